Source: an optimization exercise on an open RTL-to-GDS flow (aim: small area, a short achievable clock period and few clock cycles per item). Production flows keep margins and buffers that such runs may drop. RTL that was checked went through simulation tests only; none was proved equivalent to the original. Runs are listed by start time; runs that overlapped did not see each other's results, and the first one shown may already differ from the original design. The series may have gaps, and a smaller design here may also do less where the tests do not look. For runs 3 to 5, 12, 16 to 21 and 41, only the layout was checked, not whether the RTL still works. Power and IR drop assume default switching activity.

[flow/config.mk]
export PLATFORM = sky130hd
export DESIGN_NAME = SME
export DESIGN_NICKNAME = SME
export VERILOG_FILES = /design/flow/design.v
export SDC_FILE = /design/flow/constraint.sdc
export NUM_CORES = 4
export LEC_CHECK = 0
export CAP_MARGIN = 20
export CORE_MARGIN = 2
export CORE_UTILIZATION = 40
export SLEW_MARGIN = 20
[flow/run.sh]
#!/bin/bash
# synth_recipe.tcl (not shown) runs the flow's synth.tcl, then flattens the netlist and writes it again
# the make line also repeats each setting of config.mk as NAME=value (left out here)
make -C /OpenROAD-flow-scripts/flow DESIGN_CONFIG=/design/flow/config.mk WORK_HOME=/design/flow/orfs CLKGATE_MAP_FILE= SYNTH_SCRIPT=/design/flow/synth_recipe.tcl finish
[flow/constraint.sdc]
create_clock -name core_clock -period 7.0 [get_ports {clk}]
set_input_delay 1.4000 -clock core_clock [delete_from_list [all_inputs] [get_ports {clk}]]
set_output_delay 1.4000 -clock core_clock [all_outputs]
set_load 0.01 [all_outputs]
[flow/design.v]
module SME(clk,reset,chardata,isstring,ispattern,valid,match,match_index);
input clk;
input reset;
input [7:0] chardata;
input isstring;
input ispattern;
output reg match;
output [4:0] match_index;
output reg valid;
parameter IDEL_MA = 3'd0, anchor_MA = 3'd1, matching_MA = 3'd2, dollar_MA = 3'd3;
reg isstring_R, ispattern_R;
reg [7:0] r_string [31:0];    
reg [7:0] r_pattern [7:0];    
integer i;
reg [5:0] maxString;          
reg [3:0] maxPattern;         
reg [5:0] r_String_cnt;       
reg [3:0] r_Pattern_cnt;      
reg [5:0] r_cand;             
reg [2:0] r_SM_matching_MA;
reg [4:0] match_index_R;
assign match_index = match_index_R;
wire       lambd     = (r_pattern[maxPattern[2:0]] == 8'd94);    
wire       dollar    = (r_pattern[7] == 8'd36);                  
wire [3:0] coreFirst = maxPattern + {3'd0, lambd};               
wire [3:0] coreLast  = dollar ? 4'd6 : 4'd7;                     
wire [6:0] candLast  = {1'b0, r_cand} + {3'd0, coreLast - coreFirst};  
wire [7:0] patChar   = r_pattern[r_Pattern_cnt[2:0]];
wire [7:0] strChar   = r_string[r_String_cnt[4:0]];
wire [4:0] candPrev  = r_cand[4:0] - 5'd1;
always@(posedge clk)
begin
if(reset)begin
	isstring_R <= 0;
	ispattern_R <= 0;
	maxString <= 0;
	maxPattern <= 0;
	r_String_cnt <= 0;
	r_Pattern_cnt <= 0;
	r_cand <= 0;
	r_SM_matching_MA <= IDEL_MA;
	match_index_R <= 0;
	match <= 0;
	valid <= 0;
end
else begin
	isstring_R <= isstring;
	ispattern_R <= ispattern;
	if(isstring) begin
		r_string[31] <= chardata;
		for (i=31; i>=1; i=i-1) begin
			r_string[i-1] <= r_string[i];
		end
		if(!isstring_R)
			maxString <= 0;
		else
			maxString <= maxString + 1;
	end
	if(isstring_R && !isstring)
		maxString <= 6'd31 - maxString;
	if(ispattern) begin
		r_pattern[7] <= chardata;
		for (i=7; i>=1; i=i-1) begin
			r_pattern[i-1] <= r_pattern[i];
		end
		if(!ispattern_R)
			maxPattern <= 0;
		else
			maxPattern <= maxPattern + 1;
	end
	match <= 0;
	valid <= 0;
	case (r_SM_matching_MA)
		IDEL_MA :
			begin
				if(ispattern_R && !ispattern) begin
					maxPattern <= 4'd7 - maxPattern;
					r_cand <= maxString;
					r_SM_matching_MA <= anchor_MA;
				end
			end
		anchor_MA :
			begin
				if(candLast > 7'd31) begin             
					valid <= 1;
					r_SM_matching_MA <= IDEL_MA;
				end
				else if(lambd && r_cand != maxString && r_string[candPrev] != 8'd32) begin
					r_cand <= r_cand + 1;              
				end
				else begin
					r_String_cnt <= r_cand;
					r_Pattern_cnt <= coreFirst;
					r_SM_matching_MA <= matching_MA;
				end
			end
		matching_MA :
			begin
				if(patChar == strChar || patChar == 8'd46) begin    
					if(r_Pattern_cnt == coreLast) begin
						if(dollar) begin
							r_String_cnt <= r_String_cnt + 1;
							r_SM_matching_MA <= dollar_MA;
						end
						else begin
							valid <= 1;
							match <= 1;
							match_index_R <= r_cand[4:0] - maxString[4:0];
							r_SM_matching_MA <= IDEL_MA;
						end
					end
					else begin
						r_Pattern_cnt <= r_Pattern_cnt + 1;
						r_String_cnt <= r_String_cnt + 1;
					end
				end
				else begin
					r_cand <= r_cand + 1;
					r_SM_matching_MA <= anchor_MA;
				end
			end
		dollar_MA :
			begin
				if(r_String_cnt[5] || strChar == 8'd32) begin     
					valid <= 1;
					match <= 1;
					match_index_R <= r_cand[4:0] - maxString[4:0];
					r_SM_matching_MA <= IDEL_MA;
				end
				else begin
					r_cand <= r_cand + 1;
					r_SM_matching_MA <= anchor_MA;
				end
			end
		default :
			r_SM_matching_MA <= IDEL_MA;
	endcase
end
end
endmodule
==> results_dict.tcl, run 1 <==
set metrics [dict create \
    crit_path_cell_trace "ha_1, a22oi_1, a221o_1, o21ai_0, o21ai_0, o41ai_1, ha_1, ha_1, ha_1, inv_1, ha_1, a21oi_1, nor2b_1, o21ai_0, a21oi_1, a21oi_1, nand2_1, inv_1, a211oi_1, a311oi_1, o211ai_1, a32o_1" \
    outcome "no timing/DRC/antenna violations" \
    timing.critical_path.fanout_max 16 \
    tns_ns 0 \
    slowest_stage "dfxtp_1" \
    cts_max_level 2 \
    synth.yosys.seq_area_share 0.567 \
    drv_slew 0 \
    most_instantiated_flip_flop_cell_in_the_synthesis_netlist "edfxtp_1" \
    grt_pass1_vias 13700 \
    place.port_buffers 18 \
    clockRootBuffer "clkbuf_16" \
    layout_setup_ws_ns 1.17 \
    tightest_slew_ns 1.21 \
    areaGrowthSynthToFinish_pct 11.0 \
    vias 14800 \
    largest_net_degree_at_the_start_of_global_routing 179 \
    timing.critical_path.required_ns 7.46 \
    p_leak_uw 0.00656 \
    critical_path.top_delay_family "compound AO/OA/AOI/OAI gates" \
    maxClockFrequency_mhz 171 \
    relSlewSlack 0.191 \
    mappedNetlistArea_um2 18300 \
    critical_path.endpoint_type "flop" \
    yosysWarningCount 3 \
    final_design_area_no_fill_um2 20300 \
    cts_tree "done" \
    synth_enable_flop_cells 320 \
    numCtsBuffers 40 \
    detail_route.drc_violations 0 \
    power_frac_clock 0.424 \
    post_cts_resized 0 \
    ys_types 94 \
    detail_route.iter0.violations 2328 \
    antenna_left 0 \
    clk_latency_ns 0.58 \
    track_usage 0.301 \
    place_congestion 1.01 \
    grt.overflow.total 0 \
    drt-total-wl_um 72100 \
    max-vdd-ir-drop_v 0.000188 \
    cts_buffer_depth 3 \
    synth.avg_cell_area_um2 12.0 \
    grt_antenna_before_repair 5 \
    routedWlPerCell_um 33.7 \
    post-cts-setup-buffers 0 \
    pwr-share-seq 0.506 \
    maxCapViolations 0 \
    synth_area_leaders "edfxtp_1 53%, mux2i_1 4.6%, dfxtp_1 4.1%" \
    ioPinCount 19 \
    crit_path_max_incr_delay_ns 0.71 \
    p_per_area_nw_per_um2 246 \
    switching_share_of_total_power 0.244 \
    hold_viol 0 \
    power_frac_comb 0.070 \
    post_drt_via_cell_ratio 6.94 \
    cts.clk_slew.worst_paths_ns 0.06 \
    num_rows 78 \
    multi_input_gate_area_in_the_final_layout_um2 7260 \
    die-area_um2 47400 \
    worstPathArrival_ns 6.29 \
    layout-drive-gt1-share 0.0938 \
    area_taken_by_flip_flops_and_latches_um2 10400 \
    placed_cell_area_um2 19000 \
    post_cts_hold_buffers 0 \
    finalNetCount 1558 \
    num-fill-cells 4092 \
    period_share 0.833 \
    total_internal_power_uw 3760 \
    synth_top_cell_by_area "edfxtp_1" \
    post_synth_inst_count 1522 \
    post-dp-hpwl_um 52000 \
    clock_sinks 357 \
    dr.pass1.iters 6 \
    synth_async_sr_flop_share 0 \
    worst_hold_path_type "reg2reg" \
    die_w_um 218 \
    critical_path_class "reg2reg" \
    floorplan.initialDensity 0.404 \
    finalSetupViolCount 0 \
    timing.critical_path.buf_inv 2 \
    synth-seq-cells 357 \
    startpoint_type "flop" \
    core_um2 45200 \
    pre_cts_slack_ns 1.28 \
    rsz0062_at_grt "no" \
    total_switching_power_uw 1220 \
    fin_worst_skew_ns 0.0242 \
    die_y_um 218 \
    netlist.area_leader.share 0.526 \
    path_common_cell "ha_1" \
    period_needed_ns 5.83 \
    first_pass_grt_wire_length_um 102000 \
    post-route-util 0.449 \
]
==> registers in the layout, indices dropped and copies added (netlist names), 2 cells and up <==
register,cells
match_index_R,5
r_string,256
r_String_cnt,6
r_cand,6
r_SM_matching_MA,2
maxPattern,4
r_pattern,64
r_Pattern_cnt,4
maxString,6
==> power by group through the flow <==
stage,Sequential [uW],Clock (uW),Combinational (uW)
4_1_cts,2510,2150,341
3_5_place_dp,2560,0,339
2_1_floorplan,2500,0,231
5_1_grt,2520,2230,371
3_3_place_gp,2560,0,339
6_report,2520,2110,351
==> path summary, 6_finish.rpt <==
path | cells past startpoint | slack, ns | start | to
worst max-delay path | 22 | 1.17 | maxPattern[2] | r_cand[2]
worst min-delay path | 0 | 0.46 | r_string[6][3] | r_string[5][3]
worst max register to register | 22 | 1.17 | maxPattern[2] | r_cand[2]
worst min register to register | 0 | 0.46 | r_string[6][3] | r_string[5][3]
==> cell usage in the layout (no fill, tap or decap), types with 13 or more instances in the layout <==
cell type        instances
nand3_1                 60
nor2_1                  70
dfxtp_1                 34
nor3_1                  39
o21ai_0                 73
a311oi_1                15
buf_4                   28
mux2i_1                 84
inv_1                   41
nor2b_1                 17
mux2_2                  19
clkdlybuf4s50_1         18
nand4_1                 20
or4_1                   16
a22o_1                  15
edfxtp_1               320
o211ai_1                13
a21oi_1                 72
a22oi_1                 27
nor4_1                  16
a32o_1                  13
xnor2_1                 15
o31ai_1                 15
nand3b_1                14
o22ai_1                 27
clkbuf_16               43
ha_1                    37
a222oi_1                13
a31oi_1                 22
nand2_1                 74
a221oi_1                19
==> through the flow <==
stage	total power [uW]	cells	hold slack, ns
after floorplan	2730	1522	0.426
after detailed placement	2900	2065	0.456
after global routing	5120	2135	0.480
after global placement	2900	2065	0.446
final	4980	2137	0.465
after CTS	5010	2135	0.475
==> per-layer routing <==
layer / global-route usage / part of all wire / vias to the layer above
met5: 0 / 0.00017 / -
met3: 0.0763 / 0.11 / 280
met1: 0.409 / 0.40 / 7347
li1: - / - / 6072
met4: 0.155 / 0.060 / 2
met2: 0.446 / 0.43 / 1121
==> cell families after synthesis <==
group,Yosys count,synth area share
buffers and inverters,147,0.0377
AND/OR/NAND/NOR,413,0.125
multiplexers,104,0.0584
flip-flops,357,0.567
AO/OA/AOI/OAI,439,0.173
adder cells (fa/ha/maj),39,0.0276
XOR/XNOR,23,0.0114
==> synth_stat cells, types with 14 or more instances <==
cell type	count
nor2_1	70
o21ai_0	73
ha_1	37
nor3_1	40
mux2i_1	84
xnor2_1	16
or4_1	16
a21oi_1	72
o31ai_1	15
nor4_1	16
nand2_1	74
nand3b_1	14
clkbuf_1	63
dfxtp_1	37
edfxtp_1	320
mux2_2	19
o22ai_1	27
buf_2	21
a22oi_1	27
nand3_1	60
nor2b_1	19
a311oi_1	15
a22o_1	15
inv_1	41
nand4_1	20
a31oi_1	22
a221oi_1	19
==> layout make-up <==
| type | count | share of cell area |
|---|---|---|
| flip-flops and latches | 357 | 0.511 |
| multi-input cells | 1018 | 0.358 |
| clock buffers | 49 | 0.0547 |
| well taps | 600 | 0.0370 |
| repair buffers | 48 | 0.0212 |
| clock inverters | 21 | 0.00994 |
| inverters | 42 | 0.00778 |
| diodes | 2 | 0.000247 |
Testbench counts, summed over its fixed seeds: cycles 56,669, queries 1,536.
==> run 2: changes to the inputs <==
==> flow/design.v (replaced) <==
module SME(clk,reset,chardata,isstring,ispattern,valid,match,match_index);
input clk;
input reset;
input [7:0] chardata;
input isstring;
input ispattern;
output reg match;
output reg [4:0] match_index;
output reg valid;
reg  [6:0]  s [0:31];
reg  [31:0] v;
reg  [31:0] D;
reg  [4:0]  r0;
reg  [4:0]  X;
reg         isstring_R, ispattern_R, pwc;
wire [6:0] c         = chardata[6:0];
wire       newstring = isstring & ~isstring_R;
wire       isdot     = (c == 7'h2E);
wire       isdollar  = (c == 7'h24);
wire       iscaret   = (c == 7'h5E);
wire       init      = ~ispattern_R | pwc;    
wire [31:0] first, sp, M, Dn, geX;
genvar g;
generate
for (g = 0; g < 32; g = g + 1) begin : pos
	localparam integer N = (g + 1) % 32;
	assign first[g] = (r0 == g);
	assign sp[g]    = (s[g] == 7'h20);
	assign M[g]     = v[g] & (isdot | (s[g] == c));
	assign geX[g]   = (g >= X);
	assign Dn[g]    = isdollar ? (D[g] & (~v[N] | sp[N] | first[N]))
	                           : (M[N] & (init ? (~pwc | first[N] | sp[g]) : (D[g] & ~first[N])));
end
endgenerate
wire [31:0] hi = D & geX;
reg  [4:0]  pe_hi, pe_all;
integer i;
always @* begin
	pe_hi = 5'd0;
	pe_all = 5'd0;
	for (i = 31; i >= 0; i = i - 1) begin
		if (hi[i]) pe_hi = i;
		if (D[i])  pe_all = i;
	end
end
wire [4:0] jstar = (|hi) ? pe_hi : pe_all;
always @(posedge clk) begin
	for (i = 0; i < 31; i = i + 1)
		s[i] <= s[i+1];
	s[31] <= isstring ? c : s[0];
	v <= {isstring | v[0], v[31:1] & {31{~newstring}}};
	r0 <= newstring ? 5'd31 : r0 - 5'd1;
	X <= ispattern ? (ispattern_R ? X : r0 - 5'd1 - {4'd0, iscaret}) : X - 5'd1;
	pwc <= ispattern & iscaret;
	isstring_R <= isstring;
	ispattern_R <= ispattern;
	D <= Dn;
	match <= |D;
	match_index <= jstar - X;
	valid <= ~reset & ispattern_R & ~ispattern;
end
endmodule
==> results_dict.tcl, run 2 <==
set metrics [dict create \
    place_congestion 0.892 \
    cts_max_level 2 \
    pwr-share-seq 0.475 \
    ioPinCount 19 \
    multi_input_gate_area_in_the_final_layout_um2 6270 \
    track_usage 0.195 \
    areaGrowthSynthToFinish_pct 11.3 \
    flip_flop_count_of_the_largest_register_after_layout 224 \
    drt-total-wl_um 32700 \
    post-cts-setup-buffers 0 \
    core_um2 31600 \
    synth_enable_flop_cells 5 \
    synth.avg_cell_area_um2 9.67 \
    timing.critical_path.required_ns 7.38 \
    drv_slew 0 \
    critical_path.endpoint_type "flop" \
    area_taken_by_flip_flops_and_latches_um2 6220 \
    antenna-diode-count 0 \
    layout-drive-gt1-share 0.0688 \
    p_per_area_nw_per_um2 301 \
    final_cells 1740 \
    synth_async_sr_flop_share 0 \
    synth_xor_area_frac 0.161 \
    vias 9800 \
    p_leak_uw 0.00512 \
    final_cell_mix "303 x dfxtp_1, 138 x xnor2_1, 123 x nand3_1" \
    detail_route.drc_violations 0 \
    timing.critical_path.buf_inv 2 \
    post_cts_hold_buffers 0 \
    critical_path_class "reg2reg" \
    grt.overflow.total 0 \
    clk_latency_ns 0.50 \
    clockRootBuffer "clkbuf_16" \
    crit_path_cell_trace "inv_1, ha_1, o21bai_2, a21o_1, a211o_1, nand4b_1, nand4b_4, nor3_1, a2bb2oi_1, ha_1, inv_1, fa_1, a21o_1, a21oi_1, xnor2_1, xnor2_1" \
    crit_path_max_incr_delay_ns 0.74 \
    num-fill-cells 2977 \
    total_internal_power_uw 3130 \
    relSlewSlack 0.460 \
    startpoint_type "flop" \
    yosysWarningCount 2 \
    antenna_left 0 \
    synth_top_cell_by_area "dfxtp_1" \
    met3RoutedLength_um 1560 \
    cts_tree "done" \
    finalNetCount 1349 \
    place.port_buffers 17 \
    die_w_um 184 \
    synth-seq-cells 308 \
    die-area_um2 33700 \
    cts.clk_slew.worst_paths_ns 0.06 \
    highest-signal-layer "met4" \
    synth_area_leaders "dfxtp_1 47%, xnor2_1 9.4%, xor2_1 6.7%" \
    max-vdd-ir-drop_v 0.000128 \
    routedWlPerCell_um 18.8 \
    numCtsBuffers 34 \
    grt_antenna_before_repair 0 \
    outcome "no timing/DRC/antenna violations" \
    detail_route.iter0.violations 646 \
    fin_worst_skew_ns 0.00886 \
    post-route-util 0.454 \
    worstPathArrival_ns 4.48 \
    worst_hold_path_type "reg2reg" \
    post_cts_resized 0 \
    synth_simple_gate_area_frac 0.191 \
    first_pass_grt_wire_length_um 52800 \
    synth.yosys.seq_area_share 0.482 \
    slowest_stage "edfxtp_1" \
    die_y_um 184 \
    registers.top_by_ff_count "s" \
    num_rows 65 \
    timing.critical_path.fanout_max 18 \
    rsz0062_at_grt "no" \
    ys_types 74 \
    dr.pass1.iters 5 \
    clock_sinks 308 \
    cts_buffer_depth 3 \
    maxClockFrequency_mhz 244 \
    main_combinational_cell_family_by_area_after_synthesis "simple AND/OR/NAND/NOR gates" \
    wirelength_met1_um 15800 \
    synth_compound_area_frac 0.109 \
    most_instantiated_flip_flop_cell_in_the_synthesis_netlist "dfxtp_1" \
    post_synth_mux_area_share 0.00766 \
    power_frac_comb 0.132 \
    synth.cells.most_frequent "303 x dfxtp_1, 138 x xnor2_1, 123 x nand3_1" \
    post_synth_inst_count 1335 \
    layout_commonest_cell "dfxtp_1" \
    tightest_slew_ns 0.810 \
    period_needed_ns 4.10 \
    total_switching_power_uw 1190 \
    mappedNetlistArea_um2 12900 \
    floorplan.initialDensity 0.408 \
    largest_registers "s x224, D x32, v x32" \
    maxCapViolations 0 \
    post-place-cells 1687 \
    final_design_area_no_fill_um2 14400 \
    post-dp-hpwl_um 21900 \
    largest_net_degree_at_the_start_of_global_routing 37 \
    placed_cell_area_um2 13300 \
    post_drt_via_cell_ratio 5.63 \
    synth_most_common_cell "dfxtp_1" \
    period_share 0.586 \
    yosys.area_share.adder 0.0161 \
    dr_wl_met2_um 14800 \
    power_frac_clock 0.393 \
    tns_ns 0 \
    critical_path.top_delay_family "compound AO/OA/AOI/OAI gates" \
    switching_share_of_total_power 0.276 \
    grt_pass1_vias 9693 \
    finalSetupViolCount 0 \
    total_power_uw 4320 \
    netlist.area_leader.share 0.470 \
    hold_viol 0 \
]
[run 2: changes by cell type after synthesis, moves of 25 or more]
cell	change
nand3_1	+63
o21ai_0	-34
nor4b_1	+28
xor2_1	+93
edfxtp_1	-315
and2_1	+26
nor4_1	+25
dfxtp_1	+266
nor2_1	-40
mux2i_1	-82
o2111ai_1	+31
xnor2_1	+122
[run 2: power groups by stage]
stage	Combinational, uW	Clock (uW)	Sequential, uW
after floorplan	484	0	2010
after global placement	559	0	2090
after detailed placement	564	0	2090
after CTS	569	1730	2060
after global routing	627	1800	2080
final	570	1700	2060
[run 2: worst paths after layout]
path	cells after the start	start	slack (ns)	endpoint
max	16	X[1]	2.90	match_index[4]
min	0	s[17][5]	0.37	s[16][5]
max reg2reg	16	X[1]	2.90	match_index[4]
min reg2reg	0	s[17][5]	0.37	s[16][5]
[run 2: routing by layer]
layer | global-route usage | up-vias
met4 | 0.0531 | 0
met1 | 0.273 | 4778
met3 | 0.0263 | 54
li1 | - | 4712
met5 | 0 | -
met2 | 0.317 | 256
[run 2: final cells by class]
cell class,instances,share of cell area
tap,402,0.0350
sequential,308,0.433
clock buffer,44,0.0676
inverter,21,0.00549
clock inverter,9,0.00601
timing repair buffer,30,0.0162
multi-input combinational,926,0.437
[run 2: kinds of logic after synthesis]
kind of cell,after synthesis
AO/OA/AOI/OAI,215
adder cells (fa/ha/maj),16
multiplexers,9
flip-flops,308
buffers and inverters,101
AND/OR/NAND/NOR,449
XOR/XNOR,237
[run 2: worst reg2reg max path: stages, from the launching register on]
cell and delay [ns]:
edfxtp_1 0.74, inv_1 0.35, ha_1 0.32, o21bai_2 0.30, a21o_1 0.27, a211o_1 0.33
nand4b_1 0.22, nand4b_4 0.21, nor3_1 0.19, a2bb2oi_1 0.09, ha_1 0.20, inv_1 0.08
fa_1 0.21, a21o_1 0.12, a21oi_1 0.07, xnor2_1 0.13, xnor2_1 0.13
[run 2: metrics by stage]
stage | setup slack (ns) | hold slack [ns]
after CTS | 2.87 | 0.373
after global routing | 2.53 | 0.380
after floorplan | 3.33 | 0.358
after global placement | 2.65 | 0.366
after detailed placement | 2.66 | 0.367
final | 2.90 | 0.372
Testbench counts for the RTL of run 2, summed over its fixed seeds: cycles 12,684, queries 1,536.
==> run 3: changes to the inputs <==
==> flow/design.v (replaced) <==
module SME(clk,reset,chardata,isstring,ispattern,valid,match,match_index);
input clk;
input reset;
input [7:0] chardata;
input isstring;
input ispattern;
output reg match;
output reg [4:0] match_index;
output reg valid;
reg  [6:0]  s [0:31];
reg  [31:0] v;
reg  [31:0] D;
reg  [4:0]  q;       
reg  [4:0]  X;
reg  [31:0] G;       
reg         isstring_R, ispattern_R, pwc;
wire [6:0] c         = chardata[6:0];
wire       newstring = isstring & ~isstring_R;
wire       isdot     = (c == 7'h2E);
wire       isdollar  = (c == 7'h24);
wire       iscaret   = (c == 7'h5E);
wire       init      = ~ispattern_R | pwc;    
wire [31:0] first, sp, M, Dn, T1, T2;
wire [4:0]  qm1 = q - 5'd1;
genvar g;
generate
for (g = 0; g < 32; g = g + 1) begin : pos
	localparam integer N = (g + 1) % 32;
	assign first[g] = (q == (g + 31) % 32);
	assign sp[g]    = (s[g] == 7'h20);
	assign M[g]     = v[g] & (isdot | (s[g] == c));
	assign T1[g]    = (g >= q);
	assign T2[g]    = (g >= qm1);
	assign Dn[g]    = isdollar ? (D[g] & (~v[N] | sp[N] | first[N]))
	                           : (M[N] & (init ? (~pwc | first[N] | sp[g]) : (D[g] & ~first[N])));
end
endgenerate
wire [31:0] hi = D & G;
reg  [4:0]  pe_hi, pe_all;
integer i;
always @* begin
	pe_hi = 5'd0;
	pe_all = 5'd0;
	for (i = 31; i >= 0; i = i - 1) begin
		if (hi[i]) pe_hi = i;
		if (D[i])  pe_all = i;
	end
end
wire [4:0] idx_hi  = pe_hi - X;
wire [4:0] idx_all = pe_all - X;
always @(posedge clk) begin
	for (i = 0; i < 31; i = i + 1)
		s[i] <= s[i+1];
	s[31] <= isstring ? c : s[0];
	v <= {isstring | v[0], v[31:1] & {31{~newstring}}};
	q <= newstring ? 5'd30 : q - 5'd1;
	X <= ispattern ? (ispattern_R ? X : q - {4'd0, iscaret}) : X - 5'd1;
	if (ispattern & ~ispattern_R)
		G <= iscaret ? T2 : T1;
	pwc <= ispattern & iscaret;
	isstring_R <= isstring;
	ispattern_R <= ispattern;
	D <= Dn;
	match <= |D;
	match_index <= (|hi) ? idx_hi : idx_all;
	valid <= ~reset & ispattern_R & ~ispattern;
end
endmodule
==> results_dict.tcl, run 3 <==
set metrics [dict create \
    netlist.area_leader.share 0.428 \
    holdPathStages 0 \
    core_um2 34700 \
    finalSetupViolCount 0 \
    drv_slew 0 \
    cts_buffer_depth 3 \
    worstPathArrival_ns 4.01 \
    rsz0062_at_grt "no" \
    die_w_um 192 \
    path_common_cell "buf_4" \
    synth_most_common_cell "dfxtp_1" \
    flip_flop_count_of_the_largest_register_after_layout 224 \
    ys_types 73 \
    layout-drive-gt1-share 0.0767 \
    fin_worst_skew_ns 0.0214 \
    cts_tree "done" \
    place_congestion 0.956 \
    detail_route.drc_violations 0 \
    largest_registers "s x224, D x32, v x32" \
    die-area_um2 36900 \
    track_usage 0.214 \
    post_cts_hold_buffers 0 \
    fin_worst_hold_slack_ns 0.372 \
    layout_commonest_cell "dfxtp_1" \
    dr.pass1.iters 6 \
    largest_net_degree_at_the_start_of_global_routing 43 \
    maxClockFrequency_mhz 268 \
    hold_viol 0 \
    synth.avg_cell_area_um2 9.96 \
    first_pass_grt_wire_length_um 61000 \
    synth_enable_flop_cells 36 \
    grt_pass1_vias 10500 \
    total_power_uw 5090 \
    finalNetCount 1433 \
    detail_route.iter0.violations 919 \
    registers.top_by_ff_count "s" \
    critical_path.endpoint_type "flop" \
    tns_ns 0 \
    drt-total-wl_um 38900 \
    place.port_buffers 17 \
    r2r_cells 8 \
    post_drt_via_cell_ratio 5.61 \
    post-route-util 0.459 \
    cts.clk_slew.worst_paths_ns 0.07 \
    most_instantiated_flip_flop_cell_in_the_synthesis_netlist "dfxtp_1" \
    clock_sinks 339 \
    startpoint_type "primary input" \
    synth_async_sr_flop_share 0 \
    num_rows 68 \
    crit_path_max_incr_delay_ns 0.59 \
    grt_antenna_before_repair 0 \
    crit_path_cell_trace "buf_2, buf_4, nand4b_1, nor3_2, buf_4, nand2_1, nor2_2, o21ai_1, o21a_1" \
    antenna_left 0 \
    vias 10600 \
    yosysWarningCount 2 \
    die_y_um 192 \
    p_per_area_nw_per_um2 319 \
    post-cts-setup-buffers 0 \
    period_needed_ns 3.72 \
    max-vdd-ir-drop_v 0.000241 \
    numCtsBuffers 36 \
    clk_latency_ns 0.53 \
    post_synth_inst_count 1421 \
    post_cts_resized 0 \
    mappedNetlistArea_um2 14200 \
    worst_hold_path_type "reg2reg" \
    period_share 0.532 \
    grt.overflow.total 0 \
    maxCapViolations 0 \
    timing.critical_path.fanout_max 36 \
    relSlewSlack 0.402 \
    timing.critical_path.required_ns 7.28 \
    synth.yosys.seq_area_share 0.505 \
    post-dp-hpwl_um 25700 \
    slowest_stage "buf_4" \
    synth.cells.most_frequent "303 x dfxtp_1, 123 x nand3_1, 123 x xnor2_1" \
    tightest_slew_ns 0.896 \
    areaGrowthSynthToFinish_pct 12.6 \
    p_leak_uw 0.00575 \
    floorplan.initialDensity 0.408 \
    final_cell_mix "303 x dfxtp_1, 123 x nand3_1, 123 x xnor2_1" \
    synth_area_leaders "dfxtp_1 43%, edfxtp_1 7.6%, xnor2_1 7.6%" \
    clockRootBuffer "clkbuf_16" \
    outcome "no timing/DRC/antenna violations" \
    routedWlPerCell_um 20.6 \
    synth-seq-cells 339 \
    critical_path_class "in2reg" \
    synth_top_cell_by_area "dfxtp_1" \
    cts_max_level 2 \
    ioPinCount 19 \
]
run 3: changes by cell type after synthesis, moves of 16 or more:
cell,change
o21ai_0,-26
xor2_1,+17
edfxtp_1,+31
nand2_1,+19
nand4_1,-16
run 3: final timing paths:
path | start | endpoint | slack [ns]
max | chardata[1] | G[24] | 3.28
min | s[13][5] | s[12][5] | 0.37
min reg2reg | s[13][5] | s[12][5] | 0.37
max reg2reg | q[0] | G[24] | 3.31
run 3: stage by stage:
step                worst slack [ns]  area, um2  std cells
global route                    3.10      15900       1889
global placement                2.73      14600       1824
CTS                             3.26      15900       1889
finish                          3.28      15900       1890
detailed placement              2.73      14600       1824
floorplan                       3.64      14200       1421
run 3: power breakdown:
part           internal, uW  switching (uW)  total [uW]
sequential             2130             144        2270
combinational           279             471         750
clock                  1270             789        2060
run 3: final cells by class:
| cell class | instances | area, um2 |
|---|---|---|
| Fill cell | 3282 | 18800 |
| Sequential cell | 339 | 7150 |
| Multi-Input combinational cell | 977 | 6600 |
| Clock buffer | 51 | 1090 |
| Tap cell | 455 | 569 |
| Timing Repair Buffer | 32 | 248 |
| Clock inverter | 14 | 209 |
| Inverter | 21 | 78.8 |
| Antenna cell | 1 | 2.50 |
run 3: worst max-delay path, delay by kind of cell:
family	cells	cell delay, ns
simple gates	4	1.40
buf+inv	3	0.95
compound gates	2	0.25
run 3: routing by layer:
metal | wire (um) | global-route usage | vias to the layer above
met5 | 0 | 0 | -
met4 | 866 | 0.0628 | 0
met3 | 2040 | 0.0358 | 57
met2 | 18400 | 0.357 | 302
met1 | 17600 | 0.283 | 5183
li1 | - | - | 5061
run 3: kinds of logic (layout without fill, tap and decap cells):
family / Yosys count / in the layout / share of synthesized area
muxes: 9 / 9 / 0.00698
other: 0 / 1 / 0
adders and majority gates: 14 / 14 / 0.0129
buffers and inverters: 105 / 118 / 0.0301
DFF: 339 / 339 / 0.505
and+or+nand+nor: 485 / 485 / 0.184
AOI/OAI and AO/OA: 229 / 229 / 0.113
xor gates and xnor gates: 240 / 240 / 0.149
==> run 4: changes to the inputs <==
--- a/flow/config.mk
+++ b/flow/config.mk
@@ -8,4 +8,5 @@
 export CAP_MARGIN = 20
 export CORE_MARGIN = 2
 export CORE_UTILIZATION = 40
+export SETUP_SLACK_MARGIN = 4.2
 export SLEW_MARGIN = 20
==> results_dict.tcl, run 4 <==
set metrics [dict create \
    outcome "no timing/DRC/antenna violations" \
    p_leak_uw 0.00614 \
    grt_pass1_vias 10900 \
    cts_max_level 2 \
    synth.avg_cell_area_um2 9.96 \
    layout_commonest_cell "dfxtp_1" \
    synth_area_leaders "dfxtp_1 43%, edfxtp_1 7.6%, xnor2_1 7.6%" \
    post_synth_inst_count 1421 \
    yosysWarningCount 2 \
    synth_most_common_cell "dfxtp_1" \
    finalNetCount 1492 \
    drt-total-wl_um 43300 \
    routedWlPerCell_um 22.3 \
    met1_usage 0.317 \
    grt_util_met2 0.375 \
    synth_async_sr_flop_share 0 \
    track_usage 0.230 \
    vias 11100 \
    numCtsBuffers 36 \
    tns_ns 0 \
    post-route-util 0.480 \
    worst_setup_path_startpoint "G[24]" \
    floorplan.initialDensity 0.408 \
    cts_buffer_depth 3 \
    grt.busiest_layer "met2" \
    holdPathStages 0 \
    cp-endpoint "match_index[4]" \
    setup.reg_to_reg.worst_slack_ns 3.94 \
    post_drt_via_cell_ratio 5.71 \
    largest_net_degree_at_the_start_of_global_routing 43 \
    maxClockFrequency_mhz 327 \
    synth-seq-cells 339 \
    die-area_um2 36900 \
    first_pass_grt_wire_length_um 64800 \
    max-vdd-ir-drop_v 0.000212 \
    largest_registers "s x224, D x32, v x32" \
    flip_flop_count_of_the_largest_register_after_layout 224 \
    drv_slew 0 \
    registers.top_by_ff_count "s" \
    antenna-diode-count 0 \
    regToRegStartpoint "G[24]" \
    r2r_cells 13 \
    relSlewSlack 0.400 \
    tightest_slew_ns 0.901 \
    worstPathArrival_ns 3.51 \
    antenna_left 0 \
    terminus_of_the_critical_flop_to_flop_path "match_index[4]" \
    area_taken_by_flip_flops_and_latches_um2 7170 \
    dr.pass1.iters 5 \
    grt.overflow.total 0 \
    netlist.area_leader.share 0.428 \
    num-fill-cells 3206 \
    timing.critical_path.required_ns 7.45 \
    layout-drive-gt1-share 0.136 \
    hold_viol 0 \
    worst_hold_path_type "reg2reg" \
    timing.critical_path.fanout_max 4 \
    period_needed_ns 3.06 \
    mappedNetlistArea_um2 14200 \
    most_instantiated_flip_flop_cell_in_the_synthesis_netlist "dfxtp_1" \
    grt_antenna_before_repair 0 \
    place.port_buffers 17 \
    finalSetupViolCount 0 \
    critical_path.endpoint_type "flop" \
    die_w_um 192 \
    post-dp-hpwl_um 24800 \
    cts.clk_slew.worst_paths_ns 0.06 \
    die_y_um 192 \
    core_um2 34700 \
    clockRootBuffer "clkbuf_16" \
    maxCapViolations 0 \
    ys_types 73 \
    synth_top_cell_by_area "dfxtp_1" \
    synth.yosys.seq_area_share 0.505 \
    critical_path_class "reg2reg" \
    p_per_area_nw_per_um2 295 \
    met3_usage 0.0280 \
    detail_route.drc_violations 0 \
    cts_tree "done" \
    rsz0062_at_grt "yes" \
    areaGrowthSynthToFinish_pct 17.8 \
    synth_enable_flop_cells 36 \
    clk_latency_ns 0.54 \
    detail_route.iter0.violations 1060 \
    place_congestion 0.915 \
    multi_input_gate_area_in_the_final_layout_um2 6750 \
    period_share 0.437 \
    ioPinCount 19 \
    synth.cells.most_frequent "303 x dfxtp_1, 123 x nand3_1, 123 x xnor2_1" \
    clock_sinks 339 \
    startpoint_type "flop" \
    num_rows 68 \
    fin_worst_skew_ns 0.0279 \
    final_cell_mix "285 x dfxtp_1, 123 x nand3_1, 121 x xnor2_1" \
    fin_worst_hold_slack_ns 0.363 \
]
[run 4: cell types whose count changed in the layout (fill, tap and decap cells not counted), moves of 5 or more]
cell	change
dfxtp_1	-18
dfxtp_2	+16
clkbuf_1	+5
a22oi_2	+5
buf_4	+36
a22oi_1	-5
buf_12	+10
bufinv_16	-5
[run 4: worst max-delay path, cell delays in order (launching register included)]
cell and delay [ns]:
edfxtp_1 0.41, a22o_1 0.27, nand4bb_1 0.22, or3_4 0.39, or2_4 0.27, and4_4 0.15, a311oi_2 0.22, ha_2 0.24
fa_2 0.20, inv_1 0.04, a21o_1 0.16, a21oi_2 0.12, xnor2_1 0.14, xnor2_1 0.14
[run 4: power breakdown]
part | switching (uW) | leakage, uW | internal, uW
Combinational | 514 | 0.00273 | 324
Sequential | 143 | 0.00287 | 2130
Clock | 766 | 0.000546 | 1050
[run 4: cell type report]
type                    instances  area share
flip-flops and latches        339       0.430
multi-input cells             978       0.405
clock buffers                  52      0.0632
repair buffers                 90      0.0594
well taps                     455      0.0341
inverters                      21     0.00473
clock inverters                 8     0.00338
[run 4: worst min path at each step]
stage              from  endpoint  slack (ns)
2_1_floorplan   s[1][5]   s[0][5]        0.36
3_3_place_gp   s[12][5]  s[11][5]        0.37
3_5_place_dp   s[12][5]  s[11][5]        0.37
4_1_cts        s[11][2]  s[10][2]        0.36
5_1_grt        s[11][4]  s[10][4]        0.38
6_report       s[21][5]  s[20][5]        0.36
[run 4: stage by stage]
stage	setup WS, ns	std cells	instance area [um2]	power (uW)
floorplan	3.95	1421	14300	2810
global placement	2.88	1822	14700	3050
detailed placement	2.87	1822	14700	3060
CTS	3.94	1904	16300	4900
global route	3.82	1943	16700	5110
finish	3.94	1943	16700	4920
[run 4: cells by family (layout without fill, tap and decap cells)]
| kind of cell | Yosys count | after routing | share of synthesized area |
|---|---|---|---|
| simple gates | 485 | 486 | 0.184 |
| flops | 339 | 339 | 0.505 |
| fa+ha+maj | 14 | 14 | 0.0129 |
| xor+xnor | 240 | 240 | 0.149 |
| compound gates | 229 | 229 | 0.113 |
| mux | 9 | 9 | 0.00698 |
| buf+inv | 105 | 171 | 0.0301 |
[run 4: timing repair]
| item | CTS | global route |
|---|---|---|
| resized for setup | 49 | 18 |
| setup endpoints to repair | 70 | 35 |
| buffers inserted | 16 | 34 |
| pin swaps | 8 | 10 |
| gates cloned | 6 | 5 |
| hold buffers | 0 | 0 |
[run 4: routing by layer]
layer | vias up | wire length (um) | share of wire
met5 | - | 0 | 0
met4 | 0 | 1260 | 0.029
met3 | 83 | 2630 | 0.061
met1 | 5420 | 19400 | 0.45
li1 | 5183 | - | -
met2 | 403 | 20000 | 0.46
==> run 5: changes to the inputs <==
--- a/flow/config.mk
+++ b/flow/config.mk
@@ -5,6 +5,7 @@
 export SDC_FILE = /design/flow/constraint.sdc
 export NUM_CORES = 4
 export LEC_CHECK = 0
+export ABC_AREA = 1
 export CAP_MARGIN = 20
 export CORE_MARGIN = 2
 export CORE_UTILIZATION = 40
==> results_dict.tcl, run 5 <==
set metrics [dict create \
    numCtsBuffers 39 \
    post-dp-hpwl_um 28700 \
    cts_tree "done" \
    antenna_left 0 \
    timing.critical_path.fanout_max 2 \
    clock_sinks 339 \
    die-area_um2 37700 \
    core_um2 35600 \
    most_instantiated_flip_flop_cell_in_the_synthesis_netlist "dfxtp_1" \
    place.port_buffers 17 \
    mappedNetlistArea_um2 14500 \
    num-fill-cells 3366 \
    outcome "no timing/DRC/antenna violations" \
    tightest_slew_ns 0.862 \
    maxClockFrequency_mhz 299 \
    finalSetupViolCount 0 \
    synth_top_cell_by_area "dfxtp_1" \
    grt_antenna_before_repair 0 \
    clk_latency_ns 0.54 \
    synth.cells.most_frequent "303 x dfxtp_1, 275 x nand2_1, 143 x inv_1" \
    fin_worst_skew_ns 0.0187 \
    detail_route.drc_violations 0 \
    timing.critical_path.required_ns 7.40 \
    cts.clk_slew.worst_paths_ns 0.06 \
    rsz0062_at_grt "yes" \
    num_rows 69 \
    path_common_cell "nand2_1" \
    layout-drive-gt1-share 0.127 \
    synth_area_leaders "dfxtp_1 42%, edfxtp_1 7.5%, xnor2_1 7.4%" \
    period_needed_ns 3.35 \
    slowest_stage "edfxtp_1" \
    ys_types 56 \
    flip_flop_count_of_the_largest_register_after_layout 224 \
    critical_path_class "reg2reg" \
    worstPathArrival_ns 3.74 \
    largest_registers "s x224, D x32, v x32" \
    routedWlPerCell_um 19.3 \
    p_leak_uw 0.00693 \
    dr.pass1.iters 5 \
    track_usage 0.220 \
    detail_route.iter0.violations 1034 \
    registers.top_by_ff_count "s" \
    critical_path.endpoint_type "flop" \
    clockRootBuffer "clkbuf_16" \
    max-vdd-ir-drop_v 0.000225 \
    setup.reg_to_reg.worst_slack_ns 3.65 \
    fin_worst_hold_slack_ns 0.359 \
    p_per_area_nw_per_um2 304 \
    relSlewSlack 0.420 \
    yosysWarningCount 2 \
    drv_slew 0 \
    post_drt_via_cell_ratio 5.43 \
    synth_async_sr_flop_share 0 \
    cts_buffer_depth 3 \
    die_w_um 194 \
    grt.overflow.total 0 \
    synth.yosys.seq_area_share 0.495 \
    period_share 0.478 \
    netlist.area_leader.share 0.420 \
    crit_path_max_incr_delay_ns 0.38 \
    die_y_um 194 \
    place_congestion 1.03 \
    floorplan.initialDensity 0.406 \
    tns_ns 0 \
    startpoint_type "flop" \
    hold_viol 0 \
    ioPinCount 19 \
    first_pass_grt_wire_length_um 65500 \
    drt-total-wl_um 42400 \
    finalNetCount 1734 \
    grt_pass1_vias 11700 \
    worst_hold_path_type "reg2reg" \
    antenna-diode-count 0 \
    synth-seq-cells 339 \
    largest_net_degree_at_the_start_of_global_routing 47 \
    final_cell_mix "297 x dfxtp_1, 270 x nand2_1, 138 x inv_1" \
    post_synth_inst_count 1664 \
    maxCapViolations 0 \
    synth.avg_cell_area_um2 8.68 \
    synth_most_common_cell "dfxtp_1" \
    synth_enable_flop_cells 36 \
    vias 11900 \
    areaGrowthSynthToFinish_pct 18.5 \
    cts_max_level 2 \
    layout_commonest_cell "dfxtp_1" \
]
-- run 5: changes by cell type after synthesis, sizes merged, moves of 37 or more --
cell	delta
and2	-37
a21oi	-39
nor2	+75
o21ai	+47
nand2	+184
xor2	-48
inv	+142
nand3	-46
-- run 5: per-layer routing --
layer,GRT usage,vias up,routed length [um]
met5,0,-,0
met4,0.0752,0,1180
met3,0.0357,73,2410
met2,0.365,370,19700
met1,0.293,5749,19100
li1,-,5734,-
-- run 5: cells by family (layout without fill, tap and decap cells) --
kind of cell | after synthesis | in the layout | synth area share
AND/OR/NAND/NOR | 684 | 685 | 0.221
flip-flops | 339 | 339 | 0.495
buffers and inverters | 224 | 296 | 0.0590
AO/OA/AOI/OAI | 212 | 212 | 0.0969
XOR/XNOR | 190 | 190 | 0.115
adder cells (fa/ha/maj) | 14 | 14 | 0.0126
multiplexers | 1 | 1 | 0.000693
-- run 5: critical path, delay by kind of cell, from the launching register on --
kind | cells | cell delay (ns)
simple gates | 33 | 1.89
fa+ha+maj | 2 | 0.51
flops | 1 | 0.38
xor+xnor | 2 | 0.25
compound gates | 1 | 0.15
buf+inv | 1 | 0.04
-- run 5: timing repair --
action                     4_1_cts  5_1_grt
gates cloned                     3        1
buffers inserted                18       12
hold buffers                     0        0
pin swaps                       18       19
gates resized for setup         49       53
setup endpoints to repair      109       56
-- run 5: layout make-up --
| type | instances | area (um2) | area share |
|---|---|---|---|
| Sequential cell | 339 | 7160 | 0.418 |
| Multi-Input combinational cell | 1102 | 6770 | 0.395 |
| Clock buffer | 55 | 1150 | 0.0669 |
| Inverter | 165 | 669 | 0.0391 |
| Timing Repair Buffer | 61 | 621 | 0.0362 |
| Tap cell | 461 | 577 | 0.0337 |
| Clock inverter | 15 | 183 | 0.0107 |
-- run 5: path summary, 6_finish.rpt --
path                                from              to  cells past startpoint
worst max-delay path               G[30]  match_index[4]                     39
worst min-delay path            s[14][5]        s[13][5]                      0
worst max register to register     G[30]  match_index[4]                     39
worst min register to register  s[14][5]        s[13][5]                      0
-- run 5: power by group --
group	leakage (uW)	switching, uW	total (uW)	internal, uW
clock network	0.000666	804	2090	1290
registers	0.00288	153	2290	2140
logic	0.00339	537	818	281
total	0.00693	1490	5200	3700
-- run 5: through the flow --
stage / std cells / area, um2 / worst slack [ns] / utilization / power, uW
after floorplan: 1664 / 14600 / 3.90 / - / 2790
after global placement: 2094 / 15100 / 2.86 / 0.424 / 3030
after detailed placement: 2094 / 15100 / 2.84 / 0.424 / 3030
after CTS: 2185 / 16800 / 3.55 / 0.473 / 5160
after global routing: 2198 / 17100 / 3.29 / 0.481 / 5390
final: 2198 / 17100 / 3.65 / 0.481 / 5200
==> run 6: changes to the inputs <==
==> flow/design.v (replaced) <==
module SME(clk,reset,chardata,isstring,ispattern,valid,match,match_index);
input clk;
input reset;
input [7:0] chardata;
input isstring;
input ispattern;
output reg match;
output reg [4:0] match_index;
output reg valid;
reg  [6:0]  s [0:31];
reg  [31:0] v;
reg  [31:0] D;
reg  [4:0]  r0;
reg  [4:0]  X;
reg         isstring_R, ispattern_R, pwc;
wire [6:0] c         = chardata[6:0];
wire       newstring = isstring & ~isstring_R;
wire       isdot     = (c == 7'h2E);
wire       isdollar  = (c == 7'h24);
wire       iscaret   = (c == 7'h5E);
wire       init      = ~ispattern_R | pwc;    
wire [31:0] first, sp, M, Dn, geX;
genvar g;
generate
for (g = 0; g < 32; g = g + 1) begin : pos
	localparam integer N = (g + 1) % 32;
	assign first[g] = (r0 == g);
	assign sp[g]    = (s[g] == 7'h20);
	assign M[g]     = v[g] & (isdot | (s[g] == c));
	assign geX[g]   = (g >= X);
	assign Dn[g]    = isdollar ? (D[g] & (~v[N] | sp[N] | first[N]))
	                           : (M[N] & (init ? (~pwc | first[N] | sp[g]) : (D[g] & ~first[N])));
end
endgenerate
wire [31:0] hi = D & geX;
reg  [4:0]  pe_hi, pe_all;
integer i;
always @* begin
	pe_hi = 5'd0;
	pe_all = 5'd0;
	for (i = 31; i >= 0; i = i - 1) begin
		if (hi[i]) pe_hi = i;
		if (D[i])  pe_all = i;
	end
end
wire [4:0] jstar = (|hi) ? pe_hi : pe_all;
always @(posedge clk) begin
	for (i = 0; i < 31; i = i + 1)
		s[i] <= s[i+1];
	s[31] <= isstring ? c : s[0];
	v <= {isstring | v[0], v[31:1] & {31{~newstring}}};
	r0 <= newstring ? 5'd31 : r0 - 5'd1;
	X <= ispattern ? (ispattern_R ? X : r0 - 5'd1 - {4'd0, iscaret}) : X - 5'd1;
	pwc <= ispattern & iscaret;
	isstring_R <= isstring;
	ispattern_R <= ispattern;
	D <= Dn;
	match <= |D;
	match_index <= jstar - X;
	valid <= ~reset & ispattern_R & ~ispattern;
end
endmodule
--- a/flow/config.mk
+++ b/flow/config.mk
@@ -5,7 +5,6 @@
 export SDC_FILE = /design/flow/constraint.sdc
 export NUM_CORES = 4
 export LEC_CHECK = 0
-export ABC_AREA = 1
 export CAP_MARGIN = 20
 export CORE_MARGIN = 2
 export CORE_UTILIZATION = 40
==> results_dict.tcl, run 6 <==
set metrics [dict create \
    grt.overflow.total 0 \
    synth_area_leaders "dfxtp_1 47%, xnor2_1 9.4%, xor2_1 6.7%" \
    antenna-diode-count 0 \
    finalNetCount 1401 \
    regToRegStartpoint "X[1]" \
    numCtsBuffers 34 \
    rsz0062_at_grt "yes" \
    grt_antenna_before_repair 0 \
    yosysWarningCount 2 \
    largest_registers "s x224, D x32, v x32" \
    worst_hold_path_type "reg2reg" \
    ys_types 74 \
    maxCapViolations 0 \
    timing.critical_path.required_ns 7.38 \
    core_um2 31600 \
    final_design_area_no_fill_um2 15400 \
    layout_commonest_cell "dfxtp_1" \
    period_share 0.470 \
    cts_buffer_depth 3 \
    timing.critical_path.fanout_max 4 \
    dr.pass1.iters 6 \
    relSlewSlack 0.290 \
    drt-total-wl_um 37700 \
    synth.cells.most_frequent "303 x dfxtp_1, 138 x xnor2_1, 123 x nand3_1" \
    post_cts_hold_buffers 0 \
    netlist.area_leader.share 0.470 \
    startpoint_type "flop" \
    maxClockFrequency_mhz 304 \
    num_rows 65 \
    p_leak_uw 0.00551 \
    cts_max_level 2 \
    layout_setup_ws_ns 3.71 \
    power_frac_comb 0.183 \
    vias 10300 \
    worst_setup_path_startpoint "X[1]" \
    clk_latency_ns 0.51 \
    outcome "no timing/DRC/antenna violations" \
    period_needed_ns 3.29 \
    finalSetupViolCount 0 \
    max-vdd-ir-drop_v 0.000161 \
    flip_flop_count_of_the_largest_register_after_layout 224 \
    tightest_slew_ns 1.06 \
    synth_enable_flop_cells 5 \
    die_y_um 184 \
    synth_most_common_cell "dfxtp_1" \
    post_drt_via_cell_ratio 5.72 \
    synth.avg_cell_area_um2 9.67 \
    routedWlPerCell_um 21.0 \
    synth_async_sr_flop_share 0 \
    pwr-share-seq 0.442 \
    total_internal_power_uw 3230 \
    cts.clk_slew.worst_paths_ns 0.06 \
    cts_tree "done" \
    placed_cell_area_um2 13600 \
    synth_top_cell_by_area "dfxtp_1" \
    ioPinCount 19 \
    most_instantiated_flip_flop_cell_in_the_synthesis_netlist "dfxtp_1" \
    die_w_um 184 \
    hold_viol 0 \
    mappedNetlistArea_um2 12900 \
    fin_worst_hold_slack_ns 0.371 \
    floorplan.initialDensity 0.408 \
    critical_path.endpoint_type "flop" \
    p_per_area_nw_per_um2 296 \
    tns_ns 0 \
    clock_sinks 308 \
    die-area_um2 33700 \
    final_cells 1798 \
    place_congestion 0.906 \
    grt_pass1_vias 10100 \
    first_pass_grt_wire_length_um 57900 \
    critical_path_class "reg2reg" \
    track_usage 0.220 \
    power_frac_clock 0.374 \
    post-place-cells 1686 \
    areaGrowthSynthToFinish_pct 19.3 \
    drv_slew 0 \
    pre_cts_slack_ns 2.75 \
    min-delay-start "s[30][6]" \
    registers.top_by_ff_count "s" \
    place.port_buffers 17 \
    switching_share_of_total_power 0.290 \
    detail_route.drc_violations 0 \
    layout-drive-gt1-share 0.153 \
    fin_worst_skew_ns 0.0200 \
    synth-seq-cells 308 \
    final_cell_mix "303 x dfxtp_1, 137 x xnor2_1, 123 x nand3_1" \
    post-dp-hpwl_um 22500 \
    antenna_left 0 \
    synth.yosys.seq_area_share 0.482 \
    largest_net_degree_at_the_start_of_global_routing 37 \
    detail_route.iter0.violations 844 \
    total_switching_power_uw 1320 \
    post_synth_inst_count 1335 \
    clockRootBuffer "clkbuf_16" \
    worstPathArrival_ns 3.68 \
]
==> run 6: final timing paths <==
check                                      end  slack [ns]  cells past startpoint
worst max-delay path            match_index[4]        3.71                     16
worst min-delay path                  s[29][6]        0.37                      0
worst max register to register  match_index[4]        3.71                     16
worst min register to register        s[29][6]        0.37                      0
==> run 6: critical path, stage by stage, from the launching register on <==
cell and delay [ns]:
edfxtp_1 0.45, buf_12 0.17, ha_4 0.16, nand3b_4 0.18
o311a_1 0.37, a211o_1 0.26, nand4b_1 0.20, nand4b_4 0.22
nor3_2 0.15, a2bb2oi_2 0.09, ha_2 0.19, inv_2 0.07
fa_2 0.20, a21o_1 0.14, a21oi_2 0.07, xnor2_2 0.14
xnor2_1 0.12
==> run 6: layout make-up <==
class,count,area (um2)
fill,2871,16200
multi-input combinational,928,6710
sequential,308,6220
clock buffer,48,993
timing repair buffer,80,825
tap,402,503
inverter,21,82.6
clock inverter,11,73.8
==> run 6: timing repair <==
action	in CTS	in global routing
gates resized for setup	39	25
pin swaps	22	15
setup endpoints to repair	41	25
cloned	3	2
setup buffers	28	20
==> run 6: metrics by stage <==
step	util	total power, uW
finish	0.487	4560
global route	0.487	4720
CTS	0.478	4530
detailed placement	0.429	2700
global placement	0.429	2700
floorplan	-	2530
==> run 6: cell families after synthesis <==
logic type,Yosys count,share of synthesized area
mux,9,0.00766
buf+inv,101,0.0332
simple gates,449,0.191
flops,308,0.482
compound gates,215,0.109
fa+ha+maj,16,0.0161
xor+xnor,237,0.161
==> run 6: routing by layer <==
layer  vias up  wire length (um)  track usage
met2       386             16800        0.348
met5         -                 0            0
met3       103              2490       0.0416
met4         0              1330       0.0746
met1      4961             17100        0.302
li1       4831                 -            -
==> run 6: power groups by stage <==
stage	clock network (uW)	logic (uW)	registers (uW)
final	1710	835	2020
after global routing	1790	892	2030
after CTS	1720	789	2010
after detailed placement	0	597	2100
after global placement	0	591	2110
after floorplan	0	517	2010
Testbench counts for the RTL of run 6, summed over its fixed seeds: cycles 12,684, queries 1,536.
==> run 7: changes to the inputs <==
--- a/flow/config.mk
+++ b/flow/config.mk
@@ -7,6 +7,8 @@
 export LEC_CHECK = 0
 export CAP_MARGIN = 20
 export CORE_MARGIN = 2
-export CORE_UTILIZATION = 40
+export CORE_UTILIZATION = 60
+export CTS_CLUSTER_DIAMETER = 60
+export CTS_CLUSTER_SIZE = 30
 export SETUP_SLACK_MARGIN = 4.2
 export SLEW_MARGIN = 20
==> results_dict.tcl, run 7 <==
set metrics [dict create \
    post-dp-hpwl_um 21700 \
    relSlewSlack 0.283 \
    numCtsBuffers 19 \
    synth_simple_gate_area_frac 0.191 \
    critical_path.endpoint_type "flop" \
    synth_async_sr_flop_share 0 \
    areaGrowthSynthToFinish_pct 16.0 \
    cts_tree "done" \
    multi_input_gate_area_in_the_final_layout_um2 6710 \
    synth_top_cell_by_area "dfxtp_1" \
    ys_types 74 \
    synth_most_common_cell "dfxtp_1" \
    mappedNetlistArea_um2 12900 \
    place_congestion 0.881 \
    area_taken_by_flip_flops_and_latches_um2 6220 \
    finalNetCount 1392 \
    maxClockFrequency_mhz 295 \
    maxCapViolations 0 \
    vias 10100 \
    hold_viol 0 \
    die_y_um 151 \
    netlist.area_leader.share 0.470 \
    terminus_of_the_critical_flop_to_flop_path "match_index[4]" \
    main_combinational_cell_family_by_area_after_synthesis "simple AND/OR/NAND/NOR gates" \
    post-route-util 0.710 \
    synth-seq-cells 308 \
    detail_route.iter0.violations 631 \
    yosys.area_share.adder 0.0161 \
    regToRegStartpoint "X[1]" \
    layout-drive-gt1-share 0.146 \
    outcome "no timing/DRC/antenna violations" \
    post_synth_inst_count 1335 \
    final_cell_mix "303 x dfxtp_1, 136 x xnor2_1, 123 x nand3_1" \
    r2r_cells 16 \
    min_to "s[25][2]" \
    fin_worst_skew_ns 0.0359 \
    synth.cells.most_frequent "303 x dfxtp_1, 138 x xnor2_1, 123 x nand3_1" \
    post_cts_hold_buffers 0 \
    min-delay-start "s[26][2]" \
    antenna_left 0 \
    tightest_slew_ns 1.07 \
    dr.pass1.iters 5 \
    worst_hold_path_type "reg2reg" \
    period_share 0.484 \
    timing.critical_path.fanout_max 5 \
    largest_net_degree_at_the_start_of_global_routing 35 \
    clockRootBuffer "clkbuf_16" \
    ioPinCount 19 \
    worstPathArrival_ns 3.81 \
    num_rows 53 \
    die_w_um 151 \
    cts_buffer_depth 3 \
    die-area_um2 22700 \
    p_leak_uw 0.00541 \
    final_cells 1653 \
    rsz0062_at_grt "yes" \
    floorplan.initialDensity 0.612 \
    post_synth_mux_area_share 0.00766 \
    flip_flop_count_of_the_largest_register_after_layout 224 \
    drt-total-wl_um 35900 \
    core_um2 21100 \
    detail_route.drc_violations 0 \
    grt_pass1_vias 9849 \
    place.port_buffers 17 \
    grt_antenna_before_repair 0 \
    cts.clk_slew.worst_paths_ns 0.10 \
    timing.critical_path.required_ns 7.42 \
    clk_latency_ns 0.53 \
    setup.reg_to_reg.worst_slack_ns 3.61 \
    p_per_area_nw_per_um2 278 \
    routedWlPerCell_um 21.7 \
    finalSetupViolCount 0 \
    clock_sinks 308 \
    first_pass_grt_wire_length_um 55900 \
    cts_max_level 1 \
    total_power_uw 4160 \
    synth.yosys.seq_area_share 0.482 \
    critical_path_class "reg2reg" \
    drv_slew 0 \
    holdPathStages 0 \
    track_usage 0.318 \
    registers.top_by_ff_count "s" \
    grt.overflow.total 0 \
    synth_xor_area_frac 0.161 \
    num-fill-cells 1620 \
    yosysWarningCount 2 \
    most_instantiated_flip_flop_cell_in_the_synthesis_netlist "dfxtp_1" \
    post_drt_via_cell_ratio 6.11 \
    period_needed_ns 3.39 \
    synth_compound_area_frac 0.109 \
    layout_commonest_cell "dfxtp_1" \
    post-place-cells 1559 \
    synth.avg_cell_area_um2 9.67 \
    synth_area_leaders "dfxtp_1 47%, xnor2_1 9.4%, xor2_1 6.7%" \
    largest_registers "s x224, D x32, v x32" \
    fin_worst_hold_slack_ns 0.368 \
    synth_enable_flop_cells 5 \
    max-vdd-ir-drop_v 0.000238 \
    startpoint_type "flop" \
    tns_ns 0 \
]
## run 7: metal layers
layer  vias up  track usage  part of all wire
met5         -            0                 0
met4         0       0.0949             0.033
met3        81       0.0594             0.062
met2       325        0.510              0.45
met1      4885        0.438              0.46
li1       4802            -                 -
## run 7: worst max-delay path: stages (launching register included)
cell	delay (ns)
edfxtp_1	0.41
buf_6	0.15
ha_4	0.16
nand3b_4	0.18
o311ai_1	0.47
a31oi_2	0.21
nor2_2	0.26
nand4b_4	0.16
nor3_4	0.15
a2bb2oi_2	0.10
ha_2	0.21
inv_2	0.06
fa_2	0.20
a21o_1	0.14
a21oi_2	0.06
xnor2_1	0.21
xnor2_1	0.16
## run 7: worst max-delay path by stage
| stage | start | slack, ns | end |
|---|---|---|---|
| finish | X[1] | 3.61 | match_index[4] |
| global route | X[1] | 3.49 | match_index[4] |
| CTS | X[1] | 3.70 | match_index[4] |
| detailed placement | X[1] | 2.83 | match_index[4] |
| floorplan | X[1] | 3.86 | match_index[4] |
| global placement | X[1] | 2.84 | match_index[4] |
## run 7: layout make-up
| type | instances | share of cell area |
|---|---|---|
| Antenna cell | 1 | 0.000167 |
| Clock buffer | 19 | 0.0318 |
| Clock inverter | 15 | 0.0161 |
| Inverter | 21 | 0.00552 |
| Multi-Input combinational cell | 926 | 0.449 |
| Sequential cell | 308 | 0.415 |
| Tap cell | 275 | 0.0230 |
| Timing Repair Buffer | 88 | 0.0596 |
## run 7: report_power, final
group	internal (uW)	switching (uW)	total, uW
Clock	628	682	1310
Sequential	1890	125	2010
Combinational	360	475	835
## run 7: repair_timing
action / CTS / global route
gates cloned: 4 / 0
endpoints found under the setup margin: 42 / 15
setup buffers: 42 / 13
pin swaps: 17 / 26
resized for setup: 36 / 28
## run 7: logic make-up (layout without fill, tap and decap cells)
group                      Yosys count  after routing
other                                0              1
muxes                                9              9
buffers and inverters              101            143
AOI/OAI and AO/OA                  215            215
xor gates and xnor gates           237            237
and+or+nand+nor                    449            449
adders and majority gates           16             16
DFF                                308            308
## run 7: per-stage QoR
stage	worst slack, ns	instance area (um2)
after global placement	2.84	13400
final	3.61	15000
after detailed placement	2.83	13400
after CTS	3.70	14700
after global routing	3.49	15000
after floorplan	3.86	13300
==> run 8: changes to the inputs <==
--- a/flow/config.mk
+++ b/flow/config.mk
@@ -7,8 +7,8 @@
 export LEC_CHECK = 0
 export CAP_MARGIN = 20
 export CORE_MARGIN = 2
-export CORE_UTILIZATION = 60
-export CTS_CLUSTER_DIAMETER = 60
-export CTS_CLUSTER_SIZE = 30
+export CORE_UTILIZATION = 40
+export CTS_BUF_LIST = sky130_fd_sc_hd__clkbuf_4 sky130_fd_sc_hd__clkbuf_8
 export SETUP_SLACK_MARGIN = 4.2
 export SLEW_MARGIN = 20
+export TNS_END_PERCENT = 5
==> results_dict.tcl, run 8 <==
set metrics [dict create \
    outcome "no timing/DRC/antenna violations" \
    most_instantiated_flip_flop_cell_in_the_synthesis_netlist "dfxtp_1" \
    power_frac_comb 0.172 \
    grt_pass1_vias 9800 \
    yosysWarningCount 2 \
    met1_usage 0.289 \
    power_frac_clock 0.378 \
    numCtsBuffers 51 \
    synth_top_cell_by_area "dfxtp_1" \
    layout_commonest_cell "dfxtp_1" \
    die_y_um 184 \
    synth_enable_flop_cells 5 \
    rsz0062_at_grt "yes" \
    detail_route.iter0.violations 613 \
    dr.pass1.iters 5 \
    timing.critical_path.required_ns 7.30 \
    startpoint_type "primary input" \
    clock_sinks 308 \
    tns_ns 0 \
    worstPathArrival_ns 3.71 \
    synth_async_sr_flop_share 0 \
    worst_setup_path_startpoint "chardata[4]" \
    floorplan.initialDensity 0.408 \
    grt_antenna_before_repair 0 \
    layout-drive-gt1-share 0.127 \
    slowest_stage "buf_6" \
    hold_viol 0 \
    p_per_area_nw_per_um2 302 \
    netlist.area_leader.share 0.470 \
    tightest_slew_ns 0.808 \
    track_usage 0.204 \
    core_um2 31600 \
    p_leak_uw 0.00534 \
    max-vdd-ir-drop_v 0.000130 \
    maxClockFrequency_mhz 293 \
    post_cts_hold_buffers 0 \
    total_power_uw 4470 \
    critical_path_class "in2reg" \
    area_taken_by_flip_flops_and_latches_um2 6220 \
    drt-total-wl_um 34300 \
    die-area_um2 33700 \
    antenna_left 0 \
    registers.top_by_ff_count "s" \
    synth.cells.most_frequent "303 x dfxtp_1, 138 x xnor2_1, 123 x nand3_1" \
    met3_usage 0.0281 \
    worst_hold_path_type "reg2reg" \
    final_cells 1801 \
    switching_share_of_total_power 0.282 \
    period_share 0.488 \
    final_cell_mix "303 x dfxtp_1, 138 x xnor2_1, 123 x nand3_1" \
    timing.critical_path.fanout_max 35 \
    grt.overflow.total 0 \
    post-place-cells 1688 \
    detail_route.drc_violations 0 \
    critical_path.endpoint_type "flop" \
    synth.yosys.seq_area_share 0.482 \
    post_drt_via_cell_ratio 5.57 \
    holdPathStages 0 \
    crit_path_max_incr_delay_ns 0.42 \
    ys_types 74 \
    flip_flop_count_of_the_largest_register_after_layout 224 \
    drv_slew 0 \
    post_synth_inst_count 1335 \
    clk_latency_ns 0.58 \
    grt_util_met2 0.322 \
    ioPinCount 19 \
    clockRootBuffer "clkbuf_8" \
    place_congestion 0.884 \
    num-fill-cells 3030 \
    regToRegStartpoint "X[1]" \
    antenna-diode-count 0 \
    multi_input_gate_area_in_the_final_layout_um2 6400 \
    num_rows 65 \
    total_internal_power_uw 3200 \
    synth_most_common_cell "dfxtp_1" \
    die_w_um 184 \
    routedWlPerCell_um 19.0 \
    mappedNetlistArea_um2 12900 \
    r2r_cells 17 \
    maxCapViolations 0 \
    cts_max_level 2 \
    cts.clk_slew.worst_paths_ns 0.06 \
    synth.avg_cell_area_um2 9.67 \
    synth_area_leaders "dfxtp_1 47%, xnor2_1 9.4%, xor2_1 6.7%" \
    finalSetupViolCount 0 \
    total_switching_power_uw 1260 \
    largest_net_degree_at_the_start_of_global_routing 37 \
    place.port_buffers 17 \
    crit_path_cell_trace "buf_2, buf_6, nand2_1, nor3_2, ha_2, ha_4, o21ai_0, a21oi_1, a21oi_1, o21ai_1, xnor2_1, a21oi_1" \
    relSlewSlack 0.460 \
    path_common_cell "a21oi_1" \
    vias 10000 \
    fin_worst_hold_slack_ns 0.368 \
    grt.busiest_layer "met2" \
    areaGrowthSynthToFinish_pct 14.6 \
    fin_worst_skew_ns 0.0325 \
    min-delay-start "s[9][3]" \
    first_pass_grt_wire_length_um 54500 \
    pwr-share-seq 0.450 \
    synth-seq-cells 308 \
    period_needed_ns 3.41 \
    finalNetCount 1389 \
    post-dp-hpwl_um 22300 \
    cts_buffer_depth 3 \
    largest_registers "s x224, D x32, v x32" \
    cts_tree "done" \
]
run 8: area by class of cell:
type,instances,area share
Clock inverter,5,0.00381
Sequential cell,308,0.420
Timing Repair Buffer,53,0.0312
Clock buffer,86,0.0720
Multi-Input combinational cell,926,0.433
Tap cell,402,0.0340
Inverter,21,0.00559
run 8: final timing paths:
check / slack [ns] / to
hold reg to reg: 0.37 / s[8][3]
hold / removal: 0.37 / s[8][3]
setup reg to reg: 3.63 / match_index[4]
setup / recovery: 3.59 / X[4]
run 8: what timing repair did:
action,in CTS,in global routing
buffers inserted,21,1
gates resized for setup,15,5
gates cloned,0,0
endpoints found under the setup margin,46,47
pin swaps,3,6
run 8: per-layer routing:
layer  vias up  routed length [um]
li1       4822                   -
met1      4875               16800
met2       270               15300
met3        61                1490
met4         0                 694
met5         -                   0
run 8: cell families after synthesis:
kind of cell | count (synthesis) | synth area share
simple gates | 449 | 0.191
flops | 308 | 0.482
xor+xnor | 237 | 0.161
compound gates | 215 | 0.109
buf+inv | 101 | 0.0332
fa+ha+maj | 16 | 0.0161
mux | 9 | 0.00766
run 8: critical path: cells and delay by family:
family | cells | cell delay (ns)
compound gates | 5 | 0.63
xor+xnor | 1 | 0.24
fa+ha+maj | 2 | 0.45
buf+inv | 2 | 0.50
simple gates | 2 | 0.46
run 8: per-stage QoR:
stage	worst slack [ns]	area, um2	utilization
after floorplan	3.86	13100	-
after detailed placement	2.81	13400	0.423
after global routing	3.44	14800	0.467
final	3.59	14800	0.467
after global placement	2.81	13400	0.423
after CTS	3.69	14700	0.466
run 8: power by group through the flow:
stage / clock network [uW] / logic, uW / registers, uW
floorplan: 0 / 515 / 2010
global placement: 0 / 585 / 2100
detailed placement: 0 / 591 / 2100
CTS: 1720 / 744 / 2010
global route: 1810 / 824 / 2030
finish: 1690 / 768 / 2010
==> run 9: changes to the inputs <==
==> flow/design.v (replaced) <==
module SME(clk,reset,chardata,isstring,ispattern,valid,match,match_index);
input clk;
input reset;
input [7:0] chardata;
input isstring;
input ispattern;
output reg match;
output reg [4:0] match_index;
output reg valid;
reg  [6:0]  s [0:31];
reg  [31:0] v;
reg  [31:0] D;
reg  [4:0]  q;
reg  [4:0]  NX;       
reg  [3:0]  Hgt;      
reg  [3:0]  Heq;      
reg  [7:0]  Lge;      
reg         isstring_R, ispattern_R, pwc;
wire [6:0] c         = chardata[6:0];
wire       newstring = isstring & ~isstring_R;
wire       isdot     = (c == 7'h2E);
wire       isdollar  = (c == 7'h24);
wire       iscaret   = (c == 7'h5E);
wire       init      = ~ispattern_R | pwc;    
wire       pstart    = ispattern & ~ispattern_R;
wire [4:0] xa = q;
wire [4:0] xb = q - 5'd1;
wire [31:0] first, sp, M, Dn, G;
genvar g;
generate
for (g = 0; g < 32; g = g + 1) begin : pos
	localparam integer N = (g + 1) % 32;
	assign first[g] = (q == (g + 31) % 32);
	assign sp[g]    = ~s[g][6] & ~|s[g][4:0];
	assign M[g]     = v[g] & (isdot | (s[g] == c));
	assign G[g]     = Hgt[g / 8] | (Heq[g / 8] & Lge[g % 8]);
	assign Dn[g]    = isdollar ? (D[g] & (~v[N] | sp[N] | first[N]))
	                           : (M[N] & (init ? (~pwc | first[N] | sp[g]) : (D[g] & ~first[N])));
end
endgenerate
wire [31:0] hi = D & G;
reg  [4:0]  pe_hi, pe_all;
integer i;
always @* begin
	pe_hi = 5'd0;
	pe_all = 5'd0;
	for (i = 31; i >= 0; i = i - 1) begin
		if (hi[i]) pe_hi = i;
		if (D[i])  pe_all = i;
	end
end
wire [4:0] idx_hi  = pe_hi + NX;
wire [4:0] idx_all = pe_all + NX;
always @(posedge clk) begin
	for (i = 0; i < 31; i = i + 1)
		s[i] <= s[i+1];
	s[31] <= isstring ? c : s[0];
	v <= {isstring | v[0], v[31:1] & {31{~newstring}}};
	q <= newstring ? 5'd30 : q - 5'd1;
	if (pstart) begin
		NX <= iscaret ? -xb : -xa;
		for (i = 0; i < 4; i = i + 1) begin
			Hgt[i] <= iscaret ? (i > xb[4:3]) : (i > xa[4:3]);
			Heq[i] <= iscaret ? (i == xb[4:3]) : (i == xa[4:3]);
		end
		for (i = 0; i < 8; i = i + 1)
			Lge[i] <= iscaret ? (i >= xb[2:0]) : (i >= xa[2:0]);
	end
	pwc <= ispattern & iscaret;
	isstring_R <= isstring;
	ispattern_R <= ispattern;
	D <= Dn;
	match <= |D;
	match_index <= (|hi) ? idx_hi : idx_all;
	valid <= ~reset & ispattern_R & ~ispattern;
end
endmodule
--- a/flow/config.mk
+++ b/flow/config.mk
@@ -8,7 +8,5 @@
 export CAP_MARGIN = 20
 export CORE_MARGIN = 2
 export CORE_UTILIZATION = 40
-export CTS_BUF_LIST = sky130_fd_sc_hd__clkbuf_4 sky130_fd_sc_hd__clkbuf_8
 export SETUP_SLACK_MARGIN = 4.2
 export SLEW_MARGIN = 20
-export TNS_END_PERCENT = 5
==> results_dict.tcl, run 9 <==
set metrics [dict create \
    final_cell_mix "301 x dfxtp_1, 129 x xnor2_1, 112 x nand3_1" \
    tns_ns 0 \
    placed_cell_area_um2 13800 \
    die-area_um2 34700 \
    synth_enable_flop_cells 18 \
    largest_registers "s x224, D x32, v x32" \
    drv_slew 0 \
    cts.clk_slew.worst_paths_ns 0.06 \
    antenna_left 0 \
    die_y_um 186 \
    clockRootBuffer "clkbuf_16" \
    ioPinCount 19 \
    crit_path_max_incr_delay_ns 0.55 \
    pwr-share-seq 0.472 \
    drt-total-wl_um 34700 \
    routedWlPerCell_um 18.7 \
    detail_route.iter0.violations 752 \
    core_um2 32600 \
    final_cells 1852 \
    timing.critical_path.required_ns 7.40 \
    netlist.area_leader.share 0.457 \
    maxClockFrequency_mhz 308 \
    synth.avg_cell_area_um2 9.87 \
    rsz0062_at_grt "yes" \
    die_w_um 186 \
    registers.top_by_ff_count "s" \
    period_share 0.463 \
    synth.yosys.seq_area_share 0.498 \
    finalSetupViolCount 0 \
    post_synth_inst_count 1344 \
    vias 10200 \
    synth_area_leaders "dfxtp_1 46%, xnor2_1 8.5%, xor2_1 7.0%" \
    grt.overflow.total 0 \
    final_design_area_no_fill_um2 15600 \
    num_rows 66 \
    ys_types 72 \
    num-fill-cells 2992 \
    post-route-util 0.480 \
    critical_path.endpoint_type "flop" \
    synth_async_sr_flop_share 0 \
    synth_most_common_cell "dfxtp_1" \
    layout_commonest_cell "dfxtp_1" \
    outcome "no timing/DRC/antenna violations" \
    antenna-diode-count 0 \
    areaGrowthSynthToFinish_pct 17.9 \
    p_leak_uw 0.00586 \
    worstPathArrival_ns 3.64 \
    dr.pass1.iters 7 \
    critical_path_class "reg2reg" \
    synth.cells.most_frequent "303 x dfxtp_1, 129 x xnor2_1, 112 x nand3_1" \
    floorplan.initialDensity 0.407 \
    grt_pass1_vias 10100 \
    startpoint_type "flop" \
    total_switching_power_uw 1170 \
    most_instantiated_flip_flop_cell_in_the_synthesis_netlist "dfxtp_1" \
    first_pass_grt_wire_length_um 55400 \
    post-place-cells 1739 \
    period_needed_ns 3.24 \
    max-vdd-ir-drop_v 0.000151 \
    total_internal_power_uw 3330 \
    worst_hold_path_type "reg2reg" \
    finalNetCount 1415 \
    power_frac_comb 0.120 \
    timing.critical_path.buf_inv 1 \
    place.port_buffers 17 \
    synth_top_cell_by_area "dfxtp_1" \
    relSlewSlack 0.317 \
    track_usage 0.202 \
    detail_route.drc_violations 0 \
    power_frac_clock 0.409 \
    layout-drive-gt1-share 0.130 \
    post-dp-hpwl_um 22800 \
    place_congestion 0.837 \
    p_per_area_nw_per_um2 287 \
    cts_max_level 2 \
    largest_net_degree_at_the_start_of_global_routing 37 \
    yosysWarningCount 2 \
    timing.critical_path.fanout_max 4 \
    synth-seq-cells 321 \
    flip_flop_count_of_the_largest_register_after_layout 224 \
    numCtsBuffers 34 \
    switching_share_of_total_power 0.260 \
    maxCapViolations 0 \
    hold_viol 0 \
    critical_path.top_delay_family "simple AND/OR/NAND/NOR gates" \
    post_cts_hold_buffers 0 \
    clock_sinks 321 \
    slowest_stage "or4_4" \
    cts_buffer_depth 3 \
    post_drt_via_cell_ratio 5.50 \
    grt_antenna_before_repair 0 \
    cts_tree "done" \
    mappedNetlistArea_um2 13300 \
    clk_latency_ns 0.51 \
    tightest_slew_ns 1.02 \
    fin_worst_skew_ns 0.0162 \
    crit_path_cell_trace "buf_6, a22o_1, nand2_1, nand4_1, or4_4, nand2b_4, o311ai_4, ha_2, fa_2, a21o_1, a21oi_2, xor2_1, xnor2_1" \
]
[run 9: changes by cell type after synthesis, sizes merged, moves of 5 or more]
| cell | delta |
|---|---|
| a21o | +15 |
| nand4 | -6 |
| a22o | +5 |
| nor3 | -24 |
| or4 | +5 |
| nor4b | -31 |
| nand3 | -12 |
| nor2 | +24 |
| xnor2 | -9 |
| nor4 | +26 |
| xor2 | +7 |
| edfxtp | +13 |
[run 9: layout make-up]
type | instances | area (um2) | share of cell area
flip-flops and latches | 321 | 6610 | 0.422
clock inverters | 9 | 85.1 | 0.00544
well taps | 442 | 553 | 0.0354
inverters | 18 | 67.6 | 0.00432
clock buffers | 51 | 1090 | 0.0697
repair buffers | 84 | 776 | 0.0496
multi-input cells | 927 | 6460 | 0.413
[run 9: through the flow]
stage / hold WS, ns / setup WS, ns / total power, uW
after floorplan: 0.349 / 4.10 / 2500
after global placement: 0.353 / 2.92 / 2640
after detailed placement: 0.354 / 2.84 / 2650
after CTS: 0.363 / 3.77 / 4520
after global routing: 0.370 / 3.69 / 4680
final: 0.354 / 3.76 / 4500
[run 9: final timing paths]
| path | from | depth (start not counted) | end | slack [ns] |
|---|---|---|---|---|
| min reg2reg | s[23][5] | 0 | s[22][5] | 0.35 |
| max | Lge[1] | 13 | match_index[4] | 3.76 |
| max reg2reg | Lge[1] | 13 | match_index[4] | 3.76 |
| min | s[23][5] | 0 | s[22][5] | 0.35 |
[run 9: repair_timing]
action	in CTS	in global routing
cloned	1	1
setup endpoints to repair	56	29
setup buffers	48	3
gates resized for setup	24	22
pin swaps	19	12
[run 9: per-layer routing]
| metal | vias to the layer above | part of all wire | global-route usage | wire, um |
|---|---|---|---|---|
| li1 | 4873 | - | - | - |
| met1 | 4962 | 0.47 | 0.279 | 16300 |
| met2 | 289 | 0.45 | 0.324 | 15700 |
| met3 | 67 | 0.048 | 0.0327 | 1660 |
| met4 | 0 | 0.029 | 0.0677 | 1020 |
| met5 | - | 0 | 0 | 0 |
[run 9: cell families (layout without fill, tap and decap cells)]
group | count (synthesis) | in the layout | synth area share
and+or+nand+nor | 434 | 434 | 0.171
DFF | 321 | 321 | 0.498
xor gates and xnor gates | 235 | 235 | 0.155
AOI/OAI and AO/OA | 233 | 233 | 0.119
buffers and inverters | 96 | 162 | 0.0339
adders and majority gates | 17 | 17 | 0.0166
muxes | 8 | 8 | 0.00669
[run 9: power by group through the flow]
stage | clock network (uW) | registers (uW) | logic, uW
6_report | 1840 | 2120 | 537
5_1_grt | 1950 | 2140 | 589
4_1_cts | 1870 | 2120 | 526
3_5_place_dp | 0 | 2160 | 486
3_3_place_gp | 0 | 2160 | 478
2_1_floorplan | 0 | 2100 | 401
Testbench counts for the RTL of run 9, summed over its fixed seeds: cycles 12,684, queries 1,536.
==> run 10: changes to the inputs <==
--- a/flow/config.mk
+++ b/flow/config.mk
@@ -8,5 +8,7 @@
 export CAP_MARGIN = 20
 export CORE_MARGIN = 2
 export CORE_UTILIZATION = 40
+export CTS_BUF_LIST = sky130_fd_sc_hd__clkbuf_4 sky130_fd_sc_hd__clkbuf_8
 export SETUP_SLACK_MARGIN = 4.2
 export SLEW_MARGIN = 20
+export TNS_END_PERCENT = 5
==> results_dict.tcl, run 10 <==
set metrics [dict create \
    highest-signal-layer "met4" \
    place_congestion 0.839 \
    power_frac_clock 0.383 \
    post-place-cells 1740 \
    floorplan.initialDensity 0.407 \
    fin_worst_hold_slack_ns 0.361 \
    die-area_um2 34700 \
    synth.avg_cell_area_um2 9.87 \
    startpoint_type "flop" \
    drv_slew 0 \
    antenna_left 0 \
    clock_sinks 321 \
    hold_viol 0 \
    netlist.area_leader.share 0.457 \
    dr_wl_met2_um 15600 \
    post_drt_via_cell_ratio 5.46 \
    total_internal_power_uw 3130 \
    critical_path_class "reg2reg" \
    synth_async_sr_flop_share 0 \
    final_cells 1869 \
    grt.overflow.total 0 \
    grt_antenna_before_repair 0 \
    maxClockFrequency_mhz 317 \
    pwr-share-seq 0.494 \
    period_share 0.451 \
    mappedNetlistArea_um2 13300 \
    finalNetCount 1423 \
    wirelength_met1_um 16400 \
    fin_worst_skew_ns 0.0245 \
    worstPathArrival_ns 3.66 \
    antenna-diode-count 0 \
    layout_commonest_cell "dfxtp_1" \
    post-dp-hpwl_um 22400 \
    synth_most_common_cell "dfxtp_1" \
    rsz0062_at_grt "yes" \
    core_um2 32600 \
    first_pass_grt_wire_length_um 55300 \
    timing.critical_path.fanout_max 7 \
    place.port_buffers 17 \
    grt_pass1_vias 10100 \
    final_cell_mix "299 x dfxtp_1, 129 x xnor2_1, 112 x nand3_1" \
    largest_registers "s x224, D x32, v x32" \
    p_leak_uw 0.00571 \
    routedWlPerCell_um 18.5 \
    post_synth_inst_count 1344 \
    synth.cells.most_frequent "303 x dfxtp_1, 129 x xnor2_1, 112 x nand3_1" \
    cts.clk_slew.worst_paths_ns 0.07 \
    total_switching_power_uw 1160 \
    registers.top_by_ff_count "s" \
    dr.pass1.iters 5 \
    ys_types 72 \
    clk_latency_ns 0.58 \
    outcome "no timing/DRC/antenna violations" \
    cts_tree "done" \
    synth_enable_flop_cells 18 \
    post-route-util 0.466 \
    finalSetupViolCount 0 \
    detail_route.iter0.violations 832 \
    worst_hold_path_type "reg2reg" \
    synth_area_leaders "dfxtp_1 46%, xnor2_1 8.5%, xor2_1 7.0%" \
    most_instantiated_flip_flop_cell_in_the_synthesis_netlist "dfxtp_1" \
    synth-seq-cells 321 \
    track_usage 0.202 \
    areaGrowthSynthToFinish_pct 14.7 \
    num-fill-cells 3061 \
    cts_buffer_depth 3 \
    synth.yosys.seq_area_share 0.498 \
    cts_max_level 2 \
    numCtsBuffers 52 \
    yosysWarningCount 2 \
    detail_route.drc_violations 0 \
    drt-total-wl_um 34600 \
    synth_top_cell_by_area "dfxtp_1" \
    maxCapViolations 0 \
    critical_path.endpoint_type "flop" \
    tightest_slew_ns 1.02 \
    die_y_um 186 \
    power_frac_comb 0.122 \
    tns_ns 0 \
    largest_net_degree_at_the_start_of_global_routing 37 \
    ioPinCount 19 \
    met3RoutedLength_um 1580 \
    timing.critical_path.required_ns 7.51 \
    max-vdd-ir-drop_v 0.000140 \
    clockRootBuffer "clkbuf_8" \
    setup.reg_to_reg.worst_slack_ns 3.84 \
    vias 10200 \
    switching_share_of_total_power 0.271 \
    p_per_area_nw_per_um2 282 \
    num_rows 66 \
    period_needed_ns 3.16 \
    die_w_um 186 \
    layout-drive-gt1-share 0.134 \
    relSlewSlack 0.318 \
    flip_flop_count_of_the_largest_register_after_layout 224 \
]
[run 10: cell counts after synthesis]
Identical to the previous run, type by type.
[run 10: routing by layer]
metal,vias up,GRT usage
met5,-,0
met4,0,0.0709
met3,72,0.0294
met2,277,0.328
met1,4966,0.276
li1,4896,-
[run 10: area by class of cell]
| class | instances | area, um2 | area share |
|---|---|---|---|
| inverter | 18 | 67.6 | 0.00444 |
| tap | 442 | 553 | 0.0363 |
| timing repair buffer | 74 | 604 | 0.0397 |
| clock buffer | 84 | 1040 | 0.0682 |
| clock inverter | 3 | 27.5 | 0.00181 |
| multi-input combinational | 927 | 6310 | 0.415 |
| sequential | 321 | 6610 | 0.435 |
[run 10: per-stage QoR]
stage | setup WS [ns] | total power, uW | cell area, um2
final | 3.84 | 4290 | 15200
after global routing | 3.71 | 4470 | 15200
after CTS | 3.85 | 4320 | 15100
after detailed placement | 3.37 | 2650 | 13700
after global placement | 3.40 | 2640 | 13700
after floorplan | 4.09 | 2490 | 13400
[run 10: cells by family after synthesis]
logic type	Yosys count	synth area share
fa+ha+maj	17	0.0166
flops	321	0.498
xor+xnor	235	0.155
compound gates	233	0.119
buf+inv	96	0.0339
mux	8	0.00669
simple gates	434	0.171
[run 10: power groups by stage]
stage	clock (uW)	combinational [uW]	sequential, uW
floorplan	0	394	2100
finish	1650	524	2120
global route	1760	571	2140
detailed placement	0	487	2160
CTS	1680	514	2120
global placement	0	476	2170
[run 10: worst max-delay path, stage by stage (launching register included)]
cell      delay [ns]
edfxtp_1        0.54
a22o_1          0.18
nand2_1         0.07
buf_4           0.14
buf_4           0.13
buf_4           0.12
buf_4           0.12
buf_4           0.12
buf_4           0.12
buf_4           0.12
o21ai_0         0.09
a21o_1          0.14
o22ai_1         0.16
fa_2            0.39
a21o_1          0.20
a21oi_2         0.13
xor2_1          0.20
xnor2_1         0.13
[run 10: repair_timing]
action                                  CTS  global route
hold buffers                              0             0
buffers inserted                         39             3
gates resized for setup                   9            19
endpoints found under the setup margin   54            57
pin swaps                                19             3
[run 10: path summary, 6_finish.rpt]
| kind | depth (start not counted) | start | to |
|---|---|---|---|
| max | 17 | Lge[0] | match_index[4] |
| min | 0 | s[12][5] | s[11][5] |
| max reg2reg | 17 | Lge[0] | match_index[4] |
| min reg2reg | 0 | s[12][5] | s[11][5] |
==> run 11: changes to the inputs <==
--- a/flow/config.mk
+++ b/flow/config.mk
@@ -7,8 +7,7 @@
 export LEC_CHECK = 0
 export CAP_MARGIN = 20
 export CORE_MARGIN = 2
-export CORE_UTILIZATION = 40
+export CORE_UTILIZATION = 55
 export CTS_BUF_LIST = sky130_fd_sc_hd__clkbuf_4 sky130_fd_sc_hd__clkbuf_8
-export SETUP_SLACK_MARGIN = 4.2
+export SETUP_SLACK_MARGIN = 4.6
 export SLEW_MARGIN = 20
-export TNS_END_PERCENT = 5
==> results_dict.tcl, run 11 <==
set metrics [dict create \
    drt-total-wl_um 38800 \
    netlist.area_leader.share 0.457 \
    synth.yosys.seq_area_share 0.498 \
    ioPinCount 19 \
    synth_compound_area_frac 0.119 \
    cts_tree "done" \
    core_um2 23600 \
    fin_worst_skew_ns 0.0492 \
    place_congestion 0.875 \
    hold_viol 0 \
    layout-drive-gt1-share 0.214 \
    synth_async_sr_flop_share 0 \
    mappedNetlistArea_um2 13300 \
    post_drt_via_cell_ratio 5.89 \
    grt.overflow.total 0 \
    synth_most_common_cell "dfxtp_1" \
    finalNetCount 1466 \
    period_share 0.452 \
    drv_slew 0 \
    ys_types 72 \
    grt_antenna_before_repair 0 \
    yosys.area_share.adder 0.0166 \
    main_combinational_cell_family_by_area_after_synthesis "simple AND/OR/NAND/NOR gates" \
    post_cts_hold_buffers 0 \
    final_cells 1798 \
    first_pass_grt_wire_length_um 58000 \
    num_rows 56 \
    worstPathArrival_ns 3.60 \
    synth_simple_gate_area_frac 0.171 \
    fin_worst_hold_slack_ns 0.355 \
    maxClockFrequency_mhz 316 \
    largest_net_degree_at_the_start_of_global_routing 37 \
    crit_path_max_incr_delay_ns 0.50 \
    finalSetupViolCount 0 \
    total_internal_power_uw 3280 \
    r2r_cells 13 \
    area_taken_by_flip_flops_and_latches_um2 6610 \
    synth_enable_flop_cells 18 \
    clk_latency_ns 0.60 \
    flip_flop_count_of_the_largest_register_after_layout 224 \
    switching_share_of_total_power 0.274 \
    regToRegStartpoint "Lge[1]" \
    post_synth_mux_area_share 0.00669 \
    synth.avg_cell_area_um2 9.87 \
    met3_usage 0.0518 \
    registers.top_by_ff_count "s" \
    routedWlPerCell_um 21.6 \
    multi_input_gate_area_in_the_final_layout_um2 6850 \
    terminus_of_the_critical_flop_to_flop_path "match_index[4]" \
    tightest_slew_ns 1.01 \
    synth-seq-cells 321 \
    pwr-share-seq 0.471 \
    die-area_um2 25400 \
    yosysWarningCount 2 \
    power_frac_comb 0.136 \
    antenna-diode-count 0 \
    place.port_buffers 17 \
    worst_hold_path_type "reg2reg" \
    cts_buffer_depth 3 \
    die_y_um 159 \
    worst_setup_path_startpoint "Lge[1]" \
    final_cell_mix "297 x dfxtp_1, 129 x xnor2_1, 111 x nand3_1" \
    antenna_left 0 \
    clockRootBuffer "clkbuf_8" \
    setup.reg_to_reg.worst_slack_ns 3.84 \
    p_per_area_nw_per_um2 276 \
    power_frac_clock 0.393 \
    track_usage 0.290 \
    relSlewSlack 0.324 \
    outcome "no timing/DRC/antenna violations" \
    synth_xor_area_frac 0.155 \
    cts.clk_slew.worst_paths_ns 0.06 \
    floorplan.initialDensity 0.562 \
    num-fill-cells 1882 \
    met1_usage 0.414 \
    layout_commonest_cell "dfxtp_1" \
    dr.pass1.iters 5 \
    post-dp-hpwl_um 22700 \
    largest_registers "s x224, D x32, v x32" \
    slowest_stage "edfxtp_1" \
    vias 10600 \
    areaGrowthSynthToFinish_pct 23.4 \
    critical_path.endpoint_type "flop" \
    tns_ns 0 \
    die_w_um 159 \
    clock_sinks 321 \
    period_needed_ns 3.16 \
    post_synth_inst_count 1344 \
    synth.cells.most_frequent "303 x dfxtp_1, 129 x xnor2_1, 112 x nand3_1" \
    p_leak_uw 0.00618 \
    grt.busiest_layer "met2" \
    grt_util_met2 0.442 \
    cp-endpoint "match_index[4]" \
    startpoint_type "flop" \
    grt_pass1_vias 10100 \
    cts_max_level 2 \
    detail_route.iter0.violations 967 \
    detail_route.drc_violations 0 \
    post-place-cells 1615 \
    synth_top_cell_by_area "dfxtp_1" \
    max-vdd-ir-drop_v 0.000241 \
    maxCapViolations 0 \
    numCtsBuffers 51 \
    total_switching_power_uw 1240 \
    timing.critical_path.required_ns 7.44 \
    critical_path_class "reg2reg" \
    rsz0062_at_grt "yes" \
    synth_area_leaders "dfxtp_1 46%, xnor2_1 8.5%, xor2_1 7.0%" \
    timing.critical_path.fanout_max 5 \
    most_instantiated_flip_flop_cell_in_the_synthesis_netlist "dfxtp_1" \
    crit_path_cell_trace "buf_6, a21o_4, a22oi_4, nand2_2, or4_4, nand2b_4, o311ai_4, ha_2, fa_2, a21o_1, a21oi_2, xor2_1, xnor2_1" \
]
-- run 11: cell counts after synthesis --
Identical to the previous run, type by type.
-- run 11: layer usage --
layer / part of all wire / wire length (um) / up-vias
li1: - / - / 4996
met1: 0.46 / 17900 / 5142
met2: 0.44 / 17300 / 361
met3: 0.069 / 2670 / 85
met4: 0.026 / 1010 / 0
met5: 0 / 0 / -
-- run 11: cells by family (layout without fill, tap and decap cells) --
group,after synthesis,after routing
AO/OA/AOI/OAI,233,233
adder cells (fa/ha/maj),17,17
multiplexers,8,8
flip-flops,321,321
XOR/XNOR,235,235
buffers and inverters,96,230
AND/OR/NAND/NOR,434,435
-- run 11: through the flow --
| stage | total power [uW] | instance area (um2) | util | setup slack [ns] |
|---|---|---|---|---|
| finish | 4520 | 16400 | 0.694 | 3.84 |
| global route | 4690 | 16400 | 0.694 | 3.74 |
| CTS | 4470 | 15600 | 0.660 | 3.83 |
| detailed placement | 2670 | 13800 | 0.582 | 2.69 |
| global placement | 2660 | 13700 | 0.582 | 2.41 |
| floorplan | 2520 | 13600 | - | 4.10 |
-- run 11: critical path: cells and delay by family (launching register included) --
family / cells / cell delay, ns
AO/OA/AOI/OAI: 5 / 0.91
AND/OR/NAND/NOR: 3 / 0.69
flip-flops: 1 / 0.50
adder cells (fa/ha/maj): 2 / 0.48
XOR/XNOR: 2 / 0.28
buffers and inverters: 1 / 0.17
-- run 11: layout make-up --
| class | instances | share of cell area |
|---|---|---|
| well taps | 319 | 0.0244 |
| clock inverters | 8 | 0.00634 |
| multi-input cells | 928 | 0.418 |
| repair buffers | 117 | 0.0786 |
| flip-flops and latches | 321 | 0.404 |
| inverters | 18 | 0.00412 |
| clock buffers | 87 | 0.0647 |
-- run 11: worst min path at each step --
stage              from        to  slack (ns)  depth (start not counted)
3_3_place_gp   s[27][5]  s[26][5]        0.35                          0
5_1_grt        s[22][5]  s[21][5]        0.34                          0
4_1_cts        s[22][5]  s[21][5]        0.34                          0
2_1_floorplan  s[11][5]  s[10][5]        0.35                          0
3_5_place_dp   s[27][5]  s[26][5]        0.35                          0
6_report       s[27][5]  s[26][5]        0.36                          0
-- run 11: power by group through the flow --
| stage | clock, uW | combinational [uW] | sequential, uW |
|---|---|---|---|
| 2_1_floorplan | 0 | 416 | 2100 |
| 3_3_place_gp | 0 | 487 | 2170 |
| 3_5_place_dp | 0 | 495 | 2170 |
| 4_1_cts | 1790 | 556 | 2120 |
| 5_1_grt | 1880 | 663 | 2150 |
| 6_report | 1770 | 614 | 2130 |
-- run 11: timing repair --
action / 4_1_cts / 5_1_grt
gates resized for setup: 94 / 56
pin swaps: 50 / 41
setup endpoints to repair: 81 / 57
gates cloned: 6 / 3
setup buffers: 33 / 46
==> run 12: changes to the inputs <==
--- a/flow/design.v
+++ b/flow/design.v
@@ -15,14 +15,12 @@
 reg  [3:0]  Hgt;      
 reg  [3:0]  Heq;      
 reg  [7:0]  Lge;      
-reg         isstring_R, ispattern_R, pwc;
-wire [6:0] c         = chardata[6:0];
+reg         isstring_R, pwc;
+reg  [6:0]  c;
+reg         pat, pat_R, isdot, isdollar, iscaret;
 wire       newstring = isstring & ~isstring_R;
-wire       isdot     = (c == 7'h2E);
-wire       isdollar  = (c == 7'h24);
-wire       iscaret   = (c == 7'h5E);
-wire       init      = ~ispattern_R | pwc;    
-wire       pstart    = ispattern & ~ispattern_R;
+wire       init      = ~pat_R | pwc;    
+wire       pstart    = pat & ~pat_R;
 wire [4:0] xa = q;
 wire [4:0] xb = q - 5'd1;
 wire [31:0] first, sp, M, Dn, G;
@@ -54,7 +52,7 @@
 always @(posedge clk) begin
 	for (i = 0; i < 31; i = i + 1)
 		s[i] <= s[i+1];
-	s[31] <= isstring ? c : s[0];
+	s[31] <= isstring ? chardata[6:0] : s[0];
 	v <= {isstring | v[0], v[31:1] & {31{~newstring}}};
 	q <= newstring ? 5'd30 : q - 5'd1;
 	if (pstart) begin
@@ -66,12 +64,17 @@
 		for (i = 0; i < 8; i = i + 1)
 			Lge[i] <= iscaret ? (i >= xb[2:0]) : (i >= xa[2:0]);
 	end
-	pwc <= ispattern & iscaret;
+	pwc <= pat & iscaret;
 	isstring_R <= isstring;
-	ispattern_R <= ispattern;
+	c <= chardata[6:0];
+	isdot <= (chardata[6:0] == 7'h2E);
+	isdollar <= (chardata[6:0] == 7'h24);
+	iscaret <= (chardata[6:0] == 7'h5E);
+	pat <= ispattern;
+	pat_R <= pat & ~reset;
 	D <= Dn;
 	match <= |D;
 	match_index <= (|hi) ? idx_hi : idx_all;
-	valid <= ~reset & ispattern_R & ~ispattern;
+	valid <= ~reset & pat_R & ~pat;
 end
 endmodule
--- a/flow/config.mk
+++ b/flow/config.mk
@@ -7,7 +7,8 @@
 export LEC_CHECK = 0
 export CAP_MARGIN = 20
 export CORE_MARGIN = 2
-export CORE_UTILIZATION = 55
+export CORE_UTILIZATION = 40
 export CTS_BUF_LIST = sky130_fd_sc_hd__clkbuf_4 sky130_fd_sc_hd__clkbuf_8
 export SETUP_SLACK_MARGIN = 4.6
 export SLEW_MARGIN = 20
+export TNS_END_PERCENT = 5
==> results_dict.tcl, run 12 <==
set metrics [dict create \
    worst_hold_path_type "reg2reg" \
    area_taken_by_flip_flops_and_latches_um2 6850 \
    netlist.area_leader.share 0.466 \
    registers.top_by_ff_count "s" \
    critical_path.top_delay_family "compound AO/OA/AOI/OAI gates" \
    rsz0062_at_grt "yes" \
    place.port_buffers 17 \
    synth_top_cell_by_area "dfxtp_1" \
    fin_worst_skew_ns 0.0307 \
    routedWlPerCell_um 18.4 \
    period_needed_ns 3.02 \
    met3_usage 0.0344 \
    multi_input_gate_area_in_the_final_layout_um2 6290 \
    floorplan.initialDensity 0.405 \
    worstPathArrival_ns 3.52 \
    flip_flop_count_of_the_largest_register_after_layout 224 \
    layout_commonest_cell "dfxtp_1" \
    maxClockFrequency_mhz 331 \
    die_w_um 188 \
    timing.critical_path.required_ns 7.50 \
    path_depth 13 \
    outcome "no timing/DRC/antenna violations" \
    ys_types 72 \
    terminus_of_the_critical_flop_to_flop_path "match_index[4]" \
    critical_path.endpoint_type "flop" \
    finalSetupViolCount 0 \
    grt_util_met2 0.325 \
    crit_path_max_incr_delay_ns 0.46 \
    dr.pass1.iters 5 \
    grt_antenna_before_repair 0 \
    grt.busiest_layer "met2" \
    first_pass_grt_wire_length_um 55300 \
    post-route-util 0.459 \
    clock_sinks 332 \
    grt_pass1_vias 10100 \
    r2r_cells 13 \
    critical_path_class "reg2reg" \
    most_instantiated_flip_flop_cell_in_the_synthesis_netlist "dfxtp_1" \
    post_synth_inst_count 1359 \
    crit_path_cell_trace "buf_12, o21a_1, o22a_1, or2_0, or3_4, nor2_4, a311o_1, ha_2, fa_2, a21o_1, a21oi_2, xnor2_2, xnor2_2" \
    layout-drive-gt1-share 0.123 \
    synth.yosys.seq_area_share 0.506 \
    synth_enable_flop_cells 18 \
    p_per_area_nw_per_um2 297 \
    antenna_left 0 \
    antenna-diode-count 0 \
    synth_area_leaders "dfxtp_1 47%, xor2_1 8.6%, xnor2_1 6.6%" \
    areaGrowthSynthToFinish_pct 13.6 \
    ioPinCount 19 \
    synth_most_common_cell "dfxtp_1" \
    final_cell_mix "305 x dfxtp_1, 145 x nand3_1, 133 x xor2_1" \
    die-area_um2 35200 \
    post_cts_hold_buffers 0 \
    synth.cells.most_frequent "314 x dfxtp_1, 145 x nand3_1, 133 x xor2_1" \
    regToRegStartpoint "Hgt[2]" \
    largest_net_degree_at_the_start_of_global_routing 37 \
    cp-endpoint "match_index[4]" \
    mappedNetlistArea_um2 13500 \
    cts_buffer_depth 3 \
    synth.avg_cell_area_um2 9.93 \
    tightest_slew_ns 0.906 \
    met1_usage 0.255 \
    drv_slew 0 \
    grt.overflow.total 0 \
    track_usage 0.196 \
    core_um2 33400 \
    yosysWarningCount 2 \
    tns_ns 0 \
    cts_max_level 2 \
    max-vdd-ir-drop_v 0.000152 \
    timing.critical_path.buf_inv 1 \
    period_share 0.432 \
    detail_route.drc_violations 0 \
    place_congestion 0.868 \
    largest_registers "s x224, D x32, v x32" \
    worst_setup_path_startpoint "Hgt[2]" \
    post-place-cells 1754 \
    post-dp-hpwl_um 23000 \
    setup.reg_to_reg.worst_slack_ns 3.98 \
    hold_viol 0 \
    path_common_cell "xnor2_2" \
    p_leak_uw 0.00574 \
    startpoint_type "flop" \
    synth-seq-cells 332 \
    die_y_um 188 \
    synth_async_sr_flop_share 0 \
    cts_tree "done" \
    num_rows 67 \
    clk_latency_ns 0.61 \
    clockRootBuffer "clkbuf_8" \
    detail_route.iter0.violations 698 \
    post_drt_via_cell_ratio 5.32 \
    drt-total-wl_um 34400 \
    finalNetCount 1411 \
    num-fill-cells 3175 \
    final_cells 1871 \
    relSlewSlack 0.395 \
    numCtsBuffers 52 \
    slowest_stage "edfxtp_1" \
    maxCapViolations 0 \
    timing.critical_path.fanout_max 11 \
    cts.clk_slew.worst_paths_ns 0.06 \
    vias 9950 \
]
-- run 12: final cells by class --
class,count,share of cell area
sequential,332,0.447
multi-input combinational,928,0.410
clock buffer,84,0.0656
tap,448,0.0366
timing repair buffer,47,0.0264
clock inverter,11,0.00930
inverter,21,0.00514
-- run 12: cells by family after synthesis --
logic type,count (synthesis),share of synthesized area
muxes,8,0.00658
DFF,332,0.506
adders and majority gates,17,0.0163
buffers and inverters,99,0.0334
and+or+nand+nor,450,0.170
AOI/OAI and AO/OA,217,0.115
xor gates and xnor gates,236,0.154
-- run 12: worst min-delay path by stage --
stage	startpoint	to	cells past startpoint
5_1_grt	s[8][5]	s[7][5]	0
3_5_place_dp	s[16][5]	s[15][5]	0
3_3_place_gp	s[15][5]	s[14][5]	0
6_report	s[13][5]	s[12][5]	0
2_1_floorplan	s[13][5]	s[12][5]	0
4_1_cts	s[13][5]	s[12][5]	0
-- run 12: layer usage --
layer,vias up,part of all wire
li1,4853,-
met1,4772,0.46
met2,251,0.47
met3,74,0.049
met4,0,0.029
met5,-,0
-- run 12: repair_timing --
action,4_1_cts,5_1_grt
endpoints found under the hold margin,0,0
setup buffers,20,2
pin swaps,5,6
setup endpoints to repair,16,27
resized for setup,8,7
-- run 12: power by group --
part           switching (uW)  total [uW]  internal (uW)
logic                     318         557            239
clock network             748        1770           1020
registers                 161        2220           2060
total                    1230        4550           3320
-- run 12: stage by stage --
stage | power, uW | cell area (um2) | setup WS (ns) | hold slack (ns)
finish | 4550 | 15300 | 3.98 | 0.355
global route | 4750 | 15300 | 3.86 | 0.351
CTS | 4580 | 15300 | 3.92 | 0.360
detailed placement | 2770 | 13900 | 3.75 | 0.357
global placement | 2760 | 13900 | 3.80 | 0.354
floorplan | 2600 | 13500 | 4.31 | 0.349
-- run 12: worst reg2reg max path, stage by stage, from the launching register on --
cell and delay, ns:
edfxtp_1 0.46, buf_12 0.18, o21a_1 0.16, o22a_1 0.18, or2_0 0.22, or3_4 0.43, nor2_4 0.12, a311o_1 0.26
ha_2 0.22, fa_2 0.21, a21o_1 0.13, a21oi_2 0.07, xnor2_2 0.15, xnor2_2 0.13
==> run 13: changes to the inputs <==
--- a/flow/design.v
+++ b/flow/design.v
@@ -15,12 +15,14 @@
 reg  [3:0]  Hgt;      
 reg  [3:0]  Heq;      
 reg  [7:0]  Lge;      
-reg         isstring_R, pwc;
-reg  [6:0]  c;
-reg         pat, pat_R, isdot, isdollar, iscaret;
+reg         isstring_R, ispattern_R, pwc;
+wire [6:0] c         = chardata[6:0];
 wire       newstring = isstring & ~isstring_R;
-wire       init      = ~pat_R | pwc;    
-wire       pstart    = pat & ~pat_R;
+wire       isdot     = (c == 7'h2E);
+wire       isdollar  = (c == 7'h24);
+wire       iscaret   = (c == 7'h5E);
+wire       init      = ~ispattern_R | pwc;    
+wire       pstart    = ispattern & ~ispattern_R;
 wire [4:0] xa = q;
 wire [4:0] xb = q - 5'd1;
 wire [31:0] first, sp, M, Dn, G;
@@ -52,7 +54,7 @@
 always @(posedge clk) begin
 	for (i = 0; i < 31; i = i + 1)
 		s[i] <= s[i+1];
-	s[31] <= isstring ? chardata[6:0] : s[0];
+	s[31] <= isstring ? c : s[0];
 	v <= {isstring | v[0], v[31:1] & {31{~newstring}}};
 	q <= newstring ? 5'd30 : q - 5'd1;
 	if (pstart) begin
@@ -64,17 +66,12 @@
 		for (i = 0; i < 8; i = i + 1)
 			Lge[i] <= iscaret ? (i >= xb[2:0]) : (i >= xa[2:0]);
 	end
-	pwc <= pat & iscaret;
+	pwc <= ispattern & iscaret;
 	isstring_R <= isstring;
-	c <= chardata[6:0];
-	isdot <= (chardata[6:0] == 7'h2E);
-	isdollar <= (chardata[6:0] == 7'h24);
-	iscaret <= (chardata[6:0] == 7'h5E);
-	pat <= ispattern;
-	pat_R <= pat & ~reset;
+	ispattern_R <= ispattern;
 	D <= Dn;
 	match <= |D;
 	match_index <= (|hi) ? idx_hi : idx_all;
-	valid <= ~reset & pat_R & ~pat;
+	valid <= ~reset & ispattern_R & ~ispattern;
 end
 endmodule
--- a/flow/config.mk
+++ b/flow/config.mk
@@ -5,6 +5,7 @@
 export SDC_FILE = /design/flow/constraint.sdc
 export NUM_CORES = 4
 export LEC_CHECK = 0
+export ABC_CLOCK_PERIOD_IN_PS = 3000
 export CAP_MARGIN = 20
 export CORE_MARGIN = 2
 export CORE_UTILIZATION = 40
==> results_dict.tcl, run 13 <==
set metrics [dict create \
    worst_setup_path_startpoint "Lge[1]" \
    total_switching_power_uw 1210 \
    worst_hold_path_type "reg2reg" \
    synth_compound_area_frac 0.119 \
    cts_tree "done" \
    track_usage 0.212 \
    core_um2 32600 \
    yosys.area_share.adder 0.0166 \
    die_y_um 186 \
    worstPathArrival_ns 3.66 \
    num_rows 66 \
    registers.top_by_ff_count "s" \
    largest_net_degree_at_the_start_of_global_routing 37 \
    detail_route.iter0.violations 883 \
    clock_sinks 321 \
    synth.avg_cell_area_um2 9.87 \
    final_design_area_no_fill_um2 15700 \
    post_drt_via_cell_ratio 5.52 \
    synth-seq-cells 321 \
    synth_async_sr_flop_share 0 \
    synth_simple_gate_area_frac 0.171 \
    timing.critical_path.required_ns 7.49 \
    terminus_of_the_critical_flop_to_flop_path "match_index[4]" \
    main_combinational_cell_family_by_area_after_synthesis "simple AND/OR/NAND/NOR gates" \
    regToRegStartpoint "Lge[1]" \
    tns_ns 0 \
    startpoint_type "flop" \
    synth.yosys.seq_area_share 0.498 \
    drv_slew 0 \
    place_congestion 0.847 \
    num-fill-cells 3008 \
    outcome "no timing/DRC/antenna violations" \
    fin_worst_skew_ns 0.0408 \
    grt.overflow.total 0 \
    ys_types 72 \
    most_instantiated_flip_flop_cell_in_the_synthesis_netlist "dfxtp_1" \
    routedWlPerCell_um 20.3 \
    placed_cell_area_um2 13800 \
    max-vdd-ir-drop_v 0.000131 \
    synth.cells.most_frequent "303 x dfxtp_1, 129 x xnor2_1, 112 x nand3_1" \
    rsz0062_at_grt "yes" \
    synth_top_cell_by_area "dfxtp_1" \
    layout-drive-gt1-share 0.145 \
    die-area_um2 34700 \
    ioPinCount 19 \
    floorplan.initialDensity 0.407 \
    first_pass_grt_wire_length_um 56900 \
    yosysWarningCount 2 \
    post-dp-hpwl_um 22500 \
    synth_xor_area_frac 0.155 \
    maxClockFrequency_mhz 315 \
    post_synth_inst_count 1344 \
    finalSetupViolCount 0 \
    cp-endpoint "match_index[4]" \
    synth_area_leaders "dfxtp_1 46%, xnor2_1 8.5%, xor2_1 7.0%" \
    post-route-util 0.480 \
    setup.reg_to_reg.worst_slack_ns 3.83 \
    tightest_slew_ns 1.10 \
    cts.clk_slew.worst_paths_ns 0.07 \
    synth_enable_flop_cells 18 \
    largest_registers "s x224, D x32, v x32" \
    layout_commonest_cell "dfxtp_1" \
    place.port_buffers 17 \
    antenna_left 0 \
    post_synth_mux_area_share 0.00669 \
    cts_buffer_depth 3 \
    relSlewSlack 0.265 \
    p_per_area_nw_per_um2 279 \
    vias 10400 \
    timing.critical_path.fanout_max 3 \
    total_internal_power_uw 3160 \
    period_share 0.453 \
    flip_flop_count_of_the_largest_register_after_layout 224 \
    period_needed_ns 3.17 \
    hold_viol 0 \
    switching_share_of_total_power 0.277 \
    critical_path.endpoint_type "flop" \
    r2r_cells 13 \
    die_w_um 186 \
    areaGrowthSynthToFinish_pct 18.0 \
    pwr-share-seq 0.487 \
    clk_latency_ns 0.61 \
    detail_route.drc_violations 0 \
    cts_max_level 2 \
    power_frac_clock 0.385 \
    mappedNetlistArea_um2 13300 \
    critical_path_class "reg2reg" \
    clockRootBuffer "clkbuf_8" \
    synth_most_common_cell "dfxtp_1" \
    grt_antenna_before_repair 1 \
    finalNetCount 1436 \
    netlist.area_leader.share 0.457 \
    grt_pass1_vias 10100 \
    numCtsBuffers 52 \
    final_cell_mix "299 x dfxtp_1, 128 x xnor2_1, 112 x nand3_1" \
    p_leak_uw 0.00594 \
    maxCapViolations 0 \
    drt-total-wl_um 38200 \
    dr.pass1.iters 5 \
    power_frac_comb 0.128 \
]
-- run 13: power by group through the flow --
| stage | Combinational [uW] | Clock, uW | Sequential, uW |
|---|---|---|---|
| floorplan | 396 | 0 | 2100 |
| global placement | 476 | 0 | 2170 |
| detailed placement | 485 | 0 | 2160 |
| CTS | 532 | 1710 | 2130 |
| global route | 606 | 1790 | 2140 |
| finish | 558 | 1680 | 2130 |
-- run 13: logic make-up after synthesis --
group                    Yosys count
AND/OR/NAND/NOR                  434
flip-flops                       321
XOR/XNOR                         235
AO/OA/AOI/OAI                    233
buffers and inverters             96
adder cells (fa/ha/maj)           17
multiplexers                       8
-- run 13: worst min-delay path by stage --
stage,from,end,cells past startpoint
final,s[13][5],s[12][5],0
after detailed placement,s[6][5],s[5][5],0
after global placement,s[9][5],s[8][5],0
after global routing,s[13][5],s[12][5],0
after CTS,s[13][5],s[12][5],0
after floorplan,s[11][5],s[10][5],0
-- run 13: what timing repair did --
item | CTS | global route
endpoints found under the setup margin | 63 | 58
hold buffers | 0 | 0
gates cloned | 3 | 5
resized for setup | 27 | 30
pin swaps | 16 | 10
setup buffers | 33 | 15
-- run 13: routing by layer --
layer / share of wire / vias to the layer above / global-route usage / wire [um]
li1: - / 4929 / - / -
met1: 0.44 / 4990 / 0.283 / 17000
met2: 0.46 / 387 / 0.339 / 17400
met3: 0.064 / 92 / 0.0384 / 2430
met4: 0.036 / 2 / 0.0910 / 1380
met5: 0.00045 / - / 0 / 17
-- run 13: stage by stage --
stage	instances	hold WS (ns)	power, uW	setup slack (ns)
detailed placement	1739	0.354	2650	2.98
finish	1885	0.349	4370	3.83
CTS	1864	0.347	4370	3.78
global route	1884	0.364	4540	3.73
floorplan	1344	0.349	2490	4.09
global placement	1739	0.354	2640	2.99
-- run 13: layout make-up --
class                   instances  area [um2]  share of cell area
diodes                          1        2.50            0.000160
clock buffers                  77         941              0.0601
clock inverters                12         141             0.00902
inverters                      18        67.6             0.00431
multi-input cells             927        6350               0.405
flip-flops and latches        321        6610               0.422
well taps                     442         553              0.0353
repair buffers                 87         998              0.0637
-- run 13: worst max-delay path, stage by stage (launching register included) --
cell      delay (ns)
edfxtp_1        0.51
buf_6           0.18
a21o_1          0.16
a22o_1          0.21
a21o_1          0.15
a221o_1         0.33
o21ai_2         0.19
o311ai_4        0.15
ha_2            0.23
fa_2            0.36
a21o_1          0.20
a21oi_2         0.13
xor2_1          0.20
xnor2_1         0.09
Testbench counts for the RTL of run 13, summed over its fixed seeds: cycles 12,684, queries 1,536.
==> run 14: changes to the inputs <==
--- a/flow/config.mk
+++ b/flow/config.mk
@@ -5,7 +5,7 @@
 export SDC_FILE = /design/flow/constraint.sdc
 export NUM_CORES = 4
 export LEC_CHECK = 0
-export ABC_CLOCK_PERIOD_IN_PS = 3000
+export ABC_CLOCK_PERIOD_IN_PS = 1500
 export CAP_MARGIN = 20
 export CORE_MARGIN = 2
 export CORE_UTILIZATION = 40
==> results_dict.tcl, run 14 <==
set metrics [dict create \
    outcome "no timing/DRC/antenna violations" \
    die_w_um 186 \
    grt.overflow.total 0 \
    period_needed_ns 3.17 \
    synth_most_common_cell "dfxtp_1" \
    worstPathArrival_ns 3.66 \
    post_synth_inst_count 1344 \
    p_leak_uw 0.00594 \
    antenna_left 0 \
    path_common_cell "a21o_1" \
    max-vdd-ir-drop_v 0.000131 \
    relSlewSlack 0.265 \
    detail_route.drc_violations 0 \
    detail_route.iter0.violations 883 \
    cts_buffer_depth 3 \
    layout_commonest_cell "dfxtp_1" \
    cts_tree "done" \
    drv_slew 0 \
    grt_antenna_before_repair 1 \
    tns_ns 0 \
    setup.reg_to_reg.worst_slack_ns 3.83 \
    rsz0062_at_grt "yes" \
    synth.avg_cell_area_um2 9.87 \
    largest_registers "s x224, D x32, v x32" \
    cts.clk_slew.worst_paths_ns 0.07 \
    routedWlPerCell_um 20.3 \
    min-delay-start "s[13][5]" \
    clock_sinks 321 \
    layout-drive-gt1-share 0.145 \
    timing.critical_path.fanout_max 3 \
    synth_area_leaders "dfxtp_1 46%, xnor2_1 8.5%, xor2_1 7.0%" \
    total_internal_power_uw 3160 \
    power_frac_comb 0.128 \
    numCtsBuffers 52 \
    pre_cts_slack_ns 2.98 \
    synth_enable_flop_cells 18 \
    most_instantiated_flip_flop_cell_in_the_synthesis_netlist "dfxtp_1" \
    startpoint_type "flop" \
    period_share 0.453 \
    finalSetupViolCount 0 \
    vias 10400 \
    mappedNetlistArea_um2 13300 \
    die-area_um2 34700 \
    maxClockFrequency_mhz 315 \
    flip_flop_count_of_the_largest_register_after_layout 224 \
    core_um2 32600 \
    die_y_um 186 \
    crit_path_max_incr_delay_ns 0.51 \
    clockRootBuffer "clkbuf_8" \
    timing.critical_path.required_ns 7.49 \
    ioPinCount 19 \
    floorplan.initialDensity 0.407 \
    pwr-share-seq 0.487 \
    slowest_stage "edfxtp_1" \
    track_usage 0.212 \
    total_switching_power_uw 1210 \
    synth-seq-cells 321 \
    synth_top_cell_by_area "dfxtp_1" \
    place.port_buffers 17 \
    yosysWarningCount 2 \
    tightest_slew_ns 1.10 \
    num_rows 66 \
    critical_path_class "reg2reg" \
    switching_share_of_total_power 0.277 \
    cts_max_level 2 \
    critical_path.top_delay_family "compound AO/OA/AOI/OAI gates" \
    critical_path.endpoint_type "flop" \
    drt-total-wl_um 38200 \
    grt_pass1_vias 10100 \
    hold_viol 0 \
    ys_types 72 \
    power_frac_clock 0.385 \
    maxCapViolations 0 \
    clk_latency_ns 0.61 \
    layout_setup_ws_ns 3.83 \
    holdPathStages 0 \
    areaGrowthSynthToFinish_pct 18.0 \
    first_pass_grt_wire_length_um 56900 \
    timing.critical_path.buf_inv 1 \
    registers.top_by_ff_count "s" \
    r2r_cells 13 \
    num-fill-cells 3008 \
    netlist.area_leader.share 0.457 \
    post_cts_hold_buffers 0 \
    p_per_area_nw_per_um2 279 \
    crit_path_cell_trace "buf_6, a21o_1, a22o_1, a21o_1, a221o_1, o21ai_2, o311ai_4, ha_2, fa_2, a21o_1, a21oi_2, xor2_1, xnor2_1" \
    synth.cells.most_frequent "303 x dfxtp_1, 129 x xnor2_1, 112 x nand3_1" \
    post_drt_via_cell_ratio 5.52 \
    regToRegStartpoint "Lge[1]" \
    largest_net_degree_at_the_start_of_global_routing 37 \
    min_to "s[12][5]" \
    place_congestion 0.847 \
    fin_worst_skew_ns 0.0408 \
    dr.pass1.iters 5 \
    synth_async_sr_flop_share 0 \
    worst_hold_path_type "reg2reg" \
    synth.yosys.seq_area_share 0.498 \
    terminus_of_the_critical_flop_to_flop_path "match_index[4]" \
    post-dp-hpwl_um 22500 \
    finalNetCount 1436 \
    final_cell_mix "299 x dfxtp_1, 128 x xnor2_1, 112 x nand3_1" \
]
## run 14: cell counts after synthesis
No cell type changed its count.
## run 14: how the worst max path moves through the flow
stage                     start        endpoint  slack [ns]  cells past startpoint
floorplan           chardata[6]           D[10]        4.09                      7
global placement    chardata[1]          Hgt[3]        2.99                      8
detailed placement  chardata[1]          Hgt[3]        2.98                      8
CTS                      Lge[1]  match_index[4]        3.78                     13
global route             Lge[1]  match_index[4]        3.73                     13
finish                   Lge[1]  match_index[4]        3.83                     13
## run 14: repair_timing
| action | in CTS | in global routing |
|---|---|---|
| endpoints found under the setup margin | 63 | 58 |
| cloned | 3 | 5 |
| resized for setup | 27 | 30 |
| buffers inserted | 33 | 15 |
| pin swaps | 16 | 10 |
## run 14: layer usage
metal,up-vias,share of wire,track usage,routed length (um)
li1,4929,-,-,-
met4,2,0.036,0.0910,1380
met5,-,0.00045,0,17
met3,92,0.064,0.0384,2430
met2,387,0.46,0.339,17400
met1,4990,0.44,0.283,17000
## run 14: layout make-up
cell class / instances / area, um2 / share of cell area
antenna: 1 / 2.50 / 0.000160
clock buffer: 77 / 941 / 0.0601
clock inverter: 12 / 141 / 0.00902
inverter: 18 / 67.6 / 0.00431
multi-input combinational: 927 / 6350 / 0.405
sequential: 321 / 6610 / 0.422
tap: 442 / 553 / 0.0353
timing repair buffer: 87 / 998 / 0.0637
## run 14: cells by family after synthesis
| kind of cell | count (synthesis) | share of synthesized area |
|---|---|---|
| AND/OR/NAND/NOR | 434 | 0.171 |
| AO/OA/AOI/OAI | 233 | 0.119 |
| adder cells (fa/ha/maj) | 17 | 0.0166 |
| multiplexers | 8 | 0.00669 |
| XOR/XNOR | 235 | 0.155 |
| buffers and inverters | 96 | 0.0339 |
| flip-flops | 321 | 0.498 |
## run 14: through the flow
step	hold WS, ns	power, uW	instances	cell area [um2]	utilization
final	0.349	4370	1885	15700	0.480
after global routing	0.364	4540	1884	15700	0.480
after CTS	0.347	4370	1864	15300	0.470
after detailed placement	0.354	2650	1739	13800	0.422
after global placement	0.354	2640	1739	13800	0.422
after floorplan	0.349	2490	1344	13400	-
## run 14: power by group through the flow
| stage | clock network [uW] | registers (uW) | logic, uW |
|---|---|---|---|
| 6_report | 1680 | 2130 | 558 |
| 5_1_grt | 1790 | 2140 | 606 |
| 3_5_place_dp | 0 | 2160 | 485 |
| 2_1_floorplan | 0 | 2100 | 396 |
| 4_1_cts | 1710 | 2130 | 532 |
| 3_3_place_gp | 0 | 2170 | 476 |
==> run 15: changes to the inputs <==
--- a/flow/config.mk
+++ b/flow/config.mk
@@ -5,7 +5,6 @@
 export SDC_FILE = /design/flow/constraint.sdc
 export NUM_CORES = 4
 export LEC_CHECK = 0
-export ABC_CLOCK_PERIOD_IN_PS = 1500
 export CAP_MARGIN = 20
 export CORE_MARGIN = 2
 export CORE_UTILIZATION = 40
==> results_dict.tcl, run 15 <==
set metrics [dict create \
    synth_simple_gate_area_frac 0.171 \
    die_w_um 186 \
    synth_xor_area_frac 0.155 \
    floorplan.initialDensity 0.407 \
    grt_pass1_vias 10100 \
    routedWlPerCell_um 20.3 \
    cp-endpoint "match_index[4]" \
    outcome "no timing/DRC/antenna violations" \
    path_depth 13 \
    synth_enable_flop_cells 18 \
    post_synth_inst_count 1344 \
    registers.top_by_ff_count "s" \
    vias 10400 \
    critical_path_class "reg2reg" \
    clk_latency_ns 0.61 \
    cts_max_level 2 \
    cts.clk_slew.worst_paths_ns 0.07 \
    place.port_buffers 17 \
    post-route-util 0.480 \
    critical_path.endpoint_type "flop" \
    mappedNetlistArea_um2 13300 \
    numCtsBuffers 52 \
    layout_setup_ws_ns 3.83 \
    largest_net_degree_at_the_start_of_global_routing 37 \
    placed_cell_area_um2 13800 \
    dr.pass1.iters 5 \
    period_share 0.453 \
    maxClockFrequency_mhz 315 \
    final_design_area_no_fill_um2 15700 \
    period_needed_ns 3.17 \
    timing.critical_path.required_ns 7.49 \
    main_combinational_cell_family_by_area_after_synthesis "simple AND/OR/NAND/NOR gates" \
    r2r_cells 13 \
    terminus_of_the_critical_flop_to_flop_path "match_index[4]" \
    tns_ns 0 \
    detail_route.drc_violations 0 \
    tightest_slew_ns 1.10 \
    synth.cells.most_frequent "303 x dfxtp_1, 129 x xnor2_1, 112 x nand3_1" \
    slowest_stage "edfxtp_1" \
    cts_buffer_depth 3 \
    synth_area_leaders "dfxtp_1 46%, xnor2_1 8.5%, xor2_1 7.0%" \
    finalNetCount 1436 \
    final_cell_mix "299 x dfxtp_1, 128 x xnor2_1, 112 x nand3_1" \
    yosys.area_share.adder 0.0166 \
    ioPinCount 19 \
    max-vdd-ir-drop_v 0.000131 \
    detail_route.iter0.violations 883 \
    worstPathArrival_ns 3.66 \
    synth_most_common_cell "dfxtp_1" \
    synth_compound_area_frac 0.119 \
    synth-seq-cells 321 \
    first_pass_grt_wire_length_um 56900 \
    drt-total-wl_um 38200 \
    post_synth_mux_area_share 0.00669 \
    post_drt_via_cell_ratio 5.52 \
    layout_commonest_cell "dfxtp_1" \
    synth_async_sr_flop_share 0 \
    drv_slew 0 \
    pre_cts_slack_ns 2.98 \
    yosysWarningCount 2 \
    crit_path_cell_trace "buf_6, a21o_1, a22o_1, a21o_1, a221o_1, o21ai_2, o311ai_4, ha_2, fa_2, a21o_1, a21oi_2, xor2_1, xnor2_1" \
    final_cells 1885 \
    num-fill-cells 3008 \
    p_leak_uw 0.00594 \
    path_common_cell "a21o_1" \
    core_um2 32600 \
    netlist.area_leader.share 0.457 \
    cts_tree "done" \
    worst_hold_path_type "reg2reg" \
    worst_setup_path_startpoint "Lge[1]" \
    regToRegStartpoint "Lge[1]" \
    grt.overflow.total 0 \
    relSlewSlack 0.265 \
    antenna_left 0 \
    synth.avg_cell_area_um2 9.87 \
    post-dp-hpwl_um 22500 \
    num_rows 66 \
    maxCapViolations 0 \
    synth_top_cell_by_area "dfxtp_1" \
    synth.yosys.seq_area_share 0.498 \
    die-area_um2 34700 \
    post-place-cells 1739 \
    layout-drive-gt1-share 0.145 \
    most_instantiated_flip_flop_cell_in_the_synthesis_netlist "dfxtp_1" \
    timing.critical_path.buf_inv 1 \
    timing.critical_path.fanout_max 3 \
    finalSetupViolCount 0 \
    clock_sinks 321 \
    track_usage 0.212 \
    areaGrowthSynthToFinish_pct 18.0 \
    die_y_um 186 \
    rsz0062_at_grt "yes" \
    startpoint_type "flop" \
    critical_path.top_delay_family "compound AO/OA/AOI/OAI gates" \
    fin_worst_skew_ns 0.0408 \
    setup.reg_to_reg.worst_slack_ns 3.83 \
    place_congestion 0.847 \
    flip_flop_count_of_the_largest_register_after_layout 224 \
    hold_viol 0 \
    post_cts_hold_buffers 0 \
    area_taken_by_flip_flops_and_latches_um2 6610 \
    crit_path_max_incr_delay_ns 0.51 \
    largest_registers "s x224, D x32, v x32" \
    clockRootBuffer "clkbuf_8" \
    grt_antenna_before_repair 1 \
    p_per_area_nw_per_um2 279 \
    multi_input_gate_area_in_the_final_layout_um2 6350 \
    ys_types 72 \
]
[run 15: cell counts after synthesis]
No cell type changed its count.
[run 15: worst min path at each step]
| stage | from | end | slack [ns] | depth (start not counted) |
|---|---|---|---|---|
| after floorplan | s[11][5] | s[10][5] | 0.35 | 0 |
| after global placement | s[9][5] | s[8][5] | 0.35 | 0 |
| after detailed placement | s[6][5] | s[5][5] | 0.35 | 0 |
| after CTS | s[13][5] | s[12][5] | 0.35 | 0 |
| after global routing | s[13][5] | s[12][5] | 0.36 | 0 |
| final | s[13][5] | s[12][5] | 0.35 | 0 |
[run 15: area by class of cell]
class	instances	share of cell area
clock inverters	12	0.00902
diodes	1	0.000160
flip-flops and latches	321	0.422
clock buffers	77	0.0601
well taps	442	0.0353
multi-input cells	927	0.405
inverters	18	0.00431
repair buffers	87	0.0637
[run 15: metal layers]
metal / vias to the layer above / wire [um] / GRT usage
met5: - / 17 / 0
met2: 387 / 17400 / 0.339
li1: 4929 / - / -
met3: 92 / 2430 / 0.0384
met1: 4990 / 17000 / 0.283
met4: 2 / 1380 / 0.0910
[run 15: kinds of logic after synthesis]
| group | after synthesis |
|---|---|
| xor gates and xnor gates | 235 |
| muxes | 8 |
| AOI/OAI and AO/OA | 233 |
| and+or+nand+nor | 434 |
| adders and majority gates | 17 |
| DFF | 321 |
| buffers and inverters | 96 |
[run 15: power by group]
part	switching, uW	internal (uW)
Combinational	321	238
Clock	746	938
Sequential	145	1980
[run 15: stage by stage]
stage / power, uW / hold slack, ns
floorplan: 2490 / 0.349
CTS: 4370 / 0.347
global route: 4540 / 0.364
global placement: 2640 / 0.354
finish: 4370 / 0.349
detailed placement: 2650 / 0.354
[run 15: repair_timing]
| item | in CTS | in global routing |
|---|---|---|
| setup buffers | 33 | 15 |
| resized for setup | 27 | 30 |
| gates cloned | 3 | 5 |
| endpoints found under the setup margin | 63 | 58 |
| pin swaps | 16 | 10 |
==> run 16: changes to the inputs <==
--- a/flow/design.v
+++ b/flow/design.v
@@ -39,18 +39,38 @@
 end
 endgenerate
 wire [31:0] hi = D & G;
-reg  [4:0]  pe_hi, pe_all;
+function [5:0] pe32;    
+	input [31:0] x;
+	reg [15:0] a1; reg [15:0] i1;           
+	reg [7:0]  a2; reg [15:0] i2;           
+	reg [3:0]  a3; reg [11:0] i3;           
+	reg [1:0]  a4; reg [7:0]  i4;
+	integer k;
+	begin
+		for (k = 0; k < 16; k = k + 1) begin
+			a1[k] = x[2*k] | x[2*k+1];
+			i1[k] = ~x[2*k];
+		end
+		for (k = 0; k < 8; k = k + 1) begin
+			a2[k] = a1[2*k] | a1[2*k+1];
+			i2[2*k +: 2] = a1[2*k] ? {1'b0, i1[2*k]} : {1'b1, i1[2*k+1]};
+		end
+		for (k = 0; k < 4; k = k + 1) begin
+			a3[k] = a2[2*k] | a2[2*k+1];
+			i3[3*k +: 3] = a2[2*k] ? {1'b0, i2[4*k +: 2]} : {1'b1, i2[4*k+2 +: 2]};
+		end
+		for (k = 0; k < 2; k = k + 1) begin
+			a4[k] = a3[2*k] | a3[2*k+1];
+			i4[4*k +: 4] = a3[2*k] ? {1'b0, i3[6*k +: 3]} : {1'b1, i3[6*k+3 +: 3]};
+		end
+		pe32 = {a4[0] | a4[1], a4[0] ? {1'b0, i4[3:0]} : {1'b1, i4[7:4]}};
+	end
+endfunction
+wire [5:0] pH = pe32(hi);
+wire [5:0] pA = pe32(D);
+wire [4:0] idx_hi  = pH[4:0] + NX;
+wire [4:0] idx_all = pA[4:0] + NX;
 integer i;
-always @* begin
-	pe_hi = 5'd0;
-	pe_all = 5'd0;
-	for (i = 31; i >= 0; i = i - 1) begin
-		if (hi[i]) pe_hi = i;
-		if (D[i])  pe_all = i;
-	end
-end
-wire [4:0] idx_hi  = pe_hi + NX;
-wire [4:0] idx_all = pe_all + NX;
 always @(posedge clk) begin
 	for (i = 0; i < 31; i = i + 1)
 		s[i] <= s[i+1];
@@ -70,8 +90,8 @@
 	isstring_R <= isstring;
 	ispattern_R <= ispattern;
 	D <= Dn;
-	match <= |D;
-	match_index <= (|hi) ? idx_hi : idx_all;
+	match <= pA[5];
+	match_index <= pH[5] ? idx_hi : idx_all;
 	valid <= ~reset & ispattern_R & ~ispattern;
 end
 endmodule
==> results_dict.tcl, run 16 <==
set metrics [dict create \
    outcome "no timing/DRC/antenna violations" \
    registers.top_by_ff_count "s" \
    synth.cells.most_frequent "303 x dfxtp_1, 131 x xor2_1, 104 x xnor2_1" \
    final_design_area_no_fill_um2 15100 \
    power_frac_clock 0.389 \
    worstPathArrival_ns 3.91 \
    netlist.area_leader.share 0.466 \
    core_um2 32300 \
    total_internal_power_uw 3180 \
    final_cell_mix "303 x dfxtp_1, 131 x xor2_1, 104 x xnor2_1" \
    layout-drive-gt1-share 0.127 \
    grt_pass1_vias 9795 \
    switching_share_of_total_power 0.275 \
    min_to "s[17][5]" \
    min-delay-start "s[18][5]" \
    power_frac_comb 0.125 \
    die_y_um 184 \
    synth.yosys.seq_area_share 0.508 \
    drt-total-wl_um 35700 \
    layout_setup_ws_ns 3.54 \
    synth_area_leaders "dfxtp_1 47%, xor2_1 8.8%, xnor2_1 7.0%" \
    setup.reg_to_reg.worst_slack_ns 3.54 \
    die-area_um2 34000 \
    holdPathStages 0 \
    placed_cell_area_um2 13500 \
    post_cts_hold_buffers 0 \
    detail_route.drc_violations 0 \
    largest_registers "s x224, D x32, v x32" \
    cts.clk_slew.worst_paths_ns 0.06 \
    synth-seq-cells 321 \
    post-dp-hpwl_um 22200 \
    rsz0062_at_grt "yes" \
    largest_net_degree_at_the_start_of_global_routing 37 \
    drv_slew 0 \
    max-vdd-ir-drop_v 0.000137 \
    first_pass_grt_wire_length_um 56000 \
    areaGrowthSynthToFinish_pct 15.7 \
    antenna-diode-count 0 \
    grt_antenna_before_repair 0 \
    synth.avg_cell_area_um2 9.94 \
    clock_sinks 321 \
    r2r_cells 12 \
    timing.critical_path.fanout_max 6 \
    mappedNetlistArea_um2 13000 \
    place.port_buffers 17 \
    total_switching_power_uw 1200 \
    synth_top_cell_by_area "dfxtp_1" \
    num_rows 66 \
    floorplan.initialDensity 0.403 \
    ioPinCount 19 \
    track_usage 0.212 \
    pwr-share-seq 0.487 \
    tns_ns 0 \
    cts_max_level 2 \
    cts_tree "done" \
    p_per_area_nw_per_um2 291 \
    layout_commonest_cell "dfxtp_1" \
    finalSetupViolCount 0 \
    synth_async_sr_flop_share 0 \
    period_needed_ns 3.46 \
    pre_cts_slack_ns 2.97 \
    yosysWarningCount 2 \
    vias 9897 \
    worst_hold_path_type "reg2reg" \
    timing.critical_path.required_ns 7.45 \
    numCtsBuffers 52 \
    tightest_slew_ns 1.06 \
    cts_buffer_depth 3 \
    finalNetCount 1380 \
    ys_types 63 \
    startpoint_type "flop" \
    post_drt_via_cell_ratio 5.41 \
    period_share 0.495 \
    clockRootBuffer "clkbuf_8" \
    p_leak_uw 0.00560 \
    routedWlPerCell_um 19.5 \
    critical_path_class "reg2reg" \
    place_congestion 0.856 \
    dr.pass1.iters 5 \
    flip_flop_count_of_the_largest_register_after_layout 224 \
    most_instantiated_flip_flop_cell_in_the_synthesis_netlist "dfxtp_1" \
    detail_route.iter0.violations 831 \
    critical_path.endpoint_type "flop" \
    relSlewSlack 0.290 \
    hold_viol 0 \
    antenna_left 0 \
    synth_enable_flop_cells 18 \
    synth_most_common_cell "dfxtp_1" \
    maxClockFrequency_mhz 289 \
    maxCapViolations 0 \
    clk_latency_ns 0.59 \
    fin_worst_hold_slack_ns 0.350 \
    regToRegStartpoint "Lge[4]" \
    die_w_um 184 \
    grt.overflow.total 0 \
    post_synth_inst_count 1310 \
    fin_worst_skew_ns 0.0244 \
    terminus_of_the_critical_flop_to_flop_path "match_index[4]" \
]
run 16: cell count changes in the layout (fill, tap and decap cells not counted), moves of 16 or more:
cell,change
a31oi_1,+17
xor2_1,+25
buf_4,-16
o21ai_1,-16
a41oi_1,+28
nand4_1,-25
xnor2_1,-24
o2111ai_1,-27
run 16: timing repair:
| action | 4_1_cts | 5_1_grt |
|---|---|---|
| setup buffers | 22 | 6 |
| gates cloned | 2 | 0 |
| hold endpoints to repair | 0 | 0 |
| resized for setup | 19 | 10 |
| pin swaps | 6 | 4 |
| endpoints found under the setup margin | 63 | 57 |
run 16: stage by stage:
stage / cells / utilization / total power (uW)
after CTS: 1825 / 0.463 / 4400
after floorplan: 1310 / - / 2500
after detailed placement: 1709 / 0.419 / 2670
after global placement: 1709 / 0.419 / 2660
final: 1831 / 0.467 / 4380
after global routing: 1831 / 0.467 / 4560
run 16: power groups by stage:
stage               logic (uW)  registers (uW)  clock network [uW]
CTS                        533            2130                1740
global route               598            2150                1810
floorplan                  394            2110                   0
finish                     546            2130                1700
global placement           489            2180                   0
detailed placement         496            2170                   0
run 16: worst max path at each step:
stage | start | to | slack (ns)
after floorplan | Lge[5] | match_index[4] | 3.72
after global placement | chardata[4] | Hgt[1] | 3.00
after detailed placement | chardata[4] | Hgt[1] | 2.97
after CTS | Lge[4] | match_index[4] | 3.55
after global routing | Lge[6] | match_index[4] | 3.41
final | Lge[4] | match_index[4] | 3.54
run 16: cell families (layout without fill, tap and decap cells):
| kind of cell | after synthesis | after routing | synth area share |
|---|---|---|---|
| fa+ha+maj | 17 | 17 | 0.0169 |
| compound gates | 229 | 229 | 0.121 |
| simple gates | 412 | 412 | 0.162 |
| mux | 7 | 7 | 0.00606 |
| flops | 321 | 321 | 0.508 |
| xor+xnor | 235 | 235 | 0.158 |
| buf+inv | 89 | 168 | 0.0283 |
run 16: per-layer routing:
metal | routed length (um) | global-route usage | up-vias | part of all wire
met3 | 1750 | 0.0328 | 76 | 0.049
met4 | 1090 | 0.0762 | 0 | 0.030
met2 | 16200 | 0.334 | 282 | 0.45
li1 | - | - | 4753 | -
met5 | 0 | 0 | - | 0
met1 | 16700 | 0.294 | 4786 | 0.47
run 16: worst max-delay path: stages, from the launching register on:
cell and delay (ns):
edfxtp_1 0.52, a22o_1 0.27, a22oi_2 0.17, or4b_4 0.49, or4b_4 0.51, a31oi_1 0.16
nor3_1 0.09, ha_2 0.20, fa_2 0.35, a21o_1 0.18, a21oi_2 0.14, xor2_1 0.18
xnor2_1 0.09
run 16: cell type report:
cell class                 count  area, um2
timing repair buffer          61        569
inverter                      15       56.3
multi-input combinational    900       6160
clock buffer                  79       1010
sequential                   321       6610
fill                        2982      17200
clock inverter                13        106
tap                          442        553
==> run 17: changes to the inputs <==
--- a/flow/design.v
+++ b/flow/design.v
@@ -1,4 +1,5 @@
 module SME(clk,reset,chardata,isstring,ispattern,valid,match,match_index);
+integer i;
 input clk;
 input reset;
 input [7:0] chardata;
@@ -11,7 +12,8 @@
 reg  [31:0] v;
 reg  [31:0] D;
 reg  [4:0]  q;
-reg  [4:0]  NX;       
+reg  [1:0]  Xh;       
+reg  [2:0]  Xl;       
 reg  [3:0]  Hgt;      
 reg  [3:0]  Heq;      
 reg  [7:0]  Lge;      
@@ -25,6 +27,20 @@
 wire       pstart    = ispattern & ~ispattern_R;
 wire [4:0] xa = q;
 wire [4:0] xb = q - 5'd1;
+function [15:0] xtab;    
+	input [4:0] x;
+	integer k;
+	begin
+		for (k = 0; k < 4; k = k + 1) begin
+			xtab[k] = (k > x[4:3]);
+			xtab[4 + k] = (k == x[4:3]);
+		end
+		for (k = 0; k < 8; k = k + 1) begin
+			xtab[8 + k] = (k >= x[2:0]);
+		end
+	end
+endfunction
+wire [15:0] tab_a = xtab(xa), tab_b = xtab(xb);
 wire [31:0] first, sp, M, Dn, G;
 genvar g;
 generate
@@ -68,9 +84,13 @@
 endfunction
 wire [5:0] pH = pe32(hi);
 wire [5:0] pA = pe32(D);
-wire [4:0] idx_hi  = pH[4:0] + NX;
-wire [4:0] idx_all = pA[4:0] + NX;
-integer i;
+wire [4:0] J  = pH[5] ? pH[4:0] : pA[4:0];
+reg  [23:0] LT;       
+always @* for (i = 0; i < 8; i = i + 1) LT[3*i +: 3] = i - Xl;
+wire [2:0] lo = LT[3*J[2:0] +: 3];
+wire       br = ~Lge[J[2:0]];
+wire [1:0] h0 = J[4:3] - Xh;
+wire [1:0] h1 = J[4:3] - Xh - 2'd1;
 always @(posedge clk) begin
 	for (i = 0; i < 31; i = i + 1)
 		s[i] <= s[i+1];
@@ -78,20 +98,16 @@
 	v <= {isstring | v[0], v[31:1] & {31{~newstring}}};
 	q <= newstring ? 5'd30 : q - 5'd1;
 	if (pstart) begin
-		NX <= iscaret ? -xb : -xa;
-		for (i = 0; i < 4; i = i + 1) begin
-			Hgt[i] <= iscaret ? (i > xb[4:3]) : (i > xa[4:3]);
-			Heq[i] <= iscaret ? (i == xb[4:3]) : (i == xa[4:3]);
-		end
-		for (i = 0; i < 8; i = i + 1)
-			Lge[i] <= iscaret ? (i >= xb[2:0]) : (i >= xa[2:0]);
+		Xh <= iscaret ? xb[4:3] : xa[4:3];
+		Xl <= iscaret ? xb[2:0] : xa[2:0];
+		{Lge, Heq, Hgt} <= iscaret ? tab_b : tab_a;
 	end
 	pwc <= ispattern & iscaret;
 	isstring_R <= isstring;
 	ispattern_R <= ispattern;
 	D <= Dn;
 	match <= pA[5];
-	match_index <= pH[5] ? idx_hi : idx_all;
+	match_index <= {br ? h1 : h0, lo};
 	valid <= ~reset & ispattern_R & ~ispattern;
 end
 endmodule
==> results_dict.tcl, run 17 <==
set metrics [dict create \
    post-dp-hpwl_um 22000 \
    setup.reg_to_reg.worst_slack_ns 3.80 \
    antenna-diode-count 0 \
    final_cell_mix "299 x dfxtp_1, 140 x xnor2_1, 119 x nand3_1" \
    cts_tree "done" \
    registers.top_by_ff_count "s" \
    layout_commonest_cell "dfxtp_1" \
    drv_slew 0 \
    synth_most_common_cell "dfxtp_1" \
    layout_setup_ws_ns 3.80 \
    worst_hold_path_type "reg2reg" \
    clk_latency_ns 0.59 \
    dr.pass1.iters 5 \
    largest_registers "s x224, D x32, v x32" \
    period_needed_ns 3.20 \
    timing.critical_path.required_ns 7.49 \
    die-area_um2 34100 \
    clock_sinks 321 \
    period_share 0.458 \
    tns_ns 0 \
    timing.critical_path.fanout_max 2 \
    num_rows 66 \
    die_y_um 185 \
    netlist.area_leader.share 0.465 \
    grt_pass1_vias 10100 \
    drt-total-wl_um 35400 \
    synth.avg_cell_area_um2 9.79 \
    worstPathArrival_ns 3.70 \
    synth_enable_flop_cells 18 \
    num-fill-cells 3007 \
    synth_top_cell_by_area "dfxtp_1" \
    holdPathStages 0 \
    grt.overflow.total 0 \
    cts.clk_slew.worst_paths_ns 0.06 \
    relSlewSlack 0.249 \
    crit_path_max_incr_delay_ns 0.54 \
    ioPinCount 19 \
    crit_path_cell_trace "or4_4, or4_4, or4_4, a211o_1, a211o_2, nand2_4, o2111ai_4, a221oi_2, xnor2_1" \
    synth-seq-cells 321 \
    finalSetupViolCount 0 \
    largest_net_degree_at_the_start_of_global_routing 37 \
    post_drt_via_cell_ratio 5.49 \
    clockRootBuffer "clkbuf_8" \
    max-vdd-ir-drop_v 0.000126 \
    outcome "no timing/DRC/antenna violations" \
    place_congestion 0.870 \
    track_usage 0.211 \
    critical_path_class "reg2reg" \
    floorplan.initialDensity 0.403 \
    routedWlPerCell_um 19.1 \
    rsz0062_at_grt "yes" \
    detail_route.iter0.violations 753 \
    startpoint_type "flop" \
    placed_cell_area_um2 13600 \
    r2r_cells 9 \
    place.port_buffers 17 \
    synth_area_leaders "dfxtp_1 46%, xnor2_1 9.4%, xor2_1 6.6%" \
    min-delay-start "s[24][5]" \
    regToRegStartpoint "D[19]" \
    maxClockFrequency_mhz 312 \
    p_per_area_nw_per_um2 284 \
    pre_cts_slack_ns 3.11 \
    slowest_stage "or4_4" \
    tightest_slew_ns 1.13 \
    path_common_cell "or4_4" \
    maxCapViolations 0 \
    vias 10200 \
    mappedNetlistArea_um2 13100 \
    most_instantiated_flip_flop_cell_in_the_synthesis_netlist "dfxtp_1" \
    areaGrowthSynthToFinish_pct 17.3 \
    synth.cells.most_frequent "303 x dfxtp_1, 140 x xnor2_1, 119 x nand3_1" \
    synth_async_sr_flop_share 0 \
    min_to "s[23][5]" \
    cts_max_level 2 \
    core_um2 32400 \
    final_design_area_no_fill_um2 15300 \
    post-place-cells 1733 \
    ys_types 62 \
    detail_route.drc_violations 0 \
    flip_flop_count_of_the_largest_register_after_layout 224 \
    fin_worst_skew_ns 0.0291 \
    die_w_um 185 \
    total_power_uw 4340 \
    antenna_left 0 \
    yosysWarningCount 2 \
    p_leak_uw 0.00565 \
    final_cells 1853 \
    numCtsBuffers 52 \
    first_pass_grt_wire_length_um 56300 \
    critical_path.endpoint_type "flop" \
    grt_antenna_before_repair 0 \
    synth.yosys.seq_area_share 0.506 \
    terminus_of_the_critical_flop_to_flop_path "match_index[4]" \
    post_synth_inst_count 1334 \
    cts_buffer_depth 3 \
    hold_viol 0 \
    layout-drive-gt1-share 0.132 \
    finalNetCount 1396 \
]
-- run 17: cell types whose count changed after synthesis, moves of 8 or more --
cell       delta
a22oi_1       +8
a41oi_1      -30
nor3_1       -15
o21ai_0      +11
nand3_1      +16
a32o_1       -10
nand4_1      +30
xor2_1       -33
clkbuf_1     +22
buf_2        -19
xnor2_1      +36
a31oi_1      -17
ha_1          -8
o2111ai_1    +29
-- run 17: cell type report --
cell class,instances,area [um2],area share
Clock buffer,83,1020,0.0668
Clock inverter,6,93.8,0.00613
Inverter,16,60.1,0.00392
Multi-Input combinational cell,922,6240,0.407
Sequential cell,321,6620,0.432
Tap cell,442,553,0.0361
Timing Repair Buffer,63,727,0.0475
-- run 17: worst max-delay path by stage --
| stage | from | end | cells after the start |
|---|---|---|---|
| after CTS | D[19] | match_index[4] | 9 |
| final | D[19] | match_index[4] | 9 |
| after floorplan | D[19] | match_index[4] | 9 |
| after global routing | D[19] | match_index[3] | 9 |
| after global placement | chardata[5] | D[8] | 7 |
| after detailed placement | chardata[5] | D[5] | 7 |
-- run 17: critical path: cells and delay by family (launching register included) --
family          cells  cell delay, ns
flops               1            0.36
xor+xnor            1            0.14
compound gates      4            1.14
simple gates        4            1.48
-- run 17: power breakdown --
group          switching (uW)  leakage (uW)  total, uW  internal (uW)
Sequential                150       0.00269       2130           1980
Clock                     720      0.000591       1720            996
Combinational             283       0.00237        499            216
Total                    1150       0.00565       4340           3190
-- run 17: cell families after synthesis --
| group | share of synthesized area |
|---|---|
| buf+inv | 0.0267 |
| fa+ha+maj | 0.00767 |
| simple gates | 0.178 |
| mux | 0.00757 |
| compound gates | 0.115 |
| xor+xnor | 0.160 |
| flops | 0.506 |
-- run 17: per-stage QoR --
step / utilization / hold WS (ns)
after floorplan: - / 0.349
after global placement: 0.420 / 0.353
after detailed placement: 0.420 / 0.354
after CTS: 0.469 / 0.355
after global routing: 0.473 / 0.369
final: 0.473 / 0.361
-- run 17: routing by layer --
layer  share of wire  up-vias  GRT usage
met4           0.016        0     0.0540
li1                -     4844          -
met2            0.45      311      0.338
met5               0        -          0
met3           0.058       50     0.0375
met1            0.47     4960      0.294
-- run 17: timing repair --
| item | CTS | global route |
|---|---|---|
| pin swaps | 12 | 9 |
| endpoints found under the setup margin | 63 | 63 |
| cloned | 5 | 0 |
| hold buffers | 0 | 0 |
| buffers inserted | 20 | 6 |
| resized for setup | 38 | 15 |
==> run 18: changes to the inputs <==
--- a/flow/config.mk
+++ b/flow/config.mk
@@ -11,4 +11,3 @@
 export CTS_BUF_LIST = sky130_fd_sc_hd__clkbuf_4 sky130_fd_sc_hd__clkbuf_8
 export SETUP_SLACK_MARGIN = 4.6
 export SLEW_MARGIN = 20
-export TNS_END_PERCENT = 5
==> results_dict.tcl, run 18 <==
set metrics [dict create \
    tns_ns 0 \
    largest_net_degree_at_the_start_of_global_routing 34 \
    fin_worst_skew_ns 0.0297 \
    synth_area_leaders "dfxtp_1 46%, xnor2_1 9.4%, xor2_1 6.6%" \
    path_common_cell "or4_4" \
    netlist.area_leader.share 0.465 \
    synth_enable_flop_cells 18 \
    layout-drive-gt1-share 0.185 \
    num_rows 66 \
    power_frac_comb 0.126 \
    grt_pass1_vias 10400 \
    period_needed_ns 3.16 \
    post_synth_inst_count 1334 \
    total_switching_power_uw 1240 \
    min-delay-start "s[19][5]" \
    timing.critical_path.buf_inv 0 \
    synth.cells.most_frequent "303 x dfxtp_1, 140 x xnor2_1, 119 x nand3_1" \
    die_y_um 185 \
    power_frac_clock 0.409 \
    synth_most_common_cell "dfxtp_1" \
    synth.avg_cell_area_um2 9.79 \
    relSlewSlack 0.323 \
    num-fill-cells 2997 \
    synth-seq-cells 321 \
    die_w_um 185 \
    critical_path_class "reg2reg" \
    outcome "no timing/DRC/antenna violations" \
    core_um2 32400 \
    drt-total-wl_um 39900 \
    ioPinCount 19 \
    maxCapViolations 0 \
    switching_share_of_total_power 0.271 \
    rsz0062_at_grt "yes" \
    timing.critical_path.required_ns 7.54 \
    max-vdd-ir-drop_v 0.000152 \
    post_cts_hold_buffers 0 \
    areaGrowthSynthToFinish_pct 22.0 \
    startpoint_type "flop" \
    worst_hold_path_type "reg2reg" \
    most_instantiated_flip_flop_cell_in_the_synthesis_netlist "dfxtp_1" \
    cts.clk_slew.worst_paths_ns 0.07 \
    grt.overflow.total 0 \
    clk_latency_ns 0.62 \
    synth.yosys.seq_area_share 0.506 \
    detail_route.drc_violations 0 \
    layout_commonest_cell "dfxtp_1" \
    final_cell_mix "298 x dfxtp_1, 138 x xnor2_1, 119 x nand3_1" \
    critical_path.top_delay_family "simple AND/OR/NAND/NOR gates" \
    floorplan.initialDensity 0.403 \
    cts_tree "done" \
    drv_slew 0 \
    critical_path.endpoint_type "flop" \
    ys_types 62 \
    die-area_um2 34100 \
    crit_path_max_incr_delay_ns 0.53 \
    antenna_left 0 \
    place.port_buffers 17 \
    p_leak_uw 0.00585 \
    maxClockFrequency_mhz 317 \
    yosysWarningCount 2 \
    regToRegStartpoint "D[19]" \
    timing.critical_path.fanout_max 2 \
    dr.pass1.iters 5 \
    numCtsBuffers 52 \
    cts_buffer_depth 3 \
    post-dp-hpwl_um 21600 \
    registers.top_by_ff_count "s" \
    first_pass_grt_wire_length_um 61500 \
    finalNetCount 1404 \
    slowest_stage "or4_4" \
    post_drt_via_cell_ratio 5.62 \
    antenna-diode-count 0 \
    grt_antenna_before_repair 0 \
    mappedNetlistArea_um2 13100 \
    clockRootBuffer "clkbuf_8" \
    place_congestion 0.847 \
    track_usage 0.237 \
    period_share 0.451 \
    clock_sinks 321 \
    crit_path_cell_trace "or4_4, or4_4, or4_4, a211o_1, a211oi_2, nor2_2, o211a_1, a221oi_2, xnor2_1" \
    finalSetupViolCount 0 \
    worst_setup_path_startpoint "D[19]" \
    detail_route.iter0.violations 797 \
    vias 10500 \
    total_internal_power_uw 3330 \
    pwr-share-seq 0.466 \
    post-route-util 0.492 \
    synth_async_sr_flop_share 0 \
    hold_viol 0 \
    tightest_slew_ns 1.01 \
    synth_top_cell_by_area "dfxtp_1" \
    largest_registers "s x224, D x32, v x32" \
    flip_flop_count_of_the_largest_register_after_layout 224 \
    worstPathArrival_ns 3.70 \
    routedWlPerCell_um 21.4 \
    p_per_area_nw_per_um2 286 \
    fin_worst_hold_slack_ns 0.348 \
    cts_max_level 2 \
]
==> run 18: cell families (layout without fill, tap and decap cells) <==
kind of cell / Yosys count / count (layout) / share of synthesized area
buffers and inverters: 91 / 178 / 0.0267
DFF: 321 / 321 / 0.506
AOI/OAI and AO/OA: 221 / 221 / 0.115
and+or+nand+nor: 446 / 449 / 0.178
xor gates and xnor gates: 238 / 238 / 0.160
muxes: 9 / 9 / 0.00757
adders and majority gates: 8 / 8 / 0.00767
==> run 18: timing repair <==
action	CTS	global route
hold endpoints to repair	0	0
setup endpoints to repair	111	55
gates cloned	12	0
gates resized for setup	92	31
pin swaps	21	19
setup buffers	26	5
==> run 18: layer usage <==
layer / GRT usage / routed length (um) / vias to the layer above / share of wire
met3: 0.0391 / 2260 / 86 / 0.057
met5: 0 / 0 / - / 0
met4: 0.0949 / 1420 / 0 / 0.036
met1: 0.315 / 17900 / 5168 / 0.45
met2: 0.384 / 18300 / 361 / 0.46
li1: - / - / 4879 / -
==> run 18: path summary, 6_finish.rpt <==
check	endpoint	slack, ns	depth (start not counted)
worst max-delay path	match_index[4]	3.84	9
worst min-delay path	s[18][5]	0.35	0
worst max register to register	match_index[4]	3.84	9
worst min register to register	s[18][5]	0.35	0
==> run 18: layout make-up <==
class,instances,area (um2),area share
clock buffer,81,1010,0.0637
timing repair buffer,68,920,0.0577
sequential,321,6620,0.415
tap,442,553,0.0347
inverter,16,60.1,0.00377
multi-input combinational,925,6570,0.413
clock inverter,13,195,0.0122
==> run 18: metrics by stage <==
stage / cells / cell area, um2 / total power [uW] / setup WS, ns
after floorplan: 1334 / 13400 / 2490 / 3.93
after global placement: 1729 / 13800 / 2640 / 2.91
after detailed placement: 1729 / 13800 / 2640 / 2.90
after CTS: 1861 / 15800 / 4550 / 3.82
after global routing: 1866 / 15900 / 4730 / 3.74
final: 1866 / 15900 / 4560 / 3.84
==> run 18: power by group through the flow <==
stage | combinational, uW | sequential, uW | clock [uW]
final | 572 | 2130 | 1860
after global routing | 617 | 2140 | 1970
after CTS | 549 | 2120 | 1880
after detailed placement | 489 | 2150 | 0
after global placement | 481 | 2160 | 0
after floorplan | 397 | 2090 | 0
==> run 19: changes to the inputs <==
--- a/flow/config.mk
+++ b/flow/config.mk
@@ -11,3 +11,4 @@
 export CTS_BUF_LIST = sky130_fd_sc_hd__clkbuf_4 sky130_fd_sc_hd__clkbuf_8
 export SETUP_SLACK_MARGIN = 4.6
 export SLEW_MARGIN = 20
+export TNS_END_PERCENT = 30
==> results_dict.tcl, run 19 <==
set metrics [dict create \
    fin_worst_skew_ns 0.0295 \
    outcome "no timing/DRC/antenna violations" \
    critical_path_class "reg2reg" \
    pre_cts_slack_ns 3.02 \
    largest_registers "s x224, D x32, v x32" \
    met3RoutedLength_um 2310 \
    layout-drive-gt1-share 0.180 \
    first_pass_grt_wire_length_um 58100 \
    clk_latency_ns 0.60 \
    clock_sinks 321 \
    worstPathArrival_ns 3.68 \
    areaGrowthSynthToFinish_pct 23.5 \
    synth-seq-cells 321 \
    detail_route.iter0.violations 721 \
    synth_xor_area_frac 0.160 \
    placed_cell_area_um2 13700 \
    timing.critical_path.required_ns 7.47 \
    layout_commonest_cell "dfxtp_1" \
    maxCapViolations 0 \
    core_um2 32400 \
    final_design_area_no_fill_um2 16100 \
    finalSetupViolCount 0 \
    tns_ns 0 \
    clockRootBuffer "clkbuf_8" \
    cts_buffer_depth 3 \
    flip_flop_count_of_the_largest_register_after_layout 224 \
    ys_types 62 \
    yosys.area_share.adder 0.00767 \
    period_needed_ns 3.21 \
    die_w_um 185 \
    highest-signal-layer "met4" \
    drt-total-wl_um 38300 \
    cts.clk_slew.worst_paths_ns 0.06 \
    setup.reg_to_reg.worst_slack_ns 3.79 \
    drv_slew 0 \
    layout_setup_ws_ns 3.79 \
    period_share 0.459 \
    most_instantiated_flip_flop_cell_in_the_synthesis_netlist "dfxtp_1" \
    post_cts_hold_buffers 0 \
    ioPinCount 19 \
    synth_simple_gate_area_frac 0.178 \
    final_cell_mix "299 x dfxtp_1, 139 x xnor2_1, 119 x nand3_1" \
    num-fill-cells 2920 \
    main_combinational_cell_family_by_area_after_synthesis "simple AND/OR/NAND/NOR gates" \
    post_synth_mux_area_share 0.00757 \
    floorplan.initialDensity 0.403 \
    synth_area_leaders "dfxtp_1 46%, xnor2_1 9.4%, xor2_1 6.6%" \
    synth_enable_flop_cells 18 \
    mappedNetlistArea_um2 13100 \
    startpoint_type "flop" \
    tightest_slew_ns 1.13 \
    yosysWarningCount 2 \
    routedWlPerCell_um 20.4 \
    worst_hold_path_type "reg2reg" \
    netlist.area_leader.share 0.465 \
    finalNetCount 1415 \
    synth.yosys.seq_area_share 0.506 \
    synth.cells.most_frequent "303 x dfxtp_1, 140 x xnor2_1, 119 x nand3_1" \
    p_leak_uw 0.00589 \
    critical_path.endpoint_type "flop" \
    timing.critical_path.fanout_max 2 \
    antenna_left 0 \
    grt.overflow.total 0 \
    synth_async_sr_flop_share 0 \
    post-dp-hpwl_um 22000 \
    antenna-diode-count 0 \
    die-area_um2 34100 \
    rsz0062_at_grt "yes" \
    synth_compound_area_frac 0.115 \
    dr.pass1.iters 5 \
    cts_max_level 2 \
    maxClockFrequency_mhz 311 \
    post_drt_via_cell_ratio 5.50 \
    vias 10300 \
    grt_antenna_before_repair 0 \
    place_congestion 0.792 \
    synth_top_cell_by_area "dfxtp_1" \
    registers.top_by_ff_count "s" \
    numCtsBuffers 51 \
    fin_worst_hold_slack_ns 0.354 \
    synth_most_common_cell "dfxtp_1" \
    p_per_area_nw_per_um2 269 \
    place.port_buffers 17 \
    max-vdd-ir-drop_v 0.000146 \
    cts_tree "done" \
    detail_route.drc_violations 0 \
    grt_pass1_vias 10200 \
    hold_viol 0 \
    track_usage 0.221 \
    largest_net_degree_at_the_start_of_global_routing 37 \
    num_rows 66 \
    relSlewSlack 0.246 \
    synth.avg_cell_area_um2 9.79 \
    dr_wl_met2_um 18000 \
    wirelength_met1_um 16900 \
    die_y_um 185 \
    post_synth_inst_count 1334 \
    post-route-util 0.498 \
]
## run 19: worst paths after layout
kind / cells past startpoint / end / startpoint
hold / removal: 0 / s[2][5] / s[3][5]
setup reg to reg: 9 / match_index[4] / D[19]
hold reg to reg: 0 / s[2][5] / s[3][5]
setup / recovery: 9 / match_index[4] / D[19]
## run 19: kinds of logic (layout without fill, tap and decap cells)
kind of cell    count (synthesis)  after routing
buf+inv                        91            187
mux                             9              9
fa+ha+maj                       8              8
flops                         321            321
xor+xnor                      238            238
simple gates                  446            447
compound gates                221            221
## run 19: report_power, final
part / internal (uW) / switching, uW / total [uW]
Clock: 936 / 733 / 1670
Sequential: 1980 / 151 / 2130
Combinational: 234 / 311 / 545
Total: 3150 / 1200 / 4340
## run 19: area by class of cell
type	count	area, um2	area share
multi-input cells	923	6660	0.413
well taps	442	553	0.0343
clock inverters	12	133	0.00823
clock buffers	77	941	0.0584
flip-flops and latches	321	6620	0.410
inverters	16	60.1	0.00372
repair buffers	82	1160	0.0719
## run 19: metal layers
layer  up-vias  global-route usage
li1       4895                   -
met2       295               0.363
met4         0              0.0711
met5         -                   0
met1      5027               0.290
met3        86              0.0445
## run 19: metrics by stage
step | instances | power [uW]
5_1_grt | 1873 | 4510
2_1_floorplan | 1334 | 2480
3_5_place_dp | 1732 | 2630
4_1_cts | 1866 | 4330
6_report | 1873 | 4340
3_3_place_gp | 1732 | 2620
## run 19: critical path, cell delays in order, from the launching register on
cell and delay [ns]:
dfxtp_4 0.36, or4_4 0.54, or4_4 0.43, or4_4 0.44, a211o_4 0.37, a211o_4 0.36, nand2_4 0.09, o2111ai_4 0.12
a221oi_2 0.29, xnor2_1 0.10
## run 19: repair_timing
item                       in CTS  in global routing
cloned                         11                  2
setup buffers                  34                  5
resized for setup              89                 73
setup endpoints to repair      63                 56
pin swaps                      33                 20
==> run 20: changes to the inputs <==
--- a/flow/config.mk
+++ b/flow/config.mk
@@ -7,8 +7,9 @@
 export LEC_CHECK = 0
 export CAP_MARGIN = 20
 export CORE_MARGIN = 2
-export CORE_UTILIZATION = 40
+export CORE_UTILIZATION = 55
 export CTS_BUF_LIST = sky130_fd_sc_hd__clkbuf_4 sky130_fd_sc_hd__clkbuf_8
+export PLACE_DENSITY = 0.75
 export SETUP_SLACK_MARGIN = 4.6
 export SLEW_MARGIN = 20
-export TNS_END_PERCENT = 30
+export TNS_END_PERCENT = 5
==> results_dict.tcl, run 20 <==
set metrics [dict create \
    clk_latency_ns 0.57 \
    numCtsBuffers 50 \
    grt_pass1_vias 9985 \
    tightest_slew_ns 1.04 \
    floorplan.initialDensity 0.558 \
    die_w_um 158 \
    die_y_um 158 \
    drv_slew 0 \
    timing.critical_path.required_ns 7.47 \
    synth_top_cell_by_area "dfxtp_1" \
    path_common_cell "or4_4" \
    rsz0062_at_grt "yes" \
    worst_hold_path_type "reg2reg" \
    core_um2 23400 \
    max-vdd-ir-drop_v 0.000133 \
    post_cts_hold_buffers 0 \
    grt.busiest_layer "met2" \
    vias 10500 \
    finalSetupViolCount 0 \
    synth.cells.most_frequent "303 x dfxtp_1, 140 x xnor2_1, 119 x nand3_1" \
    post_synth_inst_count 1334 \
    timing.critical_path.fanout_max 2 \
    grt_util_met2 0.418 \
    min-delay-start "s[21][5]" \
    regToRegStartpoint "D[19]" \
    largest_registers "s x224, D x32, v x32" \
    num-fill-cells 1843 \
    cts.clk_slew.worst_paths_ns 0.06 \
    timing.critical_path.buf_inv 0 \
    critical_path.top_delay_family "simple AND/OR/NAND/NOR gates" \
    ioPinCount 19 \
    critical_path_class "reg2reg" \
    min_to "s[20][5]" \
    antenna_left 0 \
    routedWlPerCell_um 20.5 \
    areaGrowthSynthToFinish_pct 17.0 \
    critical_path.endpoint_type "flop" \
    synth-seq-cells 321 \
    synth_enable_flop_cells 18 \
    met3_usage 0.0531 \
    grt.overflow.total 0 \
    multi_input_gate_area_in_the_final_layout_um2 6210 \
    cts_max_level 2 \
    cts_buffer_depth 3 \
    grt_antenna_before_repair 1 \
    outcome "no timing/DRC/antenna violations" \
    r2r_cells 9 \
    first_pass_grt_wire_length_um 52200 \
    crit_path_cell_trace "or4_4, or4_4, or4_4, a211o_1, a211oi_2, nor2_2, o211a_1, a221oi_2, xnor2_1" \
    relSlewSlack 0.307 \
    p_per_area_nw_per_um2 288 \
    crit_path_max_incr_delay_ns 0.53 \
    drt-total-wl_um 36000 \
    period_needed_ns 3.22 \
    final_cell_mix "299 x dfxtp_1, 140 x xnor2_1, 119 x nand3_1" \
    synth_most_common_cell "dfxtp_1" \
    flip_flop_count_of_the_largest_register_after_layout 224 \
    most_instantiated_flip_flop_cell_in_the_synthesis_netlist "dfxtp_1" \
    maxClockFrequency_mhz 310 \
    die-area_um2 25000 \
    largest_net_degree_at_the_start_of_global_routing 37 \
    synth.avg_cell_area_um2 9.79 \
    registers.top_by_ff_count "s" \
    layout-drive-gt1-share 0.144 \
    maxCapViolations 0 \
    clock_sinks 321 \
    layout_commonest_cell "dfxtp_1" \
    area_taken_by_flip_flops_and_latches_um2 6620 \
    met1_usage 0.355 \
    p_leak_uw 0.00572 \
    synth_async_sr_flop_share 0 \
    startpoint_type "flop" \
    clockRootBuffer "clkbuf_8" \
    num_rows 56 \
    detail_route.iter0.violations 948 \
    post-route-util 0.653 \
    mappedNetlistArea_um2 13100 \
    fin_worst_skew_ns 0.0143 \
    ys_types 62 \
    terminus_of_the_critical_flop_to_flop_path "match_index[4]" \
    synth.yosys.seq_area_share 0.506 \
    track_usage 0.265 \
    cts_tree "done" \
    dr.pass1.iters 5 \
    yosysWarningCount 2 \
    holdPathStages 0 \
    worstPathArrival_ns 3.69 \
    place_congestion 0.911 \
    netlist.area_leader.share 0.465 \
    detail_route.drc_violations 0 \
    synth_area_leaders "dfxtp_1 46%, xnor2_1 9.4%, xor2_1 6.6%" \
    tns_ns 0 \
    place.port_buffers 17 \
    setup.reg_to_reg.worst_slack_ns 3.78 \
    period_share 0.460 \
    finalNetCount 1416 \
    hold_viol 0 \
    post_drt_via_cell_ratio 6.00 \
    post-dp-hpwl_um 20600 \
    slowest_stage "or4_4" \
]
## run 20: cell counts after synthesis
No cell type changed its count.
## run 20: where the power goes
part	switching, uW	total [uW]	internal, uW
clock network	737	1740	1000
logic	324	551	227
registers	138	2120	1980
total	1200	4410	3210
## run 20: layout make-up
type,count,area share
Timing Repair Buffer,85,0.0564
Antenna cell,1,0.000164
Tap cell,319,0.0261
Sequential cell,321,0.433
Clock buffer,77,0.0640
Clock inverter,15,0.00999
Multi-Input combinational cell,922,0.406
Inverter,16,0.00393
## run 20: layer usage
metal,vias to the layer above,share of wire,wire length [um]
met2,513,0.45,16300
li1,4901,-,-
met4,0,0.033,1190
met1,5035,0.43,15500
met3,91,0.084,3020
met5,-,0,0
## run 20: cells by family after synthesis
family,count (synthesis),synth area share
AND/OR/NAND/NOR,446,0.178
flip-flops,321,0.506
XOR/XNOR,238,0.160
AO/OA/AOI/OAI,221,0.115
buffers and inverters,91,0.0267
multiplexers,9,0.00757
adder cells (fa/ha/maj),8,0.00767
## run 20: worst max path at each step
stage / cells after the start / start / slack (ns) / endpoint
global placement: 6 / chardata[3] / 3.31 / Hgt[3]
global route: 11 / D[19] / 3.74 / match_index[2]
detailed placement: 6 / chardata[3] / 3.24 / Hgt[3]
CTS: 9 / D[19] / 3.80 / match_index[4]
finish: 9 / D[19] / 3.78 / match_index[4]
floorplan: 9 / D[19] / 3.93 / match_index[4]
## run 20: per-stage QoR
stage | hold slack (ns) | power, uW | area, um2 | worst slack [ns] | instances
2_1_floorplan | 0.349 | 2480 | 13200 | 3.93 | 1334
3_3_place_gp | 0.354 | 2620 | 13500 | 3.31 | 1611
3_5_place_dp | 0.354 | 2630 | 13500 | 3.24 | 1611
4_1_cts | 0.362 | 4350 | 14700 | 3.80 | 1709
5_1_grt | 0.365 | 4550 | 15300 | 3.74 | 1755
6_report | 0.362 | 4410 | 15300 | 3.78 | 1756
## run 20: timing repair
item | in CTS | in global routing
setup endpoints to repair | 62 | 63
gates cloned | 0 | 7
buffers inserted | 6 | 39
gates resized for setup | 9 | 43
pin swaps | 11 | 5
==> run 21: changes to the inputs <==
--- a/flow/design.v
+++ b/flow/design.v
@@ -24,9 +24,6 @@
 wire       isdollar  = (c == 7'h24);
 wire       iscaret   = (c == 7'h5E);
 wire       init      = ~ispattern_R | pwc;    
-wire       pstart    = ispattern & ~ispattern_R;
-wire [4:0] xa = q;
-wire [4:0] xb = q - 5'd1;
 function [15:0] xtab;    
 	input [4:0] x;
 	integer k;
@@ -40,7 +37,6 @@
 		end
 	end
 endfunction
-wire [15:0] tab_a = xtab(xa), tab_b = xtab(xb);
 wire [31:0] first, sp, M, Dn, G;
 genvar g;
 generate
@@ -55,6 +51,7 @@
 end
 endgenerate
 wire [31:0] hi = D & G;
+wire [31:0] wr = D & ~G;    
 function [5:0] pe32;    
 	input [31:0] x;
 	reg [15:0] a1; reg [15:0] i1;           
@@ -83,7 +80,7 @@
 	end
 endfunction
 wire [5:0] pH = pe32(hi);
-wire [5:0] pA = pe32(D);
+wire [5:0] pA = pe32(wr);    
 wire [4:0] J  = pH[5] ? pH[4:0] : pA[4:0];
 reg  [23:0] LT;       
 always @* for (i = 0; i < 8; i = i + 1) LT[3*i +: 3] = i - Xl;
@@ -97,16 +94,16 @@
 	s[31] <= isstring ? c : s[0];
 	v <= {isstring | v[0], v[31:1] & {31{~newstring}}};
 	q <= newstring ? 5'd30 : q - 5'd1;
-	if (pstart) begin
-		Xh <= iscaret ? xb[4:3] : xa[4:3];
-		Xl <= iscaret ? xb[2:0] : xa[2:0];
-		{Lge, Heq, Hgt} <= iscaret ? tab_b : tab_a;
+	if (init) begin
+		Xh <= q[4:3];
+		Xl <= q[2:0];
+		{Lge, Heq, Hgt} <= xtab(q);
 	end
 	pwc <= ispattern & iscaret;
 	isstring_R <= isstring;
 	ispattern_R <= ispattern;
 	D <= Dn;
-	match <= pA[5];
+	match <= pH[5] | pA[5];
 	match_index <= {br ? h1 : h0, lo};
 	valid <= ~reset & ispattern_R & ~ispattern;
 end
--- a/flow/config.mk
+++ b/flow/config.mk
@@ -7,9 +7,8 @@
 export LEC_CHECK = 0
 export CAP_MARGIN = 20
 export CORE_MARGIN = 2
-export CORE_UTILIZATION = 55
+export CORE_UTILIZATION = 40
 export CTS_BUF_LIST = sky130_fd_sc_hd__clkbuf_4 sky130_fd_sc_hd__clkbuf_8
-export PLACE_DENSITY = 0.75
 export SETUP_SLACK_MARGIN = 4.6
 export SLEW_MARGIN = 20
 export TNS_END_PERCENT = 5
==> results_dict.tcl, run 21 <==
set metrics [dict create \
    drv_slew 0 \
    main_combinational_cell_family_by_area_after_synthesis "simple AND/OR/NAND/NOR gates" \
    layout-drive-gt1-share 0.170 \
    tns_ns 0 \
    post_synth_mux_area_share 0.00732 \
    synth_async_sr_flop_share 0 \
    place.port_buffers 17 \
    rsz0062_at_grt "yes" \
    synth.avg_cell_area_um2 9.77 \
    outcome "no timing/DRC/antenna violations" \
    period_share 0.429 \
    critical_path.endpoint_type "flop" \
    final_cell_mix "300 x dfxtp_1, 134 x xnor2_1, 117 x nand3_1" \
    timing.critical_path.required_ns 7.51 \
    grt_pass1_vias 10800 \
    tightest_slew_ns 0.921 \
    synth_most_common_cell "dfxtp_1" \
    routedWlPerCell_um 18.1 \
    floorplan.initialDensity 0.404 \
    timing.critical_path.fanout_max 7 \
    maxClockFrequency_mhz 333 \
    post_drt_via_cell_ratio 5.47 \
    areaGrowthSynthToFinish_pct 17.9 \
    most_instantiated_flip_flop_cell_in_the_synthesis_netlist "dfxtp_1" \
    max-vdd-ir-drop_v 0.000197 \
    num_rows 67 \
    clock_sinks 321 \
    p_per_area_nw_per_um2 293 \
    post_synth_inst_count 1381 \
    post-route-util 0.477 \
    startpoint_type "flop" \
    registers.top_by_ff_count "s" \
    synth_compound_area_frac 0.135 \
    grt_antenna_before_repair 0 \
    period_needed_ns 3.00 \
    antenna_left 0 \
    maxCapViolations 0 \
    largest_registers "s x224, D x32, v x32" \
    first_pass_grt_wire_length_um 56600 \
    numCtsBuffers 53 \
    cts_tree "done" \
    synth-seq-cells 321 \
    synth.cells.most_frequent "303 x dfxtp_1, 134 x xnor2_1, 118 x nand3_1" \
    die_w_um 188 \
    relSlewSlack 0.384 \
    antenna-diode-count 0 \
    core_um2 33400 \
    finalNetCount 1461 \
    detail_route.drc_violations 0 \
    detail_route.iter0.violations 754 \
    yosys.area_share.adder 0.00742 \
    synth.yosys.seq_area_share 0.490 \
    synth_xor_area_frac 0.152 \
    cts_max_level 2 \
    worst_hold_path_type "reg2reg" \
    post_cts_hold_buffers 0 \
    yosysWarningCount 2 \
    grt.overflow.total 0 \
    die_y_um 188 \
    cts_buffer_depth 3 \
    ioPinCount 19 \
    synth_area_leaders "dfxtp_1 45%, xnor2_1 8.7%, xor2_1 6.5%" \
    place_congestion 0.865 \
    crit_path_cell_trace "buf_6, a22o_1, a22o_1, or4_4, nor4b_4, o31a_1, a211o_2, a211oi_4, o41ai_2, xnor2_1" \
    synth_top_cell_by_area "dfxtp_1" \
    clk_latency_ns 0.58 \
    worstPathArrival_ns 3.51 \
    regToRegStartpoint "Lge[4]" \
    post-dp-hpwl_um 21600 \
    track_usage 0.197 \
    min_to "s[27][5]" \
    terminus_of_the_critical_flop_to_flop_path "match_index[4]" \
    finalSetupViolCount 0 \
    drt-total-wl_um 35000 \
    crit_path_max_incr_delay_ns 0.47 \
    die-area_um2 35200 \
    p_leak_uw 0.00582 \
    clockRootBuffer "clkbuf_8" \
    dr.pass1.iters 5 \
    critical_path_class "reg2reg" \
    path_common_cell "a22o_1" \
    flip_flop_count_of_the_largest_register_after_layout 224 \
    synth_simple_gate_area_frac 0.177 \
    min-delay-start "s[28][5]" \
    synth_enable_flop_cells 18 \
    hold_viol 0 \
    ys_types 86 \
    slowest_stage "or4_4" \
    mappedNetlistArea_um2 13500 \
    holdPathStages 0 \
    netlist.area_leader.share 0.450 \
    largest_net_degree_at_the_start_of_global_routing 51 \
    fin_worst_skew_ns 0.0134 \
    vias 10600 \
    cts.clk_slew.worst_paths_ns 0.07 \
    r2r_cells 10 \
    setup.reg_to_reg.worst_slack_ns 4.00 \
    layout_commonest_cell "dfxtp_1" \
]
[run 21: cell count changes after synthesis, sizes merged, moves of 5 or more]
cell    previous run  this run
xnor2            140       134
a21o              13         4
inv               16        21
nand2b             7        15
a21bo              2         8
nand2             78        84
o21bai             2         7
a21oi             45        59
a22oi             15         8
o21ai             55        62
o21a               3         8
a32oi              0         7
nor2              59        54
o31ai              7         1
[run 21: logic make-up after synthesis]
kind of cell,count (synthesis)
buffers and inverters,103
DFF,321
xor gates and xnor gates,234
muxes,9
adders and majority gates,8
AOI/OAI and AO/OA,258
and+or+nand+nor,448
[run 21: cell type report]
| class | instances | area (um2) |
|---|---|---|
| multi-input cells | 957 | 6670 |
| well taps | 448 | 561 |
| clock buffers | 82 | 1080 |
| clock inverters | 18 | 225 |
| fillers | 3162 | 17500 |
| flip-flops and latches | 321 | 6620 |
| repair buffers | 87 | 672 |
| inverters | 21 | 78.8 |
[run 21: worst max path at each step]
stage | from | to | slack [ns] | cells after the start
after CTS | Lge[6] | match_index[4] | 4.06 | 10
final | Lge[4] | match_index[4] | 4.00 | 10
after global placement | Hgt[1] | match_index[4] | 3.45 | 9
after detailed placement | Hgt[1] | match_index[4] | 3.35 | 9
after global routing | Lge[4] | match_index[4] | 3.88 | 10
after floorplan | D[0] | match_index[4] | 4.19 | 9
[run 21: worst max-delay path, delay by kind of cell, from the launching register on]
| kind | cells | cell delay, ns |
|---|---|---|
| buffers and inverters | 1 | 0.17 |
| XOR/XNOR | 1 | 0.15 |
| flip-flops | 1 | 0.44 |
| AO/OA/AOI/OAI | 6 | 1.43 |
| AND/OR/NAND/NOR | 2 | 0.72 |
[run 21: report_power, final]
part	total, uW	internal [uW]	leakage (uW)	switching [uW]
registers	2130	1990	0.00269	139
logic	598	256	0.00243	342
clock network	1940	1170	0.000693	768
[run 21: layer usage]
metal	track usage	share of wire	vias up
met5	0	0	-
met4	0.0769	0.030	0
met3	0.0316	0.051	93
met2	0.311	0.44	316
met1	0.270	0.48	5091
li1	-	-	5075
[run 21: metrics by stage]
stage	worst slack [ns]	instances	total power (uW)	instance area (um2)	hold WS, ns
2_1_floorplan	4.19	1381	2510	13500	0.349
3_3_place_gp	3.45	1777	2650	14000	0.352
3_5_place_dp	3.35	1777	2660	14000	0.357
4_1_cts	4.06	1928	4670	15800	0.355
5_1_grt	3.88	1934	4860	15900	0.360
6_report	4.00	1934	4670	15900	0.356
[run 21: what timing repair did]
item                                    4_1_cts  5_1_grt
endpoints found under the setup margin       45       44
resized for setup                            23       21
pin swaps                                    17       12
buffers inserted                             51        6
cloned                                        0        0
==> run 22: changes to the inputs <==
--- a/flow/design.v
+++ b/flow/design.v
@@ -51,7 +51,6 @@
 end
 endgenerate
 wire [31:0] hi = D & G;
-wire [31:0] wr = D & ~G;    
 function [5:0] pe32;    
 	input [31:0] x;
 	reg [15:0] a1; reg [15:0] i1;           
@@ -80,7 +79,7 @@
 	end
 endfunction
 wire [5:0] pH = pe32(hi);
-wire [5:0] pA = pe32(wr);    
+wire [5:0] pA = pe32(D);
 wire [4:0] J  = pH[5] ? pH[4:0] : pA[4:0];
 reg  [23:0] LT;       
 always @* for (i = 0; i < 8; i = i + 1) LT[3*i +: 3] = i - Xl;
@@ -103,7 +102,7 @@
 	isstring_R <= isstring;
 	ispattern_R <= ispattern;
 	D <= Dn;
-	match <= pH[5] | pA[5];
+	match <= pA[5];
 	match_index <= {br ? h1 : h0, lo};
 	valid <= ~reset & ispattern_R & ~ispattern;
 end
==> results_dict.tcl, run 22 <==
set metrics [dict create \
    critical_path.endpoint_type "flop" \
    p_leak_uw 0.00541 \
    synth.avg_cell_area_um2 10.0 \
    crit_path_cell_trace "or4_1, o21ai_0, a31oi_1, o31ai_1, a21oi_1, o311ai_1, a2111oi_4, a211oi_2, xnor2_1" \
    timing.critical_path.required_ns 7.48 \
    period_share 0.439 \
    areaGrowthSynthToFinish_pct 14.7 \
    worst_hold_path_type "reg2reg" \
    largest_registers "s x224, D x32, v x32" \
    post-route-util 0.467 \
    post_cts_hold_buffers 0 \
    place.port_buffers 17 \
    finalNetCount 1344 \
    synth-seq-cells 321 \
    num-fill-cells 2940 \
    period_needed_ns 3.08 \
    flip_flop_count_of_the_largest_register_after_layout 224 \
    largest_net_degree_at_the_start_of_global_routing 51 \
    grt_antenna_before_repair 0 \
    max-vdd-ir-drop_v 0.000143 \
    core_um2 31600 \
    rsz0062_at_grt "yes" \
    layout_commonest_cell "dfxtp_1" \
    antenna_left 0 \
    post-dp-hpwl_um 21000 \
    detail_route.iter0.violations 587 \
    netlist.area_leader.share 0.471 \
    numCtsBuffers 52 \
    registers.top_by_ff_count "s" \
    synth_enable_flop_cells 18 \
    layout-drive-gt1-share 0.136 \
    ys_types 74 \
    mappedNetlistArea_um2 12900 \
    p_per_area_nw_per_um2 300 \
    die_w_um 184 \
    synth_async_sr_flop_share 0 \
    final_cell_mix "303 x dfxtp_1, 137 x xnor2_1, 114 x nand3_1" \
    routedWlPerCell_um 18.6 \
    met1_usage 0.274 \
    critical_path_class "reg2reg" \
    synth_top_cell_by_area "dfxtp_1" \
    finalSetupViolCount 0 \
    dr.pass1.iters 5 \
    drt-total-wl_um 32900 \
    floorplan.initialDensity 0.407 \
    yosysWarningCount 2 \
    grt.overflow.total 0 \
    startpoint_type "flop" \
    place_congestion 0.895 \
    maxClockFrequency_mhz 325 \
    worstPathArrival_ns 3.55 \
    met3_usage 0.0357 \
    clock_sinks 321 \
    cts_tree "done" \
    clk_latency_ns 0.58 \
    detail_route.drc_violations 0 \
    track_usage 0.197 \
    hold_viol 0 \
    maxCapViolations 0 \
    num_rows 65 \
    vias 9690 \
    cts_buffer_depth 3 \
    timing.critical_path.buf_inv 0 \
    most_instantiated_flip_flop_cell_in_the_synthesis_netlist "dfxtp_1" \
    synth.cells.most_frequent "303 x dfxtp_1, 137 x xnor2_1, 114 x nand3_1" \
    post_drt_via_cell_ratio 5.49 \
    clockRootBuffer "clkbuf_8" \
    timing.critical_path.fanout_max 6 \
    grt_util_met2 0.309 \
    antenna-diode-count 0 \
    critical_path.top_delay_family "compound AO/OA/AOI/OAI gates" \
    grt_pass1_vias 9662 \
    fin_worst_hold_slack_ns 0.358 \
    synth.yosys.seq_area_share 0.512 \
    die-area_um2 33700 \
    cts.clk_slew.worst_paths_ns 0.08 \
    outcome "no timing/DRC/antenna violations" \
    drv_slew 0 \
    first_pass_grt_wire_length_um 52800 \
    synth_most_common_cell "dfxtp_1" \
    fin_worst_skew_ns 0.0298 \
    cts_max_level 2 \
    die_y_um 184 \
    crit_path_max_incr_delay_ns 0.77 \
    ioPinCount 19 \
    slowest_stage "o311ai_1" \
    post_synth_inst_count 1283 \
    tightest_slew_ns 0.915 \
    grt.busiest_layer "met2" \
    synth_area_leaders "dfxtp_1 47%, xnor2_1 9.3%, xor2_1 6.6%" \
    tns_ns 0 \
    relSlewSlack 0.380 \
]
[run 22: cell types whose count changed after synthesis, moves of 4 or more]
cell	before	now
clkbuf_1	69	55
a21o_1	3	10
nand2_1	83	64
clkbuf_8	4	0
nand2b_1	15	5
buf_6	1	6
nand3_1	118	114
a21oi_1	58	49
a22o_1	8	3
a21bo_2	8	1
o21bai_1	7	3
o21a_1	8	4
[run 22: what timing repair did]
item | 4_1_cts | 5_1_grt
endpoints found under the hold margin | 0 | 0
setup buffers | 26 | 2
setup endpoints to repair | 44 | 46
resized for setup | 10 | 6
pin swaps | 8 | 5
[run 22: worst reg2reg max path: stages (launching register included)]
cell and delay (ns):
dfxtp_1 0.37, or4_1 0.58, o21ai_0 0.27, a31oi_1 0.15, o31ai_1 0.27, a21oi_1 0.15
o311ai_1 0.77, a2111oi_4 0.06, a211oi_2 0.27, xnor2_1 0.09
[run 22: metal layers]
metal,vias up,share of wire,routed length (um)
li1,4654,-,-
met1,4679,0.48,15900
met2,289,0.44,14500
met3,68,0.051,1690
met4,0,0.027,883
met5,-,0,0
[run 22: kinds of logic (layout without fill, tap and decap cells)]
logic type / Yosys count / in the layout / synth area share
compound gates: 210 / 210 / 0.111
flops: 321 / 321 / 0.512
mux: 9 / 9 / 0.00864
fa+ha+maj: 8 / 8 / 0.00777
simple gates: 410 / 410 / 0.170
xor+xnor: 234 / 234 / 0.159
buf+inv: 91 / 172 / 0.0310
[run 22: path summary, 6_finish.rpt]
check                   end  cells after the start  slack (ns)  startpoint
min reg2reg        s[18][5]                      0        0.36    s[19][5]
max reg2reg  match_index[4]                      9        3.92       D[20]
min                s[18][5]                      0        0.36    s[19][5]
max          match_index[4]                      9        3.92       D[20]
[run 22: metrics by stage]
stage | area [um2] | setup slack (ns) | std cells | total power (uW)
after floorplan | 12900 | 4.11 | 1283 | 2480
after global placement | 13300 | 3.59 | 1644 | 2620
after detailed placement | 13300 | 3.50 | 1644 | 2630
after CTS | 14700 | 3.93 | 1764 | 4450
after global routing | 14800 | 3.80 | 1766 | 4600
final | 14800 | 3.92 | 1766 | 4430
[run 22: final cells by class]
class                           count  area (um2)  share of cell area
Clock buffer                       73         911              0.0616
Clock inverter                     21         239              0.0162
Inverter                           19        71.3             0.00482
Multi-Input combinational cell    871        6000               0.406
Sequential cell                   321        6610               0.447
Tap cell                          402         503              0.0340
Timing Repair Buffer               59         454              0.0307
[run 22: report_power, final]
group,switching (uW),total (uW),internal (uW)
registers,154,2150,1990
logic,284,500,216
clock network,752,1780,1030
Testbench counts for the RTL of run 22, summed over its fixed seeds: cycles 12,684, queries 1,536.
==> run 23: changes to the inputs <==
--- a/flow/design.v
+++ b/flow/design.v
@@ -37,7 +37,7 @@
 		end
 	end
 endfunction
-wire [31:0] first, sp, M, Dn, G;
+wire [31:0] first, sp, M, Dn;
 genvar g;
 generate
 for (g = 0; g < 32; g = g + 1) begin : pos
@@ -45,12 +45,51 @@
 	assign first[g] = (q == (g + 31) % 32);
 	assign sp[g]    = ~s[g][6] & ~|s[g][4:0];
 	assign M[g]     = v[g] & (isdot | (s[g] == c));
-	assign G[g]     = Hgt[g / 8] | (Heq[g / 8] & Lge[g % 8]);
 	assign Dn[g]    = isdollar ? (D[g] & (~v[N] | sp[N] | first[N]))
 	                           : (M[N] & (init ? (~pwc | first[N] | sp[g]) : (D[g] & ~first[N])));
 end
 endgenerate
-wire [31:0] hi = D & G;
+wire       match_n;
+wire [4:0] index_n;
+SME_result result (.D(D), .Hgt(Hgt), .Heq(Heq), .Lge(Lge), .Xh(Xh), .Xl(Xl),
+                   .match(match_n), .index(index_n));
+always @(posedge clk) begin
+	for (i = 0; i < 31; i = i + 1)
+		s[i] <= s[i+1];
+	s[31] <= isstring ? c : s[0];
+	v <= {isstring | v[0], v[31:1] & {31{~newstring}}};
+	q <= newstring ? 5'd30 : q - 5'd1;
+	if (init) begin
+		Xh <= q[4:3];
+		Xl <= q[2:0];
+		{Lge, Heq, Hgt} <= xtab(q);
+	end
+	pwc <= ispattern & iscaret;
+	isstring_R <= isstring;
+	ispattern_R <= ispattern;
+	D <= Dn;
+	match <= match_n;
+	match_index <= index_n;
+	valid <= ~reset & ispattern_R & ~ispattern;
+end
+endmodule
+module SME_result(D, Hgt, Heq, Lge, Xh, Xl, match, index);
+input  [31:0] D;
+input  [3:0]  Hgt;
+input  [3:0]  Heq;
+input  [7:0]  Lge;
+input  [1:0]  Xh;
+input  [2:0]  Xl;
+output        match;
+output [4:0]  index;
+wire [31:0] G, hi;
+genvar g;
+generate
+for (g = 0; g < 32; g = g + 1) begin : pos
+	assign G[g] = Hgt[g / 8] | (Heq[g / 8] & Lge[g % 8]);
+end
+endgenerate
+assign hi = D & G;
 function [5:0] pe32;    
 	input [31:0] x;
 	reg [15:0] a1; reg [15:0] i1;           
@@ -82,28 +121,12 @@
 wire [5:0] pA = pe32(D);
 wire [4:0] J  = pH[5] ? pH[4:0] : pA[4:0];
 reg  [23:0] LT;       
+integer i;
 always @* for (i = 0; i < 8; i = i + 1) LT[3*i +: 3] = i - Xl;
 wire [2:0] lo = LT[3*J[2:0] +: 3];
 wire       br = ~Lge[J[2:0]];
 wire [1:0] h0 = J[4:3] - Xh;
 wire [1:0] h1 = J[4:3] - Xh - 2'd1;
-always @(posedge clk) begin
-	for (i = 0; i < 31; i = i + 1)
-		s[i] <= s[i+1];
-	s[31] <= isstring ? c : s[0];
-	v <= {isstring | v[0], v[31:1] & {31{~newstring}}};
-	q <= newstring ? 5'd30 : q - 5'd1;
-	if (init) begin
-		Xh <= q[4:3];
-		Xl <= q[2:0];
-		{Lge, Heq, Hgt} <= xtab(q);
-	end
-	pwc <= ispattern & iscaret;
-	isstring_R <= isstring;
-	ispattern_R <= ispattern;
-	D <= Dn;
-	match <= pA[5];
-	match_index <= {br ? h1 : h0, lo};
-	valid <= ~reset & ispattern_R & ~ispattern;
-end
+assign match = pA[5];
+assign index = {br ? h1 : h0, lo};
 endmodule
--- a/flow/config.mk
+++ b/flow/config.mk
@@ -11,4 +11,6 @@
 export CTS_BUF_LIST = sky130_fd_sc_hd__clkbuf_4 sky130_fd_sc_hd__clkbuf_8
 export SETUP_SLACK_MARGIN = 4.6
 export SLEW_MARGIN = 20
+export SYNTH_HIERARCHICAL = 1
+export SYNTH_MINIMUM_KEEP_SIZE = 0
 export TNS_END_PERCENT = 5
==> results_dict.tcl, run 23 <==
set metrics [dict create \
    ioPinCount 19 \
    max-vdd-ir-drop_v 0.000229 \
    period_needed_ns 2.96 \
    timing.critical_path.required_ns 7.51 \
    tns_ns 0 \
    finalSetupViolCount 0 \
    p_per_area_nw_per_um2 288 \
    grt.overflow.total 0 \
    fin_worst_skew_ns 0.0312 \
    post_synth_inst_count 1247 \
    die-area_um2 34400 \
    cts_max_level 2 \
    final_cells 1794 \
    yosysWarningCount 9 \
    floorplan.initialDensity 0.405 \
    post-dp-hpwl_um 21000 \
    grt_antenna_before_repair 0 \
    synth.cells.most_frequent "303 x dfxtp_1, 131 x xor2_1, 102 x xnor2_1" \
    slowest_stage "mux4_2" \
    ys_types 74 \
    netlist.area_leader.share 0.461 \
    synth.avg_cell_area_um2 10.6 \
    period_share 0.423 \
    cp-endpoint "match_index[4]" \
    num-fill-cells 2995 \
    worst_hold_path_type "reg2reg" \
    largest_net_degree_at_the_start_of_global_routing 51 \
    tightest_slew_ns 0.900 \
    largest_registers "s x224, D x32, v x32" \
    synth_area_leaders "dfxtp_1 46%, xor2_1 8.7%, xnor2_1 6.8%" \
    clk_latency_ns 0.60 \
    mappedNetlistArea_um2 13200 \
    finalNetCount 1331 \
    layout_commonest_cell "dfxtp_1" \
    crit_path_cell_trace "a21o_1, a22oi_2, nand2_2, or4_4, nor3_2, o31a_1, mux4_2, o22ai_2, xnor2_1" \
    track_usage 0.214 \
    critical_path.top_delay_family "compound AO/OA/AOI/OAI gates" \
    post_cts_hold_buffers 0 \
    clockRootBuffer "clkbuf_8" \
    regToRegStartpoint "Heq[2]" \
    synth_enable_flop_cells 18 \
    post-place-cells 1652 \
    drt-total-wl_um 36400 \
    synth_most_common_cell "dfxtp_1" \
    cts_buffer_depth 3 \
    detail_route.iter0.violations 765 \
    detail_route.drc_violations 0 \
    terminus_of_the_critical_flop_to_flop_path "match_index[4]" \
    worstPathArrival_ns 3.47 \
    antenna-diode-count 0 \
    most_instantiated_flip_flop_cell_in_the_synthesis_netlist "dfxtp_1" \
    core_um2 32500 \
    grt_pass1_vias 10100 \
    maxCapViolations 0 \
    flip_flop_count_of_the_largest_register_after_layout 224 \
    die_y_um 185 \
    synth_top_cell_by_area "dfxtp_1" \
    critical_path.endpoint_type "flop" \
    crit_path_max_incr_delay_ns 0.57 \
    clock_sinks 321 \
    drv_slew 0 \
    critical_path_class "reg2reg" \
    outcome "no timing/DRC/antenna violations" \
    hold_viol 0 \
    synth-seq-cells 321 \
    startpoint_type "flop" \
    place.port_buffers 17 \
    timing.critical_path.fanout_max 8 \
    timing.critical_path.buf_inv 0 \
    post_drt_via_cell_ratio 5.56 \
    synth.yosys.seq_area_share 0.502 \
    registers.top_by_ff_count "s" \
    relSlewSlack 0.400 \
    die_w_um 185 \
    first_pass_grt_wire_length_um 56900 \
    place_congestion 0.857 \
    cts_tree "done" \
    antenna_left 0 \
    path_depth 9 \
    p_leak_uw 0.00584 \
    rsz0062_at_grt "yes" \
    worst_setup_path_startpoint "Heq[2]" \
    cts.clk_slew.worst_paths_ns 0.06 \
    num_rows 66 \
    dr.pass1.iters 5 \
    r2r_cells 9 \
    vias 9973 \
    layout-drive-gt1-share 0.168 \
    numCtsBuffers 53 \
    final_cell_mix "299 x dfxtp_1, 131 x xor2_1, 102 x xnor2_1" \
    routedWlPerCell_um 20.3 \
    maxClockFrequency_mhz 337 \
    areaGrowthSynthToFinish_pct 17.4 \
    synth_async_sr_flop_share 0 \
    setup.reg_to_reg.worst_slack_ns 4.04 \
]
## run 23: cell type report
| type | instances | area [um2] | share of cell area |
|---|---|---|---|
| sequential | 321 | 6610 | 0.428 |
| multi-input combinational | 836 | 6300 | 0.408 |
| clock buffer | 90 | 1090 | 0.0709 |
| timing repair buffer | 74 | 742 | 0.0480 |
| tap | 442 | 553 | 0.0358 |
| inverter | 24 | 90.1 | 0.00583 |
| clock inverter | 7 | 60.1 | 0.00389 |
## run 23: Yosys stat by module (local to each module, per instance)
module	cells inside	flops+latches	copies in the design
SME	1037	321	1
SME_result	210	0	1
## run 23: how the worst min path moves through the flow
stage / start / endpoint / slack (ns) / cells after the start
3_5_place_dp: s[13][5] / s[12][5] / 0.36 / 0
2_1_floorplan: s[1][5] / s[0][5] / 0.35 / 0
6_report: s[4][5] / s[3][5] / 0.36 / 0
3_3_place_gp: s[15][5] / s[14][5] / 0.36 / 0
5_1_grt: s[4][5] / s[3][5] / 0.36 / 0
4_1_cts: s[4][5] / s[3][5] / 0.36 / 0
## run 23: cells by family after synthesis
logic type | synth area share
flip-flops | 0.502
AND/OR/NAND/NOR | 0.139
AO/OA/AOI/OAI | 0.151
XOR/XNOR | 0.155
buffers and inverters | 0.0324
multiplexers | 0.0117
adder cells (fa/ha/maj) | 0.00856
other | 0.000571
## run 23: stage by stage
step | util | power (uW) | setup WS, ns | hold WS, ns | cell area, um2
after global placement | 0.420 | 2670 | 2.88 | 0.355 | 13600
after CTS | 0.474 | 4470 | 4.06 | 0.361 | 15400
after detailed placement | 0.420 | 2680 | 2.84 | 0.357 | 13600
after global routing | 0.476 | 4630 | 3.92 | 0.361 | 15400
final | 0.476 | 4450 | 4.04 | 0.355 | 15400
after floorplan | - | 2500 | 4.07 | 0.350 | 13200
## run 23: worst register-to-register path, stage by stage (launching register included)
cell and delay (ns):
edfxtp_1 0.53, a21o_1 0.24, a22oi_2 0.23, nand2_2 0.10, or4_4 0.53, nor3_2 0.12
o31a_1 0.23, mux4_2 0.57, o22ai_2 0.21, xnor2_1 0.13
## run 23: metal layers
metal | vias up | routed length, um | track usage | part of all wire
met5 | - | 0 | 0 | 0
met3 | 85 | 1720 | 0.0289 | 0.047
met2 | 312 | 16400 | 0.345 | 0.45
met4 | 0 | 1130 | 0.0851 | 0.031
met1 | 4886 | 17100 | 0.289 | 0.47
li1 | 4690 | - | - | -
## run 23: what timing repair did
item                                    CTS  global route
cloned                                    5             0
buffers inserted                         36             4
pin swaps                                25             5
resized for setup                        53            10
endpoints found under the setup margin   44            44
## run 23: report_power, final
group	total [uW]	leakage, uW	internal (uW)	switching (uW)
clock network	1730	0.000617	985	747
registers	2200	0.00269	2000	204
logic	519	0.00254	245	273
total	4450	0.00584	3230	1220
Testbench counts for the RTL of run 23, summed over its fixed seeds: cycles 12,684, queries 1,536.
==> run 24: changes to the inputs <==
==> flow/flow/run.sh (new file) <==
#!/bin/bash
set -euo pipefail
here=$(pwd)
dont_use=$(tr -s ' \n' ' ' < "$here/flow/dont_use.txt")
bash "$here/standard.sh" "DONT_USE_CELLS=$dont_use" finish > "$here/standard.log" 2>&1
==> flow/flow/dont_use.txt (new file) <==
 sky130_fd_sc_hd__probe_p_8 sky130_fd_sc_hd__probec_p_8 sky130_fd_sc_hd__lpflow_bleeder_1 sky130_fd_sc_hd__lpflow_clkbufkapwr_1 sky130_fd_sc_hd__lpflow_clkbufkapwr_16 sky130_fd_sc_hd__lpflow_clkbufkapwr_2 sky130_fd_sc_hd__lpflow_clkbufkapwr_4 sky130_fd_sc_hd__lpflow_clkbufkapwr_8 sky130_fd_sc_hd__lpflow_clkinvkapwr_1 sky130_fd_sc_hd__lpflow_clkinvkapwr_16 sky130_fd_sc_hd__lpflow_clkinvkapwr_2 sky130_fd_sc_hd__lpflow_clkinvkapwr_4 sky130_fd_sc_hd__lpflow_clkinvkapwr_8 sky130_fd_sc_hd__lpflow_decapkapwr_12 sky130_fd_sc_hd__lpflow_decapkapwr_3 sky130_fd_sc_hd__lpflow_decapkapwr_4 sky130_fd_sc_hd__lpflow_decapkapwr_6 sky130_fd_sc_hd__lpflow_decapkapwr_8 sky130_fd_sc_hd__lpflow_inputiso0n_1 sky130_fd_sc_hd__lpflow_inputiso0p_1 sky130_fd_sc_hd__lpflow_inputiso1n_1 sky130_fd_sc_hd__lpflow_inputiso1p_1 sky130_fd_sc_hd__lpflow_inputisolatch_1 sky130_fd_sc_hd__lpflow_isobufsrc_1 sky130_fd_sc_hd__lpflow_isobufsrc_16 sky130_fd_sc_hd__lpflow_isobufsrc_2 sky130_fd_sc_hd__lpflow_isobufsrc_4 sky130_fd_sc_hd__lpflow_isobufsrc_8 sky130_fd_sc_hd__lpflow_isobufsrckapwr_16 sky130_fd_sc_hd__lpflow_lsbuf_lh_hl_isowell_tap_1 sky130_fd_sc_hd__lpflow_lsbuf_lh_hl_isowell_tap_2 sky130_fd_sc_hd__lpflow_lsbuf_lh_hl_isowell_tap_4 sky130_fd_sc_hd__lpflow_lsbuf_lh_isowell_4 sky130_fd_sc_hd__lpflow_lsbuf_lh_isowell_tap_1 sky130_fd_sc_hd__lpflow_lsbuf_lh_isowell_tap_2 sky130_fd_sc_hd__lpflow_lsbuf_lh_isowell_tap_4 # # Define fill cells export FILL_CELLS ?= sky130_fd_sc_hd__fill_1 sky130_fd_sc_hd__fill_2 sky130_fd_sc_hd__fill_4 sky130_fd_sc_hd__fill_8   sky130_fd_sc_hd__or3_1 sky130_fd_sc_hd__or3_2 sky130_fd_sc_hd__or3_4 sky130_fd_sc_hd__or3b_1 sky130_fd_sc_hd__or3b_2 sky130_fd_sc_hd__or3b_4 sky130_fd_sc_hd__or4_1 sky130_fd_sc_hd__or4_2 sky130_fd_sc_hd__or4_4 sky130_fd_sc_hd__or4b_1 sky130_fd_sc_hd__or4b_2 sky130_fd_sc_hd__or4b_4 sky130_fd_sc_hd__or4bb_1 sky130_fd_sc_hd__or4bb_2 sky130_fd_sc_hd__or4bb_4 sky130_fd_sc_hd__mux4_1 sky130_fd_sc_hd__mux4_2 sky130_fd_sc_hd__mux4_4 sky130_fd_sc_hd__clkdlybuf4s15_1 sky130_fd_sc_hd__clkdlybuf4s15_2 sky130_fd_sc_hd__clkdlybuf4s18_1 sky130_fd_sc_hd__clkdlybuf4s18_2 sky130_fd_sc_hd__clkdlybuf4s25_1 sky130_fd_sc_hd__clkdlybuf4s25_2 sky130_fd_sc_hd__clkdlybuf4s50_1 sky130_fd_sc_hd__clkdlybuf4s50_2
==> flow/standard.sh (new file) <==
#!/bin/bash
# synth_recipe.tcl (not shown) runs the flow's synth.tcl, then flattens the netlist and writes it again
# the make line also repeats each setting of config.mk as NAME=value (left out here)
make -C /OpenROAD-flow-scripts/flow DESIGN_CONFIG=/design/flow/config.mk WORK_HOME=/design/flow/orfs CLKGATE_MAP_FILE= SYNTH_SCRIPT=/design/flow/synth_recipe.tcl "${@:-finish}"
removed: flow/run.sh
==> results_dict.tcl, run 24 <==
set metrics [dict create \
    hold_viol 0 \
    place.port_buffers 17 \
    place_congestion 0.841 \
    dr.pass1.iters 6 \
    relSlewSlack 0.382 \
    tns_ns 0 \
    total_switching_power_uw 1220 \
    power_frac_comb 0.121 \
    switching_share_of_total_power 0.272 \
    critical_path_class "in2reg" \
    synth_area_leaders "dfxtp_1 45%, xor2_1 8.5%, xnor2_1 6.8%" \
    timing.critical_path.buf_inv 2 \
    tightest_slew_ns 0.927 \
    cts.clk_slew.worst_paths_ns 0.06 \
    clockRootBuffer "clkbuf_8" \
    layout_commonest_cell "dfxtp_1" \
    fin_worst_skew_ns 0.0156 \
    rsz0062_at_grt "yes" \
    netlist.area_leader.share 0.454 \
    startpoint_type "primary input" \
    most_instantiated_flip_flop_cell_in_the_synthesis_netlist "dfxtp_1" \
    synth_async_sr_flop_share 0 \
    cts_tree "done" \
    yosysWarningCount 9 \
    flip_flop_count_of_the_largest_register_after_layout 224 \
    power_frac_clock 0.396 \
    critical_path.endpoint_type "flop" \
    largest_registers "s x224, D x32, v x32" \
    synth_most_common_cell "dfxtp_1" \
    timing.critical_path.fanout_max 23 \
    synth_compound_area_frac 0.151 \
    detail_route.iter0.violations 638 \
    total_internal_power_uw 3260 \
    antenna-diode-count 0 \
    finalSetupViolCount 0 \
    max-vdd-ir-drop_v 0.000131 \
    antenna_left 0 \
    clock_sinks 321 \
    areaGrowthSynthToFinish_pct 15.0 \
    numCtsBuffers 52 \
    grt.overflow.total 0 \
    grt_pass1_vias 9897 \
    drv_slew 0 \
    routedWlPerCell_um 19.5 \
    layout-drive-gt1-share 0.159 \
    synth_simple_gate_area_frac 0.141 \
    critical_path.top_delay_family "buffers and inverters" \
    crit_path_cell_trace "buf_1, nand2b_2, buf_1, and2_1" \
    synth.yosys.seq_area_share 0.495 \
    synth-seq-cells 321 \
    period_needed_ns 2.62 \
    first_pass_grt_wire_length_um 55600 \
    drt-total-wl_um 35200 \
    floorplan.initialDensity 0.408 \
    period_share 0.374 \
    p_leak_uw 0.00577 \
    registers.top_by_ff_count "s" \
    largest_net_degree_at_the_start_of_global_routing 43 \
    ioPinCount 19 \
    synth_xor_area_frac 0.153 \
    fin_worst_hold_slack_ns 0.361 \
    core_um2 32700 \
    path_common_cell "buf_1" \
    main_combinational_cell_family_by_area_after_synthesis "XOR/XNOR gates" \
    crit_path_max_incr_delay_ns 0.47 \
    cts_buffer_depth 3 \
    outcome "no timing/DRC/antenna violations" \
    mappedNetlistArea_um2 13400 \
    maxClockFrequency_mhz 382 \
    worst_hold_path_type "reg2reg" \
    p_per_area_nw_per_um2 292 \
    synth.cells.most_frequent "303 x dfxtp_1, 130 x xor2_1, 103 x xnor2_1" \
    track_usage 0.198 \
    vias 9792 \
    yosys.area_share.adder 0.00843 \
    num_rows 66 \
    die-area_um2 34900 \
    cts_max_level 2 \
    pwr-share-seq 0.483 \
    die_y_um 187 \
    timing.critical_path.required_ns 7.46 \
    die_w_um 187 \
    maxCapViolations 0 \
    synth_top_cell_by_area "dfxtp_1" \
    synth.avg_cell_area_um2 10.5 \
    post_cts_hold_buffers 0 \
    post-route-util 0.469 \
    post_synth_mux_area_share 0.0136 \
    worstPathArrival_ns 3.08 \
    grt_antenna_before_repair 0 \
    detail_route.drc_violations 0 \
    post-dp-hpwl_um 23000 \
    ys_types 74 \
    post_synth_inst_count 1266 \
    synth_enable_flop_cells 18 \
    post_drt_via_cell_ratio 5.44 \
    slowest_stage "buf_1" \
    finalNetCount 1343 \
    clk_latency_ns 0.58 \
    final_cell_mix "289 x dfxtp_1, 130 x xor2_1, 103 x xnor2_1" \
]
[run 24: cell count changes after synthesis, moves of 14 or more]
| cell | previous run | this run |
|---|---|---|
| nand2_1 | 65 | 80 |
| or4_1 | 31 | 0 |
| nor4_1 | 40 | 69 |
| nor3_1 | 25 | 2 |
| o311ai_0 | 16 | 2 |
| o211ai_1 | 34 | 54 |
| nor3b_1 | 1 | 32 |
| nand3_1 | 26 | 11 |
[run 24: what timing repair did]
action	CTS	global route
pin swaps	9	8
resized for setup	69	20
setup endpoints to repair	82	56
setup buffers	29	8
[run 24: cell families after synthesis]
| group | Yosys count |
|---|---|
| other | 2 |
| adder cells (fa/ha/maj) | 9 |
| AND/OR/NAND/NOR | 315 |
| XOR/XNOR | 233 |
| flip-flops | 321 |
| AO/OA/AOI/OAI | 269 |
| multiplexers | 17 |
| buffers and inverters | 100 |
[run 24: worst register-to-register path, cell delays in order, from the launching register on]
cell and delay (ns):
edfxtp_1 0.53, a22o_1 0.27, a22oi_2 0.19, and2_4 0.18, and4bb_4 0.27, mux2i_4 0.25, o21ai_4 0.10, mux2i_1 0.13
mux2_4 0.29, a22oi_2 0.20, xnor2_1 0.13
[run 24: cell type report]
type                       instances  area, um2
timing repair buffer              69        445
tap                              442        553
inverter                          29        109
sequential                       321       6630
fill                            3105      17400
clock buffer                      77        972
multi-input combinational        849       6470
clock inverter                    14        176
[run 24: through the flow]
stage / setup WS (ns) / cell area (um2) / total power, uW / instances
2_1_floorplan: 4.47 / 13500 / 2540 / 1270
3_3_place_gp: 2.73 / 13700 / 2680 / 1673
3_5_place_dp: 2.68 / 13700 / 2690 / 1673
4_1_cts: 4.36 / 15300 / 4500 / 1793
5_1_grt: 4.27 / 15400 / 4650 / 1801
6_report: 4.38 / 15400 / 4480 / 1801
[run 24: worst paths after layout]
kind            start        endpoint  slack [ns]  cells after the start
max          isstring            v[1]        4.38                      4
min          s[28][5]        s[27][5]        0.36                      0
max reg2reg    Lge[2]  match_index[4]        4.39                     10
min reg2reg  s[28][5]        s[27][5]        0.36                      0
[run 24: metal layers]
layer  share of wire  routed length (um)  GRT usage  up-vias
met1            0.47               16700      0.268     4811
met4           0.032                1140     0.0836        0
li1                -                   -          -     4663
met3           0.048                1710     0.0346       72
met5               0                   0          0        -
met2            0.45               15700      0.313      246
[run 24: power by group through the flow]
stage | Sequential (uW) | Combinational (uW) | Clock (uW)
final | 2160 | 543 | 1770
after global routing | 2180 | 590 | 1880
after CTS | 2160 | 532 | 1800
after detailed placement | 2210 | 476 | 0
after global placement | 2210 | 470 | 0
after floorplan | 2120 | 415 | 0
[run 24: modules after synthesis, one instance, submodules excluded]
module      flip-flops and latches  area (um2)
SME                            321       11900
SME_result                       0        1500
==> run 25: changes to the inputs <==
--- a/flow/config.mk
+++ b/flow/config.mk
@@ -8,7 +8,9 @@
 export CAP_MARGIN = 20
 export CORE_MARGIN = 2
 export CORE_UTILIZATION = 40
-export CTS_BUF_LIST = sky130_fd_sc_hd__clkbuf_4 sky130_fd_sc_hd__clkbuf_8
+export CTS_BUF_LIST = sky130_fd_sc_hd__clkbuf_8 sky130_fd_sc_hd__clkbuf_16
+export CTS_CLUSTER_DIAMETER = 60
+export CTS_CLUSTER_SIZE = 25
 export SETUP_SLACK_MARGIN = 4.6
 export SLEW_MARGIN = 20
 export SYNTH_HIERARCHICAL = 1
==> results_dict.tcl, run 25 <==
set metrics [dict create \
    timing.critical_path.fanout_max 6 \
    mappedNetlistArea_um2 13400 \
    synth_enable_flop_cells 18 \
    antenna_left 0 \
    most_instantiated_flip_flop_cell_in_the_synthesis_netlist "dfxtp_1" \
    crit_path_cell_trace "a21oi_2, a2bb2oi_2, nand2_2, and4bb_4, mux2i_4, o21ai_4, mux2i_1, mux2_4, a22oi_2, xnor2_1" \
    place.port_buffers 17 \
    maxCapViolations 0 \
    vias 9661 \
    track_usage 0.196 \
    dr.pass1.iters 6 \
    detail_route.drc_violations 0 \
    period_share 0.377 \
    worstPathArrival_ns 3.12 \
    period_needed_ns 2.64 \
    r2r_cells 10 \
    synth_top_cell_by_area "dfxtp_1" \
    synth_most_common_cell "dfxtp_1" \
    cts.clk_slew.worst_paths_ns 0.08 \
    relSlewSlack 0.391 \
    wirelength_met1_um 16600 \
    finalNetCount 1317 \
    clock_sinks 321 \
    synth_area_leaders "dfxtp_1 45%, xor2_1 8.5%, xnor2_1 6.8%" \
    synth.yosys.seq_area_share 0.495 \
    placed_cell_area_um2 13700 \
    registers.top_by_ff_count "s" \
    tightest_slew_ns 0.914 \
    maxClockFrequency_mhz 379 \
    synth.cells.most_frequent "303 x dfxtp_1, 130 x xor2_1, 103 x xnor2_1" \
    fin_worst_skew_ns 0.0207 \
    synth.avg_cell_area_um2 10.5 \
    dr_wl_met2_um 15600 \
    clk_latency_ns 0.56 \
    p_leak_uw 0.00562 \
    grt_antenna_before_repair 0 \
    timing.critical_path.required_ns 7.48 \
    die-area_um2 34900 \
    cts_tree "done" \
    area_taken_by_flip_flops_and_latches_um2 6630 \
    timing.critical_path.buf_inv 0 \
    multi_input_gate_area_in_the_final_layout_um2 6480 \
    slowest_stage "edfxtp_1" \
    tns_ns 0 \
    worst_hold_path_type "reg2reg" \
    detail_route.iter0.violations 624 \
    post_drt_via_cell_ratio 5.50 \
    cts_buffer_depth 3 \
    regToRegStartpoint "Lge[6]" \
    die_y_um 187 \
    largest_net_degree_at_the_start_of_global_routing 43 \
    post_synth_inst_count 1266 \
    max-vdd-ir-drop_v 0.000191 \
    ioPinCount 19 \
    setup.reg_to_reg.worst_slack_ns 4.36 \
    numCtsBuffers 26 \
    grt_pass1_vias 9613 \
    layout_setup_ws_ns 4.36 \
    core_um2 32700 \
    synth-seq-cells 321 \
    crit_path_max_incr_delay_ns 0.53 \
    largest_registers "s x224, D x32, v x32" \
    antenna-diode-count 0 \
    grt.overflow.total 0 \
    cp-endpoint "match_index[4]" \
    rsz0062_at_grt "yes" \
    post-dp-hpwl_um 23000 \
    synth_async_sr_flop_share 0 \
    num-fill-cells 3118 \
    cts_max_level 1 \
    place_congestion 0.841 \
    netlist.area_leader.share 0.454 \
    critical_path.top_delay_family "compound AO/OA/AOI/OAI gates" \
    outcome "no timing/DRC/antenna violations" \
    drv_slew 0 \
    routedWlPerCell_um 19.8 \
    terminus_of_the_critical_flop_to_flop_path "match_index[4]" \
    critical_path_class "reg2reg" \
    finalSetupViolCount 0 \
    worst_setup_path_startpoint "Lge[6]" \
    path_depth 10 \
    final_design_area_no_fill_um2 15100 \
    highest-signal-layer "met4" \
    layout-drive-gt1-share 0.131 \
    startpoint_type "flop" \
    critical_path.endpoint_type "flop" \
    final_cell_mix "290 x dfxtp_1, 130 x xor2_1, 103 x xnor2_1" \
    clockRootBuffer "clkbuf_16" \
    num_rows 66 \
    layout_commonest_cell "dfxtp_1" \
    hold_viol 0 \
    flip_flop_count_of_the_largest_register_after_layout 224 \
    areaGrowthSynthToFinish_pct 13.5 \
    drt-total-wl_um 34800 \
    post-route-util 0.463 \
    pre_cts_slack_ns 2.68 \
    first_pass_grt_wire_length_um 55100 \
    ys_types 74 \
    yosysWarningCount 9 \
    die_w_um 187 \
    floorplan.initialDensity 0.408 \
    met3RoutedLength_um 1560 \
    p_per_area_nw_per_um2 282 \
]
run 25: cell types whose count changed in the layout (fill, tap and decap cells not counted), moves of 4 or more:
cell	previous run	this run
inv_6	0	5
clkbuf_8	69	6
clkbuf_16	0	28
clkinv_8	0	4
clkbuf_4	14	1
clkinv_4	0	6
bufinv_16	4	0
clkinv_2	9	0
run 25: metrics by stage:
stage	std cells	hold WS (ns)	total power (uW)
global placement	1673	0.355	2680
CTS	1752	0.361	4280
floorplan	1270	0.350	2540
detailed placement	1673	0.356	2690
finish	1758	0.361	4270
global route	1758	0.370	4440
run 25: layout make-up:
cell class	count	area share
tap	442	0.0365
timing repair buffer	69	0.0297
multi-input combinational	849	0.428
clock buffer	28	0.0463
inverter	29	0.00719
clock inverter	20	0.0153
sequential	321	0.437
run 25: worst min path at each step:
stage | startpoint | endpoint | slack, ns | cells after the start
finish | s[13][5] | s[12][5] | 0.36 | 0
global route | s[3][5] | s[2][5] | 0.37 | 0
CTS | s[3][5] | s[2][5] | 0.36 | 0
detailed placement | s[25][5] | s[24][5] | 0.36 | 0
global placement | s[25][5] | s[24][5] | 0.36 | 0
floorplan | s[1][5] | s[0][5] | 0.35 | 0
run 25: logic make-up (layout without fill, tap and decap cells):
family,count (synthesis),after routing,synth area share
adders and majority gates,9,9,0.00844
other,2,6,0.000563
and+or+nand+nor,315,315,0.141
buffers and inverters,100,146,0.0373
muxes,17,17,0.0136
xor gates and xnor gates,233,233,0.153
AOI/OAI and AO/OA,269,269,0.151
DFF,321,321,0.495
run 25: worst register-to-register path: cells and delay by family, from the launching register on:
| kind | cells | cell delay, ns |
|---|---|---|
| multiplexers | 3 | 0.67 |
| XOR/XNOR | 1 | 0.13 |
| flip-flops | 1 | 0.53 |
| AND/OR/NAND/NOR | 2 | 0.49 |
| AO/OA/AOI/OAI | 4 | 0.74 |
run 25: modules after synthesis, one instance, submodules excluded:
module	flip-flops and latches	cell area [um2]	times used
SME_result	0	1500	1
SME	321	11900	1
run 25: power by group:
group,internal [uW],total [uW],switching [uW]
Clock,781,1570,790
Combinational,230,544,314
Sequential,1990,2160,171
Total,3000,4270,1270
run 25: what timing repair did:
item	in CTS	in global routing
pin swaps	8	9
resized for setup	70	21
hold buffers	0	0
setup endpoints to repair	84	53
buffers inserted	31	6
run 25: metal layers:
layer	vias to the layer above	GRT usage
li1	4622	-
met1	4746	0.271
met2	229	0.312
met3	64	0.0282
met4	0	0.0711
met5	-	0
==> run 26: changes to the inputs <==
--- a/flow/config.mk
+++ b/flow/config.mk
@@ -15,4 +15,4 @@
 export SLEW_MARGIN = 20
 export SYNTH_HIERARCHICAL = 1
 export SYNTH_MINIMUM_KEEP_SIZE = 0
-export TNS_END_PERCENT = 5
+export TNS_END_PERCENT = 15
==> results_dict.tcl, run 26 <==
set metrics [dict create \
    yosysWarningCount 9 \
    flip_flop_count_of_the_largest_register_after_layout 224 \
    die_y_um 187 \
    post_synth_inst_count 1266 \
    cts_max_level 1 \
    largest_net_degree_at_the_start_of_global_routing 43 \
    critical_path_class "reg2reg" \
    synth.avg_cell_area_um2 10.5 \
    synth.cells.most_frequent "303 x dfxtp_1, 130 x xor2_1, 103 x xnor2_1" \
    period_needed_ns 2.71 \
    layout-drive-gt1-share 0.138 \
    netlist.area_leader.share 0.454 \
    final_cell_mix "293 x dfxtp_1, 130 x xor2_1, 103 x xnor2_1" \
    mappedNetlistArea_um2 13400 \
    critical_path.endpoint_type "flop" \
    antenna-diode-count 0 \
    place_congestion 0.866 \
    hold_viol 0 \
    num_rows 66 \
    synth.yosys.seq_area_share 0.495 \
    antenna_left 0 \
    dr.pass1.iters 5 \
    period_share 0.387 \
    core_um2 32700 \
    vias 9658 \
    drv_slew 0 \
    cts.clk_slew.worst_paths_ns 0.09 \
    grt.overflow.total 0 \
    clock_sinks 321 \
    cts_buffer_depth 3 \
    maxClockFrequency_mhz 370 \
    die-area_um2 34900 \
    most_instantiated_flip_flop_cell_in_the_synthesis_netlist "dfxtp_1" \
    synth_async_sr_flop_share 0 \
    cts_tree "done" \
    layout_setup_ws_ns 4.29 \
    tns_ns 0 \
    startpoint_type "flop" \
    timing.critical_path.required_ns 7.47 \
    die_w_um 187 \
    post-dp-hpwl_um 22900 \
    detail_route.iter0.violations 655 \
    grt_antenna_before_repair 0 \
    largest_registers "s x224, D x32, v x32" \
    finalSetupViolCount 0 \
    pre_cts_slack_ns 2.57 \
    synth_enable_flop_cells 18 \
    rsz0062_at_grt "yes" \
    relSlewSlack 0.334 \
    numCtsBuffers 26 \
    num-fill-cells 3052 \
    grt_pass1_vias 9609 \
    place.port_buffers 17 \
    worst_hold_path_type "reg2reg" \
    synth-seq-cells 321 \
    synth_most_common_cell "dfxtp_1" \
    maxCapViolations 0 \
    finalNetCount 1341 \
    first_pass_grt_wire_length_um 55200 \
    p_per_area_nw_per_um2 282 \
    track_usage 0.197 \
    detail_route.drc_violations 0 \
    floorplan.initialDensity 0.408 \
    synth_top_cell_by_area "dfxtp_1" \
    post_cts_hold_buffers 0 \
    clockRootBuffer "clkbuf_16" \
    timing.critical_path.fanout_max 6 \
    areaGrowthSynthToFinish_pct 15.8 \
    routedWlPerCell_um 19.5 \
    post_drt_via_cell_ratio 5.42 \
    drt-total-wl_um 34800 \
    clk_latency_ns 0.55 \
    outcome "no timing/DRC/antenna violations" \
    tightest_slew_ns 0.999 \
    max-vdd-ir-drop_v 0.000233 \
    ys_types 74 \
    synth_area_leaders "dfxtp_1 45%, xor2_1 8.5%, xnor2_1 6.8%" \
    layout_commonest_cell "dfxtp_1" \
    worstPathArrival_ns 3.18 \
    fin_worst_skew_ns 0.0185 \
    ioPinCount 19 \
    registers.top_by_ff_count "s" \
    p_leak_uw 0.00579 \
]
run 26: cell counts after synthesis:
Identical to the previous run, type by type.
run 26: routing by layer:
metal  global-route usage  share of wire  vias to the layer above
met5                    0              0                        -
met2                0.315           0.45                      233
li1                     -              -                     4652
met3               0.0284          0.045                       53
met1                0.275           0.48                     4720
met4               0.0589          0.025                        0
run 26: power by group:
| part | internal [uW] | switching [uW] | leakage [uW] |
|---|---|---|---|
| Combinational | 241 | 312 | 0.00262 |
| Sequential | 1990 | 181 | 0.00270 |
| Clock | 801 | 833 | 0.000473 |
run 26: modules after synthesis (local to each module, per instance):
| module | copies in the design | cells | cell area (um2) | flip-flops and latches |
|---|---|---|---|---|
| SME | 1 | 1053 | 11900 | 321 |
| SME_result | 1 | 213 | 1500 | 0 |
run 26: metrics by stage:
stage	cells	utilization	hold slack [ns]	cell area (um2)	power [uW]
final	1781	0.473	0.353	15500	4360
after global routing	1781	0.473	0.361	15500	4520
after CTS	1763	0.466	0.357	15200	4360
after detailed placement	1673	0.419	0.358	13700	2690
after global placement	1673	0.419	0.355	13700	2680
after floorplan	1270	-	0.350	13500	2540
run 26: cells by family after synthesis:
logic type      count (synthesis)  share of synthesized area
flops                         321                      0.495
simple gates                  315                      0.141
mux                            17                     0.0136
xor+xnor                      233                      0.153
buf+inv                       100                     0.0373
fa+ha+maj                       9                    0.00844
other cells                     2                   0.000563
compound gates                269                      0.151
run 26: critical path, cell delays in order, from the launching register on:
cell       delay, ns
edfxtp_1        0.47
buf_1           0.15
a21oi_2         0.22
a2bb2oi_4       0.20
nand2_2         0.10
and4bb_4        0.39
mux2i_4         0.26
o21ai_4         0.10
mux2i_1         0.13
mux2_4          0.29
a22oi_2         0.18
xnor2_1         0.14
run 26: path summary, 6_finish.rpt:
| path | start | to | slack, ns | depth (start not counted) |
|---|---|---|---|---|
| setup / recovery | Hgt[2] | match_index[4] | 4.29 | 11 |
| hold / removal | s[30][5] | s[29][5] | 0.35 | 0 |
| setup reg to reg | Hgt[2] | match_index[4] | 4.29 | 11 |
| hold reg to reg | s[30][5] | s[29][5] | 0.35 | 0 |
run 26: what timing repair did:
| item | in CTS | in global routing |
|---|---|---|
| endpoints found under the setup margin | 80 | 78 |
| cloned | 0 | 1 |
| setup buffers | 43 | 17 |
| gates resized for setup | 81 | 45 |
| pin swaps | 18 | 20 |
run 26: final cells by class:
| cell class | count | area [um2] | area share |
|---|---|---|---|
| Sequential cell | 321 | 6620 | 0.428 |
| Multi-Input combinational cell | 849 | 6520 | 0.421 |
| Clock buffer | 28 | 689 | 0.0446 |
| Timing Repair Buffer | 93 | 667 | 0.0431 |
| Tap cell | 442 | 553 | 0.0358 |
| Clock inverter | 19 | 308 | 0.0199 |
| Inverter | 29 | 109 | 0.00704 |
==> run 27: changes to the inputs <==
==> flow/flow/dont_use.txt (replaced) <==
 sky130_fd_sc_hd__probe_p_8 sky130_fd_sc_hd__probec_p_8 sky130_fd_sc_hd__lpflow_bleeder_1 sky130_fd_sc_hd__lpflow_clkbufkapwr_1 sky130_fd_sc_hd__lpflow_clkbufkapwr_16 sky130_fd_sc_hd__lpflow_clkbufkapwr_2 sky130_fd_sc_hd__lpflow_clkbufkapwr_4 sky130_fd_sc_hd__lpflow_clkbufkapwr_8 sky130_fd_sc_hd__lpflow_clkinvkapwr_1 sky130_fd_sc_hd__lpflow_clkinvkapwr_16 sky130_fd_sc_hd__lpflow_clkinvkapwr_2 sky130_fd_sc_hd__lpflow_clkinvkapwr_4 sky130_fd_sc_hd__lpflow_clkinvkapwr_8 sky130_fd_sc_hd__lpflow_decapkapwr_12 sky130_fd_sc_hd__lpflow_decapkapwr_3 sky130_fd_sc_hd__lpflow_decapkapwr_4 sky130_fd_sc_hd__lpflow_decapkapwr_6 sky130_fd_sc_hd__lpflow_decapkapwr_8 sky130_fd_sc_hd__lpflow_inputiso0n_1 sky130_fd_sc_hd__lpflow_inputiso0p_1 sky130_fd_sc_hd__lpflow_inputiso1n_1 sky130_fd_sc_hd__lpflow_inputiso1p_1 sky130_fd_sc_hd__lpflow_inputisolatch_1 sky130_fd_sc_hd__lpflow_isobufsrc_1 sky130_fd_sc_hd__lpflow_isobufsrc_16 sky130_fd_sc_hd__lpflow_isobufsrc_2 sky130_fd_sc_hd__lpflow_isobufsrc_4 sky130_fd_sc_hd__lpflow_isobufsrc_8 sky130_fd_sc_hd__lpflow_isobufsrckapwr_16 sky130_fd_sc_hd__lpflow_lsbuf_lh_hl_isowell_tap_1 sky130_fd_sc_hd__lpflow_lsbuf_lh_hl_isowell_tap_2 sky130_fd_sc_hd__lpflow_lsbuf_lh_hl_isowell_tap_4 sky130_fd_sc_hd__lpflow_lsbuf_lh_isowell_4 sky130_fd_sc_hd__lpflow_lsbuf_lh_isowell_tap_1 sky130_fd_sc_hd__lpflow_lsbuf_lh_isowell_tap_2 sky130_fd_sc_hd__lpflow_lsbuf_lh_isowell_tap_4 # # Define fill cells export FILL_CELLS ?= sky130_fd_sc_hd__fill_1 sky130_fd_sc_hd__fill_2 sky130_fd_sc_hd__fill_4 sky130_fd_sc_hd__fill_8   sky130_fd_sc_hd__or3_1 sky130_fd_sc_hd__or3_2 sky130_fd_sc_hd__or3_4 sky130_fd_sc_hd__or3b_1 sky130_fd_sc_hd__or3b_2 sky130_fd_sc_hd__or3b_4 sky130_fd_sc_hd__or4_1 sky130_fd_sc_hd__or4_2 sky130_fd_sc_hd__or4_4 sky130_fd_sc_hd__or4b_1 sky130_fd_sc_hd__or4b_2 sky130_fd_sc_hd__or4b_4 sky130_fd_sc_hd__or4bb_1 sky130_fd_sc_hd__or4bb_2 sky130_fd_sc_hd__or4bb_4 sky130_fd_sc_hd__mux4_1 sky130_fd_sc_hd__mux4_2 sky130_fd_sc_hd__mux4_4 sky130_fd_sc_hd__clkdlybuf4s15_1 sky130_fd_sc_hd__clkdlybuf4s15_2 sky130_fd_sc_hd__clkdlybuf4s18_1 sky130_fd_sc_hd__clkdlybuf4s18_2 sky130_fd_sc_hd__clkdlybuf4s25_1 sky130_fd_sc_hd__clkdlybuf4s25_2 sky130_fd_sc_hd__clkdlybuf4s50_1 sky130_fd_sc_hd__clkdlybuf4s50_2
 sky130_fd_sc_hd__buf_1 sky130_fd_sc_hd__clkbuf_1
--- a/flow/config.mk
+++ b/flow/config.mk
@@ -15,4 +15,4 @@
 export SLEW_MARGIN = 20
 export SYNTH_HIERARCHICAL = 1
 export SYNTH_MINIMUM_KEEP_SIZE = 0
-export TNS_END_PERCENT = 15
+export TNS_END_PERCENT = 5
==> results_dict.tcl, run 27 <==
set metrics [dict create \
    outcome "stopped before the end" \
    failing_step "synthesis" \
    error_that_stopped_the_run "ERROR: TCL interpreter returned an error: ABC_DRIVER_CELL names sky130_fd_sc_hd__buf_1, which is on DONT_USE_CELLS. ABC reads the library without the cells on that lis..." \
    yosysWarningCount 3 \
]
==> run 28: changes to the inputs <==
==> flow/flow/dont_use.txt (replaced) <==
 sky130_fd_sc_hd__probe_p_8 sky130_fd_sc_hd__probec_p_8 sky130_fd_sc_hd__lpflow_bleeder_1 sky130_fd_sc_hd__lpflow_clkbufkapwr_1 sky130_fd_sc_hd__lpflow_clkbufkapwr_16 sky130_fd_sc_hd__lpflow_clkbufkapwr_2 sky130_fd_sc_hd__lpflow_clkbufkapwr_4 sky130_fd_sc_hd__lpflow_clkbufkapwr_8 sky130_fd_sc_hd__lpflow_clkinvkapwr_1 sky130_fd_sc_hd__lpflow_clkinvkapwr_16 sky130_fd_sc_hd__lpflow_clkinvkapwr_2 sky130_fd_sc_hd__lpflow_clkinvkapwr_4 sky130_fd_sc_hd__lpflow_clkinvkapwr_8 sky130_fd_sc_hd__lpflow_decapkapwr_12 sky130_fd_sc_hd__lpflow_decapkapwr_3 sky130_fd_sc_hd__lpflow_decapkapwr_4 sky130_fd_sc_hd__lpflow_decapkapwr_6 sky130_fd_sc_hd__lpflow_decapkapwr_8 sky130_fd_sc_hd__lpflow_inputiso0n_1 sky130_fd_sc_hd__lpflow_inputiso0p_1 sky130_fd_sc_hd__lpflow_inputiso1n_1 sky130_fd_sc_hd__lpflow_inputiso1p_1 sky130_fd_sc_hd__lpflow_inputisolatch_1 sky130_fd_sc_hd__lpflow_isobufsrc_1 sky130_fd_sc_hd__lpflow_isobufsrc_16 sky130_fd_sc_hd__lpflow_isobufsrc_2 sky130_fd_sc_hd__lpflow_isobufsrc_4 sky130_fd_sc_hd__lpflow_isobufsrc_8 sky130_fd_sc_hd__lpflow_isobufsrckapwr_16 sky130_fd_sc_hd__lpflow_lsbuf_lh_hl_isowell_tap_1 sky130_fd_sc_hd__lpflow_lsbuf_lh_hl_isowell_tap_2 sky130_fd_sc_hd__lpflow_lsbuf_lh_hl_isowell_tap_4 sky130_fd_sc_hd__lpflow_lsbuf_lh_isowell_4 sky130_fd_sc_hd__lpflow_lsbuf_lh_isowell_tap_1 sky130_fd_sc_hd__lpflow_lsbuf_lh_isowell_tap_2 sky130_fd_sc_hd__lpflow_lsbuf_lh_isowell_tap_4 # # Define fill cells export FILL_CELLS ?= sky130_fd_sc_hd__fill_1 sky130_fd_sc_hd__fill_2 sky130_fd_sc_hd__fill_4 sky130_fd_sc_hd__fill_8   sky130_fd_sc_hd__or3_1 sky130_fd_sc_hd__or3_2 sky130_fd_sc_hd__or3_4 sky130_fd_sc_hd__or3b_1 sky130_fd_sc_hd__or3b_2 sky130_fd_sc_hd__or3b_4 sky130_fd_sc_hd__or4_1 sky130_fd_sc_hd__or4_2 sky130_fd_sc_hd__or4_4 sky130_fd_sc_hd__or4b_1 sky130_fd_sc_hd__or4b_2 sky130_fd_sc_hd__or4b_4 sky130_fd_sc_hd__or4bb_1 sky130_fd_sc_hd__or4bb_2 sky130_fd_sc_hd__or4bb_4 sky130_fd_sc_hd__mux4_1 sky130_fd_sc_hd__mux4_2 sky130_fd_sc_hd__mux4_4 sky130_fd_sc_hd__clkdlybuf4s15_1 sky130_fd_sc_hd__clkdlybuf4s15_2 sky130_fd_sc_hd__clkdlybuf4s18_1 sky130_fd_sc_hd__clkdlybuf4s18_2 sky130_fd_sc_hd__clkdlybuf4s25_1 sky130_fd_sc_hd__clkdlybuf4s25_2 sky130_fd_sc_hd__clkdlybuf4s50_1 sky130_fd_sc_hd__clkdlybuf4s50_2
--- a/flow/config.mk
+++ b/flow/config.mk
@@ -8,9 +8,9 @@
 export CAP_MARGIN = 20
 export CORE_MARGIN = 2
 export CORE_UTILIZATION = 40
-export CTS_BUF_LIST = sky130_fd_sc_hd__clkbuf_8 sky130_fd_sc_hd__clkbuf_16
-export CTS_CLUSTER_DIAMETER = 60
-export CTS_CLUSTER_SIZE = 25
+export CTS_BUF_LIST = sky130_fd_sc_hd__clkbuf_16
+export CTS_CLUSTER_DIAMETER = 90
+export CTS_CLUSTER_SIZE = 28
 export SETUP_SLACK_MARGIN = 4.6
 export SLEW_MARGIN = 20
 export SYNTH_HIERARCHICAL = 1
==> results_dict.tcl, run 28 <==
set metrics [dict create \
    cp-endpoint "match_index[4]" \
    wirelength_met1_um 16600 \
    most_instantiated_flip_flop_cell_in_the_synthesis_netlist "dfxtp_1" \
    areaGrowthSynthToFinish_pct 9.69 \
    largest_registers "s x224, D x32, v x32" \
    place.port_buffers 17 \
    post_drt_via_cell_ratio 5.50 \
    maxClockFrequency_mhz 376 \
    critical_path.endpoint_type "flop" \
    post-route-util 0.448 \
    core_um2 32700 \
    floorplan.initialDensity 0.408 \
    period_needed_ns 2.66 \
    main_combinational_cell_family_by_area_after_synthesis "XOR/XNOR gates" \
    grt_pass1_vias 9475 \
    met3RoutedLength_um 1420 \
    numCtsBuffers 16 \
    dr.pass1.iters 5 \
    synth.cells.most_frequent "303 x dfxtp_1, 130 x xor2_1, 103 x xnor2_1" \
    timing.critical_path.required_ns 7.44 \
    worst_setup_path_startpoint "Hgt[1]" \
    outcome "no timing/DRC/antenna violations" \
    clockRootBuffer "clkbuf_16" \
    place_congestion 0.841 \
    die_y_um 187 \
    tns_ns 0 \
    synth_compound_area_frac 0.151 \
    cts.clk_slew.worst_paths_ns 0.11 \
    grt.overflow.total 0 \
    final_cell_mix "293 x dfxtp_1, 130 x xor2_1, 103 x xnor2_1" \
    synth_async_sr_flop_share 0 \
    worstPathArrival_ns 3.10 \
    vias 9527 \
    post_synth_inst_count 1266 \
    first_pass_grt_wire_length_um 54000 \
    largest_net_degree_at_the_start_of_global_routing 43 \
    finalSetupViolCount 0 \
    ys_types 74 \
    setup.reg_to_reg.worst_slack_ns 4.34 \
    synth_xor_area_frac 0.153 \
    synth_area_leaders "dfxtp_1 45%, xor2_1 8.5%, xnor2_1 6.8%" \
    yosys.area_share.adder 0.00843 \
    netlist.area_leader.share 0.454 \
    relSlewSlack 0.396 \
    yosysWarningCount 9 \
    p_per_area_nw_per_um2 257 \
    startpoint_type "flop" \
    num_rows 66 \
    routedWlPerCell_um 19.8 \
    r2r_cells 11 \
    drv_slew 0 \
    detail_route.drc_violations 0 \
    flip_flop_count_of_the_largest_register_after_layout 224 \
    max-vdd-ir-drop_v 0.000132 \
    ioPinCount 19 \
    antenna_left 0 \
    finalNetCount 1305 \
    dr_wl_met2_um 15200 \
    synth_top_cell_by_area "dfxtp_1" \
    synth.avg_cell_area_um2 10.5 \
    period_share 0.380 \
    p_leak_uw 0.00540 \
    synth-seq-cells 321 \
    synth_most_common_cell "dfxtp_1" \
    cts_tree "done" \
    worst_hold_path_type "reg2reg" \
    clk_latency_ns 0.51 \
    drt-total-wl_um 34200 \
    critical_path_class "reg2reg" \
    detail_route.iter0.violations 656 \
    regToRegStartpoint "Hgt[1]" \
    registers.top_by_ff_count "s" \
    terminus_of_the_critical_flop_to_flop_path "match_index[4]" \
    track_usage 0.192 \
    rsz0062_at_grt "yes" \
    clock_sinks 321 \
    mappedNetlistArea_um2 13400 \
    cts_max_level 1 \
    synth_simple_gate_area_frac 0.141 \
    die-area_um2 34900 \
    layout-drive-gt1-share 0.108 \
    die_w_um 187 \
    layout_commonest_cell "dfxtp_1" \
    fin_worst_skew_ns 0.0210 \
    maxCapViolations 0 \
    synth_enable_flop_cells 18 \
    holdPathStages 0 \
    synth.yosys.seq_area_share 0.495 \
    post-dp-hpwl_um 23000 \
    hold_viol 0 \
    grt_antenna_before_repair 0 \
    post_cts_hold_buffers 0 \
    timing.critical_path.fanout_max 7 \
    tightest_slew_ns 0.906 \
    highest-signal-layer "met4" \
    post_synth_mux_area_share 0.0136 \
    total_power_uw 3760 \
    cts_buffer_depth 3 \
]
-- run 28: per-module statistics from Yosys (local to each module, per instance) --
module | times used | flops+latches | cell area, um2 | cells
SME | 1 | 321 | 11900 | 1053
SME_result | 1 | 0 | 1500 | 213
-- run 28: logic make-up (layout without fill, tap and decap cells) --
logic type,count (synthesis),count (layout)
AO/OA/AOI/OAI,269,269
XOR/XNOR,233,233
adder cells (fa/ha/maj),9,9
buffers and inverters,100,118
flip-flops,321,321
multiplexers,17,17
other,2,7
AND/OR/NAND/NOR,315,315
-- run 28: per-stage QoR --
step                      hold WS (ns)  worst slack (ns)  cells  area [um2]
final                            0.360              4.34   1731       14600
after global routing             0.363              4.21   1730       14600
after global placement           0.355              2.73   1673       13700
after CTS                        0.366              4.32   1711       14500
after floorplan                  0.350              4.47   1270       13500
after detailed placement         0.356              2.68   1673       13700
-- run 28: worst min-delay path by stage --
stage                        start  endpoint  slack, ns
after CTS                  s[8][5]   s[7][5]       0.37
after floorplan            s[1][5]   s[0][5]       0.35
after detailed placement  s[25][5]  s[24][5]       0.36
after global placement    s[25][5]  s[24][5]       0.36
after global routing       s[8][5]   s[7][5]       0.36
final                      s[8][5]   s[7][5]       0.36
-- run 28: metal layers --
layer  GRT usage  vias to the layer above
met5           0                        -
met3      0.0231                       53
met1       0.267                     4703
li1            -                     4565
met2       0.307                      206
met4      0.0659                        0
-- run 28: critical path, cell delays in order (launching register included) --
cell,delay [ns]
edfxtp_1,0.46
buf_4,0.19
a21o_1,0.17
a22oi_1,0.23
nand3_1,0.17
o21a_1,0.23
o31a_2,0.31
o21ai_4,0.11
mux2i_1,0.10
mux2_2,0.29
a22oi_2,0.18
xnor2_1,0.13
-- run 28: timing repair --
| action | 4_1_cts | 5_1_grt |
|---|---|---|
| setup endpoints to repair | 77 | 55 |
| gates cloned | 0 | 0 |
| setup buffers | 16 | 19 |
| pin swaps | 4 | 8 |
| gates resized for setup | 68 | 14 |
-- run 28: power breakdown --
group | switching (uW) | total [uW] | leakage [uW] | internal [uW]
combinational | 307 | 536 | 0.00246 | 228
sequential | 171 | 2160 | 0.00270 | 1990
clock | 607 | 1060 | 0.000240 | 458
-- run 28: cell type report --
class	count	area (um2)
inverter	29	109
clock buffer	17	425
clock inverter	5	55.1
timing repair buffer	67	433
tap	442	553
fill	3156	18100
multi-input combinational	849	6440
antenna	1	2.50
sequential	321	6620
==> run 29: changes to the inputs <==
==> flow/flow/run.sh (replaced) <==
#!/bin/bash
set -euo pipefail
here=$(pwd)
dont_use=$(tr -s ' \n' ' ' < "$here/flow/dont_use.txt")
bash "$here/standard.sh" "DONT_USE_CELLS=$dont_use" ABC_DRIVER_CELL=sky130_fd_sc_hd__buf_2 finish > "$here/standard.log" 2>&1
==> flow/flow/dont_use.txt (replaced) <==
 sky130_fd_sc_hd__probe_p_8 sky130_fd_sc_hd__probec_p_8 sky130_fd_sc_hd__lpflow_bleeder_1 sky130_fd_sc_hd__lpflow_clkbufkapwr_1 sky130_fd_sc_hd__lpflow_clkbufkapwr_16 sky130_fd_sc_hd__lpflow_clkbufkapwr_2 sky130_fd_sc_hd__lpflow_clkbufkapwr_4 sky130_fd_sc_hd__lpflow_clkbufkapwr_8 sky130_fd_sc_hd__lpflow_clkinvkapwr_1 sky130_fd_sc_hd__lpflow_clkinvkapwr_16 sky130_fd_sc_hd__lpflow_clkinvkapwr_2 sky130_fd_sc_hd__lpflow_clkinvkapwr_4 sky130_fd_sc_hd__lpflow_clkinvkapwr_8 sky130_fd_sc_hd__lpflow_decapkapwr_12 sky130_fd_sc_hd__lpflow_decapkapwr_3 sky130_fd_sc_hd__lpflow_decapkapwr_4 sky130_fd_sc_hd__lpflow_decapkapwr_6 sky130_fd_sc_hd__lpflow_decapkapwr_8 sky130_fd_sc_hd__lpflow_inputiso0n_1 sky130_fd_sc_hd__lpflow_inputiso0p_1 sky130_fd_sc_hd__lpflow_inputiso1n_1 sky130_fd_sc_hd__lpflow_inputiso1p_1 sky130_fd_sc_hd__lpflow_inputisolatch_1 sky130_fd_sc_hd__lpflow_isobufsrc_1 sky130_fd_sc_hd__lpflow_isobufsrc_16 sky130_fd_sc_hd__lpflow_isobufsrc_2 sky130_fd_sc_hd__lpflow_isobufsrc_4 sky130_fd_sc_hd__lpflow_isobufsrc_8 sky130_fd_sc_hd__lpflow_isobufsrckapwr_16 sky130_fd_sc_hd__lpflow_lsbuf_lh_hl_isowell_tap_1 sky130_fd_sc_hd__lpflow_lsbuf_lh_hl_isowell_tap_2 sky130_fd_sc_hd__lpflow_lsbuf_lh_hl_isowell_tap_4 sky130_fd_sc_hd__lpflow_lsbuf_lh_isowell_4 sky130_fd_sc_hd__lpflow_lsbuf_lh_isowell_tap_1 sky130_fd_sc_hd__lpflow_lsbuf_lh_isowell_tap_2 sky130_fd_sc_hd__lpflow_lsbuf_lh_isowell_tap_4 # # Define fill cells export FILL_CELLS ?= sky130_fd_sc_hd__fill_1 sky130_fd_sc_hd__fill_2 sky130_fd_sc_hd__fill_4 sky130_fd_sc_hd__fill_8   sky130_fd_sc_hd__or3_1 sky130_fd_sc_hd__or3_2 sky130_fd_sc_hd__or3_4 sky130_fd_sc_hd__or3b_1 sky130_fd_sc_hd__or3b_2 sky130_fd_sc_hd__or3b_4 sky130_fd_sc_hd__or4_1 sky130_fd_sc_hd__or4_2 sky130_fd_sc_hd__or4_4 sky130_fd_sc_hd__or4b_1 sky130_fd_sc_hd__or4b_2 sky130_fd_sc_hd__or4b_4 sky130_fd_sc_hd__or4bb_1 sky130_fd_sc_hd__or4bb_2 sky130_fd_sc_hd__or4bb_4 sky130_fd_sc_hd__mux4_1 sky130_fd_sc_hd__mux4_2 sky130_fd_sc_hd__mux4_4 sky130_fd_sc_hd__clkdlybuf4s15_1 sky130_fd_sc_hd__clkdlybuf4s15_2 sky130_fd_sc_hd__clkdlybuf4s18_1 sky130_fd_sc_hd__clkdlybuf4s18_2 sky130_fd_sc_hd__clkdlybuf4s25_1 sky130_fd_sc_hd__clkdlybuf4s25_2 sky130_fd_sc_hd__clkdlybuf4s50_1 sky130_fd_sc_hd__clkdlybuf4s50_2
 sky130_fd_sc_hd__buf_1 sky130_fd_sc_hd__clkbuf_1
==> results_dict.tcl, run 29 <==
set metrics [dict create \
    tightest_slew_ns 0.869 \
    floorplan.initialDensity 0.403 \
    first_pass_grt_wire_length_um 54600 \
    antenna_left 0 \
    hold_viol 0 \
    clock_sinks 321 \
    die_y_um 187 \
    synth.cells.most_frequent "303 x dfxtp_1, 130 x xor2_1, 103 x xnor2_1" \
    final_cell_mix "290 x dfxtp_1, 130 x xor2_1, 103 x xnor2_1" \
    fin_worst_hold_slack_ns 0.356 \
    worstPathArrival_ns 3.11 \
    die_w_um 187 \
    grt_antenna_before_repair 0 \
    post_cts_hold_buffers 0 \
    maxCapViolations 0 \
    cts_buffer_depth 3 \
    critical_path.endpoint_type "flop" \
    relSlewSlack 0.421 \
    antenna-diode-count 0 \
    startpoint_type "flop" \
    timing.critical_path.required_ns 7.42 \
    synth.yosys.seq_area_share 0.493 \
    place_congestion 0.863 \
    grt.overflow.total 0 \
    post_synth_inst_count 1271 \
    post-route-util 0.442 \
    synth_enable_flop_cells 18 \
    maxClockFrequency_mhz 371 \
    numCtsBuffers 16 \
    drv_slew 0 \
    ioPinCount 19 \
    clockRootBuffer "clkbuf_16" \
    flip_flop_count_of_the_largest_register_after_layout 224 \
    ys_types 74 \
    routedWlPerCell_um 19.6 \
    worst_hold_path_type "reg2reg" \
    rsz0062_at_grt "yes" \
    finalSetupViolCount 0 \
    synth_async_sr_flop_share 0 \
    largest_net_degree_at_the_start_of_global_routing 46 \
    finalNetCount 1301 \
    detail_route.drc_violations 0 \
    fin_worst_skew_ns 0.0268 \
    die-area_um2 35000 \
    yosysWarningCount 9 \
    registers.top_by_ff_count "s" \
    netlist.area_leader.share 0.452 \
    place.port_buffers 17 \
    outcome "no timing/DRC/antenna violations" \
    post-place-cells 1679 \
    period_needed_ns 2.70 \
    synth_most_common_cell "dfxtp_1" \
    layout_commonest_cell "dfxtp_1" \
    dr.pass1.iters 6 \
    drt-total-wl_um 33900 \
    most_instantiated_flip_flop_cell_in_the_synthesis_netlist "dfxtp_1" \
    critical_path_class "reg2reg" \
    p_leak_uw 0.00544 \
    synth_area_leaders "dfxtp_1 45%, xor2_1 8.5%, xnor2_1 6.7%" \
    layout-drive-gt1-share 0.118 \
    detail_route.iter0.violations 737 \
    synth_top_cell_by_area "dfxtp_1" \
    period_share 0.385 \
    cts_tree "done" \
    p_per_area_nw_per_um2 257 \
    grt_pass1_vias 9557 \
    total_power_uw 3780 \
    mappedNetlistArea_um2 13400 \
    areaGrowthSynthToFinish_pct 9.64 \
    timing.critical_path.fanout_max 7 \
    final_cells 1732 \
    synth-seq-cells 321 \
    track_usage 0.193 \
    num_rows 67 \
    cts.clk_slew.worst_paths_ns 0.10 \
    cts_max_level 1 \
    clk_latency_ns 0.53 \
    max-vdd-ir-drop_v 0.000134 \
    synth.avg_cell_area_um2 10.5 \
    core_um2 33300 \
    largest_registers "s x224, D x32, v x32" \
    tns_ns 0 \
    num-fill-cells 3161 \
    post-dp-hpwl_um 22700 \
    vias 9556 \
    post_drt_via_cell_ratio 5.52 \
]
==> run 29: changes by cell type after synthesis, moves of 2 or more <==
cell / previous run / this run
a22oi_2: 1 / 3
buf_2: 29 / 53
buf_4: 9 / 11
buf_6: 7 / 11
clkbuf_1: 26 / 0
==> run 29: cell families after synthesis <==
| family | share of synthesized area |
|---|---|
| XOR/XNOR | 0.152 |
| other | 0.000560 |
| adder cells (fa/ha/maj) | 0.00840 |
| buffers and inverters | 0.0437 |
| flip-flops | 0.493 |
| AND/OR/NAND/NOR | 0.140 |
| multiplexers | 0.0135 |
| AO/OA/AOI/OAI | 0.149 |
==> run 29: critical path, cell delays in order, from the launching register on <==
cell	delay, ns
dfxtp_1	0.52
a22oi_1	0.14
o21ai_0	0.26
and2b_2	0.28
and4bb_4	0.22
nor3b_2	0.15
a221o_1	0.40
o211ai_4	0.16
mux2i_1	0.22
a21oi_1	0.09
xnor2_1	0.12
==> run 29: path summary, 6_finish.rpt <==
path | end | slack [ns] | cells past startpoint | startpoint
worst min-delay path | s[1][3] | 0.36 | 0 | s[2][3]
worst max register to register | match_index[2] | 4.30 | 10 | D[28]
worst min register to register | s[1][3] | 0.36 | 0 | s[2][3]
worst max-delay path | match_index[2] | 4.30 | 10 | D[28]
==> run 29: report_power, final <==
| group | internal, uW | switching, uW | total [uW] | leakage [uW] |
|---|---|---|---|---|
| clock | 456 | 616 | 1070 | 0.000240 |
| combinational | 239 | 312 | 551 | 0.00251 |
| sequential | 1990 | 163 | 2150 | 0.00270 |
==> run 29: cell type report <==
type | instances | area [um2] | area share
clock buffers | 17 | 425 | 0.0289
clock inverters | 5 | 60.1 | 0.00409
inverters | 29 | 109 | 0.00740
multi-input cells | 849 | 6380 | 0.434
flip-flops and latches | 321 | 6620 | 0.451
well taps | 448 | 561 | 0.0381
repair buffers | 63 | 542 | 0.0369
==> run 29: what timing repair did <==
item	in CTS	in global routing
cloned	0	1
hold endpoints to repair	0	0
setup buffers	19	11
pin swaps	4	6
resized for setup	75	14
endpoints found under the setup margin	102	54
==> run 29: modules after synthesis (local to each module, per instance) <==
module	copies in the design	cells inside
SME_result	1	216
SME	1	1055
==> run 29: per-layer routing <==
| layer | track usage | up-vias | part of all wire |
|---|---|---|---|
| li1 | - | 4543 | - |
| met1 | 0.275 | 4722 | 0.48 |
| met2 | 0.311 | 247 | 0.45 |
| met3 | 0.0231 | 44 | 0.044 |
| met4 | 0.0501 | 0 | 0.019 |
| met5 | 0 | - | 0 |
==> run 29: metrics by stage <==
step	cell area, um2	setup WS [ns]
finish	14700	4.30
detailed placement	13700	3.03
global route	14700	4.18
CTS	14600	4.32
floorplan	13500	4.50
global placement	13700	3.06
==> run 30: changes to the inputs <==
==> flow/design.v: back to that of run 22 <==
==> flow/flow/run.sh (replaced) <==
#!/bin/bash
set -euo pipefail
here=$(pwd)
dont_use=$(tr -s ' \n' ' ' < "$here/flow/dont_use.txt")
bash "$here/standard.sh" "DONT_USE_CELLS=$dont_use" finish > "$here/standard.log" 2>&1
==> flow/flow/dont_use.txt (replaced) <==
 sky130_fd_sc_hd__probe_p_8 sky130_fd_sc_hd__probec_p_8 sky130_fd_sc_hd__lpflow_bleeder_1 sky130_fd_sc_hd__lpflow_clkbufkapwr_1 sky130_fd_sc_hd__lpflow_clkbufkapwr_16 sky130_fd_sc_hd__lpflow_clkbufkapwr_2 sky130_fd_sc_hd__lpflow_clkbufkapwr_4 sky130_fd_sc_hd__lpflow_clkbufkapwr_8 sky130_fd_sc_hd__lpflow_clkinvkapwr_1 sky130_fd_sc_hd__lpflow_clkinvkapwr_16 sky130_fd_sc_hd__lpflow_clkinvkapwr_2 sky130_fd_sc_hd__lpflow_clkinvkapwr_4 sky130_fd_sc_hd__lpflow_clkinvkapwr_8 sky130_fd_sc_hd__lpflow_decapkapwr_12 sky130_fd_sc_hd__lpflow_decapkapwr_3 sky130_fd_sc_hd__lpflow_decapkapwr_4 sky130_fd_sc_hd__lpflow_decapkapwr_6 sky130_fd_sc_hd__lpflow_decapkapwr_8 sky130_fd_sc_hd__lpflow_inputiso0n_1 sky130_fd_sc_hd__lpflow_inputiso0p_1 sky130_fd_sc_hd__lpflow_inputiso1n_1 sky130_fd_sc_hd__lpflow_inputiso1p_1 sky130_fd_sc_hd__lpflow_inputisolatch_1 sky130_fd_sc_hd__lpflow_isobufsrc_1 sky130_fd_sc_hd__lpflow_isobufsrc_16 sky130_fd_sc_hd__lpflow_isobufsrc_2 sky130_fd_sc_hd__lpflow_isobufsrc_4 sky130_fd_sc_hd__lpflow_isobufsrc_8 sky130_fd_sc_hd__lpflow_isobufsrckapwr_16 sky130_fd_sc_hd__lpflow_lsbuf_lh_hl_isowell_tap_1 sky130_fd_sc_hd__lpflow_lsbuf_lh_hl_isowell_tap_2 sky130_fd_sc_hd__lpflow_lsbuf_lh_hl_isowell_tap_4 sky130_fd_sc_hd__lpflow_lsbuf_lh_isowell_4 sky130_fd_sc_hd__lpflow_lsbuf_lh_isowell_tap_1 sky130_fd_sc_hd__lpflow_lsbuf_lh_isowell_tap_2 sky130_fd_sc_hd__lpflow_lsbuf_lh_isowell_tap_4 # # Define fill cells export FILL_CELLS ?= sky130_fd_sc_hd__fill_1 sky130_fd_sc_hd__fill_2 sky130_fd_sc_hd__fill_4 sky130_fd_sc_hd__fill_8   sky130_fd_sc_hd__or3_1 sky130_fd_sc_hd__or3_2 sky130_fd_sc_hd__or3_4 sky130_fd_sc_hd__or3b_1 sky130_fd_sc_hd__or3b_2 sky130_fd_sc_hd__or3b_4 sky130_fd_sc_hd__or4_1 sky130_fd_sc_hd__or4_2 sky130_fd_sc_hd__or4_4 sky130_fd_sc_hd__or4b_1 sky130_fd_sc_hd__or4b_2 sky130_fd_sc_hd__or4b_4 sky130_fd_sc_hd__or4bb_1 sky130_fd_sc_hd__or4bb_2 sky130_fd_sc_hd__or4bb_4 sky130_fd_sc_hd__mux4_1 sky130_fd_sc_hd__mux4_2 sky130_fd_sc_hd__mux4_4 sky130_fd_sc_hd__clkdlybuf4s15_1 sky130_fd_sc_hd__clkdlybuf4s15_2 sky130_fd_sc_hd__clkdlybuf4s18_1 sky130_fd_sc_hd__clkdlybuf4s18_2 sky130_fd_sc_hd__clkdlybuf4s25_1 sky130_fd_sc_hd__clkdlybuf4s25_2 sky130_fd_sc_hd__clkdlybuf4s50_1 sky130_fd_sc_hd__clkdlybuf4s50_2
--- a/flow/config.mk
+++ b/flow/config.mk
@@ -13,6 +13,4 @@
 export CTS_CLUSTER_SIZE = 28
 export SETUP_SLACK_MARGIN = 4.6
 export SLEW_MARGIN = 20
-export SYNTH_HIERARCHICAL = 1
-export SYNTH_MINIMUM_KEEP_SIZE = 0
 export TNS_END_PERCENT = 5
==> results_dict.tcl, run 30 <==
set metrics [dict create \
    total_internal_power_uw 2650 \
    synth_compound_area_frac 0.113 \
    crit_path_max_incr_delay_ns 0.52 \
    synth_xor_area_frac 0.159 \
    flip_flop_count_of_the_largest_register_after_layout 224 \
    synth.yosys.seq_area_share 0.514 \
    drv_slew 0 \
    most_instantiated_flip_flop_cell_in_the_synthesis_netlist "dfxtp_1" \
    timing.critical_path.buf_inv 10 \
    registers.top_by_ff_count "s" \
    ys_types 68 \
    r2r_cells 16 \
    timing.critical_path.required_ns 7.45 \
    critical_path_class "reg2reg" \
    place.port_buffers 17 \
    path_depth 16 \
    clk_latency_ns 0.52 \
    vias 9712 \
    holdPathStages 0 \
    critical_path.top_delay_family "buffers and inverters" \
    pwr-share-seq 0.583 \
    die-area_um2 33600 \
    detail_route.drc_violations 0 \
    path_common_cell "buf_1" \
    yosys.area_share.adder 0.00778 \
    timing.critical_path.fanout_max 5 \
    post_cts_hold_buffers 0 \
    critical_path.endpoint_type "flop" \
    period_needed_ns 3.03 \
    largest_net_degree_at_the_start_of_global_routing 51 \
    hold_viol 0 \
    floorplan.initialDensity 0.406 \
    routedWlPerCell_um 19.1 \
    synth.avg_cell_area_um2 9.93 \
    mappedNetlistArea_um2 12900 \
    cts_max_level 1 \
    finalSetupViolCount 0 \
    total_power_uw 3690 \
    total_switching_power_uw 1040 \
    core_um2 31600 \
    die_w_um 183 \
    drt-total-wl_um 33200 \
    ioPinCount 19 \
    track_usage 0.197 \
    power_frac_clock 0.285 \
    antenna_left 0 \
    period_share 0.433 \
    synth_enable_flop_cells 18 \
    startpoint_type "flop" \
    synth_simple_gate_area_frac 0.170 \
    final_cell_mix "303 x dfxtp_1, 135 x xnor2_1, 115 x nand3_1" \
    synth-seq-cells 321 \
    cts.clk_slew.worst_paths_ns 0.11 \
    layout_commonest_cell "dfxtp_1" \
    post_synth_mux_area_share 0.00691 \
    tightest_slew_ns 1.08 \
    power_frac_comb 0.132 \
    synth_async_sr_flop_share 0 \
    relSlewSlack 0.282 \
    post_drt_via_cell_ratio 5.60 \
    rsz0062_at_grt "yes" \
    cts_tree "done" \
    maxClockFrequency_mhz 330 \
    synth_top_cell_by_area "dfxtp_1" \
    synth.cells.most_frequent "303 x dfxtp_1, 135 x xnor2_1, 116 x nand3_1" \
    first_pass_grt_wire_length_um 52700 \
    netlist.area_leader.share 0.472 \
    num_rows 65 \
    layout-drive-gt1-share 0.0916 \
    grt_antenna_before_repair 0 \
    largest_registers "s x224, D x32, v x32" \
    post_synth_inst_count 1295 \
    yosysWarningCount 2 \
    tns_ns 0 \
    clock_sinks 321 \
    antenna-diode-count 0 \
    slowest_stage "edfxtp_1" \
    post-route-util 0.452 \
    layout_setup_ws_ns 3.97 \
    max-vdd-ir-drop_v 0.000130 \
    finalNetCount 1348 \
    outcome "no timing/DRC/antenna violations" \
    pre_cts_slack_ns 2.72 \
    p_per_area_nw_per_um2 258 \
    die_y_um 183 \
    post-dp-hpwl_um 22800 \
    areaGrowthSynthToFinish_pct 11.1 \
    worst_hold_path_type "reg2reg" \
    detail_route.iter0.violations 882 \
    place_congestion 0.853 \
    clockRootBuffer "clkbuf_16" \
    cts_buffer_depth 3 \
    switching_share_of_total_power 0.282 \
    grt_pass1_vias 9347 \
    grt.overflow.total 0 \
    dr.pass1.iters 5 \
    synth_most_common_cell "dfxtp_1" \
    numCtsBuffers 16 \
    worstPathArrival_ns 3.48 \
    maxCapViolations 0 \
    p_leak_uw 0.00505 \
    crit_path_cell_trace "buf_6, o21ai_4, a41oi_4, a2111oi_4, buf_1, buf_1, buf_1, buf_1, buf_1, buf_1, buf_1, buf_1, buf_1, o21ai_2, xnor2_1, xnor2_1" \
    main_combinational_cell_family_by_area_after_synthesis "simple AND/OR/NAND/NOR gates" \
    synth_area_leaders "dfxtp_1 47%, xnor2_1 9.2%, xor2_1 6.7%" \
    fin_worst_skew_ns 0.0195 \
]
[run 30: cell count changes after synthesis, sizes merged, moves of 33 or more]
cell	before	now
nor2	25	61
nand3	12	116
clkbuf	1	59
o21ai	25	58
o211ai	55	4
buf	75	11
[run 30: cell families after synthesis]
family / after synthesis
DFF: 321
adders and majority gates: 8
xor gates and xnor gates: 234
buffers and inverters: 91
AOI/OAI and AO/OA: 210
and+or+nand+nor: 423
muxes: 8
[run 30: path summary, 6_finish.rpt]
| check | startpoint | slack [ns] | to |
|---|---|---|---|
| worst max-delay path | Lge[4] | 3.97 | match_index[4] |
| worst min-delay path | s[12][5] | 0.36 | s[11][5] |
| worst max register to register | Lge[4] | 3.97 | match_index[4] |
| worst min register to register | s[12][5] | 0.36 | s[11][5] |
[run 30: layout make-up]
type                    count  area (um2)
well taps                 402         503
repair buffers             83         499
fillers                  2970       17300
clock buffers              17         425
clock inverters             5        56.3
multi-input cells         885        6120
flip-flops and latches    321        6610
inverters                  21        78.8
[run 30: per-stage QoR]
stage | area, um2 | cells | hold slack [ns]
floorplan | 13000 | 1295 | 0.349
global placement | 13300 | 1656 | 0.351
detailed placement | 13300 | 1656 | 0.355
CTS | 14100 | 1719 | 0.368
global route | 14300 | 1734 | 0.367
finish | 14300 | 1734 | 0.364
[run 30: power by group through the flow]
stage / combinational, uW / sequential, uW / clock (uW)
2_1_floorplan: 371 / 2120 / 0
3_3_place_gp: 410 / 2210 / 0
3_5_place_dp: 416 / 2210 / 0
4_1_cts: 471 / 2150 / 1070
5_1_grt: 534 / 2170 / 1140
6_report: 485 / 2150 / 1050
[run 30: per-layer routing]
metal | wire (um) | global-route usage
met5 | 0 | 0
met4 | 780 | 0.0506
met1 | 15800 | 0.279
met3 | 1850 | 0.0272
met2 | 14700 | 0.319
[run 30: repair_timing]
| action | in CTS | in global routing |
|---|---|---|
| gates cloned | 2 | 0 |
| pin swaps | 11 | 13 |
| endpoints found under the setup margin | 55 | 79 |
| buffers inserted | 39 | 15 |
| resized for setup | 49 | 23 |
Testbench counts for the RTL of run 30, summed over its fixed seeds: cycles 12,684, queries 1,536.
==> run 31: changes to the inputs <==
==> flow/design.v: back to that of run 23 <==
==> flow/flow/dont_use.txt (replaced) <==
 sky130_fd_sc_hd__probe_p_8 sky130_fd_sc_hd__probec_p_8 sky130_fd_sc_hd__lpflow_bleeder_1 sky130_fd_sc_hd__lpflow_clkbufkapwr_1 sky130_fd_sc_hd__lpflow_clkbufkapwr_16 sky130_fd_sc_hd__lpflow_clkbufkapwr_2 sky130_fd_sc_hd__lpflow_clkbufkapwr_4 sky130_fd_sc_hd__lpflow_clkbufkapwr_8 sky130_fd_sc_hd__lpflow_clkinvkapwr_1 sky130_fd_sc_hd__lpflow_clkinvkapwr_16 sky130_fd_sc_hd__lpflow_clkinvkapwr_2 sky130_fd_sc_hd__lpflow_clkinvkapwr_4 sky130_fd_sc_hd__lpflow_clkinvkapwr_8 sky130_fd_sc_hd__lpflow_decapkapwr_12 sky130_fd_sc_hd__lpflow_decapkapwr_3 sky130_fd_sc_hd__lpflow_decapkapwr_4 sky130_fd_sc_hd__lpflow_decapkapwr_6 sky130_fd_sc_hd__lpflow_decapkapwr_8 sky130_fd_sc_hd__lpflow_inputiso0n_1 sky130_fd_sc_hd__lpflow_inputiso0p_1 sky130_fd_sc_hd__lpflow_inputiso1n_1 sky130_fd_sc_hd__lpflow_inputiso1p_1 sky130_fd_sc_hd__lpflow_inputisolatch_1 sky130_fd_sc_hd__lpflow_isobufsrc_1 sky130_fd_sc_hd__lpflow_isobufsrc_16 sky130_fd_sc_hd__lpflow_isobufsrc_2 sky130_fd_sc_hd__lpflow_isobufsrc_4 sky130_fd_sc_hd__lpflow_isobufsrc_8 sky130_fd_sc_hd__lpflow_isobufsrckapwr_16 sky130_fd_sc_hd__lpflow_lsbuf_lh_hl_isowell_tap_1 sky130_fd_sc_hd__lpflow_lsbuf_lh_hl_isowell_tap_2 sky130_fd_sc_hd__lpflow_lsbuf_lh_hl_isowell_tap_4 sky130_fd_sc_hd__lpflow_lsbuf_lh_isowell_4 sky130_fd_sc_hd__lpflow_lsbuf_lh_isowell_tap_1 sky130_fd_sc_hd__lpflow_lsbuf_lh_isowell_tap_2 sky130_fd_sc_hd__lpflow_lsbuf_lh_isowell_tap_4 # # Define fill cells export FILL_CELLS ?= sky130_fd_sc_hd__fill_1 sky130_fd_sc_hd__fill_2 sky130_fd_sc_hd__fill_4 sky130_fd_sc_hd__fill_8   sky130_fd_sc_hd__or3_1 sky130_fd_sc_hd__or3_2 sky130_fd_sc_hd__or3_4 sky130_fd_sc_hd__or3b_1 sky130_fd_sc_hd__or3b_2 sky130_fd_sc_hd__or3b_4 sky130_fd_sc_hd__or4_1 sky130_fd_sc_hd__or4_2 sky130_fd_sc_hd__or4_4 sky130_fd_sc_hd__or4b_1 sky130_fd_sc_hd__or4b_2 sky130_fd_sc_hd__or4b_4 sky130_fd_sc_hd__or4bb_1 sky130_fd_sc_hd__or4bb_2 sky130_fd_sc_hd__or4bb_4 sky130_fd_sc_hd__mux4_1 sky130_fd_sc_hd__mux4_2 sky130_fd_sc_hd__mux4_4 sky130_fd_sc_hd__clkdlybuf4s15_1 sky130_fd_sc_hd__clkdlybuf4s15_2 sky130_fd_sc_hd__clkdlybuf4s18_1 sky130_fd_sc_hd__clkdlybuf4s18_2 sky130_fd_sc_hd__clkdlybuf4s25_1 sky130_fd_sc_hd__clkdlybuf4s25_2 sky130_fd_sc_hd__clkdlybuf4s50_1 sky130_fd_sc_hd__clkdlybuf4s50_2
 sky130_fd_sc_hd__nor4_1 sky130_fd_sc_hd__nor4_2 sky130_fd_sc_hd__nor4_4 sky130_fd_sc_hd__a2111oi_0 sky130_fd_sc_hd__a2111oi_1 sky130_fd_sc_hd__a2111oi_2 sky130_fd_sc_hd__a2111oi_4 sky130_fd_sc_hd__o2111ai_1 sky130_fd_sc_hd__o2111ai_2 sky130_fd_sc_hd__o2111ai_4 sky130_fd_sc_hd__nor4b_1 sky130_fd_sc_hd__nor4b_2 sky130_fd_sc_hd__nor4b_4 sky130_fd_sc_hd__nor4bb_1 sky130_fd_sc_hd__nor4bb_2 sky130_fd_sc_hd__nor4bb_4
--- a/flow/config.mk
+++ b/flow/config.mk
@@ -13,4 +13,6 @@
 export CTS_CLUSTER_SIZE = 28
 export SETUP_SLACK_MARGIN = 4.6
 export SLEW_MARGIN = 20
+export SYNTH_HIERARCHICAL = 1
+export SYNTH_MINIMUM_KEEP_SIZE = 0
 export TNS_END_PERCENT = 5
==> results_dict.tcl, run 31 <==
set metrics [dict create \
    num-fill-cells 3137 \
    place.port_buffers 17 \
    timing.critical_path.required_ns 7.45 \
    die_w_um 188 \
    ys_types 70 \
    tns_ns 0 \
    hold_viol 0 \
    layout-drive-gt1-share 0.0946 \
    maxClockFrequency_mhz 365 \
    max-vdd-ir-drop_v 0.000136 \
    rsz0062_at_grt "yes" \
    worst_hold_path_type "reg2reg" \
    synth.cells.most_frequent "303 x dfxtp_1, 162 x xor2_1, 158 x nor2_1" \
    cts_max_level 1 \
    critical_path.endpoint_type "flop" \
    crit_path_max_incr_delay_ns 0.52 \
    fin_worst_skew_ns 0.0159 \
    die_y_um 188 \
    post_synth_inst_count 1364 \
    outcome "no timing/DRC/antenna violations" \
    final_cells 1844 \
    synth_most_common_cell "dfxtp_1" \
    synth.yosys.seq_area_share 0.488 \
    final_cell_mix "300 x dfxtp_1, 162 x xor2_1, 156 x nor2_1" \
    grt_pass1_vias 9846 \
    most_instantiated_flip_flop_cell_in_the_synthesis_netlist "dfxtp_1" \
    post_synth_mux_area_share 0.0128 \
    detail_route.iter0.violations 733 \
    total_power_uw 3790 \
    synth_async_sr_flop_share 0 \
    num_rows 67 \
    placed_cell_area_um2 13900 \
    areaGrowthSynthToFinish_pct 10.4 \
    place_congestion 0.860 \
    antenna-diode-count 0 \
    drv_slew 0 \
    ioPinCount 19 \
    crit_path_cell_trace "buf_1, a21o_1, a22oi_4, buf_2, and2_1, nand2_1, and4_4, o311ai_4, buf_6, mux2i_1, mux2_4, mux2i_1, xnor2_1" \
    registers.top_by_ff_count "s" \
    drt-total-wl_um 34800 \
    largest_registers "s x224, D x32, v x32" \
    total_switching_power_uw 1090 \
    pre_cts_slack_ns 2.64 \
    period_share 0.392 \
    critical_path_class "reg2reg" \
    synth.avg_cell_area_um2 9.92 \
    mappedNetlistArea_um2 13500 \
    detail_route.drc_violations 0 \
    cts_buffer_depth 3 \
    numCtsBuffers 16 \
    timing.critical_path.fanout_max 7 \
    startpoint_type "flop" \
    synth_area_leaders "dfxtp_1 45%, xor2_1 10%, xnor2_1 4.6%" \
    final_design_area_no_fill_um2 14900 \
    clockRootBuffer "clkbuf_16" \
    clock_sinks 321 \
    layout_commonest_cell "dfxtp_1" \
    main_combinational_cell_family_by_area_after_synthesis "simple AND/OR/NAND/NOR gates" \
    p_leak_uw 0.00584 \
    layout_setup_ws_ns 4.26 \
    regToRegStartpoint "Heq[2]" \
    first_pass_grt_wire_length_um 55000 \
    pwr-share-seq 0.572 \
    power_frac_comb 0.149 \
    cts.clk_slew.worst_paths_ns 0.11 \
    dr.pass1.iters 5 \
    track_usage 0.195 \
    largest_net_degree_at_the_start_of_global_routing 42 \
    core_um2 33400 \
    post_drt_via_cell_ratio 5.32 \
    synth_enable_flop_cells 18 \
    clk_latency_ns 0.52 \
    period_needed_ns 2.74 \
    routedWlPerCell_um 18.9 \
    synth_xor_area_frac 0.151 \
    synth_simple_gate_area_frac 0.153 \
    antenna_left 0 \
    synth-seq-cells 321 \
    netlist.area_leader.share 0.448 \
    setup.reg_to_reg.worst_slack_ns 4.26 \
    post-place-cells 1776 \
    worst_setup_path_startpoint "Heq[2]" \
    min-delay-start "s[18][5]" \
    flip_flop_count_of_the_largest_register_after_layout 224 \
    path_common_cell "mux2i_1" \
    p_per_area_nw_per_um2 254 \
    switching_share_of_total_power 0.289 \
    total_internal_power_uw 2700 \
    yosys.area_share.adder 0.00832 \
    yosysWarningCount 9 \
    worstPathArrival_ns 3.19 \
    finalSetupViolCount 0 \
    slowest_stage "edfxtp_1" \
    finalNetCount 1413 \
    vias 9817 \
    maxCapViolations 0 \
    tightest_slew_ns 1.04 \
    synth_top_cell_by_area "dfxtp_1" \
    die-area_um2 35300 \
    floorplan.initialDensity 0.405 \
    grt.overflow.total 0 \
    grt_antenna_before_repair 0 \
    power_frac_clock 0.279 \
    cts_tree "done" \
    relSlewSlack 0.307 \
    synth_compound_area_frac 0.148 \
    post-dp-hpwl_um 23100 \
]
==> run 31: cell types whose count changed after synthesis, sizes merged, moves of 33 or more <==
cell,before,now
and3,1,34
clkbuf,59,25
nor4,75,0
o211ai,4,56
nand3,116,16
nor3,3,36
xnor2,135,71
o21ai,58,22
buf,11,48
xor2,99,162
nor2,61,158
==> run 31: worst paths after layout <==
check / cells after the start / end
max: 13 / match_index[3]
min reg2reg: 0 / s[17][5]
min: 0 / s[17][5]
max reg2reg: 13 / match_index[3]
==> run 31: power groups by stage <==
stage / sequential (uW) / combinational [uW] / clock, uW
6_report: 2170 / 564 / 1060
5_1_grt: 2190 / 620 / 1140
3_3_place_gp: 2240 / 454 / 0
2_1_floorplan: 2120 / 428 / 0
3_5_place_dp: 2240 / 460 / 0
4_1_cts: 2160 / 554 / 1090
==> run 31: metal layers <==
layer  track usage  wire, um  vias to the layer above
met5             0         0                        -
met4        0.0539       738                        0
met3        0.0262      1700                       42
met2         0.319     15800                      222
met1         0.271     16600                     4791
li1              -         -                     4762
==> run 31: what timing repair did <==
action | 4_1_cts | 5_1_grt
pin swaps | 14 | 8
resized for setup | 57 | 11
gates cloned | 1 | 0
buffers inserted | 42 | 3
hold buffers | 0 | 0
endpoints found under the setup margin | 71 | 69
==> run 31: critical path: cells and delay by family (launching register included) <==
family / cells / cell delay (ns)
AOI/OAI and AO/OA: 3 / 0.62
xor gates and xnor gates: 1 / 0.13
buffers and inverters: 3 / 0.49
DFF: 1 / 0.52
muxes: 3 / 0.52
and+or+nand+nor: 3 / 0.39
==> run 31: final cells by class <==
class,count,area [um2],area share
multi-input cells,944,6600,0.442
inverters,30,113,0.00754
repair buffers,79,571,0.0382
clock buffers,17,425,0.0285
well taps,448,561,0.0375
flip-flops and latches,321,6610,0.442
clock inverters,5,58.8,0.00394
==> run 31: through the flow <==
step / utilization / hold slack, ns
after floorplan: - / 0.349
after detailed placement: 0.414 / 0.354
after CTS: 0.445 / 0.359
after global placement: 0.414 / 0.355
final: 0.447 / 0.352
after global routing: 0.447 / 0.363
==> run 31: logic make-up (layout without fill, tap and decap cells) <==
logic type               Yosys count  count (layout)
AO/OA/AOI/OAI                    265             265
AND/OR/NAND/NOR                  415             415
XOR/XNOR                         233             233
flip-flops                       321             321
multiplexers                      16              16
buffers and inverters            103             131
other                              2               6
adder cells (fa/ha/maj)            9               9
==> run 31: Yosys stat by module, one instance, submodules excluded <==
module | times used | flops+latches
SME | 1 | 321
SME_result | 1 | 0
Testbench counts for the RTL of run 31, summed over its fixed seeds: cycles 12,684, queries 1,536.
==> run 32: changes to the inputs <==
==> flow/flow/dont_use.txt (replaced) <==
 sky130_fd_sc_hd__probe_p_8 sky130_fd_sc_hd__probec_p_8 sky130_fd_sc_hd__lpflow_bleeder_1 sky130_fd_sc_hd__lpflow_clkbufkapwr_1 sky130_fd_sc_hd__lpflow_clkbufkapwr_16 sky130_fd_sc_hd__lpflow_clkbufkapwr_2 sky130_fd_sc_hd__lpflow_clkbufkapwr_4 sky130_fd_sc_hd__lpflow_clkbufkapwr_8 sky130_fd_sc_hd__lpflow_clkinvkapwr_1 sky130_fd_sc_hd__lpflow_clkinvkapwr_16 sky130_fd_sc_hd__lpflow_clkinvkapwr_2 sky130_fd_sc_hd__lpflow_clkinvkapwr_4 sky130_fd_sc_hd__lpflow_clkinvkapwr_8 sky130_fd_sc_hd__lpflow_decapkapwr_12 sky130_fd_sc_hd__lpflow_decapkapwr_3 sky130_fd_sc_hd__lpflow_decapkapwr_4 sky130_fd_sc_hd__lpflow_decapkapwr_6 sky130_fd_sc_hd__lpflow_decapkapwr_8 sky130_fd_sc_hd__lpflow_inputiso0n_1 sky130_fd_sc_hd__lpflow_inputiso0p_1 sky130_fd_sc_hd__lpflow_inputiso1n_1 sky130_fd_sc_hd__lpflow_inputiso1p_1 sky130_fd_sc_hd__lpflow_inputisolatch_1 sky130_fd_sc_hd__lpflow_isobufsrc_1 sky130_fd_sc_hd__lpflow_isobufsrc_16 sky130_fd_sc_hd__lpflow_isobufsrc_2 sky130_fd_sc_hd__lpflow_isobufsrc_4 sky130_fd_sc_hd__lpflow_isobufsrc_8 sky130_fd_sc_hd__lpflow_isobufsrckapwr_16 sky130_fd_sc_hd__lpflow_lsbuf_lh_hl_isowell_tap_1 sky130_fd_sc_hd__lpflow_lsbuf_lh_hl_isowell_tap_2 sky130_fd_sc_hd__lpflow_lsbuf_lh_hl_isowell_tap_4 sky130_fd_sc_hd__lpflow_lsbuf_lh_isowell_4 sky130_fd_sc_hd__lpflow_lsbuf_lh_isowell_tap_1 sky130_fd_sc_hd__lpflow_lsbuf_lh_isowell_tap_2 sky130_fd_sc_hd__lpflow_lsbuf_lh_isowell_tap_4 # # Define fill cells export FILL_CELLS ?= sky130_fd_sc_hd__fill_1 sky130_fd_sc_hd__fill_2 sky130_fd_sc_hd__fill_4 sky130_fd_sc_hd__fill_8   sky130_fd_sc_hd__or3_1 sky130_fd_sc_hd__or3_2 sky130_fd_sc_hd__or3_4 sky130_fd_sc_hd__or3b_1 sky130_fd_sc_hd__or3b_2 sky130_fd_sc_hd__or3b_4 sky130_fd_sc_hd__or4_1 sky130_fd_sc_hd__or4_2 sky130_fd_sc_hd__or4_4 sky130_fd_sc_hd__or4b_1 sky130_fd_sc_hd__or4b_2 sky130_fd_sc_hd__or4b_4 sky130_fd_sc_hd__or4bb_1 sky130_fd_sc_hd__or4bb_2 sky130_fd_sc_hd__or4bb_4 sky130_fd_sc_hd__mux4_1 sky130_fd_sc_hd__mux4_2 sky130_fd_sc_hd__mux4_4 sky130_fd_sc_hd__clkdlybuf4s15_1 sky130_fd_sc_hd__clkdlybuf4s15_2 sky130_fd_sc_hd__clkdlybuf4s18_1 sky130_fd_sc_hd__clkdlybuf4s18_2 sky130_fd_sc_hd__clkdlybuf4s25_1 sky130_fd_sc_hd__clkdlybuf4s25_2 sky130_fd_sc_hd__clkdlybuf4s50_1 sky130_fd_sc_hd__clkdlybuf4s50_2
--- a/flow/config.mk
+++ b/flow/config.mk
@@ -7,10 +7,11 @@
 export LEC_CHECK = 0
 export CAP_MARGIN = 20
 export CORE_MARGIN = 2
-export CORE_UTILIZATION = 40
+export CORE_UTILIZATION = 55
 export CTS_BUF_LIST = sky130_fd_sc_hd__clkbuf_16
 export CTS_CLUSTER_DIAMETER = 90
 export CTS_CLUSTER_SIZE = 28
+export PLACE_DENSITY = 0.7
 export SETUP_SLACK_MARGIN = 4.6
 export SLEW_MARGIN = 20
 export SYNTH_HIERARCHICAL = 1
==> results_dict.tcl, run 32 <==
set metrics [dict create \
    tns_ns 0 \
    core_um2 24100 \
    layout_commonest_cell "dfxtp_1" \
    drt-total-wl_um 32700 \
    period_share 0.380 \
    grt_pass1_vias 9391 \
    grt.overflow.total 0 \
    worst_hold_path_type "reg2reg" \
    largest_registers "s x224, D x32, v x32" \
    ioPinCount 19 \
    layout_setup_ws_ns 4.34 \
    first_pass_grt_wire_length_um 52200 \
    maxCapViolations 0 \
    synth_most_common_cell "dfxtp_1" \
    critical_path.endpoint_type "flop" \
    min-delay-start "s[2][5]" \
    min_to "s[1][5]" \
    outcome "no timing/DRC/antenna violations" \
    synth.avg_cell_area_um2 10.5 \
    mappedNetlistArea_um2 13400 \
    r2r_cells 13 \
    total_switching_power_uw 1030 \
    synth_top_cell_by_area "dfxtp_1" \
    post-dp-hpwl_um 22100 \
    critical_path_class "reg2reg" \
    floorplan.initialDensity 0.554 \
    power_frac_comb 0.145 \
    dr.pass1.iters 6 \
    timing.critical_path.buf_inv 3 \
    synth.yosys.seq_area_share 0.495 \
    pwr-share-seq 0.594 \
    layout-drive-gt1-share 0.115 \
    critical_path.top_delay_family "compound AO/OA/AOI/OAI gates" \
    areaGrowthSynthToFinish_pct 9.57 \
    post-place-cells 1555 \
    synth.cells.most_frequent "303 x dfxtp_1, 130 x xor2_1, 103 x xnor2_1" \
    largest_net_degree_at_the_start_of_global_routing 43 \
    ys_types 74 \
    grt_antenna_before_repair 0 \
    cts_tree "done" \
    finalSetupViolCount 0 \
    clockRootBuffer "clkbuf_16" \
    cts_buffer_depth 3 \
    die-area_um2 25500 \
    post_cts_hold_buffers 0 \
    power_frac_clock 0.261 \
    antenna-diode-count 0 \
    period_needed_ns 2.66 \
    switching_share_of_total_power 0.282 \
    terminus_of_the_critical_flop_to_flop_path "match_index[4]" \
    flip_flop_count_of_the_largest_register_after_layout 224 \
    detail_route.drc_violations 0 \
    final_cells 1629 \
    tightest_slew_ns 0.930 \
    netlist.area_leader.share 0.454 \
    crit_path_cell_trace "buf_6, buf_2, clkbuf_2, a21oi_2, o22ai_2, and2b_2, nand2_2, o31a_2, o21ai_4, mux2i_1, mux2_4, a22oi_2, xnor2_1" \
    die_y_um 160 \
    crit_path_max_incr_delay_ns 0.42 \
    antenna_left 0 \
    setup.reg_to_reg.worst_slack_ns 4.34 \
    track_usage 0.253 \
    cts_max_level 1 \
    numCtsBuffers 15 \
    maxClockFrequency_mhz 376 \
    hold_viol 0 \
    synth_async_sr_flop_share 0 \
    most_instantiated_flip_flop_cell_in_the_synthesis_netlist "dfxtp_1" \
    startpoint_type "flop" \
    timing.critical_path.fanout_max 5 \
    timing.critical_path.required_ns 7.44 \
    fin_worst_hold_slack_ns 0.361 \
    worstPathArrival_ns 3.10 \
    final_design_area_no_fill_um2 14600 \
    placed_cell_area_um2 13600 \
    detail_route.iter0.violations 783 \
    place_congestion 0.875 \
    routedWlPerCell_um 20.1 \
    p_per_area_nw_per_um2 250 \
    clk_latency_ns 0.50 \
    holdPathStages 0 \
    final_cell_mix "292 x dfxtp_1, 130 x xor2_1, 103 x xnor2_1" \
    drv_slew 0 \
    cts.clk_slew.worst_paths_ns 0.11 \
    post_drt_via_cell_ratio 5.89 \
    total_internal_power_uw 2620 \
    vias 9590 \
    rsz0062_at_grt "yes" \
    yosysWarningCount 9 \
    synth-seq-cells 321 \
    max-vdd-ir-drop_v 0.000182 \
    place.port_buffers 17 \
    clock_sinks 321 \
    pre_cts_slack_ns 2.73 \
    relSlewSlack 0.380 \
    registers.top_by_ff_count "s" \
    regToRegStartpoint "Hgt[1]" \
    finalNetCount 1323 \
    num_rows 57 \
    die_w_um 160 \
    post_synth_inst_count 1266 \
    synth_area_leaders "dfxtp_1 45%, xor2_1 8.5%, xnor2_1 6.8%" \
    p_leak_uw 0.00543 \
    fin_worst_skew_ns 0.0184 \
    slowest_stage "edfxtp_1" \
    synth_enable_flop_cells 18 \
]
==> run 32: cell count changes in the layout (fill, tap and decap cells not counted), moves of 7 or more <==
cell / delta
nor2_1: -132
nor4_1: +65
nor3_1: -35
xnor2_1: +32
xor2_1: -32
nor3b_1: +30
and3_1: -29
buf_1: +13
dfxtp_1: -8
buf_2: -7
==> run 32: worst max path at each step <==
| stage | startpoint | end | slack [ns] | cells past startpoint |
|---|---|---|---|---|
| after detailed placement | chardata[3] | D[4] | 2.73 | 6 |
| final | Hgt[1] | match_index[4] | 4.34 | 13 |
| after global placement | chardata[3] | D[4] | 2.84 | 6 |
| after floorplan | chardata[6] | D[0] | 4.47 | 7 |
| after CTS | Lge[5] | match_index[4] | 4.43 | 10 |
| after global routing | Hgt[1] | match_index[4] | 4.21 | 13 |
==> run 32: power by group through the flow <==
stage | sequential [uW] | clock, uW | combinational, uW
6_report | 2170 | 953 | 530
5_1_grt | 2190 | 1030 | 572
4_1_cts | 2170 | 969 | 509
3_5_place_dp | 2230 | 0 | 448
3_3_place_gp | 2220 | 0 | 438
2_1_floorplan | 2120 | 0 | 415
==> run 32: kinds of logic (layout without fill, tap and decap cells) <==
group	after synthesis	after routing	share of synthesized area
AOI/OAI and AO/OA	269	269	0.151
and+or+nand+nor	315	316	0.141
muxes	17	17	0.0136
buffers and inverters	100	134	0.0373
xor gates and xnor gates	233	233	0.153
other	2	6	0.000563
DFF	321	321	0.495
adders and majority gates	9	9	0.00844
==> run 32: metal layers <==
layer | vias up | routed length, um | GRT usage
li1 | 4588 | - | -
met1 | 4698 | 15500 | 0.359
met2 | 256 | 14900 | 0.411
met3 | 48 | 1660 | 0.0343
met4 | 0 | 587 | 0.0594
met5 | - | 0 | 0
==> run 32: layout make-up <==
type	count	area, um2
timing repair buffer	85	551
sequential	321	6630
fill	2049	9480
clock buffer	15	375
tap	324	405
clock inverter	5	25.0
inverter	29	109
multi-input combinational	850	6540
==> run 32: repair_timing <==
| action | 4_1_cts | 5_1_grt |
|---|---|---|
| pin swaps | 26 | 5 |
| setup buffers | 49 | 4 |
| endpoints found under the setup margin | 56 | 57 |
| resized for setup | 90 | 16 |
| cloned | 1 | 0 |
==> run 32: stage by stage <==
step	utilization	total power (uW)
after detailed placement	0.562	2670
after CTS	0.603	3650
after floorplan	-	2540
after global placement	0.562	2660
after global routing	0.607	3800
final	0.607	3650
==> run 32: modules after synthesis (local to each module, per instance) <==
module / area (um2) / flops+latches
SME: 11900 / 321
SME_result: 1500 / 0
==> run 32: worst register-to-register path: stages (launching register included) <==
cell and delay (ns):
edfxtp_1 0.42, buf_6 0.15, buf_2 0.13, clkbuf_2 0.12, a21oi_2 0.16, o22ai_2 0.10
and2b_2 0.27, nand2_2 0.07, o31a_2 0.36, o21ai_4 0.12, mux2i_1 0.12, mux2_4 0.29
a22oi_2 0.17, xnor2_1 0.13
==> run 33: changes to the inputs <==
--- a/flow/config.mk
+++ b/flow/config.mk
@@ -7,12 +7,11 @@
 export LEC_CHECK = 0
 export CAP_MARGIN = 20
 export CORE_MARGIN = 2
-export CORE_UTILIZATION = 55
+export CORE_UTILIZATION = 40
 export CTS_BUF_LIST = sky130_fd_sc_hd__clkbuf_16
 export CTS_CLUSTER_DIAMETER = 90
 export CTS_CLUSTER_SIZE = 28
-export PLACE_DENSITY = 0.7
-export SETUP_SLACK_MARGIN = 4.6
+export SETUP_SLACK_MARGIN = 4.9
 export SLEW_MARGIN = 20
 export SYNTH_HIERARCHICAL = 1
 export SYNTH_MINIMUM_KEEP_SIZE = 0
==> results_dict.tcl, run 33 <==
set metrics [dict create \
    switching_share_of_total_power 0.293 \
    cts.clk_slew.worst_paths_ns 0.11 \
    rsz0062_at_grt "yes" \
    grt_pass1_vias 9913 \
    p_per_area_nw_per_um2 247 \
    antenna-diode-count 0 \
    pwr-share-seq 0.565 \
    grt.busiest_layer "met2" \
    multi_input_gate_area_in_the_final_layout_um2 6540 \
    layout-drive-gt1-share 0.135 \
    met1_usage 0.289 \
    synth-seq-cells 321 \
    grt_util_met2 0.347 \
    place.port_buffers 17 \
    tns_ns 0 \
    antenna_left 0 \
    clock_sinks 321 \
    dr.pass1.iters 5 \
    timing.critical_path.required_ns 7.43 \
    period_needed_ns 2.70 \
    finalSetupViolCount 0 \
    total_internal_power_uw 2710 \
    synth_area_leaders "dfxtp_1 45%, xor2_1 8.5%, xnor2_1 6.8%" \
    post_synth_inst_count 1266 \
    power_frac_clock 0.281 \
    flip_flop_count_of_the_largest_register_after_layout 224 \
    timing.critical_path.fanout_max 6 \
    max-vdd-ir-drop_v 0.000184 \
    fin_worst_skew_ns 0.0373 \
    tightest_slew_ns 0.890 \
    netlist.area_leader.share 0.454 \
    critical_path_class "reg2reg" \
    die-area_um2 34900 \
    final_cell_mix "292 x dfxtp_1, 129 x xor2_1, 103 x xnor2_1" \
    total_switching_power_uw 1120 \
    post-place-cells 1673 \
    startpoint_type "flop" \
    outcome "no timing/DRC/antenna violations" \
    core_um2 32700 \
    post_drt_via_cell_ratio 5.54 \
    hold_viol 0 \
    total_power_uw 3830 \
    cts_buffer_depth 3 \
    floorplan.initialDensity 0.408 \
    largest_net_degree_at_the_start_of_global_routing 43 \
    mappedNetlistArea_um2 13400 \
    place_congestion 0.871 \
    setup.reg_to_reg.worst_slack_ns 4.30 \
    synth_async_sr_flop_share 0 \
    clockRootBuffer "clkbuf_16" \
    ioPinCount 19 \
    maxClockFrequency_mhz 371 \
    num_rows 66 \
    worstPathArrival_ns 3.13 \
    registers.top_by_ff_count "s" \
    die_y_um 187 \
    synth.cells.most_frequent "303 x dfxtp_1, 130 x xor2_1, 103 x xnor2_1" \
    detail_route.drc_violations 0 \
    relSlewSlack 0.407 \
    numCtsBuffers 16 \
    die_w_um 187 \
    num-fill-cells 3086 \
    maxCapViolations 0 \
    drt-total-wl_um 38000 \
    power_frac_comb 0.154 \
    post_cts_hold_buffers 0 \
    worst_hold_path_type "reg2reg" \
    post-route-util 0.473 \
    most_instantiated_flip_flop_cell_in_the_synthesis_netlist "dfxtp_1" \
    synth_top_cell_by_area "dfxtp_1" \
    final_cells 1790 \
    critical_path.endpoint_type "flop" \
    p_leak_uw 0.00573 \
    finalNetCount 1363 \
    synth.avg_cell_area_um2 10.5 \
    drv_slew 0 \
    routedWlPerCell_um 21.3 \
    fin_worst_hold_slack_ns 0.360 \
    grt_antenna_before_repair 0 \
    first_pass_grt_wire_length_um 58900 \
    largest_registers "s x224, D x32, v x32" \
    area_taken_by_flip_flops_and_latches_um2 6630 \
    yosysWarningCount 9 \
    detail_route.iter0.violations 797 \
    synth_enable_flop_cells 18 \
    met3_usage 0.0327 \
    post-dp-hpwl_um 23200 \
    track_usage 0.215 \
    period_share 0.386 \
    synth_most_common_cell "dfxtp_1" \
    vias 9919 \
    synth.yosys.seq_area_share 0.495 \
    ys_types 74 \
    layout_commonest_cell "dfxtp_1" \
    grt.overflow.total 0 \
    cts_max_level 1 \
    areaGrowthSynthToFinish_pct 15.9 \
    clk_latency_ns 0.53 \
    cts_tree "done" \
]
-- run 33: per-layer routing --
metal	vias to the layer above	part of all wire	wire (um)
li1	4687	-	-
met1	4892	0.46	17700
met2	261	0.45	17100
met3	79	0.046	1760
met4	0	0.039	1470
met5	-	0	0
-- run 33: worst max-delay path, cell delays in order (launching register included) --
cell,delay [ns]
dfxtp_1,0.58
nor2b_1,0.18
o21ai_0,0.10
a221oi_1,0.53
o32ai_4,0.19
mux2i_4,0.20
o21ai_4,0.11
mux2i_1,0.13
mux2_4,0.29
a22oi_2,0.17
xnor2_1,0.13
-- run 33: power groups by stage --
| stage | clock network [uW] | logic, uW | registers [uW] |
|---|---|---|---|
| 6_report | 1080 | 589 | 2160 |
| 5_1_grt | 1150 | 632 | 2180 |
| 4_1_cts | 1090 | 565 | 2160 |
| 3_5_place_dp | 0 | 475 | 2210 |
| 3_3_place_gp | 0 | 467 | 2210 |
| 2_1_floorplan | 0 | 415 | 2120 |
-- run 33: area by class of cell --
type | instances | area share
tap | 442 | 0.0357
sequential | 321 | 0.429
timing repair buffer | 125 | 0.0743
clock buffer | 17 | 0.0275
clock inverter | 7 | 0.00437
inverter | 29 | 0.00703
multi-input combinational | 849 | 0.423
-- run 33: Yosys stat by module, one instance, submodules excluded --
module / cells inside / area (um2) / flops+latches / copies in the design
SME: 1053 / 11900 / 321 / 1
SME_result: 213 / 1500 / 0 / 1
-- run 33: logic make-up (layout without fill, tap and decap cells) --
| logic type | count (synthesis) | after routing | share of synthesized area |
|---|---|---|---|
| compound gates | 269 | 269 | 0.151 |
| buf+inv | 100 | 178 | 0.0373 |
| xor+xnor | 233 | 233 | 0.153 |
| fa+ha+maj | 9 | 9 | 0.00844 |
| simple gates | 315 | 315 | 0.141 |
| flops | 321 | 321 | 0.495 |
| mux | 17 | 17 | 0.0136 |
| other cells | 2 | 6 | 0.000563 |
-- run 33: stage by stage --
| step | area, um2 | setup slack [ns] |
|---|---|---|
| after global routing | 15500 | 4.23 |
| after detailed placement | 13700 | 2.55 |
| after CTS | 15300 | 4.36 |
| final | 15500 | 4.30 |
| after global placement | 13700 | 2.60 |
| after floorplan | 13500 | 4.47 |
-- run 33: final timing paths --
kind	from	end	cells after the start
hold reg to reg	s[24][5]	s[23][5]	0
hold / removal	s[24][5]	s[23][5]	0
setup reg to reg	D[7]	match_index[4]	10
setup / recovery	D[7]	match_index[4]	10
-- run 33: what timing repair did --
action,4_1_cts,5_1_grt
pin swaps,27,12
gates resized for setup,127,20
buffers inserted,66,17
gates cloned,10,0
setup endpoints to repair,100,94
==> run 34: changes to the inputs <==
--- a/flow/config.mk
+++ b/flow/config.mk
@@ -11,7 +11,7 @@
 export CTS_BUF_LIST = sky130_fd_sc_hd__clkbuf_16
 export CTS_CLUSTER_DIAMETER = 90
 export CTS_CLUSTER_SIZE = 28
-export SETUP_SLACK_MARGIN = 4.9
+export SETUP_SLACK_MARGIN = 4.3
 export SLEW_MARGIN = 20
 export SYNTH_HIERARCHICAL = 1
 export SYNTH_MINIMUM_KEEP_SIZE = 0
==> results_dict.tcl, run 34 <==
set metrics [dict create \
    outcome "no timing/DRC/antenna violations" \
    synth.avg_cell_area_um2 10.5 \
    post_cts_hold_buffers 0 \
    maxCapViolations 0 \
    synth.cells.most_frequent "303 x dfxtp_1, 130 x xor2_1, 103 x xnor2_1" \
    total_switching_power_uw 1100 \
    period_needed_ns 2.81 \
    place.port_buffers 17 \
    tns_ns 0 \
    pre_cts_slack_ns 2.64 \
    floorplan.initialDensity 0.408 \
    routedWlPerCell_um 19.5 \
    largest_registers "s x224, D x32, v x32" \
    r2r_cells 6 \
    post_drt_via_cell_ratio 5.52 \
    post_synth_mux_area_share 0.0136 \
    post_synth_inst_count 1266 \
    worst_setup_path_startpoint "chardata[3]" \
    first_pass_grt_wire_length_um 53400 \
    total_power_uw 3790 \
    clk_latency_ns 0.52 \
    hold_viol 0 \
    most_instantiated_flip_flop_cell_in_the_synthesis_netlist "dfxtp_1" \
    power_frac_clock 0.279 \
    holdPathStages 0 \
    p_per_area_nw_per_um2 255 \
    rsz0062_at_grt "yes" \
    ioPinCount 19 \
    cts.clk_slew.worst_paths_ns 0.11 \
    final_cell_mix "294 x dfxtp_1, 130 x xor2_1, 103 x xnor2_1" \
    max-vdd-ir-drop_v 0.000222 \
    track_usage 0.190 \
    setup.reg_to_reg.worst_slack_ns 4.25 \
    post-dp-hpwl_um 23000 \
    core_um2 32700 \
    finalSetupViolCount 0 \
    synth.yosys.seq_area_share 0.495 \
    cts_tree "done" \
    layout-drive-gt1-share 0.127 \
    synth-seq-cells 321 \
    cts_max_level 1 \
    critical_path.endpoint_type "flop" \
    antenna-diode-count 0 \
    cts_buffer_depth 3 \
    vias 9678 \
    antenna_left 0 \
    synth_most_common_cell "dfxtp_1" \
    grt_antenna_before_repair 0 \
    post-place-cells 1673 \
    place_congestion 0.852 \
    layout_commonest_cell "dfxtp_1" \
    p_leak_uw 0.00547 \
    netlist.area_leader.share 0.454 \
    yosys.area_share.adder 0.00843 \
    mappedNetlistArea_um2 13400 \
    synth_top_cell_by_area "dfxtp_1" \
    synth_xor_area_frac 0.153 \
    period_share 0.401 \
    yosysWarningCount 9 \
    detail_route.drc_violations 0 \
    die-area_um2 34900 \
    num_rows 66 \
    synth_enable_flop_cells 18 \
    terminus_of_the_critical_flop_to_flop_path "D[3]" \
    startpoint_type "primary input" \
    relSlewSlack 0.298 \
    synth_simple_gate_area_frac 0.141 \
    synth_compound_area_frac 0.151 \
    grt_pass1_vias 9382 \
    die_y_um 187 \
    pwr-share-seq 0.572 \
    timing.critical_path.fanout_max 18 \
    clock_sinks 321 \
    cp-endpoint "D[4]" \
    dr.pass1.iters 6 \
    drt-total-wl_um 34200 \
    critical_path_class "in2reg" \
    total_internal_power_uw 2690 \
    numCtsBuffers 16 \
    flip_flop_count_of_the_largest_register_after_layout 224 \
    synth_async_sr_flop_share 0 \
    ys_types 74 \
    power_frac_comb 0.148 \
    die_w_um 187 \
    drv_slew 0 \
    worstPathArrival_ns 3.23 \
    switching_share_of_total_power 0.291 \
    main_combinational_cell_family_by_area_after_synthesis "XOR/XNOR gates" \
    num-fill-cells 3121 \
    areaGrowthSynthToFinish_pct 11.2 \
    synth_area_leaders "dfxtp_1 45%, xor2_1 8.5%, xnor2_1 6.8%" \
    grt.overflow.total 0 \
    timing.critical_path.required_ns 7.43 \
    clockRootBuffer "clkbuf_16" \
    maxClockFrequency_mhz 356 \
    worst_hold_path_type "reg2reg" \
    regToRegStartpoint "q[3]" \
    layout_setup_ws_ns 4.19 \
    registers.top_by_ff_count "s" \
    finalNetCount 1328 \
    detail_route.iter0.violations 880 \
    final_cells 1752 \
    tightest_slew_ns 1.05 \
    largest_net_degree_at_the_start_of_global_routing 43 \
    fin_worst_skew_ns 0.0295 \
]
==> run 34: worst max-delay path, cell delays in order <==
cell      delay [ns]
clkbuf_4        0.36
buf_4           0.46
xor2_1          0.12
nor4_1          0.35
a41oi_1         0.21
o41ai_2         0.32
==> run 34: how the worst min path moves through the flow <==
stage	start	to	slack (ns)
4_1_cts	s[20][5]	s[19][5]	0.37
5_1_grt	s[20][5]	s[19][5]	0.37
6_report	s[3][5]	s[2][5]	0.36
2_1_floorplan	s[1][5]	s[0][5]	0.35
3_5_place_dp	s[23][5]	s[22][5]	0.36
3_3_place_gp	s[23][5]	s[22][5]	0.35
==> run 34: Yosys stat by module, one instance, submodules excluded <==
module | area, um2 | copies in the design
SME_result | 1500 | 1
SME | 11900 | 1
==> run 34: kinds of logic after synthesis <==
group	Yosys count
flops	321
simple gates	315
compound gates	269
xor+xnor	233
buf+inv	100
mux	17
fa+ha+maj	9
other cells	2
==> run 34: power by group through the flow <==
| stage | Combinational (uW) | Clock, uW | Sequential (uW) |
|---|---|---|---|
| 2_1_floorplan | 406 | 0 | 2120 |
| 5_1_grt | 607 | 1140 | 2190 |
| 4_1_cts | 483 | 1080 | 2180 |
| 6_report | 563 | 1060 | 2170 |
| 3_5_place_dp | 462 | 0 | 2230 |
| 3_3_place_gp | 452 | 0 | 2230 |
==> run 34: layout make-up <==
class                      instances  area (um2)  area share
clock inverter                     4        50.0     0.00337
inverter                          29         109     0.00733
clock buffer                      17         425      0.0287
timing repair buffer              90         505      0.0340
sequential                       321        6630       0.446
multi-input combinational        849        6580       0.443
tap                              442         553      0.0373
==> run 34: per-layer routing <==
metal	vias up	routed length, um	track usage
met5	-	0	0
met4	0	505	0.0305
met3	35	1820	0.0205
met2	262	15400	0.304
met1	4761	16500	0.280
li1	4620	-	-
==> run 34: per-stage QoR <==
step	hold slack [ns]	instance area, um2	utilization
final	0.365	14800	0.454
after global routing	0.372	14800	0.454
after CTS	0.367	14300	0.437
after detailed placement	0.357	13700	0.418
after global placement	0.355	13700	0.418
after floorplan	0.350	13400	-
==> run 34: timing repair <==
item	CTS	global route
buffers inserted	13	45
cloned	0	0
setup endpoints to repair	52	73
pin swaps	1	26
gates resized for setup	30	74
==> run 35: changes to the inputs <==
--- a/flow/config.mk
+++ b/flow/config.mk
@@ -11,8 +11,8 @@
 export CTS_BUF_LIST = sky130_fd_sc_hd__clkbuf_16
 export CTS_CLUSTER_DIAMETER = 90
 export CTS_CLUSTER_SIZE = 28
-export SETUP_SLACK_MARGIN = 4.3
+export SETUP_SLACK_MARGIN = 4.6
 export SLEW_MARGIN = 20
 export SYNTH_HIERARCHICAL = 1
 export SYNTH_MINIMUM_KEEP_SIZE = 0
-export TNS_END_PERCENT = 5
+export TNS_END_PERCENT = 1
==> results_dict.tcl, run 35 <==
set metrics [dict create \
    synth_most_common_cell "dfxtp_1" \
    areaGrowthSynthToFinish_pct 9.48 \
    grt.overflow.total 0 \
    power_frac_clock 0.283 \
    die-area_um2 34900 \
    die_w_um 187 \
    routedWlPerCell_um 19.7 \
    clk_latency_ns 0.51 \
    timing.critical_path.buf_inv 1 \
    dr.pass1.iters 5 \
    max-vdd-ir-drop_v 0.000130 \
    clockRootBuffer "clkbuf_16" \
    layout_commonest_cell "dfxtp_1" \
    synth.avg_cell_area_um2 10.5 \
    yosysWarningCount 9 \
    place.port_buffers 17 \
    total_power_uw 3760 \
    cts_buffer_depth 3 \
    cts.clk_slew.worst_paths_ns 0.11 \
    power_frac_comb 0.143 \
    multi_input_gate_area_in_the_final_layout_um2 6440 \
    synth-seq-cells 321 \
    mappedNetlistArea_um2 13400 \
    largest_registers "s x224, D x32, v x32" \
    finalSetupViolCount 0 \
    clock_sinks 321 \
    final_design_area_no_fill_um2 14600 \
    netlist.area_leader.share 0.454 \
    grt_pass1_vias 9453 \
    largest_net_degree_at_the_start_of_global_routing 43 \
    floorplan.initialDensity 0.408 \
    synth_top_cell_by_area "dfxtp_1" \
    place_congestion 0.841 \
    synth.cells.most_frequent "303 x dfxtp_1, 130 x xor2_1, 103 x xnor2_1" \
    cts_max_level 1 \
    critical_path_class "reg2reg" \
    maxClockFrequency_mhz 375 \
    fin_worst_skew_ns 0.0197 \
    timing.critical_path.required_ns 7.44 \
    crit_path_max_incr_delay_ns 0.46 \
    slowest_stage "edfxtp_1" \
    registers.top_by_ff_count "s" \
    flip_flop_count_of_the_largest_register_after_layout 224 \
    worstPathArrival_ns 3.11 \
    period_share 0.381 \
    period_needed_ns 2.67 \
    synth_enable_flop_cells 18 \
    drv_slew 0 \
    timing.critical_path.fanout_max 7 \
    synth_async_sr_flop_share 0 \
    post-dp-hpwl_um 23000 \
    layout-drive-gt1-share 0.106 \
    ioPinCount 19 \
    total_switching_power_uw 1090 \
    worst_hold_path_type "reg2reg" \
    detail_route.iter0.violations 624 \
    most_instantiated_flip_flop_cell_in_the_synthesis_netlist "dfxtp_1" \
    p_leak_uw 0.00537 \
    fin_worst_hold_slack_ns 0.359 \
    crit_path_cell_trace "buf_4, a21o_1, a22oi_1, nand3_1, o21a_1, o31a_2, o21ai_4, mux2i_1, mux2_2, a22oi_2, xnor2_1" \
    vias 9561 \
    drt-total-wl_um 34200 \
    antenna-diode-count 0 \
    detail_route.drc_violations 0 \
    tightest_slew_ns 0.967 \
    post_synth_inst_count 1266 \
    outcome "no timing/DRC/antenna violations" \
    critical_path.top_delay_family "compound AO/OA/AOI/OAI gates" \
    post-route-util 0.447 \
    switching_share_of_total_power 0.289 \
    maxCapViolations 0 \
    grt_antenna_before_repair 0 \
    tns_ns 0 \
    cts_tree "done" \
    ys_types 74 \
    post_cts_hold_buffers 0 \
    numCtsBuffers 16 \
    synth.yosys.seq_area_share 0.495 \
    num_rows 66 \
    post_drt_via_cell_ratio 5.52 \
    hold_viol 0 \
    die_y_um 187 \
    first_pass_grt_wire_length_um 54000 \
    area_taken_by_flip_flops_and_latches_um2 6620 \
    core_um2 32700 \
    p_per_area_nw_per_um2 257 \
    startpoint_type "flop" \
    finalNetCount 1306 \
    total_internal_power_uw 2680 \
    synth_area_leaders "dfxtp_1 45%, xor2_1 8.5%, xnor2_1 6.8%" \
    num-fill-cells 3165 \
    placed_cell_area_um2 13700 \
    pwr-share-seq 0.575 \
    rsz0062_at_grt "yes" \
    relSlewSlack 0.355 \
    critical_path.endpoint_type "flop" \
    antenna_left 0 \
    track_usage 0.192 \
    final_cell_mix "294 x dfxtp_1, 130 x xor2_1, 103 x xnor2_1" \
]
[run 35: Yosys stat by module (local to each module, per instance)]
module	area, um2	flops+latches	cells inside
SME_result	1500	0	213
SME	11900	321	1053
[run 35: cell type report]
| type | instances | area share |
|---|---|---|
| Inverter | 29 | 0.00745 |
| Tap cell | 442 | 0.0378 |
| Clock inverter | 5 | 0.00377 |
| Clock buffer | 17 | 0.0291 |
| Sequential cell | 321 | 0.453 |
| Multi-Input combinational cell | 849 | 0.441 |
| Timing Repair Buffer | 68 | 0.0283 |
[run 35: worst reg2reg max path, stage by stage, from the launching register on]
cell and delay [ns]:
edfxtp_1 0.46, buf_4 0.19, a21o_1 0.17, a22oi_1 0.24, nand3_1 0.18, o21a_1 0.24, o31a_2 0.31, o21ai_4 0.11
mux2i_1 0.10, mux2_2 0.29, a22oi_2 0.18, xnor2_1 0.13
[run 35: power groups by stage]
stage / Combinational (uW) / Clock (uW) / Sequential [uW]
floorplan: 415 / 0 / 2120
global placement: 470 / 0 / 2210
detailed placement: 476 / 0 / 2210
CTS: 501 / 1090 / 2170
global route: 582 / 1150 / 2180
finish: 537 / 1060 / 2160
[run 35: cells by family after synthesis]
| kind of cell | share of synthesized area |
|---|---|
| fa+ha+maj | 0.00844 |
| mux | 0.0136 |
| other cells | 0.000563 |
| xor+xnor | 0.153 |
| buf+inv | 0.0373 |
| simple gates | 0.141 |
| flops | 0.495 |
| compound gates | 0.151 |
[run 35: worst paths after layout]
kind            from              to  slack [ns]  depth (start not counted)
min reg2reg  s[8][5]         s[7][5]        0.36                          0
max           Hgt[1]  match_index[4]        4.33                         11
min          s[8][5]         s[7][5]        0.36                          0
max reg2reg   Hgt[1]  match_index[4]        4.33                         11
[run 35: per-stage QoR]
step,worst slack (ns),instances
finish,4.33,1731
global placement,2.73,1673
global route,4.22,1731
floorplan,4.47,1270
detailed placement,2.68,1673
CTS,4.32,1710
[run 35: routing by layer]
| metal | vias up | wire [um] | track usage |
|---|---|---|---|
| li1 | 4574 | - | - |
| met1 | 4703 | 16500 | 0.268 |
| met2 | 230 | 15200 | 0.307 |
| met3 | 54 | 1460 | 0.0226 |
| met4 | 0 | 977 | 0.0653 |
| met5 | - | 0 | 0 |
[run 35: what timing repair did]
action | in CTS | in global routing
cloned | 0 | 0
resized for setup | 57 | 21
pin swaps | 2 | 8
endpoints found under the setup margin | 77 | 60
setup buffers | 15 | 21
==> run 36: changes to the inputs <==
--- a/flow/design.v
+++ b/flow/design.v
@@ -14,8 +14,7 @@
 reg  [4:0]  q;
 reg  [1:0]  Xh;       
 reg  [2:0]  Xl;       
-reg  [3:0]  Hgt;      
-reg  [3:0]  Heq;      
+reg  [31:0] G;        
 reg  [7:0]  Lge;      
 reg         isstring_R, ispattern_R, pwc;
 wire [6:0] c         = chardata[6:0];
@@ -24,16 +23,14 @@
 wire       isdollar  = (c == 7'h24);
 wire       iscaret   = (c == 7'h5E);
 wire       init      = ~ispattern_R | pwc;    
-function [15:0] xtab;    
+function [39:0] xtab;    
 	input [4:0] x;
 	integer k;
 	begin
-		for (k = 0; k < 4; k = k + 1) begin
-			xtab[k] = (k > x[4:3]);
-			xtab[4 + k] = (k == x[4:3]);
-		end
+		for (k = 0; k < 32; k = k + 1)
+			xtab[k] = (k >= x);
 		for (k = 0; k < 8; k = k + 1) begin
-			xtab[8 + k] = (k >= x[2:0]);
+			xtab[32 + k] = (k >= x[2:0]);
 		end
 	end
 endfunction
@@ -51,7 +48,7 @@
 endgenerate
 wire       match_n;
 wire [4:0] index_n;
-SME_result result (.D(D), .Hgt(Hgt), .Heq(Heq), .Lge(Lge), .Xh(Xh), .Xl(Xl),
+SME_result result (.D(D), .G(G), .Lge(Lge), .Xh(Xh), .Xl(Xl),
                    .match(match_n), .index(index_n));
 always @(posedge clk) begin
 	for (i = 0; i < 31; i = i + 1)
@@ -62,7 +59,7 @@
 	if (init) begin
 		Xh <= q[4:3];
 		Xl <= q[2:0];
-		{Lge, Heq, Hgt} <= xtab(q);
+		{Lge, G} <= xtab(q);
 	end
 	pwc <= ispattern & iscaret;
 	isstring_R <= isstring;
@@ -73,22 +70,15 @@
 	valid <= ~reset & ispattern_R & ~ispattern;
 end
 endmodule
-module SME_result(D, Hgt, Heq, Lge, Xh, Xl, match, index);
+module SME_result(D, G, Lge, Xh, Xl, match, index);
 input  [31:0] D;
-input  [3:0]  Hgt;
-input  [3:0]  Heq;
+input  [31:0] G;
 input  [7:0]  Lge;
 input  [1:0]  Xh;
 input  [2:0]  Xl;
 output        match;
 output [4:0]  index;
-wire [31:0] G, hi;
-genvar g;
-generate
-for (g = 0; g < 32; g = g + 1) begin : pos
-	assign G[g] = Hgt[g / 8] | (Heq[g / 8] & Lge[g % 8]);
-end
-endgenerate
+wire [31:0] hi;
 assign hi = D & G;
 function [5:0] pe32;    
 	input [31:0] x;
--- a/flow/config.mk
+++ b/flow/config.mk
@@ -11,8 +11,8 @@
 export CTS_BUF_LIST = sky130_fd_sc_hd__clkbuf_16
 export CTS_CLUSTER_DIAMETER = 90
 export CTS_CLUSTER_SIZE = 28
-export SETUP_SLACK_MARGIN = 4.6
+export SETUP_SLACK_MARGIN = 4.8
 export SLEW_MARGIN = 20
 export SYNTH_HIERARCHICAL = 1
 export SYNTH_MINIMUM_KEEP_SIZE = 0
-export TNS_END_PERCENT = 1
+export TNS_END_PERCENT = 2
==> results_dict.tcl, run 36 <==
set metrics [dict create \
    outcome "no timing/DRC/antenna violations" \
    largest_registers "s x224, D x32, v x32" \
    flip_flop_count_of_the_largest_register_after_layout 224 \
    fin_worst_skew_ns 0.0373 \
    drt-total-wl_um 37900 \
    place.port_buffers 17 \
    cts.clk_slew.worst_paths_ns 0.11 \
    synth_enable_flop_cells 43 \
    timing.critical_path.fanout_max 5 \
    rsz0062_at_grt "yes" \
    mappedNetlistArea_um2 14100 \
    finalNetCount 1353 \
    final_cells 1793 \
    cts_max_level 1 \
    vias 10000 \
    routedWlPerCell_um 21.1 \
    tns_ns 0 \
    layout_setup_ws_ns 4.47 \
    synth.cells.most_frequent "303 x dfxtp_1, 130 x xor2_1, 104 x xnor2_1" \
    most_instantiated_flip_flop_cell_in_the_synthesis_netlist "dfxtp_1" \
    clk_latency_ns 0.54 \
    antenna-diode-count 0 \
    areaGrowthSynthToFinish_pct 11.7 \
    netlist.area_leader.share 0.431 \
    ioPinCount 19 \
    post_drt_via_cell_ratio 5.60 \
    post-dp-hpwl_um 25300 \
    worst_setup_path_startpoint "G[24]" \
    final_cell_mix "281 x dfxtp_1, 130 x xor2_1, 104 x xnor2_1" \
    floorplan.initialDensity 0.407 \
    timing.critical_path.required_ns 7.42 \
    placed_cell_area_um2 14500 \
    synth.avg_cell_area_um2 10.7 \
    die-area_um2 36700 \
    layout_commonest_cell "dfxtp_1" \
    core_um2 34500 \
    grt.overflow.total 0 \
    post_cts_hold_buffers 0 \
    num_rows 68 \
    hold_viol 0 \
    die_w_um 191 \
    synth.yosys.seq_area_share 0.523 \
    synth-seq-cells 346 \
    cts_buffer_depth 3 \
    maxCapViolations 0 \
    synth_top_cell_by_area "dfxtp_1" \
    post_synth_inst_count 1309 \
    worst_hold_path_type "reg2reg" \
    terminus_of_the_critical_flop_to_flop_path "match_index[4]" \
    detail_route.iter0.violations 734 \
    maxClockFrequency_mhz 395 \
    critical_path.endpoint_type "flop" \
    clockRootBuffer "clkbuf_16" \
    p_leak_uw 0.00581 \
    first_pass_grt_wire_length_um 59000 \
    post-place-cells 1730 \
    pre_cts_slack_ns 2.43 \
    setup.reg_to_reg.worst_slack_ns 4.47 \
    grt_pass1_vias 9827 \
    startpoint_type "flop" \
    layout-drive-gt1-share 0.114 \
    largest_net_degree_at_the_start_of_global_routing 46 \
    cts_tree "done" \
    numCtsBuffers 17 \
    antenna_left 0 \
    finalSetupViolCount 0 \
    period_share 0.362 \
    grt_antenna_before_repair 0 \
    ys_types 81 \
    registers.top_by_ff_count "s" \
    r2r_cells 10 \
    dr.pass1.iters 5 \
    cp-endpoint "match_index[4]" \
    tightest_slew_ns 0.820 \
    die_y_um 191 \
    yosysWarningCount 9 \
    relSlewSlack 0.452 \
    synth_async_sr_flop_share 0 \
    drv_slew 0 \
    place_congestion 0.853 \
    period_needed_ns 2.53 \
    max-vdd-ir-drop_v 0.000179 \
    critical_path_class "reg2reg" \
    regToRegStartpoint "G[24]" \
    p_per_area_nw_per_um2 259 \
    synth_most_common_cell "dfxtp_1" \
    clock_sinks 346 \
    synth_area_leaders "dfxtp_1 43%, edfxtp_1 9.2%, xor2_1 8.1%" \
    track_usage 0.208 \
    detail_route.drc_violations 0 \
    worstPathArrival_ns 2.95 \
    final_design_area_no_fill_um2 15700 \
]
==> run 36: metal layers <==
layer / vias up / part of all wire / track usage
li1: 4750 / - / -
met1: 4958 / 0.48 / 0.301
met2: 289 / 0.46 / 0.332
met3: 47 / 0.054 / 0.0266
met4: 0 / 0.016 / 0.0399
met5: - / 0 / 0
==> run 36: stage by stage <==
stage	utilization	hold WS (ns)	power [uW]
6_report	0.455	0.367	4070
5_1_grt	0.455	0.380	4240
4_1_cts	0.452	0.372	4080
3_5_place_dp	0.419	0.357	2950
3_3_place_gp	0.419	0.358	2950
2_1_floorplan	-	0.349	2770
==> run 36: critical path: stages, from the launching register on <==
cell and delay (ns):
edfxtp_1 0.43, a22o_1 0.25, a221o_1 0.37, buf_2 0.18, nor3_4 0.23, a21oi_2 0.08, o211ai_1 0.22, ha_1 0.31
o211ai_1 0.11, o22ai_1 0.12, xnor2_1 0.13
==> run 36: power breakdown <==
group	leakage, uW	switching [uW]	internal, uW	total (uW)
combinational	0.00260	362	228	590
clock	0.000248	655	463	1120
sequential	0.00296	165	2190	2360
total	0.00581	1180	2880	4070
==> run 36: what timing repair did <==
| item | in CTS | in global routing |
|---|---|---|
| buffers inserted | 26 | 8 |
| cloned | 5 | 0 |
| pin swaps | 18 | 9 |
| hold endpoints to repair | 0 | 0 |
| resized for setup | 111 | 16 |
| setup endpoints to repair | 117 | 103 |
==> run 36: layout make-up <==
type	count	area (um2)
Clock buffer	17	425
Clock inverter	7	70.1
Fill cell	3223	18800
Inverter	33	129
Multi-Input combinational cell	867	6520
Sequential cell	346	7400
Tap cell	455	569
Timing Repair Buffer	68	593
==> run 36: cell families (layout without fill, tap and decap cells) <==
family                   after synthesis  after routing  share of synthesized area
other                                  1              2                   0.000267
AND/OR/NAND/NOR                      363            366                      0.147
adder cells (fa/ha/maj)                8              8                    0.00712
AO/OA/AOI/OAI                        241            241                      0.133
flip-flops                           346            346                      0.523
buffers and inverters                100            125                     0.0319
multiplexers                          16             16                     0.0121
XOR/XNOR                             234            234                      0.146
==> run 36: worst min path at each step <==
stage,start,end,slack (ns),depth (start not counted)
floorplan,s[14][5],s[13][5],0.35,0
global placement,s[10][5],s[9][5],0.36,0
detailed placement,s[10][5],s[9][5],0.36,0
CTS,s[11][4],s[10][4],0.37,0
global route,s[11][4],s[10][4],0.38,0
finish,s[8][1],s[7][1],0.37,0
==> run 36: per-module statistics from Yosys, one instance, submodules excluded <==
module / cells / cell area [um2] / times used
SME: 1153 / 13000 / 1
SME_result: 156 / 1100 / 1
Testbench counts for the RTL of run 36, summed over its fixed seeds: cycles 12,684, queries 1,536.
==> run 37: changes to the inputs <==
--- a/flow/config.mk
+++ b/flow/config.mk
@@ -7,12 +7,13 @@
 export LEC_CHECK = 0
 export CAP_MARGIN = 20
 export CORE_MARGIN = 2
-export CORE_UTILIZATION = 40
+export CORE_UTILIZATION = 55
 export CTS_BUF_LIST = sky130_fd_sc_hd__clkbuf_16
 export CTS_CLUSTER_DIAMETER = 90
 export CTS_CLUSTER_SIZE = 28
-export SETUP_SLACK_MARGIN = 4.8
+export PLACE_DENSITY = 0.7
+export SETUP_SLACK_MARGIN = 4.6
 export SLEW_MARGIN = 20
 export SYNTH_HIERARCHICAL = 1
 export SYNTH_MINIMUM_KEEP_SIZE = 0
-export TNS_END_PERCENT = 2
+export TNS_END_PERCENT = 5
==> results_dict.tcl, run 37 <==
set metrics [dict create \
    post-dp-hpwl_um 24300 \
    areaGrowthSynthToFinish_pct 8.43 \
    final_cell_mix "286 x dfxtp_1, 130 x xor2_1, 104 x xnor2_1" \
    floorplan.initialDensity 0.560 \
    clockRootBuffer "clkbuf_16" \
    critical_path.endpoint_type "flop" \
    p_leak_uw 0.00569 \
    layout-drive-gt1-share 0.100 \
    r2r_cells 9 \
    relSlewSlack 0.316 \
    timing.critical_path.required_ns 7.44 \
    place.port_buffers 17 \
    startpoint_type "primary input" \
    multi_input_gate_area_in_the_final_layout_um2 6470 \
    synth_enable_flop_cells 43 \
    num_rows 58 \
    worstPathArrival_ns 2.99 \
    grt_pass1_vias 9765 \
    detail_route.iter0.violations 911 \
    p_per_area_nw_per_um2 265 \
    synth.cells.most_frequent "303 x dfxtp_1, 130 x xor2_1, 104 x xnor2_1" \
    synth.yosys.seq_area_share 0.523 \
    holdPathStages 0 \
    largest_net_degree_at_the_start_of_global_routing 56 \
    die_y_um 164 \
    ioPinCount 19 \
    synth_async_sr_flop_share 0 \
    min_to "s[25][5]" \
    num-fill-cells 2119 \
    cts_max_level 1 \
    place_congestion 0.906 \
    maxClockFrequency_mhz 392 \
    flip_flop_count_of_the_largest_register_after_layout 224 \
    fin_worst_skew_ns 0.0181 \
    routedWlPerCell_um 22.1 \
    cts.clk_slew.worst_paths_ns 0.12 \
    track_usage 0.273 \
    crit_path_cell_trace "clkbuf_8, buf_6, xor2_1, nor4_1, a41oi_1, o41ai_2" \
    final_cells 1648 \
    synth_area_leaders "dfxtp_1 43%, edfxtp_1 9.2%, xor2_1 8.1%" \
    cts_buffer_depth 3 \
    outcome "no timing/DRC/antenna violations" \
    detail_route.drc_violations 0 \
    terminus_of_the_critical_flop_to_flop_path "match_index[4]" \
    finalSetupViolCount 0 \
    mappedNetlistArea_um2 14100 \
    post_synth_inst_count 1309 \
    dr.pass1.iters 5 \
    synth_most_common_cell "dfxtp_1" \
    largest_registers "s x224, D x32, v x32" \
    post_drt_via_cell_ratio 6.07 \
    die_w_um 164 \
    layout_commonest_cell "dfxtp_1" \
    first_pass_grt_wire_length_um 57000 \
    hold_viol 0 \
    drv_slew 0 \
    timing.critical_path.fanout_max 19 \
    regToRegStartpoint "D[26]" \
    vias 9996 \
    antenna-diode-count 0 \
    area_taken_by_flip_flops_and_latches_um2 7380 \
    setup.reg_to_reg.worst_slack_ns 4.48 \
    clock_sinks 346 \
    worst_hold_path_type "reg2reg" \
    finalNetCount 1334 \
    synth.avg_cell_area_um2 10.7 \
    numCtsBuffers 16 \
    rsz0062_at_grt "yes" \
    yosysWarningCount 9 \
    slowest_stage "o41ai_2" \
    netlist.area_leader.share 0.431 \
    period_share 0.365 \
    registers.top_by_ff_count "s" \
    synth_top_cell_by_area "dfxtp_1" \
    antenna_left 0 \
    most_instantiated_flip_flop_cell_in_the_synthesis_netlist "dfxtp_1" \
    tightest_slew_ns 1.02 \
    clk_latency_ns 0.53 \
    crit_path_max_incr_delay_ns 0.34 \
    fin_worst_hold_slack_ns 0.358 \
    critical_path_class "in2reg" \
    core_um2 25100 \
    grt_antenna_before_repair 0 \
    maxCapViolations 0 \
    die-area_um2 26900 \
    drt-total-wl_um 36500 \
    period_needed_ns 2.55 \
    post-place-cells 1604 \
    ys_types 81 \
    grt.overflow.total 0 \
    synth-seq-cells 346 \
    cts_tree "done" \
    min-delay-start "s[26][5]" \
    max-vdd-ir-drop_v 0.000240 \
    tns_ns 0 \
]
[run 37: changes by cell type in the layout (fill, tap and decap cells not counted), moves of 4 or more]
cell / previous run / this run
buf_1: 31 / 21
buf_2: 13 / 8
dfxtp_1: 281 / 286
dfxtp_4: 5 / 0
a22oi_1: 2 / 6
a22oi_2: 8 / 4
clkbuf_16: 22 / 18
[run 37: timing repair]
item | CTS | global route
setup endpoints to repair | 80 | 79
gates cloned | 1 | 0
setup buffers | 10 | 11
pin swaps | 1 | 13
hold buffers | 0 | 0
gates resized for setup | 41 | 48
[run 37: metrics by stage]
stage	worst slack, ns	power [uW]	area [um2]	util
CTS	4.33	4030	15000	0.597
floorplan	4.29	2770	14200	-
finish	4.45	4040	15200	0.607
global route	4.36	4190	15200	0.607
global placement	3.05	2940	14300	0.570
detailed placement	3.02	2950	14300	0.570
[run 37: how the worst max path moves through the flow]
stage,startpoint,endpoint,slack [ns],cells past startpoint
finish,chardata[2],D[10],4.45,6
global route,D[14],match_index[4],4.36,9
CTS,q[2],G[28],4.33,4
detailed placement,chardata[6],D[10],3.02,5
global placement,chardata[6],D[10],3.05,5
floorplan,chardata[6],D[20],4.29,7
[run 37: kinds of logic after synthesis]
| group | share of synthesized area |
|---|---|
| flip-flops | 0.523 |
| multiplexers | 0.0121 |
| adder cells (fa/ha/maj) | 0.00712 |
| buffers and inverters | 0.0319 |
| AND/OR/NAND/NOR | 0.147 |
| XOR/XNOR | 0.146 |
| AO/OA/AOI/OAI | 0.133 |
| other | 0.000267 |
[run 37: cell type report]
cell class                 instances  area share
inverter                          33     0.00812
clock buffer                      18      0.0295
tap                              330      0.0271
multi-input combinational        865       0.424
clock inverter                     4     0.00148
sequential                       346       0.484
timing repair buffer              52      0.0256
[run 37: layer usage]
layer | GRT usage | up-vias | part of all wire
met2 | 0.429 | 281 | 0.45
met1 | 0.405 | 4968 | 0.48
met3 | 0.0237 | 54 | 0.048
met4 | 0.0758 | 0 | 0.028
met5 | 0 | - | 0
li1 | - | 4693 | -
[run 37: per-module statistics from Yosys (local to each module, per instance)]
module      copies in the design  area [um2]  flops+latches
SME                            1       13000            346
SME_result                     1        1100              0
[run 37: worst max-delay path, delay by kind of cell]
kind                   cells  cell delay (ns)
XOR/XNOR                   1             0.10
buffers and inverters      2             0.55
AO/OA/AOI/OAI              2             0.64
AND/OR/NAND/NOR            1             0.29
[run 37: report_power, final]
group | switching (uW) | total, uW | internal [uW]
clock network | 633 | 1100 | 468
logic | 343 | 561 | 218
registers | 183 | 2380 | 2190
total | 1160 | 4040 | 2880
==> run 38: changes to the inputs <==
--- a/flow/design.v
+++ b/flow/design.v
@@ -14,7 +14,8 @@
 reg  [4:0]  q;
 reg  [1:0]  Xh;       
 reg  [2:0]  Xl;       
-reg  [31:0] G;        
+reg  [3:0]  Hgt;      
+reg  [3:0]  Heq;      
 reg  [7:0]  Lge;      
 reg         isstring_R, ispattern_R, pwc;
 wire [6:0] c         = chardata[6:0];
@@ -23,14 +24,16 @@
 wire       isdollar  = (c == 7'h24);
 wire       iscaret   = (c == 7'h5E);
 wire       init      = ~ispattern_R | pwc;    
-function [39:0] xtab;    
+function [15:0] xtab;    
 	input [4:0] x;
 	integer k;
 	begin
-		for (k = 0; k < 32; k = k + 1)
-			xtab[k] = (k >= x);
+		for (k = 0; k < 4; k = k + 1) begin
+			xtab[k] = (k > x[4:3]);
+			xtab[4 + k] = (k == x[4:3]);
+		end
 		for (k = 0; k < 8; k = k + 1) begin
-			xtab[32 + k] = (k >= x[2:0]);
+			xtab[8 + k] = (k >= x[2:0]);
 		end
 	end
 endfunction
@@ -48,7 +51,7 @@
 endgenerate
 wire       match_n;
 wire [4:0] index_n;
-SME_result result (.D(D), .G(G), .Lge(Lge), .Xh(Xh), .Xl(Xl),
+SME_result result (.D(D), .Hgt(Hgt), .Heq(Heq), .Lge(Lge), .Xh(Xh), .Xl(Xl),
                    .match(match_n), .index(index_n));
 always @(posedge clk) begin
 	for (i = 0; i < 31; i = i + 1)
@@ -59,7 +62,7 @@
 	if (init) begin
 		Xh <= q[4:3];
 		Xl <= q[2:0];
-		{Lge, G} <= xtab(q);
+		{Lge, Heq, Hgt} <= xtab(q);
 	end
 	pwc <= ispattern & iscaret;
 	isstring_R <= isstring;
@@ -70,15 +73,22 @@
 	valid <= ~reset & ispattern_R & ~ispattern;
 end
 endmodule
-module SME_result(D, G, Lge, Xh, Xl, match, index);
+module SME_result(D, Hgt, Heq, Lge, Xh, Xl, match, index);
 input  [31:0] D;
-input  [31:0] G;
+input  [3:0]  Hgt;
+input  [3:0]  Heq;
 input  [7:0]  Lge;
 input  [1:0]  Xh;
 input  [2:0]  Xl;
 output        match;
 output [4:0]  index;
-wire [31:0] hi;
+wire [31:0] G, hi;
+genvar g;
+generate
+for (g = 0; g < 32; g = g + 1) begin : pos
+	assign G[g] = Hgt[g / 8] | (Heq[g / 8] & Lge[g % 8]);
+end
+endgenerate
 assign hi = D & G;
 function [5:0] pe32;    
 	input [31:0] x;
--- a/flow/config.mk
+++ b/flow/config.mk
@@ -5,13 +5,13 @@
 export SDC_FILE = /design/flow/constraint.sdc
 export NUM_CORES = 4
 export LEC_CHECK = 0
+export ABC_AREA = 1
 export CAP_MARGIN = 20
 export CORE_MARGIN = 2
-export CORE_UTILIZATION = 55
+export CORE_UTILIZATION = 40
 export CTS_BUF_LIST = sky130_fd_sc_hd__clkbuf_16
 export CTS_CLUSTER_DIAMETER = 90
 export CTS_CLUSTER_SIZE = 28
-export PLACE_DENSITY = 0.7
 export SETUP_SLACK_MARGIN = 4.6
 export SLEW_MARGIN = 20
 export SYNTH_HIERARCHICAL = 1
==> results_dict.tcl, run 38 <==
set metrics [dict create \
    outcome "no timing/DRC/antenna violations" \
    largest_net_degree_at_the_start_of_global_routing 39 \
    cts.clk_slew.worst_paths_ns 0.11 \
    grt.busiest_layer "met2" \
    synth_compound_area_frac 0.0366 \
    place.port_buffers 17 \
    flip_flop_count_of_the_largest_register_after_layout 224 \
    worst_hold_path_type "reg2reg" \
    switching_share_of_total_power 0.314 \
    synth.yosys.seq_area_share 0.432 \
    drt-total-wl_um 45300 \
    synth_async_sr_flop_share 0 \
    vias 13900 \
    cts_tree "done" \
    p_leak_uw 0.00866 \
    fin_worst_skew_ns 0.0332 \
    detail_route.iter0.violations 1298 \
    cts_buffer_depth 3 \
    main_combinational_cell_family_by_area_after_synthesis "simple AND/OR/NAND/NOR gates" \
    yosys.area_share.adder 0.00736 \
    finalNetCount 2365 \
    placed_cell_area_um2 15600 \
    floorplan.initialDensity 0.406 \
    synth_top_cell_by_area "dfxtp_1" \
    clockRootBuffer "clkbuf_16" \
    timing.critical_path.buf_inv 11 \
    synth.cells.most_frequent "924 x nand2_1, 303 x dfxtp_1, 285 x nor2_1" \
    routedWlPerCell_um 15.8 \
    period_needed_ns 2.63 \
    grt_antenna_before_repair 1 \
    p_per_area_nw_per_um2 233 \
    core_um2 37700 \
    power_frac_clock 0.291 \
    grt_util_met2 0.369 \
    grt_pass1_vias 12800 \
    cts_max_level 1 \
    crit_path_max_incr_delay_ns 0.46 \
    timing.critical_path.fanout_max 8 \
    synth_enable_flop_cells 18 \
    met3_usage 0.0221 \
    place_congestion 0.870 \
    timing.critical_path.required_ns 7.42 \
    synth_simple_gate_area_frac 0.401 \
    regToRegStartpoint "Hgt[1]" \
    post_synth_inst_count 2317 \
    post-dp-hpwl_um 29800 \
    total_internal_power_uw 2670 \
    detail_route.drc_violations 0 \
    pwr-share-seq 0.562 \
    antenna_left 0 \
    period_share 0.376 \
    first_pass_grt_wire_length_um 70700 \
    clk_latency_ns 0.53 \
    slowest_stage "edfxtp_1" \
    relSlewSlack 0.393 \
    max-vdd-ir-drop_v 0.000133 \
    rsz0062_at_grt "yes" \
    final_design_area_no_fill_um2 16600 \
    most_instantiated_flip_flop_cell_in_the_synthesis_netlist "dfxtp_1" \
    worstPathArrival_ns 3.05 \
    ioPinCount 19 \
    num_rows 71 \
    layout-drive-gt1-share 0.0673 \
    die_y_um 200 \
    antenna-diode-count 0 \
    drv_slew 0 \
    maxCapViolations 0 \
    mappedNetlistArea_um2 15300 \
    die-area_um2 39800 \
    min-delay-start "s[1][5]" \
    tns_ns 0 \
    clock_sinks 321 \
    synth.avg_cell_area_um2 6.60 \
    met1_usage 0.329 \
    areaGrowthSynthToFinish_pct 8.72 \
    grt.overflow.total 0 \
    total_switching_power_uw 1220 \
    netlist.area_leader.share 0.396 \
    registers.top_by_ff_count "s" \
    critical_path.endpoint_type "flop" \
    layout_commonest_cell "nand2_1" \
    die_w_um 200 \
    post_drt_via_cell_ratio 4.86 \
    synth_area_leaders "dfxtp_1 40%, nand2_1 23%, nor2_1 7.0%" \
    worst_setup_path_startpoint "Hgt[1]" \
    critical_path_class "reg2reg" \
    power_frac_comb 0.146 \
    numCtsBuffers 17 \
    tightest_slew_ns 0.910 \
    finalSetupViolCount 0 \
    track_usage 0.229 \
    ys_types 42 \
    yosysWarningCount 9 \
    critical_path.top_delay_family "buffers and inverters" \
    dr.pass1.iters 6 \
    final_cell_mix "920 x nand2_1, 303 x dfxtp_1, 284 x nor2_1" \
    num-fill-cells 3882 \
    startpoint_type "flop" \
    fin_worst_hold_slack_ns 0.363 \
    maxClockFrequency_mhz 380 \
    post_cts_hold_buffers 0 \
    synth_xor_area_frac 0.0195 \
    synth_most_common_cell "nand2_1" \
    largest_registers "s x224, D x32, v x32" \
    post_synth_mux_area_share 0 \
    hold_viol 0 \
    synth-seq-cells 321 \
]
run 38: cell count changes after synthesis, moves of 39 or more:
cell	delta
nand3_1	+176
nor4_1	-68
nand2_1	+836
nor2_1	+238
and2_1	-39
inv_1	+244
xnor2_1	-80
xor2_1	-120
run 38: cells by family (layout without fill, tap and decap cells):
| logic type | after synthesis | after routing |
|---|---|---|
| other | 2 | 6 |
| xor gates and xnor gates | 34 | 34 |
| DFF | 321 | 321 |
| AOI/OAI and AO/OA | 95 | 95 |
| adders and majority gates | 9 | 9 |
| buffers and inverters | 374 | 400 |
| and+or+nand+nor | 1482 | 1483 |
run 38: layout make-up:
| cell class | instances | area (um2) | share of cell area |
|---|---|---|---|
| multi-input cells | 1627 | 7170 | 0.431 |
| flip-flops and latches | 321 | 6610 | 0.397 |
| inverters | 293 | 1150 | 0.0693 |
| well taps | 511 | 639 | 0.0384 |
| repair buffers | 81 | 532 | 0.0320 |
| clock buffers | 17 | 425 | 0.0256 |
| clock inverters | 6 | 86.3 | 0.00519 |
| repair inverters | 3 | 22.5 | 0.00135 |
run 38: worst reg2reg max path: stages (launching register included):
cell and delay [ns]:
edfxtp_1 0.46, inv_2 0.10, buf_6 0.11, buf_1 0.08
buf_1 0.09, buf_1 0.10, buf_1 0.09, buf_1 0.08
buf_1 0.08, buf_2 0.10, buf_1 0.09, buf_2 0.11
a21oi_2 0.05, nand2_1 0.06, nand2_1 0.05, nand2_1 0.06
nand2_1 0.06, nand2_1 0.07, nand3_2 0.09, nand2_4 0.12
nand2_8 0.08, nand2_1 0.07, nand3_1 0.07, nand3_2 0.12
nand2_2 0.07, nand2_2 0.05, nand2_1 0.04
run 38: repair_timing:
action | CTS | global route
resized for setup | 57 | 11
cloned | 4 | 0
pin swaps | 17 | 9
endpoints found under the setup margin | 65 | 72
buffers inserted | 45 | 6
run 38: through the flow:
stage	util	std cells	total power, uW	setup WS (ns)
final	0.442	2859	3880	4.37
after global routing	0.442	2859	4060	4.10
after CTS	0.440	2853	3890	4.45
after detailed placement	0.414	2781	2750	2.13
after global placement	0.414	2781	2730	2.18
after floorplan	-	2321	2570	4.61
run 38: final timing paths:
path                    endpoint  slack [ns]  depth (start not counted)
hold reg to reg          s[0][5]        0.36                          0
setup reg to reg  match_index[4]        4.37                         26
setup / recovery  match_index[4]        4.37                         26
hold / removal           s[0][5]        0.36                          0
run 38: layer usage:
layer | wire, um | part of all wire
met5 | 0 | 0
met4 | 873 | 0.019
met3 | 2670 | 0.059
met2 | 19900 | 0.44
met1 | 21800 | 0.48
run 38: power groups by stage:
| stage | combinational (uW) | sequential [uW] | clock, uW |
|---|---|---|---|
| 2_1_floorplan | 439 | 2140 | 0 |
| 3_3_place_gp | 506 | 2220 | 0 |
| 3_5_place_dp | 520 | 2230 | 0 |
| 4_1_cts | 563 | 2180 | 1150 |
| 5_1_grt | 646 | 2200 | 1210 |
| 6_report | 569 | 2180 | 1130 |
run 38: Yosys stat by module, one instance, submodules excluded:
module | cells | flops+latches
SME | 1984 | 321
SME_result | 333 | 0
Testbench counts for the RTL of run 38, summed over its fixed seeds: cycles 12,684, queries 1,536.
==> run 39: changes to the inputs <==
--- a/flow/design.v
+++ b/flow/design.v
@@ -14,8 +14,7 @@
 reg  [4:0]  q;
 reg  [1:0]  Xh;       
 reg  [2:0]  Xl;       
-reg  [3:0]  Hgt;      
-reg  [3:0]  Heq;      
+reg  [31:0] G;        
 reg  [7:0]  Lge;      
 reg         isstring_R, ispattern_R, pwc;
 wire [6:0] c         = chardata[6:0];
@@ -24,16 +23,14 @@
 wire       isdollar  = (c == 7'h24);
 wire       iscaret   = (c == 7'h5E);
 wire       init      = ~ispattern_R | pwc;    
-function [15:0] xtab;    
+function [39:0] xtab;    
 	input [4:0] x;
 	integer k;
 	begin
-		for (k = 0; k < 4; k = k + 1) begin
-			xtab[k] = (k > x[4:3]);
-			xtab[4 + k] = (k == x[4:3]);
-		end
+		for (k = 0; k < 32; k = k + 1)
+			xtab[k] = (k >= x);
 		for (k = 0; k < 8; k = k + 1) begin
-			xtab[8 + k] = (k >= x[2:0]);
+			xtab[32 + k] = (k >= x[2:0]);
 		end
 	end
 endfunction
@@ -51,7 +48,7 @@
 endgenerate
 wire       match_n;
 wire [4:0] index_n;
-SME_result result (.D(D), .Hgt(Hgt), .Heq(Heq), .Lge(Lge), .Xh(Xh), .Xl(Xl),
+SME_result result (.D(D), .G(G), .Lge(Lge), .Xh(Xh), .Xl(Xl),
                    .match(match_n), .index(index_n));
 always @(posedge clk) begin
 	for (i = 0; i < 31; i = i + 1)
@@ -62,7 +59,7 @@
 	if (init) begin
 		Xh <= q[4:3];
 		Xl <= q[2:0];
-		{Lge, Heq, Hgt} <= xtab(q);
+		{Lge, G} <= xtab(q);
 	end
 	pwc <= ispattern & iscaret;
 	isstring_R <= isstring;
@@ -73,22 +70,15 @@
 	valid <= ~reset & ispattern_R & ~ispattern;
 end
 endmodule
-module SME_result(D, Hgt, Heq, Lge, Xh, Xl, match, index);
+module SME_result(D, G, Lge, Xh, Xl, match, index);
 input  [31:0] D;
-input  [3:0]  Hgt;
-input  [3:0]  Heq;
+input  [31:0] G;
 input  [7:0]  Lge;
 input  [1:0]  Xh;
 input  [2:0]  Xl;
 output        match;
 output [4:0]  index;
-wire [31:0] G, hi;
-genvar g;
-generate
-for (g = 0; g < 32; g = g + 1) begin : pos
-	assign G[g] = Hgt[g / 8] | (Heq[g / 8] & Lge[g % 8]);
-end
-endgenerate
+wire [31:0] hi;
 assign hi = D & G;
 function [5:0] pe32;    
 	input [31:0] x;
==> results_dict.tcl, run 39 <==
set metrics [dict create \
    outcome "no timing/DRC/antenna violations" \
    startpoint_type "flop" \
    power_frac_comb 0.148 \
    maxCapViolations 0 \
    synth.yosys.seq_area_share 0.466 \
    crit_path_max_incr_delay_ns 0.33 \
    period_share 0.342 \
    place.port_buffers 17 \
    netlist.area_leader.share 0.384 \
    drt-total-wl_um 45100 \
    layout-drive-gt1-share 0.0625 \
    rsz0062_at_grt "yes" \
    synth_top_cell_by_area "dfxtp_1" \
    registers.top_by_ff_count "s" \
    grt_antenna_before_repair 0 \
    yosys.area_share.adder 0.00634 \
    timing.critical_path.required_ns 5.60 \
    switching_share_of_total_power 0.309 \
    synth_simple_gate_area_frac 0.371 \
    fin_worst_hold_slack_ns 0.354 \
    p_per_area_nw_per_um2 247 \
    worst_hold_path_type "reg2reg" \
    antenna_left 0 \
    grt_pass1_vias 12800 \
    synth_enable_flop_cells 43 \
    num_rows 72 \
    ioPinCount 19 \
    fin_worst_skew_ns 0.0222 \
    clock_sinks 346 \
    critical_path_class "reg2out" \
    die_w_um 203 \
    multi_input_gate_area_in_the_final_layout_um2 7050 \
    max-vdd-ir-drop_v 0.000159 \
    place_congestion 0.888 \
    areaGrowthSynthToFinish_pct 8.56 \
    routedWlPerCell_um 16.0 \
    synth-seq-cells 346 \
    synth_area_leaders "dfxtp_1 38%, nand2_1 21%, edfxtp_1 8.2%" \
    detail_route.drc_violations 0 \
    synth_xor_area_frac 0.0266 \
    cts_tree "done" \
    post_drt_via_cell_ratio 4.81 \
    antenna-diode-count 0 \
    post_synth_mux_area_share 0 \
    ys_types 43 \
    num-fill-cells 3908 \
    timing.critical_path.buf_inv 1 \
    clockRootBuffer "clkbuf_16" \
    crit_path_cell_trace "buf_1" \
    final_cell_mix "895 x nand2_1, 299 x dfxtp_1, 291 x nor2_1" \
    layout_commonest_cell "nand2_1" \
    detail_route.iter0.violations 1072 \
    p_leak_uw 0.00864 \
    power_frac_clock 0.291 \
    core_um2 38800 \
    post-dp-hpwl_um 31300 \
    first_pass_grt_wire_length_um 70800 \
    yosysWarningCount 9 \
    post_cts_hold_buffers 0 \
    cp-endpoint "match_index[1]" \
    pwr-share-seq 0.561 \
    cts_buffer_depth 3 \
    clk_latency_ns 0.53 \
    post-route-util 0.441 \
    largest_registers "s x224, D x32, v x32" \
    timing.critical_path.fanout_max 1 \
    maxClockFrequency_mhz 417 \
    regToRegStartpoint "q[1]" \
    drv_slew 0 \
    worstPathArrival_ns 1.00 \
    grt.overflow.total 0 \
    slowest_stage "dfxtp_1" \
    most_instantiated_flip_flop_cell_in_the_synthesis_netlist "dfxtp_1" \
    floorplan.initialDensity 0.407 \
    tns_ns 0 \
    flip_flop_count_of_the_largest_register_after_layout 224 \
    finalSetupViolCount 0 \
    tightest_slew_ns 0.808 \
    vias 13600 \
    synth_async_sr_flop_share 0 \
    finalNetCount 2317 \
    relSlewSlack 0.461 \
    dr.pass1.iters 6 \
    synth_compound_area_frac 0.0380 \
    terminus_of_the_critical_flop_to_flop_path "G[8]" \
    r2r_cells 8 \
    track_usage 0.219 \
    total_internal_power_uw 2920 \
    mappedNetlistArea_um2 15800 \
    period_needed_ns 2.40 \
    die-area_um2 41100 \
    numCtsBuffers 18 \
    die_y_um 203 \
    largest_net_degree_at_the_start_of_global_routing 46 \
    critical_path.top_delay_family "flip-flops" \
    synth.cells.most_frequent "897 x nand2_1, 303 x dfxtp_1, 293 x nor2_1" \
    setup.reg_to_reg.worst_slack_ns 4.69 \
    main_combinational_cell_family_by_area_after_synthesis "simple AND/OR/NAND/NOR gates" \
    area_taken_by_flip_flops_and_latches_um2 7360 \
    cts_max_level 1 \
    worst_setup_path_startpoint "match_index[1]" \
    total_switching_power_uw 1310 \
    synth.avg_cell_area_um2 6.90 \
    post_synth_inst_count 2288 \
    hold_viol 0 \
    path_depth 1 \
    critical_path.endpoint_type "output port" \
    synth_most_common_cell "nand2_1" \
    cts.clk_slew.worst_paths_ns 0.11 \
]
==> run 39: cell count changes after synthesis, sizes merged, moves of 17 or more <==
cell / change
nand2: -34
xnor2: +17
nand3: -32
edfxtp: +25
o21bai: -17
o21ai: +23
==> run 39: what timing repair did <==
| action | in CTS | in global routing |
|---|---|---|
| gates resized for setup | 49 | 22 |
| setup endpoints to repair | 57 | 43 |
| pin swaps | 4 | 2 |
| cloned | 4 | 0 |
| buffers inserted | 11 | 7 |
==> run 39: power groups by stage <==
stage	Clock, uW	Combinational, uW	Sequential [uW]
CTS	1260	617	2370
detailed placement	0	601	2410
global placement	0	588	2410
floorplan	0	464	2350
global route	1320	703	2390
finish	1230	624	2370
==> run 39: how the worst min path moves through the flow <==
stage                         from        to  slack [ns]  cells after the start
final                      s[4][0]   s[3][0]        0.35                      0
after global routing       s[4][0]   s[3][0]        0.36                      0
after CTS                  s[4][0]   s[3][0]        0.36                      0
after detailed placement   s[4][4]   s[3][4]        0.36                      0
after global placement    s[11][5]  s[10][5]        0.35                      0
after floorplan           s[20][5]  s[19][5]        0.35                      0
==> run 39: Yosys stat by module (local to each module, per instance) <==
module      times used  flops+latches  cell area, um2  cells
SME                  1            346           14500   2031
SME_result           1              0            1320    257
==> run 39: final cells by class <==
| class | instances | share of cell area |
|---|---|---|
| clock buffers | 19 | 0.0277 |
| clock inverters | 9 | 0.00540 |
| inverters | 285 | 0.0648 |
| multi-input cells | 1591 | 0.411 |
| flip-flops and latches | 346 | 0.430 |
| well taps | 518 | 0.0378 |
| repair buffers | 54 | 0.0230 |
| repair inverters | 1 | 0.000438 |
==> run 39: cells by family after synthesis <==
logic type | Yosys count
adders and majority gates | 8
buffers and inverters | 355
xor gates and xnor gates | 48
other | 1
and+or+nand+nor | 1423
AOI/OAI and AO/OA | 107
DFF | 346
==> run 39: per-stage QoR <==
step / total power [uW] / setup WS [ns] / instance area, um2 / instances
after floorplan: 2810 / 4.63 / 15800 / 2289
after global placement: 3000 / 2.21 / 16200 / 2772
after detailed placement: 3010 / 2.48 / 16200 / 2773
after CTS: 4240 / 4.50 / 17000 / 2816
after global routing: 4420 / 4.53 / 17100 / 2823
final: 4230 / 4.60 / 17100 / 2823
==> run 39: layer usage <==
metal | share of wire | global-route usage | up-vias
li1 | - | - | 6957
met1 | 0.48 | 0.311 | 6215
met2 | 0.45 | 0.352 | 373
met3 | 0.061 | 0.0327 | 43
met4 | 0.016 | 0.0495 | 0
met5 | 0 | 0 | -
Testbench counts for the RTL of run 39, summed over its fixed seeds: cycles 12,684, queries 1,536.
==> run 40: changes to the inputs <==
--- a/flow/config.mk
+++ b/flow/config.mk
@@ -5,7 +5,6 @@
 export SDC_FILE = /design/flow/constraint.sdc
 export NUM_CORES = 4
 export LEC_CHECK = 0
-export ABC_AREA = 1
 export CAP_MARGIN = 20
 export CORE_MARGIN = 2
 export CORE_UTILIZATION = 40
==> results_dict.tcl, run 40 <==
set metrics [dict create \
    yosysWarningCount 9 \
    antenna-diode-count 0 \
    antenna_left 0 \
    period_share 0.360 \
    post_drt_via_cell_ratio 5.62 \
    synth.cells.most_frequent "303 x dfxtp_1, 130 x xor2_1, 104 x xnor2_1" \
    worst_setup_path_startpoint "chardata[0]" \
    regToRegStartpoint "D[17]" \
    die_y_um 191 \
    crit_path_cell_trace "clkbuf_8, nor4b_4, buf_2, buf_2, nand3_1, a31o_2, o41ai_2" \
    outcome "no timing/DRC/antenna violations" \
    detail_route.iter0.violations 664 \
    dr_wl_met2_um 16700 \
    maxCapViolations 0 \
    clockRootBuffer "clkbuf_16" \
    power_frac_comb 0.146 \
    r2r_cells 9 \
    maxClockFrequency_mhz 397 \
    largest_registers "s x224, D x32, v x32" \
    final_cells 1775 \
    registers.top_by_ff_count "s" \
    vias 9976 \
    ioPinCount 19 \
    highest-signal-layer "met4" \
    critical_path.top_delay_family "buffers and inverters" \
    core_um2 34500 \
    numCtsBuffers 17 \
    total_internal_power_uw 2880 \
    crit_path_max_incr_delay_ns 0.45 \
    met3RoutedLength_um 1790 \
    synth_async_sr_flop_share 0 \
    fin_worst_skew_ns 0.0252 \
    flip_flop_count_of_the_largest_register_after_layout 224 \
    min-delay-start "s[17][5]" \
    ys_types 81 \
    p_per_area_nw_per_um2 262 \
    path_common_cell "buf_2" \
    p_leak_uw 0.00574 \
    slowest_stage "nor4b_4" \
    routedWlPerCell_um 21.0 \
    clock_sinks 346 \
    worstPathArrival_ns 2.96 \
    critical_path_class "in2reg" \
    grt_antenna_before_repair 0 \
    rsz0062_at_grt "yes" \
    total_switching_power_uw 1180 \
    wirelength_met1_um 18000 \
    netlist.area_leader.share 0.431 \
    timing.critical_path.required_ns 7.44 \
    startpoint_type "primary input" \
    largest_net_degree_at_the_start_of_global_routing 53 \
    switching_share_of_total_power 0.292 \
    drv_slew 0 \
    post-dp-hpwl_um 25200 \
    synth_top_cell_by_area "dfxtp_1" \
    placed_cell_area_um2 14500 \
    cts_buffer_depth 3 \
    finalNetCount 1335 \
    place.port_buffers 17 \
    worst_hold_path_type "reg2reg" \
    die-area_um2 36700 \
    synth_most_common_cell "dfxtp_1" \
    synth_enable_flop_cells 43 \
    cts_max_level 1 \
    num_rows 68 \
    critical_path.endpoint_type "flop" \
    hold_viol 0 \
    layout_commonest_cell "dfxtp_1" \
    track_usage 0.203 \
    power_frac_clock 0.274 \
    relSlewSlack 0.357 \
    mappedNetlistArea_um2 14100 \
    pwr-share-seq 0.580 \
    timing.critical_path.buf_inv 3 \
    grt_pass1_vias 9800 \
    areaGrowthSynthToFinish_pct 10.3 \
    min_to "s[16][5]" \
    setup.reg_to_reg.worst_slack_ns 4.55 \
    tns_ns 0 \
    synth.avg_cell_area_um2 10.7 \
    post_cts_hold_buffers 0 \
    timing.critical_path.fanout_max 14 \
    grt.overflow.total 0 \
    layout-drive-gt1-share 0.114 \
    detail_route.drc_violations 0 \
    post_synth_inst_count 1309 \
    tightest_slew_ns 0.965 \
    post-place-cells 1732 \
    finalSetupViolCount 0 \
    max-vdd-ir-drop_v 0.000163 \
    die_w_um 191 \
    floorplan.initialDensity 0.407 \
    holdPathStages 0 \
    cts.clk_slew.worst_paths_ns 0.11 \
    dr.pass1.iters 5 \
    synth_area_leaders "dfxtp_1 43%, edfxtp_1 9.2%, xor2_1 8.1%" \
    most_instantiated_flip_flop_cell_in_the_synthesis_netlist "dfxtp_1" \
    terminus_of_the_critical_flop_to_flop_path "match_index[3]" \
    synth.yosys.seq_area_share 0.523 \
    period_needed_ns 2.52 \
    synth-seq-cells 346 \
    place_congestion 0.906 \
    clk_latency_ns 0.53 \
    first_pass_grt_wire_length_um 57800 \
    final_design_area_no_fill_um2 15500 \
    cts_tree "done" \
    drt-total-wl_um 37400 \
    final_cell_mix "279 x dfxtp_1, 130 x xor2_1, 104 x xnor2_1" \
]
[run 40: changes by cell type in the layout (fill, tap and decap cells not counted), moves of 20 or more]
cell,change
a41oi_1,+29
nor3b_1,+22
inv_1,-238
nand2_1,-807
xnor2_1,+63
nand3_1,-146
xor2_1,+123
dfxtp_1,-20
and2_1,+38
nor4_1,+62
nor2_1,-244
[run 40: layout make-up]
class	instances	area, um2
inverters	33	129
well taps	455	569
flip-flops and latches	346	7390
clock buffers	17	425
fillers	3246	19000
multi-input cells	865	6520
clock inverters	7	65.1
repair buffers	52	399
[run 40: worst max path at each step]
stage | depth (start not counted) | end
6_report | 7 | D[21]
3_5_place_dp | 5 | D[0]
2_1_floorplan | 7 | D[20]
3_3_place_gp | 5 | D[0]
4_1_cts | 9 | match_index[3]
5_1_grt | 9 | match_index[3]
[run 40: repair_timing]
action                     CTS  global route
setup endpoints to repair   78            96
resized for setup           44            69
cloned                       1             0
buffers inserted             6            12
pin swaps                    2            12
[run 40: Yosys stat by module, one instance, submodules excluded]
| module | flops+latches | cells | cell area (um2) | times used |
|---|---|---|---|---|
| SME_result | 0 | 156 | 1100 | 1 |
| SME | 346 | 1153 | 13000 | 1 |
[run 40: metal layers]
| metal | vias to the layer above | global-route usage |
|---|---|---|
| li1 | 4706 | - |
| met1 | 4968 | 0.293 |
| met2 | 249 | 0.317 |
| met3 | 53 | 0.0296 |
| met4 | 0 | 0.0541 |
| met5 | - | 0 |
[run 40: cells by family after synthesis]
| group | share of synthesized area |
|---|---|
| xor gates and xnor gates | 0.146 |
| other | 0.000267 |
| and+or+nand+nor | 0.147 |
| muxes | 0.0121 |
| buffers and inverters | 0.0319 |
| AOI/OAI and AO/OA | 0.133 |
| adders and majority gates | 0.00712 |
| DFF | 0.523 |
[run 40: worst register-to-register path, stage by stage (launching register included)]
cell	delay, ns
dfxtp_2	0.42
nor4_4	0.36
o41ai_4	0.17
a2111oi_4	0.39
o31ai_2	0.11
a21oi_4	0.25
mux2i_1	0.21
mux2i_1	0.11
mux2i_1	0.21
xnor2_1	0.15
[run 40: through the flow]
step | hold slack (ns) | total power [uW] | utilization | setup slack, ns
global placement | 0.356 | 2950 | 0.419 | 2.97
global route | 0.369 | 4230 | 0.449 | 4.39
finish | 0.362 | 4060 | 0.449 | 4.48
floorplan | 0.349 | 2770 | - | 4.29
CTS | 0.362 | 4070 | 0.439 | 4.33
detailed placement | 0.357 | 2960 | 0.419 | 2.98
[run 40: power groups by stage]
stage / Clock (uW) / Combinational (uW) / Sequential, uW
after global placement: 0 / 560 / 2390
after global routing: 1210 / 646 / 2380
final: 1110 / 593 / 2360
after CTS: 1140 / 582 / 2350
after detailed placement: 0 / 570 / 2390
after floorplan: 0 / 441 / 2330
==> run 41: changes to the inputs <==
--- a/flow/design.v
+++ b/flow/design.v
@@ -19,8 +19,6 @@
 reg         isstring_R, ispattern_R, pwc;
 wire [6:0] c         = chardata[6:0];
 wire       newstring = isstring & ~isstring_R;
-wire       isdot     = (c == 7'h2E);
-wire       isdollar  = (c == 7'h24);
 wire       iscaret   = (c == 7'h5E);
 wire       init      = ~ispattern_R | pwc;    
 function [39:0] xtab;    
@@ -34,16 +32,23 @@
 		end
 	end
 endfunction
-wire [31:0] first, sp, M, Dn;
+wire [31:0] first, Dn;
 genvar g;
 generate
 for (g = 0; g < 32; g = g + 1) begin : pos
-	localparam integer N = (g + 1) % 32;
 	assign first[g] = (q == (g + 31) % 32);
-	assign sp[g]    = ~s[g][6] & ~|s[g][4:0];
-	assign M[g]     = v[g] & (isdot | (s[g] == c));
-	assign Dn[g]    = isdollar ? (D[g] & (~v[N] | sp[N] | first[N]))
-	                           : (M[N] & (init ? (~pwc | first[N] | sp[g]) : (D[g] & ~first[N])));
+end
+for (g = 0; g < 4; g = g + 1) begin : grp
+	wire [62:0] sg;
+	wire [8:0]  vg, fg;
+	genvar k;
+	for (k = 0; k < 9; k = k + 1) begin : sl
+		assign sg[7*k +: 7] = s[(8*g + k) % 32];
+		assign vg[k] = v[(8*g + k) % 32];
+		assign fg[k] = first[(8*g + k) % 32];
+	end
+	SME_slots slots (.c(c), .s(sg), .v(vg), .first(fg), .D(D[8*g +: 8]), .init(init),
+	                 .pwc(pwc), .Dn(Dn[8*g +: 8]));
 end
 endgenerate
 wire       match_n;
@@ -120,3 +125,27 @@
 assign match = pA[5];
 assign index = {br ? h1 : h0, lo};
 endmodule
+module SME_slots(c, s, v, first, D, init, pwc, Dn);
+input  [6:0]  c;
+input  [62:0] s;
+input  [8:0]  v;
+input  [8:0]  first;
+input  [7:0]  D;
+input         init;
+input         pwc;
+output [7:0]  Dn;
+wire       isdot    = (c == 7'h2E);
+wire       isdollar = (c == 7'h24);
+wire [8:0] sp, M;
+genvar g;
+generate
+for (g = 0; g < 9; g = g + 1) begin : pos
+	assign sp[g] = ~s[7*g + 6] & ~|s[7*g +: 5];
+	assign M[g]  = v[g] & (isdot | (s[7*g +: 7] == c));
+end
+for (g = 0; g < 8; g = g + 1) begin : upd
+	assign Dn[g] = isdollar ? (D[g] & (~v[g+1] | sp[g+1] | first[g+1]))
+	                        : (M[g+1] & (init ? (~pwc | first[g+1] | sp[g]) : (D[g] & ~first[g+1])));
+end
+endgenerate
+endmodule
==> results_dict.tcl, run 41 <==
set metrics [dict create \
    max-vdd-ir-drop_v 0.000174 \
    relSlewSlack 0.324 \
    maxCapViolations 0 \
    layout-drive-gt1-share 0.111 \
    ioPinCount 19 \
    min_to "s[3][5]" \
    clockRootBuffer "clkbuf_16" \
    synth.yosys.seq_area_share 0.513 \
    setup.reg_to_reg.worst_slack_ns 4.32 \
    most_instantiated_flip_flop_cell_in_the_synthesis_netlist "dfxtp_1" \
    synth.avg_cell_area_um2 11.0 \
    r2r_cells 11 \
    yosys.area_share.adder 0.00699 \
    ys_types 76 \
    tightest_slew_ns 1.01 \
    critical_path_class "reg2reg" \
    post_drt_via_cell_ratio 5.44 \
    die-area_um2 37400 \
    grt_pass1_vias 9774 \
    clock_sinks 346 \
    synth.cells.most_frequent "303 x dfxtp_1, 130 x xor2_1, 104 x xnor2_1" \
    fin_worst_skew_ns 0.0188 \
    registers.top_by_ff_count "s" \
    synth_enable_flop_cells 43 \
    holdPathStages 0 \
    layout_commonest_cell "dfxtp_1" \
    main_combinational_cell_family_by_area_after_synthesis "simple AND/OR/NAND/NOR gates" \
    total_power_uw 4000 \
    synth_xor_area_frac 0.143 \
    synth_most_common_cell "dfxtp_1" \
    regToRegStartpoint "D[11]" \
    detail_route.iter0.violations 573 \
    clk_latency_ns 0.53 \
    final_design_area_no_fill_um2 15600 \
    p_leak_uw 0.00560 \
    hold_viol 0 \
    worstPathArrival_ns 3.13 \
    terminus_of_the_critical_flop_to_flop_path "match_index[3]" \
    num_rows 69 \
    vias 9741 \
    post-dp-hpwl_um 24400 \
    antenna-diode-count 0 \
    place.port_buffers 17 \
    floorplan.initialDensity 0.405 \
    final_cell_mix "278 x dfxtp_1, 130 x xor2_1, 104 x xnor2_1" \
    synth_simple_gate_area_frac 0.149 \
    routedWlPerCell_um 19.9 \
    final_cells 1789 \
    min-delay-start "s[4][5]" \
    synth-seq-cells 346 \
    cts_buffer_depth 3 \
    mappedNetlistArea_um2 14300 \
    areaGrowthSynthToFinish_pct 8.83 \
    cts_tree "done" \
    synth_async_sr_flop_share 0 \
    post-route-util 0.441 \
    synth_area_leaders "dfxtp_1 42%, edfxtp_1 9.0%, xor2_1 7.9%" \
    tns_ns 0 \
    track_usage 0.185 \
    first_pass_grt_wire_length_um 55700 \
    outcome "no timing/DRC/antenna violations" \
    drv_slew 0 \
    synth_top_cell_by_area "dfxtp_1" \
    worst_hold_path_type "reg2reg" \
    finalNetCount 1344 \
    p_per_area_nw_per_um2 256 \
    core_um2 35400 \
    netlist.area_leader.share 0.423 \
    grt.overflow.total 0 \
    post_synth_mux_area_share 0.00768 \
    flip_flop_count_of_the_largest_register_after_layout 224 \
    die_y_um 193 \
    drt-total-wl_um 35600 \
    maxClockFrequency_mhz 373 \
    place_congestion 0.848 \
    startpoint_type "flop" \
    timing.critical_path.fanout_max 6 \
    yosysWarningCount 9 \
    period_share 0.383 \
    synth_compound_area_frac 0.134 \
    timing.critical_path.required_ns 7.45 \
    period_needed_ns 2.68 \
    rsz0062_at_grt "yes" \
    largest_registers "s x224, D x32, v x32" \
    die_w_um 193 \
    critical_path.endpoint_type "flop" \
    largest_net_degree_at_the_start_of_global_routing 41 \
    post-place-cells 1735 \
    grt_antenna_before_repair 0 \
    dr.pass1.iters 7 \
    cts_max_level 1 \
    cts.clk_slew.worst_paths_ns 0.10 \
    finalSetupViolCount 0 \
    post_synth_inst_count 1304 \
    numCtsBuffers 17 \
    antenna_left 0 \
    placed_cell_area_um2 14600 \
    detail_route.drc_violations 0 \
]
[run 41: report_power, final]
group,total (uW),switching [uW],internal (uW)
combinational,514,322,192
sequential,2370,176,2190
clock,1120,655,462
total,4000,1150,2850
[run 41: timing repair]
| action | in CTS | in global routing |
|---|---|---|
| endpoints found under the setup margin | 45 | 75 |
| setup buffers | 12 | 18 |
| cloned | 1 | 0 |
| hold buffers | 0 | 0 |
| gates resized for setup | 60 | 36 |
| pin swaps | 13 | 9 |
[run 41: worst max path at each step]
stage	end	slack, ns	depth (start not counted)	from
finish	match_index[3]	4.32	11	D[11]
global route	match_index[3]	4.23	11	D[11]
CTS	match_index[4]	4.37	10	D[9]
detailed placement	D[0]	2.99	6	chardata[1]
global placement	D[8]	3.03	6	chardata[1]
floorplan	D[0]	4.59	6	chardata[0]
[run 41: modules after synthesis, one instance, submodules excluded]
| module | cells inside | area [um2] | flip-flops and latches | copies in the design |
|---|---|---|---|---|
| SME | 523 | 8380 | 346 | 1 |
| SME_result | 161 | 1160 | 0 | 1 |
| SME_slots | 155 | 1200 | 0 | 4 |
[run 41: layout make-up]
type,count,area [um2]
flip-flops and latches,346,7400
inverters,54,203
repair buffers,56,313
clock buffers,17,425
multi-input cells,849,6610
clock inverters,6,63.8
well taps,461,577
fillers,3367,19800
[run 41: worst max-delay path: stages, from the launching register on]
cell and delay [ns]:
dfxtp_4 0.37, nor4_4 0.38, buf_2 0.19, buf_1 0.12, clkbuf_2 0.15, nand3_4 0.09, a2111oi_4 0.27, o311a_1 0.27
nor2_4 0.08, a2111oi_4 0.36, nand4bb_1 0.19, xnor2_1 0.12
[run 41: kinds of logic after synthesis]
kind of cell | after synthesis
AO/OA/AOI/OAI | 245
adder cells (fa/ha/maj) | 8
flip-flops | 346
XOR/XNOR | 234
AND/OR/NAND/NOR | 349
buffers and inverters | 111
multiplexers | 10
other | 1
[run 41: through the flow]
stage | worst slack [ns] | hold slack [ns]
after floorplan | 4.59 | 0.350
after global placement | 3.03 | 0.357
after detailed placement | 2.99 | 0.357
after CTS | 4.37 | 0.368
after global routing | 4.23 | 0.375
final | 4.32 | 0.368
[run 41: routing by layer]
metal | GRT usage | part of all wire | vias to the layer above
met4 | 0.0486 | 0.024 | 0
met1 | 0.265 | 0.49 | 4782
met5 | 0 | 0 | -
li1 | - | - | 4726
met3 | 0.0251 | 0.039 | 49
met2 | 0.292 | 0.44 | 184

-- port drivers added, routing unchanged --
Ports are ideal in the flow. The routed layouts listed here were re-timed in OpenROAD. Step 1: set_driving_cell puts a clkbuf_16 on clk and a buf_2 on each other input, an assumption about the parent block. Step 2 times the ports against the registers' clock, not the clock port: input delays grow and output delays shrink by t, the midpoint of the rising clock arrivals with the driver on. Three values: no drivers, after step 1, after step 2; two values: the first two.
run | shift t [ns] | setup WS [ns] | slew at the worst register clock pin (ns) | worst slew at a driven data input, ns
run 1 | 0.623 | 1.169 / 1.169 / 1.169 | 0.07 / 0.07 | 0.04
run 2 | 0.542 | 2.900 / 2.900 / 2.514 | 0.06 / 0.06 | 0.05
run 3 | 0.577 | 3.275 / 3.308 / 2.731 | 0.07 / 0.07 | 0.04
run 4 | 0.575 | 3.939 / 3.939 / 3.662 | 0.07 / 0.07 | 0.04
run 5 | 0.581 | 3.652 / 3.652 / 3.591 | 0.06 / 0.06 | 0.05
run 6 | 0.552 | 3.708 / 3.708 / 3.690 | 0.06 / 0.06 | 0.08
run 7 | 0.561 | 3.613 / 3.613 / 3.598 | 0.11 / 0.11 | 0.08
run 8 | 0.609 | 3.586 / 3.614 / 3.005 | 0.06 / 0.06 | 0.03
run 9 | 0.553 | 3.758 / 3.758 / 3.753 | 0.07 / 0.07 | 0.03
run 10 | 0.611 | 3.843 / 3.843 / 3.348 | 0.07 / 0.07 | 0.03
run 11 | 0.617 | 3.836 / 3.836 / 3.836 | 0.08 / 0.08 | 0.06
run 12 | 0.646 | 3.975 / 3.975 / 3.975 | 0.07 / 0.07 | 0.06
run 13 | 0.627 | 3.829 / 3.829 / 3.681 | 0.07 / 0.07 | 0.06
run 14 | 0.627 | 3.829 / 3.829 / 3.681 | 0.07 / 0.07 | 0.06
run 15 | 0.627 | 3.829 / 3.829 / 3.681 | 0.07 / 0.07 | 0.06
run 16 | 0.623 | 3.538 / 3.538 / 3.385 | 0.07 / 0.07 | 0.03
run 17 | 0.615 | 3.796 / 3.796 / 3.419 | 0.06 / 0.06 | 0.05
run 18 | 0.650 | 3.841 / 3.841 / 3.841 | 0.07 / 0.07 | 0.06
run 19 | 0.633 | 3.785 / 3.785 / 3.705 | 0.07 / 0.07 | 0.19
run 20 | 0.601 | 3.777 / 3.777 / 3.492 | 0.07 / 0.07 | 0.06
run 21 | 0.621 | 3.996 / 3.996 / 3.626 | 0.07 / 0.07 | 0.04
run 22 | 0.610 | 3.924 / 3.924 / 3.561 | 0.08 / 0.08 | 0.05
run 23 | 0.637 | 4.037 / 4.037 / 3.671 | 0.07 / 0.07 | 0.06
run 24 | 0.616 | 4.383 / 4.387 / 3.791 | 0.06 / 0.06 | 0.06
run 25 | 0.601 | 4.364 / 4.364 / 3.815 | 0.09 / 0.09 | 0.05
run 26 | 0.595 | 4.294 / 4.294 / 3.917 | 0.10 / 0.10 | 0.06
run 28 | 0.555 | 4.339 / 4.339 / 3.934 | 0.11 / 0.11 | 0.06
run 29 | 0.570 | 4.304 / 4.304 / 3.931 | 0.11 / 0.11 | 0.04
run 30 | 0.552 | 3.971 / 3.971 / 3.743 | 0.11 / 0.11 | 0.04
run 31 | 0.560 | 4.259 / 4.259 / 3.883 | 0.11 / 0.11 | 0.07
run 32 | 0.544 | 4.341 / 4.341 / 3.915 | 0.11 / 0.11 | 0.05
run 33 | 0.567 | 4.301 / 4.301 / 3.839 | 0.11 / 0.11 | 0.18
run 34 | 0.558 | 4.192 / 4.218 / 3.659 | 0.11 / 0.11 | 0.03
run 35 | 0.553 | 4.331 / 4.331 / 3.812 | 0.11 / 0.11 | 0.06
run 36 | 0.571 | 4.468 / 4.468 / 3.928 | 0.11 / 0.11 | 0.12
run 37 | 0.577 | 4.448 / 4.467 / 3.890 | 0.12 / 0.12 | 0.07
run 38 | 0.567 | 4.366 / 4.366 / 3.918 | 0.11 / 0.11 | 0.07
run 39 | 0.575 | 4.603 / 4.549 / 4.058 | 0.11 / 0.11 | 0.07
run 40 | 0.568 | 4.481 / 4.503 / 3.935 | 0.11 / 0.11 | 0.04
run 41 | 0.570 | 4.319 / 4.319 / 3.843 | 0.11 / 0.11 | 0.05
After both steps setup and hold are still met in every run listed. The setup slack of run 24, which loses most, moves by +0.004 ns with the drivers and by -0.592 ns with both steps.
